From an optimization exercise on the open Yosys and OpenROAD flow, aimed at small area, a short achievable clock period and few clock cycles per item; shortcuts taken in it are not production practice.
Where RTL was checked, it was by simulation tests only, not by an equivalence proof against the original.
The runs stand in the order in which they began. Some may have run side by side, so a run need not build on the results above it, and the first need not be the original design.
Some runs may be left out. An edit can pass the tests and still lose a function that they never use.
Only the layout flow was run in runs 16 to 18, 20, 21, 26 to 28, 39 and 44; the RTL was not checked for function there.
Power figures rest on the tool's default switching activity, not on a simulated workload.

## flow/config.mk

```make
export PLATFORM = sky130hd
export DESIGN_NAME = mmult
export DESIGN_NICKNAME = mmult
export VERILOG_FILES = /design/flow/design.v
export SDC_FILE = /design/flow/constraint.sdc
export NUM_CORES = 4
export LEC_CHECK = 0
export CAP_MARGIN = 20
export CORE_MARGIN = 2
export CORE_UTILIZATION = 40
export SLEW_MARGIN = 20
```

## flow/constraint.sdc

```tcl
create_clock -name core_clock -period 11.0 [get_ports {clk}]
set_input_delay 2.2000 -clock core_clock [delete_from_list [all_inputs] [get_ports {clk}]]
set_output_delay 2.2000 -clock core_clock [all_outputs]
set_load 0.01 [all_outputs]
```

## flow/design.v

```verilog
module mmult(
    input clk,  
    input reset_n,  
    input enable,  
    input [0:9*8-1] A_mat,  
    input [0:9*8-1] B_mat,  
    output valid,  
    output reg [0:9*17-1] C_mat  
);
    reg [0:71] A,B;
    reg [3:0] counter;
    wire [16:0] s0, s1, s2;
    assign s0 = A[0:7]*B[0:7]+A[8:15]*B[24:31]+A[16:23]*B[48:55];
    assign s1 = A[0:7]*B[8:15]+A[8:15]*B[32:39]+A[16:23]*B[56:63];
    assign s2 = A[0:7]*B[16:23]+A[8:15]*B[40:47]+A[16:23]*B[64:71];
    assign valid = ~|(counter^3);
    always @(posedge clk) begin
        if(!enable||!reset_n) begin
            A <= A_mat;
            B <= B_mat;
            C_mat <= 0;
            counter <= 0;
        end 
        else if(!valid) begin
            C_mat <= {C_mat[51:152], s0, s1, s2};
            A <= A<<24;
            counter <= counter + 1;
        end
    end
endmodule
```

## flow/run.sh

```bash
#!/bin/bash
# synth_recipe.tcl (not shown) runs the flow's synth.tcl, then flattens the netlist and writes it again
# the make line also repeats each setting of config.mk as NAME=value (left out here)
make -C /OpenROAD-flow-scripts/flow DESIGN_CONFIG=/design/flow/config.mk WORK_HOME=/design/flow/orfs CLKGATE_MAP_FILE= SYNTH_SCRIPT=/design/flow/synth_recipe.tcl finish
```

==> results of run 1 <==
==> metal layers <==
metal,global-route usage,wire [um]
met1,0.323,40300
met2,0.324,36000
met3,0.0483,5370
met4,0.0563,2020
met5,0,0
==> worst min-delay path, delay by kind of cell, from the launching register on <==
family             cells  cell delay (ns)
DFF                    1             0.31
and+or+nand+nor        1             0.05
AOI/OAI and AO/OA      1             0.05
==> flip-flops by register name, indices dropped and copies added, names as in the netlist <==
register,count
A,72
B,72
C_mat,153
counter,4
==> layout by cell type, fill, tap and decap left out, types with 7 or more instances in the layout <==
cell / synthesis / layout
inv_1: 699 / 698
nand2_1: 605 / 604
fa_1: 480 / 480
and2_1: 402 / 401
clkdlybuf4s50_1: 0 / 300
ha_1: 292 / 292
dfxtp_1: 157 / 157
a21oi_1: 151 / 151
edfxtp_1: 144 / 144
nor2_1: 40 / 40
clkbuf_16: 0 / 40
o21ai_0: 33 / 33
xnor2_1: 32 / 32
buf_4: 0 / 22
nand3_1: 14 / 14
a211oi_1: 12 / 12
clkinv_2: 0 / 8
nand2b_1: 7 / 7
a21o_1: 7 / 7
==> area by class of cell <==
cell class / instances / share of cell area
clock inverters: 18 / 0.00437
well taps: 1030 / 0.0357
inverters: 701 / 0.0731
clock buffers: 51 / 0.0307
flip-flops and latches: 301 / 0.207
multi-input cells: 2153 / 0.561
diodes: 4 / 0.000277
repair buffers: 322 / 0.0877
==> worst max path at each step <==
stage / startpoint / end / slack, ns
global placement: A[19] / C_mat[138] / 4.42
global route: A[4] / C_mat[138] / 3.95
CTS: A[19] / C_mat[138] / 4.27
floorplan: A[2] / C_mat[138] / 5.13
detailed placement: A[19] / C_mat[138] / 4.36
finish: A[19] / C_mat[138] / 4.28
==> logic make-up (layout without fill, tap and decap cells) <==
kind of cell | Yosys count | in the layout | share of synthesized area
AO/OA/AOI/OAI | 245 | 245 | 0.0453
buffers and inverters | 812 | 1092 | 0.0994
multiplexers | 4 | 4 | 0.00138
AND/OR/NAND/NOR | 1094 | 1094 | 0.170
other | 0 | 4 | 0
flip-flops | 301 | 301 | 0.243
XOR/XNOR | 38 | 38 | 0.0108
adder cells (fa/ha/maj) | 772 | 772 | 0.431
==> metrics by stage <==
| stage | utilization | std cells |
|---|---|---|
| after global placement | 0.458 | 4507 |
| after CTS | 0.475 | 4576 |
| after floorplan | - | 3266 |
| after global routing | 0.475 | 4577 |
| after detailed placement | 0.458 | 4507 |
| final | 0.475 | 4580 |
==> summary.txt, run 1 <==
clock buffer depth=3; Cell variety after synth=52; Placement Cell Area=between 30000 and 40000 um2; Sequential Area=between 7000 and 8000 um2; top cells by count, synth=inv_1 (699), nand2_1 (605), fa_1 (480); worst-margin pin slew=1.12 ns; CTS resizes=0; Place WS=4.36 ns; Most used DFF post-synth=dfxtp_1; post-synthesis cell count=3266; total track usage=0.219; Seq/Total Area, Yosys=0.243; Final Hold Fails=0; IO Pins=301; cell mode on critical path=fa_1; hpwl dp=~65000 um; worst skew pair latency=0.58 ns; Synth area leaders=fa_1 (31%), edfxtp_1 (14%), ha_1 (12%); Routed Wire Length=~84000 um; Worst R2R Path Depth=19; Synthesis Warnings=1; Rows=101; grt total ovfl=0; PortBufs=300; Iter 0 DRT Violations=1095; syn_area_per_cell=9.43 um2; final count of pins violating max slew=0; postcts setup bufs=0; largest net degree at the start of global routing=105; die height=281 um; Die W=between 200 and 300 um; CP max-delay cell=edfxtp_1; share of cells above drive strength 1=0.0282; Post-DRT Antenna Nets=0; Final period util=0.611; vias in the first global route=23.0k; 1st-pass router iterations=5; WP data required=11.43 ns; CTS Hold Bufs=0; setup total negative slack=0 ns; Sink Count=301; crit start category=flip-flop; H-Tree Depth=2; WHS=0.449 ns; Layout area overhead=17.3%; PnR worst setup slack=4.28 ns; Max Freq=~150 MHz; Yosys top cell by area=fa_1; Vias=around 22k; status=complete, no violations; RR Endpoint=C_mat[138]; clk_skew=roughly 0.043 ns; Post-synth ARST share=0; WL per Instance=18.3 um; Post-synth EDFFs=144; Hold Crit Depth=2; unrepaired setup endpoints after global routing=no; cell family with most CP delay=adder cells; hold endpoint=C_mat[17]; number of synthesized register bits=between 300 and 400; drt drc=0; hold_sp=C_mat[17]; CP Buf/Inv Count=4; Final setup viols=0; CTS tree=done; Crit path depth=19; mapped cell area=30800 um2; top-count cell post-synth=inv_1; R2R setup slack=4.28 ns; # Max-Cap Violations=0; share of the synthesized area in the top cell type=0.312; crit-path cells=and2_1 -> fa_1 -> inv_1 -> fa_1 -> inv_1 -> fa_1 -> fa_1 -> fa_1 -> fa_1 -> inv_1 -> fa_1 -> inv_1 -> ha_1 -> and4_4 -> a21o_1 -> a211o_1 -> a31oi_1 -> xor2_1 -> o21ai_1; worst rel slew slack=0.257; Filler cells=7328; Root Buffer=clkbuf_16; CTS buffer count=39; Core Footprint=76100 um2; initial antenna violation count=5; Via density=4.73; crit end category=flip-flop; nets=approximately 4.4k; Worst path max stage delay=around 1.1 ns; Post-Synthesis Net Count=~4.2k; R2R Path Start=A[19]; Arr. time, crit path=7.15 ns; CTS clock-pin slew for the worst setup and hold paths=approximately 0.06 ns; fin area=around 36000 um2; min-delay worst type=flip-flop to flip-flop; area of the multi-input gates=20300 um2; wire length of the first global-routing pass=between 100000 and 150000 um; RD Place Congestion=0.836; Initial Utilization=0.405; Final min period=6.72 ns; CP max FO=24; Die Area=around 79000 um2; Crit Path Class=flip-flop to flip-flop
Testbench counts, summed over its fixed seeds: cycles 2,048, items 512.
Power of run 1 is left out: the tool's default activity adds up to more than one toggle a clock period on the data nets, which glitch-free logic cannot reach.
==> run 2: changes to the inputs <==
==> flow/design.v (replaced) <==
module mmult(
    input clk,
    input reset_n,
    input enable,
    input [0:9*8-1] A_mat,
    input [0:9*8-1] B_mat,
    output reg valid,
    output reg [0:9*17-1] C_mat
);
    reg [0:71] A, B;
    wire [0:152] C;
    genvar i, j;
    generate
        for (i = 0; i < 3; i = i + 1) begin : row
            for (j = 0; j < 3; j = j + 1) begin : col
                assign C[(3*i+j)*17 +: 17] =
                    A[(3*i+0)*8 +: 8] * B[(0+j)*8 +: 8] +
                    A[(3*i+1)*8 +: 8] * B[(3+j)*8 +: 8] +
                    A[(3*i+2)*8 +: 8] * B[(6+j)*8 +: 8];
            end
        end
    endgenerate
    always @(posedge clk) begin
        if (!enable || !reset_n) begin
            A <= A_mat;
            B <= B_mat;
        end
        C_mat <= C;
        valid <= enable & reset_n;
    end
endmodule
==> run 2 against run 1 <==
Still clean on timing, DRC and antenna. Count of clock-buffer cells in the layout grew 7. Register-to-register slack got worse by 0.09 ns. Final cell count increased by 110%. Wire length is 130% higher. Sequential cell count fell by 3. Die area rose by 120%. Design area increased by 110%. Sequential share of layout area down 11 points. Critical path type unchanged. Largest cell class unchanged. Highest routed layer unchanged.
==> summary.txt, run 2 <==
setup total negative slack=0 ns; grt total ovfl=0; Yosys top cell by area=fa_1; PortBufs=300; Synth area leaders=fa_1 (42%), ha_1 (16%), inv_1 (11%); clock buffer depth=3; Post-Synthesis Net Count=9723; hpwl dp=roughly 150000 um; worst rel slew slack=0.238; most frequent cells in the layout=inv_1 (2070), fa_1 (1440), and2_1 (1117), ha_1 (873), nand2_1 (647); status=complete, no violations; hold_sp=B[39]; Final min period=6.81 ns; R2R setup slack=~4.2 ns; final count of pins violating max slew=0; # Max-Cap Violations=0; Arr. time, crit path=7.32 ns; number of synthesized register bits=298; Rows=152; hold endpoint=C_mat[33]; top-count cell post-synth=inv_1; unrepaired setup endpoints after global routing=no; min-delay worst type=flip-flop to flip-flop; RR Endpoint=C_mat[136]; Post-DRT Antenna Nets=0; total track usage=0.229; wire length of the first global-routing pass=roughly 300000 um; CP max FO=24; vias in the first global route=53.1k; Top Registers=C_mat (153), A (72), B (72); Post-Route Utilization=0.445; Cell variety after synth=60; Final period util=0.619; CTS Hold Bufs=0; CTS clock-pin slew for the worst setup and hold paths=0.06 ns; crit end category=flip-flop; 1st-pass router iterations=6; Post-synth ARST share=0; clk_skew=0.0529 ns; Die Area=176000 um2; crit start category=flip-flop; syn_area_per_cell=9.50 um2; Core Footprint=171000 um2; postcts setup bufs=0; area of the multi-input gates=52700 um2; largest net degree at the start of global routing=55; Via density=slightly below 5; CTS tree=done; Crit Path Class=flip-flop to flip-flop; RD Place Congestion=0.873; max reg flops=153; Die W=419 um; initial antenna violation count=15; Worst R2R Path Depth=19; Post-synth EDFFs=between 100 and 150; WHS=1.00 ns; CTS buffer count=45; commonest non-fill, non-tap cell in the layout=inv_1; R2R Path Start=A[49]; Seq/Total Area, Yosys=0.107; nets=9904; Layout area overhead=10.6%; Routed Wire Length=between 150000 and 200000 um; Max Freq=147 MHz; Final Hold Fails=0; die height=around 420 um; top cells by count, synth=inv_1 (2070), fa_1 (1440), and2_1 (1117); mapped cell area=roughly 69000 um2; Initial Utilization=0.402; drt drc=0; Root Buffer=clkbuf_16; IO Pins=301; CTS resizes=0; share of the synthesized area in the top cell type=0.418; Synthesis Warnings=1; Vias=47.7k; post-synthesis cell count=slightly above 7k; WP data required=11.51 ns; worst-margin pin slew=1.14 ns; share of cells above drive strength 1=0.0281; Final setup viols=0; H-Tree Depth=2; worst skew pair latency=between 0.6 and 0.7 ns; Iter 0 DRT Violations=2391; Filler cells=16.7k; Sequential Area=between 7000 and 8000 um2; Setup crit start=A[49]; WL per Instance=19.8 um; Largest Register=C_mat; Most used DFF post-synth=dfxtp_1; Hold Crit Depth=3; Sink Count=298
==> run 2: changes by cell type after synthesis, sizes merged, moves of 16 or more <==
| cell | before | now |
|---|---|---|
| xnor2 | 32 | 105 |
| inv | 699 | 2070 |
| ha | 292 | 873 |
| fa | 480 | 1440 |
| nor2 | 40 | 57 |
| nor3 | 5 | 21 |
| and2 | 402 | 1117 |
| nand2 | 605 | 648 |
| a21oi | 151 | 81 |
| clkbuf | 96 | 290 |
| a21o | 7 | 29 |
==> run 2: layout make-up <==
type,count,area share
clock buffer,58,0.0165
antenna,9,0.000295
tap,2310,0.0379
multi-input combinational,4604,0.691
timing repair buffer,425,0.0521
clock inverter,26,0.00322
sequential,298,0.0971
inverter,2070,0.102
==> run 2: kinds of logic (layout without fill, tap and decap cells) <==
family                   count (synthesis)  count (layout)  synth area share
AO/OA/AOI/OAI                          243             243            0.0227
XOR/XNOR                               125             125            0.0159
adder cells (fa/ha/maj)               2313            2313             0.576
buffers and inverters                 2361            2579             0.129
flip-flops                             298             298             0.107
multiplexers                             3               3          0.000435
other                                    0               9                 0
AND/OR/NAND/NOR                       1920            1920             0.149
==> run 2: worst max-delay path by stage <==
stage / slack (ns) / endpoint
after floorplan: 5.00 / C_mat[0]
after global placement: 4.26 / C_mat[0]
after detailed placement: 4.18 / C_mat[136]
after CTS: 4.15 / C_mat[136]
after global routing: 3.87 / C_mat[136]
final: 4.19 / C_mat[136]
==> run 2: worst max-delay path, cell delays in order, from the launching register on <==
cell,delay (ns)
edfxtp_1,1.03
and2_1,0.26
fa_1,0.45
fa_1,0.55
inv_1,0.07
fa_1,0.51
fa_1,0.53
inv_1,0.06
fa_1,0.50
fa_1,0.52
inv_1,0.05
fa_1,0.51
inv_1,0.05
ha_1,0.34
a21oi_1,0.25
nand2_1,0.10
a31oi_2,0.24
o31ai_1,0.18
a221oi_1,0.32
xnor2_1,0.13
==> run 2: layer usage <==
| layer | GRT usage | vias to the layer above | wire length [um] |
|---|---|---|---|
| li1 | - | 21300 | - |
| met1 | 0.280 | 24800 | 76200 |
| met2 | 0.410 | 1274 | 99900 |
| met3 | 0.0291 | 292 | 9530 |
| met4 | 0.0886 | 0 | 8040 |
| met5 | 0 | - | 0 |
==> run 2: stage by stage <==
step	instances	cell area (um2)	worst slack [ns]
2_1_floorplan	7263	69000	5.00
4_1_cts	9790	76200	4.15
3_5_place_dp	9706	74700	4.18
6_report	9800	76300	4.19
5_1_grt	9792	76200	3.87
3_3_place_gp	9704	74700	4.26
Testbench counts for the RTL of run 2, summed over its fixed seeds: cycles 1,024, items 512.
Power of run 2 is left out for the same reason.
==> run 3: too many edits to list; what changed since run 2 <==
flow/design.v: 31 -> 4836 lines; modules unchanged: 0
  mmult: edited, 31 -> 4836 lines, shown in part
==> module mmult, changes in run 3, first 56 of 4843 lines <==
@@ -8,24 +8,4829 @@
     output reg [0:9*17-1] C_mat
 );
     reg [0:71] A, B;
-    wire [0:152] C;
-    genvar i, j;
-    generate
-        for (i = 0; i < 3; i = i + 1) begin : row
-            for (j = 0; j < 3; j = j + 1) begin : col
-                assign C[(3*i+j)*17 +: 17] =
-                    A[(3*i+0)*8 +: 8] * B[(0+j)*8 +: 8] +
-                    A[(3*i+1)*8 +: 8] * B[(3+j)*8 +: 8] +
-                    A[(3*i+2)*8 +: 8] * B[(6+j)*8 +: 8];
-            end
-        end
-    endgenerate
     always @(posedge clk) begin
         if (!enable || !reset_n) begin
             A <= A_mat;
             B <= B_mat;
         end
-        C_mat <= C;
+    end
+    wire [7:0] a0 = A[0:7];
+    wire [7:0] b0 = B[0:7];
+    wire [7:0] a1 = A[8:15];
+    wire [7:0] b1 = B[8:15];
+    wire [7:0] a2 = A[16:23];
+    wire [7:0] b2 = B[16:23];
+    wire [7:0] a3 = A[24:31];
+    wire [7:0] b3 = B[24:31];
+    wire [7:0] a4 = A[32:39];
+    wire [7:0] b4 = B[32:39];
+    wire [7:0] a5 = A[40:47];
+    wire [7:0] b5 = B[40:47];
+    wire [7:0] a6 = A[48:55];
+    wire [7:0] b6 = B[48:55];
+    wire [7:0] a7 = A[56:63];
+    wire [7:0] b7 = B[56:63];
+    wire [7:0] a8 = A[64:71];
+    wire [7:0] b8 = B[64:71];
+    wire c00_p0_0_0 = a0[0] & b0[0];
+    wire c00_p0_0_1 = a0[0] & b0[1];
+    wire c00_p0_0_2 = a0[0] & b0[2];
+    wire c00_p0_0_3 = a0[0] & b0[3];
+    wire c00_p0_0_4 = a0[0] & b0[4];
+    wire c00_p0_0_5 = a0[0] & b0[5];
+    wire c00_p0_0_6 = a0[0] & b0[6];
+    wire c00_p0_0_7 = a0[0] & b0[7];
+    wire c00_p0_1_0 = a0[1] & b0[0];
+    wire c00_p0_1_1 = a0[1] & b0[1];
+    wire c00_p0_1_2 = a0[1] & b0[2];
+    wire c00_p0_1_3 = a0[1] & b0[3];
+    wire c00_p0_1_4 = a0[1] & b0[4];
+    wire c00_p0_1_5 = a0[1] & b0[5];
+    wire c00_p0_1_6 = a0[1] & b0[6];
==> run 3 against run 2 <==
Sequential share of layout area grew 1.5 points. Count of clock-buffer cells in the layout fell by 7. First-iteration DRC count increased by 32%. Design area down 13%. Register-to-register slack better by 0.35 ns. Fmax rose by 5.3%. Clock skew is 0.0071 ns lower. Worst hold slack better by 0.017 ns.
==> summary.txt, run 3 <==
R2R setup slack=between 4 and 5 ns; number of synthesized register bits=298; top-count cell post-synth=inv_1; Crit Path Class=flip-flop to flip-flop; Place WS=4.54 ns; share of the synthesized area in the top cell type=0.488; Post-synth EDFFs=between 100 and 150; Arr. time, crit path=~7.0 ns; DR WL met3=15700 um; Top Registers=C_mat (153), A (72), B (72); CP max FO=16; Max Freq=155 MHz; hold endpoint=C_mat[135]; Final Hold Fails=0; Final min period=6.46 ns; initial antenna violation count=21; Iter 0 DRT Violations=between 3k and 4k; WHS=1.02 ns; status=complete, no violations; most frequent cells in the layout=inv_1 (1450), fa_1 (1440), and2_1 (975), nand2_1 (808), clkdlybuf4s50_1 (300); vias in the first global route=47.2k; worst rel slew slack=0.225; wire length of the first global-routing pass=293000 um; CTS clock-pin slew for the worst setup and hold paths=about 0.070 ns; Placement Cell Area=64500 um2; Vias=42.7k; CTS buffer count=44; Routed Wire Length=approximately 190000 um; max reg flops=approximately 150; share of cells above drive strength 1=0.0389; CTS Hold Bufs=0; hpwl dp=135000 um; syn_area_per_cell=9.65 um2; clock buffer depth=3; crit end category=flip-flop; Layout area overhead=11.8%; Rows=around 140; die height=about 390 um; Cell variety after synth=66; Seq/Total Area, Yosys=0.125; PnR worst setup slack=4.54 ns; post-synthesis cell count=approximately 6.1k; drt drc=0; crit start category=flip-flop; setup total negative slack=0 ns; worst skew pair latency=0.67 ns; Core Footprint=147000 um2; Yosys top cell by area=fa_1; Most used DFF post-synth=dfxtp_1; # Max-Cap Violations=0; min-delay worst type=flip-flop to flip-flop; Die Area=around 150000 um2; Root Buffer=clkbuf_16; RD Place Congestion=about 0.89; PortBufs=300; met1 WL=73100 um; top cells by count, synth=inv_1 (1450), fa_1 (1440), and2_1 (975); Synth Area in XOR/XNOR=0.0179; Final period util=0.588; H-Tree Depth=2; hold_sp=A[71]; clk_skew=0.0458 ns; largest family of logic cells by synthesized area=adder cells; Highest Signal Layer=met5; Post-synth ARST share=0; WP data required=11.51 ns; fraction of the mapped netlist area in simple logic gates=0.170; Via density=~5.1; Hold Crit Depth=2; WL per Instance=22.8 um; 1st-pass router iterations=6; Setup crit start=B[11]; Synthesis Warnings=1; met2 WL=92600 um; Synth area leaders=fa_1 (49%), and2_1 (10%), inv_1 (9.2%); Largest Register=C_mat; Worst R2R Path Depth=21; mapped cell area=59100 um2; Post-Synthesis Net Count=between 7k and 8k; Sink Count=just under 300; Initial Utilization=0.401; total track usage=0.259; Adder-Cell Fraction of Synth Area=0.540; CTS resizes=0; fin area=66000 um2; unrepaired setup endpoints after global routing=no; RR Endpoint=C_mat[68]; Final setup viols=0; IO Pins=301; nets=8145; CTS tree=done; grt total ovfl=0; largest net degree at the start of global routing=between 50 and 60; worst-margin pin slew=1.16 ns; Post-DRT Antenna Nets=0; Die W=388 um; mux cell area share after synthesis=0; compound-cell area share of the yosys netlist=0.0364; commonest non-fill, non-tap cell in the layout=inv_1; final count of pins violating max slew=0; R2R Path Start=B[11]; postcts setup bufs=0
## run 3: worst max path at each step
stage                endpoint  depth (start not counted)
floorplan           C_mat[68]                         21
global placement    C_mat[68]                         21
detailed placement  C_mat[68]                         21
CTS                 C_mat[68]                         21
global route        C_mat[68]                         21
finish              C_mat[68]                         21
## run 3: per-layer routing
metal	vias up	GRT usage
li1	18000	-
met1	22400	0.335
met2	1869	0.439
met3	407	0.0433
met4	4	0.0889
met5	-	0
## run 3: kinds of logic (layout without fill, tap and decap cells)
| kind of cell | count (synthesis) | count (layout) |
|---|---|---|
| AND/OR/NAND/NOR | 1957 | 1957 |
| buffers and inverters | 1746 | 1976 |
| adder cells (fa/ha/maj) | 1683 | 1683 |
| AO/OA/AOI/OAI | 316 | 316 |
| flip-flops | 298 | 298 |
| XOR/XNOR | 121 | 121 |
| other | 0 | 6 |
## run 3: final cells by class
type	instances	area, um2
fill	14200	81100
multi-input combinational	4077	45100
sequential	298	7410
inverter	1450	5440
timing repair buffer	444	4080
tap	1930	2410
clock buffer	51	1200
clock inverter	31	369
antenna	6	15.0
## run 3: worst max-delay path, cell delays in order, from the launching register on
cell and delay (ns):
edfxtp_1 0.50, buf_4 0.26, and2_1 0.19, fa_1 0.48, inv_1 0.06, fa_1 0.53
inv_1 0.06, fa_1 0.53, inv_1 0.05, fa_1 0.52, fa_1 0.42, inv_1 0.09
fa_1 0.41, fa_1 0.49, ha_1 0.37, a21o_1 0.20, a21o_1 0.17, a21oi_1 0.18
o21bai_1 0.10, a2111oi_0 0.41, a21oi_1 0.14, xor2_1 0.16
## run 3: per-stage QoR
step / utilization / instances
after floorplan: - / 6121
after detailed placement: 0.438 / 8199
after CTS: 0.449 / 8281
final: 0.449 / 8287
after global placement: 0.438 / 8199
after global routing: 0.449 / 8281
Testbench counts for the RTL of run 3, summed over its fixed seeds: cycles 1,024, items 512.
Power of run 3 is left out for the same reason.
## Run 4: large edit since run 3, in outline
flow/design.v: 4836 -> 1637 lines; modules unchanged: 0
  mmult: edited, 4836 -> 1637 lines, shown in part
==> module mmult, changes in run 4, first 57 of 6449 lines <==
@@ -4,4833 +4,1634 @@
     input enable,
     input [0:9*8-1] A_mat,
     input [0:9*8-1] B_mat,
-    output reg valid,
+    output valid,
     output reg [0:9*17-1] C_mat
 );
     reg [0:71] A, B;
-    always @(posedge clk) begin
-        if (!enable || !reset_n) begin
-            A <= A_mat;
-            B <= B_mat;
-        end
-    end
+    reg [1:0] cnt;
+    wire load = !enable || !reset_n;
+    assign valid = cnt[1] & cnt[0];
     wire [7:0] a0 = A[0:7];
-    wire [7:0] b0 = B[0:7];
     wire [7:0] a1 = A[8:15];
-    wire [7:0] b1 = B[8:15];
     wire [7:0] a2 = A[16:23];
+    wire [7:0] b0 = B[0:7];
+    wire [7:0] b1 = B[8:15];
     wire [7:0] b2 = B[16:23];
-    wire [7:0] a3 = A[24:31];
     wire [7:0] b3 = B[24:31];
-    wire [7:0] a4 = A[32:39];
     wire [7:0] b4 = B[32:39];
-    wire [7:0] a5 = A[40:47];
     wire [7:0] b5 = B[40:47];
-    wire [7:0] a6 = A[48:55];
     wire [7:0] b6 = B[48:55];
-    wire [7:0] a7 = A[56:63];
     wire [7:0] b7 = B[56:63];
-    wire [7:0] a8 = A[64:71];
     wire [7:0] b8 = B[64:71];
-    wire c00_p0_0_0 = a0[0] & b0[0];
-    wire c00_p0_0_1 = a0[0] & b0[1];
-    wire c00_p0_0_2 = a0[0] & b0[2];
-    wire c00_p0_0_3 = a0[0] & b0[3];
-    wire c00_p0_0_4 = a0[0] & b0[4];
-    wire c00_p0_0_5 = a0[0] & b0[5];
-    wire c00_p0_0_6 = a0[0] & b0[6];
-    wire c00_p0_0_7 = a0[0] & b0[7];
-    wire c00_p0_1_0 = a0[1] & b0[0];
-    wire c00_p0_1_1 = a0[1] & b0[1];
-    wire c00_p0_1_2 = a0[1] & b0[2];
-    wire c00_p0_1_3 = a0[1] & b0[3];
-    wire c00_p0_1_4 = a0[1] & b0[4];
-    wire c00_p0_1_5 = a0[1] & b0[5];
-    wire c00_p0_1_6 = a0[1] & b0[6];
-    wire c00_p0_1_7 = a0[1] & b0[7];
-    wire c00_p0_2_0 = a0[2] & b0[0];
-    wire c00_p0_2_1 = a0[2] & b0[1];
-    wire c00_p0_2_2 = a0[2] & b0[2];
==> run 4 against run 3 <==
Sequential share of layout area rose by 17 points. Synthesized area down 55%. Fmax down 0.91%. Synthesized cell count down 63%. Wire length is 64% lower. Critical path depth is 1 lower. Register-to-register slack got worse by 0.06 ns. Still clean on timing, DRC and antenna. Final cell count down 58%. Die area shrank 54%. Via count fell by 60%. Setup slack got worse by 0.059 ns. Global-route usage down 5.9 points.
==> summary.txt, run 4 <==
fin area=31900 um2; Synthesis Warnings=1; H-Tree Depth=2; crit start category=flip-flop; worst skew pair latency=0.57 ns; CTS resizes=0; Final period util=0.593; Via density=4.93; drt drc=0; CTS clock-pin slew for the worst setup and hold paths=0.07 ns; largest net degree at the start of global routing=83; Vias=around 17k; Post-Synthesis Net Count=2970; Top Registers=C_mat (153), A (72), B (72); CP Buf/Inv Count=5; hpwl dp=51400 um; IO Pins=301; Post-synth ARST share=0; final count of pins violating max slew=0; CTS buffer count=35; Post-DRT Antenna Nets=0; worst-margin pin slew=0.944 ns; # Max-Cap Violations=0; PnR worst setup slack=approximately 4.5 ns; number of synthesized register bits=299; Most used DFF post-synth=edfxtp_1; PortBufs=300; Core Footprint=65900 um2; commonest non-fill, non-tap cell in the layout=fa_1; crit end category=flip-flop; Largest Register=C_mat; Placement Cell Area=a little over 30000 um2; total track usage=0.200; wire length of the first global-routing pass=between 100000 and 150000 um; CTS tree=done; CP max FO=16; Final setup viols=0; initial antenna violation count=3; Initial Utilization=0.405; fin cells=around 3.5k; placed insts=3391; min-delay worst type=flip-flop to flip-flop; nets=around 3.3k; CTS Hold Bufs=0; Rows=94; Final min period=6.52 ns; share of the synthesized area in the top cell type=0.360; WL per Instance=~20 um; syn_area_per_cell=11.8 um2; unrepaired setup endpoints after global routing=no; die height=262 um; Sink Count=299; Crit Path Class=flip-flop to flip-flop; Arr. time, crit path=6.83 ns; cell mode on critical path=fa_1; top-count cell post-synth=fa_1; setup total negative slack=0 ns; post-synthesis cell count=2261; Post-synth EDFFs=297; status=complete, no violations; share of cells above drive strength 1=0.0533; top cells by count, synth=fa_1 (480), inv_1 (477), and2_1 (321); Root Buffer=clkbuf_16; postcts setup bufs=0; Routed Wire Length=67600 um; cell family with most CP delay=adder cells; Layout area overhead=19.5%; Cell variety after synth=51; vias in the first global route=19.1k; most frequent cells in the layout=fa_1 (480), inv_1 (476), and2_1 (321), clkdlybuf4s50_1 (300), edfxtp_1 (297); Final Hold Fails=0; Max Freq=153 MHz; crit-path cells=buf_4 -> and2_1 -> fa_1 -> inv_1 -> fa_1 -> inv_1 -> fa_1 -> inv_1 -> fa_1 -> fa_1 -> inv_1 -> fa_1 -> fa_1 -> ha_1 -> a21oi_1 -> o21ai_0 -> o211ai_1 -> o2bb2ai_2 -> nor3_1 -> a311o_1; Iter 0 DRT Violations=roughly 1.0k; clk_skew=0.0200 ns; Place WS=4.50 ns; Synth area leaders=fa_1 (36%), edfxtp_1 (33%), and2_1 (7.5%); grt total ovfl=0; max reg flops=153; CP max-delay cell=fa_1; worst rel slew slack=0.371; RD Place Congestion=0.915; Die Area=68800 um2; clock buffer depth=3; mapped cell area=26700 um2; 1st-pass router iterations=5; Seq/Total Area, Yosys=0.336; WP data required=11.30 ns; Die W=262 um; Worst path max stage delay=0.55 ns; Yosys top cell by area=fa_1
run 4: cell count changes after synthesis, sizes merged, moves of 152 or more:
cell | previous run | this run
edfxtp | 144 | 297
dfxtp | 154 | 2
fa | 1440 | 480
and2 | 975 | 321
ha | 243 | 82
clkbuf | 296 | 53
inv | 1450 | 477
nand2 | 809 | 271
run 4: routing by layer:
layer  global-route usage  part of all wire  vias to the layer above
li1                     -                 -                     7542
met1                0.255              0.40                     8733
met5                    0           0.00018                        -
met2                0.335              0.49                      623
met4               0.0634             0.030                        2
met3               0.0501             0.077                      133
run 4: cells by family (layout without fill, tap and decap cells):
group | after synthesis | after routing | share of synthesized area
AOI/OAI and AO/OA | 132 | 132 | 0.0341
buffers and inverters | 536 | 862 | 0.0757
muxes | 49 | 49 | 0.0206
adders and majority gates | 562 | 562 | 0.399
other | 0 | 1 | 0
xor gates and xnor gates | 40 | 40 | 0.0131
DFF | 299 | 299 | 0.336
and+or+nand+nor | 643 | 643 | 0.122
run 4: area by class of cell:
class / count / area (um2)
Antenna cell: 1 / 2.50
Clock buffer: 38 / 908
Clock inverter: 21 / 226
Fill cell: 5924 / 34000
Inverter: 477 / 1800
Multi-Input combinational cell: 1426 / 15700
Sequential cell: 299 / 8960
Tap cell: 864 / 1080
Timing Repair Buffer: 326 / 3210
run 4: path summary, 6_finish.rpt:
| check | cells past startpoint | to | slack, ns | start |
|---|---|---|---|---|
| setup / recovery | 20 | C_mat[119] | 4.48 | A[1] |
| hold / removal | 0 | C_mat[76] | 0.44 | C_mat[127] |
| hold reg to reg | 0 | C_mat[76] | 0.44 | C_mat[127] |
| setup reg to reg | 20 | C_mat[119] | 4.48 | A[1] |
run 4: metrics by stage:
step	hold slack [ns]	utilization
3_3_place_gp	0.430	0.467
6_report	0.440	0.484
3_5_place_dp	0.431	0.467
4_1_cts	0.444	0.484
2_1_floorplan	0.468	-
5_1_grt	0.451	0.484
Testbench counts for the RTL of run 4, summed over its fixed seeds: cycles 2,048, items 512.
Power of run 4 is left out for the same reason.
==> run 5: too many edits to list; what changed since run 4 <==
flow/design.v: 1637 -> 1635 lines; modules unchanged: 0
  mmult: edited, 1637 -> 1635 lines, shown in part
==> module mmult as of run 5, first 57 of 1635 lines <==
module mmult(
    input clk,
    input reset_n,
    input enable,
    input [0:9*8-1] A_mat,
    input [0:9*8-1] B_mat,
    output valid,
    output reg [0:9*17-1] C_mat
);
    reg [0:71] A, B;
    reg [1:0] cnt;
    wire load = !enable || !reset_n;
    assign valid = cnt[1] & cnt[0];
    wire [7:0] a0 = A[0:7];
    wire [7:0] a1 = A[24:31];
    wire [7:0] a2 = A[48:55];
    wire [7:0] b0 = B[0:7];
    wire [7:0] b1 = B[8:15];
    wire [7:0] b2 = B[16:23];
    wire [16:0] acc0 = C_mat[0:16];
    wire c00_p0_0 = a0[0] & b0[0];
    wire c00_p0_1 = a0[0] & b0[1];
    wire c00_p0_2 = a0[0] & b0[2];
    wire c00_p0_3 = a0[0] & b0[3];
    wire c00_p0_4 = a0[0] & b0[4];
    wire c00_p0_5 = a0[0] & b0[5];
    wire c00_p0_6 = a0[0] & b0[6];
    wire c00_p0_7 = a0[0] & b0[7];
    wire c00_p1_0 = a0[1] & b0[0];
    wire c00_p1_1 = a0[1] & b0[1];
    wire c00_p1_2 = a0[1] & b0[2];
    wire c00_p1_3 = a0[1] & b0[3];
    wire c00_p1_4 = a0[1] & b0[4];
    wire c00_p1_5 = a0[1] & b0[5];
    wire c00_p1_6 = a0[1] & b0[6];
    wire c00_p1_7 = a0[1] & b0[7];
    wire c00_p2_0 = a0[2] & b0[0];
    wire c00_p2_1 = a0[2] & b0[1];
    wire c00_p2_2 = a0[2] & b0[2];
    wire c00_p2_3 = a0[2] & b0[3];
    wire c00_p2_4 = a0[2] & b0[4];
    wire c00_p2_5 = a0[2] & b0[5];
    wire c00_p2_6 = a0[2] & b0[6];
    wire c00_p2_7 = a0[2] & b0[7];
    wire c00_p3_0 = a0[3] & b0[0];
    wire c00_p3_1 = a0[3] & b0[1];
    wire c00_p3_2 = a0[3] & b0[2];
    wire c00_p3_3 = a0[3] & b0[3];
    wire c00_p3_4 = a0[3] & b0[4];
    wire c00_p3_5 = a0[3] & b0[5];
    wire c00_p3_6 = a0[3] & b0[6];
    wire c00_p3_7 = a0[3] & b0[7];
    wire c00_p4_0 = a0[4] & b0[0];
    wire c00_p4_1 = a0[4] & b0[1];
    wire c00_p4_2 = a0[4] & b0[2];
    wire c00_p4_3 = a0[4] & b0[3];
    wire c00_p4_4 = a0[4] & b0[4];
==> run 5 against run 4 <==
Largest cell class unchanged. Critical path type unchanged. Non-clock buffer count grew 5. Clock skew rose by 0.018 ns. Fmax up 27%. Sequential cell count did not move. Still clean. Critical path depth decreased by 5. Core utilization down 0.82 points. Via count up 32%.
==> summary.txt, run 5 <==
status=complete, no violations; grt total ovfl=0; Post-synth ARST share=0; Psw=approximately 4000 uW; vias in the first global route=23.3k; Max Freq=slightly below 200 MHz; crit start category=flip-flop; postcts setup bufs=0; maximum vdd ir drop=approximately 130 uV; grt met2 use=0.341; CP max FO=24; drt drc=0; top-count cell post-synth=inv_1; 1st-pass router iterations=5; IO Pins=301; die height=approximately 280 um; Adder-Cell Fraction of Synth Area=0.385; Root Buffer=clkbuf_16; Cell variety after synth=68; nets=4442; Layout area overhead=18.0%; Most used DFF post-synth=dfxtp_1; post-synthesis cell count=3407; worst-margin pin slew=about 1.1 ns; worst rel slew slack=0.260; internal power=4750 uW; total track usage=0.208; Routed Wire Length=78300 um; PortBufs=300; clock buffer depth=3; Vias=~22k; Rows=100; fraction of the mapped netlist area in simple logic gates=0.205; Via density=just under 5; Post-synth EDFFs=24; mapped cell area=30000 um2; Sequential Area=roughly 6200 um2; most frequent cells in the layout=inv_1 (607), nand2_1 (480), and2_1 (474), fa_1 (441), clkdlybuf4s50_1 (300); Synth Area in XOR/XNOR=0.0316; CTS Hold Bufs=0; CTS resizes=0; CTS tree=done; Iter 0 DRT Violations=about 900; WL per Instance=between 15 and 20 um; share of cells above drive strength 1=0.0303; Final setup viols=0; Final min period=5.14 ns; syn_area_per_cell=a little under 9 um2; Initial Utilization=0.403; hold_sp=A[9]; hpwl dp=58200 um; unrepaired setup endpoints after global routing=no; number of synthesized register bits=299; Leak=0.0169 uW; WP data required=roughly 11 ns; Sink Count=299; Final period util=0.468; power consumption=around 8700 uW; Core Footprint=~74000 um2; Arr. time, crit path=5.56 ns; Synth area leaders=fa_1 (29%), dfxtp_1 (18%), and2_1 (9.9%); max reg flops=153; CTS buffer count=between 40 and 50; initial antenna violation count=0; setup total negative slack=0 ns; Top Registers=C_mat (153), A (72), B (72); share of the synthesized area in the top cell type=0.295; wire length of the first global-routing pass=between 100000 and 150000 um; Power Density=246 nW/um2; R2R Path Start=A[26]; area of the multi-input gates=20900 um2; Yosys top cell by area=fa_1; Die Area=roughly 77000 um2; Final Hold Fails=0; Flop pwr share=0.172; most used routing layer=met2; Clock power frac=0.168; met3 global-route usage=0.0392; Filler cells=between 7k and 8k; Crit Path Class=flip-flop to flip-flop; worst skew pair latency=just under 0.6 ns; top cells by count, synth=inv_1 (608), nand2_1 (480), and2_1 (475); compound-cell area share of the yosys netlist=0.0732; largest family of logic cells by synthesized area=adder cells; Largest Register=C_mat; Sw Share=0.455; Synthesis Warnings=1; Post-DRT Antenna Nets=0; clk_skew=0.0376 ns; mux cell area share after synthesis=0.00234; Die W=278 um; min-delay worst type=flip-flop to flip-flop; # Max-Cap Violations=0; H-Tree Depth=2; CTS clock-pin slew for the worst setup and hold paths=0.06 ns; Post-Synthesis Net Count=4212; largest net degree at the start of global routing=105; Setup crit start=A[26]; Seq/Total Area, Yosys=0.208; final count of pins violating max slew=0; RD Place Congestion=0.864; met1 Track Usage GR=0.283; crit end category=flip-flop; commonest non-fill, non-tap cell in the layout=inv_1; Combinational Power Share=0.660; ANT cells=0
-- run 5: cell types whose count changed after synthesis, sizes merged, moves of 48 or more --
cell    previous run  this run
nand2            271       480
and2             321       476
ha                82       217
nor2              31       166
dfxtp              2       275
o21ai             19        73
clkbuf            53       141
edfxtp           297        24
mux2              48         0
inv              477       608
-- run 5: layout make-up --
| class | instances | area share |
|---|---|---|
| tap | 969 | 0.0343 |
| sequential | 299 | 0.176 |
| clock inverter | 15 | 0.00771 |
| multi-input combinational | 2356 | 0.591 |
| timing repair buffer | 331 | 0.0920 |
| inverter | 608 | 0.0647 |
| clock buffer | 59 | 0.0343 |
-- run 5: logic make-up after synthesis --
logic type | count (synthesis)
flops | 299
fa+ha+maj | 658
compound gates | 336
xor+xnor | 108
buf+inv | 752
simple gates | 1247
mux | 7
-- run 5: per-stage QoR --
| step | cells | hold slack, ns | area, um2 | util | setup WS, ns |
|---|---|---|---|---|---|
| finish | 4637 | 0.411 | 35400 | 0.476 | 5.86 |
| global route | 4637 | 0.426 | 35400 | 0.476 | 5.59 |
| CTS | 4636 | 0.413 | 35400 | 0.476 | 5.79 |
| detailed placement | 4562 | 0.398 | 33900 | 0.456 | 5.78 |
| global placement | 4562 | 0.396 | 33900 | 0.456 | 5.84 |
| floorplan | 3407 | 0.392 | 30000 | - | 6.58 |
-- run 5: power groups by stage --
stage,combinational [uW],sequential (uW),clock (uW)
floorplan,4350,1470,0
global placement,5690,1530,0
detailed placement,5720,1530,0
CTS,5770,1510,1500
global route,6580,1520,1540
finish,5750,1500,1460
-- run 5: layer usage --
metal  vias up  share of wire
met4         0          0.024
met1     11000           0.47
met5         -              0
li1      10900              -
met3        91          0.047
met2       430           0.46
-- run 5: worst paths after layout --
kind / endpoint / slack (ns) / depth (start not counted)
setup reg to reg: C_mat[51] / 5.86 / 15
hold reg to reg: A[1] / 0.41 / 2
hold / removal: A[1] / 0.41 / 2
setup / recovery: C_mat[51] / 5.86 / 15
-- run 5: worst max-delay path: stages, from the launching register on --
cell	delay (ns)
dfxtp_1	1.05
and2_1	0.24
ha_1	0.24
fa_1	0.51
inv_1	0.06
fa_1	0.48
fa_1	0.56
inv_1	0.05
ha_1	0.33
a21oi_1	0.17
nand2_1	0.08
o21ai_0	0.48
o22ai_1	0.26
a31oi_1	0.26
xor2_1	0.17
nor2_1	0.05
Testbench counts for the RTL of run 5, summed over its fixed seeds: cycles 2,048, items 512.
==> run 6: changes to the inputs <==
==> flow/flow/run.sh (new file) <==
#!/bin/bash
# Standard layout, with two changes: Yosys's "abc -fast" pre-pass is skipped
# (so the full adders extract with clean polarity) and the port buffers are
# the smallest plain buffer instead of the delay buffer buffer_ports picks.
cp standard.sh standard_sh.txt
cp config.mk config_mk.txt
export SYNTH_ARGS=-noabc
export BUFFER_PORTS_ARGS="-buffer_cell sky130_fd_sc_hd__buf_1"
bash standard.sh > standard.log 2>&1
==> flow/standard.sh (new file) <==
#!/bin/bash
# synth_recipe.tcl (not shown) runs the flow's synth.tcl, then flattens the netlist and writes it again
# the make line also repeats each setting of config.mk as NAME=value (left out here)
make -C /OpenROAD-flow-scripts/flow DESIGN_CONFIG=/design/flow/config.mk WORK_HOME=/design/flow/orfs CLKGATE_MAP_FILE= SYNTH_SCRIPT=/design/flow/synth_recipe.tcl "${@:-finish}"
removed: flow/run.sh
==> run 6 against run 5 <==
Sequential share of layout area grew 1.9 points. Power shrank 3.0%. Count of clock-buffer cells in the layout shrank 3. Synthesized area shrank 4.4%. Worst hold slack lost 0.0079 ns. Clock skew shrank 0.011 ns.
==> summary.txt, run 6 <==
wire length of the first global-routing pass=127000 um; share of cells above drive strength 1=0.0389; Sw Share=0.471; CTS tree=done; power consumption=8450 uW; syn_area_per_cell=about 9.9 um2; CTS Hold Bufs=0; Seq/Total Area, Yosys=0.217; top-count cell post-synth=and2_1; hpwl dp=57500 um; total track usage=0.217; most frequent cells in the layout=and2_1 (605), fa_1 (441), nand2_1 (367), buf_1 (298), dfxtp_1 (274); Post-DRT Antenna Nets=0; Max Freq=204 MHz; status=complete, no violations; clock buffer depth=3; WP data required=between 10 and 15 ns; Post-Synthesis Net Count=3711; Final period util=0.446; top cells by count, synth=and2_1 (606), fa_1 (441), nand2_1 (367); Combinational Power Share=0.667; initial antenna violation count=2; Iter 0 DRT Violations=roughly 1.2k; vias in the first global route=22.6k; worst-margin pin slew=1.08 ns; Filler cells=~6.9k; Arr. time, crit path=5.40 ns; Sink Count=299; area of the multi-input gates=21800 um2; Final min period=4.91 ns; Post-synth EDFFs=24; maximum vdd ir drop=about 150 uV; unrepaired setup endpoints after global routing=no; final count of pins violating max slew=0; worst rel slew slack=0.281; Synthesis Warnings=1; Yosys top cell by area=fa_1; die height=272 um; Largest Register=C_mat; WL per Instance=19.0 um; Die W=around 270 um; CTS buffer count=40; 1st-pass router iterations=5; Top Registers=C_mat (153), A (72), B (72); Crit Path Class=flip-flop to flip-flop; Psw=3980 uW; CTS clock-pin slew for the worst setup and hold paths=0.06 ns; Sequential Area=6230 um2; PortBufs=300; RD Place Congestion=between 0.8 and 0.9; # Max-Cap Violations=0; mapped cell area=around 29000 um2; Final setup viols=0; Most used DFF post-synth=dfxtp_1; crit end category=flip-flop; number of synthesized register bits=~300; share of the synthesized area in the top cell type=0.308; post-synthesis cell count=2906; Core Footprint=71200 um2; Rows=98; clk_skew=between 0.02 and 0.03 ns; largest net degree at the start of global routing=approximately 100; Cell variety after synth=75; grt total ovfl=0; min-delay worst type=flip-flop to flip-flop; postcts setup bufs=0; Die Area=73800 um2; H-Tree Depth=2; Initial Utilization=0.402; CTS resizes=0; setup total negative slack=0 ns; Leak=0.0146 uW; IO Pins=301; worst skew pair latency=0.59 ns; Flop pwr share=0.175; Synth area leaders=fa_1 (31%), dfxtp_1 (19%), and2_1 (13%); crit start category=flip-flop; Final Hold Fails=0; Routed Wire Length=78300 um; internal power=4470 uW; max reg flops=153; Layout area overhead=11.7%; Power Density=264 nW/um2; CP max FO=24; Vias=21.3k; Clock power frac=0.158; Root Buffer=clkbuf_16; commonest non-fill, non-tap cell in the layout=and2_1; Post-synth ARST share=0; drt drc=0; nets=~3.9k; Via density=5.17
-- run 6: cell types whose count changed after synthesis, moves of 10 or more --
cell,delta
nand4_1,+10
mux2i_1,+14
inv_1,-590
xor2_1,-21
and2_1,+131
buf_2,+15
nand2b_1,+13
a21o_1,-10
nor3_1,+15
nand2_1,-113
-- run 6: layout make-up --
class / count / share of cell area
flip-flops and latches: 299 / 0.195
diodes: 2 / 0.000156
well taps: 950 / 0.0371
inverters: 19 / 0.00246
multi-input cells: 2433 / 0.680
clock inverters: 14 / 0.00641
clock buffers: 56 / 0.0348
repair buffers: 340 / 0.0446
-- run 6: path summary, 6_finish.rpt --
path,start,to,slack [ns],depth (start not counted)
hold reg to reg,B[40],B[16],0.40,2
setup reg to reg,B[9],C_mat[69],6.09,11
setup / recovery,B[9],C_mat[69],6.09,11
hold / removal,B[40],B[16],0.40,2
-- run 6: cells by family (layout without fill, tap and decap cells) --
kind of cell             count (synthesis)  in the layout  share of synthesized area
AND/OR/NAND/NOR                       1311           1311                      0.238
adder cells (fa/ha/maj)                658            658                      0.403
AO/OA/AOI/OAI                          352            352                     0.0834
flip-flops                             299            299                      0.217
buffers and inverters                  174            429                     0.0235
XOR/XNOR                                91             91                     0.0278
multiplexers                            21             21                    0.00733
other                                    0              2                          0
-- run 6: critical path, stage by stage, from the launching register on --
cell and delay (ns):
dfxtp_1 1.03, and2_1 0.26, fa_1 0.44, fa_1 0.43, fa_1 0.53, fa_1 0.41
ha_1 0.49, nand4_1 0.18, a211oi_1 0.45, o2111ai_1 0.16, a31oi_1 0.24, mux2i_1 0.20
-- run 6: per-stage QoR --
step / cells / hold WS, ns / setup WS, ns / utilization / cell area, um2
4_1_cts: 4111 / 0.399 / 6.13 / 0.449 / 32000
2_1_floorplan: 2906 / 0.392 / 6.84 / - / 28700
5_1_grt: 4111 / 0.414 / 5.85 / 0.449 / 32000
6_report: 4113 / 0.403 / 6.09 / 0.449 / 32000
3_3_place_gp: 4041 / 0.394 / 6.01 / 0.431 / 30700
3_5_place_dp: 4041 / 0.399 / 5.98 / 0.431 / 30700
-- run 6: layer usage --
layer | global-route usage | share of wire | vias up
met1 | 0.292 | 0.45 | 10600
met3 | 0.0424 | 0.056 | 110
met5 | 0 | 0 | -
met2 | 0.356 | 0.47 | 502
met4 | 0.0612 | 0.029 | 0
li1 | - | - | 10000
-- run 6: power by group through the flow --
stage	registers [uW]	clock network [uW]	logic, uW
after floorplan	1480	0	4380
after global placement	1510	0	5580
after detailed placement	1510	0	5600
after CTS	1490	1370	5640
after global routing	1510	1420	6410
final	1480	1330	5630
==> run 7: changes to the inputs <==
==> flow/flow/run.sh (replaced) <==
#!/bin/bash
# Standard layout, with these changes: Yosys's "abc -fast" pre-pass is skipped
# (so the full adders extract with clean polarity), the port buffers are the
# smallest plain buffer instead of the delay buffer buffer_ports picks, and
# timing repair aims for 7.0 ns of setup slack instead of 0.
export SYNTH_ARGS=-noabc
export BUFFER_PORTS_ARGS="-buffer_cell sky130_fd_sc_hd__buf_1"
export SETUP_SLACK_MARGIN=7.0
bash standard.sh > standard.log 2>&1
==> run 7 against run 6 <==
Still clean on timing, DRC and antenna. Sequential power hardly changed. Register-to-register slack better by 0.83 ns. Worst hold slack got worse by 0.00055 ns. Synthesized area unchanged. Power up 24%. Global-route usage is 1.3 points higher. Highest routed layer unchanged.
==> summary.txt, run 7 <==
status=complete, no violations; PortBufs=300; Final period util=0.371; maximum vdd ir drop=181 uV; drt drc=0; Leak=0.0155 uW; nets=4044; Sink Count=299; Yosys top cell by area=fa_1; crit start category=flip-flop; RR Endpoint=C_mat[69]; min-delay worst type=flip-flop to flip-flop; Worst R2R Path Depth=12; Routed Wire Length=around 90000 um; WHS=about 0.40 ns; worst-margin pin slew=0.944 ns; Final min period=4.08 ns; mapped cell area=between 20000 and 30000 um2; WP data required=11.48 ns; Vias=22.1k; wire length of the first global-routing pass=~130000 um; CTS clock-pin slew for the worst setup and hold paths=roughly 0.060 ns; most frequent cells in the layout=and2_1 (589), fa_1 (363), nand2_1 (360), buf_1 (298), dfxtp_1 (240); setup total negative slack=0 ns; CTS Hold Bufs=0; Seq/Total Area, Yosys=0.217; vias in the first global route=23.1k; worst skew pair latency=0.57 ns; Root Buffer=clkbuf_16; area of the multi-input gates=23400 um2; # Max-Cap Violations=0; Initial Utilization=0.402; die height=about 270 um; Synth area leaders=fa_1 (31%), dfxtp_1 (19%), and2_1 (13%); hpwl dp=approximately 57000 um; Post-Synthesis Net Count=3711; post-synthesis cell count=2906; number of synthesized register bits=299; Synthesis Warnings=1; Post-synth ARST share=0; syn_area_per_cell=between 9 and 10 um2; Final Hold Fails=0; CP max-delay cell=fa_1; Largest Register=C_mat; crit end category=flip-flop; Post-DRT Antenna Nets=0; Layout area overhead=23.6%; Core Footprint=71200 um2; Sequential Area=about 6400 um2; share of the synthesized area in the top cell type=0.308; Placement Cell Area=30700 um2; Die W=272 um; share of cells above drive strength 1=0.160; Via density=5.24; Top Registers=C_mat (153), A (72), B (72); top cells by count, synth=and2_1 (606), fa_1 (441), nand2_1 (367); H-Tree Depth=2; Die Area=73800 um2; max reg flops=153; Place WS=between 6 and 7 ns; Rows=98; grt total ovfl=0; initial antenna violation count=8; PnR worst setup slack=a little under 7 ns; Iter 0 DRT Violations=around 1.2k; R2R Path Start=B[10]; top-count cell post-synth=and2_1; CTS buffer count=37; crit-path cells=buf_12 -> and2_1 -> fa_1 -> fa_2 -> fa_1 -> fa_1 -> ha_4 -> nand4_1 -> a211oi_2 -> o2111ai_1 -> a31oi_1 -> mux2i_1; clk_skew=0.0204 ns; CP max FO=8; Crit Path Class=flip-flop to flip-flop; cell mode on critical path=fa_1; Max Freq=245 MHz; Power Density=295 nW/um2; RD Place Congestion=between 0.8 and 0.9; clock buffer depth=3; unrepaired setup endpoints after global routing=yes; CTS tree=done; fin area=35400 um2; hold endpoint=A[1]; hold_sp=A[9]; Final setup viols=0; final count of pins violating max slew=0; IO Pins=301; R2R setup slack=slightly below 7 ns; Cell variety after synth=75; Post-Route Utilization=0.497; Hold Crit Depth=2; largest net degree at the start of global routing=about 120; Worst path max stage delay=0.53 ns; Post-synth EDFFs=24; Most used DFF post-synth=dfxtp_1; WL per Instance=~21 um; Filler cells=6568; Arr. time, crit path=4.56 ns; worst rel slew slack=0.371; commonest non-fill, non-tap cell in the layout=and2_1; total track usage=0.231; 1st-pass router iterations=5
==> run 7: cell counts after synthesis <==
No cell type changed its count.
==> run 7: cell type report <==
class,count,share of cell area
well taps,950,0.0336
inverters,19,0.00237
clock inverters,19,0.00657
flip-flops and latches,299,0.179
diodes,4,0.000283
multi-input cells,2433,0.660
repair buffers,449,0.0894
clock buffers,49,0.0285
==> run 7: worst max-delay path by stage <==
stage / startpoint / to / slack (ns) / depth (start not counted)
floorplan: A[30] / C_mat[70] / 7.00 / 14
global placement: reset_n / C_mat[137] / 6.06 / 7
detailed placement: reset_n / C_mat[137] / 6.05 / 7
CTS: B[9] / C_mat[69] / 6.91 / 12
global route: B[10] / C_mat[69] / 6.79 / 12
finish: B[10] / C_mat[69] / 6.92 / 12
==> run 7: kinds of logic (layout without fill, tap and decap cells) <==
family,after synthesis,after routing,synth area share
other cells,0,4,0
buf+inv,174,536,0.0235
mux,21,21,0.00733
simple gates,1311,1311,0.238
compound gates,352,352,0.0834
xor+xnor,91,91,0.0278
fa+ha+maj,658,658,0.403
flops,299,299,0.217
==> run 7: routing by layer <==
| metal | track usage | vias up | routed length (um) | share of wire |
|---|---|---|---|---|
| li1 | - | 10300 | - | - |
| met1 | 0.304 | 11100 | 39200 | 0.44 |
| met2 | 0.385 | 616 | 42700 | 0.48 |
| met3 | 0.0487 | 108 | 5750 | 0.064 |
| met4 | 0.0602 | 0 | 2190 | 0.024 |
| met5 | 0 | - | 0 | 0 |
==> run 7: repair_timing <==
action / CTS / global route
pin swaps: 63 / 161
endpoints found under the setup margin: 167 / 61
resized for setup: 264 / 240
gates cloned: 6 / 16
setup buffers: 29 / 60
==> run 7: through the flow <==
step / instances / power, uW
3_5_place_dp: 4039 / 7090
3_3_place_gp: 4039 / 7080
2_1_floorplan: 2906 / 5870
6_report: 4222 / 10500
5_1_grt: 4221 / 11300
4_1_cts: 4142 / 9370
==> run 7: worst max-delay path, delay by kind of cell, from the launching register on <==
| kind | cells | cell delay, ns |
|---|---|---|
| muxes | 1 | 0.23 |
| adders and majority gates | 5 | 2.22 |
| buffers and inverters | 1 | 0.16 |
| AOI/OAI and AO/OA | 3 | 0.66 |
| and+or+nand+nor | 2 | 0.32 |
| DFF | 1 | 0.38 |
==> run 7: report_power, final <==
group	total, uW	switching [uW]	internal (uW)
sequential	1480	196	1290
clock	1280	531	748
combinational	7690	4000	3690
total	10500	4730	5720
==> run 8: changes to the inputs <==
==> flow/flow/run.sh (replaced) <==
#!/bin/bash
# Standard layout, with these changes: Yosys's "abc -fast" pre-pass is skipped
# (so the full adders extract with clean polarity), the port buffers are the
# smallest plain buffer instead of the delay buffer buffer_ports picks, and
# timing repair aims for 6.5 ns of setup slack instead of 0.
export SYNTH_ARGS=-noabc
export BUFFER_PORTS_ARGS="-buffer_cell sky130_fd_sc_hd__buf_1"
export SETUP_SLACK_MARGIN=6.5
bash standard.sh > standard.log 2>&1
==> run 8 against run 7 <==
Still clean on timing, DRC and antenna. Clock power increased by 4%. Wire length shrank 13%. Worst hold slack lost 0.0033 ns. Core utilization down 4.6 points. Critical path type unchanged.
==> summary.txt, run 8 <==
status=complete, no violations; Arr. time, crit path=4.72 ns; share of cells above drive strength 1=0.0465; Place WS=5.98 ns; Most used DFF post-synth=dfxtp_1; CP Buf/Inv Count=1; CTS clock-pin slew for the worst setup and hold paths=about 0.050 ns; Sequential Area=6270 um2; cell family with most CP delay=adder cells; Filler cells=6878; min-delay worst type=flip-flop to flip-flop; H-Tree Depth=2; total track usage=0.217; WL per Instance=19.1 um; Crit path depth=13; WP data required=11.43 ns; worst rel slew slack=0.493; Sink Count=299; Final period util=0.390; Final setup viols=0; CP max FO=24; initial antenna violation count=2; clk_skew=0.0276 ns; Post-synth ARST share=0; RD Place Congestion=0.854; Final min period=4.29 ns; unrepaired setup endpoints after global routing=no; Yosys top cell by area=fa_1; cell mode on critical path=fa_1; clock buffer depth=3; Vias=21.3k; CTS Hold Bufs=0; 1st-pass router iterations=5; area of the multi-input gates=21800 um2; Synthesis Warnings=1; grt total ovfl=0; share of the synthesized area in the top cell type=0.308; Max Freq=233 MHz; Crit Path Class=flip-flop to flip-flop; die height=~270 um; RR Endpoint=C_mat[70]; Top Registers=C_mat (153), A (72), B (72); crit start category=flip-flop; PortBufs=300; Die Area=73800 um2; commonest non-fill, non-tap cell in the layout=and2_1; drt drc=0; Layout area overhead=12.3%; Setup crit start=A[29]; Post-Synthesis Net Count=3711; top cells by count, synth=and2_1 (606), fa_1 (441), nand2_1 (367); Post-DRT Antenna Nets=0; Die W=approximately 270 um; CTS tree=done; Post-synth EDFFs=24; IO Pins=301; Worst R2R Path Depth=13; Iter 0 DRT Violations=around 1.1k; Post-Route Utilization=0.452; wire length of the first global-routing pass=roughly 130000 um; R2R setup slack=6.71 ns; Cell variety after synth=75; maximum vdd ir drop=146 uV; worst skew pair latency=0.59 ns; CP max-delay cell=fa_1; max reg flops=about 150; Power Density=264 nW/um2; most frequent cells in the layout=and2_1 (605), fa_1 (441), nand2_1 (367), buf_1 (298), dfxtp_1 (262); CTS buffer count=40; Root Buffer=clkbuf_16; mapped cell area=28700 um2; WHS=0.399 ns; Critical Path Sink=C_mat[70]; Initial Utilization=0.402; Via density=5.18; # Max-Cap Violations=0; Largest Register=C_mat; worst-margin pin slew=0.750 ns; syn_area_per_cell=9.86 um2; Core Footprint=71200 um2; nets=around 4k; hpwl dp=57500 um; top-count cell post-synth=and2_1; Seq/Total Area, Yosys=0.217; PnR worst setup slack=roughly 6.7 ns; Rows=98; setup total negative slack=0 ns; crit-path cells=buf_4 -> and2_1 -> fa_1 -> fa_1 -> fa_1 -> fa_1 -> ha_2 -> a21o_1 -> a311oi_1 -> o21ai_0 -> a221oi_2 -> xor2_1 -> nor2_1; Worst path max stage delay=between 0.5 and 0.6 ns; R2R Path Start=A[29]; largest net degree at the start of global routing=104; post-synthesis cell count=2906; Synth area leaders=fa_1 (31%), dfxtp_1 (19%), and2_1 (13%); Final Hold Fails=0; Leak=approximately 0.015 uW; final count of pins violating max slew=0; Routed Wire Length=78400 um; crit end category=flip-flop; vias in the first global route=22.6k; number of synthesized register bits=299; postcts setup bufs=0
## run 8: area by class of cell
class,instances,area share
multi-input combinational,2433,0.678
sequential,299,0.195
timing repair buffer,340,0.0465
tap,950,0.0369
clock buffer,56,0.0346
clock inverter,14,0.00638
inverter,19,0.00245
antenna,2,0.000156
## run 8: through the flow
step	power [uW]	instance area (um2)	instances
2_1_floorplan	5860	28700	2906
6_report	8510	32200	4113
3_3_place_gp	7090	30700	4041
4_1_cts	8510	32000	4111
5_1_grt	9390	32200	4111
3_5_place_dp	7110	30700	4041
## run 8: tightest hold or removal path: cells and delay by family (launching register included)
family	cells	cell delay [ns]
flops	1	0.29
simple gates	2	0.08
## run 8: report_power, final
part	switching (uW)	total (uW)	internal [uW]
combinational	3270	5700	2430
sequential	193	1480	1290
clock	546	1330	785
## run 8: layer usage
metal  up-vias  track usage  part of all wire
met5         -            0                 0
met4         0       0.0612             0.029
met2       521        0.356              0.47
met3       113       0.0424             0.058
met1     10600        0.292              0.45
li1      10000            -                 -
## run 8: what timing repair did
item | in CTS | in global routing
endpoints found under the setup margin | 51 | 63
endpoints found under the hold margin | 0 | 0
resized for setup | 13 | 44
## run 8: cells by family (layout without fill, tap and decap cells)
kind of cell	Yosys count	after routing	share of synthesized area
AOI/OAI and AO/OA	352	352	0.0834
and+or+nand+nor	1311	1311	0.238
other	0	2	0
DFF	299	299	0.217
muxes	21	21	0.00733
xor gates and xnor gates	91	91	0.0278
adders and majority gates	658	658	0.403
buffers and inverters	174	429	0.0235
## run 8: worst min-delay path by stage
stage	start	slack, ns	cells past startpoint	end
after floorplan	A[8]	0.39	2	A[0]
after global placement	A[59]	0.39	2	A[51]
after detailed placement	A[59]	0.40	2	A[51]
after CTS	B[40]	0.40	2	B[16]
after global routing	B[40]	0.41	2	B[16]
final	B[40]	0.40	2	B[16]
==> run 9: changes to the inputs <==
==> flow/flow/run.sh (replaced) <==
#!/bin/bash
# Standard layout, with these changes: Yosys's "abc -fast" pre-pass is skipped
# (so the full adders extract with clean polarity), the port buffers are the
# smallest plain buffer instead of the delay buffer buffer_ports picks, and
# timing repair aims for 6.0 ns of setup slack instead of 0.
export SYNTH_ARGS=-noabc
export BUFFER_PORTS_ARGS="-buffer_cell sky130_fd_sc_hd__buf_1"
export SETUP_SLACK_MARGIN=6.0
bash standard.sh > standard.log 2>&1
==> run 9 against run 8 <==
Design area down 0.49%. Die area did not move. Via count is 0.11% lower. Global-route usage barely moved. Sequential cell count did not move. Critical path type unchanged.
==> summary.txt, run 9 <==
fin area=32000 um2; RD Place Congestion=0.854; crit end category=flip-flop; min-delay worst type=flip-flop to flip-flop; Routed Wire Length=about 78000 um; # Max-Cap Violations=0; Iter 0 DRT Violations=1169; WL per Instance=19.0 um; Yosys top cell by area=fa_1; Final min period=4.73 ns; Max Freq=211 MHz; power consumption=roughly 8400 uW; worst-margin pin slew=1.07 ns; largest net degree at the start of global routing=104; share of cells above drive strength 1=0.0408; cell mode on critical path=fa_1; commonest non-fill, non-tap cell in the layout=and2_1; Final Hold Fails=0; crit-path cells=and2_1 -> fa_1 -> fa_1 -> fa_1 -> fa_1 -> ha_1 -> nand2_1 -> or3_1 -> nor4b_2 -> o31a_1 -> nor3_1; most frequent cells in the layout=and2_1 (605), fa_1 (441), nand2_1 (367), buf_1 (298), dfxtp_1 (268); Die Area=73800 um2; Post-synth ARST share=0; wire length of the first global-routing pass=127000 um; max reg flops=153; Final period util=0.430; vias in the first global route=approximately 23k; fraction of the mapped netlist area in simple logic gates=0.238; status=complete, no violations; Filler cells=6894; Initial Utilization=0.402; top cells by count, synth=and2_1 (606), fa_1 (441), nand2_1 (367); clk_skew=0.0270 ns; Root Buffer=clkbuf_16; CTS tree=done; setup total negative slack=0 ns; WP data required=between 10 and 15 ns; Synth Area in XOR/XNOR=0.0278; CP max FO=25; crit start category=flip-flop; 1st-pass router iterations=5; number of synthesized register bits=299; share of the synthesized area in the top cell type=0.308; maximum vdd ir drop=146 uV; total track usage=0.217; Top Registers=C_mat (153), A (72), B (72); Cell variety after synth=75; clock buffer depth=3; top-count cell post-synth=and2_1; unrepaired setup endpoints after global routing=no; worst skew pair latency=0.59 ns; Vias=21.3k; mapped cell area=28700 um2; final count of pins violating max slew=0; Via density=5.17; Synthesis Warnings=1; nets=3938; largest family of logic cells by synthesized area=adder cells; die height=~270 um; drt drc=0; post-synthesis cell count=between 2k and 3k; Leak=0.0146 uW; area of the multi-input gates=21800 um2; initial antenna violation count=2; Largest Register=C_mat; Placement Cell Area=~30000 um2; PortBufs=300; mux cell area share after synthesis=0.00733; Worst path max stage delay=1.02 ns; Seq/Total Area, Yosys=0.217; CTS clock-pin slew for the worst setup and hold paths=0.06 ns; PnR worst setup slack=between 6 and 7 ns; Synth area leaders=fa_1 (31%), dfxtp_1 (19%), and2_1 (13%); IO Pins=301; Final setup viols=0; hpwl dp=roughly 58000 um; postcts setup bufs=0; H-Tree Depth=2; Core Footprint=roughly 71000 um2; Sink Count=299; Post-Synthesis Net Count=between 3k and 4k; Layout area overhead=11.7%; CTS Hold Bufs=0; syn_area_per_cell=9.86 um2; Post-synth EDFFs=24; Crit Path Class=flip-flop to flip-flop; Power Density=264 nW/um2; compound-cell area share of the yosys netlist=0.0834; Rows=98; Post-DRT Antenna Nets=0; Most used DFF post-synth=dfxtp_1; grt total ovfl=0; Adder-Cell Fraction of Synth Area=0.403; Place WS=5.98 ns; Die W=272 um; CTS buffer count=40; worst rel slew slack=0.284; Arr. time, crit path=5.18 ns; CP max-delay cell=dfxtp_1; Sequential Area=6230 um2
## run 9: final timing paths
check	start	to	slack, ns	cells after the start
setup / recovery	A[4]	C_mat[34]	6.27	11
hold / removal	B[40]	B[16]	0.40	2
setup reg to reg	A[4]	C_mat[34]	6.27	11
hold reg to reg	B[40]	B[16]	0.40	2
## run 9: report_power, final
part / internal (uW) / switching [uW] / leakage [uW]
Combinational: 2400 / 3240 / 0.0114
Clock: 785 / 548 / 0.000640
Sequential: 1290 / 192 / 0.00252
## run 9: layout make-up
type,instances,area share
timing repair buffer,340,0.0446
clock inverter,14,0.00641
antenna,2,0.000156
inverter,19,0.00246
tap,950,0.0371
clock buffer,56,0.0347
multi-input combinational,2433,0.680
sequential,299,0.195
## run 9: cell families after synthesis
logic type               Yosys count
flip-flops                       299
buffers and inverters            174
AND/OR/NAND/NOR                 1311
AO/OA/AOI/OAI                    352
multiplexers                      21
adder cells (fa/ha/maj)          658
XOR/XNOR                          91
## run 9: layer usage
metal / global-route usage / vias up / part of all wire
met5: 0 / - / 0
met4: 0.0612 / 0 / 0.029
met3: 0.0424 / 111 / 0.055
met2: 0.356 / 495 / 0.47
met1: 0.292 / 10600 / 0.45
li1: - / 10100 / -
## run 9: through the flow
step                      utilization  hold WS, ns  std cells
after floorplan                     -        0.392       2906
after global placement          0.431        0.394       4041
after detailed placement        0.431        0.399       4041
after CTS                       0.449        0.399       4111
after global routing            0.449        0.410       4111
final                           0.449        0.400       4113
## run 9: worst max-delay path: cells and delay by family (launching register included)
kind	cells	cell delay [ns]
adders and majority gates	5	2.26
and+or+nand+nor	5	1.15
DFF	1	1.02
AOI/OAI and AO/OA	1	0.16
## run 9: repair_timing
action,in CTS,in global routing
endpoints found under the setup margin,0,7
resized for setup,0,6
endpoints found under the hold margin,0,0
==> run 10: changes to the inputs <==
==> flow/flow/run.sh (replaced) <==
#!/bin/bash
# Standard layout, with these changes: Yosys's "abc -fast" pre-pass is skipped
# (so the full adders extract with clean polarity), the port buffers are the
# smallest plain buffer instead of the delay buffer buffer_ports picks, and
# timing repair aims for 6.5 ns of setup slack instead of 0.
export SYNTH_ARGS=-noabc
export BUFFER_PORTS_ARGS="-buffer_cell sky130_fd_sc_hd__buf_1"
export SETUP_SLACK_MARGIN=6.5
bash standard.sh > standard.log 2>&1
--- a/flow/config.mk
+++ b/flow/config.mk
@@ -7,5 +7,5 @@
 export LEC_CHECK = 0
 export CAP_MARGIN = 20
 export CORE_MARGIN = 2
-export CORE_UTILIZATION = 40
+export CORE_UTILIZATION = 60
 export SLEW_MARGIN = 20
==> run 10 against run 9 <==
Still clean on timing, DRC and antenna. Final cell count shrank 8.5%. Clock power is 6% lower. Via count increased by 1.6%. Register-to-register slack improved by 0.40 ns. Sequential cell count is the same. Combinational power is 1% higher. Clock skew shrank 0.0075 ns. Core utilization increased by 22 points. Sequential share of layout area grew 0.50 points. Die area fell by 33%. Synthesized area did not move. Global-route usage is 9.6 points higher. Critical path type unchanged.
==> summary.txt, run 10 <==
1st-pass router iterations=6; clock buffer depth=3; Post-DRT Antenna Nets=0; Worst path max stage delay=approximately 0.56 ns; PortBufs=300; share of the synthesized area in the top cell type=0.308; crit start category=flip-flop; CP Buf/Inv Count=1; Adder-Cell Fraction of Synth Area=0.403; Rows=80; Final Hold Fails=0; Post-Synthesis Net Count=3711; maximum vdd ir drop=about 180 uV; clk_skew=between 0.015 and 0.02 ns; hpwl dp=roughly 56000 um; H-Tree Depth=2; Layout area overhead=10.1%; Sink Count=between 200 and 300; Initial Utilization=0.604; Yosys top cell by area=fa_1; cell mode on critical path=fa_1; die height=223 um; share of cells above drive strength 1=0.0445; Synth area leaders=fa_1 (31%), dfxtp_1 (19%), and2_1 (13%); cell family with most CP delay=adder cells; grt total ovfl=0; Via density=around 5.7; top-count cell post-synth=and2_1; commonest non-fill, non-tap cell in the layout=and2_1; number of synthesized register bits=299; Cell variety after synth=75; drt drc=0; Final period util=0.393; crit-path cells=buf_4 -> and2_1 -> fa_1 -> fa_1 -> fa_1 -> fa_1 -> ha_2 -> a21o_1 -> a311oi_1 -> o21ai_0 -> a221oi_1 -> xor2_1 -> nor2_1; power consumption=8460 uW; Core Footprint=47400 um2; Power Density=around 270 nW/um2; min-delay worst type=flip-flop to flip-flop; Root Buffer=clkbuf_16; status=complete, no violations; most frequent cells in the layout=and2_1 (605), fa_1 (441), nand2_1 (367), buf_1 (300), dfxtp_1 (250); Placement Cell Area=30200 um2; post-synthesis cell count=2906; top cells by count, synth=and2_1 (606), fa_1 (441), nand2_1 (367); mapped cell area=28700 um2; max reg flops=153; Arr. time, crit path=4.75 ns; total track usage=0.313; largest net degree at the start of global routing=about 120; IO Pins=around 300; worst rel slew slack=0.312; Routed Wire Length=75800 um; Synthesis Warnings=1; nets=slightly below 4k; final count of pins violating max slew=0; Iter 0 DRT Violations=1250; worst-margin pin slew=1.03 ns; compound-cell area share of the yosys netlist=0.0834; initial antenna violation count=3; Post-synth ARST share=0; Most used DFF post-synth=dfxtp_1; CTS buffer count=36; Synth Area in XOR/XNOR=0.0278; syn_area_per_cell=9.86 um2; vias in the first global route=23.1k; WP data required=11.42 ns; placed insts=3694; unrepaired setup endpoints after global routing=no; Crit Path Class=flip-flop to flip-flop; CP max-delay cell=fa_1; WL per Instance=between 20 and 25 um; Final min period=4.33 ns; setup total negative slack=0 ns; Die Area=about 50000 um2; Top Registers=C_mat (153), A (72), B (72); Die W=223 um; Final setup viols=0; Vias=21.6k; Max Freq=231 MHz; worst skew pair latency=0.58 ns; CTS Hold Bufs=0; Post-synth EDFFs=24; largest family of logic cells by synthesized area=adder cells; Leak=0.0145 uW; fraction of the mapped netlist area in simple logic gates=0.238; fin area=31600 um2; # Max-Cap Violations=0; mux cell area share after synthesis=0.00733; CP max FO=24; RD Place Congestion=0.880; wire length of the first global-routing pass=122000 um; Seq/Total Area, Yosys=0.217; ANT cells=0; Largest Register=C_mat; crit end category=flip-flop; CTS clock-pin slew for the worst setup and hold paths=0.06 ns; CTS tree=done; fin cells=3763
-- run 10: cell counts after synthesis --
Identical to the previous run, type by type.
-- run 10: metal layers --
| metal | share of wire | routed length, um | up-vias | track usage |
|---|---|---|---|---|
| met5 | 0.00017 | 13 | - | 0 |
| met4 | 0.028 | 2110 | 2 | 0.0957 |
| met3 | 0.070 | 5290 | 118 | 0.0603 |
| met2 | 0.48 | 36300 | 694 | 0.518 |
| met1 | 0.42 | 32100 | 10800 | 0.418 |
| li1 | - | - | 10000 | - |
-- run 10: final timing paths --
path | cells after the start | end | slack, ns | from
setup reg to reg | 13 | C_mat[70] | 6.67 | A[29]
setup / recovery | 13 | C_mat[70] | 6.67 | A[29]
hold / removal | 2 | A[31] | 0.41 | A[39]
hold reg to reg | 2 | A[31] | 0.41 | A[39]
-- run 10: cells by family after synthesis --
group / count (synthesis)
buffers and inverters: 174
adders and majority gates: 658
and+or+nand+nor: 1311
AOI/OAI and AO/OA: 352
xor gates and xnor gates: 91
DFF: 299
muxes: 21
-- run 10: layout make-up --
class / count / area (um2)
multi-input cells: 2434 / 21800
clock buffers: 50 / 1030
inverters: 19 / 78.8
fillers: 3946 / 15900
well taps: 615 / 769
repair buffers: 330 / 1390
flip-flops and latches: 299 / 6300
clock inverters: 16 / 190
-- run 10: worst reg2reg max path, delay by kind of cell (launching register included) --
family | cells | cell delay, ns
buffers and inverters | 1 | 0.21
AND/OR/NAND/NOR | 2 | 0.29
XOR/XNOR | 1 | 0.18
AO/OA/AOI/OAI | 4 | 0.95
adder cells (fa/ha/maj) | 5 | 2.24
flip-flops | 1 | 0.29
-- run 10: where the power goes --
| part | internal, uW | switching [uW] |
|---|---|---|
| Combinational | 2420 | 3290 |
| Sequential | 1290 | 208 |
| Clock | 736 | 515 |
-- run 10: what timing repair did --
action                                  CTS  global route
pin swaps                                 0             1
resized for setup                        24            37
cloned                                    0             1
endpoints found under the hold margin     0             0
setup buffers                             0             2
endpoints found under the setup margin   52            41
-- run 10: per-stage QoR --
stage | setup slack (ns) | util | hold slack, ns
6_report | 6.67 | 0.665 | 0.412
5_1_grt | 6.51 | 0.665 | 0.432
4_1_cts | 6.49 | 0.662 | 0.413
3_5_place_dp | 6.05 | 0.636 | 0.401
3_3_place_gp | 6.11 | 0.636 | 0.397
2_1_floorplan | 6.84 | - | 0.392
==> run 11: changes to the inputs <==
==> flow/flow/run.sh (replaced) <==
#!/bin/bash
# Standard layout, with these changes: Yosys's "abc -fast" pre-pass is skipped
# (so the full adders extract with clean polarity), the port buffers are the
# smallest plain buffer instead of the delay buffer buffer_ports picks, and
# timing repair aims for 7.5 ns of setup slack instead of 0,
# using only gate sizing and pin swaps.
export SYNTH_ARGS=-noabc
export BUFFER_PORTS_ARGS="-buffer_cell sky130_fd_sc_hd__buf_1"
export SETUP_SLACK_MARGIN=7.5
export SETUP_MOVE_SEQUENCE=unbuffer,sizeup,swap
bash standard.sh > standard.log 2>&1
--- a/flow/config.mk
+++ b/flow/config.mk
@@ -7,5 +7,5 @@
 export LEC_CHECK = 0
 export CAP_MARGIN = 20
 export CORE_MARGIN = 2
-export CORE_UTILIZATION = 60
+export CORE_UTILIZATION = 40
 export SLEW_MARGIN = 20
==> run 11 against run 10 <==
Setup slack better by 0.19 ns. Non-clock buffer count is 11 lower. Critical path depth is 1 lower. Largest power group unchanged. Highest routed layer unchanged.
==> summary.txt, run 11 <==
status=complete, no violations; hold endpoint=A[54]; die height=272 um; top-count cell post-synth=and2_1; Post-synth ARST share=0; commonest non-fill, non-tap cell in the layout=and2_1; top cells by count, synth=and2_1 (606), fa_1 (441), nand2_1 (367); unrepaired setup endpoints after global routing=yes; final count of pins violating max slew=0; WHS=0.399 ns; clock buffer depth=3; maximum vdd ir drop=228 uV; Crit Path Class=flip-flop to flip-flop; worst skew pair latency=0.60 ns; Worst path max stage delay=0.59 ns; post-synthesis cell count=~2.9k; Sink Count=299; setup total negative slack=0 ns; Final period util=0.376; Final Hold Fails=0; Arr. time, crit path=roughly 4.7 ns; share of the synthesized area in the top cell type=0.308; Cell variety after synth=75; postcts setup bufs=0; CTS Hold Bufs=0; cell mode on critical path=fa_1; worst-margin pin slew=0.628 ns; crit end category=flip-flop; H-Tree Depth=2; hpwl dp=61100 um; max reg flops=between 150 and 200; grt total ovfl=0; Largest Register=C_mat; mapped cell area=28700 um2; CTS tree=done; RR Endpoint=C_mat[85]; Vias=21.6k; CP Buf/Inv Count=0; Rows=roughly 100; largest net degree at the start of global routing=136; WP data required=11.52 ns; total track usage=0.229; min-delay worst type=flip-flop to flip-flop; Synth area leaders=fa_1 (31%), dfxtp_1 (19%), and2_1 (13%); Leak=around 0.015 uW; Final min period=between 4 and 5 ns; WL per Instance=~20 um; drt drc=0; CP max FO=24; CTS clock-pin slew for the worst setup and hold paths=about 0.06 ns; Hold Crit Depth=2; R2R setup slack=around 7 ns; cell family with most CP delay=adder cells; Worst R2R Path Depth=12; hold_sp=A[62]; Die Area=73800 um2; share of cells above drive strength 1=0.195; Post-DRT Antenna Nets=0; most frequent cells in the layout=and2_1 (503), fa_1 (359), nand2_1 (314), buf_1 (292), dfxtp_1 (231); CTS buffer count=39; number of synthesized register bits=about 300; Post-Synthesis Net Count=around 3.7k; Top Registers=C_mat (153), A (72), B (72); Root Buffer=clkbuf_16; Routed Wire Length=83700 um; Seq/Total Area, Yosys=0.217; # Max-Cap Violations=0; Post-Route Utilization=0.490; clk_skew=0.0360 ns; initial antenna violation count=7; nets=3916; Layout area overhead=21.7%; Most used DFF post-synth=dfxtp_1; Initial Utilization=0.402; RD Place Congestion=0.866; vias in the first global route=roughly 24k; Die W=272 um; Post-synth EDFFs=24; crit-path cells=and2_4 -> fa_1 -> fa_2 -> fa_1 -> fa_1 -> ha_4 -> a2111oi_4 -> o21ai_2 -> nand4_1 -> nand3_4 -> o31ai_4 -> mux2i_1; Iter 0 DRT Violations=964; fin area=34900 um2; wire length of the first global-routing pass=133000 um; Placement Cell Area=31500 um2; Max Freq=242 MHz; power consumption=10700 uW; Final setup viols=0; Power Density=308 nW/um2; Core Footprint=slightly above 70000 um2; syn_area_per_cell=9.86 um2; Synthesis Warnings=1; IO Pins=approximately 300; R2R Path Start=B[17]; 1st-pass router iterations=5; Via density=around 5.3; CP max-delay cell=dfxtp_4; Yosys top cell by area=fa_1; PortBufs=300; worst rel slew slack=0.579; Filler cells=6474; crit start category=flip-flop
run 11: cell counts after synthesis:
Identical to the previous run, type by type.
run 11: worst max-delay path by stage:
stage | startpoint | end | slack [ns] | depth (start not counted)
finish | B[17] | C_mat[85] | 6.86 | 12
global route | B[9] | C_mat[69] | 6.73 | 11
CTS | B[9] | C_mat[121] | 6.88 | 12
detailed placement | enable | C_mat[36] | 5.69 | 6
global placement | enable | C_mat[36] | 5.85 | 6
floorplan | B[12] | C_mat[70] | 7.10 | 14
run 11: through the flow:
stage	setup WS, ns	cells
after floorplan	7.10	2906
after global placement	5.85	4020
after detailed placement	5.69	4020
after CTS	6.88	4091
after global routing	6.73	4092
final	6.86	4094
run 11: cells by family (layout without fill, tap and decap cells):
logic type / after synthesis / count (layout) / synth area share
AND/OR/NAND/NOR: 1311 / 1311 / 0.238
adder cells (fa/ha/maj): 658 / 658 / 0.403
AO/OA/AOI/OAI: 352 / 352 / 0.0834
flip-flops: 299 / 299 / 0.217
buffers and inverters: 174 / 409 / 0.0235
XOR/XNOR: 91 / 91 / 0.0278
multiplexers: 21 / 21 / 0.00733
other: 0 / 3 / 0
run 11: worst register-to-register path: cells and delay by family, from the launching register on:
kind | cells | cell delay [ns]
adders and majority gates | 5 | 2.02
AOI/OAI and AO/OA | 3 | 0.73
DFF | 1 | 0.59
and+or+nand+nor | 3 | 0.53
muxes | 1 | 0.21
run 11: per-layer routing:
layer	track usage	routed length (um)	up-vias
met3	0.0464	4400	154
met1	0.291	35600	10900
met4	0.0967	3790	2
met5	0	13	-
li1	-	-	9990
met2	0.381	39900	527
run 11: timing repair:
item / 4_1_cts / 5_1_grt
pin swaps: 159 / 163
setup endpoints to repair: 289 / 211
gates resized for setup: 294 / 193
run 11: power breakdown:
part           leakage (uW)  switching, uW  internal, uW
Clock              0.000662            563           812
Sequential          0.00254            263          1290
Combinational        0.0117           4160          3640
run 11: layout make-up:
| type | count | area [um2] | share of cell area |
|---|---|---|---|
| clock inverter | 21 | 315 | 0.00904 |
| tap | 950 | 1190 | 0.0341 |
| antenna | 3 | 7.51 | 0.000215 |
| clock buffer | 50 | 1060 | 0.0303 |
| multi-input combinational | 2433 | 24400 | 0.699 |
| sequential | 299 | 6360 | 0.182 |
| timing repair buffer | 319 | 1460 | 0.0419 |
| inverter | 19 | 100 | 0.00287 |
==> run 12: changes to the inputs <==
==> flow/flow/run.sh (replaced) <==
#!/bin/bash
# Standard layout, with these changes: Yosys's "abc -fast" pre-pass is skipped
# (so the full adders extract with clean polarity), the port buffers are the
# smallest plain buffer instead of the delay buffer buffer_ports picks, and
# timing repair aims for 6.5 ns of setup slack instead of 0.
export SYNTH_ARGS=-noabc
export BUFFER_PORTS_ARGS="-buffer_cell sky130_fd_sc_hd__buf_1"
export SETUP_SLACK_MARGIN=6.5
bash standard.sh > standard.log 2>&1
--- a/flow/config.mk
+++ b/flow/config.mk
@@ -8,4 +8,5 @@
 export CAP_MARGIN = 20
 export CORE_MARGIN = 2
 export CORE_UTILIZATION = 40
+export CTS_BUF_LIST = sky130_fd_sc_hd__clkbuf_4
 export SLEW_MARGIN = 20
==> run 12 against run 11 <==
Still clean. Sequential cell count did not move. Count of clock-buffer cells in the layout rose by 81. Design area fell by 8.1%. Setup slack got worse by 0.20 ns. Synthesized cell count did not move. Die area did not move. Fmax fell by 4.5%. Combinational power fell by 27%. Synthesized area did not move. Global-route usage fell by 1.0 points. Sequential share of layout area rose by 1.3 points. Clock power fell by 18%. Critical endpoint is now C_mat[70].
==> summary.txt, run 12 <==
status=complete, no violations; share of the synthesized area in the top cell type=0.308; Sequential Area=6270 um2; setup total negative slack=0 ns; fin cells=4211; 1st-pass router iterations=5; Max Freq=231 MHz; Routed Wire Length=between 70000 and 80000 um; crit start category=flip-flop; CP max FO=24; Via density=~5.2; Post-DRT Antenna Nets=0; Final period util=0.394; Final setup viols=0; clk_skew=0.0645 ns; CP max-delay cell=fa_1; crit-path cells=buf_4 -> and2_1 -> fa_1 -> fa_1 -> fa_1 -> fa_1 -> ha_2 -> a21o_1 -> a311oi_1 -> o21ai_0 -> a221oi_2 -> xor2_1 -> nor2_1; cell family with most CP delay=adder cells; Root Buffer=clkbuf_4; Final Hold Fails=0; nets=3990; most frequent cells in the layout=and2_1 (605), fa_1 (441), nand2_1 (367), buf_1 (298), dfxtp_1 (263); syn_area_per_cell=9.86 um2; Post-synth EDFFs=24; area of the multi-input gates=roughly 22000 um2; CTS tree=done; PortBufs=300; hold_sp=A[20]; R2R setup slack=6.66 ns; RR Endpoint=C_mat[70]; Synthesis Warnings=1; Layout area overhead=11.8%; Vias=21.7k; H-Tree Depth=3; die height=272 um; Seq/Total Area, Yosys=0.217; post-synthesis cell count=between 2k and 3k; Die Area=73800 um2; Synth area leaders=fa_1 (31%), dfxtp_1 (19%), and2_1 (13%); share of cells above drive strength 1=0.0725; top cells by count, synth=and2_1 (606), fa_1 (441), nand2_1 (367); CTS buffer count=92; number of synthesized register bits=299; CP Buf/Inv Count=1; postcts setup bufs=0; Hold Crit Depth=2; # Max-Cap Violations=0; Die W=272 um; WP data required=11.69 ns; largest net degree at the start of global routing=104; worst-margin pin slew=1.02 ns; unrepaired setup endpoints after global routing=yes; Rows=98; Filler cells=approximately 7.0k; drt drc=0; WL per Instance=18.7 um; R2R Path Start=A[29]; Most used DFF post-synth=dfxtp_1; Worst R2R Path Depth=13; Sink Count=299; top-count cell post-synth=and2_1; Initial Utilization=0.402; Post-Synthesis Net Count=3711; Post-synth ARST share=0; final count of pins violating max slew=0; initial antenna violation count=4; worst skew pair latency=0.90 ns; hpwl dp=57500 um; CTS clock-pin slew for the worst setup and hold paths=0.06 ns; Crit Path Class=flip-flop to flip-flop; Final min period=4.34 ns; Crit path depth=13; Power Density=between 200 and 300 nW/um2; wire length of the first global-routing pass=around 130000 um; cell mode on critical path=fa_1; total track usage=0.219; maximum vdd ir drop=116 uV; Iter 0 DRT Violations=approximately 1k; Leak=0.0147 uW; Largest Register=C_mat; RD Place Congestion=0.854; Yosys top cell by area=fa_1; Top Registers=C_mat (153), A (72), B (72); max reg flops=153; crit end category=flip-flop; power consumption=8300 uW; commonest non-fill, non-tap cell in the layout=and2_1; worst rel slew slack=0.317; clock buffer depth=3; Arr. time, crit path=5.03 ns; Cell variety after synth=75; hold endpoint=A[12]; vias in the first global route=between 20k and 25k; min-delay worst type=flip-flop to flip-flop; placed insts=4041; grt total ovfl=0; IO Pins=approximately 300; mapped cell area=~29000 um2; Worst path max stage delay=0.56 ns; Core Footprint=slightly above 70000 um2
-- run 12: cell count changes in the layout (fill, tap and decap cells not counted), moves of 70 or more --
cell	before	now
and2_1	503	605
fa_1	359	441
fa_2	82	0
clkbuf_4	0	131
and2_4	103	1
ha_1	144	214
-- run 12: worst max-delay path by stage --
stage	from	slack, ns	end
finish	A[29]	6.66	C_mat[70]
global route	A[29]	6.47	C_mat[70]
CTS	B[8]	6.47	C_mat[69]
detailed placement	enable	5.98	C_mat[137]
global placement	enable	6.01	C_mat[137]
floorplan	reset_n	6.84	B[48]
-- run 12: area by class of cell --
type	count	share of cell area
antenna	4	0.000312
clock buffer	131	0.0307
clock inverter	35	0.00625
inverter	19	0.00246
multi-input combinational	2433	0.681
sequential	299	0.196
tap	950	0.0371
timing repair buffer	340	0.0465
-- run 12: kinds of logic after synthesis --
group,count (synthesis),share of synthesized area
and+or+nand+nor,1311,0.238
adders and majority gates,658,0.403
AOI/OAI and AO/OA,352,0.0834
DFF,299,0.217
buffers and inverters,174,0.0235
xor gates and xnor gates,91,0.0278
muxes,21,0.00733
-- run 12: what timing repair did --
item                                   in CTS  in global routing
resized for setup                          13                 43
setup endpoints to repair                  52                 30
hold buffers                                0                  0
endpoints found under the hold margin       0                  0
-- run 12: stage by stage --
stage	setup WS [ns]	area, um2	util	hold slack [ns]
finish	6.66	32000	0.450	0.384
global route	6.47	32000	0.450	0.420
CTS	6.47	31900	0.448	0.387
detailed placement	5.98	30700	0.431	0.399
global placement	6.01	30700	0.431	0.394
floorplan	6.84	28700	-	0.392
-- run 12: worst min-delay path, cell delays in order (launching register included) --
cell	delay (ns)
dfxtp_1	0.31
nand2_1	0.05
nand2_1	0.05
-- run 12: layer usage --
metal,routed length (um),part of all wire,global-route usage
met3,4660,0.059,0.0483
met4,2210,0.028,0.0719
met2,36700,0.47,0.356
met1,35300,0.45,0.290
met5,0,0,0
-- run 12: power by group --
group / total [uW] / switching (uW) / internal, uW
Sequential: 1480 / 193 / 1290
Combinational: 5700 / 3270 / 2430
Clock: 1130 / 567 / 559
Total: 8300 / 4030 / 4280
==> run 13: changes to the inputs <==
==> flow/flow/run.sh (replaced) <==
#!/bin/bash
# Standard layout (standard.sh), with these changes:
# - Yosys's "abc -fast" pre-pass is skipped, so the full adders extract with
#   clean polarity (no inverters between them);
# - the port buffers are the smallest plain buffer instead of the delay buffer
#   buffer_ports picks;
# - timing repair aims for 0 ns of setup slack in floorplan and 6.8 ns after
#   placement, instead of 0. The clock, period and constraints are unchanged.
set -e
export SYNTH_ARGS=-noabc
export BUFFER_PORTS_ARGS="-buffer_cell sky130_fd_sc_hd__buf_1"
export SETUP_SLACK_MARGIN=0
bash standard.sh synth floorplan > standard_synth_floorplan.log 2>&1
export SETUP_SLACK_MARGIN=6.8

bash standard.sh > standard.log 2>&1
--- a/flow/config.mk
+++ b/flow/config.mk
@@ -8,5 +8,4 @@
 export CAP_MARGIN = 20
 export CORE_MARGIN = 2
 export CORE_UTILIZATION = 40
-export CTS_BUF_LIST = sky130_fd_sc_hd__clkbuf_4
 export SLEW_MARGIN = 20
==> run 13 against run 12 <==
Still clean on timing, DRC and antenna. Design area is 4.9% higher. Non-clock buffer count is 32 higher. First-iteration DRC count is 16% higher. Clock power is 18% higher. Core utilization is 2.2 points higher. Critical path depth stayed put. Sequential cell count stayed put. Synthesized area stayed put. Via count is 0.28% lower. Final cell count is 1.6% lower. Wire length is 7.0% higher.
==> summary.txt, run 13 <==
WP data required=approximately 11 ns; Largest Register=C_mat; post-synthesis cell count=2906; RR Endpoint=C_mat[70]; worst rel slew slack=0.537; clk_skew=0.0263 ns; Final period util=0.376; Power Density=277 nW/um2; cell mode on critical path=fa_1; Final setup viols=0; Synth area leaders=fa_1 (31%), dfxtp_1 (19%), and2_1 (13%); Routed Wire Length=around 84000 um; share of the synthesized area in the top cell type=0.308; drt drc=0; Hold Crit Depth=2; most frequent cells in the layout=and2_1 (600), fa_1 (415), nand2_1 (365), buf_1 (298), dfxtp_1 (253); maximum vdd ir drop=between 100 and 150 uV; unrepaired setup endpoints after global routing=yes; Die W=272 um; Vias=21.7k; Worst R2R Path Depth=13; CTS tree=done; Leak=about 0.015 uW; share of cells above drive strength 1=0.0942; Initial Utilization=0.402; max reg flops=153; Via density=5.23; Top Registers=C_mat (153), A (72), B (72); Iter 0 DRT Violations=between 1k and 1.5k; CP Buf/Inv Count=1; crit-path cells=buf_12 -> and2_1 -> fa_1 -> fa_2 -> fa_1 -> fa_1 -> ha_4 -> a21o_1 -> a311oi_2 -> o21ai_1 -> a221oi_2 -> xor2_1 -> nor2_1; Post-synth EDFFs=24; Post-synth ARST share=0; initial antenna violation count=4; Final min period=about 4.1 ns; Most used DFF post-synth=dfxtp_1; status=complete, no violations; setup total negative slack=0 ns; Arr. time, crit path=4.58 ns; Worst path max stage delay=0.58 ns; Synthesis Warnings=1; R2R Path Start=B[10]; hold endpoint=B[16]; top-count cell post-synth=and2_1; worst-margin pin slew=between 0.6 and 0.7 ns; CP max FO=12; Yosys top cell by area=fa_1; Layout area overhead=17.3%; wire length of the first global-routing pass=128000 um; power consumption=9320 uW; crit start category=flip-flop; hold_sp=B[40]; 1st-pass router iterations=5; Cell variety after synth=75; final count of pins violating max slew=0; RD Place Congestion=0.854; # Max-Cap Violations=0; syn_area_per_cell=just under 10 um2; Sink Count=299; worst skew pair latency=0.59 ns; Max Freq=roughly 240 MHz; commonest non-fill, non-tap cell in the layout=and2_1; nets=3971; R2R setup slack=6.86 ns; mapped cell area=28700 um2; die height=272 um; Root Buffer=clkbuf_16; CTS clock-pin slew for the worst setup and hold paths=approximately 0.06 ns; CTS buffer count=40; Crit Path Class=flip-flop to flip-flop; Seq/Total Area, Yosys=0.217; number of synthesized register bits=299; Post-DRT Antenna Nets=0; Core Footprint=71200 um2; total track usage=0.220; grt total ovfl=0; top cells by count, synth=and2_1 (606), fa_1 (441), nand2_1 (367); PnR worst setup slack=6.86 ns; Post-Route Utilization=0.472; Post-Synthesis Net Count=3711; WL per Instance=20.4 um; CP max-delay cell=fa_2; Place WS=about 6.0 ns; hpwl dp=57500 um; Final Hold Fails=0; vias in the first global route=between 20k and 25k; largest net degree at the start of global routing=104; Rows=98; min-delay worst type=flip-flop to flip-flop; IO Pins=301; PortBufs=300; H-Tree Depth=2; cell family with most CP delay=adder cells; Die Area=approximately 74000 um2; clock buffer depth=3; crit end category=flip-flop
[run 13: changes by cell type in the layout (fill, tap and decap cells not counted), moves of 11 or more]
cell | previous run | this run
clkbuf_4 | 131 | 0
clkinv_1 | 20 | 1
ha_1 | 214 | 175
ha_4 | 0 | 24
o21ai_0 | 68 | 57
fa_2 | 0 | 26
ha_2 | 3 | 18
buf_12 | 1 | 21
clkbuf_16 | 0 | 52
fa_1 | 441 | 415
clkbuf_1 | 0 | 12
[run 13: per-stage QoR]
step	cell area, um2	std cells	hold slack [ns]
after floorplan	28700	2906	0.392
after global routing	33600	4144	0.409
after CTS	32300	4116	0.394
final	33600	4145	0.396
after global placement	30700	4041	0.394
after detailed placement	30700	4041	0.399
[run 13: how the worst max path moves through the flow]
stage               startpoint  cells after the start  slack (ns)         end
floorplan              reset_n                      5        6.84       B[48]
global placement        enable                      6        6.01  C_mat[137]
detailed placement      enable                      6        5.98  C_mat[137]
CTS                      B[10]                     12        6.76   C_mat[69]
global route             A[30]                     13        6.70   C_mat[70]
finish                   B[10]                     13        6.86   C_mat[70]
[run 13: cell families (layout without fill, tap and decap cells)]
kind of cell               Yosys count  in the layout  share of synthesized area
adders and majority gates          658            658                      0.403
buffers and inverters              174            461                     0.0235
other                                0              1                          0
and+or+nand+nor                   1311           1312                      0.238
DFF                                299            299                      0.217
muxes                               21             21                    0.00733
AOI/OAI and AO/OA                  352            352                     0.0834
xor gates and xnor gates            91             91                     0.0278
[run 13: report_power, final]
part | internal (uW) | total [uW] | switching, uW
clock | 785 | 1330 | 549
combinational | 2930 | 6500 | 3570
sequential | 1290 | 1480 | 194
[run 13: worst register-to-register path, delay by kind of cell (launching register included)]
family                     cells  cell delay, ns
buffers and inverters          1            0.15
and+or+nand+nor                2            0.22
AOI/OAI and AO/OA              4            0.89
xor gates and xnor gates       1            0.17
DFF                            1            0.37
adders and majority gates      5            2.18
[run 13: repair_timing]
item | CTS | global route
resized for setup | 76 | 208
hold buffers | 0 | 0
endpoints found under the setup margin | 181 | 72
cloned | 1 | 11
buffers inserted | 4 | 17
pin swaps | 5 | 51
[run 13: routing by layer]
metal  vias to the layer above  wire [um]  global-route usage
li1                      10100          -                   -
met1                     10900      37200               0.295
met2                       565      40000               0.362
met3                       108       5060              0.0407
met4                         0       2160              0.0619
met5                         -          0                   0
[run 13: final cells by class]
class | count | area, um2
Antenna cell | 1 | 2.50
Tap cell | 950 | 1190
Multi-Input combinational cell | 2434 | 22500
Inverter | 19 | 78.8
Timing Repair Buffer | 372 | 2210
Fill cell | 6736 | 37600
Clock inverter | 14 | 205
Sequential cell | 299 | 6310
Clock buffer | 56 | 1110
==> run 14: changes to the inputs <==
==> flow/flow/run.sh (replaced) <==
#!/bin/bash
# Standard layout (standard.sh), with these changes:
# - Yosys's "abc -fast" pre-pass is skipped, so the full adders extract with
#   clean polarity (no inverters between them);
# - the port buffers are the smallest plain buffer instead of the delay buffer
#   buffer_ports picks;
# - timing repair aims for 0 ns of setup slack in floorplan and 7.5 ns after
#   placement, instead of 0. The clock, period and constraints are unchanged.
# After placement the repair only uses these moves: unbuffer,sizeup,swap.
set -e
export SYNTH_ARGS=-noabc
export BUFFER_PORTS_ARGS="-buffer_cell sky130_fd_sc_hd__buf_1"
export SETUP_SLACK_MARGIN=0
bash standard.sh synth floorplan > standard_synth_floorplan.log 2>&1
export SETUP_SLACK_MARGIN=7.5
export SETUP_MOVE_SEQUENCE=unbuffer,sizeup,swap
bash standard.sh > standard.log 2>&1
==> run 14 against run 13 <==
Sequential power about the same. Count of clock-buffer cells in the layout unchanged. Die area unchanged. Synthesized cell count unchanged. Combinational power up 22%. Global-route usage up 0.22 points. Core utilization up 2.1 points. Fmax up 0.36%. Design area up 4.4%. Synthesized area unchanged. Worst hold slack better by 0.00051 ns. Final cell count down 0.77%.
==> summary.txt, run 14 <==
status=complete, no violations; Initial Utilization=0.402; Arr. time, crit path=4.57 ns; final count of pins violating max slew=0; Root Buffer=clkbuf_16; Post-synth ARST share=0; RR Endpoint=C_mat[105]; Worst R2R Path Depth=13; crit-path cells=buf_12 -> and2_4 -> fa_2 -> fa_1 -> fa_1 -> fa_1 -> ha_4 -> a21oi_4 -> o21ai_2 -> a2111oi_4 -> o22ai_2 -> xnor2_1 -> nor2_1; mapped cell area=28700 um2; Power Density=307 nW/um2; unrepaired setup endpoints after global routing=yes; Max Freq=~240 MHz; Top Registers=C_mat (153), A (72), B (72); number of synthesized register bits=299; Leak=0.0151 uW; Post-Synthesis Net Count=3711; Place WS=5.98 ns; cell mode on critical path=fa_1; # Max-Cap Violations=0; R2R setup slack=roughly 6.9 ns; Post-synth EDFFs=24; H-Tree Depth=2; post-synthesis cell count=2906; met3 global-route usage=0.0408; top-count cell post-synth=and2_1; CP Buf/Inv Count=1; Seq/Total Area, Yosys=0.217; Die W=approximately 270 um; largest net degree at the start of global routing=104; Critical Path Sink=C_mat[105]; worst rel slew slack=0.605; top cells by count, synth=and2_1 (606), fa_1 (441), nand2_1 (367); share of the synthesized area in the top cell type=0.308; CP max-delay cell=fa_1; nets=3938; Synthesis Warnings=1; Crit path depth=13; setup total negative slack=0 ns; worst-margin pin slew=0.586 ns; crit end category=flip-flop; WL per Instance=19.6 um; total track usage=0.222; postcts setup bufs=0; PnR worst setup slack=6.87 ns; cell family with most CP delay=adder cells; met1 Track Usage GR=0.294; clk_skew=between 0.02 and 0.03 ns; Rows=98; WP data required=11.44 ns; Core Footprint=71200 um2; IO Pins=~300; crit start category=flip-flop; most used routing layer=met2; Filler cells=6584; Worst path max stage delay=0.54 ns; Synth area leaders=fa_1 (31%), dfxtp_1 (19%), and2_1 (13%); Via density=approximately 5.2; CTS tree=done; CTS Hold Bufs=0; most frequent cells in the layout=and2_1 (497), fa_1 (361), nand2_1 (357), buf_1 (291), dfxtp_1 (236); Final period util=0.375; CTS clock-pin slew for the worst setup and hold paths=approximately 0.06 ns; Iter 0 DRT Violations=1020; Yosys top cell by area=fa_1; CTS buffer count=40; maximum vdd ir drop=169 uV; vias in the first global route=23.2k; Sink Count=around 300; die height=272 um; hpwl dp=57500 um; Post-DRT Antenna Nets=0; Most used DFF post-synth=dfxtp_1; Setup crit start=A[53]; drt drc=0; clock buffer depth=3; Die Area=between 70000 and 80000 um2; Crit Path Class=flip-flop to flip-flop; worst skew pair latency=0.59 ns; grt met2 use=0.371; syn_area_per_cell=9.86 um2; Final Hold Fails=0; initial antenna violation count=3; Vias=21.6k; Routed Wire Length=80800 um; RD Place Congestion=0.854; Layout area overhead=22.5%; share of cells above drive strength 1=0.190; Final min period=4.13 ns; 1st-pass router iterations=5; Final setup viols=0; R2R Path Start=A[53]; commonest non-fill, non-tap cell in the layout=and2_1; Cell variety after synth=75; wire length of the first global-routing pass=129000 um; Largest Register=C_mat; min-delay worst type=flip-flop to flip-flop; max reg flops=153; CP max FO=24; PortBufs=300; grt total ovfl=0
## run 14: cells by family (layout without fill, tap and decap cells)
group | after synthesis | in the layout | synth area share
other | 0 | 2 | 0
xor gates and xnor gates | 91 | 91 | 0.0278
buffers and inverters | 174 | 429 | 0.0235
adders and majority gates | 658 | 658 | 0.403
DFF | 299 | 299 | 0.217
AOI/OAI and AO/OA | 352 | 352 | 0.0834
and+or+nand+nor | 1311 | 1311 | 0.238
muxes | 21 | 21 | 0.00733
## run 14: how the worst min path moves through the flow
stage               endpoint  slack, ns  depth (start not counted)   from
floorplan               A[0]       0.39                          2   A[8]
global placement       A[51]       0.39                          2  A[59]
detailed placement     A[51]       0.40                          2  A[59]
CTS                    B[16]       0.39                          2  B[40]
global route           B[16]       0.41                          2  B[40]
finish                 B[16]       0.40                          2  B[40]
## run 14: tightest hold or removal path, cell delays in order (launching register included)
cell     delay, ns
dfxtp_1       0.29
nand2_1       0.05
nand2_1       0.04
## run 14: through the flow
step,util,hold WS (ns),cell area (um2),total power (uW),cells
CTS,0.483,0.394,34400,10200,4111
detailed placement,0.431,0.399,30700,7110,4041
floorplan,-,0.392,28700,5860,2906
global placement,0.431,0.394,30700,7090,4041
finish,0.493,0.397,35100,10800,4113
global route,0.493,0.410,35100,11700,4111
## run 14: routing by layer
| metal | routed length, um | part of all wire | vias to the layer above |
|---|---|---|---|
| met4 | 2300 | 0.028 | 0 |
| li1 | - | - | 10100 |
| met2 | 38700 | 0.48 | 479 |
| met3 | 4070 | 0.050 | 118 |
| met5 | 0 | 0 | - |
| met1 | 35700 | 0.44 | 10900 |
## run 14: layout make-up
type                       instances  area, um2  area share
antenna                            2       5.00    0.000143
clock buffer                      56       1110      0.0317
clock inverter                    14        205     0.00584
inverter                          19       87.6     0.00249
multi-input combinational       2433      24300       0.693
sequential                       299       6310       0.180
tap                              950       1190      0.0339
timing repair buffer             340       1880      0.0536
## run 14: repair_timing
action,4_1_cts,5_1_grt
gates resized for setup,571,163
setup endpoints to repair,235,105
pin swaps,307,213
## run 14: where the power goes
part	leakage (uW)	switching, uW	internal, uW	total (uW)
combinational	0.0119	4240	3720	7960
sequential	0.00253	205	1290	1500
clock	0.000640	548	785	1330
==> run 15: changes to the inputs <==
==> flow/flow/run.sh (replaced) <==
#!/bin/bash
# Standard layout, with these changes: Yosys's "abc -fast" pre-pass is skipped
# (so the full adders extract with clean polarity), the port buffers are the
# smallest plain buffer instead of the delay buffer buffer_ports picks, and
# timing repair aims for 6.5 ns of setup slack instead of 0.
export SYNTH_ARGS=-noabc
export BUFFER_PORTS_ARGS="-buffer_cell sky130_fd_sc_hd__buf_1"
export SETUP_SLACK_MARGIN=6.5
bash standard.sh > standard.log 2>&1
--- a/flow/config.mk
+++ b/flow/config.mk
@@ -5,6 +5,7 @@
 export SDC_FILE = /design/flow/constraint.sdc
 export NUM_CORES = 4
 export LEC_CHECK = 0
+export ABC_AREA = 1
 export CAP_MARGIN = 20
 export CORE_MARGIN = 2
 export CORE_UTILIZATION = 40
==> run 15 against run 14 <==
Synthesized area up 9.3%. Sequential cell count unchanged. Sequential share of layout area down 0.19 points. Synthesized cell count up 50%. Wire length up 6.8%. Sequential power about the same. Highest routed layer unchanged.
==> summary.txt, run 15 <==
largest family of logic cells by synthesized area=adder cells; Worst R2R Path Depth=16; met1 Track Usage GR=0.283; Final setup viols=0; fraction of the mapped netlist area in simple logic gates=0.257; Seq/Total Area, Yosys=0.199; top-count cell post-synth=nand2_1; IO Pins=301; mapped cell area=31300 um2; Synth Area in XOR/XNOR=0.000280; syn_area_per_cell=~7.2 um2; compound-cell area share of the yosys netlist=0.0351; Crit Path Class=flip-flop to flip-flop; drt drc=0; number of synthesized register bits=299; Post-synth ARST share=0; grt met2 use=0.388; Synthesis Warnings=1; Sw Share=0.519; Final Hold Fails=0; share of cells above drive strength 1=0.0382; power consumption=about 9000 uW; nets=5406; RD Place Congestion=0.871; total track usage=0.220; CTS Hold Bufs=0; most frequent cells in the layout=nand2_1 (1597), inv_1 (1016), fa_1 (441), buf_1 (300), dfxtp_1 (272); 1st-pass router iterations=7; Hold Crit Depth=2; worst skew pair latency=between 0.6 and 0.7 ns; Sink Count=299; Top Registers=C_mat (153), A (72), B (72); Die Area=80600 um2; postcts setup bufs=0; post-synthesis cell count=4347; Largest Register=C_mat; CTS tree=done; vias in the first global route=~27k; Cell variety after synth=28; hold endpoint=A[49]; Adder-Cell Fraction of Synth Area=0.368; R2R Path Start=B[1]; Power Density=263 nW/um2; die height=284 um; worst-margin pin slew=roughly 0.97 ns; maximum vdd ir drop=about 130 uV; Final period util=0.380; Layout area overhead=11.8%; PortBufs=300; CTS clock-pin slew for the worst setup and hold paths=0.06 ns; Die W=284 um; Synth area leaders=fa_1 (28%), nand2_1 (19%), dfxtp_1 (18%); Yosys top cell by area=fa_1; WP data required=11.50 ns; Via density=4.53; final count of pins violating max slew=0; RR Endpoint=C_mat[51]; WL per Instance=15.2 um; Root Buffer=clkbuf_16; largest net degree at the start of global routing=154; Flop pwr share=0.163; Core Footprint=77500 um2; mux cell area share after synthesis=0; commonest non-fill, non-tap cell in the layout=nand2_1; clock buffer depth=3; clk_skew=approximately 0.046 ns; top cells by count, synth=nand2_1 (1598), inv_1 (1016), fa_1 (441); internal power=4420 uW; Combinational Power Share=0.678; Max Freq=239 MHz; met3 global-route usage=0.0364; Filler cells=7879; Most used DFF post-synth=dfxtp_1; Rows=102; hpwl dp=65400 um; R2R setup slack=6.82 ns; unrepaired setup endpoints after global routing=no; share of the synthesized area in the top cell type=0.282; # Max-Cap Violations=0; status=complete, no violations; CP max FO=16; max reg flops=roughly 150; crit start category=flip-flop; Clock power frac=0.159; Psw=4780 uW; wire length of the first global-routing pass=between 100000 and 150000 um; ANT cells=0; initial antenna violation count=0; Post-synth EDFFs=24; most used routing layer=met2; setup total negative slack=0 ns; Vias=25.7k; Post-Synthesis Net Count=around 5k; Leak=0.0220 uW; CTS buffer count=40; hold_sp=A[57]; H-Tree Depth=2; Routed Wire Length=86200 um; min-delay worst type=flip-flop to flip-flop; Iter 0 DRT Violations=1419; Final min period=4.18 ns; grt total ovfl=0; Arr. time, crit path=~4.7 ns; Initial Utilization=0.404; Post-DRT Antenna Nets=0; crit end category=flip-flop; worst rel slew slack=0.351
-- run 15: cell count changes after synthesis, moves of 34 or more --
cell	before	now
nand2_1	367	1598
inv_1	18	1016
and2_1	606	17
a21oi_1	88	163
nor2_1	166	221
xnor2_1	53	0
nand3_1	28	75
clkbuf_1	135	98
xor2_1	38	1
a21o_1	34	0
nand2_2	0	34
-- run 15: how the worst max path moves through the flow --
stage	depth (start not counted)	slack [ns]	start	endpoint
5_1_grt	15	6.50	A[29]	C_mat[68]
4_1_cts	6	6.71	reset_n	C_mat[12]
6_report	16	6.82	B[1]	C_mat[51]
2_1_floorplan	16	7.38	B[1]	C_mat[0]
3_3_place_gp	6	6.12	reset_n	C_mat[12]
3_5_place_dp	6	6.06	reset_n	C_mat[12]
-- run 15: kinds of logic after synthesis --
| group | count (synthesis) |
|---|---|
| flops | 299 |
| fa+ha+maj | 658 |
| buf+inv | 1154 |
| compound gates | 218 |
| xor+xnor | 1 |
| simple gates | 2017 |
-- run 15: stage by stage --
step | hold slack, ns | worst slack (ns) | std cells | cell area (um2) | utilization
final | 0.405 | 6.82 | 5673 | 35000 | 0.452
after detailed placement | 0.402 | 6.06 | 5599 | 33500 | 0.433
after global routing | 0.428 | 6.50 | 5673 | 35000 | 0.452
after floorplan | 0.396 | 7.38 | 4347 | 31300 | -
after global placement | 0.399 | 6.12 | 5599 | 33500 | 0.433
after CTS | 0.409 | 6.71 | 5673 | 35000 | 0.452
-- run 15: final cells by class --
| cell class | instances | area [um2] | area share |
|---|---|---|---|
| tap | 1040 | 1300 | 0.0371 |
| clock inverter | 21 | 350 | 0.0100 |
| sequential | 299 | 6230 | 0.178 |
| multi-input combinational | 2894 | 20700 | 0.591 |
| timing repair buffer | 348 | 1490 | 0.0425 |
| inverter | 1018 | 3830 | 0.109 |
| clock buffer | 53 | 1130 | 0.0323 |
-- run 15: worst max-delay path, stage by stage (launching register included) --
cell and delay, ns:
dfxtp_1 0.61, buf_4 0.35, nand2_1 0.08, inv_1 0.09
fa_1 0.43, fa_1 0.43, fa_1 0.54, fa_1 0.44
ha_1 0.37, nand2_1 0.09, nand2_1 0.08, nand2_1 0.06
nand2_1 0.06, a21oi_1 0.21, nand3_1 0.10, nand2_1 0.07
nor2_1 0.05
-- run 15: power groups by stage --
stage | Sequential, uW | Clock, uW | Combinational (uW)
2_1_floorplan | 1510 | 0 | 4740
3_3_place_gp | 1530 | 0 | 6150
3_5_place_dp | 1530 | 0 | 6240
4_1_cts | 1510 | 1500 | 6280
5_1_grt | 1530 | 1540 | 7300
6_report | 1500 | 1460 | 6240
-- run 15: timing repair --
| item | in CTS | in global routing |
|---|---|---|
| setup endpoints to repair | 0 | 5 |
| endpoints found under the hold margin | 0 | 0 |
| gates resized for setup | 0 | 1 |
-- run 15: per-layer routing --
metal  share of wire  vias up
met3           0.051      102
met4           0.018        0
met5               0        -
li1                -    13100
met2            0.49      485
met1            0.44    12000
## Run 16: large edit since run 15, in outline
flow/design.v: 1635 -> 1774 lines; modules unchanged: 0
  mmult: edited, 1635 -> 1774 lines, not shown
==> flow/flow/run.sh (replaced) <==
#!/bin/bash
# Standard layout, with these changes: Yosys's "abc -fast" pre-pass is skipped
# (so the full adders extract with clean polarity), the port buffers are the
# smallest plain buffer instead of the delay buffer buffer_ports picks, and
# timing repair aims for 7.0 ns of setup slack instead of 0.
export SYNTH_ARGS=-noabc
export BUFFER_PORTS_ARGS="-buffer_cell sky130_fd_sc_hd__buf_1"
export SETUP_SLACK_MARGIN=7.0
bash standard.sh > standard.log 2>&1
--- a/flow/config.mk
+++ b/flow/config.mk
@@ -5,7 +5,6 @@
 export SDC_FILE = /design/flow/constraint.sdc
 export NUM_CORES = 4
 export LEC_CHECK = 0
-export ABC_AREA = 1
 export CAP_MARGIN = 20
 export CORE_MARGIN = 2
 export CORE_UTILIZATION = 40
==> run 16 against run 15 <==
Clock power decreased by 5%. Global-route usage decreased by 0.082 points. Combinational power decreased by 25%. Synthesized cell count decreased by 31%. First-iteration DRC count decreased by 32%. Largest cell class unchanged. Core utilization increased by 2.1 points. Clock skew decreased by 0.024 ns. Register-to-register slack improved by 0.33 ns. Final cell count decreased by 25%. Fmax decreased by 1.7%. Non-clock buffer count increased by 57. Largest power group unchanged. Via count decreased by 15%.
==> summary.txt, run 16 <==
fin area=35300 um2; grt total ovfl=0; Hold Crit Depth=2; Arr. time, crit path=2.05 ns; Die Area=approximately 78000 um2; clock buffer depth=3; Core Footprint=74600 um2; CTS tree=done; most frequent cells in the layout=and2_1 (624), fa_1 (465), nand2_1 (331), ha_1 (244), buf_1 (244); Post-Route Utilization=0.474; Top Registers=S (153), A (72), B (72); Worst R2R Path Depth=12; Cell variety after synth=41; hold endpoint=B[9]; Leak=0.0164 uW; Post-Synthesis Net Count=around 3.9k; WHS=0.401 ns; Final min period=4.25 ns; crit-path cells=ha_4 -> and4_4 -> nor2b_4 -> o21ai_1 -> xnor2_2 -> buf_2; clk_skew=0.0217 ns; Seq/Total Area, Yosys=0.210; worst rel slew slack=0.465; nets=a little over 4k; share of cells above drive strength 1=0.133; top-count cell post-synth=and2_1; IO Pins=301; Die W=279 um; status=complete, no violations; PortBufs=300; cell family with most CP delay=simple AND/OR/NAND/NOR gates; CTS clock-pin slew for the worst setup and hold paths=0.06 ns; Iter 0 DRT Violations=960; mapped cell area=30200 um2; Placement Cell Area=between 30000 and 40000 um2; die height=279 um; Final Hold Fails=0; top cells by count, synth=and2_1 (625), fa_1 (468), nand2_1 (336); power consumption=7790 uW; Most used DFF post-synth=dfxtp_1; Crit Path Class=flip-flop to output port; CP max-delay cell=dfxtp_2; vias in the first global route=23.2k; CTS Hold Bufs=0; share of the synthesized area in the top cell type=0.310; number of synthesized register bits=317; WL per Instance=20.1 um; Yosys top cell by area=fa_1; commonest non-fill, non-tap cell in the layout=and2_1; hpwl dp=a little under 60000 um; Routed Wire Length=84900 um; Rows=100; area of the multi-input gates=23700 um2; drt drc=0; hold_sp=B[33]; crit start category=flip-flop; CTS buffer count=41; crit end category=output port; total track usage=0.219; worst skew pair latency=~0.6 ns; # Max-Cap Violations=0; Vias=around 22k; Final period util=0.387; CP Buf/Inv Count=1; Final setup viols=0; largest net degree at the start of global routing=89; max reg flops=153; Largest Register=S; Via density=5.14; wire length of the first global-routing pass=roughly 130000 um; H-Tree Depth=2; Power Density=221 nW/um2; R2R setup slack=7.15 ns; final count of pins violating max slew=0; Post-synth EDFFs=0; 1st-pass router iterations=6; Sink Count=around 320; WP data required=8.80 ns; min-delay worst type=flip-flop to flip-flop; maximum vdd ir drop=between 100 and 150 uV; Layout area overhead=16.9%; Filler cells=6974; RR Endpoint=S[34]; RD Place Congestion=about 0.8; syn_area_per_cell=10.1 um2; CP max FO=2; Synth area leaders=fa_1 (31%), dfxtp_1 (21%), and2_1 (13%); Synthesis Warnings=1; post-synthesis cell count=2985; Root Buffer=clkbuf_16; unrepaired setup endpoints after global routing=yes; worst-margin pin slew=roughly 0.8 ns; R2R Path Start=A[4]; Post-DRT Antenna Nets=0; Worst path max stage delay=~0.34 ns; Post-synth ARST share=0; Max Freq=235 MHz; Sequential Area=6540 um2; Initial Utilization=0.405; initial antenna violation count=6; setup total negative slack=0 ns
==> run 16: per-stage QoR <==
stage / cells / setup WS [ns]
after floorplan: 2985 / 7.36
after global placement: 4089 / 5.85
after detailed placement: 4089 / 5.87
after CTS: 4193 / 6.66
after global routing: 4226 / 6.67
final: 4231 / 6.75
==> run 16: cell families (layout without fill, tap and decap cells) <==
logic type / after synthesis / after routing / synth area share
buffers and inverters: 232 / 501 / 0.0378
multiplexers: 1 / 1 / 0.000331
other: 0 / 6 / 0
AO/OA/AOI/OAI: 242 / 242 / 0.0514
XOR/XNOR: 142 / 142 / 0.0412
adder cells (fa/ha/maj): 739 / 739 / 0.422
flip-flops: 317 / 317 / 0.210
AND/OR/NAND/NOR: 1312 / 1314 / 0.237
==> run 16: layout make-up <==
| class | instances | share of cell area |
|---|---|---|
| Clock inverter | 17 | 0.00595 |
| Antenna cell | 6 | 0.000425 |
| Tap cell | 969 | 0.0343 |
| Clock buffer | 55 | 0.0331 |
| Multi-Input combinational cell | 2438 | 0.671 |
| Sequential cell | 317 | 0.185 |
| Timing Repair Buffer | 405 | 0.0670 |
| Inverter | 24 | 0.00255 |
==> run 16: worst register-to-register path, stage by stage (launching register included) <==
cell,delay (ns)
dfxtp_4,0.41
buf_6,0.19
and2_1,0.20
fa_1,0.44
fa_1,0.46
fa_1,0.44
fa_1,0.42
ha_1,0.24
fa_1,0.40
a21o_1,0.21
a21oi_2,0.15
xnor2_1,0.13
nor2_1,0.05
==> run 16: per-layer routing <==
metal | global-route usage | share of wire
met2 | 0.358 | 0.46
met4 | 0.0703 | 0.032
met1 | 0.299 | 0.45
met3 | 0.0342 | 0.056
met5 | 0 | 0
==> run 16: report_power, final <==
| part | switching (uW) | internal [uW] |
|---|---|---|
| registers | 291 | 1400 |
| clock network | 584 | 803 |
| logic | 2480 | 2230 |
==> run 16: worst max path at each step <==
stage           start         to  slack (ns)  cells after the start
3_5_place_dp   enable      S[11]        5.87                      7
2_1_floorplan   A[28]      S[68]        7.36                     12
4_1_cts          K[4]  C_mat[34]        6.66                      6
3_3_place_gp   enable      S[11]        5.85                      7
6_report        S[38]  C_mat[36]        6.75                      6
5_1_grt          S[6]   C_mat[0]        6.67                      5
==> run 16: timing repair <==
action | CTS | global route
gates resized for setup | 264 | 164
endpoints found under the setup margin | 274 | 100
pin swaps | 58 | 39
buffers inserted | 30 | 31
gates cloned | 2 | 1
==> run 17: changes to the inputs <==
==> flow/flow/run.sh (replaced) <==
#!/bin/bash
# Standard layout, with these changes: Yosys's "abc -fast" pre-pass is skipped
# (so the full adders extract with clean polarity), the port buffers are the
# smallest plain buffer instead of the delay buffer buffer_ports picks, and
# timing repair aims for 7.2 ns of setup slack instead of 0.
export SYNTH_ARGS=-noabc
export BUFFER_PORTS_ARGS="-buffer_cell sky130_fd_sc_hd__buf_1"
export SETUP_SLACK_MARGIN=7.2
bash standard.sh > standard.log 2>&1
==> run 17 against run 16 <==
Critical path depth is the same. Critical path type unchanged. Sequential share of layout area shrank 0.64 points. Worst hold slack lost 0.0035 ns. Clock skew shrank 0.0031 ns. Synthesized cell count is the same. Fmax is essentially flat. Highest routed layer is now met5. Final cell count grew 1.6%. Via count grew 3.1%.
==> summary.txt, run 17 <==
Core Footprint=74600 um2; Psw=3550 uW; IO Pins=301; Top Registers=S (153), A (72), B (72); clock buffer depth=3; post-synthesis cell count=2985; Seq/Total Area, Yosys=0.210; placed insts=4089; Placement Cell Area=31800 um2; largest net degree at the start of global routing=89; Post-Synthesis Net Count=3871; worst rel slew slack=0.467; unrepaired setup endpoints after global routing=yes; Synthesis Warnings=1; wire length of the first global-routing pass=~140000 um; setup total negative slack=0 ns; Post-synth EDFFs=0; drt drc=0; WL per Instance=21.4 um; cell family with most CP delay=simple AND/OR/NAND/NOR gates; vias in the first global route=23.8k; # Max-Cap Violations=0; share of cells above drive strength 1=0.202; Rows=100; Routed Wire Length=91800 um; crit start category=flip-flop; commonest non-fill, non-tap cell in the layout=and2_1; Sink Count=around 320; Initial Utilization=0.405; WP data required=about 9 ns; grt total ovfl=0; Vias=22.4k; internal power=4750 uW; CP max FO=2; Most used DFF post-synth=dfxtp_1; Layout area overhead=22.2%; fin cells=4298; CP Buf/Inv Count=1; fin area=between 30000 and 40000 um2; max reg flops=153; CTS buffer count=41; Post-synth ARST share=0; worst-margin pin slew=approximately 0.80 ns; Worst path max stage delay=0.34 ns; die height=between 200 and 300 um; Post-Route Utilization=0.495; Final period util=0.387; CTS Hold Bufs=0; Synth area leaders=fa_1 (31%), dfxtp_1 (21%), and2_1 (13%); total track usage=0.232; Via density=approximately 5.2; mapped cell area=30200 um2; Combinational Power Share=0.628; min-delay worst type=flip-flop to flip-flop; syn_area_per_cell=10.1 um2; Die W=279 um; worst skew pair latency=~0.6 ns; Die Area=77800 um2; CTS tree=done; Power Density=225 nW/um2; number of synthesized register bits=317; Post-DRT Antenna Nets=0; clk_skew=0.0185 ns; initial antenna violation count=9; Largest Register=S; status=complete, no violations; Iter 0 DRT Violations=1087; Sw Share=0.428; crit-path cells=ha_4 -> and4_4 -> nor2b_4 -> o21ai_1 -> xnor2_2 -> buf_2; Clock power frac=0.168; Final setup viols=0; power consumption=8300 uW; 1st-pass router iterations=7; Max Freq=approximately 230 MHz; Crit Path Class=flip-flop to output port; Final min period=~4.3 ns; Final Hold Fails=0; top cells by count, synth=and2_1 (625), fa_1 (468), nand2_1 (336); H-Tree Depth=2; share of the synthesized area in the top cell type=0.310; Arr. time, crit path=2.06 ns; maximum vdd ir drop=126 uV; CP max-delay cell=dfxtp_2; PortBufs=300; Yosys top cell by area=fa_1; Root Buffer=clkbuf_16; Flop pwr share=0.204; final count of pins violating max slew=0; hpwl dp=58300 um; nets=between 4k and 5k; crit end category=output port; Cell variety after synth=41; CTS clock-pin slew for the worst setup and hold paths=0.06 ns; Leak=0.0170 uW; most frequent cells in the layout=and2_1 (623), fa_1 (390), nand2_1 (331), ha_1 (227), dfxtp_1 (222); RD Place Congestion=0.811; top-count cell post-synth=and2_1
## run 17: cell count changes in the layout (fill, tap and decap cells not counted), sizes merged
cell,delta
buf,+45
and2,+1
nand2,+1
bufbuf,+4
clkbuf,+11
diode,+5
## run 17: final timing paths
check	start	to	slack (ns)	cells after the start
max	S[38]	C_mat[36]	6.74	6
min	B[33]	B[9]	0.40	2
max reg2reg	B[8]	S[23]	7.28	12
min reg2reg	B[33]	B[9]	0.40	2
## run 17: final cells by class
type                       count  area, um2
fill                        6835      37600
multi-input combinational   2440      24300
sequential                   317       6610
timing repair buffer         465       3280
tap                          969       1210
clock buffer                  55       1170
clock inverter                17        210
inverter                      24       90.1
antenna                       11       27.5
## run 17: through the flow
stage                     worst slack, ns  hold slack (ns)
after floorplan                      7.36            0.392
after global placement               5.85            0.394
after detailed placement             5.87            0.398
after CTS                            6.66            0.405
after global routing                 6.68            0.423
final                                6.74            0.398
## run 17: repair_timing
action	in CTS	in global routing
buffers inserted	65	44
gates resized for setup	436	233
pin swaps	72	78
endpoints found under the setup margin	322	126
cloned	8	9
hold endpoints to repair	0	0
## run 17: power groups by stage
| stage | clock [uW] | sequential (uW) | combinational [uW] |
|---|---|---|---|
| 2_1_floorplan | 0 | 1540 | 3520 |
| 3_3_place_gp | 0 | 1660 | 4390 |
| 3_5_place_dp | 0 | 1660 | 4440 |
| 4_1_cts | 1420 | 1680 | 4770 |
| 5_1_grt | 1460 | 1730 | 5910 |
| 6_report | 1390 | 1690 | 5220 |
## run 17: cell families (layout without fill, tap and decap cells)
family / count (synthesis) / in the layout / synth area share
flip-flops: 317 / 317 / 0.210
XOR/XNOR: 142 / 142 / 0.0412
other: 0 / 11 / 0
multiplexers: 1 / 1 / 0.000331
buffers and inverters: 232 / 561 / 0.0378
AO/OA/AOI/OAI: 242 / 242 / 0.0514
AND/OR/NAND/NOR: 1312 / 1316 / 0.237
adder cells (fa/ha/maj): 739 / 739 / 0.422
## run 17: worst register-to-register path: cells and delay by family (launching register included)
| kind | cells | cell delay [ns] |
|---|---|---|
| adder cells (fa/ha/maj) | 5 | 2.17 |
| flip-flops | 1 | 0.38 |
| AO/OA/AOI/OAI | 2 | 0.36 |
| buffers and inverters | 2 | 0.30 |
| AND/OR/NAND/NOR | 2 | 0.22 |
| XOR/XNOR | 1 | 0.16 |
## run 17: layer usage
layer,wire length [um],vias up,part of all wire,global-route usage
met5,13,-,0.00014,0
met2,42800,687,0.47,0.378
li1,-,10300,-,-
met1,39600,11200,0.43,0.313
met3,5850,165,0.064,0.0361
met4,3490,2,0.038,0.0834
## Run 18: large edit since run 17, in outline
flow/design.v: 1774 -> 1636 lines; modules unchanged: 0
  mmult: edited, 1774 -> 1636 lines, shown in part
==> module mmult as of run 18, first 51 of 1636 lines <==
module mmult(
    input clk,
    input reset_n,
    input enable,
    input [0:9*8-1] A_mat,
    input [0:9*8-1] B_mat,
    output valid,
    output reg [0:9*17-1] C_mat
);
    reg [0:71] A, B;
    reg [1:0] cnt;
    reg first;
    wire load = !enable || !reset_n;
    assign valid = cnt[1] & cnt[0];
    wire [7:0] a0 = A[0:7];
    wire [7:0] a1 = A[24:31];
    wire [7:0] a2 = A[48:55];
    wire [7:0] b0 = B[0:7];
    wire [7:0] b1 = B[8:15];
    wire [7:0] b2 = B[16:23];
    wire [16:0] acc0 = C_mat[0:16] & {17{!first}};
    wire c00_p0_0 = a0[0] & b0[0];
    wire c00_p0_1 = a0[0] & b0[1];
    wire c00_p0_2 = a0[0] & b0[2];
    wire c00_p0_3 = a0[0] & b0[3];
    wire c00_p0_4 = a0[0] & b0[4];
    wire c00_p0_5 = a0[0] & b0[5];
    wire c00_p0_6 = a0[0] & b0[6];
    wire c00_p0_7 = a0[0] & b0[7];
    wire c00_p1_0 = a0[1] & b0[0];
    wire c00_p1_1 = a0[1] & b0[1];
    wire c00_p1_2 = a0[1] & b0[2];
    wire c00_p1_3 = a0[1] & b0[3];
    wire c00_p1_4 = a0[1] & b0[4];
    wire c00_p1_5 = a0[1] & b0[5];
    wire c00_p1_6 = a0[1] & b0[6];
    wire c00_p1_7 = a0[1] & b0[7];
    wire c00_p2_0 = a0[2] & b0[0];
    wire c00_p2_1 = a0[2] & b0[1];
    wire c00_p2_2 = a0[2] & b0[2];
    wire c00_p2_3 = a0[2] & b0[3];
    wire c00_p2_4 = a0[2] & b0[4];
    wire c00_p2_5 = a0[2] & b0[5];
    wire c00_p2_6 = a0[2] & b0[6];
    wire c00_p2_7 = a0[2] & b0[7];
    wire c00_p3_0 = a0[3] & b0[0];
    wire c00_p3_1 = a0[3] & b0[1];
    wire c00_p3_2 = a0[3] & b0[2];
    wire c00_p3_3 = a0[3] & b0[3];
    wire c00_p3_4 = a0[3] & b0[4];
    wire c00_p3_5 = a0[3] & b0[5];
==> flow/flow/run.sh (replaced) <==
#!/bin/bash
# Standard layout, with these changes: Yosys's "abc -fast" pre-pass is skipped
# (so the full adders extract with clean polarity), the port buffers are the
# smallest plain buffer instead of the delay buffer buffer_ports picks, and
# timing repair aims for 6.5 ns of setup slack instead of 0.
export SYNTH_ARGS=-noabc
export BUFFER_PORTS_ARGS="-buffer_cell sky130_fd_sc_hd__buf_1"
export SETUP_SLACK_MARGIN=6.5
bash standard.sh > standard.log 2>&1
==> run 18 against run 17 <==
Power rose by 9.9%. Critical path type is now flip-flop to flip-flop. Sequential share of layout area up 1.8 points. Clock skew fell by 0.0020 ns. Critical path depth grew 8. Sequential cell count down 17.
==> summary.txt, run 18 <==
IO Pins=301; Top Registers=C_mat (153), A (72), B (72); fin area=around 32000 um2; 1st-pass router iterations=5; top cells by count, synth=and2_1 (604), fa_1 (441), dfxtp_1 (276); CTS Hold Bufs=0; Synthesis Warnings=1; WL per Instance=19.5 um; number of synthesized register bits=300; RR Endpoint=C_mat[136]; H-Tree Depth=2; Max Freq=229 MHz; worst skew pair latency=around 0.59 ns; Sw Share=0.450; Final Hold Fails=0; Seq/Total Area, Yosys=0.219; hold endpoint=B[22]; Post-Route Utilization=0.459; Root Buffer=clkbuf_16; fraction of the mapped netlist area in simple logic gates=0.199; drt drc=0; largest family of logic cells by synthesized area=adder cells; Post-Synthesis Net Count=3456; RD Place Congestion=roughly 0.88; Filler cells=6610; Vias=roughly 20k; Via density=5.17; Combinational Power Share=0.656; Synth area leaders=fa_1 (31%), dfxtp_1 (19%), and2_1 (13%); commonest non-fill, non-tap cell in the layout=and2_1; met3 global-route usage=0.0409; Crit Path Class=flip-flop to flip-flop; nets=3694; internal power=around 5000 uW; status=complete, no violations; Leak=0.0140 uW; Clock power frac=0.149; final count of pins violating max slew=0; Arr. time, crit path=4.88 ns; Flop pwr share=0.195; placed insts=3774; Hold Crit Depth=1; worst rel slew slack=0.296; Die W=around 270 um; fin cells=3860; share of cells above drive strength 1=0.0874; Rows=97; Psw=4100 uW; Routed Wire Length=75300 um; maximum vdd ir drop=173 uV; Worst R2R Path Depth=14; Initial Utilization=0.406; Final min period=about 4.4 ns; clk_skew=0.0165 ns; initial antenna violation count=5; max reg flops=approximately 150; R2R setup slack=6.63 ns; Synth Area in XOR/XNOR=0.0371; worst-margin pin slew=between 1 and 1.5 ns; Final period util=0.397; Post-DRT Antenna Nets=0; Largest Register=C_mat; vias in the first global route=22.1k; hold_sp=B[46]; CTS buffer count=39; Adder-Cell Fraction of Synth Area=0.404; crit end category=flip-flop; Most used DFF post-synth=dfxtp_1; R2R Path Start=B[17]; Post-synth EDFFs=24; most used routing layer=met2; post-synthesis cell count=between 2k and 3k; share of the synthesized area in the top cell type=0.309; Power Density=about 280 nW/um2; grt met2 use=0.349; clock buffer depth=3; CTS tree=done; setup total negative slack=0 ns; total track usage=0.203; Cell variety after synth=70; top-count cell post-synth=and2_1; die height=between 200 and 300 um; Post-synth ARST share=0; crit start category=flip-flop; syn_area_per_cell=~11 um2; WP data required=11.51 ns; Die Area=73500 um2; largest net degree at the start of global routing=roughly 90; most frequent cells in the layout=and2_1 (604), fa_1 (441), buf_1 (300), dfxtp_1 (242), ha_1 (215); Sink Count=300; PortBufs=300; Placement Cell Area=between 30000 and 40000 um2; Layout area overhead=13.1%; mux cell area share after synthesis=0.0382; # Max-Cap Violations=0; min-delay worst type=flip-flop to flip-flop; wire length of the first global-routing pass=~120000 um; Iter 0 DRT Violations=~900; hpwl dp=55300 um; compound-cell area share of the yosys netlist=0.0807; mapped cell area=28600 um2; grt total ovfl=0; Final setup viols=0; Core Footprint=70400 um2; CTS clock-pin slew for the worst setup and hold paths=0.06 ns; CP max FO=13; Yosys top cell by area=fa_1; met1 Track Usage GR=0.259; unrepaired setup endpoints after global routing=yes
run 18: cell types whose count changed in the layout (fill, tap and decap cells not counted), sizes merged, moves of 35 or more:
cell	delta
and3	-52
buf	-118
nor2	-43
ha	-54
nand2	-290
nor2b	+159
nor3b	-35
dfxtp	-41
a21oi	+52
mux2	+96
run 18: logic make-up after synthesis:
logic type               after synthesis
XOR/XNOR                             121
flip-flops                           300
buffers and inverters                165
AO/OA/AOI/OAI                        351
AND/OR/NAND/NOR                      959
adder cells (fa/ha/maj)              658
multiplexers                          97
run 18: repair_timing:
action | in CTS | in global routing
gates cloned | 0 | 2
endpoints found under the hold margin | 0 | 0
gates resized for setup | 46 | 48
setup endpoints to repair | 51 | 23
setup buffers | 1 | 11
pin swaps | 0 | 2
run 18: metrics by stage:
step / worst slack, ns / power, uW / hold WS, ns
global route: 6.48 / 9990 / 0.469
CTS: 6.47 / 9050 / 0.455
global placement: 6.06 / 7520 / 0.436
detailed placement: 6.03 / 7610 / 0.441
finish: 6.63 / 9130 / 0.454
floorplan: 6.70 / 6230 / 0.434
run 18: critical path: stages (launching register included):
cell and delay, ns:
dfxtp_4 0.47, clkbuf_8 0.23, and2_1 0.16, fa_1 0.45
fa_1 0.52, fa_1 0.43, fa_1 0.46, ha_1 0.38
a21oi_2 0.20, o21ai_0 0.11, a21oi_1 0.19, a2bb2oi_1 0.19
o311ai_0 0.14, a21oi_1 0.20, xnor2_1 0.14
run 18: power by group through the flow:
| stage | clock network (uW) | registers [uW] | logic, uW |
|---|---|---|---|
| floorplan | 0 | 1760 | 4470 |
| CTS | 1400 | 1790 | 5870 |
| finish | 1360 | 1780 | 5990 |
| detailed placement | 0 | 1800 | 5800 |
| global route | 1440 | 1810 | 6740 |
| global placement | 0 | 1800 | 5720 |
run 18: how the worst max path moves through the flow:
| stage | from | to | slack, ns | cells after the start |
|---|---|---|---|---|
| global placement | first | C_mat[69] | 6.06 | 13 |
| finish | B[17] | C_mat[136] | 6.63 | 14 |
| global route | B[17] | C_mat[136] | 6.48 | 14 |
| detailed placement | first | C_mat[69] | 6.03 | 13 |
| floorplan | first | C_mat[2] | 6.70 | 16 |
| CTS | first | C_mat[69] | 6.47 | 13 |
run 18: final cells by class:
| class | count | area, um2 | area share |
|---|---|---|---|
| inverter | 30 | 113 | 0.00349 |
| clock buffer | 56 | 1160 | 0.0360 |
| tap | 940 | 1180 | 0.0364 |
| timing repair buffer | 332 | 1520 | 0.0471 |
| multi-input combinational | 2186 | 21800 | 0.674 |
| clock inverter | 14 | 186 | 0.00577 |
| sequential | 300 | 6370 | 0.197 |
| antenna | 2 | 5.00 | 0.000155 |
run 18: routing by layer:
metal  up-vias  part of all wire
met2       510              0.48
met1     10100              0.43
met5         -           0.00031
met4         4             0.029
li1       9244                 -
met3       126             0.059
==> run 19: changes to the inputs <==
==> flow/design.v: back to that of run 5 <==
==> flow/flow/run.sh (replaced) <==
#!/bin/bash
# Standard layout, with these changes: Yosys's "abc -fast" pre-pass is skipped
# (so the full adders extract with clean polarity), the port buffers are the
# smallest plain buffer instead of the delay buffer buffer_ports picks, and
# timing repair aims for 6.6 ns of setup slack instead of 0.
export SYNTH_ARGS=-noabc
export BUFFER_PORTS_ARGS="-buffer_cell sky130_fd_sc_hd__buf_1"
export SETUP_SLACK_MARGIN=6.6
bash standard.sh > standard.log 2>&1
==> run 19 against run 18 <==
Still clean on timing, DRC and antenna. Via count rose by 7.2%. Sequential power fell by 17%. Combinational power shrank 4.2%.
==> summary.txt, run 19 <==
Power Density=265 nW/um2; 1st-pass router iterations=5; total track usage=0.218; most frequent cells in the layout=and2_1 (604), fa_1 (441), nand2_1 (367), buf_1 (298), dfxtp_1 (262); top-count cell post-synth=and2_1; nets=3942; Largest Register=C_mat; Layout area overhead=12.7%; vias in the first global route=22.7k; Final min period=4.25 ns; Post-synth EDFFs=24; clk_skew=0.0276 ns; CTS Hold Bufs=0; die height=272 um; largest family of logic cells by synthesized area=adder cells; syn_area_per_cell=about 9.9 um2; Cell variety after synth=75; Via density=5.19; PortBufs=300; drt drc=0; Worst path max stage delay=0.59 ns; mapped cell area=28700 um2; crit end category=flip-flop; worst-margin pin slew=0.753 ns; Root Buffer=clkbuf_16; final count of pins violating max slew=0; Rows=98; cell mode on critical path=fa_1; maximum vdd ir drop=145 uV; Yosys top cell by area=fa_1; CTS buffer count=40; Crit Path Class=flip-flop to flip-flop; crit-path cells=buf_6 -> and2_1 -> fa_1 -> fa_1 -> fa_1 -> fa_1 -> ha_1 -> o21ai_0 -> o21bai_1 -> a21oi_1 -> o211ai_1 -> a31oi_1 -> mux2i_1; PnR worst setup slack=6.75 ns; Die W=272 um; compound-cell area share of the yosys netlist=0.0834; Post-DRT Antenna Nets=0; Vias=21.4k; WL per Instance=approximately 19 um; status=complete, no violations; unrepaired setup endpoints after global routing=yes; Routed Wire Length=79100 um; CP max FO=24; RD Place Congestion=0.854; Iter 0 DRT Violations=1146; CTS clock-pin slew for the worst setup and hold paths=0.06 ns; Final period util=0.386; crit start category=flip-flop; Leak=0.0147 uW; Max Freq=235 MHz; # Max-Cap Violations=0; WP data required=about 11 ns; cell family with most CP delay=adder cells; Post-synth ARST share=0; IO Pins=301; share of the synthesized area in the top cell type=0.308; Adder-Cell Fraction of Synth Area=0.403; Sink Count=299; Die Area=73800 um2; CTS tree=done; CP max-delay cell=fa_1; share of cells above drive strength 1=0.0509; number of synthesized register bits=299; CP Buf/Inv Count=1; top cells by count, synth=and2_1 (606), fa_1 (441), nand2_1 (367); Final setup viols=0; hpwl dp=57500 um; wire length of the first global-routing pass=127000 um; commonest non-fill, non-tap cell in the layout=and2_1; max reg flops=153; grt total ovfl=0; initial antenna violation count=2; Place WS=5.98 ns; Synthesis Warnings=1; worst rel slew slack=0.498; H-Tree Depth=2; min-delay worst type=flip-flop to flip-flop; Initial Utilization=0.402; Synth Area in XOR/XNOR=0.0278; mux cell area share after synthesis=0.00733; clock buffer depth=3; Top Registers=C_mat (153), A (72), B (72); largest net degree at the start of global routing=between 100 and 150; post-synthesis cell count=2906; worst skew pair latency=0.59 ns; fraction of the mapped netlist area in simple logic gates=0.238; Most used DFF post-synth=dfxtp_1; Post-Synthesis Net Count=3711; Post-Route Utilization=0.453; setup total negative slack=0 ns; Final Hold Fails=0; Seq/Total Area, Yosys=0.217; Synth area leaders=fa_1 (31%), dfxtp_1 (19%), and2_1 (13%); Core Footprint=71200 um2; Arr. time, crit path=4.72 ns
-- run 19: report_power, final --
group | switching, uW | internal (uW) | total (uW) | leakage [uW]
clock | 547 | 785 | 1330 | 0.000640
combinational | 3280 | 2460 | 5740 | 0.0115
sequential | 192 | 1290 | 1480 | 0.00253
-- run 19: cell families after synthesis --
logic type,count (synthesis)
and+or+nand+nor,1311
adders and majority gates,658
AOI/OAI and AO/OA,352
DFF,299
buffers and inverters,174
xor gates and xnor gates,91
muxes,21
-- run 19: path summary, 6_finish.rpt --
check	cells after the start	slack [ns]	from	end
max	13	6.75	B[2]	C_mat[3]
min	2	0.40	B[40]	B[16]
max reg2reg	13	6.75	B[2]	C_mat[3]
min reg2reg	2	0.40	B[40]	B[16]
-- run 19: worst reg2reg max path, cell delays in order (launching register included) --
cell	delay, ns
dfxtp_1	0.31
buf_6	0.18
and2_1	0.24
fa_1	0.45
fa_1	0.59
fa_1	0.44
fa_1	0.45
ha_1	0.38
o21ai_0	0.11
o21bai_1	0.19
a21oi_1	0.10
o211ai_1	0.37
a31oi_1	0.18
mux2i_1	0.14
-- run 19: area by class of cell --
| cell class | count | area [um2] |
|---|---|---|
| Multi-Input combinational cell | 2434 | 21900 |
| Tap cell | 950 | 1190 |
| Clock inverter | 14 | 205 |
| Antenna cell | 2 | 5.00 |
| Fill cell | 6876 | 38900 |
| Clock buffer | 56 | 1110 |
| Timing Repair Buffer | 343 | 1580 |
| Sequential cell | 299 | 6270 |
| Inverter | 19 | 78.8 |
-- run 19: metrics by stage --
stage          std cells  total power, uW  instance area, um2  hold slack [ns]
6_report            4117             8550               32300            0.397
2_1_floorplan       2906             5860               28700            0.392
3_3_place_gp        4041             7090               30700            0.394
5_1_grt             4115             9440               32300            0.409
4_1_cts             4112             8510               32100            0.396
3_5_place_dp        4041             7110               30700            0.399
-- run 19: what timing repair did --
item                       CTS  global route
gates cloned                 1             0
setup endpoints to repair   63           138
resized for setup           24            59
pin swaps                    1             1
buffers inserted             0             3
-- run 19: per-layer routing --
metal / share of wire / up-vias / global-route usage
li1: - / 10100 / -
met1: 0.45 / 10700 / 0.294
met2: 0.47 / 513 / 0.358
met3: 0.054 / 113 / 0.0424
met4: 0.030 / 0 / 0.0612
met5: 0 / - / 0
Testbench counts for the RTL of run 19, summed over its fixed seeds: cycles 2,048, items 512.
==> run 20: changes to the inputs <==
--- a/flow/design.v
+++ b/flow/design.v
@@ -1627,7 +1627,7 @@
             C_mat <= 153'd0;
         end else begin
             A <= {A[8:23], 8'd0, A[32:47], 8'd0, A[56:71], 8'd0};
-            B[0:47] <= B[24:71];
+            B <= {B[24:71], 24'd0};
             if (!valid) cnt <= cnt + 2'd1;
             C_mat <= {c00_s, c01_s, c02_s, c10_s, c11_s, c12_s, c20_s, c21_s, c22_s};
         end
==> flow/flow/run.sh (replaced) <==
#!/bin/bash
# Standard layout, with these changes: Yosys's "abc -fast" pre-pass is skipped
# (so the full adders extract with clean polarity), the port buffers are the
# smallest plain buffer instead of the delay buffer buffer_ports picks, and
# timing repair aims for 6.8 ns of setup slack instead of 0.
export SYNTH_ARGS=-noabc
export BUFFER_PORTS_ARGS="-buffer_cell sky130_fd_sc_hd__buf_1"
export SETUP_SLACK_MARGIN=6.8
bash standard.sh > standard.log 2>&1
==> run 20 against run 19 <==
Core utilization increased by 2.9 points. Final cell count grew 2.5%. Fmax is 2.0% higher. First-iteration DRC count is 9.9% higher. Design area increased by 5.2%. Count of clock-buffer cells in the layout shrank 3. Largest power group unchanged. Clock power hardly changed. Global-route usage increased by 0.88 points.
==> summary.txt, run 20 <==
status=complete, no violations; CP max-delay cell=fa_1; Sw Share=0.461; clock buffer depth=3; largest family of logic cells by synthesized area=adder cells; hpwl dp=60200 um; Synthesis Warnings=1; total track usage=0.227; die height=about 270 um; crit end category=flip-flop; number of synthesized register bits=around 300; Vias=22.1k; worst-margin pin slew=0.727 ns; Final period util=0.378; CTS tree=done; crit-path cells=buf_12 -> and2_1 -> fa_1 -> fa_2 -> fa_1 -> fa_1 -> ha_4 -> a211oi_2 -> o211ai_1 -> a41oi_2 -> o21ai_2 -> a31oi_2 -> mux2i_1; drt drc=0; Rows=between 90 and 100; crit start category=flip-flop; syn_area_per_cell=9.64 um2; cell family with most CP delay=adder cells; Routed Wire Length=89300 um; Worst R2R Path Depth=13; largest net degree at the start of global routing=between 80 and 90; fraction of the mapped netlist area in simple logic gates=0.243; CP max FO=12; Core Footprint=70400 um2; compound-cell area share of the yosys netlist=0.0863; cell mode on critical path=fa_1; PortBufs=300; Post-synth ARST share=0; Post-DRT Antenna Nets=0; WL per Instance=approximately 21 um; Crit Path Class=flip-flop to flip-flop; Synth area leaders=fa_1 (31%), dfxtp_1 (21%), and2_1 (14%); Die W=271 um; Psw=about 4400 uW; WP data required=11.50 ns; Top Registers=C_mat (153), A (72), B (72); Die Area=around 74000 um2; maximum vdd ir drop=191 uV; most frequent cells in the layout=and2_1 (620), fa_1 (394), nand2_1 (369), buf_1 (298), dfxtp_1 (269); final count of pins violating max slew=0; worst rel slew slack=0.515; mux cell area share after synthesis=0.00701; Via density=5.23; Worst path max stage delay=0.61 ns; Leak=0.0152 uW; internal power=5090 uW; Arr. time, crit path=approximately 4.7 ns; Largest Register=C_mat; Sink Count=299; Post-Synthesis Net Count=3767; Adder-Cell Fraction of Synth Area=0.404; # Max-Cap Violations=0; Most used DFF post-synth=dfxtp_1; Clock power frac=0.140; Post-Route Utilization=0.482; min-delay worst type=flip-flop to flip-flop; mapped cell area=approximately 29000 um2; unrepaired setup endpoints after global routing=yes; Flop pwr share=0.158; Synth Area in XOR/XNOR=0.0255; vias in the first global route=22.2k; Post-synth EDFFs=0; share of the synthesized area in the top cell type=0.309; Cell variety after synth=65; nets=4051; 1st-pass router iterations=6; Yosys top cell by area=fa_1; setup total negative slack=0 ns; Iter 0 DRT Violations=1260; wire length of the first global-routing pass=~130000 um; top cells by count, synth=and2_1 (631), fa_1 (441), nand2_1 (371); CTS clock-pin slew for the worst setup and hold paths=roughly 0.070 ns; clk_skew=0.0311 ns; share of cells above drive strength 1=0.113; CP Buf/Inv Count=1; IO Pins=301; Hold Crit Depth=2; Power Density=278 nW/um2; Seq/Total Area, Yosys=0.210; Layout area overhead=18.9%; Final setup viols=0; Max Freq=240 MHz; Final min period=about 4.2 ns; H-Tree Depth=2; CTS buffer count=39; max reg flops=153; post-synthesis cell count=2962; worst skew pair latency=0.58 ns; Initial Utilization=0.406; Combinational Power Share=0.701; grt total ovfl=0; Crit path depth=13; commonest non-fill, non-tap cell in the layout=and2_1; top-count cell post-synth=and2_1; Final Hold Fails=0; Root Buffer=clkbuf_16; initial antenna violation count=11; RD Place Congestion=0.896
==> run 20: cell count changes after synthesis, sizes merged, moves of 7 or more <==
cell / previous run / this run
clkbuf: 136 / 147
edfxtp: 24 / 0
a211oi: 31 / 41
and2: 606 / 632
inv: 19 / 35
dfxtp: 275 / 299
a31oi: 11 / 18
buf: 19 / 7
nor2: 166 / 177
o21ai: 74 / 93
==> run 20: repair_timing <==
action | in CTS | in global routing
endpoints found under the setup margin | 163 | 120
hold buffers | 0 | 0
gates resized for setup | 107 | 228
setup buffers | 11 | 35
gates cloned | 1 | 13
pin swaps | 8 | 89
==> run 20: cell type report <==
class	instances	area (um2)
Antenna cell	3	7.51
Clock buffer	53	1090
Clock inverter	18	213
Fill cell	6670	36400
Inverter	35	131
Multi-Input combinational cell	2474	22700
Sequential cell	299	6090
Tap cell	940	1180
Timing Repair Buffer	397	2510
==> run 20: per-layer routing <==
layer,wire length [um],vias to the layer above,GRT usage,part of all wire
li1,-,10300,-,-
met1,39900,11000,0.313,0.45
met2,41500,623,0.373,0.47
met3,5600,110,0.0395,0.063
met4,2190,6,0.0518,0.025
met5,33,-,0,0.00037
==> run 20: worst register-to-register path: stages (launching register included) <==
cell      delay, ns
dfxtp_4        0.39
buf_12         0.17
and2_1         0.17
fa_1           0.48
fa_2           0.36
fa_1           0.47
fa_1           0.61
ha_4           0.23
a211oi_2       0.21
o211ai_1       0.20
a41oi_2        0.30
o21ai_2        0.10
a31oi_2        0.22
mux2i_1        0.19
==> run 20: path summary, 6_finish.rpt <==
check | from | to | slack (ns)
max | A[55] | C_mat[119] | 6.84
max reg2reg | A[55] | C_mat[119] | 6.84
min | B[42] | B[18] | 0.40
min reg2reg | B[42] | B[18] | 0.40
==> run 20: power by group through the flow <==
stage | Combinational, uW | Sequential (uW) | Clock, uW
4_1_cts | 5740 | 1500 | 1360
2_1_floorplan | 4310 | 1460 | 0
5_1_grt | 7360 | 1520 | 1410
3_5_place_dp | 5490 | 1530 | 0
6_report | 6620 | 1500 | 1320
3_3_place_gp | 5480 | 1540 | 0
==> run 20: cell families after synthesis <==
logic type | Yosys count
compound gates | 379
mux | 20
fa+ha+maj | 658
xor+xnor | 83
simple gates | 1334
buf+inv | 189
flops | 299
==> run 20: metrics by stage <==
stage               setup slack [ns]  hold WS, ns  total power [uW]  instance area, um2  instances
finish                          6.84        0.399              9440               34000       4219
global route                    6.68        0.420             10300               34000       4217
CTS                             6.77        0.409              8600               32400       4168
detailed placement              6.06        0.398              7020               30600       4085
global placement                6.09        0.395              7010               30600       4085
floorplan                       6.89        0.392              5770               28600       2962
==> run 21: changes to the inputs <==
==> flow/flow/run.sh (replaced) <==
#!/bin/bash
# Standard layout, with these changes: Yosys's "abc -fast" pre-pass is skipped
# (so the full adders extract with clean polarity), the port buffers are the
# smallest plain buffer instead of the delay buffer buffer_ports picks, and
# timing repair aims for 6.6 ns of setup slack instead of 0.
export SYNTH_ARGS=-noabc
export BUFFER_PORTS_ARGS="-buffer_cell sky130_fd_sc_hd__buf_1"
export SETUP_SLACK_MARGIN=6.6
bash standard.sh > standard.log 2>&1
==> run 21 against run 20 <==
Still clean. Synthesized cell count unchanged. Non-clock buffer count down 51. Clock power about the same. Via count down 2.5%. Core utilization down 2.3 points. Critical path depth unchanged. Wire length down 7.8%. Combinational power down 13%. Worst hold slack better by 0.011 ns. Final cell count down 1.3%. Critical path type unchanged. Largest power group unchanged.
==> summary.txt, run 21 <==
status=complete, no violations; Post-Synthesis Net Count=3767; grt total ovfl=0; Cell variety after synth=65; Psw=a little over 4000 uW; Leak=0.0148 uW; Power Density=between 200 and 300 nW/um2; crit end category=flip-flop; cell mode on critical path=fa_1; Crit Path Class=flip-flop to flip-flop; Yosys top cell by area=fa_1; most frequent cells in the layout=and2_1 (631), fa_1 (440), nand2_1 (370), buf_1 (298), dfxtp_1 (278); Post-DRT Antenna Nets=0; Top Registers=C_mat (153), A (72), B (72); worst-margin pin slew=just over 0.7 ns; final count of pins violating max slew=0; CTS buffer count=39; wire length of the first global-routing pass=between 100000 and 150000 um; Max Freq=234 MHz; maximum vdd ir drop=roughly 160 uV; Routed Wire Length=between 80000 and 90000 um; # Max-Cap Violations=0; PortBufs=300; Rows=97; CP Buf/Inv Count=1; Final period util=0.389; Sink Count=299; vias in the first global route=between 20k and 25k; 1st-pass router iterations=5; Combinational Power Share=0.672; share of cells above drive strength 1=0.0552; Flop pwr share=0.174; drt drc=0; post-synthesis cell count=roughly 3k; cell family with most CP delay=adder cells; Post-synth EDFFs=0; CP max FO=24; share of the synthesized area in the top cell type=0.309; syn_area_per_cell=roughly 9.6 um2; CTS clock-pin slew for the worst setup and hold paths=0.07 ns; Worst path max stage delay=around 0.54 ns; CTS tree=done; worst rel slew slack=0.516; RD Place Congestion=0.896; total track usage=0.222; Place WS=6.06 ns; Final min period=about 4.3 ns; Final setup viols=0; Via density=5.16; Clock power frac=0.154; crit-path cells=buf_12 -> and2_1 -> fa_1 -> fa_1 -> fa_1 -> fa_1 -> ha_1 -> a211oi_1 -> o211ai_1 -> a41oi_2 -> o21ai_1 -> a31oi_1 -> mux2i_1; WL per Instance=between 15 and 20 um; Vias=~22k; Final Hold Fails=0; Post-synth ARST share=0; Synthesis Warnings=1; largest net degree at the start of global routing=86; commonest non-fill, non-tap cell in the layout=and2_1; Initial Utilization=0.406; IO Pins=roughly 300; Synth area leaders=fa_1 (31%), dfxtp_1 (21%), and2_1 (14%); Die W=roughly 270 um; Largest Register=C_mat; Sw Share=0.471; WP data required=11.50 ns; nets=~4k; clock buffer depth=3; Seq/Total Area, Yosys=0.210; Iter 0 DRT Violations=1124; internal power=4540 uW; H-Tree Depth=2; hpwl dp=60200 um; Most used DFF post-synth=dfxtp_1; number of synthesized register bits=roughly 300; PnR worst setup slack=6.72 ns; top cells by count, synth=and2_1 (631), fa_1 (441), nand2_1 (371); setup total negative slack=0 ns; worst skew pair latency=0.57 ns; Core Footprint=70400 um2; Arr. time, crit path=4.78 ns; min-delay worst type=flip-flop to flip-flop; crit start category=flip-flop; Layout area overhead=13.4%; unrepaired setup endpoints after global routing=yes; max reg flops=153; CP max-delay cell=fa_1; ANT cells=0; Die Area=73500 um2; clk_skew=0.0280 ns; die height=271 um; initial antenna violation count=8; top-count cell post-synth=and2_1; Root Buffer=clkbuf_16; mapped cell area=around 29000 um2
==> run 21: per-stage QoR <==
| step | hold WS [ns] | power, uW | util | std cells | cell area, um2 |
|---|---|---|---|---|---|
| after detailed placement | 0.398 | 7020 | 0.434 | 4085 | 30600 |
| final | 0.410 | 8580 | 0.460 | 4165 | 32400 |
| after global placement | 0.395 | 7010 | 0.434 | 4085 | 30600 |
| after global routing | 0.420 | 9440 | 0.460 | 4165 | 32400 |
| after floorplan | 0.392 | 5770 | - | 2962 | 28600 |
| after CTS | 0.409 | 8430 | 0.455 | 4158 | 32000 |
==> run 21: metal layers <==
layer  GRT usage  share of wire  up-vias
met3      0.0392          0.061       92
met2       0.368           0.47      587
met1       0.304           0.45    10600
met5           0        0.00052        -
met4      0.0510          0.023        6
li1            -              -    10200
==> run 21: final timing paths <==
path              startpoint    endpoint  slack, ns  cells after the start
setup / recovery       A[55]  C_mat[119]       6.72                     13
hold / removal         B[42]       B[18]       0.41                      2
setup reg to reg       A[55]  C_mat[119]       6.72                     13
hold reg to reg        B[42]       B[18]       0.41                      2
==> run 21: repair_timing <==
item,4_1_cts,5_1_grt
endpoints found under the setup margin,59,122
pin swaps,1,7
endpoints found under the hold margin,0,0
hold buffers,0,0
buffers inserted,2,7
gates resized for setup,44,84
==> run 21: power groups by stage <==
stage / registers, uW / logic (uW) / clock network, uW
floorplan: 1460 / 4310 / 0
global placement: 1540 / 5480 / 0
detailed placement: 1530 / 5490 / 0
CTS: 1510 / 5570 / 1360
global route: 1520 / 6510 / 1410
finish: 1490 / 5770 / 1320
==> run 21: layout make-up <==
type,instances,area [um2]
flip-flops and latches,299,6050
clock inverters,18,213
multi-input cells,2474,22000
repair buffers,346,1670
well taps,940,1180
clock buffers,53,1090
inverters,35,131
fillers,6836,38000
==> run 21: worst register-to-register path, cell delays in order (launching register included) <==
cell and delay (ns):
dfxtp_2 0.41, buf_12 0.19, and2_1 0.16, fa_1 0.46, fa_1 0.45, fa_1 0.54, fa_1 0.41, ha_1 0.33
a211oi_1 0.30, o211ai_1 0.20, a41oi_2 0.22, o21ai_1 0.14, a31oi_1 0.21, mux2i_1 0.20
==> run 21: cell families (layout without fill, tap and decap cells) <==
kind of cell / Yosys count / count (layout) / share of synthesized area
AOI/OAI and AO/OA: 379 / 379 / 0.0863
muxes: 20 / 20 / 0.00701
buffers and inverters: 189 / 452 / 0.0248
adders and majority gates: 658 / 658 / 0.404
and+or+nand+nor: 1334 / 1334 / 0.243
DFF: 299 / 299 / 0.210
xor gates and xnor gates: 83 / 83 / 0.0255
==> run 22: changes to the inputs <==
--- a/flow/design.v
+++ b/flow/design.v
@@ -1627,7 +1627,7 @@
             C_mat <= 153'd0;
         end else begin
             A <= {A[8:23], 8'd0, A[32:47], 8'd0, A[56:71], 8'd0};
-            B <= {B[24:71], 24'd0};
+            B[0:47] <= B[24:71];
             if (!valid) cnt <= cnt + 2'd1;
             C_mat <= {c00_s, c01_s, c02_s, c10_s, c11_s, c12_s, c20_s, c21_s, c22_s};
         end
--- a/flow/config.mk
+++ b/flow/config.mk
@@ -8,4 +8,6 @@
 export CAP_MARGIN = 20
 export CORE_MARGIN = 2
 export CORE_UTILIZATION = 40
+export CTS_CLUSTER_DIAMETER = 150
+export CTS_CLUSTER_SIZE = 20
 export SLEW_MARGIN = 20
==> run 22 against run 21 <==
Combinational power about the same. Sequential cell count stayed put. Count of clock-buffer cells in the layout is 27 lower. Synthesized cell count fell by 1.9%. Still clean on timing, DRC and antenna.
==> summary.txt, run 22 <==
Post-DRT Antenna Nets=0; Post-Synthesis Net Count=about 3.7k; die height=~270 um; Rows=98; CTS tree=done; Post-synth EDFFs=24; status=complete, no violations; crit end category=flip-flop; min-delay worst type=flip-flop to flip-flop; final count of pins violating max slew=0; WP data required=11.44 ns; Final period util=0.388; top cells by count, synth=and2_1 (606), fa_1 (441), nand2_1 (367); share of the synthesized area in the top cell type=0.308; CTS Hold Bufs=0; Core Footprint=slightly above 70000 um2; worst skew pair latency=0.57 ns; hold_sp=A[65]; crit start category=flip-flop; mapped cell area=28700 um2; drt drc=0; Final Hold Fails=0; R2R Path Start=B[4]; CTS clock-pin slew for the worst setup and hold paths=approximately 0.11 ns; setup total negative slack=0 ns; WL per Instance=around 19 um; Initial Utilization=0.402; Most used DFF post-synth=dfxtp_1; Synthesis Warnings=1; grt total ovfl=0; Place WS=5.98 ns; Synth area leaders=fa_1 (31%), dfxtp_1 (19%), and2_1 (13%); Cell variety after synth=75; CTS buffer count=19; R2R setup slack=6.73 ns; share of cells above drive strength 1=0.0410; number of synthesized register bits=299; Largest Register=C_mat; unrepaired setup endpoints after global routing=yes; nets=3920; CP max FO=24; Final min period=between 4 and 5 ns; Iter 0 DRT Violations=1169; Power Density=253 nW/um2; vias in the first global route=22.4k; post-synthesis cell count=2906; Root Buffer=clkbuf_16; syn_area_per_cell=9.86 um2; top-count cell post-synth=and2_1; H-Tree Depth=1; maximum vdd ir drop=132 uV; clock buffer depth=3; worst rel slew slack=0.502; max reg flops=153; total track usage=0.216; Yosys top cell by area=fa_1; 1st-pass router iterations=6; clk_skew=0.0299 ns; Setup crit start=B[4]; # Max-Cap Violations=0; commonest non-fill, non-tap cell in the layout=and2_1; most frequent cells in the layout=and2_1 (603), fa_1 (441), nand2_1 (367), buf_1 (298), dfxtp_1 (262); Post-synth ARST share=0; PnR worst setup slack=6.73 ns; Arr. time, crit path=4.72 ns; IO Pins=301; PortBufs=300; placed insts=about 4k; Vias=between 20k and 25k; Worst R2R Path Depth=13; fin cells=4076; Top Registers=C_mat (153), A (72), B (72); Filler cells=just under 7k; Die W=272 um; Routed Wire Length=78300 um; Layout area overhead=9.93%; Final setup viols=0; Hold Crit Depth=2; largest net degree at the start of global routing=104; RD Place Congestion=0.854; worst-margin pin slew=between 0.7 and 0.8 ns; Max Freq=234 MHz; Sink Count=299; Via density=5.21; initial antenna violation count=1; Seq/Total Area, Yosys=0.217; Crit Path Class=flip-flop to flip-flop; hpwl dp=about 58000 um; Leak=0.0143 uW; Die Area=73800 um2; wire length of the first global-routing pass=between 100000 and 150000 um
run 22: path summary, 6_finish.rpt:
check,endpoint
min reg2reg,A[57]
min,A[57]
max,C_mat[3]
max reg2reg,C_mat[3]
run 22: worst max-delay path: stages, from the launching register on:
cell	delay, ns
dfxtp_2	0.42
buf_6	0.25
and2_1	0.17
fa_1	0.43
fa_1	0.40
fa_1	0.53
fa_1	0.42
ha_1	0.39
o21ai_0	0.11
o21bai_1	0.20
a21oi_1	0.10
o211ai_1	0.38
a31oi_1	0.18
mux2i_1	0.14
run 22: kinds of logic after synthesis:
kind of cell,Yosys count,share of synthesized area
xor+xnor,91,0.0278
flops,299,0.217
fa+ha+maj,658,0.403
simple gates,1311,0.238
mux,21,0.00733
compound gates,352,0.0834
buf+inv,174,0.0235
run 22: area by class of cell:
type	count	area, um2	area share
Sequential cell	299	6270	0.199
Antenna cell	2	5.00	0.000159
Multi-Input combinational cell	2434	21900	0.694
Timing Repair Buffer	342	1550	0.0492
Clock buffer	26	502	0.0159
Inverter	19	78.8	0.00250
Tap cell	950	1190	0.0377
Clock inverter	4	33.8	0.00107
run 22: stage by stage:
| stage | hold WS (ns) | cell area (um2) | util | power, uW |
|---|---|---|---|---|
| after floorplan | 0.392 | 28700 | - | 5860 |
| after global placement | 0.394 | 30700 | 0.431 | 7090 |
| after detailed placement | 0.399 | 30700 | 0.431 | 7110 |
| after CTS | 0.399 | 31300 | 0.439 | 7920 |
| after global routing | 0.423 | 31500 | 0.442 | 8850 |
| final | 0.393 | 31500 | 0.442 | 7980 |
run 22: routing by layer:
| layer | up-vias | track usage | wire (um) |
|---|---|---|---|
| met5 | - | 0 | 0 |
| met4 | 0 | 0.0552 | 2080 |
| met3 | 96 | 0.0342 | 4090 |
| met2 | 503 | 0.356 | 36700 |
| met1 | 10600 | 0.295 | 35400 |
| li1 | 9985 | - | - |
run 22: repair_timing:
action	in CTS	in global routing
gates cloned	1	0
pin swaps	1	1
setup buffers	0	2
setup endpoints to repair	63	139
gates resized for setup	22	59
run 22: where the power goes:
group / internal [uW] / switching [uW]
clock: 326 / 426
sequential: 1280 / 193
combinational: 2460 / 3290
total: 4070 / 3910
Testbench counts for the RTL of run 22, summed over its fixed seeds: cycles 2,048, items 512.
==> run 23: changes to the inputs <==
--- a/flow/config.mk
+++ b/flow/config.mk
@@ -8,6 +8,6 @@
 export CAP_MARGIN = 20
 export CORE_MARGIN = 2
 export CORE_UTILIZATION = 40
-export CTS_CLUSTER_DIAMETER = 150
-export CTS_CLUSTER_SIZE = 20
+export CTS_CLUSTER_DIAMETER = 100
+export CTS_CLUSTER_SIZE = 24
 export SLEW_MARGIN = 20
==> run 23 against run 22 <==
Sequential power is essentially flat. Count of clock-buffer cells in the layout grew 1. Critical path depth shrank 7. Wire length is essentially flat. Setup slack gained 0.0092 ns. Still clean on timing, DRC and antenna. Worst hold slack gained 0.0092 ns. Sequential cell count is the same.
==> summary.txt, run 23 <==
status=complete, no violations; Final min period=between 4 and 5 ns; Top Registers=C_mat (153), A (72), B (72); Arr. time, crit path=4.79 ns; drt drc=0; cell family with most CP delay=simple AND/OR/NAND/NOR gates; most frequent cells in the layout=and2_1 (604), fa_1 (441), nand2_1 (367), buf_1 (298), dfxtp_1 (262); fraction of the mapped netlist area in simple logic gates=0.238; number of synthesized register bits=299; compound-cell area share of the yosys netlist=0.0834; WHS=0.403 ns; RD Place Congestion=0.854; worst-margin pin slew=0.729 ns; Die W=between 200 and 300 um; worst skew pair latency=around 0.6 ns; final count of pins violating max slew=0; unrepaired setup endpoints after global routing=yes; Sink Count=299; CP Buf/Inv Count=3; Post-synth ARST share=0; post-synthesis cell count=2906; Root Buffer=clkbuf_16; CTS clock-pin slew for the worst setup and hold paths=0.09 ns; Max Freq=235 MHz; worst rel slew slack=0.514; vias in the first global route=22.5k; CTS buffer count=23; nets=3925; wire length of the first global-routing pass=126000 um; Placement Cell Area=~30000 um2; min-delay worst type=flip-flop to flip-flop; WL per Instance=19.1 um; Post-Route Utilization=0.446; # Max-Cap Violations=0; WP data required=roughly 12 ns; crit end category=flip-flop; PortBufs=300; Final setup viols=0; top-count cell post-synth=and2_1; commonest non-fill, non-tap cell in the layout=and2_1; share of cells above drive strength 1=0.0456; mux cell area share after synthesis=0.00733; Cell variety after synth=75; Place WS=5.98 ns; Layout area overhead=11.0%; Power Density=257 nW/um2; Post-Synthesis Net Count=3711; crit-path cells=clkbuf_2 -> and2_4 -> inv_8 -> buf_6 -> or4_1 -> nand3_1; Seq/Total Area, Yosys=0.217; hpwl dp=57500 um; share of the synthesized area in the top cell type=0.308; Adder-Cell Fraction of Synth Area=0.403; CP max-delay cell=and2_4; clk_skew=0.0298 ns; Vias=~21k; PnR worst setup slack=a little under 7 ns; top cells by count, synth=and2_1 (606), fa_1 (441), nand2_1 (367); CTS tree=done; syn_area_per_cell=9.86 um2; Largest Register=C_mat; Worst path max stage delay=0.59 ns; crit start category=primary input; Routed Wire Length=78200 um; 1st-pass router iterations=5; largest net degree at the start of global routing=104; Most used DFF post-synth=dfxtp_1; Final Hold Fails=0; grt total ovfl=0; Yosys top cell by area=fa_1; setup total negative slack=0 ns; Core Footprint=approximately 70000 um2; maximum vdd ir drop=146 uV; Post-synth EDFFs=24; Synth area leaders=fa_1 (31%), dfxtp_1 (19%), and2_1 (13%); Initial Utilization=0.402; IO Pins=301; Synth Area in XOR/XNOR=0.0278; Synthesis Warnings=1; die height=roughly 270 um; CP max FO=90; fin area=31800 um2; Leak=0.0144 uW; Rows=98; Iter 0 DRT Violations=1160; clock buffer depth=3; Post-DRT Antenna Nets=0; CTS Hold Bufs=0; Via density=5.18; Crit Path Class=primary input to flip-flop; total track usage=0.215; Final period util=0.388; initial antenna violation count=2; Die Area=roughly 74000 um2; max reg flops=about 150; mapped cell area=around 29000 um2; H-Tree Depth=1; largest family of logic cells by synthesized area=adder cells
run 23: area by class of cell:
| type | count | area (um2) |
|---|---|---|
| Tap cell | 950 | 1190 |
| Sequential cell | 299 | 6270 |
| Antenna cell | 1 | 2.50 |
| Clock buffer | 27 | 601 |
| Multi-Input combinational cell | 2433 | 21900 |
| Fill cell | 6921 | 39400 |
| Inverter | 19 | 78.8 |
| Clock inverter | 15 | 239 |
| Timing Repair Buffer | 344 | 1570 |
run 23: metal layers:
metal	track usage	vias to the layer above	part of all wire
li1	-	10000	-
met3	0.0370	83	0.055
met4	0.0513	0	0.024
met1	0.293	10600	0.45
met5	0	-	0
met2	0.355	479	0.47
run 23: worst paths after layout:
path	slack, ns	from	depth (start not counted)	end
setup / recovery	6.74	reset_n	6	C_mat[137]
hold / removal	0.40	B[40]	2	B[16]
setup reg to reg	6.75	A[29]	13	C_mat[70]
hold reg to reg	0.40	B[40]	2	B[16]
run 23: through the flow:
| stage | cells | total power, uW |
|---|---|---|
| floorplan | 2906 | 5860 |
| global placement | 4041 | 7090 |
| detailed placement | 4041 | 7110 |
| CTS | 4083 | 8130 |
| global route | 4087 | 9050 |
| finish | 4088 | 8170 |
run 23: report_power, final:
group / switching, uW / internal, uW / total (uW) / leakage, uW
sequential: 191 / 1280 / 1480 / 0.00253
combinational: 3280 / 2450 / 5740 / 0.0115
clock: 527 / 434 / 961 / 0.000401
run 23: worst min-delay path, delay by kind of cell (launching register included):
family	cells	cell delay (ns)
simple gates	2	0.08
flops	1	0.31
run 23: logic make-up after synthesis:
family | Yosys count
and+or+nand+nor | 1311
adders and majority gates | 658
AOI/OAI and AO/OA | 352
DFF | 299
buffers and inverters | 174
xor gates and xnor gates | 91
muxes | 21
run 23: what timing repair did:
item | in CTS | in global routing
resized for setup | 22 | 56
setup endpoints to repair | 62 | 141
buffers inserted | 0 | 4
pin swaps | 0 | 2
==> run 24: changes to the inputs <==
--- a/flow/design.v
+++ b/flow/design.v
@@ -18,70 +18,70 @@
     wire [7:0] b1 = B[8:15];
     wire [7:0] b2 = B[16:23];
     wire [16:0] acc0 = C_mat[0:16];
-    wire c00_p0_0 = a0[0] & b0[0];
-    wire c00_p0_1 = a0[0] & b0[1];
-    wire c00_p0_2 = a0[0] & b0[2];
-    wire c00_p0_3 = a0[0] & b0[3];
-    wire c00_p0_4 = a0[0] & b0[4];
-    wire c00_p0_5 = a0[0] & b0[5];
-    wire c00_p0_6 = a0[0] & b0[6];
-    wire c00_p0_7 = a0[0] & b0[7];
-    wire c00_p1_0 = a0[1] & b0[0];
-    wire c00_p1_1 = a0[1] & b0[1];
-    wire c00_p1_2 = a0[1] & b0[2];
-    wire c00_p1_3 = a0[1] & b0[3];
-    wire c00_p1_4 = a0[1] & b0[4];
-    wire c00_p1_5 = a0[1] & b0[5];
-    wire c00_p1_6 = a0[1] & b0[6];
-    wire c00_p1_7 = a0[1] & b0[7];
-    wire c00_p2_0 = a0[2] & b0[0];
-    wire c00_p2_1 = a0[2] & b0[1];
-    wire c00_p2_2 = a0[2] & b0[2];
-    wire c00_p2_3 = a0[2] & b0[3];
-    wire c00_p2_4 = a0[2] & b0[4];
-    wire c00_p2_5 = a0[2] & b0[5];
-    wire c00_p2_6 = a0[2] & b0[6];
-    wire c00_p2_7 = a0[2] & b0[7];
-    wire c00_p3_0 = a0[3] & b0[0];
-    wire c00_p3_1 = a0[3] & b0[1];
-    wire c00_p3_2 = a0[3] & b0[2];
-    wire c00_p3_3 = a0[3] & b0[3];
-    wire c00_p3_4 = a0[3] & b0[4];
-    wire c00_p3_5 = a0[3] & b0[5];
-    wire c00_p3_6 = a0[3] & b0[6];
-    wire c00_p3_7 = a0[3] & b0[7];
-    wire c00_p4_0 = a0[4] & b0[0];
-    wire c00_p4_1 = a0[4] & b0[1];
-    wire c00_p4_2 = a0[4] & b0[2];
-    wire c00_p4_3 = a0[4] & b0[3];
-    wire c00_p4_4 = a0[4] & b0[4];
-    wire c00_p4_5 = a0[4] & b0[5];
-    wire c00_p4_6 = a0[4] & b0[6];
-    wire c00_p4_7 = a0[4] & b0[7];
-    wire c00_p5_0 = a0[5] & b0[0];
-    wire c00_p5_1 = a0[5] & b0[1];
-    wire c00_p5_2 = a0[5] & b0[2];
-    wire c00_p5_3 = a0[5] & b0[3];
-    wire c00_p5_4 = a0[5] & b0[4];
-    wire c00_p5_5 = a0[5] & b0[5];
-    wire c00_p5_6 = a0[5] & b0[6];
-    wire c00_p5_7 = a0[5] & b0[7];
-    wire c00_p6_0 = a0[6] & b0[0];
-    wire c00_p6_1 = a0[6] & b0[1];
-    wire c00_p6_2 = a0[6] & b0[2];
-    wire c00_p6_3 = a0[6] & b0[3];
-    wire c00_p6_4 = a0[6] & b0[4];
-    wire c00_p6_5 = a0[6] & b0[5];
-    wire c00_p6_6 = a0[6] & b0[6];
-    wire c00_p6_7 = a0[6] & b0[7];
-    wire c00_p7_0 = a0[7] & b0[0];
-    wire c00_p7_1 = a0[7] & b0[1];
-    wire c00_p7_2 = a0[7] & b0[2];
-    wire c00_p7_3 = a0[7] & b0[3];
-    wire c00_p7_4 = a0[7] & b0[4];
-    wire c00_p7_5 = a0[7] & b0[5];
-    wire c00_p7_6 = a0[7] & b0[6];
-    wire c00_p7_7 = a0[7] & b0[7];
+    wire c00_p0_0 = ~a0[0] & ~b0[0];
+    wire c00_p0_1 = ~a0[0] & ~b0[1];
+    wire c00_p0_2 = ~a0[0] & ~b0[2];
+    wire c00_p0_3 = ~a0[0] & ~b0[3];
+    wire c00_p0_4 = ~a0[0] & ~b0[4];
+    wire c00_p0_5 = ~a0[0] & ~b0[5];
+    wire c00_p0_6 = ~a0[0] & ~b0[6];
+    wire c00_p0_7 = ~a0[0] & ~b0[7];
+    wire c00_p1_0 = ~a0[1] & ~b0[0];
+    wire c00_p1_1 = ~a0[1] & ~b0[1];
+    wire c00_p1_2 = ~a0[1] & ~b0[2];
+    wire c00_p1_3 = ~a0[1] & ~b0[3];
+    wire c00_p1_4 = ~a0[1] & ~b0[4];
+    wire c00_p1_5 = ~a0[1] & ~b0[5];
+    wire c00_p1_6 = ~a0[1] & ~b0[6];
+    wire c00_p1_7 = ~a0[1] & ~b0[7];
+    wire c00_p2_0 = ~a0[2] & ~b0[0];
+    wire c00_p2_1 = ~a0[2] & ~b0[1];
+    wire c00_p2_2 = ~a0[2] & ~b0[2];
+    wire c00_p2_3 = ~a0[2] & ~b0[3];
+    wire c00_p2_4 = ~a0[2] & ~b0[4];
+    wire c00_p2_5 = ~a0[2] & ~b0[5];
+    wire c00_p2_6 = ~a0[2] & ~b0[6];
+    wire c00_p2_7 = ~a0[2] & ~b0[7];
+    wire c00_p3_0 = ~a0[3] & ~b0[0];
+    wire c00_p3_1 = ~a0[3] & ~b0[1];
+    wire c00_p3_2 = ~a0[3] & ~b0[2];
+    wire c00_p3_3 = ~a0[3] & ~b0[3];
+    wire c00_p3_4 = ~a0[3] & ~b0[4];
+    wire c00_p3_5 = ~a0[3] & ~b0[5];
+    wire c00_p3_6 = ~a0[3] & ~b0[6];
+    wire c00_p3_7 = ~a0[3] & ~b0[7];
+    wire c00_p4_0 = ~a0[4] & ~b0[0];
+    wire c00_p4_1 = ~a0[4] & ~b0[1];
+    wire c00_p4_2 = ~a0[4] & ~b0[2];
+    wire c00_p4_3 = ~a0[4] & ~b0[3];
+    wire c00_p4_4 = ~a0[4] & ~b0[4];
+    wire c00_p4_5 = ~a0[4] & ~b0[5];
+    wire c00_p4_6 = ~a0[4] & ~b0[6];
+    wire c00_p4_7 = ~a0[4] & ~b0[7];
+    wire c00_p5_0 = ~a0[5] & ~b0[0];
+    wire c00_p5_1 = ~a0[5] & ~b0[1];
+    wire c00_p5_2 = ~a0[5] & ~b0[2];
+    wire c00_p5_3 = ~a0[5] & ~b0[3];
+    wire c00_p5_4 = ~a0[5] & ~b0[4];
+    wire c00_p5_5 = ~a0[5] & ~b0[5];
+    wire c00_p5_6 = ~a0[5] & ~b0[6];
+    wire c00_p5_7 = ~a0[5] & ~b0[7];
+    wire c00_p6_0 = ~a0[6] & ~b0[0];
+    wire c00_p6_1 = ~a0[6] & ~b0[1];
+    wire c00_p6_2 = ~a0[6] & ~b0[2];
+    wire c00_p6_3 = ~a0[6] & ~b0[3];
+    wire c00_p6_4 = ~a0[6] & ~b0[4];
+    wire c00_p6_5 = ~a0[6] & ~b0[5];
+    wire c00_p6_6 = ~a0[6] & ~b0[6];
+    wire c00_p6_7 = ~a0[6] & ~b0[7];
+    wire c00_p7_0 = ~a0[7] & ~b0[0];
+    wire c00_p7_1 = ~a0[7] & ~b0[1];
+    wire c00_p7_2 = ~a0[7] & ~b0[2];
+    wire c00_p7_3 = ~a0[7] & ~b0[3];
+    wire c00_p7_4 = ~a0[7] & ~b0[4];
+    wire c00_p7_5 = ~a0[7] & ~b0[5];
+    wire c00_p7_6 = ~a0[7] & ~b0[6];
+    wire c00_p7_7 = ~a0[7] & ~b0[7];
     wire c00_w1 = acc0[5] ^ c00_p0_5;
     wire c00_w2 = acc0[5] & c00_p0_5;
     wire c00_w3 = acc0[6] ^ c00_p0_6 ^ c00_p1_5;
@@ -196,70 +196,70 @@
     wire c00_w112 = (acc0[14] & c00_p7_7) | (acc0[14] & c00_w84) | (c00_p7_7 & c00_w84);
     wire [16:0] c00_s = {acc0[16], acc0[15], c00_w111, c00_w109, c00_w106, c00_w104, c00_w102, c00_w100, c00_w98, c00_w96, c00_w94, c00_w92, c00_w90, c00_w88, c00_w86, c00_p1_0, acc0[0]} + {1'b0, c00_w112, c00_w110, c00_w108, c00_w107, c00_w105, c00_w103, c00_w101, c00_w99, c00_w97, c00_w95, c00_w93, c00_w91, c00_w89, c00_w87, c00_w85, c00_p0_0};
     wire [16:0] acc1 = C_mat[17:33];
-    wire c01_p0_0 = a0[0] & b1[0];
-    wire c01_p0_1 = a0[0] & b1[1];
-    wire c01_p0_2 = a0[0] & b1[2];
-    wire c01_p0_3 = a0[0] & b1[3];
-    wire c01_p0_4 = a0[0] & b1[4];
-    wire c01_p0_5 = a0[0] & b1[5];
-    wire c01_p0_6 = a0[0] & b1[6];
-    wire c01_p0_7 = a0[0] & b1[7];
-    wire c01_p1_0 = a0[1] & b1[0];
-    wire c01_p1_1 = a0[1] & b1[1];
-    wire c01_p1_2 = a0[1] & b1[2];
-    wire c01_p1_3 = a0[1] & b1[3];
-    wire c01_p1_4 = a0[1] & b1[4];
-    wire c01_p1_5 = a0[1] & b1[5];
-    wire c01_p1_6 = a0[1] & b1[6];
-    wire c01_p1_7 = a0[1] & b1[7];
-    wire c01_p2_0 = a0[2] & b1[0];
-    wire c01_p2_1 = a0[2] & b1[1];
-    wire c01_p2_2 = a0[2] & b1[2];
-    wire c01_p2_3 = a0[2] & b1[3];
-    wire c01_p2_4 = a0[2] & b1[4];
-    wire c01_p2_5 = a0[2] & b1[5];
-    wire c01_p2_6 = a0[2] & b1[6];
-    wire c01_p2_7 = a0[2] & b1[7];
-    wire c01_p3_0 = a0[3] & b1[0];
-    wire c01_p3_1 = a0[3] & b1[1];
-    wire c01_p3_2 = a0[3] & b1[2];
-    wire c01_p3_3 = a0[3] & b1[3];
-    wire c01_p3_4 = a0[3] & b1[4];
-    wire c01_p3_5 = a0[3] & b1[5];
-    wire c01_p3_6 = a0[3] & b1[6];
-    wire c01_p3_7 = a0[3] & b1[7];
-    wire c01_p4_0 = a0[4] & b1[0];
-    wire c01_p4_1 = a0[4] & b1[1];
-    wire c01_p4_2 = a0[4] & b1[2];
-    wire c01_p4_3 = a0[4] & b1[3];
-    wire c01_p4_4 = a0[4] & b1[4];
-    wire c01_p4_5 = a0[4] & b1[5];
-    wire c01_p4_6 = a0[4] & b1[6];
-    wire c01_p4_7 = a0[4] & b1[7];
-    wire c01_p5_0 = a0[5] & b1[0];
-    wire c01_p5_1 = a0[5] & b1[1];
-    wire c01_p5_2 = a0[5] & b1[2];
-    wire c01_p5_3 = a0[5] & b1[3];
-    wire c01_p5_4 = a0[5] & b1[4];
-    wire c01_p5_5 = a0[5] & b1[5];
-    wire c01_p5_6 = a0[5] & b1[6];
-    wire c01_p5_7 = a0[5] & b1[7];
-    wire c01_p6_0 = a0[6] & b1[0];
-    wire c01_p6_1 = a0[6] & b1[1];
-    wire c01_p6_2 = a0[6] & b1[2];
-    wire c01_p6_3 = a0[6] & b1[3];
-    wire c01_p6_4 = a0[6] & b1[4];
-    wire c01_p6_5 = a0[6] & b1[5];
-    wire c01_p6_6 = a0[6] & b1[6];
-    wire c01_p6_7 = a0[6] & b1[7];
-    wire c01_p7_0 = a0[7] & b1[0];
-    wire c01_p7_1 = a0[7] & b1[1];
-    wire c01_p7_2 = a0[7] & b1[2];
-    wire c01_p7_3 = a0[7] & b1[3];
-    wire c01_p7_4 = a0[7] & b1[4];
-    wire c01_p7_5 = a0[7] & b1[5];
-    wire c01_p7_6 = a0[7] & b1[6];
-    wire c01_p7_7 = a0[7] & b1[7];
+    wire c01_p0_0 = ~a0[0] & ~b1[0];
+    wire c01_p0_1 = ~a0[0] & ~b1[1];
+    wire c01_p0_2 = ~a0[0] & ~b1[2];
+    wire c01_p0_3 = ~a0[0] & ~b1[3];
+    wire c01_p0_4 = ~a0[0] & ~b1[4];
+    wire c01_p0_5 = ~a0[0] & ~b1[5];
+    wire c01_p0_6 = ~a0[0] & ~b1[6];
+    wire c01_p0_7 = ~a0[0] & ~b1[7];
+    wire c01_p1_0 = ~a0[1] & ~b1[0];
+    wire c01_p1_1 = ~a0[1] & ~b1[1];
+    wire c01_p1_2 = ~a0[1] & ~b1[2];
+    wire c01_p1_3 = ~a0[1] & ~b1[3];
+    wire c01_p1_4 = ~a0[1] & ~b1[4];
+    wire c01_p1_5 = ~a0[1] & ~b1[5];
+    wire c01_p1_6 = ~a0[1] & ~b1[6];
+    wire c01_p1_7 = ~a0[1] & ~b1[7];
+    wire c01_p2_0 = ~a0[2] & ~b1[0];
+    wire c01_p2_1 = ~a0[2] & ~b1[1];
+    wire c01_p2_2 = ~a0[2] & ~b1[2];
+    wire c01_p2_3 = ~a0[2] & ~b1[3];
+    wire c01_p2_4 = ~a0[2] & ~b1[4];
+    wire c01_p2_5 = ~a0[2] & ~b1[5];
+    wire c01_p2_6 = ~a0[2] & ~b1[6];
+    wire c01_p2_7 = ~a0[2] & ~b1[7];
+    wire c01_p3_0 = ~a0[3] & ~b1[0];
+    wire c01_p3_1 = ~a0[3] & ~b1[1];
+    wire c01_p3_2 = ~a0[3] & ~b1[2];
+    wire c01_p3_3 = ~a0[3] & ~b1[3];
+    wire c01_p3_4 = ~a0[3] & ~b1[4];
+    wire c01_p3_5 = ~a0[3] & ~b1[5];
+    wire c01_p3_6 = ~a0[3] & ~b1[6];
+    wire c01_p3_7 = ~a0[3] & ~b1[7];
+    wire c01_p4_0 = ~a0[4] & ~b1[0];
+    wire c01_p4_1 = ~a0[4] & ~b1[1];
+    wire c01_p4_2 = ~a0[4] & ~b1[2];
+    wire c01_p4_3 = ~a0[4] & ~b1[3];
+    wire c01_p4_4 = ~a0[4] & ~b1[4];
+    wire c01_p4_5 = ~a0[4] & ~b1[5];
+    wire c01_p4_6 = ~a0[4] & ~b1[6];
+    wire c01_p4_7 = ~a0[4] & ~b1[7];
+    wire c01_p5_0 = ~a0[5] & ~b1[0];
+    wire c01_p5_1 = ~a0[5] & ~b1[1];
+    wire c01_p5_2 = ~a0[5] & ~b1[2];
+    wire c01_p5_3 = ~a0[5] & ~b1[3];
+    wire c01_p5_4 = ~a0[5] & ~b1[4];
+    wire c01_p5_5 = ~a0[5] & ~b1[5];
+    wire c01_p5_6 = ~a0[5] & ~b1[6];
+    wire c01_p5_7 = ~a0[5] & ~b1[7];
+    wire c01_p6_0 = ~a0[6] & ~b1[0];
+    wire c01_p6_1 = ~a0[6] & ~b1[1];
+    wire c01_p6_2 = ~a0[6] & ~b1[2];
+    wire c01_p6_3 = ~a0[6] & ~b1[3];
+    wire c01_p6_4 = ~a0[6] & ~b1[4];
+    wire c01_p6_5 = ~a0[6] & ~b1[5];
+    wire c01_p6_6 = ~a0[6] & ~b1[6];
+    wire c01_p6_7 = ~a0[6] & ~b1[7];
+    wire c01_p7_0 = ~a0[7] & ~b1[0];
+    wire c01_p7_1 = ~a0[7] & ~b1[1];
+    wire c01_p7_2 = ~a0[7] & ~b1[2];
+    wire c01_p7_3 = ~a0[7] & ~b1[3];
+    wire c01_p7_4 = ~a0[7] & ~b1[4];
+    wire c01_p7_5 = ~a0[7] & ~b1[5];
+    wire c01_p7_6 = ~a0[7] & ~b1[6];
+    wire c01_p7_7 = ~a0[7] & ~b1[7];
     wire c01_w1 = acc1[5] ^ c01_p0_5;
     wire c01_w2 = acc1[5] & c01_p0_5;
     wire c01_w3 = acc1[6] ^ c01_p0_6 ^ c01_p1_5;
@@ -374,70 +374,70 @@
     wire c01_w112 = (acc1[14] & c01_p7_7) | (acc1[14] & c01_w84) | (c01_p7_7 & c01_w84);
     wire [16:0] c01_s = {acc1[16], acc1[15], c01_w111, c01_w109, c01_w106, c01_w104, c01_w102, c01_w100, c01_w98, c01_w96, c01_w94, c01_w92, c01_w90, c01_w88, c01_w86, c01_p1_0, acc1[0]} + {1'b0, c01_w112, c01_w110, c01_w108, c01_w107, c01_w105, c01_w103, c01_w101, c01_w99, c01_w97, c01_w95, c01_w93, c01_w91, c01_w89, c01_w87, c01_w85, c01_p0_0};
     wire [16:0] acc2 = C_mat[34:50];
-    wire c02_p0_0 = a0[0] & b2[0];
-    wire c02_p0_1 = a0[0] & b2[1];
-    wire c02_p0_2 = a0[0] & b2[2];
-    wire c02_p0_3 = a0[0] & b2[3];
-    wire c02_p0_4 = a0[0] & b2[4];
-    wire c02_p0_5 = a0[0] & b2[5];
-    wire c02_p0_6 = a0[0] & b2[6];
-    wire c02_p0_7 = a0[0] & b2[7];
-    wire c02_p1_0 = a0[1] & b2[0];
-    wire c02_p1_1 = a0[1] & b2[1];
-    wire c02_p1_2 = a0[1] & b2[2];
-    wire c02_p1_3 = a0[1] & b2[3];
-    wire c02_p1_4 = a0[1] & b2[4];
-    wire c02_p1_5 = a0[1] & b2[5];
-    wire c02_p1_6 = a0[1] & b2[6];
-    wire c02_p1_7 = a0[1] & b2[7];
-    wire c02_p2_0 = a0[2] & b2[0];
-    wire c02_p2_1 = a0[2] & b2[1];
-    wire c02_p2_2 = a0[2] & b2[2];
-    wire c02_p2_3 = a0[2] & b2[3];
-    wire c02_p2_4 = a0[2] & b2[4];
-    wire c02_p2_5 = a0[2] & b2[5];
-    wire c02_p2_6 = a0[2] & b2[6];
-    wire c02_p2_7 = a0[2] & b2[7];
-    wire c02_p3_0 = a0[3] & b2[0];
-    wire c02_p3_1 = a0[3] & b2[1];
-    wire c02_p3_2 = a0[3] & b2[2];
-    wire c02_p3_3 = a0[3] & b2[3];
-    wire c02_p3_4 = a0[3] & b2[4];
-    wire c02_p3_5 = a0[3] & b2[5];
-    wire c02_p3_6 = a0[3] & b2[6];
-    wire c02_p3_7 = a0[3] & b2[7];
-    wire c02_p4_0 = a0[4] & b2[0];
-    wire c02_p4_1 = a0[4] & b2[1];
-    wire c02_p4_2 = a0[4] & b2[2];
-    wire c02_p4_3 = a0[4] & b2[3];
-    wire c02_p4_4 = a0[4] & b2[4];
-    wire c02_p4_5 = a0[4] & b2[5];
-    wire c02_p4_6 = a0[4] & b2[6];
-    wire c02_p4_7 = a0[4] & b2[7];
-    wire c02_p5_0 = a0[5] & b2[0];
-    wire c02_p5_1 = a0[5] & b2[1];
-    wire c02_p5_2 = a0[5] & b2[2];
-    wire c02_p5_3 = a0[5] & b2[3];
-    wire c02_p5_4 = a0[5] & b2[4];
-    wire c02_p5_5 = a0[5] & b2[5];
-    wire c02_p5_6 = a0[5] & b2[6];
-    wire c02_p5_7 = a0[5] & b2[7];
-    wire c02_p6_0 = a0[6] & b2[0];
-    wire c02_p6_1 = a0[6] & b2[1];
-    wire c02_p6_2 = a0[6] & b2[2];
-    wire c02_p6_3 = a0[6] & b2[3];
-    wire c02_p6_4 = a0[6] & b2[4];
-    wire c02_p6_5 = a0[6] & b2[5];
-    wire c02_p6_6 = a0[6] & b2[6];
-    wire c02_p6_7 = a0[6] & b2[7];
-    wire c02_p7_0 = a0[7] & b2[0];
-    wire c02_p7_1 = a0[7] & b2[1];
-    wire c02_p7_2 = a0[7] & b2[2];
-    wire c02_p7_3 = a0[7] & b2[3];
-    wire c02_p7_4 = a0[7] & b2[4];
-    wire c02_p7_5 = a0[7] & b2[5];
-    wire c02_p7_6 = a0[7] & b2[6];
-    wire c02_p7_7 = a0[7] & b2[7];
+    wire c02_p0_0 = ~a0[0] & ~b2[0];
+    wire c02_p0_1 = ~a0[0] & ~b2[1];
+    wire c02_p0_2 = ~a0[0] & ~b2[2];
+    wire c02_p0_3 = ~a0[0] & ~b2[3];
+    wire c02_p0_4 = ~a0[0] & ~b2[4];
+    wire c02_p0_5 = ~a0[0] & ~b2[5];
+    wire c02_p0_6 = ~a0[0] & ~b2[6];
+    wire c02_p0_7 = ~a0[0] & ~b2[7];
+    wire c02_p1_0 = ~a0[1] & ~b2[0];
+    wire c02_p1_1 = ~a0[1] & ~b2[1];
+    wire c02_p1_2 = ~a0[1] & ~b2[2];
+    wire c02_p1_3 = ~a0[1] & ~b2[3];
+    wire c02_p1_4 = ~a0[1] & ~b2[4];
+    wire c02_p1_5 = ~a0[1] & ~b2[5];
+    wire c02_p1_6 = ~a0[1] & ~b2[6];
+    wire c02_p1_7 = ~a0[1] & ~b2[7];
+    wire c02_p2_0 = ~a0[2] & ~b2[0];
+    wire c02_p2_1 = ~a0[2] & ~b2[1];
+    wire c02_p2_2 = ~a0[2] & ~b2[2];
+    wire c02_p2_3 = ~a0[2] & ~b2[3];
+    wire c02_p2_4 = ~a0[2] & ~b2[4];
+    wire c02_p2_5 = ~a0[2] & ~b2[5];
+    wire c02_p2_6 = ~a0[2] & ~b2[6];
+    wire c02_p2_7 = ~a0[2] & ~b2[7];
+    wire c02_p3_0 = ~a0[3] & ~b2[0];
+    wire c02_p3_1 = ~a0[3] & ~b2[1];
+    wire c02_p3_2 = ~a0[3] & ~b2[2];
+    wire c02_p3_3 = ~a0[3] & ~b2[3];
+    wire c02_p3_4 = ~a0[3] & ~b2[4];
+    wire c02_p3_5 = ~a0[3] & ~b2[5];
+    wire c02_p3_6 = ~a0[3] & ~b2[6];
+    wire c02_p3_7 = ~a0[3] & ~b2[7];
+    wire c02_p4_0 = ~a0[4] & ~b2[0];
+    wire c02_p4_1 = ~a0[4] & ~b2[1];
+    wire c02_p4_2 = ~a0[4] & ~b2[2];
+    wire c02_p4_3 = ~a0[4] & ~b2[3];
+    wire c02_p4_4 = ~a0[4] & ~b2[4];
+    wire c02_p4_5 = ~a0[4] & ~b2[5];
+    wire c02_p4_6 = ~a0[4] & ~b2[6];
+    wire c02_p4_7 = ~a0[4] & ~b2[7];
+    wire c02_p5_0 = ~a0[5] & ~b2[0];
+    wire c02_p5_1 = ~a0[5] & ~b2[1];
+    wire c02_p5_2 = ~a0[5] & ~b2[2];
+    wire c02_p5_3 = ~a0[5] & ~b2[3];
+    wire c02_p5_4 = ~a0[5] & ~b2[4];
+    wire c02_p5_5 = ~a0[5] & ~b2[5];
+    wire c02_p5_6 = ~a0[5] & ~b2[6];
+    wire c02_p5_7 = ~a0[5] & ~b2[7];
+    wire c02_p6_0 = ~a0[6] & ~b2[0];
+    wire c02_p6_1 = ~a0[6] & ~b2[1];
+    wire c02_p6_2 = ~a0[6] & ~b2[2];
+    wire c02_p6_3 = ~a0[6] & ~b2[3];
+    wire c02_p6_4 = ~a0[6] & ~b2[4];
+    wire c02_p6_5 = ~a0[6] & ~b2[5];
+    wire c02_p6_6 = ~a0[6] & ~b2[6];
+    wire c02_p6_7 = ~a0[6] & ~b2[7];
+    wire c02_p7_0 = ~a0[7] & ~b2[0];
+    wire c02_p7_1 = ~a0[7] & ~b2[1];
+    wire c02_p7_2 = ~a0[7] & ~b2[2];
+    wire c02_p7_3 = ~a0[7] & ~b2[3];
+    wire c02_p7_4 = ~a0[7] & ~b2[4];
+    wire c02_p7_5 = ~a0[7] & ~b2[5];
+    wire c02_p7_6 = ~a0[7] & ~b2[6];
+    wire c02_p7_7 = ~a0[7] & ~b2[7];
     wire c02_w1 = acc2[5] ^ c02_p0_5;
     wire c02_w2 = acc2[5] & c02_p0_5;
     wire c02_w3 = acc2[6] ^ c02_p0_6 ^ c02_p1_5;
@@ -552,70 +552,70 @@
     wire c02_w112 = (acc2[14] & c02_p7_7) | (acc2[14] & c02_w84) | (c02_p7_7 & c02_w84);
     wire [16:0] c02_s = {acc2[16], acc2[15], c02_w111, c02_w109, c02_w106, c02_w104, c02_w102, c02_w100, c02_w98, c02_w96, c02_w94, c02_w92, c02_w90, c02_w88, c02_w86, c02_p1_0, acc2[0]} + {1'b0, c02_w112, c02_w110, c02_w108, c02_w107, c02_w105, c02_w103, c02_w101, c02_w99, c02_w97, c02_w95, c02_w93, c02_w91, c02_w89, c02_w87, c02_w85, c02_p0_0};
     wire [16:0] acc3 = C_mat[51:67];
-    wire c10_p0_0 = a1[0] & b0[0];
-    wire c10_p0_1 = a1[0] & b0[1];
-    wire c10_p0_2 = a1[0] & b0[2];
-    wire c10_p0_3 = a1[0] & b0[3];
-    wire c10_p0_4 = a1[0] & b0[4];
-    wire c10_p0_5 = a1[0] & b0[5];
-    wire c10_p0_6 = a1[0] & b0[6];
-    wire c10_p0_7 = a1[0] & b0[7];
-    wire c10_p1_0 = a1[1] & b0[0];
-    wire c10_p1_1 = a1[1] & b0[1];
-    wire c10_p1_2 = a1[1] & b0[2];
-    wire c10_p1_3 = a1[1] & b0[3];
-    wire c10_p1_4 = a1[1] & b0[4];
-    wire c10_p1_5 = a1[1] & b0[5];
-    wire c10_p1_6 = a1[1] & b0[6];
-    wire c10_p1_7 = a1[1] & b0[7];
-    wire c10_p2_0 = a1[2] & b0[0];
-    wire c10_p2_1 = a1[2] & b0[1];
-    wire c10_p2_2 = a1[2] & b0[2];
-    wire c10_p2_3 = a1[2] & b0[3];
-    wire c10_p2_4 = a1[2] & b0[4];
-    wire c10_p2_5 = a1[2] & b0[5];
-    wire c10_p2_6 = a1[2] & b0[6];
-    wire c10_p2_7 = a1[2] & b0[7];
-    wire c10_p3_0 = a1[3] & b0[0];
-    wire c10_p3_1 = a1[3] & b0[1];
-    wire c10_p3_2 = a1[3] & b0[2];
-    wire c10_p3_3 = a1[3] & b0[3];
-    wire c10_p3_4 = a1[3] & b0[4];
-    wire c10_p3_5 = a1[3] & b0[5];
-    wire c10_p3_6 = a1[3] & b0[6];
-    wire c10_p3_7 = a1[3] & b0[7];
-    wire c10_p4_0 = a1[4] & b0[0];
-    wire c10_p4_1 = a1[4] & b0[1];
-    wire c10_p4_2 = a1[4] & b0[2];
-    wire c10_p4_3 = a1[4] & b0[3];
-    wire c10_p4_4 = a1[4] & b0[4];
-    wire c10_p4_5 = a1[4] & b0[5];
-    wire c10_p4_6 = a1[4] & b0[6];
-    wire c10_p4_7 = a1[4] & b0[7];
-    wire c10_p5_0 = a1[5] & b0[0];
-    wire c10_p5_1 = a1[5] & b0[1];
-    wire c10_p5_2 = a1[5] & b0[2];
-    wire c10_p5_3 = a1[5] & b0[3];
-    wire c10_p5_4 = a1[5] & b0[4];
-    wire c10_p5_5 = a1[5] & b0[5];
-    wire c10_p5_6 = a1[5] & b0[6];
-    wire c10_p5_7 = a1[5] & b0[7];
-    wire c10_p6_0 = a1[6] & b0[0];
-    wire c10_p6_1 = a1[6] & b0[1];
-    wire c10_p6_2 = a1[6] & b0[2];
-    wire c10_p6_3 = a1[6] & b0[3];
-    wire c10_p6_4 = a1[6] & b0[4];
-    wire c10_p6_5 = a1[6] & b0[5];
-    wire c10_p6_6 = a1[6] & b0[6];
-    wire c10_p6_7 = a1[6] & b0[7];
-    wire c10_p7_0 = a1[7] & b0[0];
-    wire c10_p7_1 = a1[7] & b0[1];
-    wire c10_p7_2 = a1[7] & b0[2];
-    wire c10_p7_3 = a1[7] & b0[3];
-    wire c10_p7_4 = a1[7] & b0[4];
-    wire c10_p7_5 = a1[7] & b0[5];
-    wire c10_p7_6 = a1[7] & b0[6];
-    wire c10_p7_7 = a1[7] & b0[7];
+    wire c10_p0_0 = ~a1[0] & ~b0[0];
+    wire c10_p0_1 = ~a1[0] & ~b0[1];
+    wire c10_p0_2 = ~a1[0] & ~b0[2];
+    wire c10_p0_3 = ~a1[0] & ~b0[3];
+    wire c10_p0_4 = ~a1[0] & ~b0[4];
+    wire c10_p0_5 = ~a1[0] & ~b0[5];
+    wire c10_p0_6 = ~a1[0] & ~b0[6];
+    wire c10_p0_7 = ~a1[0] & ~b0[7];
+    wire c10_p1_0 = ~a1[1] & ~b0[0];
+    wire c10_p1_1 = ~a1[1] & ~b0[1];
+    wire c10_p1_2 = ~a1[1] & ~b0[2];
+    wire c10_p1_3 = ~a1[1] & ~b0[3];
+    wire c10_p1_4 = ~a1[1] & ~b0[4];
+    wire c10_p1_5 = ~a1[1] & ~b0[5];
+    wire c10_p1_6 = ~a1[1] & ~b0[6];
+    wire c10_p1_7 = ~a1[1] & ~b0[7];
+    wire c10_p2_0 = ~a1[2] & ~b0[0];
+    wire c10_p2_1 = ~a1[2] & ~b0[1];
+    wire c10_p2_2 = ~a1[2] & ~b0[2];
+    wire c10_p2_3 = ~a1[2] & ~b0[3];
+    wire c10_p2_4 = ~a1[2] & ~b0[4];
+    wire c10_p2_5 = ~a1[2] & ~b0[5];
+    wire c10_p2_6 = ~a1[2] & ~b0[6];
+    wire c10_p2_7 = ~a1[2] & ~b0[7];
+    wire c10_p3_0 = ~a1[3] & ~b0[0];
+    wire c10_p3_1 = ~a1[3] & ~b0[1];
+    wire c10_p3_2 = ~a1[3] & ~b0[2];
+    wire c10_p3_3 = ~a1[3] & ~b0[3];
+    wire c10_p3_4 = ~a1[3] & ~b0[4];
+    wire c10_p3_5 = ~a1[3] & ~b0[5];
+    wire c10_p3_6 = ~a1[3] & ~b0[6];
+    wire c10_p3_7 = ~a1[3] & ~b0[7];
+    wire c10_p4_0 = ~a1[4] & ~b0[0];
+    wire c10_p4_1 = ~a1[4] & ~b0[1];
+    wire c10_p4_2 = ~a1[4] & ~b0[2];
+    wire c10_p4_3 = ~a1[4] & ~b0[3];
+    wire c10_p4_4 = ~a1[4] & ~b0[4];
+    wire c10_p4_5 = ~a1[4] & ~b0[5];
+    wire c10_p4_6 = ~a1[4] & ~b0[6];
+    wire c10_p4_7 = ~a1[4] & ~b0[7];
+    wire c10_p5_0 = ~a1[5] & ~b0[0];
+    wire c10_p5_1 = ~a1[5] & ~b0[1];
+    wire c10_p5_2 = ~a1[5] & ~b0[2];
+    wire c10_p5_3 = ~a1[5] & ~b0[3];
+    wire c10_p5_4 = ~a1[5] & ~b0[4];
+    wire c10_p5_5 = ~a1[5] & ~b0[5];
+    wire c10_p5_6 = ~a1[5] & ~b0[6];
+    wire c10_p5_7 = ~a1[5] & ~b0[7];
+    wire c10_p6_0 = ~a1[6] & ~b0[0];
+    wire c10_p6_1 = ~a1[6] & ~b0[1];
+    wire c10_p6_2 = ~a1[6] & ~b0[2];
+    wire c10_p6_3 = ~a1[6] & ~b0[3];
+    wire c10_p6_4 = ~a1[6] & ~b0[4];
+    wire c10_p6_5 = ~a1[6] & ~b0[5];
+    wire c10_p6_6 = ~a1[6] & ~b0[6];
+    wire c10_p6_7 = ~a1[6] & ~b0[7];
+    wire c10_p7_0 = ~a1[7] & ~b0[0];
+    wire c10_p7_1 = ~a1[7] & ~b0[1];
+    wire c10_p7_2 = ~a1[7] & ~b0[2];
+    wire c10_p7_3 = ~a1[7] & ~b0[3];
+    wire c10_p7_4 = ~a1[7] & ~b0[4];
+    wire c10_p7_5 = ~a1[7] & ~b0[5];
+    wire c10_p7_6 = ~a1[7] & ~b0[6];
+    wire c10_p7_7 = ~a1[7] & ~b0[7];
     wire c10_w1 = acc3[5] ^ c10_p0_5;
     wire c10_w2 = acc3[5] & c10_p0_5;
     wire c10_w3 = acc3[6] ^ c10_p0_6 ^ c10_p1_5;
@@ -730,70 +730,70 @@
     wire c10_w112 = (acc3[14] & c10_p7_7) | (acc3[14] & c10_w84) | (c10_p7_7 & c10_w84);
     wire [16:0] c10_s = {acc3[16], acc3[15], c10_w111, c10_w109, c10_w106, c10_w104, c10_w102, c10_w100, c10_w98, c10_w96, c10_w94, c10_w92, c10_w90, c10_w88, c10_w86, c10_p1_0, acc3[0]} + {1'b0, c10_w112, c10_w110, c10_w108, c10_w107, c10_w105, c10_w103, c10_w101, c10_w99, c10_w97, c10_w95, c10_w93, c10_w91, c10_w89, c10_w87, c10_w85, c10_p0_0};
     wire [16:0] acc4 = C_mat[68:84];
-    wire c11_p0_0 = a1[0] & b1[0];
-    wire c11_p0_1 = a1[0] & b1[1];
-    wire c11_p0_2 = a1[0] & b1[2];
-    wire c11_p0_3 = a1[0] & b1[3];
-    wire c11_p0_4 = a1[0] & b1[4];
-    wire c11_p0_5 = a1[0] & b1[5];
-    wire c11_p0_6 = a1[0] & b1[6];
-    wire c11_p0_7 = a1[0] & b1[7];
-    wire c11_p1_0 = a1[1] & b1[0];
-    wire c11_p1_1 = a1[1] & b1[1];
-    wire c11_p1_2 = a1[1] & b1[2];
-    wire c11_p1_3 = a1[1] & b1[3];
-    wire c11_p1_4 = a1[1] & b1[4];
-    wire c11_p1_5 = a1[1] & b1[5];
-    wire c11_p1_6 = a1[1] & b1[6];
-    wire c11_p1_7 = a1[1] & b1[7];
-    wire c11_p2_0 = a1[2] & b1[0];
-    wire c11_p2_1 = a1[2] & b1[1];
-    wire c11_p2_2 = a1[2] & b1[2];
-    wire c11_p2_3 = a1[2] & b1[3];
-    wire c11_p2_4 = a1[2] & b1[4];
-    wire c11_p2_5 = a1[2] & b1[5];
-    wire c11_p2_6 = a1[2] & b1[6];
-    wire c11_p2_7 = a1[2] & b1[7];
-    wire c11_p3_0 = a1[3] & b1[0];
-    wire c11_p3_1 = a1[3] & b1[1];
-    wire c11_p3_2 = a1[3] & b1[2];
-    wire c11_p3_3 = a1[3] & b1[3];
-    wire c11_p3_4 = a1[3] & b1[4];
-    wire c11_p3_5 = a1[3] & b1[5];
-    wire c11_p3_6 = a1[3] & b1[6];
-    wire c11_p3_7 = a1[3] & b1[7];
-    wire c11_p4_0 = a1[4] & b1[0];
-    wire c11_p4_1 = a1[4] & b1[1];
-    wire c11_p4_2 = a1[4] & b1[2];
-    wire c11_p4_3 = a1[4] & b1[3];
-    wire c11_p4_4 = a1[4] & b1[4];
-    wire c11_p4_5 = a1[4] & b1[5];
-    wire c11_p4_6 = a1[4] & b1[6];
-    wire c11_p4_7 = a1[4] & b1[7];
-    wire c11_p5_0 = a1[5] & b1[0];
-    wire c11_p5_1 = a1[5] & b1[1];
-    wire c11_p5_2 = a1[5] & b1[2];
-    wire c11_p5_3 = a1[5] & b1[3];
-    wire c11_p5_4 = a1[5] & b1[4];
-    wire c11_p5_5 = a1[5] & b1[5];
-    wire c11_p5_6 = a1[5] & b1[6];
-    wire c11_p5_7 = a1[5] & b1[7];
-    wire c11_p6_0 = a1[6] & b1[0];
-    wire c11_p6_1 = a1[6] & b1[1];
-    wire c11_p6_2 = a1[6] & b1[2];
-    wire c11_p6_3 = a1[6] & b1[3];
-    wire c11_p6_4 = a1[6] & b1[4];
-    wire c11_p6_5 = a1[6] & b1[5];
-    wire c11_p6_6 = a1[6] & b1[6];
-    wire c11_p6_7 = a1[6] & b1[7];
-    wire c11_p7_0 = a1[7] & b1[0];
-    wire c11_p7_1 = a1[7] & b1[1];
-    wire c11_p7_2 = a1[7] & b1[2];
-    wire c11_p7_3 = a1[7] & b1[3];
-    wire c11_p7_4 = a1[7] & b1[4];
-    wire c11_p7_5 = a1[7] & b1[5];
-    wire c11_p7_6 = a1[7] & b1[6];
-    wire c11_p7_7 = a1[7] & b1[7];
+    wire c11_p0_0 = ~a1[0] & ~b1[0];
+    wire c11_p0_1 = ~a1[0] & ~b1[1];
+    wire c11_p0_2 = ~a1[0] & ~b1[2];
+    wire c11_p0_3 = ~a1[0] & ~b1[3];
+    wire c11_p0_4 = ~a1[0] & ~b1[4];
+    wire c11_p0_5 = ~a1[0] & ~b1[5];
+    wire c11_p0_6 = ~a1[0] & ~b1[6];
+    wire c11_p0_7 = ~a1[0] & ~b1[7];
+    wire c11_p1_0 = ~a1[1] & ~b1[0];
+    wire c11_p1_1 = ~a1[1] & ~b1[1];
+    wire c11_p1_2 = ~a1[1] & ~b1[2];
+    wire c11_p1_3 = ~a1[1] & ~b1[3];
+    wire c11_p1_4 = ~a1[1] & ~b1[4];
+    wire c11_p1_5 = ~a1[1] & ~b1[5];
+    wire c11_p1_6 = ~a1[1] & ~b1[6];
+    wire c11_p1_7 = ~a1[1] & ~b1[7];
+    wire c11_p2_0 = ~a1[2] & ~b1[0];
+    wire c11_p2_1 = ~a1[2] & ~b1[1];
+    wire c11_p2_2 = ~a1[2] & ~b1[2];
+    wire c11_p2_3 = ~a1[2] & ~b1[3];
+    wire c11_p2_4 = ~a1[2] & ~b1[4];
+    wire c11_p2_5 = ~a1[2] & ~b1[5];
+    wire c11_p2_6 = ~a1[2] & ~b1[6];
+    wire c11_p2_7 = ~a1[2] & ~b1[7];
+    wire c11_p3_0 = ~a1[3] & ~b1[0];
+    wire c11_p3_1 = ~a1[3] & ~b1[1];
+    wire c11_p3_2 = ~a1[3] & ~b1[2];
+    wire c11_p3_3 = ~a1[3] & ~b1[3];
+    wire c11_p3_4 = ~a1[3] & ~b1[4];
+    wire c11_p3_5 = ~a1[3] & ~b1[5];
+    wire c11_p3_6 = ~a1[3] & ~b1[6];
+    wire c11_p3_7 = ~a1[3] & ~b1[7];
+    wire c11_p4_0 = ~a1[4] & ~b1[0];
+    wire c11_p4_1 = ~a1[4] & ~b1[1];
+    wire c11_p4_2 = ~a1[4] & ~b1[2];
+    wire c11_p4_3 = ~a1[4] & ~b1[3];
+    wire c11_p4_4 = ~a1[4] & ~b1[4];
+    wire c11_p4_5 = ~a1[4] & ~b1[5];
+    wire c11_p4_6 = ~a1[4] & ~b1[6];
+    wire c11_p4_7 = ~a1[4] & ~b1[7];
+    wire c11_p5_0 = ~a1[5] & ~b1[0];
+    wire c11_p5_1 = ~a1[5] & ~b1[1];
+    wire c11_p5_2 = ~a1[5] & ~b1[2];
+    wire c11_p5_3 = ~a1[5] & ~b1[3];
+    wire c11_p5_4 = ~a1[5] & ~b1[4];
+    wire c11_p5_5 = ~a1[5] & ~b1[5];
+    wire c11_p5_6 = ~a1[5] & ~b1[6];
+    wire c11_p5_7 = ~a1[5] & ~b1[7];
+    wire c11_p6_0 = ~a1[6] & ~b1[0];
+    wire c11_p6_1 = ~a1[6] & ~b1[1];
+    wire c11_p6_2 = ~a1[6] & ~b1[2];
+    wire c11_p6_3 = ~a1[6] & ~b1[3];
+    wire c11_p6_4 = ~a1[6] & ~b1[4];
+    wire c11_p6_5 = ~a1[6] & ~b1[5];
+    wire c11_p6_6 = ~a1[6] & ~b1[6];
+    wire c11_p6_7 = ~a1[6] & ~b1[7];
+    wire c11_p7_0 = ~a1[7] & ~b1[0];
+    wire c11_p7_1 = ~a1[7] & ~b1[1];
+    wire c11_p7_2 = ~a1[7] & ~b1[2];
+    wire c11_p7_3 = ~a1[7] & ~b1[3];
+    wire c11_p7_4 = ~a1[7] & ~b1[4];
+    wire c11_p7_5 = ~a1[7] & ~b1[5];
+    wire c11_p7_6 = ~a1[7] & ~b1[6];
+    wire c11_p7_7 = ~a1[7] & ~b1[7];
     wire c11_w1 = acc4[5] ^ c11_p0_5;
     wire c11_w2 = acc4[5] & c11_p0_5;
     wire c11_w3 = acc4[6] ^ c11_p0_6 ^ c11_p1_5;
@@ -908,70 +908,70 @@
     wire c11_w112 = (acc4[14] & c11_p7_7) | (acc4[14] & c11_w84) | (c11_p7_7 & c11_w84);
     wire [16:0] c11_s = {acc4[16], acc4[15], c11_w111, c11_w109, c11_w106, c11_w104, c11_w102, c11_w100, c11_w98, c11_w96, c11_w94, c11_w92, c11_w90, c11_w88, c11_w86, c11_p1_0, acc4[0]} + {1'b0, c11_w112, c11_w110, c11_w108, c11_w107, c11_w105, c11_w103, c11_w101, c11_w99, c11_w97, c11_w95, c11_w93, c11_w91, c11_w89, c11_w87, c11_w85, c11_p0_0};
     wire [16:0] acc5 = C_mat[85:101];
-    wire c12_p0_0 = a1[0] & b2[0];
-    wire c12_p0_1 = a1[0] & b2[1];
-    wire c12_p0_2 = a1[0] & b2[2];
-    wire c12_p0_3 = a1[0] & b2[3];
-    wire c12_p0_4 = a1[0] & b2[4];
-    wire c12_p0_5 = a1[0] & b2[5];
-    wire c12_p0_6 = a1[0] & b2[6];
-    wire c12_p0_7 = a1[0] & b2[7];
-    wire c12_p1_0 = a1[1] & b2[0];
-    wire c12_p1_1 = a1[1] & b2[1];
-    wire c12_p1_2 = a1[1] & b2[2];
-    wire c12_p1_3 = a1[1] & b2[3];
-    wire c12_p1_4 = a1[1] & b2[4];
-    wire c12_p1_5 = a1[1] & b2[5];
-    wire c12_p1_6 = a1[1] & b2[6];
-    wire c12_p1_7 = a1[1] & b2[7];
-    wire c12_p2_0 = a1[2] & b2[0];
-    wire c12_p2_1 = a1[2] & b2[1];
-    wire c12_p2_2 = a1[2] & b2[2];
-    wire c12_p2_3 = a1[2] & b2[3];
-    wire c12_p2_4 = a1[2] & b2[4];
-    wire c12_p2_5 = a1[2] & b2[5];
-    wire c12_p2_6 = a1[2] & b2[6];
-    wire c12_p2_7 = a1[2] & b2[7];
-    wire c12_p3_0 = a1[3] & b2[0];
-    wire c12_p3_1 = a1[3] & b2[1];
-    wire c12_p3_2 = a1[3] & b2[2];
-    wire c12_p3_3 = a1[3] & b2[3];
-    wire c12_p3_4 = a1[3] & b2[4];
-    wire c12_p3_5 = a1[3] & b2[5];
-    wire c12_p3_6 = a1[3] & b2[6];
-    wire c12_p3_7 = a1[3] & b2[7];
-    wire c12_p4_0 = a1[4] & b2[0];
-    wire c12_p4_1 = a1[4] & b2[1];
-    wire c12_p4_2 = a1[4] & b2[2];
-    wire c12_p4_3 = a1[4] & b2[3];
-    wire c12_p4_4 = a1[4] & b2[4];
-    wire c12_p4_5 = a1[4] & b2[5];
-    wire c12_p4_6 = a1[4] & b2[6];
-    wire c12_p4_7 = a1[4] & b2[7];
-    wire c12_p5_0 = a1[5] & b2[0];
-    wire c12_p5_1 = a1[5] & b2[1];
-    wire c12_p5_2 = a1[5] & b2[2];
-    wire c12_p5_3 = a1[5] & b2[3];
-    wire c12_p5_4 = a1[5] & b2[4];
-    wire c12_p5_5 = a1[5] & b2[5];
-    wire c12_p5_6 = a1[5] & b2[6];
-    wire c12_p5_7 = a1[5] & b2[7];
-    wire c12_p6_0 = a1[6] & b2[0];
-    wire c12_p6_1 = a1[6] & b2[1];
-    wire c12_p6_2 = a1[6] & b2[2];
-    wire c12_p6_3 = a1[6] & b2[3];
-    wire c12_p6_4 = a1[6] & b2[4];
-    wire c12_p6_5 = a1[6] & b2[5];
-    wire c12_p6_6 = a1[6] & b2[6];
-    wire c12_p6_7 = a1[6] & b2[7];
-    wire c12_p7_0 = a1[7] & b2[0];
-    wire c12_p7_1 = a1[7] & b2[1];
-    wire c12_p7_2 = a1[7] & b2[2];
-    wire c12_p7_3 = a1[7] & b2[3];
-    wire c12_p7_4 = a1[7] & b2[4];
-    wire c12_p7_5 = a1[7] & b2[5];
-    wire c12_p7_6 = a1[7] & b2[6];
-    wire c12_p7_7 = a1[7] & b2[7];
+    wire c12_p0_0 = ~a1[0] & ~b2[0];
+    wire c12_p0_1 = ~a1[0] & ~b2[1];
+    wire c12_p0_2 = ~a1[0] & ~b2[2];
+    wire c12_p0_3 = ~a1[0] & ~b2[3];
+    wire c12_p0_4 = ~a1[0] & ~b2[4];
+    wire c12_p0_5 = ~a1[0] & ~b2[5];
+    wire c12_p0_6 = ~a1[0] & ~b2[6];
+    wire c12_p0_7 = ~a1[0] & ~b2[7];
+    wire c12_p1_0 = ~a1[1] & ~b2[0];
+    wire c12_p1_1 = ~a1[1] & ~b2[1];
+    wire c12_p1_2 = ~a1[1] & ~b2[2];
+    wire c12_p1_3 = ~a1[1] & ~b2[3];
+    wire c12_p1_4 = ~a1[1] & ~b2[4];
+    wire c12_p1_5 = ~a1[1] & ~b2[5];
+    wire c12_p1_6 = ~a1[1] & ~b2[6];
+    wire c12_p1_7 = ~a1[1] & ~b2[7];
+    wire c12_p2_0 = ~a1[2] & ~b2[0];
+    wire c12_p2_1 = ~a1[2] & ~b2[1];
+    wire c12_p2_2 = ~a1[2] & ~b2[2];
+    wire c12_p2_3 = ~a1[2] & ~b2[3];
+    wire c12_p2_4 = ~a1[2] & ~b2[4];
+    wire c12_p2_5 = ~a1[2] & ~b2[5];
+    wire c12_p2_6 = ~a1[2] & ~b2[6];
+    wire c12_p2_7 = ~a1[2] & ~b2[7];
+    wire c12_p3_0 = ~a1[3] & ~b2[0];
+    wire c12_p3_1 = ~a1[3] & ~b2[1];
+    wire c12_p3_2 = ~a1[3] & ~b2[2];
+    wire c12_p3_3 = ~a1[3] & ~b2[3];
+    wire c12_p3_4 = ~a1[3] & ~b2[4];
+    wire c12_p3_5 = ~a1[3] & ~b2[5];
+    wire c12_p3_6 = ~a1[3] & ~b2[6];
+    wire c12_p3_7 = ~a1[3] & ~b2[7];
+    wire c12_p4_0 = ~a1[4] & ~b2[0];
+    wire c12_p4_1 = ~a1[4] & ~b2[1];
+    wire c12_p4_2 = ~a1[4] & ~b2[2];
+    wire c12_p4_3 = ~a1[4] & ~b2[3];
+    wire c12_p4_4 = ~a1[4] & ~b2[4];
+    wire c12_p4_5 = ~a1[4] & ~b2[5];
+    wire c12_p4_6 = ~a1[4] & ~b2[6];
+    wire c12_p4_7 = ~a1[4] & ~b2[7];
+    wire c12_p5_0 = ~a1[5] & ~b2[0];
+    wire c12_p5_1 = ~a1[5] & ~b2[1];
+    wire c12_p5_2 = ~a1[5] & ~b2[2];
+    wire c12_p5_3 = ~a1[5] & ~b2[3];
+    wire c12_p5_4 = ~a1[5] & ~b2[4];
+    wire c12_p5_5 = ~a1[5] & ~b2[5];
+    wire c12_p5_6 = ~a1[5] & ~b2[6];
+    wire c12_p5_7 = ~a1[5] & ~b2[7];
+    wire c12_p6_0 = ~a1[6] & ~b2[0];
+    wire c12_p6_1 = ~a1[6] & ~b2[1];
+    wire c12_p6_2 = ~a1[6] & ~b2[2];
+    wire c12_p6_3 = ~a1[6] & ~b2[3];
+    wire c12_p6_4 = ~a1[6] & ~b2[4];
+    wire c12_p6_5 = ~a1[6] & ~b2[5];
+    wire c12_p6_6 = ~a1[6] & ~b2[6];
+    wire c12_p6_7 = ~a1[6] & ~b2[7];
+    wire c12_p7_0 = ~a1[7] & ~b2[0];
+    wire c12_p7_1 = ~a1[7] & ~b2[1];
+    wire c12_p7_2 = ~a1[7] & ~b2[2];
+    wire c12_p7_3 = ~a1[7] & ~b2[3];
+    wire c12_p7_4 = ~a1[7] & ~b2[4];
+    wire c12_p7_5 = ~a1[7] & ~b2[5];
+    wire c12_p7_6 = ~a1[7] & ~b2[6];
+    wire c12_p7_7 = ~a1[7] & ~b2[7];
     wire c12_w1 = acc5[5] ^ c12_p0_5;
     wire c12_w2 = acc5[5] & c12_p0_5;
     wire c12_w3 = acc5[6] ^ c12_p0_6 ^ c12_p1_5;
@@ -1086,70 +1086,70 @@
     wire c12_w112 = (acc5[14] & c12_p7_7) | (acc5[14] & c12_w84) | (c12_p7_7 & c12_w84);
     wire [16:0] c12_s = {acc5[16], acc5[15], c12_w111, c12_w109, c12_w106, c12_w104, c12_w102, c12_w100, c12_w98, c12_w96, c12_w94, c12_w92, c12_w90, c12_w88, c12_w86, c12_p1_0, acc5[0]} + {1'b0, c12_w112, c12_w110, c12_w108, c12_w107, c12_w105, c12_w103, c12_w101, c12_w99, c12_w97, c12_w95, c12_w93, c12_w91, c12_w89, c12_w87, c12_w85, c12_p0_0};
     wire [16:0] acc6 = C_mat[102:118];
-    wire c20_p0_0 = a2[0] & b0[0];
-    wire c20_p0_1 = a2[0] & b0[1];
-    wire c20_p0_2 = a2[0] & b0[2];
-    wire c20_p0_3 = a2[0] & b0[3];
-    wire c20_p0_4 = a2[0] & b0[4];
-    wire c20_p0_5 = a2[0] & b0[5];
-    wire c20_p0_6 = a2[0] & b0[6];
-    wire c20_p0_7 = a2[0] & b0[7];
-    wire c20_p1_0 = a2[1] & b0[0];
-    wire c20_p1_1 = a2[1] & b0[1];
-    wire c20_p1_2 = a2[1] & b0[2];
-    wire c20_p1_3 = a2[1] & b0[3];
-    wire c20_p1_4 = a2[1] & b0[4];
-    wire c20_p1_5 = a2[1] & b0[5];
-    wire c20_p1_6 = a2[1] & b0[6];
-    wire c20_p1_7 = a2[1] & b0[7];
-    wire c20_p2_0 = a2[2] & b0[0];
-    wire c20_p2_1 = a2[2] & b0[1];
-    wire c20_p2_2 = a2[2] & b0[2];
-    wire c20_p2_3 = a2[2] & b0[3];
-    wire c20_p2_4 = a2[2] & b0[4];
-    wire c20_p2_5 = a2[2] & b0[5];
-    wire c20_p2_6 = a2[2] & b0[6];
-    wire c20_p2_7 = a2[2] & b0[7];
-    wire c20_p3_0 = a2[3] & b0[0];
-    wire c20_p3_1 = a2[3] & b0[1];
-    wire c20_p3_2 = a2[3] & b0[2];
-    wire c20_p3_3 = a2[3] & b0[3];
-    wire c20_p3_4 = a2[3] & b0[4];
-    wire c20_p3_5 = a2[3] & b0[5];
-    wire c20_p3_6 = a2[3] & b0[6];
-    wire c20_p3_7 = a2[3] & b0[7];
-    wire c20_p4_0 = a2[4] & b0[0];
-    wire c20_p4_1 = a2[4] & b0[1];
-    wire c20_p4_2 = a2[4] & b0[2];
-    wire c20_p4_3 = a2[4] & b0[3];
-    wire c20_p4_4 = a2[4] & b0[4];
-    wire c20_p4_5 = a2[4] & b0[5];
-    wire c20_p4_6 = a2[4] & b0[6];
-    wire c20_p4_7 = a2[4] & b0[7];
-    wire c20_p5_0 = a2[5] & b0[0];
-    wire c20_p5_1 = a2[5] & b0[1];
-    wire c20_p5_2 = a2[5] & b0[2];
-    wire c20_p5_3 = a2[5] & b0[3];
-    wire c20_p5_4 = a2[5] & b0[4];
-    wire c20_p5_5 = a2[5] & b0[5];
-    wire c20_p5_6 = a2[5] & b0[6];
-    wire c20_p5_7 = a2[5] & b0[7];
-    wire c20_p6_0 = a2[6] & b0[0];
-    wire c20_p6_1 = a2[6] & b0[1];
-    wire c20_p6_2 = a2[6] & b0[2];
-    wire c20_p6_3 = a2[6] & b0[3];
-    wire c20_p6_4 = a2[6] & b0[4];
-    wire c20_p6_5 = a2[6] & b0[5];
-    wire c20_p6_6 = a2[6] & b0[6];
-    wire c20_p6_7 = a2[6] & b0[7];
-    wire c20_p7_0 = a2[7] & b0[0];
-    wire c20_p7_1 = a2[7] & b0[1];
-    wire c20_p7_2 = a2[7] & b0[2];
-    wire c20_p7_3 = a2[7] & b0[3];
-    wire c20_p7_4 = a2[7] & b0[4];
-    wire c20_p7_5 = a2[7] & b0[5];
-    wire c20_p7_6 = a2[7] & b0[6];
-    wire c20_p7_7 = a2[7] & b0[7];
+    wire c20_p0_0 = ~a2[0] & ~b0[0];
+    wire c20_p0_1 = ~a2[0] & ~b0[1];
+    wire c20_p0_2 = ~a2[0] & ~b0[2];
+    wire c20_p0_3 = ~a2[0] & ~b0[3];
+    wire c20_p0_4 = ~a2[0] & ~b0[4];
+    wire c20_p0_5 = ~a2[0] & ~b0[5];
+    wire c20_p0_6 = ~a2[0] & ~b0[6];
+    wire c20_p0_7 = ~a2[0] & ~b0[7];
+    wire c20_p1_0 = ~a2[1] & ~b0[0];
+    wire c20_p1_1 = ~a2[1] & ~b0[1];
+    wire c20_p1_2 = ~a2[1] & ~b0[2];
+    wire c20_p1_3 = ~a2[1] & ~b0[3];
+    wire c20_p1_4 = ~a2[1] & ~b0[4];
+    wire c20_p1_5 = ~a2[1] & ~b0[5];
+    wire c20_p1_6 = ~a2[1] & ~b0[6];
+    wire c20_p1_7 = ~a2[1] & ~b0[7];
+    wire c20_p2_0 = ~a2[2] & ~b0[0];
+    wire c20_p2_1 = ~a2[2] & ~b0[1];
+    wire c20_p2_2 = ~a2[2] & ~b0[2];
+    wire c20_p2_3 = ~a2[2] & ~b0[3];
+    wire c20_p2_4 = ~a2[2] & ~b0[4];
+    wire c20_p2_5 = ~a2[2] & ~b0[5];
+    wire c20_p2_6 = ~a2[2] & ~b0[6];
+    wire c20_p2_7 = ~a2[2] & ~b0[7];
+    wire c20_p3_0 = ~a2[3] & ~b0[0];
+    wire c20_p3_1 = ~a2[3] & ~b0[1];
+    wire c20_p3_2 = ~a2[3] & ~b0[2];
+    wire c20_p3_3 = ~a2[3] & ~b0[3];
+    wire c20_p3_4 = ~a2[3] & ~b0[4];
+    wire c20_p3_5 = ~a2[3] & ~b0[5];
+    wire c20_p3_6 = ~a2[3] & ~b0[6];
+    wire c20_p3_7 = ~a2[3] & ~b0[7];
+    wire c20_p4_0 = ~a2[4] & ~b0[0];
+    wire c20_p4_1 = ~a2[4] & ~b0[1];
+    wire c20_p4_2 = ~a2[4] & ~b0[2];
+    wire c20_p4_3 = ~a2[4] & ~b0[3];
+    wire c20_p4_4 = ~a2[4] & ~b0[4];
+    wire c20_p4_5 = ~a2[4] & ~b0[5];
+    wire c20_p4_6 = ~a2[4] & ~b0[6];
+    wire c20_p4_7 = ~a2[4] & ~b0[7];
+    wire c20_p5_0 = ~a2[5] & ~b0[0];
+    wire c20_p5_1 = ~a2[5] & ~b0[1];
+    wire c20_p5_2 = ~a2[5] & ~b0[2];
+    wire c20_p5_3 = ~a2[5] & ~b0[3];
+    wire c20_p5_4 = ~a2[5] & ~b0[4];
+    wire c20_p5_5 = ~a2[5] & ~b0[5];
+    wire c20_p5_6 = ~a2[5] & ~b0[6];
+    wire c20_p5_7 = ~a2[5] & ~b0[7];
+    wire c20_p6_0 = ~a2[6] & ~b0[0];
+    wire c20_p6_1 = ~a2[6] & ~b0[1];
+    wire c20_p6_2 = ~a2[6] & ~b0[2];
+    wire c20_p6_3 = ~a2[6] & ~b0[3];
+    wire c20_p6_4 = ~a2[6] & ~b0[4];
+    wire c20_p6_5 = ~a2[6] & ~b0[5];
+    wire c20_p6_6 = ~a2[6] & ~b0[6];
+    wire c20_p6_7 = ~a2[6] & ~b0[7];
+    wire c20_p7_0 = ~a2[7] & ~b0[0];
+    wire c20_p7_1 = ~a2[7] & ~b0[1];
+    wire c20_p7_2 = ~a2[7] & ~b0[2];
+    wire c20_p7_3 = ~a2[7] & ~b0[3];
+    wire c20_p7_4 = ~a2[7] & ~b0[4];
+    wire c20_p7_5 = ~a2[7] & ~b0[5];
+    wire c20_p7_6 = ~a2[7] & ~b0[6];
+    wire c20_p7_7 = ~a2[7] & ~b0[7];
     wire c20_w1 = acc6[5] ^ c20_p0_5;
     wire c20_w2 = acc6[5] & c20_p0_5;
     wire c20_w3 = acc6[6] ^ c20_p0_6 ^ c20_p1_5;
@@ -1264,70 +1264,70 @@
     wire c20_w112 = (acc6[14] & c20_p7_7) | (acc6[14] & c20_w84) | (c20_p7_7 & c20_w84);
     wire [16:0] c20_s = {acc6[16], acc6[15], c20_w111, c20_w109, c20_w106, c20_w104, c20_w102, c20_w100, c20_w98, c20_w96, c20_w94, c20_w92, c20_w90, c20_w88, c20_w86, c20_p1_0, acc6[0]} + {1'b0, c20_w112, c20_w110, c20_w108, c20_w107, c20_w105, c20_w103, c20_w101, c20_w99, c20_w97, c20_w95, c20_w93, c20_w91, c20_w89, c20_w87, c20_w85, c20_p0_0};
     wire [16:0] acc7 = C_mat[119:135];
-    wire c21_p0_0 = a2[0] & b1[0];
-    wire c21_p0_1 = a2[0] & b1[1];
-    wire c21_p0_2 = a2[0] & b1[2];
-    wire c21_p0_3 = a2[0] & b1[3];
-    wire c21_p0_4 = a2[0] & b1[4];
-    wire c21_p0_5 = a2[0] & b1[5];
-    wire c21_p0_6 = a2[0] & b1[6];
-    wire c21_p0_7 = a2[0] & b1[7];
-    wire c21_p1_0 = a2[1] & b1[0];
-    wire c21_p1_1 = a2[1] & b1[1];
-    wire c21_p1_2 = a2[1] & b1[2];
-    wire c21_p1_3 = a2[1] & b1[3];
-    wire c21_p1_4 = a2[1] & b1[4];
-    wire c21_p1_5 = a2[1] & b1[5];
-    wire c21_p1_6 = a2[1] & b1[6];
-    wire c21_p1_7 = a2[1] & b1[7];
-    wire c21_p2_0 = a2[2] & b1[0];
-    wire c21_p2_1 = a2[2] & b1[1];
-    wire c21_p2_2 = a2[2] & b1[2];
-    wire c21_p2_3 = a2[2] & b1[3];
-    wire c21_p2_4 = a2[2] & b1[4];
-    wire c21_p2_5 = a2[2] & b1[5];
-    wire c21_p2_6 = a2[2] & b1[6];
-    wire c21_p2_7 = a2[2] & b1[7];
-    wire c21_p3_0 = a2[3] & b1[0];
-    wire c21_p3_1 = a2[3] & b1[1];
-    wire c21_p3_2 = a2[3] & b1[2];
-    wire c21_p3_3 = a2[3] & b1[3];
-    wire c21_p3_4 = a2[3] & b1[4];
-    wire c21_p3_5 = a2[3] & b1[5];
-    wire c21_p3_6 = a2[3] & b1[6];
-    wire c21_p3_7 = a2[3] & b1[7];
-    wire c21_p4_0 = a2[4] & b1[0];
-    wire c21_p4_1 = a2[4] & b1[1];
-    wire c21_p4_2 = a2[4] & b1[2];
-    wire c21_p4_3 = a2[4] & b1[3];
-    wire c21_p4_4 = a2[4] & b1[4];
-    wire c21_p4_5 = a2[4] & b1[5];
-    wire c21_p4_6 = a2[4] & b1[6];
-    wire c21_p4_7 = a2[4] & b1[7];
-    wire c21_p5_0 = a2[5] & b1[0];
-    wire c21_p5_1 = a2[5] & b1[1];
-    wire c21_p5_2 = a2[5] & b1[2];
-    wire c21_p5_3 = a2[5] & b1[3];
-    wire c21_p5_4 = a2[5] & b1[4];
-    wire c21_p5_5 = a2[5] & b1[5];
-    wire c21_p5_6 = a2[5] & b1[6];
-    wire c21_p5_7 = a2[5] & b1[7];
-    wire c21_p6_0 = a2[6] & b1[0];
-    wire c21_p6_1 = a2[6] & b1[1];
-    wire c21_p6_2 = a2[6] & b1[2];
-    wire c21_p6_3 = a2[6] & b1[3];
-    wire c21_p6_4 = a2[6] & b1[4];
-    wire c21_p6_5 = a2[6] & b1[5];
-    wire c21_p6_6 = a2[6] & b1[6];
-    wire c21_p6_7 = a2[6] & b1[7];
-    wire c21_p7_0 = a2[7] & b1[0];
-    wire c21_p7_1 = a2[7] & b1[1];
-    wire c21_p7_2 = a2[7] & b1[2];
-    wire c21_p7_3 = a2[7] & b1[3];
-    wire c21_p7_4 = a2[7] & b1[4];
-    wire c21_p7_5 = a2[7] & b1[5];
-    wire c21_p7_6 = a2[7] & b1[6];
-    wire c21_p7_7 = a2[7] & b1[7];
+    wire c21_p0_0 = ~a2[0] & ~b1[0];
+    wire c21_p0_1 = ~a2[0] & ~b1[1];
+    wire c21_p0_2 = ~a2[0] & ~b1[2];
+    wire c21_p0_3 = ~a2[0] & ~b1[3];
+    wire c21_p0_4 = ~a2[0] & ~b1[4];
+    wire c21_p0_5 = ~a2[0] & ~b1[5];
+    wire c21_p0_6 = ~a2[0] & ~b1[6];
+    wire c21_p0_7 = ~a2[0] & ~b1[7];
+    wire c21_p1_0 = ~a2[1] & ~b1[0];
+    wire c21_p1_1 = ~a2[1] & ~b1[1];
+    wire c21_p1_2 = ~a2[1] & ~b1[2];
+    wire c21_p1_3 = ~a2[1] & ~b1[3];
+    wire c21_p1_4 = ~a2[1] & ~b1[4];
+    wire c21_p1_5 = ~a2[1] & ~b1[5];
+    wire c21_p1_6 = ~a2[1] & ~b1[6];
+    wire c21_p1_7 = ~a2[1] & ~b1[7];
+    wire c21_p2_0 = ~a2[2] & ~b1[0];
+    wire c21_p2_1 = ~a2[2] & ~b1[1];
+    wire c21_p2_2 = ~a2[2] & ~b1[2];
+    wire c21_p2_3 = ~a2[2] & ~b1[3];
+    wire c21_p2_4 = ~a2[2] & ~b1[4];
+    wire c21_p2_5 = ~a2[2] & ~b1[5];
+    wire c21_p2_6 = ~a2[2] & ~b1[6];
+    wire c21_p2_7 = ~a2[2] & ~b1[7];
+    wire c21_p3_0 = ~a2[3] & ~b1[0];
+    wire c21_p3_1 = ~a2[3] & ~b1[1];
+    wire c21_p3_2 = ~a2[3] & ~b1[2];
+    wire c21_p3_3 = ~a2[3] & ~b1[3];
+    wire c21_p3_4 = ~a2[3] & ~b1[4];
+    wire c21_p3_5 = ~a2[3] & ~b1[5];
+    wire c21_p3_6 = ~a2[3] & ~b1[6];
+    wire c21_p3_7 = ~a2[3] & ~b1[7];
+    wire c21_p4_0 = ~a2[4] & ~b1[0];
+    wire c21_p4_1 = ~a2[4] & ~b1[1];
+    wire c21_p4_2 = ~a2[4] & ~b1[2];
+    wire c21_p4_3 = ~a2[4] & ~b1[3];
+    wire c21_p4_4 = ~a2[4] & ~b1[4];
+    wire c21_p4_5 = ~a2[4] & ~b1[5];
+    wire c21_p4_6 = ~a2[4] & ~b1[6];
+    wire c21_p4_7 = ~a2[4] & ~b1[7];
+    wire c21_p5_0 = ~a2[5] & ~b1[0];
+    wire c21_p5_1 = ~a2[5] & ~b1[1];
+    wire c21_p5_2 = ~a2[5] & ~b1[2];
+    wire c21_p5_3 = ~a2[5] & ~b1[3];
+    wire c21_p5_4 = ~a2[5] & ~b1[4];
+    wire c21_p5_5 = ~a2[5] & ~b1[5];
+    wire c21_p5_6 = ~a2[5] & ~b1[6];
+    wire c21_p5_7 = ~a2[5] & ~b1[7];
+    wire c21_p6_0 = ~a2[6] & ~b1[0];
+    wire c21_p6_1 = ~a2[6] & ~b1[1];
+    wire c21_p6_2 = ~a2[6] & ~b1[2];
+    wire c21_p6_3 = ~a2[6] & ~b1[3];
+    wire c21_p6_4 = ~a2[6] & ~b1[4];
+    wire c21_p6_5 = ~a2[6] & ~b1[5];
+    wire c21_p6_6 = ~a2[6] & ~b1[6];
+    wire c21_p6_7 = ~a2[6] & ~b1[7];
+    wire c21_p7_0 = ~a2[7] & ~b1[0];
+    wire c21_p7_1 = ~a2[7] & ~b1[1];
+    wire c21_p7_2 = ~a2[7] & ~b1[2];
+    wire c21_p7_3 = ~a2[7] & ~b1[3];
+    wire c21_p7_4 = ~a2[7] & ~b1[4];
+    wire c21_p7_5 = ~a2[7] & ~b1[5];
+    wire c21_p7_6 = ~a2[7] & ~b1[6];
+    wire c21_p7_7 = ~a2[7] & ~b1[7];
     wire c21_w1 = acc7[5] ^ c21_p0_5;
     wire c21_w2 = acc7[5] & c21_p0_5;
     wire c21_w3 = acc7[6] ^ c21_p0_6 ^ c21_p1_5;
@@ -1442,70 +1442,70 @@
     wire c21_w112 = (acc7[14] & c21_p7_7) | (acc7[14] & c21_w84) | (c21_p7_7 & c21_w84);
     wire [16:0] c21_s = {acc7[16], acc7[15], c21_w111, c21_w109, c21_w106, c21_w104, c21_w102, c21_w100, c21_w98, c21_w96, c21_w94, c21_w92, c21_w90, c21_w88, c21_w86, c21_p1_0, acc7[0]} + {1'b0, c21_w112, c21_w110, c21_w108, c21_w107, c21_w105, c21_w103, c21_w101, c21_w99, c21_w97, c21_w95, c21_w93, c21_w91, c21_w89, c21_w87, c21_w85, c21_p0_0};
     wire [16:0] acc8 = C_mat[136:152];
-    wire c22_p0_0 = a2[0] & b2[0];
-    wire c22_p0_1 = a2[0] & b2[1];
-    wire c22_p0_2 = a2[0] & b2[2];
-    wire c22_p0_3 = a2[0] & b2[3];
-    wire c22_p0_4 = a2[0] & b2[4];
-    wire c22_p0_5 = a2[0] & b2[5];
-    wire c22_p0_6 = a2[0] & b2[6];
-    wire c22_p0_7 = a2[0] & b2[7];
-    wire c22_p1_0 = a2[1] & b2[0];
-    wire c22_p1_1 = a2[1] & b2[1];
-    wire c22_p1_2 = a2[1] & b2[2];
-    wire c22_p1_3 = a2[1] & b2[3];
-    wire c22_p1_4 = a2[1] & b2[4];
-    wire c22_p1_5 = a2[1] & b2[5];
-    wire c22_p1_6 = a2[1] & b2[6];
-    wire c22_p1_7 = a2[1] & b2[7];
-    wire c22_p2_0 = a2[2] & b2[0];
-    wire c22_p2_1 = a2[2] & b2[1];
-    wire c22_p2_2 = a2[2] & b2[2];
-    wire c22_p2_3 = a2[2] & b2[3];
-    wire c22_p2_4 = a2[2] & b2[4];
-    wire c22_p2_5 = a2[2] & b2[5];
-    wire c22_p2_6 = a2[2] & b2[6];
-    wire c22_p2_7 = a2[2] & b2[7];
-    wire c22_p3_0 = a2[3] & b2[0];
-    wire c22_p3_1 = a2[3] & b2[1];
-    wire c22_p3_2 = a2[3] & b2[2];
-    wire c22_p3_3 = a2[3] & b2[3];
-    wire c22_p3_4 = a2[3] & b2[4];
-    wire c22_p3_5 = a2[3] & b2[5];
-    wire c22_p3_6 = a2[3] & b2[6];
-    wire c22_p3_7 = a2[3] & b2[7];
-    wire c22_p4_0 = a2[4] & b2[0];
-    wire c22_p4_1 = a2[4] & b2[1];
-    wire c22_p4_2 = a2[4] & b2[2];
-    wire c22_p4_3 = a2[4] & b2[3];
-    wire c22_p4_4 = a2[4] & b2[4];
-    wire c22_p4_5 = a2[4] & b2[5];
-    wire c22_p4_6 = a2[4] & b2[6];
-    wire c22_p4_7 = a2[4] & b2[7];
-    wire c22_p5_0 = a2[5] & b2[0];
-    wire c22_p5_1 = a2[5] & b2[1];
-    wire c22_p5_2 = a2[5] & b2[2];
-    wire c22_p5_3 = a2[5] & b2[3];
-    wire c22_p5_4 = a2[5] & b2[4];
-    wire c22_p5_5 = a2[5] & b2[5];
-    wire c22_p5_6 = a2[5] & b2[6];
-    wire c22_p5_7 = a2[5] & b2[7];
-    wire c22_p6_0 = a2[6] & b2[0];
-    wire c22_p6_1 = a2[6] & b2[1];
-    wire c22_p6_2 = a2[6] & b2[2];
-    wire c22_p6_3 = a2[6] & b2[3];
-    wire c22_p6_4 = a2[6] & b2[4];
-    wire c22_p6_5 = a2[6] & b2[5];
-    wire c22_p6_6 = a2[6] & b2[6];
-    wire c22_p6_7 = a2[6] & b2[7];
-    wire c22_p7_0 = a2[7] & b2[0];
-    wire c22_p7_1 = a2[7] & b2[1];
-    wire c22_p7_2 = a2[7] & b2[2];
-    wire c22_p7_3 = a2[7] & b2[3];
-    wire c22_p7_4 = a2[7] & b2[4];
-    wire c22_p7_5 = a2[7] & b2[5];
-    wire c22_p7_6 = a2[7] & b2[6];
-    wire c22_p7_7 = a2[7] & b2[7];
+    wire c22_p0_0 = ~a2[0] & ~b2[0];
+    wire c22_p0_1 = ~a2[0] & ~b2[1];
+    wire c22_p0_2 = ~a2[0] & ~b2[2];
+    wire c22_p0_3 = ~a2[0] & ~b2[3];
+    wire c22_p0_4 = ~a2[0] & ~b2[4];
+    wire c22_p0_5 = ~a2[0] & ~b2[5];
+    wire c22_p0_6 = ~a2[0] & ~b2[6];
+    wire c22_p0_7 = ~a2[0] & ~b2[7];
+    wire c22_p1_0 = ~a2[1] & ~b2[0];
+    wire c22_p1_1 = ~a2[1] & ~b2[1];
+    wire c22_p1_2 = ~a2[1] & ~b2[2];
+    wire c22_p1_3 = ~a2[1] & ~b2[3];
+    wire c22_p1_4 = ~a2[1] & ~b2[4];
+    wire c22_p1_5 = ~a2[1] & ~b2[5];
+    wire c22_p1_6 = ~a2[1] & ~b2[6];
+    wire c22_p1_7 = ~a2[1] & ~b2[7];
+    wire c22_p2_0 = ~a2[2] & ~b2[0];
+    wire c22_p2_1 = ~a2[2] & ~b2[1];
+    wire c22_p2_2 = ~a2[2] & ~b2[2];
+    wire c22_p2_3 = ~a2[2] & ~b2[3];
+    wire c22_p2_4 = ~a2[2] & ~b2[4];
+    wire c22_p2_5 = ~a2[2] & ~b2[5];
+    wire c22_p2_6 = ~a2[2] & ~b2[6];
+    wire c22_p2_7 = ~a2[2] & ~b2[7];
+    wire c22_p3_0 = ~a2[3] & ~b2[0];
+    wire c22_p3_1 = ~a2[3] & ~b2[1];
+    wire c22_p3_2 = ~a2[3] & ~b2[2];
+    wire c22_p3_3 = ~a2[3] & ~b2[3];
+    wire c22_p3_4 = ~a2[3] & ~b2[4];
+    wire c22_p3_5 = ~a2[3] & ~b2[5];
+    wire c22_p3_6 = ~a2[3] & ~b2[6];
+    wire c22_p3_7 = ~a2[3] & ~b2[7];
+    wire c22_p4_0 = ~a2[4] & ~b2[0];
+    wire c22_p4_1 = ~a2[4] & ~b2[1];
+    wire c22_p4_2 = ~a2[4] & ~b2[2];
+    wire c22_p4_3 = ~a2[4] & ~b2[3];
+    wire c22_p4_4 = ~a2[4] & ~b2[4];
+    wire c22_p4_5 = ~a2[4] & ~b2[5];
+    wire c22_p4_6 = ~a2[4] & ~b2[6];
+    wire c22_p4_7 = ~a2[4] & ~b2[7];
+    wire c22_p5_0 = ~a2[5] & ~b2[0];
+    wire c22_p5_1 = ~a2[5] & ~b2[1];
+    wire c22_p5_2 = ~a2[5] & ~b2[2];
+    wire c22_p5_3 = ~a2[5] & ~b2[3];
+    wire c22_p5_4 = ~a2[5] & ~b2[4];
+    wire c22_p5_5 = ~a2[5] & ~b2[5];
+    wire c22_p5_6 = ~a2[5] & ~b2[6];
+    wire c22_p5_7 = ~a2[5] & ~b2[7];
+    wire c22_p6_0 = ~a2[6] & ~b2[0];
+    wire c22_p6_1 = ~a2[6] & ~b2[1];
+    wire c22_p6_2 = ~a2[6] & ~b2[2];
+    wire c22_p6_3 = ~a2[6] & ~b2[3];
+    wire c22_p6_4 = ~a2[6] & ~b2[4];
+    wire c22_p6_5 = ~a2[6] & ~b2[5];
+    wire c22_p6_6 = ~a2[6] & ~b2[6];
+    wire c22_p6_7 = ~a2[6] & ~b2[7];
+    wire c22_p7_0 = ~a2[7] & ~b2[0];
+    wire c22_p7_1 = ~a2[7] & ~b2[1];
+    wire c22_p7_2 = ~a2[7] & ~b2[2];
+    wire c22_p7_3 = ~a2[7] & ~b2[3];
+    wire c22_p7_4 = ~a2[7] & ~b2[4];
+    wire c22_p7_5 = ~a2[7] & ~b2[5];
+    wire c22_p7_6 = ~a2[7] & ~b2[6];
+    wire c22_p7_7 = ~a2[7] & ~b2[7];
     wire c22_w1 = acc8[5] ^ c22_p0_5;
     wire c22_w2 = acc8[5] & c22_p0_5;
     wire c22_w3 = acc8[6] ^ c22_p0_6 ^ c22_p1_5;
@@ -1621,12 +1621,12 @@
     wire [16:0] c22_s = {acc8[16], acc8[15], c22_w111, c22_w109, c22_w106, c22_w104, c22_w102, c22_w100, c22_w98, c22_w96, c22_w94, c22_w92, c22_w90, c22_w88, c22_w86, c22_p1_0, acc8[0]} + {1'b0, c22_w112, c22_w110, c22_w108, c22_w107, c22_w105, c22_w103, c22_w101, c22_w99, c22_w97, c22_w95, c22_w93, c22_w91, c22_w89, c22_w87, c22_w85, c22_p0_0};
     always @(posedge clk) begin
         if (load) begin
-            A <= A_mat;
-            B <= B_mat;
+            A <= ~A_mat;
+            B <= ~B_mat;
             cnt <= 2'd0;
             C_mat <= 153'd0;
         end else begin
-            A <= {A[8:23], 8'd0, A[32:47], 8'd0, A[56:71], 8'd0};
+            A <= {A[8:23], 8'hff, A[32:47], 8'hff, A[56:71], 8'hff};
             B[0:47] <= B[24:71];
             if (!valid) cnt <= cnt + 2'd1;
             C_mat <= {c00_s, c01_s, c02_s, c10_s, c11_s, c12_s, c20_s, c21_s, c22_s};
--- a/flow/config.mk
+++ b/flow/config.mk
@@ -8,6 +8,4 @@
 export CAP_MARGIN = 20
 export CORE_MARGIN = 2
 export CORE_UTILIZATION = 40
-export CTS_CLUSTER_DIAMETER = 100
-export CTS_CLUSTER_SIZE = 24
 export SLEW_MARGIN = 20
==> run 24 against run 23 <==
Non-clock buffer count up 10. Via count up 2.3%. Count of clock-buffer cells in the layout up 25. Die area down 5.1%. Register-to-register slack about the same.
==> summary.txt, run 24 <==
status=complete, no violations; nets=3930; top-count cell post-synth=nor2_1; maximum vdd ir drop=142 uV; Via density=5.38; Arr. time, crit path=4.67 ns; syn_area_per_cell=9.41 um2; worst-margin pin slew=slightly below 0.9 ns; vias in the first global route=between 20k and 25k; Max Freq=235 MHz; Final setup viols=0; number of synthesized register bits=299; Final period util=0.386; share of the synthesized area in the top cell type=0.325; final count of pins violating max slew=0; Rows=95; clk_skew=around 0.027 ns; die height=265 um; worst skew pair latency=0.58 ns; min-delay worst type=flip-flop to flip-flop; clock buffer depth=3; H-Tree Depth=2; share of cells above drive strength 1=0.0530; Largest Register=C_mat; worst rel slew slack=0.418; CTS clock-pin slew for the worst setup and hold paths=0.06 ns; Initial Utilization=0.404; CTS tree=done; cell mode on critical path=fa_1; crit start category=flip-flop; Sink Count=299; Cell variety after synth=68; Yosys top cell by area=fa_1; crit-path cells=buf_12 -> nor2_1 -> fa_1 -> fa_1 -> fa_1 -> fa_1 -> ha_2 -> and3_1 -> and2_1 -> nand2_1 -> o32ai_2 -> xnor2_1 -> nor2_1; R2R Path Start=A[53]; R2R setup slack=6.75 ns; Die W=265 um; placed insts=just under 4k; post-synthesis cell count=between 2k and 3k; most frequent cells in the layout=nor2_1 (859), fa_1 (441), buf_1 (300), dfxtp_1 (271), ha_1 (208); Most used DFF post-synth=dfxtp_1; grt total ovfl=0; Core Footprint=67200 um2; hold_sp=B[41]; Post-synth EDFFs=24; Die Area=70000 um2; Crit Path Class=flip-flop to flip-flop; WP data required=between 10 and 15 ns; commonest non-fill, non-tap cell in the layout=nor2_1; CP max-delay cell=fa_1; IO Pins=301; largest net degree at the start of global routing=190; max reg flops=153; # Max-Cap Violations=0; wire length of the first global-routing pass=127000 um; Final Hold Fails=0; cell family with most CP delay=adder cells; Routed Wire Length=80300 um; unrepaired setup endpoints after global routing=yes; Synthesis Warnings=1; Post-DRT Antenna Nets=0; Worst path max stage delay=approximately 0.57 ns; Synth area leaders=fa_1 (33%), dfxtp_1 (20%), nor2_1 (12%); RD Place Congestion=0.913; CTS Hold Bufs=0; Setup crit start=A[53]; Final min period=~4.2 ns; Leak=0.0139 uW; CP Buf/Inv Count=1; mapped cell area=about 27000 um2; Post-synth ARST share=0; Seq/Total Area, Yosys=0.229; Layout area overhead=13.9%; drt drc=0; total track usage=0.232; Top Registers=C_mat (153), A (72), B (72); WL per Instance=roughly 20 um; Vias=21.7k; hpwl dp=59000 um; top cells by count, synth=nor2_1 (859), fa_1 (441), dfxtp_1 (275); fin cells=4026; initial antenna violation count=0; ANT cells=0; CTS buffer count=38; setup total negative slack=0 ns; 1st-pass router iterations=7; Root Buffer=clkbuf_16; PortBufs=300; Power Density=287 nW/um2; CP max FO=12; crit end category=flip-flop; Iter 0 DRT Violations=1503; Post-Synthesis Net Count=around 3.7k
[run 24: changes by cell type in the layout (fill, tap and decap cells not counted), sizes merged, moves of 25 or more]
cell	before	now
and2	606	9
nor2	166	859
nand2	367	119
inv	26	54
clkbuf	29	54
a21oi	89	193
[run 24: where the power goes]
part | switching [uW] | internal (uW) | total, uW
sequential | 185 | 1290 | 1480
clock | 529 | 741 | 1270
combinational | 3580 | 2560 | 6140
[run 24: layout make-up]
class | instances | area [um2]
clock buffers | 52 | 1080
clock inverters | 16 | 164
multi-input cells | 2380 | 20300
inverters | 52 | 203
fillers | 6479 | 36200
well taps | 873 | 1090
repair buffers | 354 | 1850
flip-flops and latches | 299 | 6240
[run 24: timing repair]
| action | in CTS | in global routing |
|---|---|---|
| buffers inserted | 0 | 1 |
| pin swaps | 0 | 3 |
| cloned | 0 | 2 |
| gates resized for setup | 12 | 99 |
| endpoints found under the setup margin | 27 | 38 |
[run 24: kinds of logic after synthesis]
| family | count (synthesis) | synth area share |
|---|---|---|
| xor+xnor | 99 | 0.0319 |
| compound gates | 483 | 0.112 |
| flops | 299 | 0.229 |
| mux | 12 | 0.00442 |
| simple gates | 1128 | 0.168 |
| fa+ha+maj | 658 | 0.425 |
| buf+inv | 209 | 0.0289 |
[run 24: worst reg2reg max path, delay by kind of cell (launching register included)]
kind            cells  cell delay, ns
flops               1            0.40
buf+inv             1            0.18
xor+xnor            1            0.16
fa+ha+maj           5            2.32
simple gates        5            0.72
compound gates      1            0.33
[run 24: worst paths after layout]
| kind | depth (start not counted) | endpoint |
|---|---|---|
| worst max-delay path | 13 | C_mat[104] |
| worst min-delay path | 2 | B[17] |
| worst max register to register | 13 | C_mat[104] |
| worst min register to register | 2 | B[17] |
[run 24: per-stage QoR]
step / setup WS [ns] / utilization / power, uW / hold slack (ns) / area (um2)
after floorplan: 6.84 / - / 6060 / 0.444 / 27200
after global placement: 6.31 / 0.435 / 7400 / 0.452 / 29200
after detailed placement: 6.23 / 0.435 / 7390 / 0.455 / 29200
after CTS: 6.60 / 0.454 / 8730 / 0.468 / 30500
after global routing: 6.52 / 0.461 / 9790 / 0.487 / 30900
final: 6.75 / 0.461 / 8890 / 0.461 / 30900
[run 24: metal layers]
metal  wire, um  up-vias  track usage
met5          0        -            0
met4       2740        0       0.0762
li1           -    10100            -
met3       6220      138       0.0521
met2      36600      758        0.371
met1      34700    10700        0.311
Testbench counts for the RTL of run 24, summed over its fixed seeds: cycles 2,048, items 512.
==> run 25: changes to the inputs <==
--- a/flow/config.mk
+++ b/flow/config.mk
@@ -8,4 +8,6 @@
 export CAP_MARGIN = 20
 export CORE_MARGIN = 2
 export CORE_UTILIZATION = 40
+export CTS_CLUSTER_DIAMETER = 150
+export CTS_CLUSTER_SIZE = 20
 export SLEW_MARGIN = 20
==> run 25 against run 24 <==
Still clean. Via count down 0.39%. Global-route usage shrank 0.27 points. Non-clock buffer count shrank 1. Critical endpoint is now C_mat[68]. Largest power group unchanged.
==> summary.txt, run 25 <==
status=complete, no violations; initial antenna violation count=0; total track usage=0.229; commonest non-fill, non-tap cell in the layout=nor2_1; H-Tree Depth=1; top-count cell post-synth=nor2_1; largest family of logic cells by synthesized area=adder cells; Die W=265 um; maximum vdd ir drop=160 uV; Arr. time, crit path=between 4 and 5 ns; WL per Instance=20.0 um; Layout area overhead=11.1%; Leak=0.0135 uW; clk_skew=0.0262 ns; CTS tree=done; Most used DFF post-synth=dfxtp_1; Seq/Total Area, Yosys=0.229; Post-synth ARST share=0; Synth Area in XOR/XNOR=0.0319; Final setup viols=0; Synth area leaders=fa_1 (33%), dfxtp_1 (20%), nor2_1 (12%); CTS clock-pin slew for the worst setup and hold paths=0.10 ns; postcts setup bufs=0; mapped cell area=27200 um2; 1st-pass router iterations=5; most frequent cells in the layout=nor2_1 (859), fa_1 (441), buf_1 (300), dfxtp_1 (271), ha_1 (209); CP max FO=24; clock buffer depth=3; setup total negative slack=0 ns; Top Registers=C_mat (153), A (72), B (72); Max Freq=235 MHz; drt drc=0; hpwl dp=between 50000 and 60000 um; PortBufs=300; Sink Count=299; Largest Register=C_mat; Die Area=70000 um2; CTS buffer count=18; ANT cells=0; Root Buffer=clkbuf_16; WP data required=between 10 and 15 ns; grt total ovfl=0; post-synthesis cell count=roughly 2.9k; worst skew pair latency=0.56 ns; IO Pins=around 300; syn_area_per_cell=9.41 um2; unrepaired setup endpoints after global routing=yes; final count of pins violating max slew=0; mux cell area share after synthesis=0.00442; fraction of the mapped netlist area in simple logic gates=0.168; worst-margin pin slew=slightly above 1 ns; min-delay worst type=flip-flop to flip-flop; Post-DRT Antenna Nets=0; Final period util=0.387; Adder-Cell Fraction of Synth Area=0.425; Initial Utilization=0.404; Post-synth EDFFs=24; Final Hold Fails=0; compound-cell area share of the yosys netlist=0.112; Final min period=4.26 ns; Synthesis Warnings=1; die height=265 um; Cell variety after synth=68; # Max-Cap Violations=0; Core Footprint=67200 um2; worst rel slew slack=0.325; RD Place Congestion=around 0.91; share of cells above drive strength 1=0.0392; crit end category=flip-flop; crit start category=flip-flop; top cells by count, synth=nor2_1 (859), fa_1 (441), dfxtp_1 (275); Power Density=between 200 and 300 nW/um2; nets=around 4k; Worst R2R Path Depth=13; Yosys top cell by area=fa_1; vias in the first global route=22.1k; Iter 0 DRT Violations=1556; share of the synthesized area in the top cell type=0.325; number of synthesized register bits=299; placed insts=3955; Post-Synthesis Net Count=between 3k and 4k; Rows=95; Via density=5.42; largest net degree at the start of global routing=190; Vias=21.6k; wire length of the first global-routing pass=approximately 130000 um; max reg flops=roughly 150; fin cells=3984; Routed Wire Length=79900 um; Crit Path Class=flip-flop to flip-flop; Hold Crit Depth=2
==> run 25: cell families after synthesis <==
group | Yosys count
adder cells (fa/ha/maj) | 658
AO/OA/AOI/OAI | 483
buffers and inverters | 209
flip-flops | 299
multiplexers | 12
AND/OR/NAND/NOR | 1128
XOR/XNOR | 99
==> run 25: final timing paths <==
check	slack, ns	from	end
max reg2reg	6.74	B[10]	C_mat[68]
max	6.74	B[10]	C_mat[68]
min reg2reg	0.46	B[25]	B[1]
min	0.46	B[25]	B[1]
==> run 25: power breakdown <==
group | leakage (uW) | internal, uW | switching, uW
Clock | 0.000244 | 319 | 409
Sequential | 0.00253 | 1290 | 187
Combinational | 0.0108 | 2550 | 3580
==> run 25: cell type report <==
cell class | count | area [um2]
well taps | 873 | 1090
inverters | 52 | 203
fillers | 6559 | 37000
multi-input cells | 2380 | 20300
clock buffers | 27 | 505
flip-flops and latches | 299 | 6240
repair buffers | 353 | 1840
==> run 25: metrics by stage <==
step                      total power, uW  hold slack (ns)  setup slack (ns)  utilization  instance area, um2
after floorplan                      6060            0.444              6.84            -               27200
after global placement               7400            0.452              6.31        0.435               29200
final                                8340            0.457              6.74        0.449               30200
after global routing                 9220            0.490              6.48        0.449               30200
after CTS                            8180            0.451              6.60        0.443               29700
after detailed placement             7390            0.455              6.23        0.435               29200
==> run 25: what timing repair did <==
action | 4_1_cts | 5_1_grt
setup endpoints to repair | 26 | 35
cloned | 0 | 2
hold buffers | 0 | 0
gates resized for setup | 13 | 95
pin swaps | 0 | 3
==> run 25: metal layers <==
| layer | global-route usage | up-vias | wire length (um) |
|---|---|---|---|
| met1 | 0.312 | 10700 | 34900 |
| met3 | 0.0445 | 122 | 5960 |
| met2 | 0.371 | 736 | 36500 |
| met4 | 0.0662 | 0 | 2510 |
| li1 | - | 10000 | - |
| met5 | 0 | - | 0 |
==> run 25: critical path: stages, from the launching register on <==
cell      delay, ns
dfxtp_1        0.35
buf_8          0.21
nor2_1         0.11
fa_1           0.45
fa_1           0.47
fa_1           0.52
fa_1           0.50
ha_2           0.32
a21oi_1        0.21
o21ai_0        0.12
a221oi_1       0.30
o31ai_1        0.18
a31oi_1        0.23
mux2i_1        0.20
## Run 26: large edit since run 25, in outline
flow/design.v: 1635 -> 2688 lines; modules unchanged: 0
  mmult: edited, 1635 -> 2688 lines, shown in part
==> module mmult, changes in run 26, first 33 of 1134 lines <==
@@ -194,7 +194,124 @@
     wire c00_w110 = (c00_w60 & c00_w83) | (c00_w60 & c00_w82) | (c00_w83 & c00_w82);
     wire c00_w111 = acc0[14] ^ c00_p7_7 ^ c00_w84;
     wire c00_w112 = (acc0[14] & c00_p7_7) | (acc0[14] & c00_w84) | (c00_p7_7 & c00_w84);
-    wire [16:0] c00_s = {acc0[16], acc0[15], c00_w111, c00_w109, c00_w106, c00_w104, c00_w102, c00_w100, c00_w98, c00_w96, c00_w94, c00_w92, c00_w90, c00_w88, c00_w86, c00_p1_0, acc0[0]} + {1'b0, c00_w112, c00_w110, c00_w108, c00_w107, c00_w105, c00_w103, c00_w101, c00_w99, c00_w97, c00_w95, c00_w93, c00_w91, c00_w89, c00_w87, c00_w85, c00_p0_0};
+    wire c00_cg0_0 = acc0[0] & c00_p0_0;
+    wire c00_cp0_0 = acc0[0] ^ c00_p0_0;
+    wire c00_cg0_1 = c00_p1_0 & c00_w85;
+    wire c00_cp0_1 = c00_p1_0 ^ c00_w85;
+    wire c00_cg0_2 = c00_w86 & c00_w87;
+    wire c00_cp0_2 = c00_w86 ^ c00_w87;
+    wire c00_cg0_3 = c00_w88 & c00_w89;
+    wire c00_cp0_3 = c00_w88 ^ c00_w89;
+    wire c00_cg0_4 = c00_w90 & c00_w91;
+    wire c00_cp0_4 = c00_w90 ^ c00_w91;
+    wire c00_cg0_5 = c00_w92 & c00_w93;
+    wire c00_cp0_5 = c00_w92 ^ c00_w93;
+    wire c00_cg0_6 = c00_w94 & c00_w95;
+    wire c00_cp0_6 = c00_w94 ^ c00_w95;
+    wire c00_cg0_7 = c00_w96 & c00_w97;
+    wire c00_cp0_7 = c00_w96 ^ c00_w97;
+    wire c00_cg0_8 = c00_w98 & c00_w99;
+    wire c00_cp0_8 = c00_w98 ^ c00_w99;
+    wire c00_cg0_9 = c00_w100 & c00_w101;
+    wire c00_cp0_9 = c00_w100 ^ c00_w101;
+    wire c00_cg0_10 = c00_w102 & c00_w103;
+    wire c00_cp0_10 = c00_w102 ^ c00_w103;
+    wire c00_cg0_11 = c00_w104 & c00_w105;
+    wire c00_cp0_11 = c00_w104 ^ c00_w105;
+    wire c00_cg0_12 = c00_w106 & c00_w107;
+    wire c00_cp0_12 = c00_w106 ^ c00_w107;
+    wire c00_cg0_13 = c00_w109 & c00_w108;
+    wire c00_cp0_13 = c00_w109 ^ c00_w108;
==> run 26 against run 25 <==
Still clean on timing, DRC and antenna. Via count shrank 8.2%. Core utilization rose by 3.1 points. Sequential share of layout area grew 0.33 points. Sequential power hardly changed. Synthesized area is 6.3% lower. Wire length up 3.0%. Sequential cell count did not move. Clock power hardly changed. Worst hold slack better by 0.0048 ns. Power down 9.1%. First-iteration DRC count shrank 16%. Critical path type unchanged. Highest routed layer unchanged.
==> summary.txt, run 26 <==
status=complete, no violations; min-delay worst type=flip-flop to flip-flop; crit-path cells=buf_12 -> nor2_2 -> fa_2 -> fa_1 -> fa_1 -> fa_2 -> ha_1 -> o21ai_2 -> nor2_2 -> o41ai_2 -> o31ai_2 -> a221o_2 -> a21oi_2 -> mux2i_1; WL per Instance=~23 um; CP max FO=12; Worst path max stage delay=roughly 0.60 ns; Initial Utilization=0.404; Post-Synthesis Net Count=3328; WHS=0.462 ns; Crit Path Class=flip-flop to flip-flop; largest net degree at the start of global routing=188; Vias=19.8k; total track usage=0.244; Final Hold Fails=0; clock buffer depth=3; setup total negative slack=0 ns; Die Area=65600 um2; worst-margin pin slew=0.891 ns; CTS buffer count=18; CTS clock-pin slew for the worst setup and hold paths=0.09 ns; commonest non-fill, non-tap cell in the layout=nor2_1; Via density=about 5.4; met3 global-route usage=0.0377; Synthesis Warnings=1; RD Place Congestion=0.866; drt drc=0; most frequent cells in the layout=nor2_1 (764), fa_1 (447), buf_1 (298), dfxtp_1 (242), ha_1 (192); number of synthesized register bits=299; final count of pins violating max slew=0; Sink Count=~300; Routed Wire Length=around 82000 um; wire length of the first global-routing pass=124000 um; Power Density=251 nW/um2; Final min period=about 4.4 ns; crit start category=flip-flop; initial antenna violation count=2; syn_area_per_cell=roughly 10 um2; Seq/Total Area, Yosys=0.245; worst skew pair latency=0.56 ns; cell family with most CP delay=adder cells; 1st-pass router iterations=5; maximum vdd ir drop=129 uV; Place WS=5.86 ns; unrepaired setup endpoints after global routing=yes; grt total ovfl=0; Final period util=0.397; Post-synth EDFFs=24; worst rel slew slack=0.406; Top Registers=C_mat (153), A (72), B (72); Leak=around 0.014 uW; top cells by count, synth=nor2_1 (792), fa_1 (468), dfxtp_1 (275); Root Buffer=clkbuf_16; # Max-Cap Violations=0; CP max-delay cell=fa_2; Iter 0 DRT Violations=roughly 1.3k; Die W=256 um; vias in the first global route=21.3k; clk_skew=0.0266 ns; Final setup viols=0; Filler cells=5847; grt met2 use=0.436; Post-DRT Antenna Nets=0; IO Pins=301; max reg flops=around 150; crit end category=flip-flop; Most used DFF post-synth=dfxtp_1; mapped cell area=about 25000 um2; share of the synthesized area in the top cell type=0.368; post-synthesis cell count=between 2k and 3k; Post-synth ARST share=0; Arr. time, crit path=4.84 ns; Yosys top cell by area=fa_1; Core Footprint=63000 um2; Max Freq=229 MHz; Layout area overhead=18.7%; met1 Track Usage GR=0.307; power consumption=~7600 uW; most used routing layer=met2; hpwl dp=56400 um; Cell variety after synth=52; Largest Register=C_mat; CP Buf/Inv Count=1; die height=256 um; PortBufs=300; H-Tree Depth=1; Synth area leaders=fa_1 (37%), dfxtp_1 (22%), nor2_1 (12%); CTS tree=done; Rows=92; WP data required=11.47 ns; share of cells above drive strength 1=0.102; PnR worst setup slack=~6.6 ns; top-count cell post-synth=nor2_1; nets=3617
run 26: changes by cell type in the layout (fill, tap and decap cells not counted), moves of 28 or more:
| cell | delta |
|---|---|
| buf_12 | +28 |
| a211oi_1 | -30 |
| o21ai_0 | -59 |
| nand2_1 | -68 |
| dfxtp_1 | -29 |
| a21oi_1 | -51 |
| dfxtp_4 | +29 |
| buf_4 | +31 |
| nor2_1 | -95 |
run 26: report_power, final:
group          internal, uW  switching [uW]  leakage (uW)
logic                  2540            2820        0.0113
registers              1290             196       0.00253
clock network           320             407      0.000244
total                  4150            3430        0.0141
run 26: cell type report:
type                            count  area, um2  share of cell area
Antenna cell                        1       2.50           0.0000828
Clock buffer                       27        505              0.0167
Inverter                           39        163             0.00538
Multi-Input combinational cell   2016      19000               0.628
Sequential cell                   299       6340               0.210
Tap cell                          846       1060              0.0350
Timing Repair Buffer              420       3170               0.105
run 26: final timing paths:
check,end,cells past startpoint,start,slack (ns)
max reg2reg,C_mat[17],14,A[5],6.64
min reg2reg,A[51],2,A[59],0.46
max,C_mat[17],14,A[5],6.64
min,A[51],2,A[59],0.46
run 26: kinds of logic (layout without fill, tap and decap cells):
| logic type | count (synthesis) | in the layout | share of synthesized area |
|---|---|---|---|
| AO/OA/AOI/OAI | 271 | 271 | 0.0669 |
| AND/OR/NAND/NOR | 970 | 970 | 0.154 |
| multiplexers | 5 | 5 | 0.00197 |
| flip-flops | 299 | 299 | 0.245 |
| buffers and inverters | 190 | 486 | 0.0294 |
| other | 0 | 1 | 0 |
| XOR/XNOR | 94 | 94 | 0.0324 |
| adder cells (fa/ha/maj) | 676 | 676 | 0.470 |
run 26: stage by stage:
step,area [um2],utilization,instances
global placement,27400,0.435,3548
finish,30200,0.480,3648
detailed placement,27400,0.435,3548
floorplan,25400,-,2505
global route,30200,0.480,3648
CTS,29100,0.462,3608
run 26: layer usage:
layer | part of all wire | up-vias
met3 | 0.072 | 139
li1 | - | 8653
met4 | 0.030 | 0
met5 | 0 | -
met2 | 0.50 | 732
met1 | 0.39 | 10300
run 26: timing repair:
item	CTS	global route
gates cloned	17	12
hold buffers	0	0
buffers inserted	16	27
resized for setup	146	138
endpoints found under the setup margin	53	136
endpoints found under the hold margin	0	0
pin swaps	16	33
run 26: worst register-to-register path, cell delays in order, from the launching register on:
cell     delay (ns)
dfxtp_4        0.38
buf_12         0.15
nor2_2         0.06
fa_2           0.38
fa_1           0.57
fa_1           0.46
fa_2           0.60
ha_1           0.25
o21ai_2        0.14
nor2_2         0.06
o41ai_2        0.31
o31ai_2        0.14
a221o_2        0.44
a21oi_2        0.17
mux2i_1        0.19
--- run 27: outline of the changes from run 26 ---
flow/design.v: 2688 -> 3066 lines; modules unchanged: 0
  mmult: edited, 2688 -> 3066 lines, not shown
==> run 27 against run 26 <==
Still clean on timing, DRC and antenna. Count of clock-buffer cells in the layout decreased by 1. Global-route usage decreased by 2.0 points. Final cell count increased by 8.9%. Largest cell class unchanged. Highest routed layer unchanged.
==> summary.txt, run 27 <==
unrepaired setup endpoints after global routing=yes; most frequent cells in the layout=nor2_1 (862), fa_1 (441), buf_1 (300), dfxtp_1 (272), ha_1 (208); Layout area overhead=10.6%; Synthesis Warnings=1; Final Hold Fails=0; clock buffer depth=3; Iter 0 DRT Violations=1370; Setup crit start=A[24]; PortBufs=300; syn_area_per_cell=roughly 9.4 um2; Synth area leaders=fa_1 (32%), dfxtp_1 (20%), nor2_1 (12%); WL per Instance=between 15 and 20 um; Final period util=0.389; final count of pins violating max slew=0; commonest non-fill, non-tap cell in the layout=nor2_1; R2R Path Start=A[24]; Max Freq=roughly 230 MHz; share of cells above drive strength 1=0.0400; Arr. time, crit path=approximately 4.7 ns; hold_sp=B[33]; fin cells=3973; 1st-pass router iterations=8; mapped cell area=27200 um2; Yosys top cell by area=fa_1; setup total negative slack=0 ns; worst-margin pin slew=0.900 ns; Post-Synthesis Net Count=3692; post-synthesis cell count=between 2k and 3k; worst skew pair latency=slightly below 0.6 ns; ANT cells=0; Top Registers=C_mat (153), A (72), B (72); Post-DRT Antenna Nets=0; number of synthesized register bits=~300; status=complete, no violations; Final min period=between 4 and 5 ns; die height=265 um; CTS buffer count=18; Die W=approximately 260 um; crit start category=flip-flop; met1 Track Usage GR=0.311; WP data required=11.43 ns; placed insts=3943; Die Area=70200 um2; Leak=0.0135 uW; vias in the first global route=21.9k; Post-synth EDFFs=24; max reg flops=153; Power Density=around 270 nW/um2; Most used DFF post-synth=dfxtp_1; wire length of the first global-routing pass=124000 um; Root Buffer=clkbuf_16; crit end category=flip-flop; Seq/Total Area, Yosys=0.229; CTS tree=done; CP max FO=24; grt total ovfl=0; Via density=5.40; CTS clock-pin slew for the worst setup and hold paths=around 0.090 ns; Final setup viols=0; IO Pins=301; Crit Path Class=flip-flop to flip-flop; top-count cell post-synth=nor2_1; RD Place Congestion=around 0.9; fin area=30100 um2; Core Footprint=between 60000 and 70000 um2; initial antenna violation count=1; # Max-Cap Violations=0; Sink Count=299; Post-synth ARST share=0; clk_skew=roughly 0.03 ns; Placement Cell Area=between 20000 and 30000 um2; share of the synthesized area in the top cell type=0.324; Initial Utilization=0.405; met3 global-route usage=0.0388; power consumption=8270 uW; drt drc=0; Rows=95; hpwl dp=roughly 58000 um; largest net degree at the start of global routing=between 200 and 250; nets=3898; worst rel slew slack=0.400; Largest Register=C_mat; Vias=21.5k; top cells by count, synth=nor2_1 (862), fa_1 (441), dfxtp_1 (275); total track usage=0.224; min-delay worst type=flip-flop to flip-flop; Cell variety after synth=between 70 and 80; maximum vdd ir drop=140 uV; Routed Wire Length=78400 um; grt met2 use=0.364; most used routing layer=met2; H-Tree Depth=1
[run 27: cell count changes in the layout (fill, tap and decap cells not counted), moves of 29 or more]
cell	change
o21ai_0	+63
buf_4	-29
a21oi_1	+55
dfxtp_4	-29
a211oi_1	+29
nor2_1	+98
dfxtp_1	+30
nand2_1	+44
[run 27: path summary, 6_finish.rpt]
kind                to  slack (ns)  depth (start not counted)
min               B[9]        0.46                          2
max reg2reg  C_mat[68]        6.72                         13
max          C_mat[68]        6.72                         13
min reg2reg       B[9]        0.46                          2
[run 27: metal layers]
layer  vias to the layer above  routed length, um  part of all wire
met5                         -                  0                 0
met4                         0               2250             0.029
met3                        93               4960             0.063
met2                       657              36200              0.46
met1                     10700              35000              0.45
li1                      10000                  -                 -
[run 27: logic make-up after synthesis]
family	after synthesis	share of synthesized area
and+or+nand+nor	1107	0.165
adders and majority gates	658	0.424
muxes	11	0.00409
AOI/OAI and AO/OA	499	0.115
buffers and inverters	215	0.0313
xor gates and xnor gates	98	0.0315
DFF	299	0.229
[run 27: area by class of cell]
type / count / area (um2)
flip-flops and latches: 299 / 6230
inverters: 48 / 193
fillers: 6603 / 37200
clock buffers: 26 / 480
multi-input cells: 2373 / 20300
repair buffers: 353 / 1800
clock inverters: 1 / 30.0
well taps: 873 / 1090
[run 27: stage by stage]
step / setup WS [ns] / utilization / hold slack (ns)
6_report: 6.72 / 0.447 / 0.457
3_3_place_gp: 5.96 / 0.434 / 0.449
3_5_place_dp: 5.97 / 0.434 / 0.454
2_1_floorplan: 6.76 / - / 0.443
4_1_cts: 6.59 / 0.443 / 0.456
5_1_grt: 6.51 / 0.447 / 0.475
[run 27: where the power goes]
group	switching, uW	internal, uW	total, uW
Sequential	179	1290	1470
Clock	424	310	733
Combinational	3550	2520	6060
Total	4150	4110	8270
[run 27: critical path, cell delays in order (launching register included)]
cell and delay [ns]:
dfxtp_1 0.42, buf_4 0.37, nor2_1 0.10, ha_1 0.31, fa_1 0.42, fa_1 0.51, fa_1 0.50, ha_2 0.32
a21o_1 0.23, a31o_1 0.24, a221o_1 0.33, a31oi_2 0.20, xor2_1 0.16, nor2_1 0.05
[run 27: what timing repair did]
item | CTS | global route
pin swaps | 0 | 1
setup endpoints to repair | 62 | 41
hold endpoints to repair | 0 | 0
setup buffers | 0 | 3
gates resized for setup | 31 | 68
hold buffers | 0 | 0
==> run 28: too many edits to list; what changed since run 27 <==
flow/design.v: 3066 -> 2454 lines; modules unchanged: 0
  mmult: edited, 3066 -> 2454 lines, not shown
==> run 28 against run 27 <==
Register-to-register slack got worse by 0.14 ns. Sequential share of layout area fell by 0.26 points. Worst hold slack got worse by 0.0030 ns. Clock power fell by 0.8%. Via count fell by 9.2%. Final cell count fell by 9.3%. Highest routed layer is now met5.
==> summary.txt, run 28 <==
Psw=3470 uW; commonest non-fill, non-tap cell in the layout=nor2_1; H-Tree Depth=1; Sink Count=about 300; largest net degree at the start of global routing=114; setup total negative slack=0 ns; Final setup viols=0; CTS clock-pin slew for the worst setup and hold paths=0.10 ns; internal power=~4300 uW; Core Footprint=63000 um2; initial antenna violation count=2; drt drc=0; CTS buffer count=18; PortBufs=300; top cells by count, synth=nor2_1 (765), fa_1 (495), dfxtp_1 (275); Synthesis Warnings=1; die height=about 260 um; total track usage=0.253; Most used DFF post-synth=dfxtp_1; maximum vdd ir drop=152 uV; final count of pins violating max slew=0; Top Registers=C_mat (153), A (72), B (72); IO Pins=roughly 300; Die Area=approximately 66000 um2; nets=approximately 3.6k; area of the multi-input gates=19100 um2; WP data required=about 12 ns; Iter 0 DRT Violations=about 1.4k; wire length of the first global-routing pass=127000 um; Yosys top cell by area=fa_1; # Max-Cap Violations=0; crit-path cells=buf_12 -> buf_4 -> nor2_2 -> fa_1 -> fa_2 -> fa_1 -> fa_1 -> ha_4 -> and4_4 -> or2_1 -> a21o_1 -> a21o_1 -> fa_2 -> and3_1; Clock power frac=0.093; Post-Synthesis Net Count=3223; crit end category=flip-flop; CP max FO=5; clock buffer depth=3; fin area=about 31000 um2; Arr. time, crit path=~4.9 ns; ANT cells=0; Root Buffer=clkbuf_16; crit start category=flip-flop; Final period util=0.402; Post-synth EDFFs=24; WL per Instance=24.0 um; worst-margin pin slew=1.02 ns; most frequent cells in the layout=nor2_1 (704), fa_1 (433), buf_1 (298), dfxtp_1 (230), ha_1 (162); Largest Register=C_mat; Layout area overhead=23.0%; CTS tree=done; Synth area leaders=fa_1 (39%), dfxtp_1 (22%), nor2_1 (11%); Seq/Total Area, Yosys=0.245; Sw Share=0.446; worst rel slew slack=0.318; CTS Hold Bufs=0; Post-DRT Antenna Nets=0; Via density=5.41; status=complete, no violations; Filler cells=5589; share of cells above drive strength 1=0.167; Initial Utilization=0.403; CP Buf/Inv Count=2; Rows=just over 90; worst skew pair latency=~0.58 ns; grt total ovfl=0; Die W=256 um; cell family with most CP delay=adder cells; Post-synth ARST share=0; Cell variety after synth=37; Final Hold Fails=0; cell mode on critical path=fa_1; clk_skew=0.0239 ns; Worst path max stage delay=0.59 ns; vias in the first global route=21.1k; Final min period=4.42 ns; top-count cell post-synth=nor2_1; CP max-delay cell=fa_1; RD Place Congestion=0.856; Routed Wire Length=86300 um; Sequential Area=~6400 um2; Max Freq=226 MHz; hpwl dp=53200 um; 1st-pass router iterations=5; Vias=19.5k; number of synthesized register bits=approximately 300; share of the synthesized area in the top cell type=0.390; Combinational Power Share=0.715; max reg flops=153; mapped cell area=about 25000 um2; Placement Cell Area=between 20000 and 30000 um2; Power Density=about 250 nW/um2; Flop pwr share=0.192; unrepaired setup endpoints after global routing=yes; min-delay worst type=flip-flop to flip-flop; post-synthesis cell count=between 2k and 2.5k; Leak=0.0143 uW; Crit Path Class=flip-flop to flip-flop; syn_area_per_cell=roughly 11 um2
## run 28: changes by cell type after synthesis, sizes merged, moves of 25 or more
| cell | previous run | this run |
|---|---|---|
| o21ai | 98 | 11 |
| ha | 217 | 181 |
| and3 | 31 | 80 |
| nand2 | 95 | 60 |
| xor2 | 37 | 1 |
| a21oi | 193 | 133 |
| buf | 19 | 45 |
| nor2 | 862 | 765 |
| clkbuf | 148 | 110 |
| nor3 | 25 | 0 |
| fa | 441 | 495 |
| a211oi | 41 | 0 |
## run 28: worst reg2reg max path, delay by kind of cell (launching register included)
family | cells | cell delay, ns
compound gates | 2 | 0.36
fa+ha+maj | 6 | 2.66
buf+inv | 2 | 0.29
flops | 1 | 0.39
simple gates | 4 | 0.67
## run 28: path summary, 6_finish.rpt
check / start / endpoint / slack (ns) / depth (start not counted)
max: B[2] / C_mat[5] / 6.58 / 14
min: B[36] / B[12] / 0.45 / 2
max reg2reg: B[2] / C_mat[5] / 6.58 / 14
min reg2reg: B[36] / B[12] / 0.45 / 2
## run 28: cell families (layout without fill, tap and decap cells)
family / Yosys count / in the layout / synth area share
AND/OR/NAND/NOR: 962 / 962 / 0.158
buffers and inverters: 183 / 539 / 0.0329
multiplexers: 10 / 10 / 0.00394
adder cells (fa/ha/maj): 676 / 676 / 0.479
XOR/XNOR: 64 / 64 / 0.0221
AO/OA/AOI/OAI: 206 / 206 / 0.0586
flip-flops: 299 / 299 / 0.245
## run 28: per-layer routing
| layer | vias up | global-route usage | routed length, um |
|---|---|---|---|
| li1 | 8381 | - | - |
| met1 | 9972 | 0.306 | 31300 |
| met2 | 910 | 0.448 | 42400 |
| met3 | 225 | 0.0433 | 7130 |
| met4 | 2 | 0.0996 | 5440 |
| met5 | - | 0 | 11 |
## run 28: timing repair
item                       4_1_cts  5_1_grt
buffers inserted                49       38
pin swaps                       60      109
gates resized for setup        237      185
gates cloned                    31       15
setup endpoints to repair       39       33
## run 28: area by class of cell
cell class | count | share of cell area
Clock buffer | 26 | 0.0154
Multi-Input combinational cell | 1918 | 0.610
Tap cell | 846 | 0.0339
Clock inverter | 1 | 0.000961
Inverter | 28 | 0.00360
Timing Repair Buffer | 484 | 0.131
Sequential cell | 299 | 0.205
## run 28: through the flow
step	hold slack, ns	instances	setup WS, ns	total power (uW)	util
global route	0.477	3602	6.46	8470	0.496
CTS	0.460	3549	6.57	7280	0.476
global placement	0.451	3442	5.99	5940	0.433
floorplan	0.444	2400	6.58	4970	-
finish	0.454	3602	6.58	7790	0.496
detailed placement	0.455	3442	5.91	6050	0.433
## run 28: power by group through the flow
stage / sequential (uW) / clock, uW / combinational [uW]
6_report: 1500 / 727 / 5570
5_1_grt: 1520 / 780 / 6170
4_1_cts: 1490 / 745 / 5040
3_5_place_dp: 1510 / 0 / 4550
3_3_place_gp: 1510 / 0 / 4430
2_1_floorplan: 1500 / 0 / 3470
==> run 29: changes to the inputs <==
==> flow/design.v: back to that of run 24 <==
==> flow/flow/run.sh (replaced) <==
#!/bin/bash
# Standard layout, with these changes: Yosys's "abc -fast" pre-pass is skipped
# (so the full adders extract with clean polarity), the port buffers are the
# smallest plain buffer instead of the delay buffer buffer_ports picks, and
# timing repair aims for 7.0 ns of setup slack instead of 0.
export SYNTH_ARGS=-noabc
export BUFFER_PORTS_ARGS="-buffer_cell sky130_fd_sc_hd__buf_1"
export SETUP_SLACK_MARGIN=7.0
bash standard.sh > standard.log 2>&1
==> run 29 against run 28 <==
Global-route usage decreased by 0.40 points. Final cell count increased by 14%. Via count increased by 17%. Still clean. Sequential power about the same. Power increased by 34%. Critical path depth decreased by 1. Count of clock-buffer cells in the layout unchanged. Non-clock buffer count decreased by 15. Worst hold slack got worse by 0.0057 ns. Wire length increased by 9.4%. Clock power increased by 3.9%.
==> summary.txt, run 29 <==
Cell variety after synth=68; hold endpoint=B[5]; R2R setup slack=6.94 ns; Max Freq=246 MHz; ANT cells=0; Final period util=0.369; status=complete, no violations; Worst R2R Path Depth=13; worst skew pair latency=0.57 ns; crit start category=flip-flop; WP data required=approximately 12 ns; Final setup viols=0; largest net degree at the start of global routing=~130; CTS Hold Bufs=0; PnR worst setup slack=6.94 ns; Synth area leaders=fa_1 (33%), dfxtp_1 (20%), nor2_1 (12%); Final min period=4.06 ns; max reg flops=roughly 150; Place WS=between 6 and 7 ns; Routed Wire Length=94400 um; syn_area_per_cell=9.41 um2; clk_skew=0.0280 ns; Filler cells=6095; most frequent cells in the layout=nor2_1 (750), fa_1 (357), buf_1 (298), dfxtp_1 (236), a21oi_1 (163); CP Buf/Inv Count=1; Top Registers=C_mat (153), A (72), B (72); Power Density=about 300 nW/um2; Core Footprint=~67000 um2; Sink Count=299; Synthesis Warnings=1; commonest non-fill, non-tap cell in the layout=nor2_1; CTS clock-pin slew for the worst setup and hold paths=0.10 ns; Yosys top cell by area=fa_1; Vias=22.8k; Post-Synthesis Net Count=around 3.7k; Most used DFF post-synth=dfxtp_1; WL per Instance=23.0 um; IO Pins=301; R2R Path Start=B[19]; cell mode on critical path=fa_1; top-count cell post-synth=nor2_1; Post-synth ARST share=0; Iter 0 DRT Violations=1798; nets=approximately 4k; CP max-delay cell=fa_1; H-Tree Depth=1; Die W=265 um; share of the synthesized area in the top cell type=0.325; total track usage=0.249; mapped cell area=27200 um2; top cells by count, synth=nor2_1 (859), fa_1 (441), dfxtp_1 (275); Worst path max stage delay=between 0.5 and 0.6 ns; Via density=about 5.6; Post-synth EDFFs=24; CTS buffer count=19; Initial Utilization=0.404; Crit Path Class=flip-flop to flip-flop; number of synthesized register bits=299; hpwl dp=58900 um; post-synthesis cell count=2888; Rows=95; crit end category=flip-flop; vias in the first global route=about 23k; Seq/Total Area, Yosys=0.229; worst-margin pin slew=0.609 ns; crit-path cells=buf_12 -> nor2_1 -> fa_2 -> fa_1 -> fa_1 -> fa_1 -> ha_1 -> a21o_1 -> nand3_1 -> a21oi_1 -> nor3_1 -> a21oi_2 -> mux2i_1; Die Area=70000 um2; min-delay worst type=flip-flop to flip-flop; RR Endpoint=C_mat[85]; PortBufs=300; share of cells above drive strength 1=0.193; Hold Crit Depth=2; RD Place Congestion=0.870; worst rel slew slack=0.594; 1st-pass router iterations=6; Layout area overhead=27.0%; die height=265 um; maximum vdd ir drop=144 uV; clock buffer depth=3; final count of pins violating max slew=0; Leak=0.0148 uW; hold_sp=B[29]; unrepaired setup endpoints after global routing=yes; Post-DRT Antenna Nets=0; cell family with most CP delay=adder cells; CTS tree=done; setup total negative slack=0 ns; Arr. time, crit path=4.56 ns; Root Buffer=clkbuf_16; Largest Register=C_mat; Final Hold Fails=0; wire length of the first global-routing pass=134000 um; drt drc=0; # Max-Cap Violations=0; grt total ovfl=0; CP max FO=12; initial antenna violation count=0
[run 29: worst reg2reg max path: stages, from the launching register on]
cell,delay [ns]
dfxtp_4,0.36
buf_12,0.15
nor2_1,0.18
fa_2,0.48
fa_1,0.40
fa_1,0.53
fa_1,0.42
ha_1,0.49
a21o_1,0.23
nand3_1,0.12
a21oi_1,0.21
nor3_1,0.08
a21oi_2,0.15
mux2i_1,0.20
[run 29: where the power goes]
group	switching, uW	internal, uW	leakage [uW]	total (uW)
Sequential	205	1290	0.00254	1490
Combinational	4380	3820	0.0120	8200
Clock	430	324	0.000256	755
[run 29: how the worst max path moves through the flow]
stage | startpoint | endpoint | slack (ns) | depth (start not counted)
global placement | reset_n | C_mat[140] | 6.29 | 8
CTS | B[2] | C_mat[51] | 6.95 | 13
global route | B[0] | C_mat[51] | 6.83 | 13
floorplan | A[29] | C_mat[68] | 6.98 | 14
detailed placement | A[7] | C_mat[34] | 6.20 | 12
finish | B[19] | C_mat[85] | 6.94 | 13
[run 29: layout make-up]
cell class	instances	area (um2)	area share
tap	873	1090	0.0317
sequential	299	6370	0.185
inverter	52	208	0.00602
clock inverter	3	26.3	0.000762
clock buffer	26	502	0.0145
timing repair buffer	469	4050	0.117
multi-input combinational	2380	22200	0.645
[run 29: stage by stage]
stage / util / hold WS (ns) / cell area [um2] / total power (uW) / instances
detailed placement: 0.435 / 0.454 / 29200 / 7410 / 3955
finish: 0.513 / 0.449 / 34500 / 10500 / 4102
floorplan: - / 0.444 / 27300 / 6070 / 2888
global route: 0.513 / 0.471 / 34500 / 11300 / 4102
global placement: 0.435 / 0.449 / 29200 / 7410 / 3955
CTS: 0.476 / 0.452 / 32000 / 9050 / 4027
[run 29: what timing repair did]
action | in CTS | in global routing
resized for setup | 307 | 406
cloned | 25 | 22
endpoints found under the setup margin | 137 | 68
pin swaps | 45 | 187
buffers inserted | 18 | 53
[run 29: cell families (layout without fill, tap and decap cells)]
family,after synthesis,in the layout,share of synthesized area
buffers and inverters,209,550,0.0289
AND/OR/NAND/NOR,1128,1128,0.168
multiplexers,12,12,0.00442
flip-flops,299,299,0.229
adder cells (fa/ha/maj),658,658,0.425
XOR/XNOR,99,99,0.0319
AO/OA/AOI/OAI,483,483,0.112
[run 29: metal layers]
metal  track usage  wire (um)
met5             0          0
met4        0.0811       3780
met1         0.329      38800
met2         0.398      42800
met3        0.0650       9070
Testbench counts for the RTL of run 29, summed over its fixed seeds: cycles 2,048, items 512.
==> run 30: changes to the inputs <==
==> flow/flow/run.sh (replaced) <==
#!/bin/bash
# Standard layout, with these changes: Yosys's "abc -fast" pre-pass is skipped
# (so the full adders extract with clean polarity), the port buffers are the
# smallest plain buffer instead of the delay buffer buffer_ports picks, and
# timing repair aims for 6.7 ns of setup slack instead of 0.
export SYNTH_ARGS=-noabc
export BUFFER_PORTS_ARGS="-buffer_cell sky130_fd_sc_hd__buf_1"
export SETUP_SLACK_MARGIN=6.7
bash standard.sh > standard.log 2>&1
==> run 30 against run 29 <==
Highest routed layer unchanged. Critical path depth unchanged. Critical endpoint is now C_mat[105]. Final cell count shrank 2.8%. Combinational power shrank 23%. Die area unchanged. Count of clock-buffer cells in the layout grew 1. Synthesized cell count did not move. Largest power group unchanged. Largest cell class unchanged. Power fell by 19%. Worst hold slack improved by 0.012 ns.
==> summary.txt, run 30 <==
Leak=0.0136 uW; max reg flops=153; Most used DFF post-synth=dfxtp_1; ANT cells=0; Rows=95; Post-synth EDFFs=24; Synthesis Warnings=1; grt total ovfl=0; WHS=0.461 ns; largest net degree at the start of global routing=190; clk_skew=around 0.024 ns; Final Hold Fails=0; number of synthesized register bits=299; wire length of the first global-routing pass=126000 um; total track usage=0.229; Vias=~22k; Iter 0 DRT Violations=1393; Root Buffer=clkbuf_16; nets=just under 4k; CTS clock-pin slew for the worst setup and hold paths=0.10 ns; worst skew pair latency=between 0.5 and 0.6 ns; H-Tree Depth=1; PortBufs=300; Top Registers=C_mat (153), A (72), B (72); Crit Path Class=flip-flop to flip-flop; Initial Utilization=0.404; Via density=5.42; Sink Count=299; unrepaired setup endpoints after global routing=yes; RD Place Congestion=0.913; IO Pins=301; final count of pins violating max slew=0; WP data required=11.41 ns; clock buffer depth=3; Yosys top cell by area=fa_1; Cell variety after synth=68; worst-margin pin slew=0.967 ns; syn_area_per_cell=9.41 um2; Final min period=4.21 ns; Post-synth ARST share=0; CTS Hold Bufs=0; Arr. time, crit path=~4.6 ns; Die Area=roughly 70000 um2; Largest Register=C_mat; Worst R2R Path Depth=13; vias in the first global route=around 22k; Max Freq=237 MHz; min-delay worst type=flip-flop to flip-flop; post-synthesis cell count=around 2.9k; fin cells=3988; Synth area leaders=fa_1 (33%), dfxtp_1 (20%), nor2_1 (12%); Layout area overhead=12.2%; crit start category=flip-flop; drt drc=0; Final setup viols=0; share of cells above drive strength 1=0.0488; Seq/Total Area, Yosys=0.229; maximum vdd ir drop=160 uV; WL per Instance=~20 um; Final period util=0.383; placed insts=about 4.0k; top-count cell post-synth=nor2_1; Routed Wire Length=between 80000 and 90000 um; die height=265 um; worst rel slew slack=0.356; status=complete, no violations; crit end category=flip-flop; Filler cells=6535; commonest non-fill, non-tap cell in the layout=nor2_1; mapped cell area=27200 um2; CTS buffer count=18; 1st-pass router iterations=5; Post-DRT Antenna Nets=0; hpwl dp=59000 um; top cells by count, synth=nor2_1 (859), fa_1 (441), dfxtp_1 (275); Die W=265 um; CP max FO=24; Core Footprint=between 60000 and 70000 um2; most frequent cells in the layout=nor2_1 (858), fa_1 (441), buf_1 (300), dfxtp_1 (270), ha_1 (203); setup total negative slack=0 ns; # Max-Cap Violations=0; Power Density=279 nW/um2; Post-Synthesis Net Count=3693; CTS tree=done; share of the synthesized area in the top cell type=0.325; initial antenna violation count=0; Hold Crit Depth=2
[run 30: cell types whose count changed in the layout (fill, tap and decap cells not counted), moves of 34 or more]
cell	before	now
buf_4	61	15
fa_1	357	441
ha_1	149	203
nor2_1	750	858
nor2_2	86	1
ha_4	49	3
fa_2	84	0
dfxtp_1	236	270
dfxtp_4	39	3
[run 30: repair_timing]
item	4_1_cts	5_1_grt
gates resized for setup	42	118
cloned	0	3
setup endpoints to repair	42	40
pin swaps	1	4
setup buffers	0	3
hold endpoints to repair	0	0
[run 30: area by class of cell]
cell class                 instances  area, um2  area share
inverter                          52        203     0.00665
clock buffer                      27        505      0.0166
sequential                       299       6240       0.205
tap                              873       1090      0.0358
timing repair buffer             357       1980      0.0649
multi-input combinational       2380      20500       0.671
[run 30: routing by layer]
layer | vias to the layer above | wire length [um] | track usage
met5 | - | 0 | 0
met4 | 0 | 2030 | 0.0551
met2 | 729 | 37500 | 0.377
met1 | 10700 | 34900 | 0.314
met3 | 107 | 6090 | 0.0420
li1 | 10000 | - | -
[run 30: metrics by stage]
stage | utilization | area (um2) | setup slack, ns | total power (uW)
6_report | 0.454 | 30500 | 6.79 | 8500
5_1_grt | 0.454 | 30500 | 6.62 | 9380
4_1_cts | 0.444 | 29800 | 6.70 | 8200
3_5_place_dp | 0.435 | 29200 | 6.23 | 7390
3_3_place_gp | 0.435 | 29200 | 6.31 | 7400
2_1_floorplan | - | 27200 | 6.84 | 6060
[run 30: logic make-up after synthesis]
| family | Yosys count | share of synthesized area |
|---|---|---|
| AO/OA/AOI/OAI | 483 | 0.112 |
| XOR/XNOR | 99 | 0.0319 |
| adder cells (fa/ha/maj) | 658 | 0.425 |
| buffers and inverters | 209 | 0.0289 |
| flip-flops | 299 | 0.229 |
| multiplexers | 12 | 0.00442 |
| AND/OR/NAND/NOR | 1128 | 0.168 |
[run 30: path summary, 6_finish.rpt]
path,start,slack [ns],to
max,B[4],6.79,C_mat[105]
min reg2reg,B[36],0.46,B[12]
max reg2reg,B[4],6.79,C_mat[105]
min,B[36],0.46,B[12]
[run 30: report_power, final]
group | internal, uW | switching, uW
logic | 2650 | 3650
registers | 1290 | 185
clock network | 319 | 411
[run 30: worst max-delay path, cell delays in order (launching register included)]
cell	delay, ns
dfxtp_1	0.36
buf_8	0.25
nor2_1	0.10
fa_1	0.42
fa_1	0.57
fa_1	0.43
fa_1	0.45
ha_2	0.39
and3_1	0.23
and2_1	0.18
nand2_1	0.14
nor4_4	0.33
o31a_1	0.18
nor3_2	0.04
==> run 31: changes to the inputs <==
==> flow/flow/run.sh (replaced) <==
#!/bin/bash
# Standard layout, with these changes: Yosys's "abc -fast" pre-pass is skipped
# (so the full adders extract with clean polarity), the port buffers are the
# smallest plain buffer instead of the delay buffer buffer_ports picks, and
# timing repair aims for 6.6 ns of setup slack instead of 0.
export SYNTH_ARGS=-noabc
export BUFFER_PORTS_ARGS="-buffer_cell sky130_fd_sc_hd__buf_1"
export SETUP_SLACK_MARGIN=6.6
bash standard.sh > standard.log 2>&1
--- a/flow/config.mk
+++ b/flow/config.mk
@@ -7,7 +7,7 @@
 export LEC_CHECK = 0
 export CAP_MARGIN = 20
 export CORE_MARGIN = 2
-export CORE_UTILIZATION = 40
+export CORE_UTILIZATION = 55
 export CTS_CLUSTER_DIAMETER = 150
 export CTS_CLUSTER_SIZE = 20
 export SLEW_MARGIN = 20
==> run 31 against run 30 <==
Critical path type unchanged. Synthesized cell count is the same. First-iteration DRC count grew 3.6%. Fmax shrank 1.4%.
==> summary.txt, run 31 <==
WP data required=around 11 ns; Largest Register=C_mat; H-Tree Depth=1; Layout area overhead=9.74%; Die Area=51200 um2; mapped cell area=between 20000 and 30000 um2; worst-margin pin slew=0.821 ns; final count of pins violating max slew=0; 1st-pass router iterations=7; status=complete, no violations; crit end category=flip-flop; Arr. time, crit path=4.72 ns; Placement Cell Area=28900 um2; Synth Area in XOR/XNOR=0.0319; CTS clock-pin slew for the worst setup and hold paths=roughly 0.1 ns; Top Registers=C_mat (153), A (72), B (72); number of synthesized register bits=299; Seq/Total Area, Yosys=0.229; die height=226 um; fraction of the mapped netlist area in simple logic gates=0.168; CTS tree=done; Final Hold Fails=0; syn_area_per_cell=between 9 and 10 um2; worst rel slew slack=0.453; min-delay worst type=flip-flop to flip-flop; Iter 0 DRT Violations=1443; max reg flops=approximately 150; unrepaired setup endpoints after global routing=yes; Vias=between 20k and 25k; compound-cell area share of the yosys netlist=0.112; Synth area leaders=fa_1 (33%), dfxtp_1 (20%), nor2_1 (12%); grt total ovfl=0; Post-synth EDFFs=24; share of the synthesized area in the top cell type=0.325; Root Buffer=clkbuf_16; Routed Wire Length=78100 um; clock buffer depth=3; largest family of logic cells by synthesized area=adder cells; Post-Route Utilization=0.610; Max Freq=234 MHz; # Max-Cap Violations=0; share of cells above drive strength 1=0.0383; Highest Signal Layer=met4; Final min period=4.28 ns; clk_skew=between 0.02 and 0.03 ns; Synthesis Warnings=1; fin area=approximately 30000 um2; Post-synth ARST share=0; Leak=0.0135 uW; Final setup viols=0; Power Density=282 nW/um2; RD Place Congestion=0.981; Yosys top cell by area=fa_1; largest net degree at the start of global routing=roughly 170; vias in the first global route=22.9k; power consumption=8390 uW; met1 WL=33800 um; CTS buffer count=18; R2R setup slack=6.72 ns; top cells by count, synth=nor2_1 (859), fa_1 (441), dfxtp_1 (275); met2 WL=35500 um; Rows=81; most frequent cells in the layout=nor2_1 (859), fa_1 (441), buf_1 (300), dfxtp_1 (271), ha_1 (210); Cell variety after synth=68; mux cell area share after synthesis=0.00442; fin cells=3773; IO Pins=301; WL per Instance=20.7 um; worst skew pair latency=0.56 ns; Via density=5.81; placed insts=3743; Adder-Cell Fraction of Synth Area=0.425; CTS Hold Bufs=0; Initial Utilization=0.556; Crit Path Class=flip-flop to flip-flop; crit start category=flip-flop; top-count cell post-synth=nor2_1; setup total negative slack=0 ns; PortBufs=300; Post-Synthesis Net Count=3693; Most used DFF post-synth=dfxtp_1; nets=3905; CP max FO=24; wire length of the first global-routing pass=124000 um; total track usage=0.311; DR WL met3=5720 um; post-synthesis cell count=2888; Post-DRT Antenna Nets=0; Sink Count=299; initial antenna violation count=0; maximum vdd ir drop=144 uV; commonest non-fill, non-tap cell in the layout=nor2_1; hpwl dp=58500 um; Die W=226 um; Final period util=0.389; Core Footprint=48800 um2; drt drc=0
==> run 31: cell counts after synthesis <==
No cell type changed its count.
==> run 31: worst max-delay path: stages (launching register included) <==
cell	delay, ns
dfxtp_1	0.35
buf_8	0.24
nor2_1	0.10
fa_1	0.44
fa_1	0.56
fa_1	0.43
fa_1	0.52
ha_2	0.31
a21o_1	0.20
a311o_1	0.33
o211ai_1	0.10
a21oi_1	0.12
o31a_1	0.28
nor3_1	0.17
==> run 31: area by class of cell <==
cell class / count / area (um2)
Clock buffer: 28 / 509
Fill cell: 4314 / 19000
Multi-Input combinational cell: 2380 / 20300
Timing Repair Buffer: 349 / 1710
Tap cell: 664 / 831
Inverter: 52 / 203
Antenna cell: 1 / 2.50
Sequential cell: 299 / 6240
==> run 31: logic make-up after synthesis <==
| group | count (synthesis) |
|---|---|
| AO/OA/AOI/OAI | 483 |
| AND/OR/NAND/NOR | 1128 |
| flip-flops | 299 |
| XOR/XNOR | 99 |
| multiplexers | 12 |
| adder cells (fa/ha/maj) | 658 |
| buffers and inverters | 209 |
==> run 31: path summary, 6_finish.rpt <==
kind	startpoint	to	depth (start not counted)
min reg2reg	B[24]	B[0]	2
max reg2reg	B[3]	C_mat[105]	13
min	B[24]	B[0]	2
max	B[3]	C_mat[105]	13
==> run 31: per-stage QoR <==
| stage | hold slack (ns) | setup WS, ns |
|---|---|---|
| floorplan | 0.444 | 6.84 |
| global placement | 0.450 | 6.00 |
| detailed placement | 0.454 | 5.95 |
| CTS | 0.447 | 6.59 |
| global route | 0.464 | 6.56 |
| finish | 0.452 | 6.72 |
==> run 31: report_power, final <==
group,internal (uW),total [uW],switching [uW]
clock,320,721,401
sequential,1290,1470,177
combinational,2550,6210,3660
==> run 31: layer usage <==
metal / up-vias / GRT usage
met1: 10900 / 0.419
met3: 166 / 0.0610
met4: 0 / 0.114
li1: 10000 / -
met2: 857 / 0.500
met5: - / 0
==> run 31: timing repair <==
item,CTS,global route
buffers inserted,0,1
pin swaps,0,2
setup endpoints to repair,52,38
endpoints found under the hold margin,0,0
cloned,0,0
resized for setup,15,81
==> run 32: changes to the inputs <==
--- a/flow/config.mk
+++ b/flow/config.mk
@@ -7,7 +7,8 @@
 export LEC_CHECK = 0
 export CAP_MARGIN = 20
 export CORE_MARGIN = 2
-export CORE_UTILIZATION = 55
-export CTS_CLUSTER_DIAMETER = 150
-export CTS_CLUSTER_SIZE = 20
+export CORE_UTILIZATION = 40
+export CTS_BUF_LIST = sky130_fd_sc_hd__clkbuf_8
+export CTS_CLUSTER_DIAMETER = 60
+export CTS_CLUSTER_SIZE = 10
 export SLEW_MARGIN = 20
==> run 32 against run 31 <==
Fmax down 0.55%. Worst hold slack better by 0.0095 ns. Design area up 2.2%. Global-route usage down 7.9 points. Sequential power about the same.
==> summary.txt, run 32 <==
status=complete, no violations; crit end category=flip-flop; Sink Count=299; cell mode on critical path=fa_1; RD Place Congestion=between 0.9 and 1; total track usage=0.232; share of cells above drive strength 1=0.0531; Filler cells=6550; 1st-pass router iterations=5; Post-Synthesis Net Count=roughly 3.7k; Via density=around 5.4; nets=3938; vias in the first global route=22.3k; Arr. time, crit path=4.87 ns; Place WS=6.23 ns; RR Endpoint=C_mat[68]; Yosys top cell by area=fa_1; setup total negative slack=0 ns; Critical Path Sink=C_mat[68]; wire length of the first global-routing pass=127000 um; Worst path max stage delay=between 0.5 and 0.6 ns; Worst R2R Path Depth=13; Die Area=70000 um2; # Max-Cap Violations=0; maximum vdd ir drop=143 uV; max reg flops=153; WL per Instance=approximately 20 um; PortBufs=300; Vias=21.7k; Power Density=between 200 and 300 nW/um2; Combinational Power Share=0.721; Leak=0.0138 uW; Iter 0 DRT Violations=1489; initial antenna violation count=1; Seq/Total Area, Yosys=0.229; top cells by count, synth=nor2_1 (859), fa_1 (441), dfxtp_1 (275); IO Pins=301; Clock power frac=0.106; Psw=about 4300 uW; unrepaired setup endpoints after global routing=yes; mapped cell area=about 27000 um2; Final Hold Fails=0; Crit Path Class=flip-flop to flip-flop; CTS buffer count=46; Rows=95; Final period util=0.391; WP data required=about 12 ns; share of the synthesized area in the top cell type=0.325; min-delay worst type=flip-flop to flip-flop; largest net degree at the start of global routing=190; crit-path cells=buf_8 -> nor2_1 -> fa_1 -> fa_1 -> fa_1 -> fa_1 -> ha_2 -> a21oi_1 -> o21ai_0 -> a221oi_1 -> o31ai_1 -> a31oi_1 -> mux2i_1; most frequent cells in the layout=nor2_1 (859), fa_1 (441), buf_1 (300), dfxtp_1 (271), ha_1 (209); Post-DRT Antenna Nets=0; Sw Share=0.501; Most used DFF post-synth=dfxtp_1; Core Footprint=67200 um2; grt total ovfl=0; final count of pins violating max slew=0; CP max-delay cell=fa_1; R2R Path Start=B[10]; Final setup viols=0; Die W=265 um; CTS tree=done; commonest non-fill, non-tap cell in the layout=nor2_1; Largest Register=C_mat; crit start category=flip-flop; syn_area_per_cell=9.41 um2; post-synthesis cell count=2888; H-Tree Depth=2; clk_skew=0.0398 ns; CTS clock-pin slew for the worst setup and hold paths=approximately 0.070 ns; worst skew pair latency=0.66 ns; Top Registers=C_mat (153), A (72), B (72); clock buffer depth=3; Flop pwr share=0.173; CTS Hold Bufs=0; worst rel slew slack=0.337; hpwl dp=a little under 60000 um; Synth area leaders=fa_1 (33%), dfxtp_1 (20%), nor2_1 (12%); Max Freq=between 200 and 250 MHz; number of synthesized register bits=299; Routed Wire Length=between 80000 and 90000 um; die height=265 um; internal power=roughly 4200 uW; Final min period=4.30 ns; Synthesis Warnings=1; Setup crit start=B[10]; CP max FO=24; PnR worst setup slack=6.70 ns; Layout area overhead=12.2%; Cell variety after synth=68; drt drc=0; worst-margin pin slew=0.995 ns; top-count cell post-synth=nor2_1; Post-synth EDFFs=24; Initial Utilization=0.404; R2R setup slack=between 6 and 7 ns; Post-synth ARST share=0; Root Buffer=clkbuf_8
[run 32: cell counts after synthesis]
Identical to the previous run, type by type.
[run 32: cells by family after synthesis]
group | Yosys count | synth area share
adder cells (fa/ha/maj) | 658 | 0.425
buffers and inverters | 209 | 0.0289
AND/OR/NAND/NOR | 1128 | 0.168
flip-flops | 299 | 0.229
multiplexers | 12 | 0.00442
AO/OA/AOI/OAI | 483 | 0.112
XOR/XNOR | 99 | 0.0319
[run 32: repair_timing]
item,CTS,global route
setup endpoints to repair,30,38
pin swaps,0,1
resized for setup,18,91
gates cloned,0,2
setup buffers,0,1
[run 32: power groups by stage]
stage | logic, uW | registers [uW] | clock network, uW
after floorplan | 4570 | 1490 | 0
final | 6130 | 1470 | 903
after global routing | 6930 | 1500 | 981
after CTS | 5940 | 1480 | 936
after global placement | 5890 | 1510 | 0
after detailed placement | 5890 | 1500 | 0
[run 32: layout make-up]
type	count	area (um2)	share of cell area
clock inverters	32	180	0.00591
flip-flops and latches	299	6240	0.205
multi-input cells	2380	20300	0.666
well taps	873	1090	0.0358
diodes	1	2.50	0.0000821
inverters	52	203	0.00665
clock buffers	46	633	0.0208
repair buffers	354	1830	0.0602
[run 32: stage by stage]
stage / total power (uW) / instances / hold WS, ns / utilization / instance area, um2
2_1_floorplan: 6060 / 2888 / 0.444 / - / 27200
3_3_place_gp: 7400 / 3955 / 0.452 / 0.435 / 29200
3_5_place_dp: 7390 / 3955 / 0.455 / 0.435 / 29200
4_1_cts: 8360 / 4033 / 0.465 / 0.448 / 30100
5_1_grt: 9410 / 4037 / 0.485 / 0.454 / 30500
6_report: 8510 / 4037 / 0.461 / 0.454 / 30500
[run 32: layer usage]
| layer | global-route usage | up-vias | wire length, um |
|---|---|---|---|
| li1 | - | 10100 | - |
| met3 | 0.0520 | 130 | 6060 |
| met4 | 0.0732 | 0 | 2520 |
| met2 | 0.372 | 732 | 36700 |
| met5 | 0 | - | 0 |
| met1 | 0.312 | 10700 | 35000 |
[run 32: critical path, delay by kind of cell (launching register included)]
family	cells	cell delay (ns)
flops	1	0.34
fa+ha+maj	5	2.25
buf+inv	1	0.21
mux	1	0.21
compound gates	5	1.08
simple gates	1	0.11
[run 32: how the worst min path moves through the flow]
stage                      from  endpoint  slack (ns)  depth (start not counted)
final                     B[26]      B[2]        0.46                          2
after detailed placement  A[43]     A[35]        0.46                          2
after floorplan            A[8]      A[0]        0.44                          2
after global routing      A[15]      A[7]        0.48                          2
after CTS                 A[61]     A[53]        0.47                          2
after global placement    B[26]      B[2]        0.45                          2
==> run 33: changes to the inputs <==
--- a/flow/design.v
+++ b/flow/design.v
@@ -1627,7 +1627,7 @@
             C_mat <= 153'd0;
         end else begin
             A <= {A[8:23], 8'hff, A[32:47], 8'hff, A[56:71], 8'hff};
-            B[0:47] <= B[24:71];
+            B <= {B[24:71], 24'hffffff};
             if (!valid) cnt <= cnt + 2'd1;
             C_mat <= {c00_s, c01_s, c02_s, c10_s, c11_s, c12_s, c20_s, c21_s, c22_s};
         end
--- a/flow/config.mk
+++ b/flow/config.mk
@@ -8,7 +8,6 @@
 export CAP_MARGIN = 20
 export CORE_MARGIN = 2
 export CORE_UTILIZATION = 40
-export CTS_BUF_LIST = sky130_fd_sc_hd__clkbuf_8
-export CTS_CLUSTER_DIAMETER = 60
-export CTS_CLUSTER_SIZE = 10
+export CTS_CLUSTER_DIAMETER = 150
+export CTS_CLUSTER_SIZE = 20
 export SLEW_MARGIN = 20
==> run 33 against run 32 <==
Still clean. Sequential share of layout area fell by 0.28 points. Worst hold slack got worse by 0.022 ns. Non-clock buffer count increased by 6. Final cell count fell by 1.8%. Synthesized area decreased by 1.2%. Sequential power about the same. Clock power decreased by 22%. Synthesized cell count shrank 0.38%. Setup slack better by 0.096 ns. Critical endpoint is now C_mat[54]. Highest routed layer is now met5.
==> summary.txt, run 33 <==
Final period util=0.382; Post-DRT Antenna Nets=0; Core Footprint=66100 um2; PortBufs=300; vias in the first global route=roughly 22k; WL per Instance=20.0 um; Hold Crit Depth=2; hold_sp=B[41]; WP data required=11.42 ns; H-Tree Depth=1; commonest non-fill, non-tap cell in the layout=nor2_1; 1st-pass router iterations=5; Filler cells=6559; die height=263 um; top-count cell post-synth=nor2_1; Setup crit start=B[2]; clk_skew=0.0320 ns; clock buffer depth=3; IO Pins=approximately 300; worst skew pair latency=0.57 ns; Leak=0.0134 uW; R2R Path Start=B[2]; Iter 0 DRT Violations=about 1.3k; unrepaired setup endpoints after global routing=no; largest net degree at the start of global routing=111; worst rel slew slack=0.337; final count of pins violating max slew=0; CTS buffer count=18; cell mode on critical path=fa_1; Top Registers=C_mat (153), A (72), B (72); internal power=roughly 4000 uW; Die Area=69200 um2; Sw Share=0.503; grt total ovfl=0; max reg flops=153; drt drc=0; CP max-delay cell=fa_1; Clock power frac=0.086; Via density=approximately 5.4; Synthesis Warnings=1; Post-synth ARST share=0; Final Hold Fails=0; Sink Count=299; syn_area_per_cell=9.33 um2; most frequent cells in the layout=nor2_1 (855), fa_1 (441), buf_1 (300), dfxtp_1 (292), ha_1 (211); Rows=94; crit-path cells=buf_12 -> nor2_1 -> fa_1 -> fa_1 -> fa_1 -> fa_1 -> ha_2 -> nand3_1 -> o221ai_2 -> a211oi_1 -> o221ai_1 -> xnor2_1 -> nor2_1; Post-synth EDFFs=0; Root Buffer=clkbuf_16; Flop pwr share=0.180; mapped cell area=26800 um2; CP max FO=24; Largest Register=C_mat; share of cells above drive strength 1=0.0393; crit start category=flip-flop; status=complete, no violations; Yosys top cell by area=fa_1; Vias=21.4k; # Max-Cap Violations=0; Seq/Total Area, Yosys=0.223; RD Place Congestion=a little over 0.9; crit end category=flip-flop; Post-Synthesis Net Count=3682; WHS=~0.44 ns; initial antenna violation count=2; nets=3906; Layout area overhead=11.0%; setup total negative slack=0 ns; CTS tree=done; Max Freq=roughly 240 MHz; Power Density=276 nW/um2; share of the synthesized area in the top cell type=0.329; CTS clock-pin slew for the worst setup and hold paths=0.10 ns; wire length of the first global-routing pass=125000 um; Combinational Power Share=0.733; post-synthesis cell count=2877; Final min period=between 4 and 5 ns; top cells by count, synth=nor2_1 (855), fa_1 (441), dfxtp_1 (299); Cell variety after synth=63; Die W=~260 um; number of synthesized register bits=299; Synth area leaders=fa_1 (33%), dfxtp_1 (22%), nor2_1 (12%); Routed Wire Length=roughly 80000 um; total track usage=0.227; worst-margin pin slew=around 1 ns; maximum vdd ir drop=130 uV; Psw=4130 uW; Crit Path Class=flip-flop to flip-flop; Worst path max stage delay=0.56 ns; hpwl dp=about 60000 um; ANT cells=0; fin area=29800 um2; Initial Utilization=0.406; Most used DFF post-synth=dfxtp_1; Worst R2R Path Depth=13; Placement Cell Area=28800 um2; Final setup viols=0; CTS Hold Bufs=0; Arr. time, crit path=roughly 4.6 ns; min-delay worst type=flip-flop to flip-flop
[run 33: cell count changes after synthesis, sizes merged, moves of 9 or more]
cell,before,now
inv,51,18
a21o,23,32
o21ai,89,104
o21bai,4,16
dfxtp,275,299
nand2,119,147
a211oi,38,59
edfxtp,24,0
[run 33: repair_timing]
item / 4_1_cts / 5_1_grt
setup buffers: 0 / 8
setup endpoints to repair: 35 / 34
pin swaps: 0 / 2
resized for setup: 13 / 81
cloned: 0 / 2
[run 33: kinds of logic (layout without fill, tap and decap cells)]
| kind of cell | Yosys count | count (layout) | synth area share |
|---|---|---|---|
| AOI/OAI and AO/OA | 520 | 520 | 0.121 |
| xor gates and xnor gates | 93 | 93 | 0.0304 |
| adders and majority gates | 658 | 658 | 0.430 |
| buffers and inverters | 174 | 398 | 0.0244 |
| DFF | 299 | 299 | 0.223 |
| muxes | 12 | 12 | 0.00448 |
| and+or+nand+nor | 1121 | 1121 | 0.166 |
[run 33: area by class of cell]
type	instances	area, um2	share of cell area
Clock inverter	1	30.0	0.00101
Inverter	18	67.6	0.00227
Timing Repair Buffer	360	1850	0.0623
Clock buffer	19	454	0.0152
Sequential cell	299	6010	0.202
Tap cell	864	1080	0.0363
Multi-Input combinational cell	2404	20300	0.681
[run 33: critical path, delay by kind of cell, from the launching register on]
family | cells | cell delay (ns)
compound gates | 3 | 0.67
flops | 1 | 0.37
xor+xnor | 1 | 0.16
buf+inv | 1 | 0.20
fa+ha+maj | 5 | 2.31
simple gates | 3 | 0.33
[run 33: metal layers]
metal	global-route usage	vias up	part of all wire
met4	0.0476	2	0.023
met1	0.313	10600	0.44
li1	-	10000	-
met3	0.0398	76	0.071
met5	0	-	0.00025
met2	0.376	653	0.46
[run 33: power groups by stage]
stage / sequential, uW / clock (uW) / combinational [uW]
after floorplan: 1480 / 0 / 4540
after global placement: 1520 / 0 / 5840
after detailed placement: 1520 / 0 / 5860
after CTS: 1490 / 729 / 5910
after global routing: 1510 / 765 / 6840
final: 1480 / 708 / 6020
[run 33: path summary, 6_finish.rpt]
| kind | to | slack [ns] |
|---|---|---|
| max | C_mat[54] | 6.80 |
| min | B[17] | 0.44 |
| min reg2reg | B[17] | 0.44 |
| max reg2reg | C_mat[54] | 6.80 |
[run 33: stage by stage]
stage	std cells	setup slack [ns]	power [uW]	utilization
4_1_cts	3955	6.57	8130	0.444
2_1_floorplan	2877	6.73	6030	-
5_1_grt	3965	6.59	9110	0.451
6_report	3965	6.80	8210	0.451
3_3_place_gp	3935	6.09	7360	0.436
3_5_place_dp	3935	6.05	7370	0.436
Testbench counts for the RTL of run 33, summed over its fixed seeds: cycles 2,048, items 512.
==> run 34: changes to the inputs <==
--- a/flow/config.mk
+++ b/flow/config.mk
@@ -8,6 +8,6 @@
 export CAP_MARGIN = 20
 export CORE_MARGIN = 2
 export CORE_UTILIZATION = 40
-export CTS_CLUSTER_DIAMETER = 150
-export CTS_CLUSTER_SIZE = 20
+export CTS_CLUSTER_DIAMETER = 130
+export CTS_CLUSTER_SIZE = 18
 export SLEW_MARGIN = 20
==> run 34 against run 33 <==
Core utilization is 0.11 points higher. Final cell count hardly changed. Design area is 0.24% higher. Register-to-register slack worse by 0.03 ns. Largest cell class unchanged. Worst hold slack better by 0.011 ns. Die area stayed put. Combinational power hardly changed. Non-clock buffer count stayed put. Synthesized area stayed put. Wire length is 0.14% higher.
==> summary.txt, run 34 <==
status=complete, no violations; vias in the first global route=22.3k; initial antenna violation count=2; syn_area_per_cell=roughly 9.3 um2; Leak=about 0.013 uW; top-count cell post-synth=nor2_1; Crit Path Class=flip-flop to flip-flop; power consumption=around 8300 uW; Most used DFF post-synth=dfxtp_1; worst rel slew slack=0.336; Worst R2R Path Depth=13; fin cells=3968; final count of pins violating max slew=0; Largest Register=C_mat; Final setup viols=0; number of synthesized register bits=299; maximum vdd ir drop=between 100 and 150 uV; Die W=263 um; grt total ovfl=0; crit start category=flip-flop; Routed Wire Length=79200 um; worst skew pair latency=between 0.5 and 0.6 ns; placed insts=3935; top cells by count, synth=nor2_1 (855), fa_1 (441), dfxtp_1 (299); post-synthesis cell count=2877; H-Tree Depth=1; CP max FO=24; Core Footprint=66100 um2; clock buffer depth=3; CTS buffer count=20; Cell variety after synth=63; Synthesis Warnings=1; IO Pins=301; Placement Cell Area=28800 um2; Synth area leaders=fa_1 (33%), dfxtp_1 (22%), nor2_1 (12%); Post-synth EDFFs=0; Rows=between 90 and 100; total track usage=0.228; max reg flops=~150; CTS clock-pin slew for the worst setup and hold paths=0.09 ns; crit end category=flip-flop; mapped cell area=26800 um2; WL per Instance=20.0 um; Post-Synthesis Net Count=3682; Initial Utilization=0.406; share of cells above drive strength 1=0.0403; 1st-pass router iterations=5; Die Area=69200 um2; Max Freq=~240 MHz; Layout area overhead=11.3%; Final period util=0.385; Vias=21.5k; CTS tree=done; WP data required=between 10 and 15 ns; most frequent cells in the layout=nor2_1 (855), fa_1 (441), buf_1 (300), dfxtp_1 (292), ha_1 (211); Seq/Total Area, Yosys=0.223; fin area=29900 um2; Iter 0 DRT Violations=1326; setup total negative slack=0 ns; commonest non-fill, non-tap cell in the layout=nor2_1; largest net degree at the start of global routing=111; hpwl dp=60200 um; Top Registers=C_mat (153), A (72), B (72); wire length of the first global-routing pass=around 130000 um; Post-synth ARST share=0; ANT cells=0; nets=3908; Final min period=4.23 ns; Hold Crit Depth=2; Root Buffer=clkbuf_16; unrepaired setup endpoints after global routing=no; worst-margin pin slew=0.996 ns; Arr. time, crit path=4.72 ns; Sink Count=299; Via density=5.41; # Max-Cap Violations=0; Post-DRT Antenna Nets=0; Yosys top cell by area=fa_1; clk_skew=0.0313 ns; PortBufs=300; Final Hold Fails=0; share of the synthesized area in the top cell type=0.329; die height=263 um; min-delay worst type=flip-flop to flip-flop; RD Place Congestion=about 0.9; Power Density=roughly 280 nW/um2; drt drc=0
run 34: kinds of logic (layout without fill, tap and decap cells):
group / after synthesis / after routing / share of synthesized area
AOI/OAI and AO/OA: 520 / 520 / 0.121
xor gates and xnor gates: 93 / 93 / 0.0304
adders and majority gates: 658 / 658 / 0.430
buffers and inverters: 174 / 401 / 0.0244
DFF: 299 / 299 / 0.223
muxes: 12 / 12 / 0.00448
and+or+nand+nor: 1121 / 1121 / 0.166
run 34: path summary, 6_finish.rpt:
check / from / end / slack (ns)
setup / recovery: A[29] / C_mat[52] / 6.77
hold / removal: B[43] / B[19] / 0.45
setup reg to reg: A[29] / C_mat[52] / 6.77
hold reg to reg: B[43] / B[19] / 0.45
run 34: final cells by class:
class | instances | area, um2
Clock buffer | 20 | 500
Clock inverter | 3 | 65.1
Fill cell | 6551 | 36200
Inverter | 18 | 67.6
Multi-Input combinational cell | 2404 | 20300
Sequential cell | 299 | 6010
Tap cell | 864 | 1080
Timing Repair Buffer | 360 | 1850
run 34: timing repair:
| item | 4_1_cts | 5_1_grt |
|---|---|---|
| hold buffers | 0 | 0 |
| buffers inserted | 0 | 8 |
| resized for setup | 15 | 78 |
| gates cloned | 0 | 2 |
| pin swaps | 0 | 3 |
| setup endpoints to repair | 39 | 33 |
run 34: layer usage:
layer  GRT usage  up-vias  part of all wire
met4      0.0568        2             0.027
met2       0.375      635              0.46
met3      0.0405       88             0.069
met1       0.313    10700              0.44
li1            -    10000                 -
met5           0        -           0.00025
run 34: per-stage QoR:
stage	utilization	hold WS [ns]	worst slack, ns
after global routing	0.452	0.463	6.59
after CTS	0.445	0.447	6.60
final	0.452	0.450	6.77
after floorplan	-	0.444	6.73
after global placement	0.436	0.452	6.09
after detailed placement	0.436	0.455	6.05
run 34: critical path, stage by stage (launching register included):
cell and delay [ns]:
dfxtp_1 0.34, buf_6 0.24, nor2_1 0.11, fa_1 0.46
fa_1 0.56, fa_1 0.44, fa_1 0.50, ha_2 0.31
a21o_1 0.19, o21ba_2 0.22, a311oi_2 0.26, nor2_1 0.08
a211oi_2 0.22, mux2i_1 0.19
run 34: where the power goes:
group | switching [uW] | total [uW] | internal (uW)
Combinational | 3510 | 6020 | 2510
Sequential | 205 | 1480 | 1280
Clock | 418 | 772 | 354
==> run 35: changes to the inputs <==
==> flow/flow/run.sh (replaced) <==
#!/bin/bash
# Standard layout, with these changes: Yosys's "abc -fast" pre-pass is skipped
# (so the full adders extract with clean polarity), the port buffers are the
# smallest plain buffer instead of the delay buffer buffer_ports picks, and
# timing repair aims for 6.7 ns of setup slack instead of 0.
export SYNTH_ARGS=-noabc
export BUFFER_PORTS_ARGS="-buffer_cell sky130_fd_sc_hd__buf_1"
export SETUP_SLACK_MARGIN=6.7
bash standard.sh > standard.log 2>&1
--- a/flow/config.mk
+++ b/flow/config.mk
@@ -8,6 +8,6 @@
 export CAP_MARGIN = 20
 export CORE_MARGIN = 2
 export CORE_UTILIZATION = 40
-export CTS_CLUSTER_DIAMETER = 130
-export CTS_CLUSTER_SIZE = 18
+export CTS_CLUSTER_DIAMETER = 150
+export CTS_CLUSTER_SIZE = 20
 export SLEW_MARGIN = 20
==> run 35 against run 34 <==
Design area increased by 1.0%. Final cell count increased by 0.33%. Power increased by 0.43%. First-iteration DRC count increased by 0.60%. Synthesized cell count unchanged. Worst hold slack got worse by 0.0088 ns. Die area unchanged. Core utilization increased by 0.46 points. Critical path type unchanged. Critical endpoint is now C_mat[136]. Largest cell class unchanged.
==> summary.txt, run 35 <==
top cells by count, synth=nor2_1 (855), fa_1 (441), dfxtp_1 (299); Die Area=a little under 70000 um2; RD Place Congestion=0.913; CTS Hold Bufs=0; worst-margin pin slew=0.999 ns; Crit Path Class=flip-flop to flip-flop; Max Freq=238 MHz; RR Endpoint=C_mat[136]; Power Density=275 nW/um2; hold endpoint=B[17]; R2R Path Start=B[17]; Vias=21.5k; Post-Route Utilization=0.456; Post-DRT Antenna Nets=0; vias in the first global route=22.2k; syn_area_per_cell=approximately 9.3 um2; worst skew pair latency=between 0.5 and 0.6 ns; Final Hold Fails=0; Final min period=between 4 and 5 ns; drt drc=0; Place WS=6.05 ns; Final setup viols=0; CP max FO=7; Layout area overhead=12.4%; share of the synthesized area in the top cell type=0.329; crit end category=flip-flop; die height=263 um; Sink Count=299; grt total ovfl=0; IO Pins=about 300; Arr. time, crit path=4.70 ns; Post-synth ARST share=0; CTS buffer count=18; post-synthesis cell count=2877; min-delay worst type=flip-flop to flip-flop; WL per Instance=20.4 um; Synthesis Warnings=1; final count of pins violating max slew=0; Post-synth EDFFs=0; unrepaired setup endpoints after global routing=yes; maximum vdd ir drop=between 100 and 150 uV; nets=3922; Worst R2R Path Depth=12; initial antenna violation count=2; commonest non-fill, non-tap cell in the layout=nor2_1; Leak=0.0135 uW; top-count cell post-synth=nor2_1; Yosys top cell by area=fa_1; CTS clock-pin slew for the worst setup and hold paths=0.10 ns; fin cells=3981; Post-Synthesis Net Count=3682; setup total negative slack=0 ns; clock buffer depth=3; Cell variety after synth=63; PortBufs=300; Synth area leaders=fa_1 (33%), dfxtp_1 (22%), nor2_1 (12%); crit start category=flip-flop; hpwl dp=around 60000 um; # Max-Cap Violations=0; Die W=263 um; mapped cell area=26800 um2; H-Tree Depth=1; total track usage=0.228; share of cells above drive strength 1=0.0517; 1st-pass router iterations=5; R2R setup slack=6.79 ns; PnR worst setup slack=6.79 ns; Hold Crit Depth=2; Largest Register=C_mat; Root Buffer=clkbuf_16; Core Footprint=66100 um2; hold_sp=B[41]; CTS tree=done; Rows=94; Final period util=0.382; Initial Utilization=0.406; placed insts=3935; Iter 0 DRT Violations=1334; Seq/Total Area, Yosys=0.223; most frequent cells in the layout=nor2_1 (852), fa_1 (440), buf_1 (300), dfxtp_1 (287), ha_1 (204); largest net degree at the start of global routing=111; ANT cells=0; Routed Wire Length=~80000 um; Top Registers=C_mat (153), A (72), B (72); Via density=5.40; number of synthesized register bits=between 200 and 300; Most used DFF post-synth=dfxtp_1; max reg flops=153; wire length of the first global-routing pass=125000 um; status=complete, no violations; clk_skew=0.0308 ns; WP data required=roughly 11 ns; worst rel slew slack=0.334
-- run 35: cell counts after synthesis --
Identical to the previous run, type by type.
-- run 35: layer usage --
layer,share of wire,track usage
met1,0.44,0.313
met2,0.47,0.377
met3,0.067,0.0409
met4,0.022,0.0485
met5,0.00025,0
-- run 35: worst max path at each step --
stage	slack, ns	start	cells after the start	end
2_1_floorplan	6.73	B[18]	13	C_mat[136]
3_3_place_gp	6.09	A[53]	12	C_mat[136]
3_5_place_dp	6.05	A[53]	12	C_mat[136]
4_1_cts	6.68	B[18]	13	C_mat[136]
5_1_grt	6.62	B[17]	13	C_mat[136]
6_report	6.79	B[17]	12	C_mat[136]
-- run 35: logic make-up after synthesis --
family | count (synthesis) | share of synthesized area
adders and majority gates | 658 | 0.430
and+or+nand+nor | 1121 | 0.166
AOI/OAI and AO/OA | 520 | 0.121
DFF | 299 | 0.223
buffers and inverters | 174 | 0.0244
xor gates and xnor gates | 93 | 0.0304
muxes | 12 | 0.00448
-- run 35: layout make-up --
type,count,area [um2]
tap,864,1080
inverter,18,67.6
multi-input combinational,2404,20400
timing repair buffer,376,2140
clock inverter,1,30.0
sequential,299,6030
fill,6524,35900
clock buffer,19,454
-- run 35: stage by stage --
stage / area, um2 / power (uW) / hold slack, ns
global route: 30200 / 9200 / 0.470
CTS: 29500 / 8140 / 0.446
floorplan: 26800 / 6030 / 0.444
finish: 30200 / 8300 / 0.442
global placement: 28800 / 7360 / 0.452
detailed placement: 28800 / 7370 / 0.455
-- run 35: report_power, final --
group          total, uW  internal, uW  leakage, uW  switching (uW)
logic               6120          2560       0.0108            3550
registers           1480          1280      0.00249             208
clock network        705           300     0.000234             405
total               8300          4140       0.0135            4160
-- run 35: timing repair --
item                       4_1_cts  5_1_grt
gates resized for setup         46       99
gates cloned                     0        7
pin swaps                        0        4
setup buffers                    4       15
setup endpoints to repair       51       40
-- run 35: critical path, stage by stage, from the launching register on --
cell     delay [ns]
dfxtp_4        0.44
buf_2          0.22
nor2_1         0.07
fa_1           0.46
fa_1           0.43
fa_1           0.50
fa_1           0.51
ha_2           0.31
and3_2         0.23
a41o_1         0.29
a221o_1        0.34
a21oi_2        0.15
mux2i_1        0.17
## Run 36: large edit since run 35, in outline
flow/design.v: 1635 -> 1756 lines; modules unchanged: 0
  mmult: edited, 1635 -> 1756 lines, not shown
==> flow/flow/run.sh (replaced) <==
#!/bin/bash
# Standard layout, with these changes: Yosys's "abc -fast" pre-pass is skipped
# (so the full adders extract with clean polarity), the port buffers are the
# smallest plain buffer instead of the delay buffer buffer_ports picks, and
# timing repair aims for 6.6 ns of setup slack instead of 0.
export SYNTH_ARGS=-noabc
export BUFFER_PORTS_ARGS="-buffer_cell sky130_fd_sc_hd__buf_1"
export SETUP_SLACK_MARGIN=6.6
bash standard.sh > standard.log 2>&1
==> run 36 against run 35 <==
Still clean. Register-to-register slack got worse by 0.05 ns. Die area rose by 2.0%. Final cell count fell by 4.5%. Non-clock buffer count fell by 22. Critical endpoint is now C_mat[102]. Largest cell class unchanged.
==> summary.txt, run 36 <==
largest net degree at the start of global routing=163; Setup crit start=K[6]; R2R setup slack=6.74 ns; clock buffer depth=3; number of synthesized register bits=308; unrepaired setup endpoints after global routing=yes; Crit Path Class=flip-flop to output port; Power Density=240 nW/um2; clk_skew=0.0374 ns; Vias=19.7k; hpwl dp=55100 um; Final period util=0.390; fin area=29200 um2; Initial Utilization=0.406; CTS buffer count=19; worst skew pair latency=0.57 ns; vias in the first global route=around 20k; RR Endpoint=S[108]; WP data required=slightly below 9 ns; worst-margin pin slew=0.905 ns; WL per Instance=approximately 20 um; Final min period=between 4 and 5 ns; Post-DRT Antenna Nets=0; min-delay worst type=flip-flop to flip-flop; Via density=5.18; nets=3792; CTS Hold Bufs=0; Arr. time, crit path=2.09 ns; Yosys top cell by area=fa_1; wire length of the first global-routing pass=~120000 um; placed insts=3776; 1st-pass router iterations=5; Highest Signal Layer=met5; Core Footprint=~68000 um2; RD Place Congestion=0.811; Max Freq=about 230 MHz; IO Pins=301; Synthesis Warnings=1; Root Buffer=clkbuf_16; initial antenna violation count=3; # Max-Cap Violations=0; final count of pins violating max slew=0; max reg flops=153; CTS resizes=1; Leak=0.0138 uW; Largest Register=S; most frequent cells in the layout=nor2_1 (812), fa_1 (450), dfxtp_1 (307), buf_1 (298), ha_1 (271); worst rel slew slack=0.397; Cell variety after synth=48; top cells by count, synth=nor2_1 (812), fa_1 (450), dfxtp_1 (308); Most used DFF post-synth=dfxtp_1; Synth area leaders=fa_1 (33%), dfxtp_1 (23%), ha_1 (12%); Sink Count=308; Layout area overhead=6.69%; hold_sp=A[67]; setup total negative slack=0 ns; Final Hold Fails=0; CP max FO=2; fin cells=3801; Sw Share=0.464; met1 WL=~32000 um; post-synthesis cell count=~2.8k; CTS clock-pin slew for the worst setup and hold paths=around 0.10 ns; Die W=266 um; hold endpoint=A[59]; top-count cell post-synth=nor2_1; share of cells above drive strength 1=0.0297; drt drc=0; share of the synthesized area in the top cell type=0.329; R2R Path Start=B[2]; die height=266 um; Routed Wire Length=approximately 74000 um; Post-Synthesis Net Count=3671; maximum vdd ir drop=~120 uV; Flop pwr share=0.216; Post-synth EDFFs=0; Top Registers=S (153), A (72), B (72); status=complete, no violations; Worst R2R Path Depth=12; CTS tree=done; Filler cells=~6.7k; syn_area_per_cell=roughly 10 um2; internal power=3750 uW; grt total ovfl=0; DR WL met3=5910 um; postcts setup bufs=0; power consumption=7000 uW; Rows=95; PortBufs=300; mapped cell area=27400 um2; Post-synth ARST share=0; crit end category=output port; Combinational Power Share=0.679; Final setup viols=0; crit start category=flip-flop; Die Area=70600 um2; Hold Crit Depth=2; H-Tree Depth=1; Placement Cell Area=28700 um2; commonest non-fill, non-tap cell in the layout=nor2_1; Psw=3250 uW; Seq/Total Area, Yosys=0.225; total track usage=0.213; met2 WL=about 34000 um; Clock power frac=0.105; Iter 0 DRT Violations=1151
-- run 36: changes by cell type after synthesis, moves of 13 or more --
cell / delta
xnor2_1: +23
xor2_1: +25
a21oi_1: -24
o31ai_1: -13
ha_1: +54
clkbuf_1: -18
o211ai_1: -18
and3_1: +14
nand2_1: -65
o21ai_0: -42
nor2_1: -43
a211oi_1: -36
buf_4: +108
-- run 36: worst max-delay path by stage --
stage,to,slack [ns]
global placement,S[108],6.42
CTS,S[108],6.65
finish,C_mat[102],6.71
global route,S[108],6.57
detailed placement,S[108],6.35
floorplan,S[108],6.97
-- run 36: worst max-delay path: stages (launching register included) --
cell	delay (ns)
dfxtp_1	0.40
ha_1	0.21
ha_1	0.19
nand3_1	0.10
xnor2_1	0.41
buf_1	0.20
-- run 36: cell type report --
class / count / area, um2 / area share
inverters: 12 / 45.0 / 0.00154
flip-flops and latches: 308 / 6170 / 0.211
clock buffers: 20 / 479 / 0.0164
repair buffers: 354 / 1570 / 0.0538
diodes: 2 / 5.00 / 0.000171
well taps: 873 / 1090 / 0.0374
multi-input cells: 2229 / 19800 / 0.679
clock inverters: 3 / 22.5 / 0.000771
-- run 36: cells by family after synthesis --
| family | Yosys count | share of synthesized area |
|---|---|---|
| compound gates | 352 | 0.0771 |
| xor+xnor | 141 | 0.0451 |
| fa+ha+maj | 721 | 0.453 |
| buf+inv | 266 | 0.0513 |
| flops | 308 | 0.225 |
| mux | 2 | 0.000731 |
| simple gates | 1013 | 0.148 |
-- run 36: metrics by stage --
stage | setup WS (ns) | hold slack, ns | util
finish | 6.71 | 0.441 | 0.433
global route | 6.57 | 0.478 | 0.433
CTS | 6.65 | 0.439 | 0.432
detailed placement | 6.35 | 0.454 | 0.425
global placement | 6.42 | 0.447 | 0.425
floorplan | 6.97 | 0.444 | -
-- run 36: per-layer routing --
layer	up-vias	GRT usage
li1	9245	-
met1	9757	0.290
met2	588	0.344
met3	79	0.0481
met4	2	0.0518
met5	-	0
-- run 36: power groups by stage --
stage | clock network, uW | logic (uW) | registers, uW
after floorplan | 0 | 3820 | 1470
after global placement | 0 | 4720 | 1550
after detailed placement | 0 | 4730 | 1550
after CTS | 768 | 4780 | 1520
after global routing | 799 | 5450 | 1540
final | 737 | 4750 | 1510
Testbench counts for the RTL of run 36, summed over its fixed seeds: cycles 2,048, items 512.
==> run 37: changes to the inputs <==
==> flow/flow/run.sh (replaced) <==
#!/bin/bash
# Standard layout, with these changes: Yosys's "abc -fast" pre-pass is skipped
# (so the full adders extract with clean polarity), the port buffers are the
# smallest plain buffer instead of the delay buffer buffer_ports picks, and
# timing repair aims for 6.9 ns of setup slack instead of 0.
export SYNTH_ARGS=-noabc
export BUFFER_PORTS_ARGS="-buffer_cell sky130_fd_sc_hd__buf_1"
export SETUP_SLACK_MARGIN=6.9
bash standard.sh > standard.log 2>&1
==> run 37 against run 36 <==
Critical path depth did not move. Worst hold slack about the same. First-iteration DRC count is 3.2% higher. Largest power group unchanged. Count of clock-buffer cells in the layout stayed put. Wire length is 1.3% higher. Still clean. Global-route usage is 0.067 points higher. Power grew 1.7%. Sequential share of layout area decreased by 0.30 points. Combinational power rose by 2%. Synthesized cell count did not move. Largest cell class unchanged.
==> summary.txt, run 37 <==
CTS tree=done; Final Hold Fails=0; syn_area_per_cell=9.77 um2; setup total negative slack=0 ns; CTS clock-pin slew for the worst setup and hold paths=0.10 ns; min-delay worst type=flip-flop to flip-flop; Crit Path Class=flip-flop to output port; vias in the first global route=20.3k; Iter 0 DRT Violations=1188; initial antenna violation count=3; worst rel slew slack=0.399; worst-margin pin slew=~0.9 ns; number of synthesized register bits=308; Post-synth EDFFs=0; clk_skew=0.0348 ns; RR Endpoint=S[108]; max reg flops=153; unrepaired setup endpoints after global routing=yes; Sink Count=308; Max Freq=around 250 MHz; CTS Hold Bufs=0; Most used DFF post-synth=dfxtp_1; Cell variety after synth=48; clock buffer depth=3; drt drc=0; worst skew pair latency=about 0.58 ns; WL per Instance=19.6 um; Root Buffer=clkbuf_16; Filler cells=6629; Layout area overhead=8.50%; most frequent cells in the layout=nor2_1 (812), fa_1 (450), dfxtp_1 (298), buf_1 (293), ha_1 (264); maximum vdd ir drop=roughly 120 uV; R2R setup slack=7.01 ns; crit end category=output port; Die W=266 um; Final period util=0.364; Die Area=70600 um2; Seq/Total Area, Yosys=0.225; commonest non-fill, non-tap cell in the layout=nor2_1; largest net degree at the start of global routing=163; Top Registers=S (153), A (72), B (72); Yosys top cell by area=fa_1; grt total ovfl=0; share of the synthesized area in the top cell type=0.329; Vias=roughly 20k; R2R Path Start=B[2]; Arr. time, crit path=1.81 ns; nets=3796; WP data required=8.80 ns; Largest Register=S; CP max FO=2; total track usage=0.213; share of cells above drive strength 1=0.0430; crit start category=flip-flop; mapped cell area=27400 um2; Synthesis Warnings=1; Final setup viols=0; Via density=slightly above 5; H-Tree Depth=1; Post-synth ARST share=0; RD Place Congestion=0.811; final count of pins violating max slew=0; IO Pins=301; Leak=0.0140 uW; CTS buffer count=19; Hold Crit Depth=2; Synth area leaders=fa_1 (33%), dfxtp_1 (23%), ha_1 (12%); Post-Synthesis Net Count=3671; Core Footprint=about 68000 um2; top cells by count, synth=nor2_1 (812), fa_1 (450), dfxtp_1 (308); Worst R2R Path Depth=12; Routed Wire Length=74800 um; Placement Cell Area=28700 um2; Power Density=240 nW/um2; Initial Utilization=0.406; 1st-pass router iterations=5; Rows=95; Post-DRT Antenna Nets=0; wire length of the first global-routing pass=117000 um; hpwl dp=55100 um; hold endpoint=A[59]; fin area=between 20000 and 30000 um2; # Max-Cap Violations=0; post-synthesis cell count=2803; top-count cell post-synth=nor2_1; status=complete, no violations; die height=266 um; Final min period=4.01 ns; PortBufs=300; hold_sp=A[67]
[run 37: cell types whose count changed in the layout (fill, tap and decap cells not counted), sizes merged]
cell / change
buf: -1
clkbuf: +5
[run 37: area by class of cell]
class / count / area, um2 / share of cell area
flip-flops and latches: 308 / 6190 / 0.208
repair buffers: 358 / 1890 / 0.0638
well taps: 873 / 1090 / 0.0368
inverters: 12 / 45.0 / 0.00152
clock inverters: 3 / 22.5 / 0.000758
multi-input cells: 2229 / 20000 / 0.673
diodes: 2 / 5.00 / 0.000168
clock buffers: 20 / 479 / 0.0161
[run 37: timing repair]
action	in CTS	in global routing
setup endpoints to repair	27	41
setup buffers	2	0
pin swaps	4	5
resized for setup	38	79
cloned	0	2
[run 37: logic make-up (layout without fill, tap and decap cells)]
| family | after synthesis | after routing | synth area share |
|---|---|---|---|
| muxes | 2 | 2 | 0.000731 |
| adders and majority gates | 721 | 721 | 0.453 |
| xor gates and xnor gates | 141 | 141 | 0.0451 |
| other | 0 | 2 | 0 |
| AOI/OAI and AO/OA | 352 | 352 | 0.0771 |
| buffers and inverters | 266 | 393 | 0.0513 |
| and+or+nand+nor | 1013 | 1013 | 0.148 |
| DFF | 308 | 308 | 0.225 |
[run 37: worst max-delay path by stage]
stage	start	to	slack (ns)	cells past startpoint
after CTS	B[2]	S[108]	6.84	12
after global placement	B[1]	S[108]	6.42	11
after global routing	A[55]	S[108]	6.84	12
after detailed placement	B[1]	S[108]	6.35	11
final	S[140]	C_mat[136]	6.99	5
after floorplan	A[55]	S[108]	6.97	12
[run 37: critical path, cell delays in order (launching register included)]
cell     delay, ns
dfxtp_1       0.40
ha_1          0.20
ha_1          0.18
nand3_1       0.12
xnor2_2       0.18
buf_1         0.17
[run 37: where the power goes]
group          switching, uW  internal (uW)  total (uW)
registers                199           1320        1520
logic                   2680           2180        4860
clock network            425            315         740
total                   3300           3820        7120
[run 37: routing by layer]
metal,share of wire,up-vias,global-route usage
li1,-,9253,-
met1,0.44,9832,0.292
met2,0.46,587,0.345
met3,0.076,77,0.0459
met4,0.025,4,0.0519
met5,0.00035,-,0
[run 37: per-stage QoR]
step | total power [uW] | worst slack, ns | utilization | hold slack, ns | instances
2_1_floorplan | 5290 | 6.97 | - | 0.444 | 2803
3_3_place_gp | 6270 | 6.42 | 0.425 | 0.447 | 3776
3_5_place_dp | 6280 | 6.35 | 0.425 | 0.454 | 3776
4_1_cts | 7100 | 6.84 | 0.435 | 0.439 | 3801
5_1_grt | 7900 | 6.84 | 0.440 | 0.478 | 3803
6_report | 7120 | 6.99 | 0.440 | 0.441 | 3805
==> run 38: changes to the inputs <==
==> flow/flow/run.sh (replaced) <==
#!/bin/bash
# Standard layout, with these changes: Yosys's "abc -fast" pre-pass is skipped
# (so the full adders extract with clean polarity), the port buffers are the
# smallest plain buffer instead of the delay buffer buffer_ports picks, and
# timing repair aims for 7.1 ns of setup slack instead of 0.
export SYNTH_ARGS=-noabc
export BUFFER_PORTS_ARGS="-buffer_cell sky130_fd_sc_hd__buf_1"
export SETUP_SLACK_MARGIN=7.1
bash standard.sh > standard.log 2>&1
==> run 38 against run 37 <==
Worst hold slack got worse by 0.015 ns. Sequential cell count unchanged. Non-clock buffer count increased by 47. Setup slack improved by 0.075 ns. Largest cell class unchanged. Power grew 7.7%. Synthesized cell count is the same. First-iteration DRC count rose by 16%. Still clean. Count of clock-buffer cells in the layout stayed put. Die area stayed put. Clock power about the same. Core utilization is 2.9 points higher.
==> summary.txt, run 38 <==
# Max-Cap Violations=0; clk_skew=0.0467 ns; min-delay worst type=flip-flop to flip-flop; IO Pins=301; ANT cells=0; CP Buf/Inv Count=1; WP data required=8.80 ns; setup total negative slack=0 ns; Placement Cell Area=between 20000 and 30000 um2; post-synthesis cell count=roughly 2.8k; CTS buffer count=19; crit end category=output port; Final period util=0.358; mapped cell area=27400 um2; top-count cell post-synth=nor2_1; share of cells above drive strength 1=0.110; Post-Route Utilization=0.469; Most used DFF post-synth=dfxtp_1; number of synthesized register bits=308; Crit path depth=5; Core Footprint=around 68000 um2; Post-synth ARST share=0; Sink Count=308; Root Buffer=clkbuf_16; Initial Utilization=0.406; largest net degree at the start of global routing=around 120; crit-path cells=ha_4 -> ha_4 -> nand3_4 -> xnor2_4 -> buf_6; CTS tree=done; Leak=around 0.015 uW; CTS clock-pin slew for the worst setup and hold paths=0.10 ns; PortBufs=300; Post-synth EDFFs=0; vias in the first global route=20.9k; RD Place Congestion=0.840; worst-margin pin slew=0.902 ns; WL per Instance=21.8 um; CP max FO=2; share of the synthesized area in the top cell type=0.329; maximum vdd ir drop=161 uV; 1st-pass router iterations=5; Post-DRT Antenna Nets=0; Synthesis Warnings=1; final count of pins violating max slew=0; syn_area_per_cell=9.77 um2; Yosys top cell by area=fa_1; Max Freq=254 MHz; Seq/Total Area, Yosys=0.225; Post-Synthesis Net Count=3671; Iter 0 DRT Violations=1380; Die Area=70600 um2; Worst path max stage delay=0.37 ns; Layout area overhead=15.6%; internal power=4140 uW; total track usage=0.220; top cells by count, synth=nor2_1 (812), fa_1 (450), dfxtp_1 (308); Die W=266 um; drt drc=0; crit start category=flip-flop; Flop pwr share=0.204; die height=266 um; H-Tree Depth=1; cell family with most CP delay=flip-flops; Psw=3530 uW; Cell variety after synth=48; Synth area leaders=fa_1 (33%), dfxtp_1 (23%), ha_1 (12%); Hold Crit Depth=2; wire length of the first global-routing pass=120000 um; Combinational Power Share=0.700; Clock power frac=0.096; hpwl dp=55800 um; CP max-delay cell=dfxtp_4; Via density=about 5.3; grt total ovfl=0; cell mode on critical path=ha_4; commonest non-fill, non-tap cell in the layout=nor2_1; worst rel slew slack=0.398; clock buffer depth=3; Sw Share=0.460; Final Hold Fails=0; worst skew pair latency=0.57 ns; Arr. time, crit path=1.73 ns; unrepaired setup endpoints after global routing=yes; Vias=20.5k; nets=3844; fin area=roughly 32000 um2; Top Registers=S (153), A (72), B (72); most frequent cells in the layout=nor2_1 (788), fa_1 (426), buf_1 (286), dfxtp_1 (262), ha_1 (234); Final setup viols=0; Worst R2R Path Depth=13; Rows=95; max reg flops=153; Crit Path Class=flip-flop to output port; Final min period=slightly below 4 ns; initial antenna violation count=2; Largest Register=S; status=complete, no violations; Power Density=about 240 nW/um2; Routed Wire Length=84000 um
[run 38: cell families (layout without fill, tap and decap cells)]
family                   after synthesis  after routing  share of synthesized area
AO/OA/AOI/OAI                        352            352                     0.0771
XOR/XNOR                             141            141                     0.0451
adder cells (fa/ha/maj)              721            721                      0.453
buffers and inverters                266            438                     0.0513
flip-flops                           308            308                      0.225
multiplexers                           2              2                   0.000731
AND/OR/NAND/NOR                     1013           1014                      0.148
[run 38: final timing paths]
path / startpoint / endpoint / slack [ns]
hold / removal: A[38] / A[30] / 0.43
setup / recovery: S[106] / C_mat[102] / 7.07
hold reg to reg: A[38] / A[30] / 0.43
setup reg to reg: B[10] / S[73] / 7.18
[run 38: through the flow]
step	setup slack, ns	hold WS [ns]	power, uW	instances
detailed placement	5.64	0.453	6300	3775
CTS	7.04	0.415	7280	3809
global placement	5.66	0.448	6270	3775
finish	7.07	0.426	7670	3849
floorplan	7.13	0.444	5290	2803
global route	7.02	0.438	8420	3849
[run 38: timing repair]
action,in CTS,in global routing
gates resized for setup,176,223
buffers inserted,10,13
setup endpoints to repair,231,85
cloned,3,27
pin swaps,17,43
hold buffers,0,0
[run 38: power by group through the flow]
stage | registers, uW | clock network (uW) | logic, uW
after CTS | 1550 | 763 | 4970
after global routing | 1590 | 795 | 6040
after floorplan | 1470 | 0 | 3820
final | 1560 | 737 | 5370
after global placement | 1540 | 0 | 4720
after detailed placement | 1540 | 0 | 4760
[run 38: area by class of cell]
class,count,area [um2]
multi-input combinational,2230,20700
tap,873,1090
fill,6394,35800
sequential,308,6320
clock buffer,20,479
timing repair buffer,405,2990
inverter,12,45.0
clock inverter,1,16.3
[run 38: worst register-to-register path, cell delays in order (launching register included)]
cell       delay [ns]
dfxtp_4          0.45
clkbuf_16        0.20
nor2_2           0.05
fa_1             0.47
fa_2             0.35
fa_1             0.46
fa_1             0.57
ha_4             0.22
a21o_1           0.22
a21oi_2          0.17
nor3b_2          0.20
a21oi_1          0.10
xnor2_1          0.19
nor2_1           0.07
[run 38: metal layers]
layer  vias up  track usage  share of wire
met1     10300        0.297           0.42
met4         0       0.0585          0.025
li1       9365            -              -
met2       716        0.359           0.47
met5         -            0              0
met3        98       0.0456          0.079
## Run 39: large edit since run 38, in outline
flow/design.v: 1756 -> 1774 lines; modules unchanged: 0
  mmult: edited, 1756 -> 1774 lines, not shown
==> flow/flow/run.sh (replaced) <==
#!/bin/bash
# Standard layout, with these changes: Yosys's "abc -fast" pre-pass is skipped
# (so the full adders extract with clean polarity), the port buffers are the
# smallest plain buffer instead of the delay buffer buffer_ports picks, and
# timing repair aims for 6.9 ns of setup slack instead of 0.
export SYNTH_ARGS=-noabc
export BUFFER_PORTS_ARGS="-buffer_cell sky130_fd_sc_hd__buf_1"
export SETUP_SLACK_MARGIN=6.9
bash standard.sh > standard.log 2>&1
==> run 39 against run 38 <==
Still clean. Worst hold slack improved by 0.023 ns. Global-route usage decreased by 0.53 points. Final cell count increased by 3.3%. Critical path depth unchanged. Register-to-register slack got worse by 0.14 ns. Fmax decreased by 3.2%. Combinational power decreased by 3%. Synthesized area increased by 3.0%. Critical endpoint is now C_mat[103]. Largest cell class unchanged.
==> summary.txt, run 39 <==
status=complete, no violations; Max Freq=246 MHz; initial antenna violation count=0; nets=between 3k and 4k; post-synthesis cell count=2908; drt drc=0; commonest non-fill, non-tap cell in the layout=nor2_1; Seq/Total Area, Yosys=0.219; CP max FO=3; Final period util=0.369; worst rel slew slack=0.301; CTS Hold Bufs=0; Post-synth EDFFs=0; Die Area=72600 um2; Filler cells=6886; R2R Path Start=A[28]; Cell variety after synth=42; Most used DFF post-synth=dfxtp_1; Post-Route Utilization=0.443; Vias=20.9k; R2R setup slack=between 7 and 8 ns; Adder-Cell Fraction of Synth Area=0.440; Synth area leaders=fa_1 (32%), dfxtp_1 (22%), ha_1 (12%); top-count cell post-synth=nor2_1; syn_area_per_cell=approximately 9.7 um2; Yosys top cell by area=fa_1; Power Density=241 nW/um2; Final Hold Fails=0; power consumption=around 7500 uW; share of cells above drive strength 1=0.0517; most frequent cells in the layout=nor2_1 (798), fa_1 (450), dfxtp_1 (295), buf_1 (290), ha_1 (257); total track usage=0.214; wire length of the first global-routing pass=123000 um; largest family of logic cells by synthesized area=adder cells; final count of pins violating max slew=0; maximum vdd ir drop=120 uV; Largest Register=S; area of the multi-input gates=20700 um2; RR Endpoint=S[57]; Crit Path Class=flip-flop to output port; WL per Instance=20.3 um; CTS tree=done; crit start category=flip-flop; RD Place Congestion=0.821; IO Pins=approximately 300; mapped cell area=~28000 um2; Worst R2R Path Depth=12; worst skew pair latency=0.55 ns; Post-DRT Antenna Nets=0; Setup crit start=S[107]; Die W=270 um; min-delay worst type=flip-flop to flip-flop; vias in the first global route=between 20k and 25k; hpwl dp=approximately 57000 um; PnR worst setup slack=6.94 ns; Leak=0.0146 uW; Core Footprint=69900 um2; worst-margin pin slew=1.05 ns; WHS=~0.45 ns; CTS buffer count=19; PortBufs=300; fraction of the mapped netlist area in simple logic gates=0.161; Synthesis Warnings=1; share of the synthesized area in the top cell type=0.319; die height=roughly 270 um; top cells by count, synth=nor2_1 (800), fa_1 (450), dfxtp_1 (308); setup total negative slack=0 ns; mux cell area share after synthesis=0.00674; Sink Count=308; Post-Synthesis Net Count=3776; compound-cell area share of the yosys netlist=0.0834; number of synthesized register bits=approximately 300; Post-synth ARST share=0; Root Buffer=clkbuf_16; Via density=5.26; ANT cells=0; crit end category=output port; Critical Path Sink=C_mat[103]; Layout area overhead=9.84%; Final min period=between 4 and 5 ns; grt total ovfl=0; Arr. time, crit path=1.86 ns; Top Registers=S (153), A (72), B (72); 1st-pass router iterations=5; max reg flops=153; Rows=97; Initial Utilization=0.403; unrepaired setup endpoints after global routing=yes; # Max-Cap Violations=0; CTS clock-pin slew for the worst setup and hold paths=0.11 ns; Sequential Area=6210 um2; Iter 0 DRT Violations=~1.1k; clock buffer depth=3; largest net degree at the start of global routing=approximately 130; clk_skew=0.0374 ns; H-Tree Depth=1; WP data required=8.80 ns; Place WS=between 6 and 7 ns; Synth Area in XOR/XNOR=0.0382; Final setup viols=0; Routed Wire Length=slightly above 80000 um
[run 39: power by group]
group	internal, uW	leakage, uW	switching, uW
Combinational	2350	0.0118	2840
Clock	313	0.000241	418
Sequential	1330	0.00256	213
Total	3990	0.0146	3470
[run 39: per-layer routing]
| metal | vias up | global-route usage | share of wire |
|---|---|---|---|
| li1 | 9762 | - | - |
| met1 | 10400 | 0.295 | 0.45 |
| met2 | 622 | 0.348 | 0.46 |
| met3 | 92 | 0.0376 | 0.067 |
| met4 | 0 | 0.0588 | 0.026 |
| met5 | - | 0 | 0 |
[run 39: timing repair]
item,4_1_cts,5_1_grt
buffers inserted,0,4
resized for setup,52,117
endpoints found under the setup margin,50,36
pin swaps,3,3
cloned,0,12
[run 39: final cells by class]
class,instances,area share
multi-input cells,2322,0.670
inverters,16,0.00194
repair buffers,370,0.0737
well taps,940,0.0380
flip-flops and latches,308,0.201
clock inverters,1,0.000525
clock buffers,19,0.0154
[run 39: kinds of logic after synthesis]
group                    after synthesis
AND/OR/NAND/NOR                     1084
adder cells (fa/ha/maj)              721
AO/OA/AOI/OAI                        375
flip-flops                           308
buffers and inverters                278
XOR/XNOR                             123
multiplexers                          19
[run 39: worst min-delay path by stage]
stage / to / from / slack (ns) / cells after the start
2_1_floorplan: A[0] / A[8] / 0.44 / 2
3_3_place_gp: A[39] / A[47] / 0.45 / 2
3_5_place_dp: B[30] / B[54] / 0.45 / 2
4_1_cts: A[13] / A[21] / 0.46 / 2
5_1_grt: A[38] / A[46] / 0.47 / 2
6_report: A[4] / A[12] / 0.45 / 2
[run 39: worst max-delay path, stage by stage, from the launching register on]
cell     delay [ns]
dfxtp_1        0.36
ha_1           0.21
ha_1           0.24
nand3_1        0.15
xnor2_2        0.19
buf_4          0.16
[run 39: metrics by stage]
step | cell area [um2] | instances
5_1_grt | 31000 | 3976
2_1_floorplan | 28200 | 2908
6_report | 31000 | 3976
4_1_cts | 30200 | 3960
3_5_place_dp | 29500 | 3940
3_3_place_gp | 29500 | 3940
==> run 40: changes to the inputs <==
==> flow/design.v: back to that of run 36 <==
==> flow/flow/run.sh (replaced) <==
#!/bin/bash
# Standard layout, with these changes: Yosys's "abc -fast" pre-pass is skipped
# (so the full adders extract with clean polarity), the port buffers are the
# smallest plain buffer instead of the delay buffer buffer_ports picks, and
# timing repair aims for 6.8 ns of setup slack instead of 0.
export SYNTH_ARGS=-noabc
export BUFFER_PORTS_ARGS="-buffer_cell sky130_fd_sc_hd__buf_1"
export SETUP_SLACK_MARGIN=6.8
bash standard.sh > standard.log 2>&1
==> run 40 against run 39 <==
Still clean. Combinational power down 7.9%. Register-to-register slack worse by 0.14 ns. Clock power up 0.7%. Synthesized cell count down 3.6%. Setup slack worse by 0.077 ns. Critical endpoint is now C_mat[102]. Largest power group unchanged.
==> summary.txt, run 40 <==
largest net degree at the start of global routing=roughly 160; WP data required=just under 9 ns; Synthesis Warnings=1; setup total negative slack=0 ns; grt total ovfl=0; crit start category=flip-flop; Seq/Total Area, Yosys=0.225; vias in the first global route=~20k; mux cell area share after synthesis=0.000731; Leak=between 0.01 and 0.015 uW; R2R setup slack=6.90 ns; Clock power frac=0.105; die height=approximately 270 um; 1st-pass router iterations=5; share of the synthesized area in the top cell type=0.329; clock buffer depth=3; top-count cell post-synth=nor2_1; CP max FO=2; Rows=95; Die Area=70600 um2; Post-Synthesis Net Count=3671; # Max-Cap Violations=0; Arr. time, crit path=1.94 ns; Max Freq=242 MHz; most frequent cells in the layout=nor2_1 (812), fa_1 (450), dfxtp_1 (302), buf_1 (296), ha_1 (269); RD Place Congestion=roughly 0.81; Layout area overhead=7.34%; Die W=266 um; Power Density=239 nW/um2; Placement Cell Area=28700 um2; CTS tree=done; Top Registers=S (153), A (72), B (72); Most used DFF post-synth=dfxtp_1; nets=3792; worst skew pair latency=about 0.57 ns; Final Hold Fails=0; Final setup viols=0; crit end category=output port; max reg flops=approximately 150; unrepaired setup endpoints after global routing=yes; met1 Track Usage GR=0.290; Post-synth EDFFs=0; Iter 0 DRT Violations=between 1k and 1.5k; cell family with most CP delay=adder cells; Synth Area in XOR/XNOR=0.0451; Synth area leaders=fa_1 (33%), dfxtp_1 (23%), ha_1 (12%); number of synthesized register bits=308; fraction of the mapped netlist area in simple logic gates=0.148; hpwl dp=55100 um; Post-Route Utilization=0.435; maximum vdd ir drop=~120 uV; Sw Share=0.464; largest family of logic cells by synthesized area=adder cells; initial antenna violation count=3; worst-margin pin slew=about 0.9 ns; compound-cell area share of the yosys netlist=0.0771; Sink Count=roughly 310; Adder-Cell Fraction of Synth Area=0.453; drt drc=0; share of cells above drive strength 1=0.0352; Flop pwr share=0.216; top cells by count, synth=nor2_1 (812), fa_1 (450), dfxtp_1 (308); Initial Utilization=0.406; status=complete, no violations; Psw=3270 uW; H-Tree Depth=1; WL per Instance=19.4 um; syn_area_per_cell=between 9 and 10 um2; CTS Hold Bufs=0; Routed Wire Length=73800 um; PortBufs=300; grt met2 use=0.344; Cell variety after synth=48; Post-DRT Antenna Nets=0; Combinational Power Share=0.680; clk_skew=0.0354 ns; most used routing layer=met2; Post-synth ARST share=0; Core Footprint=67500 um2; Worst path max stage delay=0.37 ns; Vias=19.7k; worst rel slew slack=0.401; met3 global-route usage=0.0481; CTS clock-pin slew for the worst setup and hold paths=0.10 ns; wire length of the first global-routing pass=about 120000 um; Root Buffer=clkbuf_16; CP max-delay cell=dfxtp_2; IO Pins=301; final count of pins violating max slew=0; Via density=between 5 and 6; min-delay worst type=flip-flop to flip-flop; Final period util=0.376; total track usage=0.213; Final min period=approximately 4.1 ns; fin area=29400 um2; Largest Register=S; mapped cell area=27400 um2; CTS buffer count=19; CP Buf/Inv Count=1; commonest non-fill, non-tap cell in the layout=nor2_1; cell mode on critical path=ha_1; crit-path cells=ha_1 -> ha_1 -> nand3_1 -> xnor2_2 -> buf_2; internal power=3770 uW; post-synthesis cell count=around 2.8k; Crit Path Class=flip-flop to output port; Yosys top cell by area=fa_1
[run 40: cell types whose count changed after synthesis, sizes merged, moves of 14 or more]
cell and change:
a31oi -14, and3 -28, buf -29, clkbuf +21, mux2i -17, nand4 -23
nor4 -15, xnor2 +22
[run 40: power by group through the flow]
| stage | registers, uW | logic [uW] | clock network, uW |
|---|---|---|---|
| global route | 1550 | 5470 | 799 |
| detailed placement | 1550 | 4730 | 0 |
| CTS | 1520 | 4790 | 768 |
| global placement | 1550 | 4720 | 0 |
| finish | 1520 | 4780 | 736 |
| floorplan | 1470 | 3820 | 0 |
[run 40: stage by stage]
step                      hold slack (ns)  std cells  power, uW  setup WS [ns]
after floorplan                     0.444       2803       5290           6.97
final                               0.441       3801       7040           6.86
after global routing                0.478       3799       7820           6.73
after CTS                           0.439       3799       7080           6.76
after global placement              0.447       3776       6270           6.42
after detailed placement            0.454       3776       6280           6.35
[run 40: logic make-up (layout without fill, tap and decap cells)]
| group | count (synthesis) | after routing |
|---|---|---|
| mux | 2 | 2 |
| other cells | 0 | 2 |
| xor+xnor | 141 | 141 |
| simple gates | 1013 | 1013 |
| flops | 308 | 308 |
| fa+ha+maj | 721 | 721 |
| buf+inv | 266 | 389 |
| compound gates | 352 | 352 |
[run 40: worst reg2reg max path: stages, from the launching register on]
cell	delay, ns
dfxtp_1	0.33
buf_6	0.25
nor2_1	0.13
fa_1	0.47
fa_1	0.43
fa_1	0.53
fa_1	0.42
ha_1	0.36
a2111oi_0	0.42
o21ai_1	0.18
a41oi_2	0.25
xor2_1	0.17
nor2_1	0.05
[run 40: worst paths after layout]
check	depth (start not counted)	from	end
worst max-delay path	5	K[6]	C_mat[102]
worst max register to register	12	B[2]	S[108]
worst min-delay path	2	A[67]	A[59]
worst min register to register	2	A[67]	A[59]
[run 40: final cells by class]
cell class              count  area [um2]
flip-flops and latches    308        6180
fillers                  6656       38100
diodes                      2        5.00
clock buffers              20         479
clock inverters             3        22.5
repair buffers            354        1690
well taps                 873        1090
inverters                  12        45.0
multi-input cells        2229       19900
[run 40: what timing repair did]
item / CTS / global route
gates resized for setup: 13 / 45
pin swaps: 2 / 2
endpoints found under the hold margin: 0 / 0
endpoints found under the setup margin: 16 / 19
buffers inserted: 0 / 0
[run 40: layer usage]
| layer | share of wire | wire length, um |
|---|---|---|
| met5 | 0.00035 | 26 |
| met4 | 0.025 | 1840 |
| met3 | 0.080 | 5900 |
| met2 | 0.46 | 33900 |
| met1 | 0.44 | 32100 |
Testbench counts for the RTL of run 40, summed over its fixed seeds: cycles 2,048, items 512.
==> run 41: changes to the inputs <==
==> flow/flow/run.sh (replaced) <==
#!/bin/bash
# Standard layout, with these changes: Yosys's "abc -fast" pre-pass is skipped
# (so the full adders extract with clean polarity), the port buffers are the
# smallest plain buffer instead of the delay buffer buffer_ports picks, and
# timing repair aims for 7.0 ns of setup slack instead of 0.
export SYNTH_ARGS=-noabc
export BUFFER_PORTS_ARGS="-buffer_cell sky130_fd_sc_hd__buf_1"
export SETUP_SLACK_MARGIN=7.0
bash standard.sh > standard.log 2>&1
==> run 41 against run 40 <==
First-iteration DRC count shrank 0.26%. Register-to-register slack gained 0.21 ns. Combinational power grew 7.3%. Critical path depth is the same. Critical path type unchanged. Largest cell class unchanged. Largest power group unchanged.
==> summary.txt, run 41 <==
R2R setup slack=7.11 ns; Layout area overhead=11.6%; post-synthesis cell count=2803; initial antenna violation count=1; area of the multi-input gates=about 20000 um2; commonest non-fill, non-tap cell in the layout=nor2_1; Crit Path Class=flip-flop to output port; cell mode on critical path=ha_4; # Max-Cap Violations=0; Yosys top cell by area=fa_1; 1st-pass router iterations=5; Via density=5.25; wire length of the first global-routing pass=118000 um; Post-DRT Antenna Nets=0; Worst path max stage delay=0.39 ns; vias in the first global route=between 20k and 25k; number of synthesized register bits=between 300 and 400; Initial Utilization=0.406; hpwl dp=55200 um; maximum vdd ir drop=133 uV; die height=266 um; Post-synth EDFFs=0; CTS clock-pin slew for the worst setup and hold paths=0.10 ns; largest net degree at the start of global routing=175; Post-Route Utilization=0.453; clk_skew=0.0348 ns; Cell variety after synth=48; final count of pins violating max slew=0; mapped cell area=~27000 um2; worst-margin pin slew=0.965 ns; unrepaired setup endpoints after global routing=yes; top-count cell post-synth=nor2_1; top cells by count, synth=nor2_1 (812), fa_1 (450), dfxtp_1 (308); share of the synthesized area in the top cell type=0.329; Filler cells=6511; RD Place Congestion=between 0.8 and 0.9; Arr. time, crit path=about 1.8 ns; share of cells above drive strength 1=0.0749; WL per Instance=20.5 um; Largest Register=S; Adder-Cell Fraction of Synth Area=0.453; drt drc=0; max reg flops=153; Die Area=70600 um2; crit start category=flip-flop; Final Hold Fails=0; min-delay worst type=flip-flop to flip-flop; Final period util=0.360; Max Freq=253 MHz; Leak=between 0.01 and 0.015 uW; CTS tree=done; Sink Count=308; Synth area leaders=fa_1 (33%), dfxtp_1 (23%), ha_1 (12%); largest family of logic cells by synthesized area=adder cells; Most used DFF post-synth=dfxtp_1; fin cells=between 3k and 4k; most frequent cells in the layout=nor2_1 (801), fa_1 (444), buf_1 (289), dfxtp_1 (280), ha_1 (246); Die W=between 200 and 300 um; total track usage=0.216; Post-Synthesis Net Count=3671; syn_area_per_cell=a little under 10 um2; compound-cell area share of the yosys netlist=0.0771; Seq/Total Area, Yosys=0.225; fraction of the mapped netlist area in simple logic gates=0.148; worst skew pair latency=0.56 ns; crit end category=output port; cell family with most CP delay=flip-flops; CP Buf/Inv Count=1; Power Density=243 nW/um2; CTS Hold Bufs=0; Core Footprint=67500 um2; WP data required=8.80 ns; status=complete, no violations; PortBufs=300; worst rel slew slack=0.357; Routed Wire Length=78300 um; Sequential Area=6240 um2; Iter 0 DRT Violations=1160; Root Buffer=clkbuf_16; IO Pins=301; CTS buffer count=19; CP max FO=2; Final min period=3.96 ns; CP max-delay cell=dfxtp_4; Final setup viols=0; crit-path cells=ha_4 -> ha_4 -> nand3_4 -> xnor2_4 -> buf_6; Rows=95; Vias=approximately 20k; Synth Area in XOR/XNOR=0.0451; Synthesis Warnings=1; H-Tree Depth=1; nets=3817; setup total negative slack=0 ns; clock buffer depth=3; Post-synth ARST share=0; placed insts=3773; Top Registers=S (153), A (72), B (72); grt total ovfl=0; mux cell area share after synthesis=0.000731
run 41: power by group:
| part | total [uW] | switching, uW | internal (uW) | leakage (uW) |
|---|---|---|---|---|
| Sequential | 1540 | 210 | 1330 | 0.00257 |
| Clock | 738 | 423 | 315 | 0.000247 |
| Combinational | 5130 | 2780 | 2350 | 0.0114 |
run 41: per-layer routing:
layer  GRT usage  routed length, um  vias up
met5           0                  0        -
met4      0.0721               2590        0
met3      0.0349               5320      106
met2       0.348              36100      610
met1       0.298              34300    10000
li1            -                  -     9308
run 41: path summary, 6_finish.rpt:
| path | startpoint | endpoint | cells past startpoint |
|---|---|---|---|
| setup / recovery | K[6] | C_mat[102] | 5 |
| hold / removal | A[37] | A[29] | 2 |
| setup reg to reg | B[2] | S[102] | 13 |
| hold reg to reg | A[37] | A[29] | 2 |
run 41: final cells by class:
type | instances | area share
multi-input cells | 2229 | 0.665
flip-flops and latches | 308 | 0.204
repair buffers | 379 | 0.0772
well taps | 873 | 0.0357
clock buffers | 20 | 0.0157
inverters | 12 | 0.00147
clock inverters | 2 | 0.000819
diodes | 1 | 0.0000819
run 41: worst min-delay path, delay by kind of cell, from the launching register on:
kind,cells,cell delay [ns]
AND/OR/NAND/NOR,1,0.09
flip-flops,1,0.30
AO/OA/AOI/OAI,1,0.04
run 41: through the flow:
step                area [um2]  hold WS (ns)  worst slack [ns]  total power, uW
floorplan                27400         0.444              7.01             5290
global placement         28700         0.449              6.67             6260
detailed placement       28700         0.457              6.66             6300
CTS                      29700         0.454              6.90             7190
global route             30600         0.464              6.93             8180
finish                   30600         0.446              7.04             7410
run 41: cells by family after synthesis:
kind of cell / after synthesis
buffers and inverters: 266
DFF: 308
AOI/OAI and AO/OA: 352
and+or+nand+nor: 1013
muxes: 2
xor gates and xnor gates: 141
adders and majority gates: 721
run 41: timing repair:
action / in CTS / in global routing
pin swaps: 8 / 19
endpoints found under the setup margin: 34 / 48
setup buffers: 5 / 13
gates resized for setup: 98 / 148
gates cloned: 2 / 8
==> run 42: changes to the inputs <==
==> flow/flow/run.sh (replaced) <==
#!/bin/bash
# Standard layout, with these changes: Yosys's "abc -fast" pre-pass is skipped
# (so the full adders extract with clean polarity), the port buffers are the
# smallest plain buffer instead of the delay buffer buffer_ports picks, and
# timing repair aims for 6.9 ns of setup slack instead of 0.
export SYNTH_ARGS=-noabc
export BUFFER_PORTS_ARGS="-buffer_cell sky130_fd_sc_hd__buf_1"
export SETUP_SLACK_MARGIN=6.9
bash standard.sh > standard.log 2>&1
--- a/flow/config.mk
+++ b/flow/config.mk
@@ -7,7 +7,7 @@
 export LEC_CHECK = 0
 export CAP_MARGIN = 20
 export CORE_MARGIN = 2
-export CORE_UTILIZATION = 40
+export CORE_UTILIZATION = 50
 export CTS_CLUSTER_DIAMETER = 150
 export CTS_CLUSTER_SIZE = 20
 export SLEW_MARGIN = 20
==> run 42 against run 41 <==
Global-route usage rose by 4.9 points. Register-to-register slack got worse by 0.07 ns. Clock skew rose by 0.0068 ns. Non-clock buffer count fell by 25. Synthesized cell count did not move. Critical path depth did not move. Count of clock-buffer cells in the layout fell by 1. Via count fell by 0.24%. Die area fell by 20%. Fmax fell by 2.1%. Sequential cell count did not move. First-iteration DRC count fell by 4.0%. Largest cell class unchanged. Highest routed layer is now met5.
==> summary.txt, run 42 <==
final count of pins violating max slew=0; Routed Wire Length=73900 um; Post-DRT Antenna Nets=0; commonest non-fill, non-tap cell in the layout=nor2_1; Final min period=4.04 ns; CTS clock-pin slew for the worst setup and hold paths=0.10 ns; RD Place Congestion=about 0.86; crit end category=output port; wire length of the first global-routing pass=118000 um; Post-Synthesis Net Count=3671; Max Freq=248 MHz; Synth area leaders=fa_1 (33%), dfxtp_1 (23%), ha_1 (12%); clock buffer depth=3; Clock power frac=0.102; Layout area overhead=7.29%; total track usage=0.266; CTS buffer count=19; syn_area_per_cell=9.77 um2; Crit Path Class=flip-flop to output port; H-Tree Depth=1; Synthesis Warnings=1; ANT cells=0; Via density=5.53; IO Pins=301; Core Footprint=about 54000 um2; die height=238 um; WHS=roughly 0.45 ns; Top Registers=S (153), A (72), B (72); Root Buffer=clkbuf_16; Sw Share=0.462; largest net degree at the start of global routing=219; Final setup viols=0; Initial Utilization=0.507; Post-synth EDFFs=0; unrepaired setup endpoints after global routing=no; Psw=between 3000 and 4000 uW; Leak=0.0139 uW; Final period util=0.367; top cells by count, synth=nor2_1 (812), fa_1 (450), dfxtp_1 (308); # Max-Cap Violations=0; WL per Instance=approximately 20 um; max reg flops=between 150 and 200; share of the synthesized area in the top cell type=0.329; Vias=between 20k and 25k; setup total negative slack=0 ns; hold_sp=B[64]; CTS tree=done; Iter 0 DRT Violations=between 1k and 1.5k; Setup crit start=K[2]; initial antenna violation count=3; crit start category=flip-flop; Yosys top cell by area=fa_1; Final Hold Fails=0; Flop pwr share=0.214; clk_skew=0.0416 ns; grt total ovfl=0; 1st-pass router iterations=7; Die Area=about 57000 um2; share of cells above drive strength 1=0.0397; PortBufs=300; status=complete, no violations; worst rel slew slack=0.311; R2R Path Start=B[16]; top-count cell post-synth=nor2_1; number of synthesized register bits=308; Seq/Total Area, Yosys=0.225; postcts setup bufs=0; WP data required=about 8.8 ns; Die W=238 um; Most used DFF post-synth=dfxtp_1; drt drc=0; nets=roughly 3.8k; Rows=85; vias in the first global route=21.4k; Arr. time, crit path=1.84 ns; hpwl dp=~54000 um; Sink Count=308; mapped cell area=27400 um2; maximum vdd ir drop=~120 uV; Cell variety after synth=48; most frequent cells in the layout=nor2_1 (811), fa_1 (449), dfxtp_1 (301), buf_1 (295), ha_1 (266); worst-margin pin slew=1.03 ns; CP max FO=2; Power Density=242 nW/um2; Combinational Power Share=0.684; Largest Register=S; min-delay worst type=flip-flop to flip-flop; post-synthesis cell count=approximately 2.8k; Post-synth ARST share=0; worst skew pair latency=0.57 ns; internal power=3830 uW
run 42: metrics by stage:
stage | worst slack, ns | power (uW) | util | instances | instance area [um2]
3_5_place_dp | 6.63 | 6260 | 0.526 | 3597 | 28400
3_3_place_gp | 6.67 | 6180 | 0.526 | 3597 | 28400
2_1_floorplan | 6.97 | 5290 | - | 2803 | 27400
4_1_cts | 6.85 | 7060 | 0.537 | 3619 | 29000
6_report | 6.96 | 7120 | 0.544 | 3621 | 29400
5_1_grt | 6.88 | 7880 | 0.544 | 3621 | 29400
run 42: routing by layer:
metal | wire length (um) | global-route usage
met5 | 13 | 0
met4 | 2850 | 0.0922
met3 | 5560 | 0.0529
met2 | 34000 | 0.430
met1 | 31400 | 0.357
run 42: final timing paths:
| kind | end | slack (ns) | depth (start not counted) |
|---|---|---|---|
| min | B[40] | 0.45 | 2 |
| max | C_mat[34] | 6.96 | 5 |
| min reg2reg | B[40] | 0.45 | 2 |
| max reg2reg | S[90] | 7.04 | 13 |
run 42: worst max-delay path, cell delays in order (launching register included):
cell and delay (ns):
dfxtp_2 0.37, ha_2 0.20, ha_1 0.18, nand3_1 0.12
xnor2_2 0.24, buf_2 0.17
run 42: power groups by stage:
stage	combinational (uW)	sequential (uW)	clock [uW]
floorplan	3820	1470	0
global placement	4630	1550	0
detailed placement	4720	1550	0
CTS	4780	1530	747
global route	5540	1550	782
finish	4870	1520	723
run 42: layout make-up:
| cell class | count | area [um2] |
|---|---|---|
| clock inverter | 3 | 25.0 |
| timing repair buffer | 354 | 1840 |
| fill | 5032 | 24600 |
| sequential | 308 | 6180 |
| clock buffer | 19 | 475 |
| inverter | 12 | 45.0 |
| tap | 696 | 871 |
| multi-input combinational | 2229 | 19900 |
run 42: repair_timing:
item / in CTS / in global routing
gates resized for setup: 20 / 83
cloned: 0 / 2
setup endpoints to repair: 14 / 29
hold buffers: 0 / 0
pin swaps: 1 / 5
run 42: cells by family (layout without fill, tap and decap cells):
kind of cell             count (synthesis)  after routing  share of synthesized area
adder cells (fa/ha/maj)                721            721                      0.453
flip-flops                             308            308                      0.225
XOR/XNOR                               141            141                     0.0451
AO/OA/AOI/OAI                          352            352                     0.0771
buffers and inverters                  266            388                     0.0513
multiplexers                             2              2                   0.000731
AND/OR/NAND/NOR                       1013           1013                      0.148
==> run 43: changes to the inputs <==
--- a/flow/config.mk
+++ b/flow/config.mk
@@ -7,7 +7,7 @@
 export LEC_CHECK = 0
 export CAP_MARGIN = 20
 export CORE_MARGIN = 2
-export CORE_UTILIZATION = 50
+export CORE_UTILIZATION = 60
 export CTS_CLUSTER_DIAMETER = 150
 export CTS_CLUSTER_SIZE = 20
 export SLEW_MARGIN = 20
==> run 43 against run 42 <==
Fmax is essentially flat. Count of clock-buffer cells in the layout is the same. Power grew 0.53%. Global-route usage grew 4.4 points. Critical path type unchanged. Largest cell class unchanged.
==> summary.txt, run 43 <==
worst skew pair latency=0.57 ns; clk_skew=between 0.03 and 0.04 ns; power consumption=roughly 7200 uW; PortBufs=300; post-synthesis cell count=2803; most frequent cells in the layout=nor2_1 (809), fa_1 (449), dfxtp_1 (295), buf_1 (294), ha_1 (269); setup total negative slack=0 ns; Place WS=just over 6 ns; Post-DRT Antenna Nets=0; drt drc=0; initial antenna violation count=1; Post-Synthesis Net Count=3671; Iter 0 DRT Violations=between 1k and 1.5k; ANT cells=0; top-count cell post-synth=nor2_1; Post-synth ARST share=0; CP max-delay cell=dfxtp_1; share of the synthesized area in the top cell type=0.329; syn_area_per_cell=9.77 um2; Cell variety after synth=48; Final Hold Fails=0; CTS clock-pin slew for the worst setup and hold paths=0.09 ns; commonest non-fill, non-tap cell in the layout=nor2_1; die height=218 um; crit start category=flip-flop; Via density=roughly 5.7; Post-synth EDFFs=0; Vias=20.2k; # Max-Cap Violations=0; share of cells above drive strength 1=0.0420; Sink Count=308; Initial Utilization=0.606; RD Place Congestion=0.875; Yosys top cell by area=fa_1; Root Buffer=clkbuf_16; Die W=around 220 um; Worst path max stage delay=approximately 0.38 ns; H-Tree Depth=1; Seq/Total Area, Yosys=0.225; 1st-pass router iterations=5; number of synthesized register bits=308; Final min period=just over 4 ns; Power Density=roughly 240 nW/um2; IO Pins=301; worst-margin pin slew=about 0.73 ns; min-delay worst type=flip-flop to flip-flop; nets=3797; CP max FO=2; CTS tree=done; grt total ovfl=0; fin area=29400 um2; clock buffer depth=3; Layout area overhead=7.35%; vias in the first global route=21.6k; Max Freq=around 250 MHz; final count of pins violating max slew=0; Placement Cell Area=between 20000 and 30000 um2; unrepaired setup endpoints after global routing=yes; worst rel slew slack=0.511; Synth area leaders=fa_1 (33%), dfxtp_1 (23%), ha_1 (12%); Core Footprint=45200 um2; Routed Wire Length=72500 um; crit end category=output port; PnR worst setup slack=slightly below 7 ns; hpwl dp=52500 um; Most used DFF post-synth=dfxtp_1; max reg flops=153; Die Area=47400 um2; WP data required=just under 9 ns; maximum vdd ir drop=~150 uV; Final setup viols=0; top cells by count, synth=nor2_1 (812), fa_1 (450), dfxtp_1 (308); Largest Register=S; total track usage=0.309; Top Registers=S (153), A (72), B (72); Rows=approximately 80; Leak=0.0140 uW; WL per Instance=20.5 um; status=complete, no violations; Crit Path Class=flip-flop to output port; Synthesis Warnings=1; crit-path cells=ha_1 -> ha_1 -> nand3_1 -> xnor2_2 -> clkbuf_2; Arr. time, crit path=1.84 ns; largest net degree at the start of global routing=approximately 270; CTS buffer count=19; cell mode on critical path=ha_1; wire length of the first global-routing pass=114000 um; Final period util=0.367; mapped cell area=about 27000 um2
## run 43: what timing repair did
item,4_1_cts,5_1_grt
cloned,0,5
gates resized for setup,35,80
buffers inserted,0,5
pin swaps,2,9
hold buffers,0,0
setup endpoints to repair,153,98
## run 43: cell families (layout without fill, tap and decap cells)
logic type      after synthesis  in the layout  synth area share
fa+ha+maj                   721            721             0.453
simple gates               1013           1014             0.148
xor+xnor                    141            141            0.0451
flops                       308            308             0.225
mux                           2              2          0.000731
compound gates              352            352            0.0771
buf+inv                     266            391            0.0513
## run 43: where the power goes
part           internal, uW  switching [uW]  total (uW)
clock network           313             412         726
logic                  2200            2710        4910
registers              1320             193        1520
## run 43: worst paths after layout
| path | to | cells past startpoint | slack, ns | from |
|---|---|---|---|---|
| max | C_mat[34] | 5 | 6.96 | K[2] |
| max reg2reg | S[5] | 12 | 7.04 | A[7] |
| min | B[1] | 2 | 0.46 | B[25] |
| min reg2reg | B[1] | 2 | 0.46 | B[25] |
## run 43: layout make-up
cell class / instances / area [um2]
multi-input combinational: 2230 / 20000
fill: 3787 / 15800
sequential: 308 / 6200
timing repair buffer: 358 / 1940
tap: 600 / 751
clock buffer: 19 / 475
inverter: 12 / 45.0
clock inverter: 2 / 25.0
## run 43: metal layers
| metal | global-route usage | up-vias | share of wire |
|---|---|---|---|
| met5 | 0.00625 | - | 0.00050 |
| met4 | 0.0911 | 2 | 0.031 |
| met1 | 0.418 | 10100 | 0.42 |
| met3 | 0.0541 | 105 | 0.083 |
| met2 | 0.511 | 773 | 0.47 |
| li1 | - | 9247 | - |
## run 43: per-stage QoR
step                hold slack [ns]  std cells   util
floorplan                     0.444       2803      -
global placement              0.449       3497  0.626
detailed placement            0.455       3497  0.626
CTS                           0.459       3518  0.640
global route                  0.481       3529  0.651
finish                        0.456       3529  0.651
## run 43: critical path: cells and delay by family, from the launching register on
kind	cells	cell delay, ns
simple gates	1	0.12
fa+ha+maj	2	0.38
xor+xnor	1	0.23
buf+inv	1	0.18
flops	1	0.38
==> run 44: too many edits to list; what changed since run 43 <==
flow/design.v: 1756 -> 1774 lines; modules unchanged: 0
  mmult: edited, 1756 -> 1774 lines, not shown
--- a/flow/config.mk
+++ b/flow/config.mk
@@ -7,7 +7,7 @@
 export LEC_CHECK = 0
 export CAP_MARGIN = 20
 export CORE_MARGIN = 2
-export CORE_UTILIZATION = 60
+export CORE_UTILIZATION = 40
 export CTS_CLUSTER_DIAMETER = 150
 export CTS_CLUSTER_SIZE = 20
 export SLEW_MARGIN = 20
==> run 44 against run 43 <==
Clock skew is essentially flat. Final cell count grew 11%. Core utilization shrank 21 points. First-iteration DRC count shrank 29%. Critical path depth shrank 1. Setup slack gained 0.0085 ns. Via count shrank 2.0%. Sequential share of layout area shrank 0.52 points. Largest cell class unchanged. Count of clock-buffer cells in the layout grew 4. Global-route usage shrank 10 points. Non-clock buffer count grew 3. Design area grew 3.0%.
==> summary.txt, run 44 <==
status=complete, no violations; Psw=2980 uW; CTS tree=done; Worst R2R Path Depth=12; Initial Utilization=0.405; Crit path depth=4; drt drc=0; Power Density=221 nW/um2; number of synthesized register bits=around 300; most frequent cells in the layout=nor2_1 (711), fa_1 (448), dfxtp_1 (296), buf_1 (296), ha_1 (264); Max Freq=248 MHz; Layout area overhead=8.51%; Top Registers=S (153), A (72), B (72); H-Tree Depth=1; Sink Count=approximately 310; Core Footprint=between 60000 and 70000 um2; share of the synthesized area in the top cell type=0.323; setup total negative slack=0 ns; CTS buffer count=19; syn_area_per_cell=9.84 um2; Final min period=4.03 ns; crit start category=flip-flop; Largest Register=S; Crit Path Class=flip-flop to output port; Synth area leaders=fa_1 (32%), dfxtp_1 (22%), ha_1 (12%); WL per Instance=18.8 um; Clock power frac=0.111; Post-Synthesis Net Count=3703; commonest non-fill, non-tap cell in the layout=nor2_1; Sw Share=0.445; post-synthesis cell count=2835; cell mode on critical path=ha_2; WP data required=between 8 and 9 ns; CTS Hold Bufs=0; hold_sp=B[41]; Final period util=0.367; # Max-Cap Violations=0; Combinational Power Share=0.635; Root Buffer=clkbuf_16; worst rel slew slack=0.305; WHS=0.444 ns; Flop pwr share=0.254; Post-synth ARST share=0; Final Hold Fails=0; unrepaired setup endpoints after global routing=yes; Vias=about 20k; wire length of the first global-routing pass=between 100000 and 150000 um; worst skew pair latency=0.57 ns; nets=about 3.8k; Hold Crit Depth=2; Leak=between 0.01 and 0.015 uW; Cell variety after synth=47; Filler cells=a little under 7k; final count of pins violating max slew=0; crit-path cells=ha_2 -> ha_2 -> xor2_1 -> buf_1; initial antenna violation count=1; maximum vdd ir drop=125 uV; crit end category=output port; Synthesis Warnings=1; Iter 0 DRT Violations=931; die height=268 um; vias in the first global route=20.7k; CP max FO=2; placed insts=between 3k and 4k; worst-margin pin slew=1.04 ns; CP max-delay cell=dfxtp_2; power consumption=between 6000 and 7000 uW; Rows=96; Die W=268 um; IO Pins=around 300; Seq/Total Area, Yosys=0.222; grt total ovfl=0; PortBufs=300; Final setup viols=0; largest net degree at the start of global routing=117; share of cells above drive strength 1=0.0421; top cells by count, synth=nor2_1 (712), fa_1 (450), dfxtp_1 (309); mapped cell area=27900 um2; Setup crit start=K[2]; Post-DRT Antenna Nets=0; internal power=3710 uW; cell family with most CP delay=adder cells; fin cells=~3.9k; Post-synth EDFFs=0; Arr. time, crit path=1.83 ns; RD Place Congestion=0.808; total track usage=0.205; clk_skew=approximately 0.032 ns; 1st-pass router iterations=5; Routed Wire Length=73400 um; clock buffer depth=3; Sequential Area=6220 um2; Via density=5.07; Yosys top cell by area=fa_1; R2R Path Start=B[4]; max reg flops=153; CTS clock-pin slew for the worst setup and hold paths=0.10 ns; top-count cell post-synth=nor2_1; Die Area=~70000 um2; hpwl dp=54100 um; Most used DFF post-synth=dfxtp_1; CP Buf/Inv Count=1; Post-Route Utilization=0.440; min-delay worst type=flip-flop to flip-flop; area of the multi-input gates=between 20000 and 25000 um2; Worst path max stage delay=0.35 ns
## run 44: path summary, 6_finish.rpt
path                     to  slack (ns)
setup reg to reg       S[5]        7.04
setup / recovery  C_mat[36]        6.97
hold reg to reg       B[17]        0.44
hold / removal        B[17]        0.44
## run 44: final cells by class
class	instances	share of cell area
Timing Repair Buffer	361	0.0635
Sequential cell	309	0.206
Inverter	15	0.00186
Tap cell	931	0.0385
Antenna cell	1	0.0000827
Clock inverter	2	0.000579
Clock buffer	23	0.0169
Multi-Input combinational cell	2261	0.673
## run 44: timing repair
action	in CTS	in global routing
pin swaps	1	2
gates cloned	0	6
setup endpoints to repair	37	109
resized for setup	16	86
buffers inserted	0	4
## run 44: kinds of logic (layout without fill, tap and decap cells)
kind of cell               count (synthesis)  in the layout  synth area share
muxes                                      1              1          0.000359
buffers and inverters                    265            401            0.0505
other                                      0              1                 0
and+or+nand+nor                         1068           1068             0.166
AOI/OAI and AO/OA                        319            319            0.0693
xor gates and xnor gates                 152            152            0.0477
adders and majority gates                721            721             0.445
DFF                                      309            309             0.222
## run 44: stage by stage
step / setup WS (ns) / cell area, um2
2_1_floorplan: 6.97 / 27900
5_1_grt: 6.81 / 30300
4_1_cts: 6.76 / 29800
3_3_place_gp: 6.43 / 29200
6_report: 6.97 / 30300
3_5_place_dp: 6.42 / 29200
## run 44: per-layer routing
metal  vias to the layer above  track usage  wire, um
met2                       517        0.345     34900
met3                        82       0.0364      4580
met5                         -            0         0
met1                      9881        0.273     32000
met4                         0       0.0528      1990
li1                       9307            -         -
## run 44: worst register-to-register path, stage by stage (launching register included)
cell and delay [ns]:
dfxtp_1 0.34, buf_4 0.32, nor2_1 0.16, fa_1 0.43, fa_1 0.48, fa_1 0.57, fa_1 0.41, ha_1 0.36
and3_1 0.22, and3_1 0.18, o2111ai_1 0.09, o211ai_1 0.14, xor2_1 0.16
## run 44: power by group through the flow
stage	combinational (uW)	clock [uW]	sequential, uW
after floorplan	3480	0	1620
after global placement	4160	0	1730
after detailed placement	4210	0	1720
after CTS	4250	778	1710
after global routing	4830	811	1730
final	4240	745	1700

==> separate check: timing with driven ports <==
Ports are ideal in the flow. The routed layouts listed here were re-timed in OpenROAD. Step 1: set_driving_cell puts a clkbuf_16 on clk and a buf_2 on each other input, an assumption about the parent block. Step 2 adds t to the input delays and takes it off the output delays; t is the mean of the earliest and latest rising clock arrival at the registers after step 1. Input paths then give back, and output paths get back, about the clock's delay inside the block. Three values: ideal, step 1, step 2; two values: the first two.
run | t (ns) | setup WS [ns] | worst slew at a driven data input, ns
run 1 | 0.628 | 4.277 / 4.277 / 4.277 | 0.13
run 2 | 0.742 | 4.190 / 4.190 / 4.190 | 0.12
run 3 | 0.724 | 4.535 / 4.535 / 4.535 | 0.13
run 4 | 0.616 | 4.476 / 4.476 / 4.476 | 0.07
run 5 | 0.641 | 5.856 / 5.856 / 5.811 | 0.05
run 6 | 0.641 | 6.092 / 6.092 / 6.015 | 0.07
run 7 | 0.624 | 6.923 / 6.923 / 6.511 | 0.06
run 8 | 0.640 | 6.707 / 6.707 / 6.134 | 0.07
run 9 | 0.642 | 6.270 / 6.270 / 5.994 | 0.07
run 10 | 0.624 | 6.674 / 6.674 / 6.248 | 0.06
run 11 | 0.653 | 6.861 / 6.861 / 6.766 | 0.09
run 12 | 0.928 | 6.664 / 6.664 / 5.939 | 0.08
run 13 | 0.643 | 6.859 / 6.859 / 6.365 | 0.07
run 14 | 0.640 | 6.874 / 6.874 / 6.654 | 0.07
run 15 | 0.655 | 6.820 / 6.820 / 6.356 | 0.10
run 16 | 0.653 | 6.746 / 6.679 / 6.540 | 0.06
run 17 | 0.653 | 6.742 / 6.676 / 6.685 | 0.06
run 18 | 0.644 | 6.631 / 6.631 / 6.568 | 0.08
run 19 | 0.641 | 6.753 / 6.753 / 6.264 | 0.07
run 20 | 0.629 | 6.838 / 6.838 / 6.486 | 0.11
run 21 | 0.625 | 6.717 / 6.717 / 6.342 | 0.10
run 22 | 0.617 | 6.727 / 6.727 / 6.266 | 0.07
run 23 | 0.639 | 6.736 / 6.747 / 6.137 | 0.07
run 24 | 0.619 | 6.751 / 6.751 / 6.467 | 0.06
run 25 | 0.604 | 6.739 / 6.739 / 6.491 | 0.06
run 26 | 0.605 | 6.638 / 6.638 / 6.099 | 0.08
run 27 | 0.631 | 6.717 / 6.717 / 6.124 | 0.05
run 28 | 0.629 | 6.578 / 6.578 / 6.151 | 0.06
run 29 | 0.617 | 6.941 / 6.941 / 6.620 | 0.07
run 30 | 0.607 | 6.785 / 6.785 / 6.503 | 0.06
run 31 | 0.605 | 6.724 / 6.724 / 6.188 | 0.07
run 32 | 0.696 | 6.700 / 6.700 / 6.500 | 0.07
run 33 | 0.613 | 6.796 / 6.796 / 6.363 | 0.06
run 34 | 0.629 | 6.769 / 6.769 / 6.360 | 0.06
run 35 | 0.613 | 6.794 / 6.794 / 6.346 | 0.06
run 36 | 0.617 | 6.712 / 6.648 / 6.480 | 0.07
run 37 | 0.623 | 6.991 / 6.925 / 6.464 | 0.07
run 38 | 0.615 | 7.066 / 7.003 / 6.684 | 0.08
run 39 | 0.604 | 6.937 / 6.866 / 6.424 | 0.09
run 40 | 0.617 | 6.860 / 6.796 / 6.483 | 0.07
run 41 | 0.603 | 7.044 / 6.987 / 6.719 | 0.06
run 42 | 0.603 | 6.960 / 6.901 / 6.478 | 0.07
run 43 | 0.613 | 6.960 / 6.901 / 6.441 | 0.06
run 44 | 0.611 | 6.968 / 6.910 / 6.660 | 0.08
After both steps setup and hold are still met in every run listed. The setup slack of run 12, which loses most, moves by 0.000 ns with the drivers and by -0.725 ns with both steps.
